Source: an optimization exercise on an open RTL-to-GDS flow (aim: small area and a short achievable clock period). Production flows keep margins and buffers that such runs may drop.
Function was checked by simulation only, so behaviour that the tests miss may differ from the original.
Order is by start time. A run may have started before the one above it ended, and the first run may already hold edits.
Not every run is shown, and edits may drop behaviour that the tests do not exercise.
The flow treats the clock pin as an ideal source, which a real chip does not have.
Power is estimated from default activity; no workload was simulated.

==> flow/design.v <==
module int16to8 #(
    parameter pTYPE_OF_TRANSFORM = "lin"              
)(
    input                   iclk ,
    input        [15:0]     idata,
    output logic [7:0]      odata
);
    generate 
        if ( pTYPE_OF_TRANSFORM == "lin" ) begin : g_lin
            always_ff @( posedge iclk ) begin 
                odata <= idata / 8'd255;
            end    
        end
        else if ( pTYPE_OF_TRANSFORM == "log" ) begin : g_log  
            always_ff @( posedge iclk ) begin 
                if ( idata < 16'd255 ) begin         
                    odata <= {1'b0, idata[6:0]};
                end
                else if ( idata < 16'd511 ) begin    
                    odata <= idata[8:1] + 8'd128;
                end
                else if ( idata < 16'd1023 ) begin   
                    odata <= idata[9:2] + 8'd192;
                end
                else if ( idata < 16'd2043 ) begin   
                    odata <= idata[10:3] + 8'd224;
                end
                else if ( idata < 16'd4047 ) begin   
                    odata <= idata[11:4] + 8'd240;
                end 
                else if ( idata < 16'd8191 ) begin   
                    odata <= idata[12:5] + 8'd248;
                end
                else if ( idata < 16'd16383 ) begin   
                    odata <= idata[13:6] + 8'd248;
                end
                else if ( idata < 16'd32767  ) begin   
                    odata <= idata[14:7] + 8'd248;
                end
                else  begin   
                    odata <= idata[15:8] + 8'd254;
                end 
            end
        end
    endgenerate 
endmodule
module add3_3#(
    parameter pDATA_W = 8
)(
    input                               iclk ,
    input                               ien  ,
    input        [8:0][pDATA_W-1:0]     idata,
    output logic [(pDATA_W*2)-1:0]      odata
);
    localparam          lpNUM = 8;
    localparam          lpINT_W = pDATA_W + 4;
    logic [lpNUM-1:0][lpINT_W-1:0]      pre_adders;
    logic [2:0][lpINT_W-1:0]             data_9;
    always_ff @( posedge iclk ) begin : blockName
        if ( ien ) begin 
            pre_adders[0] <= idata[0] + idata[1];                
            pre_adders[1] <= idata[2] + idata[3];
            pre_adders[2] <= idata[4] + idata[5];
            pre_adders[3] <= idata[6] + idata[7];
            data_9[0]     <= idata[8];
            pre_adders[4] <= pre_adders[0] + pre_adders[1];      
            pre_adders[5] <= pre_adders[2] + pre_adders[3];
            data_9[1]     <= data_9[0];  
            pre_adders[6] <= pre_adders[4] + pre_adders[5];      
            data_9[2]     <= data_9[1];
            pre_adders[7] <= pre_adders[6] + data_9[2];          
            odata <= pre_adders[7] / 16;
        end
    end
endmodule
module mult_core_fast#(
    parameter pDATA_W   = 8,
    parameter pKERNEL_X = 3,
    parameter pKERNEL_Y = 3,
    parameter pTYPE_OF_TRANSFORM = "lin"
)(
    input                                           iclk        , 
    input                                           irst        ,
    input [pKERNEL_Y*pKERNEL_X*pDATA_W-1:0]         idata       ,
    input [pKERNEL_Y*pKERNEL_X*pDATA_W-1:0]         idata_kernel,
    input                                           icalc_en    ,
    output logic [pDATA_W-1:0]                      odata       ,
    output logic                                    odata_valid 
);
    localparam lpMULT_RES_W = pKERNEL_Y*pKERNEL_X;
    localparam lpLATENCY    = 7;
    logic [lpMULT_RES_W-1:0][pDATA_W-1:0]           mult_results;
    logic [lpMULT_RES_W-1:0][pDATA_W*2-1:0]         post_mult_results;    
    logic [pDATA_W*2-1:0]                           sum_result;
    logic [lpLATENCY-1:0]                           valid_pipe;
    generate
        if ( (pKERNEL_X == 3) && (pKERNEL_Y == 3) ) begin : g_add3_3
            add3_3 #(
                .pDATA_W (pDATA_W )
                ) u_add3_3(
            	    .iclk  ( iclk         ),
                    .ien   ( 1'b1         ),
                    .idata ( mult_results ),
                    .odata ( sum_result   )
            );
        end
        if ( pDATA_W == 8 ) begin : g_conv
            for ( genvar i = 0; i < lpMULT_RES_W; i++ ) begin : g_int16to8
                int16to8 #(
                    .pTYPE_OF_TRANSFORM (pTYPE_OF_TRANSFORM )
                )
                u_int16to8(
                    .iclk  ( iclk                 ),
                    .idata ( post_mult_results[i] ),
                    .odata ( mult_results[i]      )
                );
            end 
        end
    endgenerate
    assign odata       = sum_result[pDATA_W-1:0];
    assign odata_valid = valid_pipe[lpLATENCY-1];
    always_ff @( posedge iclk ) begin : MainBlock
        if ( irst ) begin 
            valid_pipe <= '0;
        end
        else begin 
            valid_pipe <= {valid_pipe[lpLATENCY-2:0], icalc_en};
            if ( icalc_en ) begin 
                for( int i=0; i<pKERNEL_Y; i++ ) begin
                    for( int j=0; j<pKERNEL_X; j++ ) begin 
                        post_mult_results[j+pKERNEL_X*i] <=
                            idata_kernel[(j+pKERNEL_X*i)*pDATA_W +: pDATA_W] *
                            idata       [(j+pKERNEL_X*i)*pDATA_W +: pDATA_W];
                    end
                end
            end
        end
    end
endmodule 
==> flow/run.sh <==
#!/bin/bash
# synth_recipe.tcl (not shown) runs the flow's synth.tcl, then flattens the netlist and writes it again
# the make line also repeats each setting of config.mk as NAME=value (left out here)
make -C /OpenROAD-flow-scripts/flow DESIGN_CONFIG=/design/flow/config.mk WORK_HOME=/design/flow/orfs CLKGATE_MAP_FILE= SYNTH_SCRIPT=/design/flow/synth_recipe.tcl finish
==> flow/config.mk <==
export PLATFORM = sky130hd
export DESIGN_NAME = mult_core_fast
export DESIGN_NICKNAME = mult_core_fast
export VERILOG_FILES = /design/flow/design.v
export SDC_FILE = /design/flow/constraint.sdc
export NUM_CORES = 4
export LEC_CHECK = 0
export CAP_MARGIN = 20
export CORE_MARGIN = 2
export CORE_UTILIZATION = 40
export SLEW_MARGIN = 20
==> flow/constraint.sdc <==
create_clock -name core_clock -period 8.5 [get_ports {iclk}]
set_input_delay 1.7000 -clock core_clock [delete_from_list [all_inputs] [get_ports {iclk}]]
set_output_delay 1.7000 -clock core_clock [all_outputs]
set_load 0.01 [all_outputs]
==> impl_metrics.py, run 1 <==
metrics = {
    "sta": {
        "finalCriticalPeriod_ns": 6.92,
        "final_hold_viol_count": 0,
        "fin_ws_ns": 1.58,
        "setup_tns_ns": 0,
        "worst_pin_slew_ns": 0.917,
        "period_share": 0.815,
        "grt_setup_unrepaired": "false",
        "relSlewSlack": 0.383,
        "max_freq_mhz": 144,
        "skew_ns": 0.0289,
        "setup_viol": 0,
        "slew_viol_final": 0,
    },
    "global_routing": {
        "antenna_found_initial": 2,
        "overflow": 0,
        "grt_first_pass_wirelength_mm": 174,
        "grt_usage": 0.182,
        "grt_max_degree": 145,
        "grt_pass1_vias": 35700,
    },
    "outcome": {
        "status": "no timing/DRC/antenna violations",
    },
    "synth": {
        "ys_seq_elements": 330,
        "postSynthAreaPerCell_um2": 8.46,
        "synth_warnings": 3,
        "synth_area_leaders": "fa_1 15%, ha_1 11%, edfxtp_1 9.9%, dfxtp_1 8.6%, inv_1 5.3%",
        "synth_nets": 6023,
        "async_flop_share": 0,
        "syn_inst": 5145,
        "yosys.area.top_type_share": 0.152,
        "synth_top_area_cell": "fa_1",
        "synth_edf_count": 144,
        "synth_cell_type_count": 128,
        "synth-main-ff-cell": "dfxtp_1",
        "synth_area_um2": 43500,
        "ys_seq_area_frac": 0.185,
    },
    "detailed_routing": {
        "wl_per_cell_um": 15.3,
        "wl_mm": 102,
        "drc": 0,
        "drtIter0Drc": 2415,
        "via_per_inst": 5.51,
        "final_antenna_net_count": 0,
        "vias": 36700,
        "drtPass1Iterations": 6,
    },
    "power": {
        "p_switching_mw": 7.96,
        "p_int_mw": 8.22,
        "comb_power_share": 0.678,
        "power_mw": 16.2,
        "ir_drop_uv": 144,
        "p_leak_nw": 21.1,
        "clkPwrFrac": 0.123,
        "swShare": 0.492,
        "seq_power_share": 0.199,
        "p_per_area_nw_per_um2": 338,
    },
    "clock_tree": {
        "post_cts_resized": 0,
        "cts_tree": "yes",
        "clock_path_buffers": 3,
        "insertion_delay_ns": 0.58,
        "path_clk_slew_ns": 0.06,
        "postCtsHoldBufs": 0,
        "cts_buffers": 42,
        "root_buffer": "clkbuf_16",
        "htreeDepth": 2,
        "clock-sinks": 330,
        "post_cts_buffers": 0,
    },
    "worst_setup_path": {
        "cp.arrival_ns": 7.44,
        "path_buf_inv": 0,
        "reg2reg_from": "post_mult_results[78]$_DFFE_PP_",
        "crit_type": "register to register",
        "critPathRequiredTime_ns": 9.02,
        "r2r-end": "g_conv.g_int16to8[4].u_int16to8.odata[0]$_DFF_P_",
        "worstPathMaxFanout": 9,
        "path_cells": "and4_1 -> o21ai_0 -> a211oi_2 -> nor3_1 -> or4b_1 -> nor2_1 -> a21boi_1 -> and3_1 -> a221oi_2 -> and3_1 -> a41oi_1 -> nand3_1 -> o21ai_1 -> mux2i_1 -> ha_1 -> o21ai_0 -> nor3b_1 -> and3_1 -> o211ai_1 -> o41a_1 -> a2111o_1 -> o21ai_1",
        "crit_family": "compound AO/OA/AOI/OAI gates",
        "r2r_slack_ns": 1.58,
        "cp_common_cell": "and3_1",
        "r2r_cells": 22,
        "cp-start-kind": "register",
        "cp_slowest_cell": "or4b_1",
        "slowest_delay_ns": 0.58,
        "endpoint_kind": "register",
    },
    "layout": {
        "syn_to_final_growth_pct": 9.80,
        "finalNetCount": 6084,
        "drive_above_1_share": 0.0410,
        "post-route-util": 0.441,
        "mostFrequentLayoutCell": "inv_1",
        "final_cell_mix": "619 x inv_1, 540 x nand2_1, 400 x ha_1, 366 x and2_1, 331 x fa_1",
    },
    "placed_design": {
        "portBuffers": 155,
        "gp_congestion": 0.888,
        "dp_worst_setup_slack_ns": 1.57,
        "dp.final_hpwl_mm": 81.5,
    },
    "die": {
        "die_area_um2": 112000,
        "die_h_um": 334,
        "start_util": 0.402,
        "die_x_um": 334,
        "core_um2": 108000,
        "ios": 156,
        "placementRows": 121,
    },
    "min_path": {
        "hold_depth": 0,
        "hp-class": "register to register",
        "min_from": "g_add3_3.u_add3_3.data_9[0]$_DFF_P_",
        "hold_end": "g_add3_3.u_add3_3.data_9[12]$_DFF_P_",
    },
    "flow_run": {
        "maxCapViolCount": 0,
    },
}
[cell usage after synthesis (33+ instances only)]
| cell | number |
|---|---|
| inv_1 | 619 |
| nand2_1 | 540 |
| ha_1 | 400 |
| and2_1 | 366 |
| fa_1 | 331 |
| a21oi_1 | 292 |
| nor2_1 | 223 |
| o21ai_0 | 206 |
| dfxtp_1 | 186 |
| xnor2_1 | 172 |
| edfxtp_1 | 144 |
| nand3_1 | 126 |
| xor2_1 | 92 |
| clkbuf_1 | 89 |
| a21o_1 | 75 |
| nor3_1 | 75 |
| nand4_1 | 70 |
| and3_1 | 66 |
| a31oi_1 | 65 |
| o21bai_1 | 50 |
| o211ai_1 | 44 |
| or3_1 | 40 |
| o31ai_1 | 35 |
| or2_2 | 34 |
| and4_1 | 33 |
[cell type report]
cell class                      instances  area, um2
Fill cell                           10600      60600
Multi-Input combinational cell       4056      32600
Sequential cell                       330       8050
Inverter                              619       2320
Tap cell                             1414       1770
Timing Repair Buffer                  157       1580
Clock buffer                           54       1210
Clock inverter                         23        329
Antenna cell                            1       2.50
[flip-flops by register name (all words and copies together) (netlist names)]
signal	flops
g_add3_3.u_add3_3.odata	8
g_conv.g_int16to8.u_int16to8.odata	72
g_add3_3.u_add3_3.data_9	24
g_add3_3.u_add3_3.pre_adders	75
post_mult_results	144
valid_pipe	7
[how the worst max path moves through the flow]
| stage | startpoint | end | slack (ns) | cells after the start |
|---|---|---|---|---|
| global route | post_mult_results[24]$_DFFE_PP_ | g_conv.g_int16to8[1].u_int16to8.odata[0]$_DFF_P_ | 0.85 | 21 |
| global placement | idata[44] | post_mult_results[95]$_DFFE_PP_ | 1.66 | 20 |
| CTS | post_mult_results[79]$_DFFE_PP_ | g_conv.g_int16to8[4].u_int16to8.odata[0]$_DFF_P_ | 1.71 | 22 |
| floorplan | idata[4] | post_mult_results[15]$_DFFE_PP_ | 2.53 | 19 |
| detailed placement | idata[52] | post_mult_results[111]$_DFFE_PP_ | 1.57 | 20 |
| finish | post_mult_results[78]$_DFFE_PP_ | g_conv.g_int16to8[4].u_int16to8.odata[0]$_DFF_P_ | 1.58 | 22 |
[worst reg2reg max path, stage by stage, from the launching register on]
cell and delay (ns):
edfxtp_1 0.52, and4_1 0.39, o21ai_0 0.14, a211oi_2 0.55, nor3_1 0.22, or4b_1 0.58
nor2_1 0.43, a21boi_1 0.23, and3_1 0.25, a221oi_2 0.55, and3_1 0.33, a41oi_1 0.15
nand3_1 0.29, o21ai_1 0.20, mux2i_1 0.24, ha_1 0.21, o21ai_0 0.11, nor3b_1 0.21
and3_1 0.18, o211ai_1 0.09, o41a_1 0.48, a2111o_1 0.39, o21ai_1 0.13
[power groups by stage]
| stage | clock network, mW | registers [mW] | logic (mW) |
|---|---|---|---|
| final | 1.99 | 3.23 | 11.0 |
| after global routing | 2.11 | 3.32 | 12.4 |
| after global placement | 0 | 3.25 | 10.8 |
| after floorplan | 0 | 2.77 | 8.96 |
| after detailed placement | 0 | 3.25 | 10.9 |
| after CTS | 2.06 | 3.22 | 11.0 |
[cell families after synthesis]
logic type               count (synthesis)  share of synthesized area
AO/OA/AOI/OAI                         1222                      0.197
XOR/XNOR                               266                     0.0540
adder cells (fa/ha/maj)                745                      0.270
buffers and inverters                  759                     0.0678
flip-flops                             330                      0.185
multiplexers                            49                     0.0127
AND/OR/NAND/NOR                       1774                      0.214
[layer usage]
| layer | vias up | wire length (um) | share of wire | GRT usage |
|---|---|---|---|---|
| met5 | - | 0 | 0 | 0 |
| met4 | 0 | 1870 | 0.018 | 0.0411 |
| met3 | 106 | 3720 | 0.037 | 0.0173 |
| met2 | 714 | 47700 | 0.47 | 0.306 |
| met1 | 17600 | 48500 | 0.48 | 0.251 |
| li1 | 18300 | - | - | - |
[through the flow]
stage               cell area, um2  hold slack, ns  std cells
finish                       47800           0.324       6654
floorplan                    43500           0.310       5145
global route                 47800           0.329       6653
detailed placement           46300           0.312       6576
global placement             46300           0.310       6576
CTS                          47800           0.325       6653
==> run 2: changes to the inputs <==
==> flow/design.v (replaced) <==
module int16to8 (
    input        [15:0]     idata,
    output logic [7:0]      oh   ,
    output logic            oc
);
    logic [8:0] t;
    assign t  = {1'b0, idata[15:8]} + {1'b0, idata[7:0]} + 9'd1;
    assign oh = idata[15:8];
    assign oc = t[8];
endmodule
module add3_3 (
    input        [8:0][7:0]     ih,
    input        [8:0]          ic,
    output logic [11:0]         osum
);
    always_comb begin
        osum = 12'd0;
        for (int e = 0; e < 9; e++)
            osum = osum + {4'd0, ih[e]} + {11'd0, ic[e]};
    end
endmodule
module mult_core_fast #(
    parameter CUT_IN = 1,
    parameter CUT_P  = 1,
    parameter CUT_HC = 0,
    parameter CUT_OUT = 1
)(
    input                iclk        ,
    input                irst        ,
    input        [71:0]  idata       ,
    input        [71:0]  idata_kernel,
    input                icalc_en    ,
    output logic [7:0]   odata       ,
    output logic         odata_valid
);
    localparam LAT = CUT_IN + CUT_P + CUT_HC + CUT_OUT;
    logic [71:0]          d_a, d_b;
    logic [8:0][15:0]     p, p_q;
    logic [8:0][7:0]      h, h_q;
    logic [8:0]           c, c_q;
    logic [11:0]          s;
    logic [7:0]           o;
    generate
        if (CUT_IN) begin : g_in
            always_ff @(posedge iclk) begin d_a <= idata; d_b <= idata_kernel; end
        end else begin : g_nin
            assign d_a = idata; assign d_b = idata_kernel;
        end
        for (genvar e = 0; e < 9; e++) begin : g_mul
            assign p[e] = d_a[8*e +: 8] * d_b[8*e +: 8];
        end
        if (CUT_P) begin : g_p
            always_ff @(posedge iclk) p_q <= p;
        end else begin : g_np
            assign p_q = p;
        end
        for (genvar e = 0; e < 9; e++) begin : g_rs
            int16to8 u_rs (.idata(p_q[e]), .oh(h[e]), .oc(c[e]));
        end
        if (CUT_HC) begin : g_hc
            always_ff @(posedge iclk) begin h_q <= h; c_q <= c; end
        end else begin : g_nhc
            assign h_q = h; assign c_q = c;
        end
    endgenerate
    add3_3 u_sum (.ih(h_q), .ic(c_q), .osum(s));
    generate
        if (CUT_OUT) begin : g_out
            always_ff @(posedge iclk) o <= s[11:4];
        end else begin : g_nout
            assign o = s[11:4];
        end
        if (LAT == 0) begin : g_v0
            assign odata_valid = icalc_en & ~irst;
        end else begin : g_v
            logic [LAT-1:0] valid_pipe;
            always_ff @(posedge iclk) begin
                if (irst) valid_pipe <= '0;
                else      valid_pipe <= LAT == 1 ? icalc_en : {valid_pipe, icalc_en};
            end
            assign odata_valid = valid_pipe[LAT-1];
        end
    endgenerate
    assign odata = o;
endmodule
==> impl_metrics.py, run 2 <==
metrics = {
    "outcome": {
        "status": "no timing/DRC/antenna violations",
    },
    "synth": {
        "synth-main-ff-cell": "dfxtp_1",
        "ys_seq_elements": 299,
        "synth_area_leaders": "fa_1 27%, dfxtp_1 21%, ha_1 18%, and2_1 7.3%, inv_1 6.7%",
        "synth_warnings": 2,
        "ys_seq_area_frac": 0.214,
        "synthMostInstantiatedCell": "inv_1",
        "synth_area_um2": 27900,
        "async_flop_share": 0,
        "synth_top_area_cell": "fa_1",
        "syn_inst": 2857,
        "synth_cell_type_count": 63,
        "yosys-top-cells-count": "498 x inv_1, 401 x ha_1, 383 x fa_1",
        "synth_nets": 3788,
        "synth_edf_count": 0,
        "yosys.area.top_type_share": 0.274,
        "postSynthAreaPerCell_um2": 9.78,
    },
    "die": {
        "die_area_um2": 72000,
        "die_x_um": 268,
        "die_h_um": 268,
        "ios": 156,
        "start_util": 0.406,
        "core_um2": 68800,
        "placementRows": 96,
    },
    "global_routing": {
        "grt_pass1_vias": 21500,
        "overflow": 0,
        "grt_first_pass_wirelength_mm": 105,
        "antenna_found_initial": 0,
        "grt_usage": 0.179,
        "grt_max_degree": 15,
    },
    "clock_tree": {
        "cts_tree": "yes",
        "post_cts_resized": 0,
        "htreeDepth": 2,
        "cts_buffers": 38,
        "path_clk_slew_ns": 0.06,
        "postCtsHoldBufs": 0,
        "post_cts_buffers": 0,
        "clock-sinks": 299,
        "insertion_delay_ns": 0.57,
        "clock_path_buffers": 3,
        "root_buffer": "clkbuf_16",
    },
    "detailed_routing": {
        "drc": 0,
        "final_antenna_net_count": 0,
        "vias": 19700,
        "wl_per_cell_um": 15.3,
        "drtIter0Drc": 847,
        "wl_mm": 61.3,
        "drtPass1Iterations": 5,
        "via_per_inst": 4.92,
    },
    "layout": {
        "drive_above_1_share": 0.0319,
        "postLayoutCellArea_um2": 31900,
        "mostFrequentLayoutCell": "inv_1",
        "largestRegisters": "p_q: 144 flops, d_a: 72 flops, d_b: 72 flops",
        "n_fill_cell": 6399,
        "regArea_um2": 5990,
        "n_antenna_cell": 0,
        "post-route-util": 0.464,
        "final_cell_mix": "498 x inv_1, 401 x ha_1, 383 x fa_1, 325 x and2_1, 308 x nand2_1",
        "multiInputGateArea_um2": 20100,
        "syn_to_final_growth_pct": 14.2,
        "largest_reg_flops": 144,
        "top_register": "p_q",
        "finalNetCount": 3977,
    },
    "worst_setup_path": {
        "cp-start-kind": "register",
        "slowest_delay_ns": 0.51,
        "cp_slowest_cell": "fa_1",
        "path_cells": "ha_1 -> o21a_1 -> o21a_1 -> o21a_1 -> o211ai_1 -> a21oi_1 -> ha_1 -> xor2_1 -> fa_1 -> inv_1 -> fa_1 -> fa_1 -> fa_1 -> inv_1 -> ha_1 -> o21ai_0 -> o21ai_1 -> a31oi_2 -> nor4b_1 -> or3_1",
        "critPathRequiredTime_ns": 8.96,
        "crit_type": "register to register",
        "startpoint": "p_q[9]$_DFF_P_",
        "reg2reg_from": "p_q[9]$_DFF_P_",
        "endpoint_kind": "register",
        "worstPathMaxFanout": 6,
        "cp.arrival_ns": 5.88,
        "cp_common_cell": "fa_1",
    },
    "sta": {
        "grt_setup_unrepaired": "false",
        "setup_tns_ns": 0,
        "relSlewSlack": 0.421,
        "worst_pin_slew_ns": 0.857,
        "skew_ns": 0.0166,
        "max_freq_mhz": 184,
        "setup_viol": 0,
        "slew_viol_final": 0,
        "period_share": 0.638,
        "finalCriticalPeriod_ns": 5.42,
        "final_hold_viol_count": 0,
    },
    "min_path": {
        "hp-class": "register to register",
        "min_from": "g_v.valid_pipe[0]$_SDFF_PP0_",
    },
    "placed_design": {
        "gp_congestion": 0.841,
        "place_area_um2": 30600,
        "portBuffers": 155,
        "dp.final_hpwl_mm": 50.5,
    },
    "flow_run": {
        "maxCapViolCount": 0,
    },
}
run 2: cell count changes after synthesis, sizes merged, moves of 52 or more:
cell,change
clkbuf,-84
dfxtp,+113
nand4,-63
a31oi,-58
o21ai,-160
xor2,-62
nand2,-235
a21oi,-214
nand3,-96
nor2,-165
xnor2,-102
edfxtp,-144
inv,-121
fa,+52
run 2: cell families after synthesis:
group,Yosys count,share of synthesized area
and+or+nand+nor,861,0.158
adders and majority gates,784,0.454
buffers and inverters,504,0.0677
AOI/OAI and AO/OA,303,0.0725
DFF,299,0.214
xor gates and xnor gates,101,0.0317
muxes,5,0.00184
run 2: cell type report:
cell class	instances	area share
well taps	931	0.0365
flip-flops and latches	299	0.187
repair buffers	155	0.0486
multi-input cells	2054	0.629
inverters	498	0.0586
clock buffers	40	0.0303
clock inverters	29	0.00984
run 2: worst paths after layout:
path / end / slack, ns / cells after the start
worst min register to register: g_v.valid_pipe[1]$_SDFF_PP0_ / 0.44 / 1
worst max register to register: o[4]$_DFF_P_ / 3.08 / 20
worst min-delay path: g_v.valid_pipe[1]$_SDFF_PP0_ / 0.44 / 1
worst max-delay path: o[4]$_DFF_P_ / 3.08 / 20
run 2: through the flow:
stage / std cells / setup WS, ns / hold slack [ns]
2_1_floorplan: 2857 / 3.50 / 0.414
3_3_place_gp: 3937 / 3.26 / 0.430
3_5_place_dp: 3937 / 3.13 / 0.424
4_1_cts: 4006 / 3.08 / 0.447
5_1_grt: 4006 / 2.85 / 0.472
6_report: 4006 / 3.08 / 0.444
run 2: metal layers:
layer | global-route usage | up-vias | share of wire
li1 | - | 9516 | -
met1 | 0.222 | 9748 | 0.43
met2 | 0.318 | 332 | 0.50
met3 | 0.0300 | 97 | 0.040
met4 | 0.0517 | 0 | 0.027
met5 | 0 | - | 0
run 2: critical path: cells and delay by family, from the launching register on:
kind            cells  cell delay, ns
fa+ha+maj           7            2.62
compound gates      8            1.43
simple gates        2            0.47
flops               1            0.43
xor+xnor            1            0.22
buf+inv             2            0.13
Power of run 2 is not shown: the default activity estimate is doubtful for this run.
## Run 3: large edit since run 2, in outline
flow/design.v: 85 -> 3275 lines; modules unchanged: 0
  add_fa: new, 6 lines
  add_ha: new, 6 lines
  add_han: new, 7 lines
  mult_core_fast: edited, 64 -> 3256 lines, shown in part
  removed: int16to8, add3_3
==> module add_fa as of run 3 <==
module add_fa (
    input  a, b, c,
    output s, co
);
    assign {co, s} = a + b + c;
endmodule
==> module add_ha as of run 3 <==
module add_ha (
    input  a, b,
    output s, co
);
    assign {co, s} = a + b;
endmodule
==> module add_han as of run 3 <==
module add_han (
    input  a, b,
    output s, co
);
    assign s  = ~(a ^ b);
    assign co = a | b;
endmodule
==> module mult_core_fast as of run 3, first 92 of 3256 lines <==
module mult_core_fast (
    input                iclk        ,
    input                irst        ,
    input        [71:0]  idata       ,
    input        [71:0]  idata_kernel,
    input                icalc_en    ,
    output logic [7:0]   odata       ,
    output logic         odata_valid
);
    logic rin_1;
    logic rin_2;
    logic rin_3;
    logic rin_4;
    logic rin_5;
    logic rin_6;
    logic rin_7;
    logic rin_8;
    logic rin_9;
    logic rin_10;
    logic rin_11;
    logic rin_12;
    logic rin_13;
    logic rin_14;
    logic rin_15;
    logic rin_16;
    logic rin_17;
    logic rin_18;
    logic rin_19;
    logic rin_20;
    logic rin_21;
    logic rin_22;
    logic rin_23;
    logic rin_24;
    logic rin_25;
    logic rin_26;
    logic rin_27;
    logic rin_28;
    logic rin_29;
    logic rin_30;
    logic rin_31;
    logic rin_32;
    logic rin_33;
    logic rin_34;
    logic rin_35;
    logic rin_36;
    logic rin_37;
    logic rin_38;
    logic rin_39;
    logic rin_40;
    logic rin_41;
    logic rin_42;
    logic rin_43;
    logic rin_44;
    logic rin_45;
    logic rin_46;
    logic rin_47;
    logic rin_48;
    logic rin_49;
    logic rin_50;
    logic rin_51;
    logic rin_52;
    logic rin_53;
    logic rin_54;
    logic rin_55;
    logic rin_56;
    logic rin_57;
    logic rin_58;
    logic rin_59;
    logic rin_60;
    logic rin_61;
    logic rin_62;
    logic rin_63;
    logic rin_64;
    logic rin_65;
    logic rin_66;
    logic rin_67;
    logic rin_68;
    logic rin_69;
    logic rin_70;
    logic rin_71;
    logic rin_72;
    logic rin_73;
    logic rin_74;
    logic rin_75;
    logic rin_76;
    logic rin_77;
    logic rin_78;
    logic rin_79;
    logic rin_80;
    logic rin_81;
    logic rin_82;
    logic rin_83;
--- a/flow/config.mk
+++ b/flow/config.mk
@@ -9,3 +9,4 @@
 export CORE_MARGIN = 2
 export CORE_UTILIZATION = 40
 export SLEW_MARGIN = 20
+export SYNTH_HIERARCHICAL = 1
==> impl_metrics.py, run 3 <==
metrics = {
    "global_routing": {
        "grt_first_pass_wirelength_mm": 96.2,
        "overflow": 0,
        "grt_pass1_vias": 19000,
        "grt_usage": 0.180,
        "antenna_found_initial": 0,
        "grt_max_degree": 14,
    },
    "synth": {
        "ys_seq_elements": 312,
        "synthMostInstantiatedCell": "and2_1",
        "async_flop_share": 0,
        "synth_area_um2": 25300,
        "yosys.area.top_type_share": 0.304,
        "synth_cell_type_count": 53,
        "synth_top_area_cell": "fa_1",
        "synth_edf_count": 0,
        "synth_nets": 3060,
        "postSynthAreaPerCell_um2": 11.2,
        "syn_inst": 2255,
        "synth_area_leaders": "fa_1 30%, dfxtp_1 25%, and2_1 14%, ha_1 14%, xnor2_1 2.6%",
        "yosys-top-cells-count": "572 x and2_1, 384 x fa_1, 312 x dfxtp_1",
        "synth-main-ff-cell": "dfxtp_1",
        "synth_warnings": 7,
        "ys_seq_area_frac": 0.247,
    },
    "min_path": {
        "hold_depth": 1,
        "hold_end": "valid_pipe[2]$_SDFF_PP0_",
        "min_from": "valid_pipe[1]$_SDFF_PP0_",
        "hp-class": "register to register",
    },
    "worst_setup_path": {
        "r2r-end": "rp_1614$_DFF_P_",
        "path_cells": "ha_1 -> o21ai_0 -> a22oi_1 -> a31oi_2 -> nor2_1 -> a311oi_1 -> xnor2_1 -> clkdlybuf4s50_1",
        "endpoint_kind": "output pin",
        "worstPathMaxFanout": 4,
        "cp_slowest_cell": "a311oi_1",
        "critPathRequiredTime_ns": 6.80,
        "slowest_delay_ns": 0.69,
        "r2r_cells": 10,
        "reg2reg_from": "rin_99$_DFF_P_",
        "crit_type": "register to output pin",
        "r2r_slack_ns": 4.41,
        "cp.arrival_ns": 3.34,
        "cp-start-kind": "register",
    },
    "layout": {
        "final_cell_mix": "572 x and2_1, 384 x fa_1, 312 x dfxtp_1, 274 x ha_1, 155 x clkdlybuf4s50_1",
        "n_antenna_cell": 0,
        "mostFrequentLayoutCell": "and2_1",
        "postLayoutCellArea_um2": 29300,
        "drive_above_1_share": 0.0315,
        "syn_to_final_growth_pct": 15.8,
        "top_register": "valid_pipe",
        "finalNetCount": 3251,
        "largest_reg_flops": 3,
    },
    "detailed_routing": {
        "wl_mm": 55.7,
        "drtIter0Drc": 621,
        "drtPass1Iterations": 5,
        "wl_per_cell_um": 16.8,
        "via_per_inst": 5.00,
        "final_antenna_net_count": 0,
        "drc": 0,
        "vias": 16600,
    },
    "placed_design": {
        "place_area_um2": 27900,
        "gp_congestion": 0.842,
        "dp.final_hpwl_mm": 45.2,
        "portBuffers": 155,
    },
    "die": {
        "die_area_um2": 65300,
        "die_h_um": 255,
        "ios": 156,
        "core_um2": 62900,
        "placementRows": 92,
        "start_util": 0.402,
        "die_x_um": 255,
    },
    "clock_tree": {
        "path_clk_slew_ns": 0.06,
        "clock-sinks": 312,
        "postCtsHoldBufs": 0,
        "htreeDepth": 2,
        "root_buffer": "clkbuf_16",
        "post_cts_buffers": 0,
        "insertion_delay_ns": 0.56,
        "cts_tree": "yes",
        "post_cts_resized": 0,
        "clock_path_buffers": 3,
        "cts_buffers": 39,
    },
    "sta": {
        "grt_setup_unrepaired": "false",
        "finalCriticalPeriod_ns": 5.04,
        "setup_viol": 0,
        "worst_pin_slew_ns": 0.786,
        "skew_ns": 0.00898,
        "slew_viol_final": 0,
        "relSlewSlack": 0.472,
        "max_freq_mhz": 198,
        "hold_ws_ns": 0.435,
        "period_share": 0.593,
        "final_hold_viol_count": 0,
        "setup_tns_ns": 0,
    },
    "power": {
        "p_per_area_nw_per_um2": 331,
        "ir_drop_uv": 342,
        "p_leak_nw": 13.1,
        "power_mw": 9.70,
        "swShare": 0.405,
        "comb_power_share": 0.579,
        "p_int_mw": 5.77,
        "p_switching_mw": 3.93,
        "seq_power_share": 0.236,
        "clkPwrFrac": 0.185,
    },
    "outcome": {
        "status": "no timing/DRC/antenna violations",
    },
    "flow_run": {
        "maxCapViolCount": 0,
    },
}
## run 3: changes by cell type in the layout (fill, tap and decap cells not counted), moves of 13 or more
cell,change
nand2_1,-270
nor3_1,-24
dfxtp_1,+13
ha_1,-127
a21oi_1,+25
nand3_1,-20
and2_1,+247
a21o_1,+30
inv_1,-458
## run 3: how the worst max path moves through the flow
stage / end / start / cells past startpoint
after floorplan: rp_1551$_DFF_P_ / rin_48$_DFF_P_ / 13
after global placement: odata[6] / rs_1825$_DFF_P_ / 8
after detailed placement: odata[6] / rs_1825$_DFF_P_ / 8
after CTS: odata[6] / rs_1825$_DFF_P_ / 8
after global routing: odata[6] / rs_1825$_DFF_P_ / 8
final: odata[6] / rs_1825$_DFF_P_ / 8
## run 3: area by class of cell
class / instances / area, um2
multi-input cells: 1898 / 18900
well taps: 846 / 1060
fillers: 5822 / 33600
flip-flops and latches: 312 / 6250
inverters: 40 / 150
repair buffers: 155 / 1550
clock buffers: 47 / 1090
clock inverters: 22 / 309
## run 3: per-layer routing
metal | track usage | vias to the layer above | wire [um]
met5 | 0 | - | 0
met4 | 0.0507 | 0 | 1230
met3 | 0.0249 | 75 | 1690
met2 | 0.320 | 207 | 28100
met1 | 0.227 | 8318 | 24600
li1 | - | 7987 | -
## run 3: cells by family (layout without fill, tap and decap cells)
kind of cell               count (synthesis)  after routing  synth area share
AOI/OAI and AO/OA                        348            348            0.0878
DFF                                      312            312             0.247
and+or+nand+nor                          793            793             0.185
xor gates and xnor gates                  98             98            0.0339
buffers and inverters                     45            264           0.00668
adders and majority gates                658            658             0.439
muxes                                      1              1          0.000396
## run 3: stage by stage
step / setup slack, ns / std cells / utilization
after floorplan: 4.79 / 2255 / -
after global placement: 4.03 / 3251 / 0.444
after detailed placement: 4.04 / 3251 / 0.444
after CTS: 3.39 / 3320 / 0.466
after global routing: 3.25 / 3320 / 0.466
final: 3.46 / 3320 / 0.466
## run 3: power groups by stage
stage	Sequential [mW]	Clock [mW]	Combinational [mW]
floorplan	2.16	0	4.05
global placement	2.32	0	5.56
detailed placement	2.33	0	5.66
CTS	2.30	1.86	5.73
global route	2.34	1.91	6.50
finish	2.29	1.79	5.62
## run 3: critical path: cells and delay by family (launching register included)
family	cells	cell delay, ns
flops	1	0.30
xor+xnor	1	0.19
buf+inv	1	0.56
simple gates	1	0.09
compound gates	4	1.36
fa+ha+maj	1	0.28
## run 3: modules after synthesis (local to each module, per instance)
module / copies in the design / flip-flops and latches / area [um2] / cells inside
mult_core_fast: 1 / 312 / 16800 / 1804
add_fa: 375 / 0 / 20.0 / 1
add_ha: 76 / 0 / 12.5 / 1
==> run 4: changes to the inputs <==
--- a/flow/config.mk
+++ b/flow/config.mk
@@ -7,6 +7,6 @@
 export LEC_CHECK = 0
 export CAP_MARGIN = 20
 export CORE_MARGIN = 2
-export CORE_UTILIZATION = 40
+export CORE_UTILIZATION = 65
 export SLEW_MARGIN = 20
 export SYNTH_HIERARCHICAL = 1
==> impl_metrics.py, run 4 <==
metrics = {
    "placed_design": {
        "dp_worst_setup_slack_ns": 4.27,
        "gp_congestion": 0.886,
        "dp.final_hpwl_mm": 42.4,
        "portBuffers": 155,
        "place_inst": 2923,
    },
    "power": {
        "seq_power_share": 0.244,
        "swShare": 0.409,
        "p_leak_nw": 13.1,
        "clkPwrFrac": 0.170,
        "comb_power_share": 0.587,
        "p_per_area_nw_per_um2": 329,
        "p_int_mw": 5.58,
        "p_switching_mw": 3.86,
        "ir_drop_uv": 358,
    },
    "clock_tree": {
        "post_cts_buffers": 0,
        "path_clk_slew_ns": 0.06,
        "postCtsHoldBufs": 0,
        "root_buffer": "clkbuf_16",
        "cts_buffers": 38,
        "htreeDepth": 2,
        "clock_path_buffers": 3,
        "post_cts_resized": 0,
        "insertion_delay_ns": 0.56,
        "cts_tree": "yes",
        "clock-sinks": 312,
    },
    "layout": {
        "mostFrequentLayoutCell": "and2_1",
        "syn_to_final_growth_pct": 13.6,
        "n_antenna_cell": 0,
        "post-route-util": 0.745,
        "top_register": "valid_pipe",
        "drive_above_1_share": 0.0303,
        "finalNetCount": 3250,
        "largest_reg_flops": 3,
        "final_cell_mix": "572 x and2_1, 384 x fa_1, 312 x dfxtp_1, 274 x ha_1, 155 x clkdlybuf4s50_1",
        "layout.cells.non_filler": 2992,
    },
    "worst_setup_path": {
        "crit_type": "register to output pin",
        "r2r_cells": 10,
        "worstPathMaxFanout": 4,
        "cp.arrival_ns": 3.13,
        "path_cells": "ha_1 -> o21ai_0 -> a22oi_1 -> a31oi_2 -> nor2_1 -> a311oi_1 -> xnor2_1 -> clkdlybuf4s50_1",
        "cp-start-kind": "register",
        "critPathRequiredTime_ns": 6.80,
        "endpoint_kind": "output pin",
        "cp_slowest_cell": "clkdlybuf4s50_1",
        "path_buf_inv": 1,
        "crit_cells": 8,
        "slowest_delay_ns": 0.56,
        "crit_family": "compound AO/OA/AOI/OAI gates",
    },
    "die": {
        "die_h_um": 201,
        "ios": 156,
        "core_um2": 38600,
        "start_util": 0.656,
        "placementRows": 72,
        "die_x_um": 201,
        "die_area_um2": 40500,
    },
    "sta": {
        "setup_tns_ns": 0,
        "hold_ws_ns": 0.440,
        "period_share": 0.568,
        "relSlewSlack": 0.548,
        "finalCriticalPeriod_ns": 4.83,
        "skew_ns": 0.0171,
        "worst_pin_slew_ns": 0.669,
        "slew_viol_final": 0,
        "final_hold_viol_count": 0,
        "max_freq_mhz": 207,
        "grt_setup_unrepaired": "false",
        "setup_viol": 0,
        "fin_ws_ns": 3.67,
    },
    "synth": {
        "synth-main-ff-cell": "dfxtp_1",
        "postSynthAreaPerCell_um2": 11.2,
        "async_flop_share": 0,
        "yosys.area.top_type_share": 0.304,
        "synth_warnings": 7,
        "synth_area_um2": 25300,
        "synth_top_area_cell": "fa_1",
        "synth_area_leaders": "fa_1 30%, dfxtp_1 25%, and2_1 14%, ha_1 14%, xnor2_1 2.6%",
        "ys_seq_area_frac": 0.247,
        "synthMostInstantiatedCell": "and2_1",
        "synth_edf_count": 0,
        "synth_cell_type_count": 53,
        "synth_nets": 3060,
        "yosys-top-cells-count": "572 x and2_1, 384 x fa_1, 312 x dfxtp_1",
        "syn_inst": 2255,
        "ys_seq_elements": 312,
    },
    "min_path": {
        "hp-class": "register to register",
        "hold_depth": 1,
    },
    "global_routing": {
        "grt_first_pass_wirelength_mm": 89.8,
        "antenna_found_initial": 0,
        "grt_usage": 0.273,
        "grt_pass1_vias": 18700,
        "overflow": 0,
        "grt_max_degree": 14,
    },
    "detailed_routing": {
        "drc": 0,
        "highest_layer": "met4",
        "via_per_inst": 5.59,
        "vias": 16700,
        "wl_per_cell_um": 17.3,
        "final_antenna_net_count": 0,
        "drtIter0Drc": 704,
        "drtPass1Iterations": 5,
        "wl_met1_mm": 22.6,
        "dr_wl_met2_mm": 26.0,
        "wl_met3_mm": 1.73,
        "wl_mm": 51.8,
    },
    "flow_run": {
        "maxCapViolCount": 0,
    },
    "outcome": {
        "status": "no timing/DRC/antenna violations",
    },
}
==> run 4: cell counts after synthesis <==
Identical to the previous run, type by type.
==> run 4: Yosys stat by module (local to each module, per instance) <==
| module | flops+latches | cells |
|---|---|---|
| mult_core_fast | 312 | 1804 |
| add_fa | 0 | 1 |
| add_ha | 0 | 1 |
==> run 4: path summary, 6_finish.rpt <==
kind	startpoint	slack, ns	endpoint
max reg2reg	rin_111$_DFF_P_	4.45	rp_1614$_DFF_P_
min	valid_pipe[1]$_SDFF_PP0_	0.44	valid_pipe[2]$_SDFF_PP0_
min reg2reg	valid_pipe[1]$_SDFF_PP0_	0.44	valid_pipe[2]$_SDFF_PP0_
max	rs_1825$_DFF_P_	3.67	odata[6]
==> run 4: routing by layer <==
layer / vias up / global-route usage
met4: 0 / 0.0922
met5: - / 0
met2: 282 / 0.475
li1: 7998 / -
met1: 8356 / 0.355
met3: 81 / 0.0347
==> run 4: cell families (layout without fill, tap and decap cells) <==
family	after synthesis	count (layout)	share of synthesized area
xor gates and xnor gates	98	98	0.0339
muxes	1	1	0.000396
adders and majority gates	658	658	0.439
buffers and inverters	45	264	0.00668
AOI/OAI and AO/OA	348	348	0.0878
DFF	312	312	0.247
and+or+nand+nor	793	793	0.185
==> run 4: power groups by stage <==
stage	sequential, mW	combinational (mW)	clock, mW
after floorplan	2.16	4.05	0
final	2.30	5.54	1.60
after global placement	2.33	5.36	0
after global routing	2.34	6.30	1.70
after CTS	2.31	5.58	1.64
after detailed placement	2.34	5.53	0
==> run 4: layout make-up <==
type | instances | area, um2
multi-input cells | 1898 | 18900
flip-flops and latches | 312 | 6250
repair buffers | 155 | 1550
well taps | 518 | 648
inverters | 40 | 150
fillers | 2805 | 9830
clock buffers | 50 | 1100
clock inverters | 19 | 153
==> run 4: worst register-to-register path, cell delays in order, from the launching register on <==
cell      delay [ns]
dfxtp_1         0.45
and2_1          0.21
fa_1            0.46
fa_1            0.42
fa_1            0.52
fa_1            0.42
ha_1            0.34
nor2b_1         0.15
o41ai_1         0.56
o311ai_0        0.23
xor2_1          0.18
==> run 4: stage by stage <==
step | cell area [um2] | total power, mW
4_1_cts | 28700 | 9.54
6_report | 28700 | 9.44
5_1_grt | 28700 | 10.3
3_5_place_dp | 27500 | 7.86
2_1_floorplan | 25300 | 6.21
3_3_place_gp | 27500 | 7.69
## Run 5: large edit since run 4, in outline
flow/design.v: 3275 -> 4871 lines; modules unchanged: 3
  mult_core_fast: edited, 3256 -> 4852 lines, shown in part
==> module mult_core_fast, changes in run 5, first 81 of 2883 lines <==
@@ -1483,204 +1483,204 @@
     logic c1474;
     logic s1475;
     logic c1476;
-    logic [15:0] ca1477;
-    logic [15:0] cb1478;
-    logic [15:0] cy1479;
-    logic [15:0] ca1480;
-    logic [15:0] cb1481;
-    logic [15:0] cy1482;
-    logic [15:0] ca1483;
-    logic [15:0] cb1484;
-    logic [15:0] cy1485;
-    logic [15:0] ca1486;
-    logic [15:0] cb1487;
-    logic [15:0] cy1488;
-    logic [15:0] ca1489;
-    logic [15:0] cb1490;
-    logic [15:0] cy1491;
-    logic [15:0] ca1492;
-    logic [15:0] cb1493;
-    logic [15:0] cy1494;
-    logic [15:0] ca1495;
-    logic [15:0] cb1496;
-    logic [15:0] cy1497;
-    logic [15:0] ca1498;
-    logic [15:0] cb1499;
-    logic [15:0] cy1500;
-    logic [15:0] ca1501;
-    logic [15:0] cb1502;
-    logic [15:0] cy1503;
-    logic rp_1504;
-    logic rp_1505;
-    logic rp_1506;
-    logic rp_1507;
-    logic rp_1508;
-    logic rp_1509;
-    logic rp_1510;
-    logic rp_1511;
-    logic rp_1512;
-    logic rp_1513;
-    logic rp_1514;
-    logic rp_1515;
-    logic rp_1516;
-    logic rp_1517;
-    logic rp_1518;
-    logic rp_1519;
-    logic rp_1520;
-    logic rp_1521;
-    logic rp_1522;
-    logic rp_1523;
-    logic rp_1524;
-    logic rp_1525;
-    logic rp_1526;
-    logic rp_1527;
-    logic rp_1528;
-    logic rp_1529;
-    logic rp_1530;
-    logic rp_1531;
-    logic rp_1532;
-    logic rp_1533;
-    logic rp_1534;
-    logic rp_1535;
-    logic rp_1536;
-    logic rp_1537;
-    logic rp_1538;
-    logic rp_1539;
-    logic rp_1540;
-    logic rp_1541;
-    logic rp_1542;
-    logic rp_1543;
-    logic rp_1544;
-    logic rp_1545;
-    logic rp_1546;
-    logic rp_1547;
-    logic rp_1548;
-    logic rp_1549;
-    logic rp_1550;
-    logic rp_1551;
-    logic rp_1552;
-    logic rp_1553;
==> impl_metrics.py, run 5 <==
metrics = {
    "sta": {
        "fin_ws_ns": 4.51,
        "period_share": 0.470,
        "hold_ws_ns": 0.431,
        "skew_ns": 0.0160,
        "relSlewSlack": 0.702,
        "grt_setup_unrepaired": "false",
        "worst_pin_slew_ns": 0.442,
        "final_hold_viol_count": 0,
        "finalCriticalPeriod_ns": 3.99,
        "max_freq_mhz": 250,
        "slew_viol_final": 0,
        "setup_viol": 0,
        "setup_tns_ns": 0,
    },
    "placed_design": {
        "portBuffers": 155,
        "place_area_um2": 27000,
        "dp_worst_setup_slack_ns": 4.53,
        "dp.final_hpwl_mm": 41.6,
        "gp_congestion": 0.871,
        "place_inst": 2772,
    },
    "global_routing": {
        "grt_max_degree": 13,
        "grt_pass1_vias": 17500,
        "grt_first_pass_wirelength_mm": 85.6,
        "overflow": 0,
        "grt_usage": 0.276,
        "antenna_found_initial": 0,
    },
    "detailed_routing": {
        "vias": 15700,
        "dr_wl_met2_mm": 25.5,
        "drc": 0,
        "wl_met1_mm": 21.4,
        "final_antenna_net_count": 0,
        "wl_per_cell_um": 17.9,
        "wl_met3_mm": 2.07,
        "drtPass1Iterations": 5,
        "highest_layer": "met4",
        "wl_mm": 50.8,
        "via_per_inst": 5.54,
        "drtIter0Drc": 533,
    },
    "clock_tree": {
        "root_buffer": "clkbuf_16",
        "clock_path_buffers": 3,
        "clock-sinks": 321,
        "postCtsHoldBufs": 0,
        "insertion_delay_ns": 0.55,
        "cts_tree": "yes",
        "htreeDepth": 2,
        "cts_buffers": 38,
        "path_clk_slew_ns": 0.05,
        "post_cts_resized": 0,
        "post_cts_buffers": 0,
    },
    "layout": {
        "largest_reg_flops": 4,
        "post-route-util": 0.749,
        "mostFrequentLayoutCell": "and2_1",
        "drive_above_1_share": 0.0353,
        "n_antenna_cell": 0,
        "postLayoutCellArea_um2": 28200,
        "n_fill_cell": 2706,
        "final_cell_mix": "577 x and2_1, 375 x fa_1, 321 x dfxtp_1, 304 x ha_1, 155 x clkdlybuf4s50_1",
        "layout.cells.non_filler": 2833,
        "finalNetCount": 3127,
        "syn_to_final_growth_pct": 13.4,
        "top_register": "valid_pipe",
        "multiInputGateArea_um2": 18400,
        "regArea_um2": 6430,
    },
    "worst_setup_path": {
        "crit_type": "register to register",
        "cp.arrival_ns": 4.43,
        "startpoint": "rin_48$_DFF_P_",
        "r2r_slack_ns": 4.51,
        "cp-start-kind": "register",
        "endpoint_kind": "register",
        "reg2reg_from": "rin_48$_DFF_P_",
        "critPathRequiredTime_ns": 8.94,
        "worstPathMaxFanout": 8,
        "r2r_cells": 12,
        "r2r-end": "rp_2352$_DFF_P_",
    },
    "die": {
        "die_x_um": 200,
        "start_util": 0.661,
        "ios": 156,
        "core_um2": 37700,
        "die_area_um2": 39900,
        "placementRows": 71,
        "die_h_um": 200,
    },
    "synth": {
        "synth_area_leaders": "fa_1 30%, dfxtp_1 26%, ha_1 15%, and2_1 15%, a21o_1 2.1%",
        "synth_top_area_cell": "fa_1",
        "ys_seq_area_frac": 0.258,
        "synthMostInstantiatedCell": "and2_1",
        "synth_warnings": 7,
        "synth_nets": 2940,
        "syn_inst": 2114,
        "synth_area_um2": 24900,
        "ys_seq_elements": 321,
        "yosys-top-cells-count": "577 x and2_1, 375 x fa_1, 321 x dfxtp_1",
        "synth_cell_type_count": 38,
        "postSynthAreaPerCell_um2": 11.8,
        "async_flop_share": 0,
        "synth-main-ff-cell": "dfxtp_1",
        "yosys.area.top_type_share": 0.302,
        "synth_edf_count": 0,
    },
    "min_path": {
        "min_from": "valid_pipe[1]$_SDFF_PP0_",
        "hold_end": "valid_pipe[2]$_SDFF_PP0_",
        "hp-class": "register to register",
        "hold_depth": 1,
    },
    "flow_run": {
        "maxCapViolCount": 0,
    },
    "power": {
        "ir_drop_uv": 329,
        "p_per_area_nw_per_um2": 315,
        "power_mw": 8.90,
        "p_leak_nw": 13.2,
    },
    "outcome": {
        "status": "no timing/DRC/antenna violations",
    },
}
## run 5: changes by cell type after synthesis, sizes merged, moves of 9 or more
cell   before  now
dfxtp     312  321
nor2b      23    9
a21o       57   68
xnor2      76   58
fa        384  375
ha        274  304
inv        40   10
o21a       31   15
o21ai      72   47
a21oi     105   44
## run 5: critical path: stages (launching register included)
cell and delay (ns):
dfxtp_1 0.36, and2_1 0.20, fa_1 0.50, fa_1 0.43, fa_1 0.52, fa_1 0.41
ha_1 0.33, and3_1 0.19, a22oi_2 0.25, a211oi_2 0.13, o31ai_2 0.26, nand2b_1 0.13
a21o_1 0.19
## run 5: worst max-delay path by stage
stage	endpoint	slack, ns
after floorplan	rp_2320$_DFF_P_	4.80
after global placement	rp_2448$_DFF_P_	4.61
after detailed placement	rp_2352$_DFF_P_	4.53
after CTS	rp_2352$_DFF_P_	4.49
after global routing	rp_2352$_DFF_P_	4.24
final	rp_2352$_DFF_P_	4.51
## run 5: kinds of logic (layout without fill, tap and decap cells)
group / count (synthesis) / in the layout / share of synthesized area
buffers and inverters: 18 / 226 / 0.00392
DFF: 321 / 321 / 0.258
adders and majority gates: 679 / 679 / 0.454
and+or+nand+nor: 773 / 773 / 0.185
xor gates and xnor gates: 83 / 83 / 0.0292
AOI/OAI and AO/OA: 240 / 240 / 0.0690
## run 5: power breakdown
part           internal (mW)  leakage [nW]  switching, mW
Combinational           2.40          9.95           2.52
Sequential              2.02          2.70          0.356
Clock                  0.971         0.586          0.630
## run 5: per-module statistics from Yosys, one instance, submodules excluded
module	flops+latches	cells inside	copies in the design
mult_core_fast	321	1527	1
add_ha	0	1	212
add_fa	0	1	375
## run 5: cell type report
type | count | share of cell area
clock buffer | 51 | 0.0380
clock inverter | 10 | 0.00474
inverter | 10 | 0.00133
multi-input combinational | 1775 | 0.651
sequential | 321 | 0.228
tap | 511 | 0.0227
timing repair buffer | 155 | 0.0550
## run 5: metal layers
| metal | up-vias | GRT usage |
|---|---|---|
| met2 | 278 | 0.481 |
| met3 | 123 | 0.0496 |
| met5 | - | 0 |
| met4 | 0 | 0.102 |
| li1 | 7456 | - |
| met1 | 7836 | 0.344 |
==> run 6: changes to the inputs <==
--- a/flow/config.mk
+++ b/flow/config.mk
@@ -8,5 +8,6 @@
 export CAP_MARGIN = 20
 export CORE_MARGIN = 2
 export CORE_UTILIZATION = 65
+export SETUP_SLACK_MARGIN = 4.7
 export SLEW_MARGIN = 20
 export SYNTH_HIERARCHICAL = 1
==> impl_metrics.py, run 6 <==
metrics = {
    "clock_tree": {
        "htreeDepth": 2,
        "insertion_delay_ns": 0.55,
        "clock-sinks": 321,
        "clock_path_buffers": 3,
        "path_clk_slew_ns": 0.05,
        "root_buffer": "clkbuf_16",
        "cts_tree": "yes",
        "cts_buffers": 38,
    },
    "worst_setup_path": {
        "cp.arrival_ns": 4.29,
        "cp-start-kind": "register",
        "worstPathMaxFanout": 8,
        "critPathRequiredTime_ns": 8.94,
        "endpoint_kind": "register",
        "crit_type": "register to register",
    },
    "synth": {
        "yosys-top-cells-count": "577 x and2_1, 375 x fa_1, 321 x dfxtp_1",
        "synth_area_leaders": "fa_1 30%, dfxtp_1 26%, ha_1 15%, and2_1 15%, a21o_1 2.1%",
        "synth_warnings": 7,
        "postSynthAreaPerCell_um2": 11.8,
        "async_flop_share": 0,
        "ys_seq_area_frac": 0.258,
        "synth_cell_type_count": 38,
        "synth_area_um2": 24900,
        "syn_inst": 2114,
        "synth_top_area_cell": "fa_1",
        "synthMostInstantiatedCell": "and2_1",
        "synth_nets": 2940,
        "synth-main-ff-cell": "dfxtp_1",
        "synth_edf_count": 0,
        "yosys.area.top_type_share": 0.302,
        "ys_seq_elements": 321,
    },
    "outcome": {
        "status": "no timing/DRC/antenna violations",
    },
    "layout": {
        "finalNetCount": 3147,
        "syn_to_final_growth_pct": 16.4,
        "top_register": "valid_pipe",
        "final_cell_mix": "567 x and2_1, 358 x fa_1, 280 x ha_1, 254 x dfxtp_1, 155 x clkdlybuf4s50_1",
        "mostFrequentLayoutCell": "and2_1",
        "largest_reg_flops": 4,
        "n_antenna_cell": 0,
        "drive_above_1_share": 0.108,
    },
    "sta": {
        "period_share": 0.452,
        "setup_tns_ns": 0,
        "slew_viol_final": 0,
        "relSlewSlack": 0.694,
        "worst_pin_slew_ns": 0.454,
        "fin_ws_ns": 4.66,
        "grt_setup_unrepaired": "true",
        "finalCriticalPeriod_ns": 3.84,
        "final_hold_viol_count": 0,
        "skew_ns": 0.0193,
        "max_freq_mhz": 260,
        "setup_viol": 0,
    },
    "die": {
        "die_h_um": 200,
        "placementRows": 71,
        "core_um2": 37700,
        "die_area_um2": 39900,
        "die_x_um": 200,
        "ios": 156,
        "start_util": 0.661,
    },
    "flow_run": {
        "maxCapViolCount": 0,
    },
    "min_path": {
        "hp-class": "register to register",
    },
    "global_routing": {
        "grt_pass1_vias": 17600,
        "grt_usage": 0.279,
        "antenna_found_initial": 0,
        "grt_max_degree": 13,
        "grt_first_pass_wirelength_mm": 86.4,
        "overflow": 0,
    },
    "power": {
        "ir_drop_uv": 329,
        "p_per_area_nw_per_um2": 321,
        "p_leak_nw": 13.3,
    },
    "placed_design": {
        "portBuffers": 155,
        "dp.final_hpwl_mm": 41.6,
        "dp_worst_setup_slack_ns": 4.53,
        "gp_congestion": 0.871,
    },
    "detailed_routing": {
        "via_per_inst": 5.57,
        "drc": 0,
        "wl_mm": 52.3,
        "drtPass1Iterations": 4,
        "drtIter0Drc": 513,
        "wl_per_cell_um": 18.3,
        "vias": 15900,
        "final_antenna_net_count": 0,
    },
}
-- run 6: cell counts after synthesis --
No cell type changed its count.
-- run 6: path summary, 6_finish.rpt --
kind                            start                       end  slack, ns  cells after the start
max                   rin_128$_DFF_P_           rp_2432$_DFF_P_       4.66                     12
min          valid_pipe[1]$_SDFF_PP0_  valid_pipe[2]$_SDFF_PP0_       0.43                      1
max reg2reg           rin_128$_DFF_P_           rp_2432$_DFF_P_       4.66                     12
min reg2reg  valid_pipe[1]$_SDFF_PP0_  valid_pipe[2]$_SDFF_PP0_       0.43                      1
-- run 6: cell type report --
class,instances,area (um2)
multi-input cells,1775,18800
fillers,2558,8690
flip-flops and latches,321,6560
repair buffers,175,1700
clock buffers,51,1070
well taps,511,639
clock inverters,10,134
inverters,10,37.5
-- run 6: layer usage --
metal	wire length (um)	vias up	global-route usage
li1	-	7489	-
met1	21800	7965	0.347
met2	26300	304	0.486
met3	2210	139	0.0500
met4	2020	0	0.104
met5	0	-	0
-- run 6: modules after synthesis, one instance, submodules excluded --
module / cells inside / copies in the design
mult_core_fast: 1527 / 1
add_fa: 1 / 375
add_ha: 1 / 212
-- run 6: where the power goes --
part | leakage (nW) | internal, mW | switching (mW)
Clock | 0.586 | 0.971 | 0.634
Combinational | 10.0 | 2.64 | 2.67
Sequential | 2.71 | 2.02 | 0.355
-- run 6: worst max-delay path: stages (launching register included) --
cell and delay, ns:
dfxtp_4 0.37, and2_4 0.16, fa_1 0.49, fa_2 0.37, fa_1 0.46, fa_1 0.53
ha_4 0.22, and3_4 0.15, a22oi_2 0.29, a211oi_4 0.12, o31ai_2 0.27, nand2b_1 0.12
a21o_1 0.19
-- run 6: stage by stage --
stage | util | power (mW) | area [um2] | hold slack [ns] | instances
after floorplan | - | 5.96 | 24900 | 0.414 | 2114
after global placement | 0.717 | 7.09 | 27000 | 0.421 | 2772
after detailed placement | 0.717 | 7.32 | 27000 | 0.422 | 2772
after CTS | 0.757 | 9.16 | 28500 | 0.436 | 2837
after global routing | 0.769 | 10.2 | 29000 | 0.455 | 2853
final | 0.769 | 9.29 | 29000 | 0.430 | 2853
-- run 6: what timing repair did --
| action | CTS | global route |
|---|---|---|
| setup buffers | 4 | 16 |
| gates cloned | 0 | 0 |
| pin swaps | 19 | 44 |
| hold buffers | 0 | 0 |
| setup endpoints to repair | 34 | 40 |
| resized for setup | 84 | 111 |
-- run 6: cell families (layout without fill, tap and decap cells) --
family,count (synthesis),in the layout,share of synthesized area
compound gates,240,240,0.0690
xor+xnor,83,83,0.0292
fa+ha+maj,679,679,0.454
buf+inv,18,246,0.00392
flops,321,321,0.258
simple gates,773,773,0.185
==> run 7: changes to the inputs <==
==> flow/flow/run.sh (new file) <==
#!/bin/bash
# Standard layout, except that the port buffers are plain buf_1 cells instead of
# the default delay buffers. Each tool's output goes to its own log in this folder.
set -euo pipefail
export BUFFER_PORTS_ARGS="-buffer_cell sky130_fd_sc_hd__buf_1"
bash standard.sh > orfs_make.log 2>&1
==> flow/standard.sh (new file) <==
#!/bin/bash
# synth_recipe.tcl (not shown) runs the flow's synth.tcl, then flattens the netlist and writes it again
# the make line also repeats each setting of config.mk as NAME=value (left out here)
make -C /OpenROAD-flow-scripts/flow DESIGN_CONFIG=/design/flow/config.mk WORK_HOME=/design/flow/orfs CLKGATE_MAP_FILE= SYNTH_SCRIPT=/design/flow/synth_recipe.tcl "${@:-finish}"
--- a/flow/config.mk
+++ b/flow/config.mk
@@ -8,6 +8,5 @@
 export CAP_MARGIN = 20
 export CORE_MARGIN = 2
 export CORE_UTILIZATION = 65
-export SETUP_SLACK_MARGIN = 4.7
 export SLEW_MARGIN = 20
 export SYNTH_HIERARCHICAL = 1
removed: flow/run.sh
==> impl_metrics.py, run 7 <==
metrics = {
    "worst_setup_path": {
        "r2r_cells": 12,
        "endpoint_kind": "register",
        "r2r-end": "rp_2400$_DFF_P_",
        "reg2reg_from": "rin_95$_DFF_P_",
        "worstPathMaxFanout": 8,
        "crit_type": "register to register",
        "cp.arrival_ns": 4.44,
        "cp-start-kind": "register",
        "r2r_slack_ns": 4.51,
        "critPathRequiredTime_ns": 8.95,
    },
    "clock_tree": {
        "post_cts_resized": 0,
        "htreeDepth": 2,
        "cts_buffers": 37,
        "insertion_delay_ns": 0.55,
        "clock-sinks": 321,
        "postCtsHoldBufs": 0,
        "post_cts_buffers": 0,
        "cts_tree": "yes",
        "clock_path_buffers": 3,
        "root_buffer": "clkbuf_16",
        "path_clk_slew_ns": 0.06,
    },
    "min_path": {
        "min_from": "rs_2642$_DFF_P_",
        "hp-class": "register to register",
        "hold_end": "ro_2709$_DFF_P_",
        "hold_depth": 1,
    },
    "placed_design": {
        "portBuffers": 155,
        "dp.final_hpwl_mm": 40.8,
        "gp_congestion": 0.872,
        "dp_worst_setup_slack_ns": 4.54,
    },
    "power": {
        "comb_power_share": 0.547,
        "p_switching_mw": 3.56,
        "swShare": 0.397,
        "clkPwrFrac": 0.188,
        "seq_power_share": 0.265,
        "p_int_mw": 5.40,
        "p_leak_nw": 12.9,
        "ir_drop_uv": 323,
        "p_per_area_nw_per_um2": 327,
        "power_mw": 8.96,
    },
    "layout": {
        "syn_to_final_growth_pct": 9.92,
        "largest_reg_flops": 4,
        "mostFrequentLayoutCell": "and2_1",
        "regArea_um2": 6430,
        "multiInputGateArea_um2": 18400,
        "top_register": "valid_pipe",
        "n_fill_cell": 2782,
        "drive_above_1_share": 0.0399,
        "finalNetCount": 3126,
        "final_cell_mix": "577 x and2_1, 375 x fa_1, 321 x dfxtp_1, 304 x ha_1, 155 x buf_1",
        "post-route-util": 0.726,
        "n_antenna_cell": 0,
    },
    "detailed_routing": {
        "final_antenna_net_count": 0,
        "wl_per_cell_um": 17.6,
        "wl_mm": 49.8,
        "vias": 15400,
        "drtIter0Drc": 520,
        "via_per_inst": 5.44,
        "drtPass1Iterations": 5,
        "drc": 0,
    },
    "synth": {
        "synth_area_leaders": "fa_1 30%, dfxtp_1 26%, ha_1 15%, and2_1 15%, a21o_1 2.1%",
        "synth-main-ff-cell": "dfxtp_1",
        "synth_warnings": 7,
        "ys_seq_elements": 321,
        "synth_top_area_cell": "fa_1",
        "synth_nets": 2940,
        "synthMostInstantiatedCell": "and2_1",
        "synth_area_um2": 24900,
        "async_flop_share": 0,
        "syn_inst": 2114,
        "ys_seq_area_frac": 0.258,
        "postSynthAreaPerCell_um2": 11.8,
        "synth_cell_type_count": 38,
        "yosys-top-cells-count": "577 x and2_1, 375 x fa_1, 321 x dfxtp_1",
        "yosys.area.top_type_share": 0.302,
        "synth_edf_count": 0,
    },
    "global_routing": {
        "grt_first_pass_wirelength_mm": 83.5,
        "grt_usage": 0.269,
        "antenna_found_initial": 0,
        "overflow": 0,
        "grt_max_degree": 15,
        "grt_pass1_vias": 16800,
    },
    "die": {
        "ios": 156,
        "die_area_um2": 39900,
        "die_x_um": 200,
        "start_util": 0.661,
        "core_um2": 37700,
        "placementRows": 71,
        "die_h_um": 200,
    },
    "sta": {
        "slew_viol_final": 0,
        "hold_ws_ns": 0.441,
        "fin_ws_ns": 4.51,
        "setup_tns_ns": 0,
        "skew_ns": 0.0120,
        "setup_viol": 0,
        "worst_pin_slew_ns": 0.424,
        "grt_setup_unrepaired": "false",
        "final_hold_viol_count": 0,
        "finalCriticalPeriod_ns": 3.99,
        "max_freq_mhz": 250,
        "period_share": 0.470,
        "relSlewSlack": 0.715,
    },
    "outcome": {
        "status": "no timing/DRC/antenna violations",
    },
    "flow_run": {
        "maxCapViolCount": 0,
    },
}
[run 7: cell counts after synthesis]
No cell type changed its count.
[run 7: worst max-delay path by stage]
stage	from	to	slack, ns	depth (start not counted)
after global routing	rin_79$_DFF_P_	rp_2384$_DFF_P_	4.29	12
after CTS	rin_95$_DFF_P_	rp_2400$_DFF_P_	4.50	12
after global placement	rin_129$_DFF_P_	rp_2448$_DFF_P_	4.63	12
after detailed placement	rin_95$_DFF_P_	rp_2400$_DFF_P_	4.54	12
after floorplan	rin_16$_DFF_P_	rp_2320$_DFF_P_	4.80	12
final	rin_95$_DFF_P_	rp_2400$_DFF_P_	4.51	12
[run 7: cells by family after synthesis]
kind of cell / count (synthesis) / synth area share
adder cells (fa/ha/maj): 679 / 0.454
flip-flops: 321 / 0.258
AND/OR/NAND/NOR: 773 / 0.185
XOR/XNOR: 83 / 0.0292
buffers and inverters: 18 / 0.00392
AO/OA/AOI/OAI: 240 / 0.0690
[run 7: metrics by stage]
stage          instance area (um2)  std cells
2_1_floorplan                24900       2114
3_3_place_gp                 26000       2772
3_5_place_dp                 26000       2772
4_1_cts                      27400       2839
5_1_grt                      27400       2839
6_report                     27400       2839
[run 7: cell type report]
type / instances / area share
flip-flops and latches: 321 / 0.235
multi-input cells: 1775 / 0.671
inverters: 10 / 0.00137
well taps: 511 / 0.0234
repair buffers: 155 / 0.0213
clock buffers: 50 / 0.0397
clock inverters: 17 / 0.00810
[run 7: power groups by stage]
| stage | clock network (mW) | registers (mW) | logic [mW] |
|---|---|---|---|
| floorplan | 0 | 2.23 | 3.73 |
| global placement | 0 | 2.41 | 4.65 |
| detailed placement | 0 | 2.41 | 4.90 |
| CTS | 1.72 | 2.38 | 4.97 |
| global route | 1.78 | 2.42 | 5.67 |
| finish | 1.68 | 2.37 | 4.90 |
[run 7: metal layers]
layer  vias to the layer above  track usage  wire length, um
met2                       223        0.473            25500
met4                         0       0.0680             1010
met5                         -            0                0
met3                        71       0.0456             1850
li1                       7463            -                -
met1                      7692        0.345            21400
[run 7: Yosys stat by module (local to each module, per instance)]
module | cells | copies in the design | cell area [um2] | flops+latches
add_fa | 1 | 375 | 20.0 | 0
mult_core_fast | 1527 | 1 | 14700 | 321
add_ha | 1 | 212 | 12.5 | 0
[run 7: critical path: stages, from the launching register on]
cell,delay (ns)
dfxtp_1,0.43
and2_1,0.20
fa_1,0.44
fa_1,0.41
fa_1,0.51
fa_1,0.42
ha_1,0.33
and3_1,0.18
a22oi_2,0.26
a211oi_2,0.13
o31ai_2,0.27
nand2b_1,0.12
a21o_1,0.19
==> run 8: changes to the inputs <==
==> flow/run.sh (new file) <==
#!/bin/bash
# synth_recipe.tcl (not shown) runs the flow's synth.tcl, then flattens the netlist and writes it again
# the make line also repeats each setting of config.mk as NAME=value (left out here)
make -C /OpenROAD-flow-scripts/flow DESIGN_CONFIG=/design/flow/config.mk WORK_HOME=/design/flow/orfs CLKGATE_MAP_FILE= SYNTH_SCRIPT=/design/flow/synth_recipe.tcl finish
--- a/flow/config.mk
+++ b/flow/config.mk
@@ -7,6 +7,8 @@
 export LEC_CHECK = 0
 export CAP_MARGIN = 20
 export CORE_MARGIN = 2
-export CORE_UTILIZATION = 65
+export CORE_UTILIZATION = 75
+export CTS_BUF_LIST = sky130_fd_sc_hd__clkbuf_8
+export CTS_CLUSTER_SIZE = 20
 export SLEW_MARGIN = 20
 export SYNTH_HIERARCHICAL = 1
removed: flow/flow/run.sh
removed: flow/standard.sh
==> impl_metrics.py, run 8 <==
metrics = {
    "worst_setup_path": {
        "cp.arrival_ns": 4.62,
        "crit_family": "adder cells",
        "r2r_slack_ns": 4.41,
        "endpoint_kind": "register",
        "cp_slowest_cell": "fa_1",
        "cp-start-kind": "register",
        "crit_type": "register to register",
        "crit_end": "rp_2432$_DFF_P_",
        "startpoint": "rin_114$_DFF_P_",
        "crit_cells": 12,
        "path_buf_inv": 0,
        "worstPathMaxFanout": 8,
        "critPathRequiredTime_ns": 9.02,
        "r2r_cells": 12,
        "slowest_delay_ns": 0.53,
        "cp_common_cell": "fa_1",
        "path_cells": "and2_1 -> fa_1 -> fa_1 -> fa_1 -> fa_1 -> ha_1 -> and3_1 -> a22oi_2 -> a211oi_2 -> o31ai_2 -> nand2b_1 -> a21o_1",
        "reg2reg_from": "rin_114$_DFF_P_",
        "r2r-end": "rp_2432$_DFF_P_",
    },
    "layout": {
        "n_antenna_cell": 0,
        "final_cell_mix": "577 x and2_1, 375 x fa_1, 321 x dfxtp_1, 304 x ha_1, 155 x clkdlybuf4s50_1",
        "mostFrequentLayoutCell": "and2_1",
        "n_fill_cell": 1650,
        "finalNetCount": 3142,
        "largest_reg_flops": 4,
        "drive_above_1_share": 0.0488,
        "syn_to_final_growth_pct": 12.7,
        "top_register": "valid_pipe",
    },
    "power": {
        "ir_drop_uv": 345,
        "p_int_mw": 5.23,
        "power_mw": 8.91,
        "seq_power_share": 0.267,
        "swShare": 0.413,
        "clkPwrFrac": 0.158,
        "comb_power_share": 0.575,
        "p_switching_mw": 3.68,
        "p_leak_nw": 13.3,
        "p_per_area_nw_per_um2": 318,
    },
    "sta": {
        "final_hold_viol_count": 0,
        "period_share": 0.481,
        "setup_viol": 0,
        "grt_setup_unrepaired": "false",
        "setup_tns_ns": 0,
        "finalCriticalPeriod_ns": 4.09,
        "skew_ns": 0.0177,
        "fin_ws_ns": 4.41,
        "worst_pin_slew_ns": 0.487,
        "slew_viol_final": 0,
        "hold_ws_ns": 0.441,
        "max_freq_mhz": 244,
        "relSlewSlack": 0.672,
    },
    "detailed_routing": {
        "wl_per_cell_um": 19.1,
        "drtIter0Drc": 720,
        "via_per_inst": 5.87,
        "final_antenna_net_count": 0,
        "drtPass1Iterations": 7,
        "vias": 16400,
        "wl_mm": 53.3,
        "drc": 0,
    },
    "die": {
        "core_um2": 32600,
        "placementRows": 66,
        "die_area_um2": 34700,
        "start_util": 0.763,
        "die_x_um": 186,
        "die_h_um": 186,
        "ios": 156,
    },
    "synth": {
        "ys_seq_elements": 321,
        "synth-main-ff-cell": "dfxtp_1",
        "syn_inst": 2114,
        "synth_area_leaders": "fa_1 30%, dfxtp_1 26%, ha_1 15%, and2_1 15%, a21o_1 2.1%",
        "async_flop_share": 0,
        "synth_nets": 2940,
        "yosys.area.top_type_share": 0.302,
        "synth_top_area_cell": "fa_1",
        "synth_edf_count": 0,
        "synth_cell_type_count": 38,
        "postSynthAreaPerCell_um2": 11.8,
        "synthMostInstantiatedCell": "and2_1",
        "synth_warnings": 7,
        "ys_seq_area_frac": 0.258,
        "yosys-top-cells-count": "577 x and2_1, 375 x fa_1, 321 x dfxtp_1",
        "synth_area_um2": 24900,
    },
    "global_routing": {
        "antenna_found_initial": 0,
        "grtUsageMet2": 0.589,
        "grt_max_degree": 14,
        "grt_usage": 0.328,
        "grt_first_pass_wirelength_mm": 88.6,
        "grt-busiest-layer": "met2",
        "overflow": 0,
        "met3_usage": 0.0535,
        "grt_pass1_vias": 18400,
        "met1_usage": 0.393,
    },
    "clock_tree": {
        "htreeDepth": 2,
        "postCtsHoldBufs": 0,
        "post_cts_buffers": 0,
        "root_buffer": "clkbuf_8",
        "insertion_delay_ns": 0.63,
        "clock_path_buffers": 3,
        "post_cts_resized": 0,
        "cts_buffers": 53,
        "cts_tree": "yes",
        "path_clk_slew_ns": 0.07,
        "clock-sinks": 321,
    },
    "placed_design": {
        "gp_congestion": 0.865,
        "dp_worst_setup_slack_ns": 4.46,
        "dp.final_hpwl_mm": 42.0,
        "portBuffers": 155,
    },
    "outcome": {
        "status": "no timing/DRC/antenna violations",
    },
    "flow_run": {
        "maxCapViolCount": 0,
    },
    "min_path": {
        "hp-class": "register to register",
    },
}
## run 8: cell type report
| type | count | area, um2 | share of cell area |
|---|---|---|---|
| sequential | 321 | 6430 | 0.229 |
| timing repair buffer | 155 | 1550 | 0.0553 |
| clock buffer | 67 | 922 | 0.0329 |
| inverter | 10 | 37.5 | 0.00134 |
| multi-input combinational | 1775 | 18400 | 0.655 |
| clock inverter | 28 | 194 | 0.00691 |
| tap | 442 | 553 | 0.0197 |
## run 8: Yosys stat by module (local to each module, per instance)
module	cell area [um2]	times used	cells
mult_core_fast	14700	1	1527
add_fa	20.0	375	1
add_ha	12.5	212	1
## run 8: cells by family after synthesis
| group | count (synthesis) | synth area share |
|---|---|---|
| adders and majority gates | 679 | 0.454 |
| DFF | 321 | 0.258 |
| xor gates and xnor gates | 83 | 0.0292 |
| and+or+nand+nor | 773 | 0.185 |
| buffers and inverters | 18 | 0.00392 |
| AOI/OAI and AO/OA | 240 | 0.0690 |
## run 8: per-stage QoR
| stage | instance area (um2) | std cells | utilization |
|---|---|---|---|
| floorplan | 24900 | 2114 | - |
| global placement | 26900 | 2703 | 0.826 |
| detailed placement | 26900 | 2703 | 0.826 |
| CTS | 28000 | 2798 | 0.860 |
| global route | 28000 | 2798 | 0.860 |
| finish | 28000 | 2798 | 0.860 |
## run 8: power by group through the flow
stage / combinational (mW) / sequential [mW] / clock (mW)
final: 5.12 / 2.37 / 1.41
after global placement: 4.64 / 2.39 / 0
after global routing: 5.80 / 2.41 / 1.51
after detailed placement: 4.96 / 2.40 / 0
after CTS: 5.08 / 2.37 / 1.44
after floorplan: 3.73 / 2.23 / 0
## run 8: worst min path at each step
stage / start / end / slack, ns / cells after the start
2_1_floorplan: valid_pipe[0]$_SDFF_PP0_ / valid_pipe[1]$_SDFF_PP0_ / 0.41 / 1
3_3_place_gp: valid_pipe[1]$_SDFF_PP0_ / valid_pipe[2]$_SDFF_PP0_ / 0.42 / 1
3_5_place_dp: valid_pipe[2]$_SDFF_PP0_ / valid_pipe[3]$_SDFF_PP0_ / 0.43 / 1
4_1_cts: valid_pipe[2]$_SDFF_PP0_ / valid_pipe[3]$_SDFF_PP0_ / 0.44 / 1
5_1_grt: valid_pipe[2]$_SDFF_PP0_ / valid_pipe[3]$_SDFF_PP0_ / 0.46 / 1
6_report: valid_pipe[2]$_SDFF_PP0_ / valid_pipe[3]$_SDFF_PP0_ / 0.44 / 1
## run 8: per-layer routing
| metal | vias up | wire (um) |
|---|---|---|
| li1 | 7516 | - |
| met1 | 8240 | 20700 |
| met2 | 489 | 27900 |
| met3 | 181 | 2430 |
| met4 | 0 | 2240 |
| met5 | - | 0 |
--- run 9: outline of the changes from run 8 ---
flow/design.v: 4871 -> 5281 lines; modules unchanged: 2
  add_xnor: new, 6 lines
  add_or: new, 6 lines
  mult_core_fast: edited, 4852 -> 5257 lines, shown in part
  removed: add_han
==> module add_xnor as of run 9 <==
module add_xnor (
    input  a, b,
    output y
);
    assign y = ~(a ^ b);
endmodule
==> module add_or as of run 9 <==
module add_or (
    input  a, b,
    output y
);
    assign y = a | b;
endmodule
==> module mult_core_fast, changes in run 9, first 97 of 6199 lines <==
@@ -1483,159 +1483,159 @@
     logic c1474;
     logic s1475;
     logic c1476;
-    logic s1477;
-    logic c1478;
-    logic s1479;
-    logic c1480;
+    logic p1477;
+    logic s1478;
+    logic c1479;
+    logic g1480;
     logic s1481;
     logic c1482;
-    logic s1483;
-    logic c1484;
-    logic s1485;
-    logic c1486;
+    logic g1483;
+    logic s1484;
+    logic c1485;
+    logic g1486;
     logic s1487;
     logic c1488;
-    logic s1489;
-    logic c1490;
-    logic s1491;
-    logic c1492;
+    logic g1489;
+    logic s1490;
+    logic c1491;
+    logic g1492;
     logic s1493;
     logic c1494;
-    logic s1495;
-    logic c1496;
-    logic s1497;
-    logic c1498;
+    logic g1495;
+    logic s1496;
+    logic c1497;
+    logic g1498;
     logic s1499;
     logic c1500;
-    logic s1501;
-    logic c1502;
-    logic s1503;
-    logic c1504;
-    logic gg1505;
-    logic gg1506;
-    logic pq1507;
-    logic gg1508;
-    logic pq1509;
-    logic gg1510;
-    logic pq1511;
-    logic gg1512;
-    logic pq1513;
-    logic gg1514;
-    logic pq1515;
-    logic gg1516;
-    logic pq1517;
-    logic gg1518;
-    logic pq1519;
+    logic g1501;
+    logic s1502;
+    logic c1503;
+    logic g1504;
+    logic s1505;
+    logic c1506;
+    logic g1507;
+    logic s1508;
+    logic c1509;
+    logic g1510;
+    logic s1511;
+    logic c1512;
+    logic g1513;
+    logic s1514;
+    logic c1515;
+    logic g1516;
+    logic s1517;
+    logic c1518;
+    logic g1519;
     logic gg1520;
     logic gg1521;
-    logic gg1522;
-    logic pq1523;
-    logic gg1524;
-    logic pq1525;
-    logic gg1526;
-    logic pq1527;
-    logic gg1528;
-    logic pq1529;
-    logic gg1530;
-    logic pq1531;
-    logic gg1532;
-    logic pq1533;
-    logic gg1534;
removed: flow/run.sh
==> flow/flow/run.sh (new file) <==
#!/bin/bash
# Standard layout, except that the port buffers are plain buf_1 cells instead of
# the default delay buffers. Each tool's output goes to its own log in this folder.
set -euo pipefail
export BUFFER_PORTS_ARGS="-buffer_cell sky130_fd_sc_hd__buf_1"
bash standard.sh > orfs_make.log 2>&1
==> flow/standard.sh (new file) <==
#!/bin/bash
# synth_recipe.tcl (not shown) runs the flow's synth.tcl, then flattens the netlist and writes it again
# the make line also repeats each setting of config.mk as NAME=value (left out here)
make -C /OpenROAD-flow-scripts/flow DESIGN_CONFIG=/design/flow/config.mk WORK_HOME=/design/flow/orfs CLKGATE_MAP_FILE= SYNTH_SCRIPT=/design/flow/synth_recipe.tcl "${@:-finish}"
--- a/flow/config.mk
+++ b/flow/config.mk
@@ -7,8 +7,8 @@
 export LEC_CHECK = 0
 export CAP_MARGIN = 20
 export CORE_MARGIN = 2
-export CORE_UTILIZATION = 75
-export CTS_BUF_LIST = sky130_fd_sc_hd__clkbuf_8
-export CTS_CLUSTER_SIZE = 20
+export CORE_UTILIZATION = 65
+export CTS_CLUSTER_DIAMETER = 100
+export CTS_CLUSTER_SIZE = 40
 export SLEW_MARGIN = 20
 export SYNTH_HIERARCHICAL = 1
==> impl_metrics.py, run 9 <==
metrics = {
    "clock_tree": {
        "htreeDepth": 1,
        "clock-sinks": 321,
        "cts_buffers": 15,
        "clock_path_buffers": 3,
        "path_clk_slew_ns": 0.12,
        "cts_tree": "yes",
        "post_cts_buffers": 0,
        "insertion_delay_ns": 0.52,
        "root_buffer": "clkbuf_16",
        "post_cts_resized": 0,
        "postCtsHoldBufs": 0,
    },
    "layout": {
        "post-route-util": 0.692,
        "n_antenna_cell": 0,
        "syn_to_final_growth_pct": 4.76,
        "final_cell_mix": "629 x nand2_1, 375 x fa_1, 321 x dfxtp_1, 155 x buf_1, 151 x ha_1",
        "regArea_um2": 6430,
        "mostFrequentLayoutCell": "nand2_1",
        "layout.cells.non_filler": 2802,
        "finalNetCount": 3006,
        "top_register": "valid_pipe",
        "drive_above_1_share": 0.0367,
        "multiInputGateArea_um2": 16500,
        "largest_reg_flops": 4,
        "n_fill_cell": 2819,
        "postLayoutCellArea_um2": 24700,
    },
    "global_routing": {
        "grt_pass1_vias": 16200,
        "grt_usage": 0.257,
        "grt_first_pass_wirelength_mm": 78.9,
        "antenna_found_initial": 0,
        "overflow": 0,
        "grt_max_degree": 35,
    },
    "worst_setup_path": {
        "cp_common_cell": "fa_1",
        "r2r_cells": 12,
        "path_buf_inv": 0,
        "path_cells": "nand2_1 -> fa_1 -> fa_1 -> fa_1 -> fa_1 -> ha_1 -> nand4_1 -> or3b_1 -> a31oi_1 -> o31a_2 -> a21oi_1 -> xnor2_1",
        "cp.arrival_ns": 4.53,
        "critPathRequiredTime_ns": 8.90,
        "cp_slowest_cell": "dfxtp_1",
        "endpoint_kind": "register",
        "crit_type": "register to register",
        "worstPathMaxFanout": 8,
        "slowest_delay_ns": 0.52,
        "crit_cells": 12,
        "crit_family": "adder cells",
        "cp-start-kind": "register",
    },
    "placed_design": {
        "dp_worst_setup_slack_ns": 4.42,
        "place_inst": 2777,
        "gp_congestion": 0.900,
        "place_area_um2": 24200,
        "portBuffers": 155,
        "dp.final_hpwl_mm": 38.3,
    },
    "die": {
        "ios": 156,
        "die_area_um2": 37800,
        "start_util": 0.660,
        "core_um2": 35700,
        "die_h_um": 194,
        "die_x_um": 194,
        "placementRows": 69,
    },
    "sta": {
        "fin_ws_ns": 4.37,
        "skew_ns": 0.0177,
        "setup_tns_ns": 0,
        "hold_ws_ns": 0.452,
        "setup_viol": 0,
        "slew_viol_final": 0,
        "period_share": 0.486,
        "max_freq_mhz": 242,
        "grt_setup_unrepaired": "false",
        "finalCriticalPeriod_ns": 4.13,
        "final_hold_viol_count": 0,
        "worst_pin_slew_ns": 0.403,
        "relSlewSlack": 0.729,
    },
    "synth": {
        "ys_seq_area_frac": 0.273,
        "synth_area_um2": 23500,
        "synth_cell_type_count": 48,
        "syn_inst": 2295,
        "synth_nets": 2968,
        "synthMostInstantiatedCell": "nand2_1",
        "async_flop_share": 0,
        "synth_top_area_cell": "fa_1",
        "yosys.area.top_type_share": 0.319,
        "synth_area_leaders": "fa_1 32%, dfxtp_1 27%, nand2_1 10%, ha_1 8.0%, xnor2_1 5.2%",
        "synth-main-ff-cell": "dfxtp_1",
        "postSynthAreaPerCell_um2": 10.3,
        "synth_edf_count": 0,
        "yosys-top-cells-count": "629 x nand2_1, 375 x fa_1, 321 x dfxtp_1",
        "synth_warnings": 7,
        "ys_seq_elements": 321,
    },
    "detailed_routing": {
        "drtIter0Drc": 774,
        "via_per_inst": 5.55,
        "drtPass1Iterations": 21,
        "vias": 15600,
        "final_antenna_net_count": 0,
        "drc": 0,
        "wl_mm": 46.3,
        "wl_per_cell_um": 16.5,
    },
    "min_path": {
        "hp-class": "register to register",
        "hold_depth": 1,
    },
    "power": {
        "p_leak_nw": 9.33,
        "power_mw": 9.02,
        "ir_drop_uv": 330,
        "p_per_area_nw_per_um2": 366,
    },
    "outcome": {
        "status": "no timing/DRC/antenna violations",
    },
    "flow_run": {
        "maxCapViolCount": 0,
    },
}
run 9: kinds of logic after synthesis:
logic type	Yosys count	synth area share
fa+ha+maj	553	0.412
simple gates	854	0.153
mux	19	0.00850
xor+xnor	184	0.0684
flops	321	0.273
compound gates	203	0.0584
buf+inv	161	0.0269
run 9: layout make-up:
class / count / area share
Timing Repair Buffer: 155 / 0.0236
Multi-Input combinational cell: 1813 / 0.668
Clock buffer: 16 / 0.0158
Sequential cell: 321 / 0.261
Clock inverter: 9 / 0.00431
Tap cell: 461 / 0.0234
Inverter: 27 / 0.00411
run 9: path summary, 6_finish.rpt:
check	from	to	slack, ns
setup / recovery	rin_2$_DFF_P_	rp_2454$_DFF_P_	4.37
hold reg to reg	rs_2777$_DFF_P_	ro_2844$_DFF_P_	0.45
setup reg to reg	rin_2$_DFF_P_	rp_2454$_DFF_P_	4.37
hold / removal	rs_2777$_DFF_P_	ro_2844$_DFF_P_	0.45
run 9: per-layer routing:
layer / GRT usage / share of wire
met5: 0 / 0
met4: 0.0405 / 0.014
met3: 0.0298 / 0.044
met1: 0.355 / 0.44
met2: 0.450 / 0.50
run 9: where the power goes:
group          switching (mW)  internal (mW)  total [mW]  leakage, nW
Sequential              0.451           2.09        2.54         2.71
Clock                   0.519          0.361       0.880        0.243
Combinational            2.88           2.73        5.61         6.38
run 9: Yosys stat by module, one instance, submodules excluded:
module | flip-flops and latches | cells inside | area (um2) | times used
add_fa | 0 | 1 | 20.0 | 375
add_ha | 0 | 1 | 12.5 | 149
add_or | 0 | 1 | 6.26 | 63
add_xnor | 0 | 1 | 8.76 | 63
mult_core_fast | 321 | 1645 | 13200 | 1
==> run 10: changes to the inputs <==
--- a/flow/config.mk
+++ b/flow/config.mk
@@ -8,7 +8,5 @@
 export CAP_MARGIN = 20
 export CORE_MARGIN = 2
 export CORE_UTILIZATION = 65
-export CTS_CLUSTER_DIAMETER = 100
-export CTS_CLUSTER_SIZE = 40
 export SLEW_MARGIN = 20
 export SYNTH_HIERARCHICAL = 1
==> impl_metrics.py, run 10 <==
metrics = {
    "sta": {
        "grt_setup_unrepaired": "false",
        "relSlewSlack": 0.730,
        "finalCriticalPeriod_ns": 4.11,
        "setup_viol": 0,
        "fin_ws_ns": 4.39,
        "setup_tns_ns": 0,
        "period_share": 0.483,
        "max_freq_mhz": 243,
        "hold_ws_ns": 0.441,
        "worst_pin_slew_ns": 0.402,
        "skew_ns": 0.0167,
        "slew_viol_final": 0,
        "final_hold_viol_count": 0,
    },
    "global_routing": {
        "antenna_found_initial": 0,
        "grt_usage": 0.265,
        "grt_max_degree": 15,
        "grt_pass1_vias": 16500,
        "overflow": 0,
        "grt_first_pass_wirelength_mm": 80.5,
    },
    "worst_setup_path": {
        "crit_cells": 12,
        "critPathRequiredTime_ns": 8.91,
        "cp.arrival_ns": 4.52,
        "path_buf_inv": 0,
        "path_cells": "nand2_1 -> fa_1 -> fa_1 -> fa_1 -> fa_1 -> ha_1 -> nand4_1 -> or3b_1 -> a31oi_1 -> o31a_2 -> a21oi_1 -> xnor2_1",
        "r2r_slack_ns": 4.39,
        "r2r-end": "rp_2454$_DFF_P_",
        "cp_common_cell": "fa_1",
        "endpoint_kind": "register",
        "worstPathMaxFanout": 8,
        "crit_type": "register to register",
        "crit_family": "adder cells",
        "r2r_cells": 12,
        "startpoint": "rin_2$_DFF_P_",
        "crit_end": "rp_2454$_DFF_P_",
        "cp-start-kind": "register",
        "reg2reg_from": "rin_2$_DFF_P_",
        "cp_slowest_cell": "fa_1",
        "slowest_delay_ns": 0.52,
    },
    "layout": {
        "finalNetCount": 3027,
        "final_cell_mix": "629 x nand2_1, 375 x fa_1, 321 x dfxtp_1, 155 x buf_1, 151 x ha_1",
        "drive_above_1_share": 0.0504,
        "syn_to_final_growth_pct": 8.03,
        "n_fill_cell": 2738,
        "n_antenna_cell": 0,
        "mostFrequentLayoutCell": "nand2_1",
        "largest_reg_flops": 4,
        "top_register": "valid_pipe",
    },
    "synth": {
        "yosys.area.top_type_share": 0.319,
        "ys_seq_area_frac": 0.273,
        "synth_area_leaders": "fa_1 32%, dfxtp_1 27%, nand2_1 10%, ha_1 8.0%, xnor2_1 5.2%",
        "synth-main-ff-cell": "dfxtp_1",
        "postSynthAreaPerCell_um2": 10.3,
        "ys_seq_elements": 321,
        "async_flop_share": 0,
        "yosys-top-cells-count": "629 x nand2_1, 375 x fa_1, 321 x dfxtp_1",
        "synth_top_area_cell": "fa_1",
        "syn_inst": 2295,
        "synth_cell_type_count": 48,
        "synth_edf_count": 0,
        "synthMostInstantiatedCell": "nand2_1",
        "synth_nets": 2968,
        "synth_area_um2": 23500,
        "synth_warnings": 7,
    },
    "die": {
        "ios": 156,
        "die_area_um2": 37800,
        "die_x_um": 194,
        "die_h_um": 194,
        "core_um2": 35700,
        "start_util": 0.660,
        "placementRows": 69,
    },
    "clock_tree": {
        "postCtsHoldBufs": 0,
        "path_clk_slew_ns": 0.06,
        "clock_path_buffers": 3,
        "post_cts_buffers": 0,
        "root_buffer": "clkbuf_16",
        "post_cts_resized": 0,
        "insertion_delay_ns": 0.54,
        "htreeDepth": 2,
        "clock-sinks": 321,
        "cts_tree": "yes",
        "cts_buffers": 36,
    },
    "detailed_routing": {
        "via_per_inst": 5.54,
        "wl_mm": 47.5,
        "drtPass1Iterations": 22,
        "wl_per_cell_um": 16.7,
        "vias": 15800,
        "final_antenna_net_count": 0,
        "drtIter0Drc": 674,
        "drc": 0,
    },
    "placed_design": {
        "dp.final_hpwl_mm": 38.3,
        "portBuffers": 155,
        "dp_worst_setup_slack_ns": 4.42,
        "gp_congestion": 0.900,
    },
    "min_path": {
        "hp-class": "register to register",
        "hold_depth": 1,
    },
    "flow_run": {
        "maxCapViolCount": 0,
    },
    "power": {
        "p_leak_nw": 9.70,
        "p_per_area_nw_per_um2": 386,
        "ir_drop_uv": 335,
    },
    "outcome": {
        "status": "no timing/DRC/antenna violations",
    },
}
-- run 10: logic make-up (layout without fill, tap and decap cells) --
group                      Yosys count  in the layout  share of synthesized area
AOI/OAI and AO/OA                  203            203                     0.0584
xor gates and xnor gates           184            184                     0.0684
adders and majority gates          553            553                      0.412
buffers and inverters              161            246                     0.0269
DFF                                321            321                      0.273
muxes                               19             19                    0.00850
and+or+nand+nor                    854            854                      0.153
-- run 10: layout make-up --
class | instances | area [um2] | area share
multi-input cells | 1813 | 16500 | 0.648
flip-flops and latches | 321 | 6430 | 0.253
clock buffers | 50 | 1050 | 0.0415
repair buffers | 155 | 582 | 0.0229
well taps | 461 | 577 | 0.0227
clock inverters | 14 | 211 | 0.00831
inverters | 27 | 101 | 0.00398
-- run 10: how the worst min path moves through the flow --
stage | startpoint | end | slack (ns)
finish | valid_pipe[2]$_SDFF_PP0_ | valid_pipe[3]$_SDFF_PP0_ | 0.44
global route | valid_pipe[1]$_SDFF_PP0_ | valid_pipe[2]$_SDFF_PP0_ | 0.47
CTS | rs_2777$_DFF_P_ | ro_2844$_DFF_P_ | 0.45
detailed placement | valid_pipe[2]$_SDFF_PP0_ | valid_pipe[3]$_SDFF_PP0_ | 0.43
global placement | valid_pipe[0]$_SDFF_PP0_ | valid_pipe[1]$_SDFF_PP0_ | 0.42
floorplan | valid_pipe[0]$_SDFF_PP0_ | valid_pipe[1]$_SDFF_PP0_ | 0.41
-- run 10: power by group --
part / total [mW] / switching, mW / internal [mW]
Clock: 1.64 / 0.624 / 1.02
Sequential: 2.55 / 0.454 / 2.09
Combinational: 5.64 / 2.90 / 2.74
-- run 10: layer usage --
layer | track usage | part of all wire | up-vias
met4 | 0.0726 | 0.020 | 0
met5 | 0 | 0 | -
met2 | 0.457 | 0.50 | 378
met3 | 0.0375 | 0.048 | 65
li1 | - | - | 7484
met1 | 0.355 | 0.44 | 7826
-- run 10: per-module statistics from Yosys (local to each module, per instance) --
| module | cells inside | flops+latches | cell area [um2] | times used |
|---|---|---|---|---|
| add_or | 1 | 0 | 6.26 | 63 |
| add_xnor | 1 | 0 | 8.76 | 63 |
| mult_core_fast | 1645 | 321 | 13200 | 1 |
| add_ha | 1 | 0 | 12.5 | 149 |
| add_fa | 1 | 0 | 20.0 | 375 |
-- run 10: per-stage QoR --
stage          cells  power, mW   util  area (um2)
2_1_floorplan   2295       6.85      -       23500
3_3_place_gp    2777       8.08  0.678       24200
3_5_place_dp    2777       8.23  0.678       24200
4_1_cts         2841       9.94  0.713       25400
5_1_grt         2841       10.8  0.713       25400
6_report        2841       9.83  0.713       25400
-- run 10: worst register-to-register path, stage by stage, from the launching register on --
cell and delay, ns:
dfxtp_1 0.51, nand2_1 0.13, fa_1 0.49, fa_1 0.40, fa_1 0.52, fa_1 0.41, ha_1 0.37, nand4_1 0.11
or3b_1 0.38, a31oi_1 0.24, o31a_2 0.20, a21oi_1 0.08, xnor2_1 0.14
==> run 11: changes to the inputs <==
--- a/flow/config.mk
+++ b/flow/config.mk
@@ -8,5 +8,8 @@
 export CAP_MARGIN = 20
 export CORE_MARGIN = 2
 export CORE_UTILIZATION = 65
+export CTS_CLUSTER_DIAMETER = 100
+export CTS_CLUSTER_SIZE = 40
+export SETUP_SLACK_MARGIN = 4.6
 export SLEW_MARGIN = 20
 export SYNTH_HIERARCHICAL = 1
==> impl_metrics.py, run 11 <==
metrics = {
    "layout": {
        "syn_to_final_growth_pct": 8.87,
        "finalNetCount": 3041,
        "regArea_um2": 6730,
        "n_fill_cell": 2678,
        "largest_reg_flops": 4,
        "top_register": "valid_pipe",
        "final_cell_mix": "626 x nand2_1, 367 x fa_1, 190 x dfxtp_1, 155 x buf_1, 141 x xnor2_1",
        "multiInputGateArea_um2": 16900,
        "mostFrequentLayoutCell": "nand2_1",
        "drive_above_1_share": 0.132,
        "n_antenna_cell": 0,
    },
    "synth": {
        "synthMostInstantiatedCell": "nand2_1",
        "synth_cell_type_count": 48,
        "synth-main-ff-cell": "dfxtp_1",
        "synth_area_leaders": "fa_1 32%, dfxtp_1 27%, nand2_1 10%, ha_1 8.0%, xnor2_1 5.2%",
        "yosys.area.top_type_share": 0.319,
        "synth_nets": 2968,
        "ys_seq_area_frac": 0.273,
        "synth_top_area_cell": "fa_1",
        "ys_seq_elements": 321,
        "synth_edf_count": 0,
        "synth_area_um2": 23500,
        "postSynthAreaPerCell_um2": 10.3,
        "async_flop_share": 0,
        "yosys-top-cells-count": "629 x nand2_1, 375 x fa_1, 321 x dfxtp_1",
        "syn_inst": 2295,
        "synth_warnings": 7,
    },
    "sta": {
        "setup_tns_ns": 0,
        "grt_setup_unrepaired": "true",
        "relSlewSlack": 0.729,
        "finalCriticalPeriod_ns": 3.81,
        "slew_viol_final": 0,
        "max_freq_mhz": 262,
        "worst_pin_slew_ns": 0.402,
        "fin_ws_ns": 4.69,
        "period_share": 0.449,
        "skew_ns": 0.0177,
        "final_hold_viol_count": 0,
        "setup_viol": 0,
    },
    "worst_setup_path": {
        "endpoint_kind": "register",
        "cp-start-kind": "register",
        "r2r-end": "rp_2486$_DFF_P_",
        "reg2reg_from": "rin_33$_DFF_P_",
        "r2r_cells": 12,
        "slowest_delay_ns": 0.51,
        "path_cells": "nand2_1 -> fa_1 -> fa_1 -> fa_1 -> fa_1 -> ha_4 -> nand4_1 -> or3b_4 -> a31oi_2 -> o31a_2 -> a21oi_1 -> xnor2_1",
        "cp_slowest_cell": "fa_1",
        "critPathRequiredTime_ns": 8.92,
        "crit_type": "register to register",
        "r2r_slack_ns": 4.69,
        "cp_common_cell": "fa_1",
        "cp.arrival_ns": 4.24,
        "worstPathMaxFanout": 8,
    },
    "global_routing": {
        "grt_pass1_vias": 16300,
        "overflow": 0,
        "antenna_found_initial": 0,
        "grt_first_pass_wirelength_mm": 79.2,
        "grt_max_degree": 35,
        "grt_usage": 0.258,
    },
    "die": {
        "ios": 156,
        "core_um2": 35700,
        "start_util": 0.660,
        "die_h_um": 194,
        "die_x_um": 194,
        "placementRows": 69,
        "die_area_um2": 37800,
    },
    "power": {
        "clkPwrFrac": 0.094,
        "comb_power_share": 0.637,
        "p_leak_nw": 9.53,
        "seq_power_share": 0.269,
        "ir_drop_uv": 331,
        "power_mw": 9.42,
        "p_int_mw": 5.41,
        "swShare": 0.426,
        "p_per_area_nw_per_um2": 368,
        "p_switching_mw": 4.01,
    },
    "detailed_routing": {
        "drtPass1Iterations": 23,
        "via_per_inst": 5.58,
        "wl_mm": 47.7,
        "drc": 0,
        "wl_per_cell_um": 16.8,
        "vias": 15800,
        "final_antenna_net_count": 0,
        "drtIter0Drc": 803,
    },
    "clock_tree": {
        "cts_tree": "yes",
        "postCtsHoldBufs": 0,
        "clock_path_buffers": 3,
        "root_buffer": "clkbuf_16",
        "clock-sinks": 321,
        "path_clk_slew_ns": 0.12,
        "cts_buffers": 15,
        "htreeDepth": 1,
        "insertion_delay_ns": 0.52,
    },
    "placed_design": {
        "dp.final_hpwl_mm": 38.3,
        "gp_congestion": 0.900,
        "portBuffers": 155,
        "dp_worst_setup_slack_ns": 4.42,
    },
    "min_path": {
        "hold_end": "ro_2844$_DFF_P_",
        "hold_depth": 1,
        "hp-class": "register to register",
        "min_from": "rs_2777$_DFF_P_",
    },
    "outcome": {
        "status": "no timing/DRC/antenna violations",
    },
    "flow_run": {
        "maxCapViolCount": 0,
    },
}
[run 11: changes by cell type in the layout (fill, tap and decap cells not counted), sizes merged]
cell / delta
inv: +6
clkbuf: -34
bufinv: -5
clkinvlp: -5
buf: +35
clkinv: -1
[run 11: metal layers]
layer  global-route usage  wire length (um)  share of wire  vias to the layer above
li1                     -                 -              -                     7501
met1                0.357             20700           0.43                     7928
met2                0.452             24200           0.51                      365
met3               0.0298              2140          0.045                       38
met4               0.0405               672          0.014                        0
met5                    0                 0              0                        -
[run 11: power by group through the flow]
| stage | combinational (mW) | sequential, mW | clock (mW) |
|---|---|---|---|
| after floorplan | 4.51 | 2.33 | 0 |
| after global routing | 6.91 | 2.58 | 0.962 |
| final | 6.01 | 2.53 | 0.883 |
| after global placement | 5.51 | 2.57 | 0 |
| after CTS | 5.74 | 2.55 | 0.911 |
| after detailed placement | 5.66 | 2.58 | 0 |
[run 11: worst max path at each step]
stage                         start              end  slack [ns]  depth (start not counted)
detailed placement    rin_2$_DFF_P_  rp_2454$_DFF_P_        4.42                         12
CTS                   rin_4$_DFF_P_  rp_2454$_DFF_P_        4.57                         12
floorplan            rin_16$_DFF_P_  rp_2454$_DFF_P_        4.66                         13
global route        rin_129$_DFF_P_  rp_2582$_DFF_P_        4.57                         12
global placement     rin_98$_DFF_P_  rp_2549$_DFF_P_        4.56                         12
finish               rin_33$_DFF_P_  rp_2486$_DFF_P_        4.69                         12
[run 11: worst max-delay path: cells and delay by family, from the launching register on]
kind	cells	cell delay, ns
compound gates	3	0.46
xor+xnor	1	0.12
simple gates	3	0.54
flops	1	0.41
fa+ha+maj	5	2.19
[run 11: cell type report]
cell class,count,area share
Tap cell,461,0.0225
Multi-Input combinational cell,1813,0.659
Timing Repair Buffer,190,0.0329
Clock inverter,9,0.00415
Clock buffer,16,0.0152
Sequential cell,321,0.263
Inverter,27,0.00395
[run 11: cells by family (layout without fill, tap and decap cells)]
kind of cell,count (synthesis),count (layout),synth area share
buf+inv,161,242,0.0269
fa+ha+maj,553,553,0.412
xor+xnor,184,184,0.0684
flops,321,321,0.273
simple gates,854,854,0.153
compound gates,203,203,0.0584
mux,19,19,0.00850
[run 11: metrics by stage]
stage / instance area (um2) / instances / hold slack (ns) / utilization
finish: 25600 / 2837 / 0.452 / 0.719
global route: 25600 / 2837 / 0.476 / 0.719
CTS: 24800 / 2802 / 0.455 / 0.696
detailed placement: 24200 / 2777 / 0.429 / 0.678
global placement: 24200 / 2777 / 0.421 / 0.678
floorplan: 23500 / 2295 / 0.414 / -
[run 11: timing repair]
item,4_1_cts,5_1_grt
hold endpoints to repair,0,0
setup buffers,0,35
resized for setup,85,170
setup endpoints to repair,29,44
pin swaps,0,23
[run 11: Yosys stat by module, one instance, submodules excluded]
module / flops+latches / cell area (um2) / cells inside / copies in the design
add_ha: 0 / 12.5 / 1 / 149
mult_core_fast: 321 / 13200 / 1645 / 1
add_xnor: 0 / 8.76 / 1 / 63
add_fa: 0 / 20.0 / 1 / 375
add_or: 0 / 6.26 / 1 / 63
==> run 12: changes to the inputs <==
--- a/flow/config.mk
+++ b/flow/config.mk
@@ -9,7 +9,7 @@
 export CORE_MARGIN = 2
 export CORE_UTILIZATION = 65
 export CTS_CLUSTER_DIAMETER = 100
-export CTS_CLUSTER_SIZE = 40
+export CTS_CLUSTER_SIZE = 30
 export SETUP_SLACK_MARGIN = 4.6
 export SLEW_MARGIN = 20
 export SYNTH_HIERARCHICAL = 1
==> impl_metrics.py, run 12 <==
metrics = {
    "synth": {
        "synth_compound_area_frac": 0.0584,
        "synth-main-ff-cell": "dfxtp_1",
        "yosys.area_share.simple": 0.153,
        "ys_seq_area_frac": 0.273,
        "postSynthAreaPerCell_um2": 10.3,
        "synth.area.mux_share": 0.00850,
        "synth_nets": 2968,
        "yosys.area.top_type_share": 0.319,
        "synth_warnings": 7,
        "yosys-top-cells-count": "629 x nand2_1, 375 x fa_1, 321 x dfxtp_1",
        "synth_cell_type_count": 48,
        "ys_seq_elements": 321,
        "synth_area_um2": 23500,
        "synth_edf_count": 0,
        "synthMostInstantiatedCell": "nand2_1",
        "synth_area_leaders": "fa_1 32%, dfxtp_1 27%, nand2_1 10%, ha_1 8.0%, xnor2_1 5.2%",
        "synthXorXnorAreaFrac": 0.0684,
        "synthAdderAreaFrac": 0.412,
        "synth_top_area_cell": "fa_1",
        "syn_inst": 2295,
        "synth_top_family_by_area": "adder cells",
        "async_flop_share": 0,
    },
    "layout": {
        "largest_reg_flops": 4,
        "mostFrequentLayoutCell": "nand2_1",
        "regArea_um2": 6740,
        "finalNetCount": 3027,
        "postLayoutCellArea_um2": 25500,
        "top_register": "valid_pipe",
        "n_antenna_cell": 0,
        "drive_above_1_share": 0.123,
        "syn_to_final_growth_pct": 8.32,
        "layout.cells.non_filler": 2822,
        "multiInputGateArea_um2": 16900,
        "n_fill_cell": 2703,
        "final_cell_mix": "627 x nand2_1, 369 x fa_1, 189 x dfxtp_1, 155 x buf_1, 141 x xnor2_1",
        "post-route-util": 0.715,
    },
    "die": {
        "die_x_um": 194,
        "start_util": 0.660,
        "die_area_um2": 37800,
        "ios": 156,
        "placementRows": 69,
        "core_um2": 35700,
        "die_h_um": 194,
    },
    "clock_tree": {
        "clock-sinks": 321,
        "postCtsHoldBufs": 0,
        "htreeDepth": 1,
        "path_clk_slew_ns": 0.11,
        "clock_path_buffers": 3,
        "cts_buffers": 15,
        "cts_tree": "yes",
        "root_buffer": "clkbuf_16",
        "insertion_delay_ns": 0.52,
    },
    "detailed_routing": {
        "drtPass1Iterations": 22,
        "via_per_inst": 5.56,
        "final_antenna_net_count": 0,
        "drtIter0Drc": 774,
        "drc": 0,
        "wl_mm": 47.3,
        "wl_per_cell_um": 16.8,
        "vias": 15700,
    },
    "worst_setup_path": {
        "cp_slowest_cell": "fa_1",
        "critPathRequiredTime_ns": 8.92,
        "crit_cells": 12,
        "cp.arrival_ns": 4.22,
        "reg2reg_from": "rin_48$_DFF_P_",
        "path_cells": "nand2_1 -> fa_1 -> fa_1 -> fa_1 -> fa_1 -> ha_4 -> nand4_1 -> or3b_4 -> a31oi_2 -> o31a_2 -> a21oi_1 -> xnor2_1",
        "r2r_cells": 12,
        "worstPathMaxFanout": 8,
        "crit_end": "rp_2486$_DFF_P_",
        "crit_family": "adder cells",
        "path_buf_inv": 0,
        "cp_common_cell": "fa_1",
        "crit_type": "register to register",
        "r2r_slack_ns": 4.69,
        "startpoint": "rin_48$_DFF_P_",
        "r2r-end": "rp_2486$_DFF_P_",
        "endpoint_kind": "register",
        "slowest_delay_ns": 0.51,
        "cp-start-kind": "register",
    },
    "sta": {
        "grt_setup_unrepaired": "true",
        "finalCriticalPeriod_ns": 3.81,
        "period_share": 0.448,
        "setup_viol": 0,
        "hold_ws_ns": 0.451,
        "final_hold_viol_count": 0,
        "fin_ws_ns": 4.69,
        "worst_pin_slew_ns": 0.403,
        "setup_tns_ns": 0,
        "slew_viol_final": 0,
        "max_freq_mhz": 263,
        "skew_ns": 0.0158,
        "relSlewSlack": 0.729,
    },
    "power": {
        "p_leak_nw": 9.47,
        "p_per_area_nw_per_um2": 368,
        "clkPwrFrac": 0.095,
        "ir_drop_uv": 350,
        "p_switching_mw": 3.96,
        "p_int_mw": 5.42,
        "power_mw": 9.38,
        "comb_power_share": 0.634,
        "seq_power_share": 0.270,
        "swShare": 0.422,
    },
    "min_path": {
        "hp-class": "register to register",
    },
    "global_routing": {
        "grt_max_degree": 31,
        "grt_pass1_vias": 16200,
        "antenna_found_initial": 0,
        "grt_usage": 0.258,
        "overflow": 0,
        "grt_first_pass_wirelength_mm": 79.1,
    },
    "placed_design": {
        "dp_worst_setup_slack_ns": 4.42,
        "portBuffers": 155,
        "gp_congestion": 0.900,
        "place_area_um2": 24200,
        "dp.final_hpwl_mm": 38.3,
        "place_inst": 2777,
    },
    "flow_run": {
        "maxCapViolCount": 0,
    },
    "outcome": {
        "status": "no timing/DRC/antenna violations",
    },
}
run 12: layout make-up:
type,count,share of cell area
Clock buffer,18,0.0156
Inverter,27,0.00397
Clock inverter,6,0.00383
Sequential cell,321,0.264
Multi-Input combinational cell,1813,0.661
Timing Repair Buffer,176,0.0290
Tap cell,461,0.0226
run 12: cell families after synthesis:
kind of cell / count (synthesis)
AND/OR/NAND/NOR: 854
adder cells (fa/ha/maj): 553
flip-flops: 321
AO/OA/AOI/OAI: 203
XOR/XNOR: 184
buffers and inverters: 161
multiplexers: 19
run 12: power groups by stage:
stage	sequential, mW	combinational (mW)	clock [mW]
2_1_floorplan	2.33	4.51	0
3_3_place_gp	2.57	5.51	0
3_5_place_dp	2.58	5.66	0
4_1_cts	2.55	5.75	0.926
5_1_grt	2.58	6.84	0.973
6_report	2.53	5.95	0.895
run 12: repair_timing:
action	in CTS	in global routing
buffers inserted	0	21
resized for setup	89	159
pin swaps	0	11
setup endpoints to repair	28	41
run 12: metal layers:
metal / global-route usage / vias up / share of wire
met4: 0.0427 / 0 / 0.015
met3: 0.0311 / 38 / 0.044
met5: 0 / - / 0
met1: 0.355 / 7853 / 0.44
met2: 0.450 / 324 / 0.50
li1: - / 7477 / -
run 12: per-module statistics from Yosys (local to each module, per instance):
module | copies in the design | area, um2 | cells | flops+latches
add_fa | 375 | 20.0 | 1 | 0
add_ha | 149 | 12.5 | 1 | 0
add_or | 63 | 6.26 | 1 | 0
add_xnor | 63 | 8.76 | 1 | 0
mult_core_fast | 1 | 13200 | 1645 | 321
run 12: worst min path at each step:
stage | endpoint | cells past startpoint | startpoint
detailed placement | valid_pipe[3]$_SDFF_PP0_ | 1 | valid_pipe[2]$_SDFF_PP0_
global route | valid_pipe[2]$_SDFF_PP0_ | 1 | valid_pipe[1]$_SDFF_PP0_
floorplan | valid_pipe[1]$_SDFF_PP0_ | 1 | valid_pipe[0]$_SDFF_PP0_
finish | ro_2844$_DFF_P_ | 1 | rs_2777$_DFF_P_
CTS | ro_2844$_DFF_P_ | 1 | rs_2777$_DFF_P_
global placement | valid_pipe[1]$_SDFF_PP0_ | 1 | valid_pipe[0]$_SDFF_PP0_
==> run 13: changes to the inputs <==
==> flow/flow/run.sh (replaced) <==
#!/bin/bash
# Standard layout with two changes:
#  - the port buffers are plain buf_1 cells instead of the default delay buffers;
#  - after clock tree synthesis, flow/skew.tcl delays the clock of the two
#    internal register banks (rp_*: products, rs_*: adder-tree rows), whose
#    inputs and outputs are all other registers, to balance the three internal
#    register-to-register stages (useful skew). Registers next to ports
#    (rin_*, ro_*, valid_pipe) keep the tree's clock.
# Each tool's output goes to its own log in this folder.
set -euo pipefail
export BUFFER_PORTS_ARGS="-buffer_cell sky130_fd_sc_hd__buf_1"
bash standard.sh cts > orfs_to_cts.log 2>&1
R=orfs/results/sky130hd/mult_core_fast/base
export SKEW_IN=$R/4_1_cts.odb
export SKEW_OUT=$R/4_1_cts.odb
export SKEW_CLASSES="rp_* sky130_fd_sc_hd__clkdlybuf4s50_1 sky130_fd_sc_hd__clkbuf_1 ; rs_* sky130_fd_sc_hd__clkdlybuf4s50_1 sky130_fd_sc_hd__clkdlybuf4s50_1"
openroad -no_splash -exit flow/skew.tcl > skew.log 2>&1
cp $R/4_1_cts.odb $R/4_cts.odb
bash standard.sh > orfs_finish.log 2>&1
==> flow/flow/skew.tcl (new file) <==
# Useful skew for internal register-to-register paths.
# Delays the clock of the registers named in SKEW_CLASSES by putting a chain of
# clock buffers between their leaf clock net and their clock pins, one chain per
# leaf net and class. Only registers whose inputs and outputs are other
# registers (no port paths) are listed.
# env: SKEW_IN, SKEW_OUT (odb files), SKEW_CLASSES: "pattern cell cell ... ; pattern cell ..."
# (the listed cells make the delay; a clkbuf sized for the sink count is added last)
read_db $::env(SKEW_IN)
set db [ord::get_db]
set block [ord::get_db_block]
set classes {}
foreach spec [split $::env(SKEW_CLASSES) ";"] {
  set spec [string trim $spec]
  if {$spec eq ""} continue
  lappend classes $spec
}
set n 0
set nets {}
foreach net [$block getNets] {
  if {[$net getSigType] eq "CLOCK"} { lappend nets $net }
}
foreach net $nets {
  foreach spec $classes {
    set pat [lindex $spec 0]
    set cells [lrange $spec 1 end]
    set sinks {}
    foreach it [$net getITerms] {
      if {[[$it getMTerm] getName] ne "CLK"} continue
      if {[string match $pat [[$it getInst] getName]]} { lappend sinks $it }
    }
    if {[llength $sinks] == 0} continue
    # centroid of the sinks
    set sx 0; set sy 0
    foreach it $sinks {
      set b [[$it getInst] getBBox]
      set sx [expr {$sx + [$b xMin]}]; set sy [expr {$sy + [$b yMin]}]
    }
    set cx [expr {int($sx / [llength $sinks])}]; set cy [expr {int($sy / [llength $sinks])}]
    set drv $net
    # the last buffer drives the sinks: size it by their number
    set k [llength $sinks]
    if {$k <= 8} { set last sky130_fd_sc_hd__clkbuf_4 } elseif {$k <= 18} { set last sky130_fd_sc_hd__clkbuf_8 } else { set last sky130_fd_sc_hd__clkbuf_16 }
    foreach cell [concat $cells $last] {
      set m [$db findMaster $cell]
      incr n
      set inst [odb::dbInst_create $block $m "skewbuf_$n"]
      set onet [odb::dbNet_create $block "skewnet_$n"]
      $onet setSigType CLOCK
      [$inst findITerm A] connect $drv
      [$inst findITerm X] connect $onet
      $inst setLocation $cx $cy
      $inst setPlacementStatus PLACED
      set drv $onet
    }
    foreach it $sinks {
      $it disconnect
      $it connect $drv
    }
    puts "skew: net [$net getName] class $pat: [llength $sinks] sinks behind [llength $cells] buffers"
  }
}
detailed_placement
check_placement -verbose
write_db $::env(SKEW_OUT)
--- a/flow/config.mk
+++ b/flow/config.mk
@@ -9,7 +9,6 @@
 export CORE_MARGIN = 2
 export CORE_UTILIZATION = 65
 export CTS_CLUSTER_DIAMETER = 100
-export CTS_CLUSTER_SIZE = 30
-export SETUP_SLACK_MARGIN = 4.6
+export CTS_CLUSTER_SIZE = 40
 export SLEW_MARGIN = 20
 export SYNTH_HIERARCHICAL = 1
==> impl_metrics.py, run 13 <==
metrics = {
    "outcome": {
        "status": "complete, but fails checks",
        "violations": "hold timing",
    },
    "worst_setup_path": {
        "crit_type": "register to register",
        "critPathRequiredTime_ns": 9.60,
        "reg2reg_from": "rin_2$_DFF_P_",
        "r2r_slack_ns": 5.06,
        "cp-start-kind": "register",
        "worstPathMaxFanout": 8,
        "cp.arrival_ns": 4.53,
        "r2r_cells": 12,
        "endpoint_kind": "register",
        "r2r-end": "rp_2454$_DFF_P_",
    },
    "layout": {
        "final_cell_mix": "629 x nand2_1, 375 x fa_1, 321 x dfxtp_1, 155 x buf_1, 151 x ha_1",
        "top_register": "valid_pipe",
        "post-route-util": 0.716,
        "multiInputGateArea_um2": 16500,
        "regArea_um2": 6430,
        "n_fill_cell": 2713,
        "syn_to_final_growth_pct": 8.50,
        "n_antenna_cell": 0,
        "largest_reg_flops": 4,
        "mostFrequentLayoutCell": "nand2_1",
        "finalNetCount": 3098,
        "drive_above_1_share": 0.0423,
    },
    "synth": {
        "yosys.area_share.simple": 0.153,
        "synth_warnings": 7,
        "synth-main-ff-cell": "dfxtp_1",
        "synth_area_um2": 23500,
        "synth_top_family_by_area": "adder cells",
        "yosys.area.top_type_share": 0.319,
        "synthMostInstantiatedCell": "nand2_1",
        "synth_area_leaders": "fa_1 32%, dfxtp_1 27%, nand2_1 10%, ha_1 8.0%, xnor2_1 5.2%",
        "ys_seq_elements": 321,
        "synth_cell_type_count": 48,
        "synth_compound_area_frac": 0.0584,
        "async_flop_share": 0,
        "synth_edf_count": 0,
        "synthAdderAreaFrac": 0.412,
        "synth_nets": 2968,
        "yosys-top-cells-count": "629 x nand2_1, 375 x fa_1, 321 x dfxtp_1",
        "synth_top_area_cell": "fa_1",
        "ys_seq_area_frac": 0.273,
        "syn_inst": 2295,
        "synthXorXnorAreaFrac": 0.0684,
        "synth.area.mux_share": 0.00850,
        "postSynthAreaPerCell_um2": 10.3,
    },
    "clock_tree": {
        "cts_tree": "yes",
        "clock-sinks": 321,
        "cts_buffers": 15,
        "path_clk_slew_ns": 0.09,
        "htreeDepth": 1,
        "root_buffer": "clkbuf_16",
        "clock_path_buffers": 3,
        "post_cts_buffers": 0,
        "insertion_delay_ns": 1.63,
        "postCtsHoldBufs": 0,
        "post_cts_resized": 0,
    },
    "detailed_routing": {
        "via_per_inst": 5.52,
        "drtIter0Drc": 834,
        "wl_per_cell_um": 16.5,
        "wl_mm": 47.8,
        "drtPass1Iterations": 23,
        "final_antenna_net_count": 0,
        "drc": 0,
        "vias": 16000,
    },
    "placed_design": {
        "portBuffers": 155,
        "dp.final_hpwl_mm": 38.3,
        "dp_worst_setup_slack_ns": 4.42,
        "gp_congestion": 0.900,
    },
    "die": {
        "start_util": 0.660,
        "ios": 156,
        "die_area_um2": 37800,
        "core_um2": 35700,
        "placementRows": 69,
        "die_x_um": 194,
        "die_h_um": 194,
    },
    "sta": {
        "relSlewSlack": 0.729,
        "fin_ws_ns": 5.06,
        "skew_ns": 1.15,
        "hold_ws_ns": -0.0124,
        "period_share": 0.404,
        "worst_pin_slew_ns": 0.402,
        "finalCriticalPeriod_ns": 3.44,
        "setup_viol": 0,
        "final_hold_viol_count": 2,
        "slew_viol_final": 0,
        "setup_tns_ns": 0,
        "max_freq_mhz": 291,
        "grt_setup_unrepaired": "false",
    },
    "min_path": {
        "min_from": "rin_121$_DFF_P_",
        "hold_depth": 3,
        "hp-class": "register to register",
        "hold_end": "rp_2554$_DFF_P_",
    },
    "flow_run": {
        "maxCapViolCount": 0,
    },
    "power": {
        "p_per_area_nw_per_um2": 373,
        "p_leak_nw": 9.73,
        "ir_drop_uv": 332,
    },
    "global_routing": {
        "antenna_found_initial": 0,
        "grt_max_degree": 28,
        "grt_pass1_vias": 16700,
        "grt_usage": 0.263,
        "overflow": 0,
        "grt_first_pass_wirelength_mm": 80.3,
    },
}
run 13: worst max path at each step:
stage               slack (ns)            from         endpoint
floorplan                 4.66  rin_16$_DFF_P_  rp_2454$_DFF_P_
CTS                       4.39   rin_2$_DFF_P_  rp_2454$_DFF_P_
global placement          4.56  rin_98$_DFF_P_  rp_2549$_DFF_P_
finish                    5.06   rin_2$_DFF_P_  rp_2454$_DFF_P_
global route              4.85   rin_2$_DFF_P_  rp_2454$_DFF_P_
detailed placement        4.42   rin_2$_DFF_P_  rp_2454$_DFF_P_
run 13: power breakdown:
part / internal [mW] / switching [mW] / total, mW
clock: 0.709 / 0.626 / 1.34
combinational: 2.76 / 2.91 / 5.66
sequential: 2.09 / 0.451 / 2.54
run 13: cell type report:
class / count / area share
Buffer: 51 / 0.0184
Sequential cell: 321 / 0.252
Clock inverter: 9 / 0.00416
Inverter: 27 / 0.00397
Clock buffer: 16 / 0.0152
Tap cell: 461 / 0.0226
Multi-Input combinational cell: 1813 / 0.645
Timing Repair Buffer: 196 / 0.0388
run 13: worst max-delay path, cell delays in order, from the launching register on:
cell and delay [ns]:
dfxtp_1 0.52, nand2_1 0.13, fa_1 0.50, fa_1 0.41, fa_1 0.52, fa_1 0.42, ha_1 0.37, nand4_1 0.11
or3b_1 0.39, a31oi_1 0.24, o31a_2 0.20, a21oi_1 0.08, xnor2_1 0.14
run 13: cell families after synthesis:
family / Yosys count
xor gates and xnor gates: 184
buffers and inverters: 161
AOI/OAI and AO/OA: 203
and+or+nand+nor: 854
adders and majority gates: 553
DFF: 321
muxes: 19
run 13: Yosys stat by module, one instance, submodules excluded:
module | cells inside | flops+latches | area, um2
add_ha | 1 | 0 | 12.5
add_xnor | 1 | 0 | 8.76
mult_core_fast | 1645 | 321 | 13200
add_or | 1 | 0 | 6.26
add_fa | 1 | 0 | 20.0
run 13: metal layers:
layer	vias to the layer above	track usage	part of all wire	wire length (um)
met1	7961	0.358	0.44	21000
met5	-	0	0	0
met4	0	0.0533	0.017	816
met3	59	0.0333	0.043	2080
li1	7618	-	-	-
met2	348	0.456	0.50	23900
run 13: stage by stage:
stage / power, mW / cell area [um2] / std cells / hold WS (ns)
floorplan: 6.85 / 23500 / 2295 / 0.414
global placement: 8.08 / 24200 / 2777 / 0.421
detailed placement: 8.23 / 24200 / 2777 / 0.429
CTS: 9.15 / 24700 / 2802 / 0.455
global route: 10.6 / 25500 / 2894 / 0.00132
finish: 9.54 / 25500 / 2894 / -0.0124
==> run 14: changes to the inputs <==
--- a/flow/flow/run.sh
+++ b/flow/flow/run.sh
@@ -6,6 +6,8 @@
 #    inputs and outputs are all other registers, to balance the three internal
 #    register-to-register stages (useful skew). Registers next to ports
 #    (rin_*, ro_*, valid_pipe) keep the tree's clock.
+# From global routing on, timing repair keeps a hold margin (and, where set
+# here, a setup margin) over the skewed clocks.
 # Each tool's output goes to its own log in this folder.
 set -euo pipefail
 export BUFFER_PORTS_ARGS="-buffer_cell sky130_fd_sc_hd__buf_1"
@@ -16,4 +18,4 @@
 export SKEW_CLASSES="rp_* sky130_fd_sc_hd__clkdlybuf4s50_1 sky130_fd_sc_hd__clkbuf_1 ; rs_* sky130_fd_sc_hd__clkdlybuf4s50_1 sky130_fd_sc_hd__clkdlybuf4s50_1"
 openroad -no_splash -exit flow/skew.tcl > skew.log 2>&1
 cp $R/4_1_cts.odb $R/4_cts.odb
-bash standard.sh > orfs_finish.log 2>&1
+HOLD_SLACK_MARGIN=0.1 bash standard.sh > orfs_finish.log 2>&1
--- a/flow/config.mk
+++ b/flow/config.mk
@@ -9,6 +9,6 @@
 export CORE_MARGIN = 2
 export CORE_UTILIZATION = 65
 export CTS_CLUSTER_DIAMETER = 100
-export CTS_CLUSTER_SIZE = 40
+export CTS_CLUSTER_SIZE = 30
 export SLEW_MARGIN = 20
 export SYNTH_HIERARCHICAL = 1
==> impl_metrics.py, run 14 <==
metrics = {
    "worst_setup_path": {
        "path_cells": "nand2_1 -> fa_1 -> fa_1 -> fa_1 -> fa_1 -> ha_1 -> nand4_1 -> or3b_1 -> a31oi_1 -> o31a_2 -> a21oi_1 -> xnor2_1",
        "worstPathMaxFanout": 8,
        "endpoint_kind": "register",
        "cp_slowest_cell": "dfxtp_1",
        "critPathRequiredTime_ns": 9.59,
        "cp-start-kind": "register",
        "crit_type": "register to register",
        "cp.arrival_ns": 4.53,
        "cp_common_cell": "fa_1",
        "slowest_delay_ns": 0.52,
    },
    "die": {
        "core_um2": 35700,
        "die_area_um2": 37800,
        "die_x_um": 194,
        "placementRows": 69,
        "start_util": 0.660,
        "die_h_um": 194,
        "ios": 156,
    },
    "layout": {
        "drive_above_1_share": 0.0408,
        "postLayoutCellArea_um2": 25700,
        "largest_reg_flops": 4,
        "mostFrequentLayoutCell": "nand2_1",
        "final_cell_mix": "629 x nand2_1, 375 x fa_1, 321 x dfxtp_1, 155 x buf_1, 151 x ha_1",
        "syn_to_final_growth_pct": 9.24,
        "layout.cells.non_filler": 2911,
        "n_antenna_cell": 0,
        "finalNetCount": 3116,
        "top_register": "valid_pipe",
    },
    "placed_design": {
        "gp_congestion": 0.900,
        "place_inst": 2777,
        "portBuffers": 155,
        "dp.final_hpwl_mm": 38.3,
        "place_area_um2": 24200,
    },
    "global_routing": {
        "overflow": 0,
        "grt_first_pass_wirelength_mm": 80.1,
        "antenna_found_initial": 0,
        "grt_pass1_vias": 16600,
        "grt_max_degree": 27,
        "grt_usage": 0.262,
    },
    "clock_tree": {
        "cts_tree": "yes",
        "root_buffer": "clkbuf_16",
        "insertion_delay_ns": 1.62,
        "post_cts_buffers": 0,
        "clock-sinks": 321,
        "post_cts_resized": 0,
        "path_clk_slew_ns": 0.10,
        "clock_path_buffers": 3,
        "cts_buffers": 15,
        "htreeDepth": 1,
    },
    "synth": {
        "postSynthAreaPerCell_um2": 10.3,
        "synth_area_um2": 23500,
        "synth_warnings": 7,
        "synthMostInstantiatedCell": "nand2_1",
        "synth_area_leaders": "fa_1 32%, dfxtp_1 27%, nand2_1 10%, ha_1 8.0%, xnor2_1 5.2%",
        "yosys-top-cells-count": "629 x nand2_1, 375 x fa_1, 321 x dfxtp_1",
        "ys_seq_elements": 321,
        "synth_nets": 2968,
        "syn_inst": 2295,
        "async_flop_share": 0,
        "synth_cell_type_count": 48,
        "yosys.area.top_type_share": 0.319,
        "synth_top_area_cell": "fa_1",
        "synth-main-ff-cell": "dfxtp_1",
        "ys_seq_area_frac": 0.273,
        "synth_edf_count": 0,
    },
    "sta": {
        "finalCriticalPeriod_ns": 3.44,
        "worst_pin_slew_ns": 0.401,
        "grt_setup_unrepaired": "false",
        "slew_viol_final": 0,
        "relSlewSlack": 0.730,
        "hold_ws_ns": 0.0768,
        "period_share": 0.405,
        "setup_tns_ns": 0,
        "setup_viol": 0,
        "max_freq_mhz": 290,
        "final_hold_viol_count": 0,
        "skew_ns": 1.15,
    },
    "detailed_routing": {
        "final_antenna_net_count": 0,
        "wl_mm": 47.9,
        "vias": 16100,
        "drc": 0,
        "drtIter0Drc": 723,
        "drtPass1Iterations": 22,
        "wl_per_cell_um": 16.4,
        "via_per_inst": 5.52,
    },
    "power": {
        "ir_drop_uv": 342,
        "p_per_area_nw_per_um2": 372,
        "p_leak_nw": 9.79,
        "power_mw": 9.56,
    },
    "outcome": {
        "status": "no timing/DRC/antenna violations",
    },
    "min_path": {
        "hp-class": "register to register",
    },
    "flow_run": {
        "maxCapViolCount": 0,
    },
}
run 14: cell counts after synthesis:
No cell type changed its count.
run 14: report_power, final:
group	internal [mW]	switching, mW
clock network	0.749	0.590
logic	2.76	2.92
registers	2.09	0.451
total	5.60	3.96
run 14: worst paths after layout:
path,slack [ns],to,startpoint,cells past startpoint
worst min-delay path,0.08,rp_2567$_DFF_P_,rin_120$_DFF_P_,3
worst max-delay path,5.06,rp_2454$_DFF_P_,rin_2$_DFF_P_,12
worst max register to register,5.06,rp_2454$_DFF_P_,rin_2$_DFF_P_,12
worst min register to register,0.08,rp_2567$_DFF_P_,rin_120$_DFF_P_,3
run 14: critical path, delay by kind of cell (launching register included):
| family | cells | cell delay, ns |
|---|---|---|
| adders and majority gates | 5 | 2.23 |
| and+or+nand+nor | 3 | 0.63 |
| DFF | 1 | 0.52 |
| AOI/OAI and AO/OA | 3 | 0.52 |
| xor gates and xnor gates | 1 | 0.14 |
run 14: modules after synthesis (local to each module, per instance):
module          copies in the design  cell area [um2]  flops+latches  cells inside
add_or                            63             6.26              0             1
add_xnor                          63             8.76              0             1
add_ha                           149             12.5              0             1
mult_core_fast                     1            13200            321          1645
add_fa                           375             20.0              0             1
run 14: cell type report:
cell class                      instances  area [um2]
Timing Repair Buffer                  214        1170
Fill cell                            2723        9930
Tap cell                              461         577
Sequential cell                       321        6430
Buffer                                 51         465
Clock buffer                           18         397
Clock inverter                          6        97.6
Multi-Input combinational cell       1813       16500
Inverter                               27         101
run 14: logic make-up after synthesis:
group	Yosys count	synth area share
adder cells (fa/ha/maj)	553	0.412
multiplexers	19	0.00850
AO/OA/AOI/OAI	203	0.0584
flip-flops	321	0.273
XOR/XNOR	184	0.0684
buffers and inverters	161	0.0269
AND/OR/NAND/NOR	854	0.153
run 14: stage by stage:
step | setup WS, ns | utilization
after detailed placement | 4.42 | 0.678
after CTS | 4.39 | 0.692
after global placement | 4.56 | 0.678
after global routing | 4.85 | 0.721
final | 5.06 | 0.721
after floorplan | 4.66 | -
run 14: repair_timing:
action                                  in CTS  in global routing
endpoints found under the setup margin       0                  0
hold buffers                                 0                 59
endpoints found under the hold margin        0                 31
run 14: routing by layer:
layer  track usage  vias up  wire (um)
met5             0        -          0
met4        0.0533        0        814
met3        0.0345       51       2240
met2         0.454      371      23800
met1         0.356     7992      21000
li1              -     7652          -
==> run 15: changes to the inputs <==
--- a/flow/flow/run.sh
+++ b/flow/flow/run.sh
@@ -18,4 +18,4 @@
 export SKEW_CLASSES="rp_* sky130_fd_sc_hd__clkdlybuf4s50_1 sky130_fd_sc_hd__clkbuf_1 ; rs_* sky130_fd_sc_hd__clkdlybuf4s50_1 sky130_fd_sc_hd__clkdlybuf4s50_1"
 openroad -no_splash -exit flow/skew.tcl > skew.log 2>&1
 cp $R/4_1_cts.odb $R/4_cts.odb
-HOLD_SLACK_MARGIN=0.1 bash standard.sh > orfs_finish.log 2>&1
+HOLD_SLACK_MARGIN=0.1 SETUP_SLACK_MARGIN=5.2 bash standard.sh > orfs_finish.log 2>&1
==> impl_metrics.py, run 15 <==
metrics = {
    "power": {
        "p_leak_nw": 9.86,
        "p_per_area_nw_per_um2": 371,
        "ir_drop_uv": 339,
    },
    "detailed_routing": {
        "wl_mm": 48.3,
        "drtPass1Iterations": 22,
        "final_antenna_net_count": 0,
        "vias": 16100,
        "drtIter0Drc": 736,
        "wl_per_cell_um": 16.5,
        "via_per_inst": 5.51,
        "drc": 0,
    },
    "layout": {
        "top_register": "valid_pipe",
        "mostFrequentLayoutCell": "nand2_1",
        "final_cell_mix": "629 x nand2_1, 373 x fa_1, 239 x dfxtp_1, 155 x buf_1, 147 x ha_1",
        "finalNetCount": 3131,
        "syn_to_final_growth_pct": 10.9,
        "n_antenna_cell": 0,
        "post-route-util": 0.733,
        "drive_above_1_share": 0.0815,
        "largest_reg_flops": 4,
    },
    "sta": {
        "setup_viol": 0,
        "relSlewSlack": 0.730,
        "max_freq_mhz": 311,
        "setup_tns_ns": 0,
        "skew_ns": 1.14,
        "slew_viol_final": 0,
        "finalCriticalPeriod_ns": 3.21,
        "period_share": 0.378,
        "grt_setup_unrepaired": "true",
        "final_hold_viol_count": 0,
        "fin_ws_ns": 5.29,
        "worst_pin_slew_ns": 0.401,
    },
    "synth": {
        "synth_warnings": 7,
        "synth_top_area_cell": "fa_1",
        "synthMostInstantiatedCell": "nand2_1",
        "yosys.area.top_type_share": 0.319,
        "synth_edf_count": 0,
        "postSynthAreaPerCell_um2": 10.3,
        "ys_seq_area_frac": 0.273,
        "synth_nets": 2968,
        "synth_area_leaders": "fa_1 32%, dfxtp_1 27%, nand2_1 10%, ha_1 8.0%, xnor2_1 5.2%",
        "async_flop_share": 0,
        "synth-main-ff-cell": "dfxtp_1",
        "synth_area_um2": 23500,
        "yosys-top-cells-count": "629 x nand2_1, 375 x fa_1, 321 x dfxtp_1",
        "syn_inst": 2295,
        "ys_seq_elements": 321,
        "synth_cell_type_count": 48,
    },
    "worst_setup_path": {
        "worstPathMaxFanout": 3,
        "crit_type": "register to register",
        "cp.arrival_ns": 4.71,
        "critPathRequiredTime_ns": 10.00,
        "endpoint_kind": "register",
        "cp-start-kind": "register",
    },
    "die": {
        "core_um2": 35700,
        "die_x_um": 194,
        "die_area_um2": 37800,
        "start_util": 0.660,
        "ios": 156,
        "placementRows": 69,
        "die_h_um": 194,
    },
    "global_routing": {
        "overflow": 0,
        "grt_usage": 0.262,
        "antenna_found_initial": 0,
        "grt_max_degree": 27,
        "grt_pass1_vias": 16600,
        "grt_first_pass_wirelength_mm": 80.1,
    },
    "clock_tree": {
        "cts_buffers": 15,
        "root_buffer": "clkbuf_16",
        "clock-sinks": 321,
        "path_clk_slew_ns": 0.09,
        "htreeDepth": 1,
        "insertion_delay_ns": 1.61,
        "cts_tree": "yes",
        "clock_path_buffers": 3,
    },
    "flow_run": {
        "maxCapViolCount": 0,
    },
    "placed_design": {
        "dp_worst_setup_slack_ns": 4.42,
        "dp.final_hpwl_mm": 38.3,
        "portBuffers": 155,
        "gp_congestion": 0.900,
    },
    "min_path": {
        "hp-class": "register to register",
    },
    "outcome": {
        "status": "no timing/DRC/antenna violations",
    },
}
[run 15: what timing repair did]
action,in CTS,in global routing
gates resized for setup,0,113
endpoints found under the hold margin,0,39
hold buffers,0,73
setup buffers,0,1
endpoints found under the setup margin,0,35
[run 15: metal layers]
| metal | global-route usage | vias up | wire length, um |
|---|---|---|---|
| met5 | 0 | - | 0 |
| li1 | - | 7680 | - |
| met4 | 0.0533 | 0 | 787 |
| met2 | 0.454 | 363 | 24200 |
| met1 | 0.356 | 8032 | 21200 |
| met3 | 0.0345 | 52 | 2140 |
[run 15: metrics by stage]
stage	instances	power (mW)	hold WS (ns)	area (um2)
5_1_grt	2926	10.7	0.119	26100
3_5_place_dp	2777	8.23	0.429	24200
2_1_floorplan	2295	6.85	0.414	23500
3_3_place_gp	2777	8.08	0.421	24200
4_1_cts	2801	9.16	0.444	24700
6_report	2926	9.70	0.110	26100
[run 15: cell families after synthesis]
group / Yosys count / share of synthesized area
XOR/XNOR: 184 / 0.0684
AND/OR/NAND/NOR: 854 / 0.153
buffers and inverters: 161 / 0.0269
AO/OA/AOI/OAI: 203 / 0.0584
flip-flops: 321 / 0.273
adder cells (fa/ha/maj): 553 / 0.412
multiplexers: 19 / 0.00850
[run 15: area by class of cell]
class                   instances  area (um2)
fillers                      2666        9540
multi-input cells            1813       16600
plain buffers                  51         465
well taps                     461         577
repair buffers                229        1320
flip-flops and latches        321        6560
inverters                      27         101
clock inverters                 6        97.6
clock buffers                  18         397
[run 15: critical path, cell delays in order (launching register included)]
cell,delay [ns]
dfxtp_1,0.36
a22oi_1,0.22
a21oi_1,0.11
maj3_2,0.31
maj3_2,0.31
maj3_2,0.31
a221oi_2,0.21
a21oi_2,0.08
fa_2,0.40
ha_4,0.29
fa_1,0.42
fa_1,0.43
[run 15: worst paths after layout]
check                       start  slack [ns]               to  cells after the start
setup / recovery  rp_2514$_DFF_P_        5.29  rs_2760$_DFF_P_                     11
hold / removal     rin_42$_DFF_P_        0.11  rp_2474$_DFF_P_                      4
setup reg to reg  rp_2514$_DFF_P_        5.29  rs_2760$_DFF_P_                     11
hold reg to reg    rin_42$_DFF_P_        0.11  rp_2474$_DFF_P_                      4
[run 15: modules after synthesis, one instance, submodules excluded]
module | cell area, um2 | cells
add_fa | 20.0 | 1
add_ha | 12.5 | 1
add_or | 6.26 | 1
add_xnor | 8.76 | 1
mult_core_fast | 13200 | 1645
[run 15: power breakdown]
part / switching (mW) / internal (mW) / leakage (nW)
combinational: 2.97 / 2.84 / 6.69
sequential: 0.451 / 2.10 / 2.71
clock: 0.590 / 0.749 / 0.453
==> run 16: changes to the inputs <==
--- a/flow/design.v
+++ b/flow/design.v
@@ -1,3 +1,22 @@
+module int16to8 (
+    input  [7:0] ih,
+    input  [7:0] il,
+    output       oc
+);
+    wire [7:0] g = ih & il;
+    wire [7:0] p = ih | il;
+    wire g10 = g[1] | (p[1] & (g[0] | p[0]));
+    wire g32 = g[3] | (p[3] & g[2]);
+    wire p32 = p[3] & p[2];
+    wire g54 = g[5] | (p[5] & g[4]);
+    wire p54 = p[5] & p[4];
+    wire g76 = g[7] | (p[7] & g[6]);
+    wire p76 = p[7] & p[6];
+    wire g30 = g32 | (p32 & g10);
+    wire g74 = g76 | (p76 & g54);
+    wire p74 = p76 & p54;
+    assign oc = g74 | (p74 & g30);
+endmodule
 module add_fa (
     input  a, b, c,
     output s, co
@@ -4732,103 +4751,40 @@
     assign sum2439 = 1'b0 ^ gg2423;
     assign hv2584 = {rp_2455, rp_2454, rp_2453, rp_2452, rp_2451, rp_2450, rp_2449, rp_2448};
     assign lv2585 = {rp_2447, rp_2446, rp_2445, rp_2444, rp_2443, rp_2442, rp_2441, rp_2440};
-    assign t2586[0] = 1'b1;
-    assign t2586[1] = (hv2584[0] & lv2585[0]) | (t2586[0] & (hv2584[0] | lv2585[0]));
-    assign t2586[2] = (hv2584[1] & lv2585[1]) | (t2586[1] & (hv2584[1] | lv2585[1]));
-    assign t2586[3] = (hv2584[2] & lv2585[2]) | (t2586[2] & (hv2584[2] | lv2585[2]));
-    assign t2586[4] = (hv2584[3] & lv2585[3]) | (t2586[3] & (hv2584[3] | lv2585[3]));
-    assign t2586[5] = (hv2584[4] & lv2585[4]) | (t2586[4] & (hv2584[4] | lv2585[4]));
-    assign t2586[6] = (hv2584[5] & lv2585[5]) | (t2586[5] & (hv2584[5] | lv2585[5]));
-    assign t2586[7] = (hv2584[6] & lv2585[6]) | (t2586[6] & (hv2584[6] | lv2585[6]));
-    assign t2586[8] = (hv2584[7] & lv2585[7]) | (t2586[7] & (hv2584[7] | lv2585[7]));
+    int16to8 u_cmp0 (.ih(hv2584), .il(lv2585), .oc(t2586[8]));
+    assign t2586[7:0] = 8'd0;
     assign hv2587 = {rp_2471, rp_2470, rp_2469, rp_2468, rp_2467, rp_2466, rp_2465, rp_2464};
     assign lv2588 = {rp_2463, rp_2462, rp_2461, rp_2460, rp_2459, rp_2458, rp_2457, rp_2456};
-    assign t2589[0] = 1'b1;
-    assign t2589[1] = (hv2587[0] & lv2588[0]) | (t2589[0] & (hv2587[0] | lv2588[0]));
-    assign t2589[2] = (hv2587[1] & lv2588[1]) | (t2589[1] & (hv2587[1] | lv2588[1]));
-    assign t2589[3] = (hv2587[2] & lv2588[2]) | (t2589[2] & (hv2587[2] | lv2588[2]));
-    assign t2589[4] = (hv2587[3] & lv2588[3]) | (t2589[3] & (hv2587[3] | lv2588[3]));
-    assign t2589[5] = (hv2587[4] & lv2588[4]) | (t2589[4] & (hv2587[4] | lv2588[4]));
-    assign t2589[6] = (hv2587[5] & lv2588[5]) | (t2589[5] & (hv2587[5] | lv2588[5]));
-    assign t2589[7] = (hv2587[6] & lv2588[6]) | (t2589[6] & (hv2587[6] | lv2588[6]));
-    assign t2589[8] = (hv2587[7] & lv2588[7]) | (t2589[7] & (hv2587[7] | lv2588[7]));
+    int16to8 u_cmp1 (.ih(hv2587), .il(lv2588), .oc(t2589[8]));
+    assign t2589[7:0] = 8'd0;
     assign hv2590 = {rp_2487, rp_2486, rp_2485, rp_2484, rp_2483, rp_2482, rp_2481, rp_2480};
     assign lv2591 = {rp_2479, rp_2478, rp_2477, rp_2476, rp_2475, rp_2474, rp_2473, rp_2472};
-    assign t2592[0] = 1'b1;
-    assign t2592[1] = (hv2590[0] & lv2591[0]) | (t2592[0] & (hv2590[0] | lv2591[0]));
-    assign t2592[2] = (hv2590[1] & lv2591[1]) | (t2592[1] & (hv2590[1] | lv2591[1]));
-    assign t2592[3] = (hv2590[2] & lv2591[2]) | (t2592[2] & (hv2590[2] | lv2591[2]));
-    assign t2592[4] = (hv2590[3] & lv2591[3]) | (t2592[3] & (hv2590[3] | lv2591[3]));
-    assign t2592[5] = (hv2590[4] & lv2591[4]) | (t2592[4] & (hv2590[4] | lv2591[4]));
-    assign t2592[6] = (hv2590[5] & lv2591[5]) | (t2592[5] & (hv2590[5] | lv2591[5]));
-    assign t2592[7] = (hv2590[6] & lv2591[6]) | (t2592[6] & (hv2590[6] | lv2591[6]));
-    assign t2592[8] = (hv2590[7] & lv2591[7]) | (t2592[7] & (hv2590[7] | lv2591[7]));
+    int16to8 u_cmp2 (.ih(hv2590), .il(lv2591), .oc(t2592[8]));
+    assign t2592[7:0] = 8'd0;
     assign hv2593 = {rp_2503, rp_2502, rp_2501, rp_2500, rp_2499, rp_2498, rp_2497, rp_2496};
     assign lv2594 = {rp_2495, rp_2494, rp_2493, rp_2492, rp_2491, rp_2490, rp_2489, rp_2488};
-    assign t2595[0] = 1'b1;
-    assign t2595[1] = (hv2593[0] & lv2594[0]) | (t2595[0] & (hv2593[0] | lv2594[0]));
-    assign t2595[2] = (hv2593[1] & lv2594[1]) | (t2595[1] & (hv2593[1] | lv2594[1]));
-    assign t2595[3] = (hv2593[2] & lv2594[2]) | (t2595[2] & (hv2593[2] | lv2594[2]));
-    assign t2595[4] = (hv2593[3] & lv2594[3]) | (t2595[3] & (hv2593[3] | lv2594[3]));
-    assign t2595[5] = (hv2593[4] & lv2594[4]) | (t2595[4] & (hv2593[4] | lv2594[4]));
-    assign t2595[6] = (hv2593[5] & lv2594[5]) | (t2595[5] & (hv2593[5] | lv2594[5]));
-    assign t2595[7] = (hv2593[6] & lv2594[6]) | (t2595[6] & (hv2593[6] | lv2594[6]));
-    assign t2595[8] = (hv2593[7] & lv2594[7]) | (t2595[7] & (hv2593[7] | lv2594[7]));
+    int16to8 u_cmp3 (.ih(hv2593), .il(lv2594), .oc(t2595[8]));
+    assign t2595[7:0] = 8'd0;
     assign hv2596 = {rp_2519, rp_2518, rp_2517, rp_2516, rp_2515, rp_2514, rp_2513, rp_2512};
     assign lv2597 = {rp_2511, rp_2510, rp_2509, rp_2508, rp_2507, rp_2506, rp_2505, rp_2504};
-    assign t2598[0] = 1'b1;
-    assign t2598[1] = (hv2596[0] & lv2597[0]) | (t2598[0] & (hv2596[0] | lv2597[0]));
-    assign t2598[2] = (hv2596[1] & lv2597[1]) | (t2598[1] & (hv2596[1] | lv2597[1]));
-    assign t2598[3] = (hv2596[2] & lv2597[2]) | (t2598[2] & (hv2596[2] | lv2597[2]));
-    assign t2598[4] = (hv2596[3] & lv2597[3]) | (t2598[3] & (hv2596[3] | lv2597[3]));
-    assign t2598[5] = (hv2596[4] & lv2597[4]) | (t2598[4] & (hv2596[4] | lv2597[4]));
-    assign t2598[6] = (hv2596[5] & lv2597[5]) | (t2598[5] & (hv2596[5] | lv2597[5]));
-    assign t2598[7] = (hv2596[6] & lv2597[6]) | (t2598[6] & (hv2596[6] | lv2597[6]));
-    assign t2598[8] = (hv2596[7] & lv2597[7]) | (t2598[7] & (hv2596[7] | lv2597[7]));
+    int16to8 u_cmp4 (.ih(hv2596), .il(lv2597), .oc(t2598[8]));
+    assign t2598[7:0] = 8'd0;
     assign hv2599 = {rp_2535, rp_2534, rp_2533, rp_2532, rp_2531, rp_2530, rp_2529, rp_2528};
     assign lv2600 = {rp_2527, rp_2526, rp_2525, rp_2524, rp_2523, rp_2522, rp_2521, rp_2520};
-    assign t2601[0] = 1'b1;
-    assign t2601[1] = (hv2599[0] & lv2600[0]) | (t2601[0] & (hv2599[0] | lv2600[0]));
-    assign t2601[2] = (hv2599[1] & lv2600[1]) | (t2601[1] & (hv2599[1] | lv2600[1]));
-    assign t2601[3] = (hv2599[2] & lv2600[2]) | (t2601[2] & (hv2599[2] | lv2600[2]));
-    assign t2601[4] = (hv2599[3] & lv2600[3]) | (t2601[3] & (hv2599[3] | lv2600[3]));
-    assign t2601[5] = (hv2599[4] & lv2600[4]) | (t2601[4] & (hv2599[4] | lv2600[4]));
-    assign t2601[6] = (hv2599[5] & lv2600[5]) | (t2601[5] & (hv2599[5] | lv2600[5]));
-    assign t2601[7] = (hv2599[6] & lv2600[6]) | (t2601[6] & (hv2599[6] | lv2600[6]));
-    assign t2601[8] = (hv2599[7] & lv2600[7]) | (t2601[7] & (hv2599[7] | lv2600[7]));
+    int16to8 u_cmp5 (.ih(hv2599), .il(lv2600), .oc(t2601[8]));
+    assign t2601[7:0] = 8'd0;
     assign hv2602 = {rp_2551, rp_2550, rp_2549, rp_2548, rp_2547, rp_2546, rp_2545, rp_2544};
     assign lv2603 = {rp_2543, rp_2542, rp_2541, rp_2540, rp_2539, rp_2538, rp_2537, rp_2536};
-    assign t2604[0] = 1'b1;
-    assign t2604[1] = (hv2602[0] & lv2603[0]) | (t2604[0] & (hv2602[0] | lv2603[0]));
-    assign t2604[2] = (hv2602[1] & lv2603[1]) | (t2604[1] & (hv2602[1] | lv2603[1]));
-    assign t2604[3] = (hv2602[2] & lv2603[2]) | (t2604[2] & (hv2602[2] | lv2603[2]));
-    assign t2604[4] = (hv2602[3] & lv2603[3]) | (t2604[3] & (hv2602[3] | lv2603[3]));
-    assign t2604[5] = (hv2602[4] & lv2603[4]) | (t2604[4] & (hv2602[4] | lv2603[4]));
-    assign t2604[6] = (hv2602[5] & lv2603[5]) | (t2604[5] & (hv2602[5] | lv2603[5]));
-    assign t2604[7] = (hv2602[6] & lv2603[6]) | (t2604[6] & (hv2602[6] | lv2603[6]));
-    assign t2604[8] = (hv2602[7] & lv2603[7]) | (t2604[7] & (hv2602[7] | lv2603[7]));
+    int16to8 u_cmp6 (.ih(hv2602), .il(lv2603), .oc(t2604[8]));
+    assign t2604[7:0] = 8'd0;
     assign hv2605 = {rp_2567, rp_2566, rp_2565, rp_2564, rp_2563, rp_2562, rp_2561, rp_2560};
     assign lv2606 = {rp_2559, rp_2558, rp_2557, rp_2556, rp_2555, rp_2554, rp_2553, rp_2552};
-    assign t2607[0] = 1'b1;
-    assign t2607[1] = (hv2605[0] & lv2606[0]) | (t2607[0] & (hv2605[0] | lv2606[0]));
-    assign t2607[2] = (hv2605[1] & lv2606[1]) | (t2607[1] & (hv2605[1] | lv2606[1]));
-    assign t2607[3] = (hv2605[2] & lv2606[2]) | (t2607[2] & (hv2605[2] | lv2606[2]));
-    assign t2607[4] = (hv2605[3] & lv2606[3]) | (t2607[3] & (hv2605[3] | lv2606[3]));
-    assign t2607[5] = (hv2605[4] & lv2606[4]) | (t2607[4] & (hv2605[4] | lv2606[4]));
-    assign t2607[6] = (hv2605[5] & lv2606[5]) | (t2607[5] & (hv2605[5] | lv2606[5]));
-    assign t2607[7] = (hv2605[6] & lv2606[6]) | (t2607[6] & (hv2605[6] | lv2606[6]));
-    assign t2607[8] = (hv2605[7] & lv2606[7]) | (t2607[7] & (hv2605[7] | lv2606[7]));
+    int16to8 u_cmp7 (.ih(hv2605), .il(lv2606), .oc(t2607[8]));
+    assign t2607[7:0] = 8'd0;
     assign hv2608 = {rp_2583, rp_2582, rp_2581, rp_2580, rp_2579, rp_2578, rp_2577, rp_2576};
     assign lv2609 = {rp_2575, rp_2574, rp_2573, rp_2572, rp_2571, rp_2570, rp_2569, rp_2568};
-    assign t2610[0] = 1'b1;
-    assign t2610[1] = (hv2608[0] & lv2609[0]) | (t2610[0] & (hv2608[0] | lv2609[0]));
-    assign t2610[2] = (hv2608[1] & lv2609[1]) | (t2610[1] & (hv2608[1] | lv2609[1]));
-    assign t2610[3] = (hv2608[2] & lv2609[2]) | (t2610[2] & (hv2608[2] | lv2609[2]));
-    assign t2610[4] = (hv2608[3] & lv2609[3]) | (t2610[3] & (hv2608[3] | lv2609[3]));
-    assign t2610[5] = (hv2608[4] & lv2609[4]) | (t2610[4] & (hv2608[4] | lv2609[4]));
-    assign t2610[6] = (hv2608[5] & lv2609[5]) | (t2610[5] & (hv2608[5] | lv2609[5]));
-    assign t2610[7] = (hv2608[6] & lv2609[6]) | (t2610[6] & (hv2608[6] | lv2609[6]));
-    assign t2610[8] = (hv2608[7] & lv2609[7]) | (t2610[7] & (hv2608[7] | lv2609[7]));
+    int16to8 u_cmp8 (.ih(hv2608), .il(lv2609), .oc(t2610[8]));
+    assign t2610[7:0] = 8'd0;
     add_fa u_s2611 (.a(rp_2448), .b(rp_2464), .c(rp_2480), .s(s2611), .co(c2612));
     add_fa u_s2613 (.a(rp_2496), .b(rp_2512), .c(rp_2528), .s(s2613), .co(c2614));
     add_ha u_s2615 (.a(rp_2544), .b(rp_2560), .s(s2615), .co(c2616));
--- a/flow/flow/run.sh
+++ b/flow/flow/run.sh
@@ -15,7 +15,7 @@
 R=orfs/results/sky130hd/mult_core_fast/base
 export SKEW_IN=$R/4_1_cts.odb
 export SKEW_OUT=$R/4_1_cts.odb
-export SKEW_CLASSES="rp_* sky130_fd_sc_hd__clkdlybuf4s50_1 sky130_fd_sc_hd__clkbuf_1 ; rs_* sky130_fd_sc_hd__clkdlybuf4s50_1 sky130_fd_sc_hd__clkdlybuf4s50_1"
+export SKEW_CLASSES="rp_* sky130_fd_sc_hd__clkdlybuf4s50_1 sky130_fd_sc_hd__clkbuf_1 sky130_fd_sc_hd__clkbuf_1 ; rs_* sky130_fd_sc_hd__clkdlybuf4s50_1 sky130_fd_sc_hd__clkdlybuf4s50_1"
 openroad -no_splash -exit flow/skew.tcl > skew.log 2>&1
 cp $R/4_1_cts.odb $R/4_cts.odb
 HOLD_SLACK_MARGIN=0.1 SETUP_SLACK_MARGIN=5.2 bash standard.sh > orfs_finish.log 2>&1
==> impl_metrics.py, run 16 <==
metrics = {
    "layout": {
        "mostFrequentLayoutCell": "nand2_1",
        "n_antenna_cell": 0,
        "syn_to_final_growth_pct": 10.2,
        "n_fill_cell": 2868,
        "final_cell_mix": "617 x nand2_1, 375 x fa_1, 280 x dfxtp_1, 155 x buf_1, 151 x ha_1",
        "drive_above_1_share": 0.0503,
        "postLayoutCellArea_um2": 27300,
        "top_register": "valid_pipe",
        "largest_reg_flops": 4,
        "finalNetCount": 3329,
        "post-route-util": 0.726,
    },
    "worst_setup_path": {
        "cp-start-kind": "register",
        "cp.arrival_ns": 3.56,
        "endpoint_kind": "register",
        "critPathRequiredTime_ns": 8.90,
        "crit_type": "register to register",
        "worstPathMaxFanout": 4,
    },
    "detailed_routing": {
        "final_antenna_net_count": 0,
        "wl_per_cell_um": 16.3,
        "wl_mm": 51.7,
        "drtIter0Drc": 905,
        "drtPass1Iterations": 6,
        "drc": 0,
        "vias": 18000,
        "via_per_inst": 5.68,
    },
    "sta": {
        "final_hold_viol_count": 0,
        "relSlewSlack": 0.666,
        "setup_viol": 0,
        "max_freq_mhz": 316,
        "period_share": 0.372,
        "worst_pin_slew_ns": 0.496,
        "grt_setup_unrepaired": "true",
        "setup_tns_ns": 0,
        "skew_ns": 1.14,
        "finalCriticalPeriod_ns": 3.17,
        "slew_viol_final": 0,
    },
    "clock_tree": {
        "insertion_delay_ns": 1.63,
        "post_cts_buffers": 0,
        "clock_path_buffers": 3,
        "root_buffer": "clkbuf_16",
        "cts_tree": "yes",
        "path_clk_slew_ns": 0.09,
        "clock-sinks": 321,
        "cts_buffers": 16,
        "htreeDepth": 1,
    },
    "placed_design": {
        "gp_congestion": 0.867,
        "dp.final_hpwl_mm": 40.8,
        "place_area_um2": 25400,
        "portBuffers": 155,
    },
    "synth": {
        "synth_cell_type_count": 52,
        "synth_area_um2": 24800,
        "synth_edf_count": 0,
        "async_flop_share": 0,
        "synthMostInstantiatedCell": "nand2_1",
        "yosys-top-cells-count": "617 x nand2_1, 375 x fa_1, 321 x dfxtp_1",
        "ys_seq_area_frac": 0.259,
        "synth_area_leaders": "fa_1 30%, dfxtp_1 26%, nand2_1 9.3%, ha_1 7.6%, xnor2_1 3.8%",
        "postSynthAreaPerCell_um2": 9.97,
        "synth_nets": 3161,
        "synth_warnings": 7,
        "synth_top_area_cell": "fa_1",
        "synth-main-ff-cell": "dfxtp_1",
        "syn_inst": 2488,
        "ys_seq_elements": 321,
        "yosys.area.top_type_share": 0.303,
    },
    "global_routing": {
        "grt_usage": 0.268,
        "grt_max_degree": 26,
        "grt_first_pass_wirelength_mm": 85.7,
        "grt_pass1_vias": 18300,
        "antenna_found_initial": 0,
        "overflow": 0,
    },
    "die": {
        "placementRows": 71,
        "start_util": 0.659,
        "die_area_um2": 39700,
        "die_x_um": 199,
        "core_um2": 37700,
        "ios": 156,
        "die_h_um": 199,
    },
    "power": {
        "ir_drop_uv": 332,
        "p_leak_nw": 10.2,
        "power_mw": 10.3,
        "p_per_area_nw_per_um2": 379,
    },
    "min_path": {
        "hp-class": "register to register",
    },
    "flow_run": {
        "maxCapViolCount": 0,
    },
    "outcome": {
        "status": "no timing/DRC/antenna violations",
    },
}
## run 16: changes by cell type in the layout (fill, tap and decap cells not counted), moves of 30 or more
cell | before | now
xnor2_1 | 141 | 108
nor2_1 | 76 | 109
dfxtp_1 | 239 | 280
nand2b_1 | 11 | 47
o21ai_0 | 33 | 63
## run 16: layout make-up
type / count / area (um2) / share of cell area
clock buffer: 17 / 425 / 0.0156
timing repair buffer: 235 / 1380 / 0.0506
buffer: 64 / 514 / 0.0188
tap: 511 / 639 / 0.0234
inverter: 3 / 11.3 / 0.000412
multi-input combinational: 2015 / 17800 / 0.651
clock inverter: 9 / 91.3 / 0.00334
sequential: 321 / 6480 / 0.237
## run 16: cell families after synthesis
family,after synthesis,share of synthesized area
buf+inv,152,0.0245
simple gates,1018,0.189
compound gates,269,0.0746
xor+xnor,163,0.0575
flops,321,0.259
mux,30,0.0126
fa+ha+maj,535,0.383
## run 16: timing repair
item / CTS / global route
hold buffers: 0 / 80
hold endpoints to repair: 0 / 45
setup endpoints to repair: 0 / 24
gates resized for setup: 0 / 45
## run 16: power by group
part           total [mW]  internal (mW)  switching (mW)
combinational        6.38           2.99            3.39
sequential           2.56           2.10           0.464
clock                1.40          0.753           0.650
## run 16: layer usage
layer | track usage | part of all wire | routed length [um] | up-vias
met2 | 0.466 | 0.50 | 25800 | 407
met4 | 0.0664 | 0.018 | 909 | 0
li1 | - | - | - | 8577
met1 | 0.361 | 0.44 | 22800 | 8977
met3 | 0.0307 | 0.043 | 2240 | 58
met5 | 0 | 0 | 0 | -
## run 16: worst max-delay path, cell delays in order, from the launching register on
cell	delay [ns]
dfxtp_1	0.30
ha_1	0.28
a21oi_1	0.20
o21ai_1	0.13
a31o_2	0.30
nor3_2	0.18
nor2_1	0.09
ha_1	0.18
nor2_1	0.11
xnor2_1	0.17
## run 16: path summary, 6_finish.rpt
| check | startpoint | endpoint | slack, ns | cells past startpoint |
|---|---|---|---|---|
| hold / removal | rin_10$_DFF_P_ | rp_2442$_DFF_P_ | 0.06 | 4 |
| hold reg to reg | rin_10$_DFF_P_ | rp_2442$_DFF_P_ | 0.06 | 4 |
| setup / recovery | rs_2759$_DFF_P_ | ro_2843$_DFF_P_ | 5.33 | 9 |
| setup reg to reg | rs_2759$_DFF_P_ | ro_2843$_DFF_P_ | 5.33 | 9 |
## run 16: per-module statistics from Yosys, one instance, submodules excluded
| module | flip-flops and latches | cell area, um2 | times used | cells |
|---|---|---|---|---|
| mult_core_fast | 321 | 13600 | 1 | 1685 |
| add_or | 0 | 6.26 | 63 | 1 |
| int16to8 | 0 | 96.3 | 9 | 17 |
| add_fa | 0 | 20.0 | 375 | 1 |
| add_xnor | 0 | 8.76 | 63 | 1 |
| add_ha | 0 | 12.5 | 149 | 1 |
## run 16: through the flow
stage	setup WS [ns]	hold WS (ns)	cells
2_1_floorplan	4.74	0.414	2488
3_3_place_gp	4.55	0.432	3005
3_5_place_dp	4.47	0.437	3005
4_1_cts	4.43	0.461	3031
5_1_grt	5.14	0.0996	3175
6_report	5.33	0.0620	3175
==> run 17: changes to the inputs <==
--- a/flow/flow/run.sh
+++ b/flow/flow/run.sh
@@ -18,4 +18,4 @@
 export SKEW_CLASSES="rp_* sky130_fd_sc_hd__clkdlybuf4s50_1 sky130_fd_sc_hd__clkbuf_1 sky130_fd_sc_hd__clkbuf_1 ; rs_* sky130_fd_sc_hd__clkdlybuf4s50_1 sky130_fd_sc_hd__clkdlybuf4s50_1"
 openroad -no_splash -exit flow/skew.tcl > skew.log 2>&1
 cp $R/4_1_cts.odb $R/4_cts.odb
-HOLD_SLACK_MARGIN=0.1 SETUP_SLACK_MARGIN=5.2 bash standard.sh > orfs_finish.log 2>&1
+HOLD_SLACK_MARGIN=0.1 SETUP_SLACK_MARGIN=5.45 bash standard.sh > orfs_finish.log 2>&1
==> impl_metrics.py, run 17 <==
metrics = {
    "clock_tree": {
        "root_buffer": "clkbuf_16",
        "cts_buffers": 16,
        "insertion_delay_ns": 1.61,
        "clock-sinks": 321,
        "path_clk_slew_ns": 0.09,
        "htreeDepth": 1,
        "clock_path_buffers": 3,
        "cts_tree": "yes",
    },
    "sta": {
        "setup_tns_ns": 0,
        "setup_viol": 0,
        "max_freq_mhz": 332,
        "skew_ns": 1.13,
        "period_share": 0.354,
        "worst_pin_slew_ns": 0.492,
        "slew_viol_final": 0,
        "grt_setup_unrepaired": "true",
        "finalCriticalPeriod_ns": 3.01,
        "final_hold_viol_count": 0,
        "relSlewSlack": 0.669,
    },
    "die": {
        "die_area_um2": 39700,
        "ios": 156,
        "die_x_um": 199,
        "start_util": 0.659,
        "die_h_um": 199,
        "placementRows": 71,
        "core_um2": 37700,
    },
    "worst_setup_path": {
        "cp.arrival_ns": 4.50,
        "r2r_cells": 8,
        "cp_common_cell": "fa_1",
        "endpoint_kind": "register",
        "worstPathMaxFanout": 3,
        "crit_family": "adder cells",
        "path_buf_inv": 0,
        "r2r_slack_ns": 5.49,
        "r2r-end": "rs_2760$_DFF_P_",
        "reg2reg_from": "rp_2481$_DFF_P_",
        "path_cells": "o31ai_2 -> a31oi_1 -> maj3_2 -> a211o_1 -> fa_1 -> ha_1 -> fa_1 -> fa_1",
        "slowest_delay_ns": 0.53,
        "cp-start-kind": "register",
        "cp_slowest_cell": "fa_1",
        "critPathRequiredTime_ns": 9.98,
        "crit_type": "register to register",
    },
    "power": {
        "clkPwrFrac": 0.131,
        "ir_drop_uv": 339,
        "seq_power_share": 0.239,
        "p_int_mw": 6.11,
        "p_per_area_nw_per_um2": 383,
        "comb_power_share": 0.631,
        "swShare": 0.432,
        "p_leak_nw": 10.3,
        "p_switching_mw": 4.65,
        "power_mw": 10.8,
    },
    "synth": {
        "syn_inst": 2488,
        "synth_top_area_cell": "fa_1",
        "synth_top_family_by_area": "adder cells",
        "synthAdderAreaFrac": 0.383,
        "synth_warnings": 7,
        "synth_cell_type_count": 52,
        "synth_nets": 3161,
        "synth.area.mux_share": 0.0126,
        "synth_edf_count": 0,
        "synth_area_leaders": "fa_1 30%, dfxtp_1 26%, nand2_1 9.3%, ha_1 7.6%, xnor2_1 3.8%",
        "async_flop_share": 0,
        "synth-main-ff-cell": "dfxtp_1",
        "synth_compound_area_frac": 0.0746,
        "yosys-top-cells-count": "617 x nand2_1, 375 x fa_1, 321 x dfxtp_1",
        "ys_seq_elements": 321,
        "synthMostInstantiatedCell": "nand2_1",
        "ys_seq_area_frac": 0.259,
        "yosys.area.top_type_share": 0.303,
        "yosys.area_share.simple": 0.189,
        "synth_area_um2": 24800,
        "postSynthAreaPerCell_um2": 9.97,
        "synthXorXnorAreaFrac": 0.0575,
    },
    "outcome": {
        "status": "no timing/DRC/antenna violations",
    },
    "global_routing": {
        "grt_first_pass_wirelength_mm": 85.7,
        "overflow": 0,
        "grt_max_degree": 26,
        "grt_pass1_vias": 18300,
        "antenna_found_initial": 0,
        "grt_usage": 0.268,
    },
    "placed_design": {
        "place_area_um2": 25400,
        "gp_congestion": 0.867,
        "portBuffers": 155,
        "dp.final_hpwl_mm": 40.8,
    },
    "layout": {
        "n_antenna_cell": 0,
        "finalNetCount": 3340,
        "drive_above_1_share": 0.0957,
        "mostFrequentLayoutCell": "nand2_1",
        "postLayoutCellArea_um2": 28100,
        "largest_reg_flops": 4,
        "top_register": "valid_pipe",
        "final_cell_mix": "617 x nand2_1, 374 x fa_1, 225 x dfxtp_1, 155 x buf_1, 117 x ha_1",
        "syn_to_final_growth_pct": 13.2,
    },
    "detailed_routing": {
        "drtPass1Iterations": 6,
        "wl_per_cell_um": 16.7,
        "final_antenna_net_count": 0,
        "via_per_inst": 5.69,
        "drtIter0Drc": 922,
        "vias": 18100,
        "drc": 0,
        "wl_mm": 53.1,
    },
    "min_path": {
        "hold_end": "rp_2442$_DFF_P_",
        "hold_depth": 4,
        "hp-class": "register to register",
        "min_from": "rin_10$_DFF_P_",
    },
    "flow_run": {
        "maxCapViolCount": 0,
    },
}
run 17: cell counts after synthesis:
No cell type changed its count.
run 17: Yosys stat by module, one instance, submodules excluded:
| module | cells inside | flip-flops and latches | area, um2 | times used |
|---|---|---|---|---|
| mult_core_fast | 1685 | 321 | 13600 | 1 |
| int16to8 | 17 | 0 | 96.3 | 9 |
| add_or | 1 | 0 | 6.26 | 63 |
| add_ha | 1 | 0 | 12.5 | 149 |
| add_fa | 1 | 0 | 20.0 | 375 |
| add_xnor | 1 | 0 | 8.76 | 63 |
run 17: tightest hold or removal path: cells and delay by family (launching register included):
family / cells / cell delay [ns]
XOR/XNOR: 1 / 0.12
flip-flops: 1 / 0.40
AND/OR/NAND/NOR: 2 / 0.17
adder cells (fa/ha/maj): 1 / 0.19
run 17: final cells by class:
cell class                      count  area, um2
Inverter                            3       11.3
Fill cell                        2770       9590
Clock buffer                       17        425
Multi-Input combinational cell   2015      18300
Tap cell                          511        639
Clock inverter                      9       91.3
Sequential cell                   321       6660
Buffer                             64        514
Timing Repair Buffer              246       1480
run 17: cell families (layout without fill, tap and decap cells):
group	count (synthesis)	count (layout)
adders and majority gates	535	535
xor gates and xnor gates	163	163
and+or+nand+nor	1018	1018
AOI/OAI and AO/OA	269	269
buffers and inverters	152	339
muxes	30	30
DFF	321	321
run 17: power groups by stage:
stage          Clock (mW)  Sequential [mW]  Combinational (mW)
2_1_floorplan           0             2.34                5.03
3_3_place_gp            0             2.58                6.09
3_5_place_dp            0             2.60                6.32
4_1_cts             0.950             2.56                6.36
5_1_grt              1.51             2.62                7.71
6_report             1.41             2.57                6.78
run 17: worst max path at each step:
stage                    start              end  slack [ns]  depth (start not counted)
6_report       rp_2481$_DFF_P_  rs_2760$_DFF_P_        5.49                          8
3_3_place_gp   rin_129$_DFF_P_  rp_2582$_DFF_P_        4.55                         11
5_1_grt        rs_2764$_DFF_P_  ro_2843$_DFF_P_        5.40                          9
4_1_cts         rin_34$_DFF_P_  rp_2485$_DFF_P_        4.43                         11
3_5_place_dp    rin_34$_DFF_P_  rp_2485$_DFF_P_        4.47                         11
2_1_floorplan   rin_34$_DFF_P_  rp_2486$_DFF_P_        4.74                         12
run 17: what timing repair did:
| item | 4_1_cts | 5_1_grt |
|---|---|---|
| endpoints found under the hold margin | 0 | 48 |
| hold buffers | 0 | 85 |
| gates resized for setup | 0 | 230 |
| setup endpoints to repair | 0 | 56 |
| setup buffers | 0 | 6 |
run 17: per-layer routing:
layer / routed length, um / vias to the layer above / track usage / share of wire
li1: - / 8603 / - / -
met1: 23300 / 9082 / 0.361 / 0.44
met2: 26700 / 379 / 0.466 / 0.50
met3: 2040 / 68 / 0.0307 / 0.038
met4: 1020 / 0 / 0.0664 / 0.019
met5: 0 / - / 0 / 0
run 17: through the flow:
stage | hold WS (ns) | utilization | setup WS [ns] | std cells
after CTS | 0.461 | 0.689 | 4.43 | 3031
after global placement | 0.432 | 0.675 | 4.55 | 3005
after global routing | 0.0861 | 0.746 | 5.40 | 3186
after floorplan | 0.414 | - | 4.74 | 2488
final | 0.0463 | 0.746 | 5.49 | 3186
after detailed placement | 0.437 | 0.675 | 4.47 | 3005
==> run 18: changes to the inputs <==
--- a/flow/design.v
+++ b/flow/design.v
@@ -1,22 +1,3 @@
-module int16to8 (
-    input  [7:0] ih,
-    input  [7:0] il,
-    output       oc
-);
-    wire [7:0] g = ih & il;
-    wire [7:0] p = ih | il;
-    wire g10 = g[1] | (p[1] & (g[0] | p[0]));
-    wire g32 = g[3] | (p[3] & g[2]);
-    wire p32 = p[3] & p[2];
-    wire g54 = g[5] | (p[5] & g[4]);
-    wire p54 = p[5] & p[4];
-    wire g76 = g[7] | (p[7] & g[6]);
-    wire p76 = p[7] & p[6];
-    wire g30 = g32 | (p32 & g10);
-    wire g74 = g76 | (p76 & g54);
-    wire p74 = p76 & p54;
-    assign oc = g74 | (p74 & g30);
-endmodule
 module add_fa (
     input  a, b, c,
     output s, co
@@ -2489,51 +2470,51 @@
     logic sum2437;
     logic sum2438;
     logic sum2439;
-    logic rp_2440;
-    logic rp_2441;
-    logic rp_2442;
-    logic rp_2443;
-    logic rp_2444;
-    logic rp_2445;
-    logic rp_2446;
-    logic rp_2447;
-    logic rp_2448;
-    logic rp_2449;
-    logic rp_2450;
-    logic rp_2451;
-    logic rp_2452;
-    logic rp_2453;
-    logic rp_2454;
-    logic rp_2455;
-    logic rp_2456;
-    logic rp_2457;
-    logic rp_2458;
-    logic rp_2459;
-    logic rp_2460;
-    logic rp_2461;
-    logic rp_2462;
-    logic rp_2463;
-    logic rp_2464;
-    logic rp_2465;
-    logic rp_2466;
-    logic rp_2467;
-    logic rp_2468;
-    logic rp_2469;
-    logic rp_2470;
-    logic rp_2471;
-    logic rp_2472;
-    logic rp_2473;
-    logic rp_2474;
-    logic rp_2475;
-    logic rp_2476;
-    logic rp_2477;
-    logic rp_2478;
-    logic rp_2479;
-    logic rp_2480;
-    logic rp_2481;
-    logic rp_2482;
-    logic rp_2483;
-    logic rp_2484;
+    logic rpl_2440;
+    logic rpl_2441;
+    logic rpl_2442;
+    logic rpl_2443;
+    logic rpl_2444;
+    logic rpl_2445;
+    logic rpl_2446;
+    logic rpl_2447;
+    logic rpl_2448;
+    logic rpl_2449;
+    logic rpl_2450;
+    logic rpl_2451;
+    logic rpl_2452;
+    logic rpl_2453;
+    logic rpl_2454;
+    logic rpl_2455;
+    logic rpl_2456;
+    logic rpl_2457;
+    logic rpl_2458;
+    logic rpl_2459;
+    logic rpl_2460;
+    logic rpl_2461;
+    logic rpl_2462;
+    logic rpl_2463;
+    logic rpl_2464;
+    logic rpl_2465;
+    logic rpl_2466;
+    logic rpl_2467;
+    logic rpl_2468;
+    logic rpl_2469;
+    logic rpl_2470;
+    logic rpl_2471;
+    logic rpl_2472;
+    logic rpl_2473;
+    logic rpl_2474;
+    logic rpl_2475;
+    logic rpl_2476;
+    logic rpl_2477;
+    logic rpl_2478;
+    logic rpl_2479;
+    logic rpl_2480;
+    logic rpl_2481;
+    logic rpl_2482;
+    logic rpl_2483;
+    logic rpl_2484;
     logic rp_2485;
     logic rp_2486;
     logic rp_2487;
@@ -4749,79 +4730,142 @@
     assign sum2437 = s2370 ^ gg2421;
     assign sum2438 = s2373 ^ gg2422;
     assign sum2439 = 1'b0 ^ gg2423;
-    assign hv2584 = {rp_2455, rp_2454, rp_2453, rp_2452, rp_2451, rp_2450, rp_2449, rp_2448};
-    assign lv2585 = {rp_2447, rp_2446, rp_2445, rp_2444, rp_2443, rp_2442, rp_2441, rp_2440};
-    int16to8 u_cmp0 (.ih(hv2584), .il(lv2585), .oc(t2586[8]));
-    assign t2586[7:0] = 8'd0;
-    assign hv2587 = {rp_2471, rp_2470, rp_2469, rp_2468, rp_2467, rp_2466, rp_2465, rp_2464};
-    assign lv2588 = {rp_2463, rp_2462, rp_2461, rp_2460, rp_2459, rp_2458, rp_2457, rp_2456};
-    int16to8 u_cmp1 (.ih(hv2587), .il(lv2588), .oc(t2589[8]));
-    assign t2589[7:0] = 8'd0;
-    assign hv2590 = {rp_2487, rp_2486, rp_2485, rp_2484, rp_2483, rp_2482, rp_2481, rp_2480};
-    assign lv2591 = {rp_2479, rp_2478, rp_2477, rp_2476, rp_2475, rp_2474, rp_2473, rp_2472};
-    int16to8 u_cmp2 (.ih(hv2590), .il(lv2591), .oc(t2592[8]));
-    assign t2592[7:0] = 8'd0;
-    assign hv2593 = {rp_2503, rp_2502, rp_2501, rp_2500, rp_2499, rp_2498, rp_2497, rp_2496};
-    assign lv2594 = {rp_2495, rp_2494, rp_2493, rp_2492, rp_2491, rp_2490, rp_2489, rp_2488};
-    int16to8 u_cmp3 (.ih(hv2593), .il(lv2594), .oc(t2595[8]));
-    assign t2595[7:0] = 8'd0;
-    assign hv2596 = {rp_2519, rp_2518, rp_2517, rp_2516, rp_2515, rp_2514, rp_2513, rp_2512};
-    assign lv2597 = {rp_2511, rp_2510, rp_2509, rp_2508, rp_2507, rp_2506, rp_2505, rp_2504};
-    int16to8 u_cmp4 (.ih(hv2596), .il(lv2597), .oc(t2598[8]));
-    assign t2598[7:0] = 8'd0;
-    assign hv2599 = {rp_2535, rp_2534, rp_2533, rp_2532, rp_2531, rp_2530, rp_2529, rp_2528};
-    assign lv2600 = {rp_2527, rp_2526, rp_2525, rp_2524, rp_2523, rp_2522, rp_2521, rp_2520};
-    int16to8 u_cmp5 (.ih(hv2599), .il(lv2600), .oc(t2601[8]));
-    assign t2601[7:0] = 8'd0;
-    assign hv2602 = {rp_2551, rp_2550, rp_2549, rp_2548, rp_2547, rp_2546, rp_2545, rp_2544};
-    assign lv2603 = {rp_2543, rp_2542, rp_2541, rp_2540, rp_2539, rp_2538, rp_2537, rp_2536};
-    int16to8 u_cmp6 (.ih(hv2602), .il(lv2603), .oc(t2604[8]));
-    assign t2604[7:0] = 8'd0;
-    assign hv2605 = {rp_2567, rp_2566, rp_2565, rp_2564, rp_2563, rp_2562, rp_2561, rp_2560};
-    assign lv2606 = {rp_2559, rp_2558, rp_2557, rp_2556, rp_2555, rp_2554, rp_2553, rp_2552};
-    int16to8 u_cmp7 (.ih(hv2605), .il(lv2606), .oc(t2607[8]));
-    assign t2607[7:0] = 8'd0;
+    assign hv2584 = {rp_2495, rp_2494, rp_2493, rp_2492, rp_2491, rp_2490, rp_2489, rp_2488};
+    assign lv2585 = {rp_2487, rp_2486, rp_2485, rpl_2444, rpl_2443, rpl_2442, rpl_2441, rpl_2440};
+    assign t2586[0] = 1'b1;
+    assign t2586[1] = (hv2584[0] & lv2585[0]) | (t2586[0] & (hv2584[0] | lv2585[0]));
+    assign t2586[2] = (hv2584[1] & lv2585[1]) | (t2586[1] & (hv2584[1] | lv2585[1]));
+    assign t2586[3] = (hv2584[2] & lv2585[2]) | (t2586[2] & (hv2584[2] | lv2585[2]));
+    assign t2586[4] = (hv2584[3] & lv2585[3]) | (t2586[3] & (hv2584[3] | lv2585[3]));
+    assign t2586[5] = (hv2584[4] & lv2585[4]) | (t2586[4] & (hv2584[4] | lv2585[4]));
+    assign t2586[6] = (hv2584[5] & lv2585[5]) | (t2586[5] & (hv2584[5] | lv2585[5]));
+    assign t2586[7] = (hv2584[6] & lv2585[6]) | (t2586[6] & (hv2584[6] | lv2585[6]));
+    assign t2586[8] = (hv2584[7] & lv2585[7]) | (t2586[7] & (hv2584[7] | lv2585[7]));
+    assign hv2587 = {rp_2506, rp_2505, rp_2504, rp_2503, rp_2502, rp_2501, rp_2500, rp_2499};
+    assign lv2588 = {rp_2498, rp_2497, rp_2496, rpl_2449, rpl_2448, rpl_2447, rpl_2446, rpl_2445};
+    assign t2589[0] = 1'b1;
+    assign t2589[1] = (hv2587[0] & lv2588[0]) | (t2589[0] & (hv2587[0] | lv2588[0]));
+    assign t2589[2] = (hv2587[1] & lv2588[1]) | (t2589[1] & (hv2587[1] | lv2588[1]));
+    assign t2589[3] = (hv2587[2] & lv2588[2]) | (t2589[2] & (hv2587[2] | lv2588[2]));
+    assign t2589[4] = (hv2587[3] & lv2588[3]) | (t2589[3] & (hv2587[3] | lv2588[3]));
+    assign t2589[5] = (hv2587[4] & lv2588[4]) | (t2589[4] & (hv2587[4] | lv2588[4]));
+    assign t2589[6] = (hv2587[5] & lv2588[5]) | (t2589[5] & (hv2587[5] | lv2588[5]));
+    assign t2589[7] = (hv2587[6] & lv2588[6]) | (t2589[6] & (hv2587[6] | lv2588[6]));
+    assign t2589[8] = (hv2587[7] & lv2588[7]) | (t2589[7] & (hv2587[7] | lv2588[7]));
+    assign hv2590 = {rp_2517, rp_2516, rp_2515, rp_2514, rp_2513, rp_2512, rp_2511, rp_2510};
+    assign lv2591 = {rp_2509, rp_2508, rp_2507, rpl_2454, rpl_2453, rpl_2452, rpl_2451, rpl_2450};
+    assign t2592[0] = 1'b1;
+    assign t2592[1] = (hv2590[0] & lv2591[0]) | (t2592[0] & (hv2590[0] | lv2591[0]));
+    assign t2592[2] = (hv2590[1] & lv2591[1]) | (t2592[1] & (hv2590[1] | lv2591[1]));
+    assign t2592[3] = (hv2590[2] & lv2591[2]) | (t2592[2] & (hv2590[2] | lv2591[2]));
+    assign t2592[4] = (hv2590[3] & lv2591[3]) | (t2592[3] & (hv2590[3] | lv2591[3]));
+    assign t2592[5] = (hv2590[4] & lv2591[4]) | (t2592[4] & (hv2590[4] | lv2591[4]));
+    assign t2592[6] = (hv2590[5] & lv2591[5]) | (t2592[5] & (hv2590[5] | lv2591[5]));
+    assign t2592[7] = (hv2590[6] & lv2591[6]) | (t2592[6] & (hv2590[6] | lv2591[6]));
+    assign t2592[8] = (hv2590[7] & lv2591[7]) | (t2592[7] & (hv2590[7] | lv2591[7]));
+    assign hv2593 = {rp_2528, rp_2527, rp_2526, rp_2525, rp_2524, rp_2523, rp_2522, rp_2521};
+    assign lv2594 = {rp_2520, rp_2519, rp_2518, rpl_2459, rpl_2458, rpl_2457, rpl_2456, rpl_2455};
+    assign t2595[0] = 1'b1;
+    assign t2595[1] = (hv2593[0] & lv2594[0]) | (t2595[0] & (hv2593[0] | lv2594[0]));
+    assign t2595[2] = (hv2593[1] & lv2594[1]) | (t2595[1] & (hv2593[1] | lv2594[1]));
+    assign t2595[3] = (hv2593[2] & lv2594[2]) | (t2595[2] & (hv2593[2] | lv2594[2]));
+    assign t2595[4] = (hv2593[3] & lv2594[3]) | (t2595[3] & (hv2593[3] | lv2594[3]));
+    assign t2595[5] = (hv2593[4] & lv2594[4]) | (t2595[4] & (hv2593[4] | lv2594[4]));
+    assign t2595[6] = (hv2593[5] & lv2594[5]) | (t2595[5] & (hv2593[5] | lv2594[5]));
+    assign t2595[7] = (hv2593[6] & lv2594[6]) | (t2595[6] & (hv2593[6] | lv2594[6]));
+    assign t2595[8] = (hv2593[7] & lv2594[7]) | (t2595[7] & (hv2593[7] | lv2594[7]));
+    assign hv2596 = {rp_2539, rp_2538, rp_2537, rp_2536, rp_2535, rp_2534, rp_2533, rp_2532};
+    assign lv2597 = {rp_2531, rp_2530, rp_2529, rpl_2464, rpl_2463, rpl_2462, rpl_2461, rpl_2460};
+    assign t2598[0] = 1'b1;
+    assign t2598[1] = (hv2596[0] & lv2597[0]) | (t2598[0] & (hv2596[0] | lv2597[0]));
+    assign t2598[2] = (hv2596[1] & lv2597[1]) | (t2598[1] & (hv2596[1] | lv2597[1]));
+    assign t2598[3] = (hv2596[2] & lv2597[2]) | (t2598[2] & (hv2596[2] | lv2597[2]));
+    assign t2598[4] = (hv2596[3] & lv2597[3]) | (t2598[3] & (hv2596[3] | lv2597[3]));
+    assign t2598[5] = (hv2596[4] & lv2597[4]) | (t2598[4] & (hv2596[4] | lv2597[4]));
+    assign t2598[6] = (hv2596[5] & lv2597[5]) | (t2598[5] & (hv2596[5] | lv2597[5]));
+    assign t2598[7] = (hv2596[6] & lv2597[6]) | (t2598[6] & (hv2596[6] | lv2597[6]));
+    assign t2598[8] = (hv2596[7] & lv2597[7]) | (t2598[7] & (hv2596[7] | lv2597[7]));
+    assign hv2599 = {rp_2550, rp_2549, rp_2548, rp_2547, rp_2546, rp_2545, rp_2544, rp_2543};
+    assign lv2600 = {rp_2542, rp_2541, rp_2540, rpl_2469, rpl_2468, rpl_2467, rpl_2466, rpl_2465};
+    assign t2601[0] = 1'b1;
+    assign t2601[1] = (hv2599[0] & lv2600[0]) | (t2601[0] & (hv2599[0] | lv2600[0]));
+    assign t2601[2] = (hv2599[1] & lv2600[1]) | (t2601[1] & (hv2599[1] | lv2600[1]));
+    assign t2601[3] = (hv2599[2] & lv2600[2]) | (t2601[2] & (hv2599[2] | lv2600[2]));
+    assign t2601[4] = (hv2599[3] & lv2600[3]) | (t2601[3] & (hv2599[3] | lv2600[3]));
+    assign t2601[5] = (hv2599[4] & lv2600[4]) | (t2601[4] & (hv2599[4] | lv2600[4]));
+    assign t2601[6] = (hv2599[5] & lv2600[5]) | (t2601[5] & (hv2599[5] | lv2600[5]));
+    assign t2601[7] = (hv2599[6] & lv2600[6]) | (t2601[6] & (hv2599[6] | lv2600[6]));
+    assign t2601[8] = (hv2599[7] & lv2600[7]) | (t2601[7] & (hv2599[7] | lv2600[7]));
+    assign hv2602 = {rp_2561, rp_2560, rp_2559, rp_2558, rp_2557, rp_2556, rp_2555, rp_2554};
+    assign lv2603 = {rp_2553, rp_2552, rp_2551, rpl_2474, rpl_2473, rpl_2472, rpl_2471, rpl_2470};
+    assign t2604[0] = 1'b1;
+    assign t2604[1] = (hv2602[0] & lv2603[0]) | (t2604[0] & (hv2602[0] | lv2603[0]));
+    assign t2604[2] = (hv2602[1] & lv2603[1]) | (t2604[1] & (hv2602[1] | lv2603[1]));
+    assign t2604[3] = (hv2602[2] & lv2603[2]) | (t2604[2] & (hv2602[2] | lv2603[2]));
+    assign t2604[4] = (hv2602[3] & lv2603[3]) | (t2604[3] & (hv2602[3] | lv2603[3]));
+    assign t2604[5] = (hv2602[4] & lv2603[4]) | (t2604[4] & (hv2602[4] | lv2603[4]));
+    assign t2604[6] = (hv2602[5] & lv2603[5]) | (t2604[5] & (hv2602[5] | lv2603[5]));
+    assign t2604[7] = (hv2602[6] & lv2603[6]) | (t2604[6] & (hv2602[6] | lv2603[6]));
+    assign t2604[8] = (hv2602[7] & lv2603[7]) | (t2604[7] & (hv2602[7] | lv2603[7]));
+    assign hv2605 = {rp_2572, rp_2571, rp_2570, rp_2569, rp_2568, rp_2567, rp_2566, rp_2565};
+    assign lv2606 = {rp_2564, rp_2563, rp_2562, rpl_2479, rpl_2478, rpl_2477, rpl_2476, rpl_2475};
+    assign t2607[0] = 1'b1;
+    assign t2607[1] = (hv2605[0] & lv2606[0]) | (t2607[0] & (hv2605[0] | lv2606[0]));
+    assign t2607[2] = (hv2605[1] & lv2606[1]) | (t2607[1] & (hv2605[1] | lv2606[1]));
+    assign t2607[3] = (hv2605[2] & lv2606[2]) | (t2607[2] & (hv2605[2] | lv2606[2]));
+    assign t2607[4] = (hv2605[3] & lv2606[3]) | (t2607[3] & (hv2605[3] | lv2606[3]));
+    assign t2607[5] = (hv2605[4] & lv2606[4]) | (t2607[4] & (hv2605[4] | lv2606[4]));
+    assign t2607[6] = (hv2605[5] & lv2606[5]) | (t2607[5] & (hv2605[5] | lv2606[5]));
+    assign t2607[7] = (hv2605[6] & lv2606[6]) | (t2607[6] & (hv2605[6] | lv2606[6]));
+    assign t2607[8] = (hv2605[7] & lv2606[7]) | (t2607[7] & (hv2605[7] | lv2606[7]));
     assign hv2608 = {rp_2583, rp_2582, rp_2581, rp_2580, rp_2579, rp_2578, rp_2577, rp_2576};
-    assign lv2609 = {rp_2575, rp_2574, rp_2573, rp_2572, rp_2571, rp_2570, rp_2569, rp_2568};
-    int16to8 u_cmp8 (.ih(hv2608), .il(lv2609), .oc(t2610[8]));
-    assign t2610[7:0] = 8'd0;
-    add_fa u_s2611 (.a(rp_2448), .b(rp_2464), .c(rp_2480), .s(s2611), .co(c2612));
-    add_fa u_s2613 (.a(rp_2496), .b(rp_2512), .c(rp_2528), .s(s2613), .co(c2614));
-    add_ha u_s2615 (.a(rp_2544), .b(rp_2560), .s(s2615), .co(c2616));
+    assign lv2609 = {rp_2575, rp_2574, rp_2573, rpl_2484, rpl_2483, rpl_2482, rpl_2481, rpl_2480};
+    assign t2610[0] = 1'b1;
+    assign t2610[1] = (hv2608[0] & lv2609[0]) | (t2610[0] & (hv2608[0] | lv2609[0]));
+    assign t2610[2] = (hv2608[1] & lv2609[1]) | (t2610[1] & (hv2608[1] | lv2609[1]));
+    assign t2610[3] = (hv2608[2] & lv2609[2]) | (t2610[2] & (hv2608[2] | lv2609[2]));
+    assign t2610[4] = (hv2608[3] & lv2609[3]) | (t2610[3] & (hv2608[3] | lv2609[3]));
+    assign t2610[5] = (hv2608[4] & lv2609[4]) | (t2610[4] & (hv2608[4] | lv2609[4]));
+    assign t2610[6] = (hv2608[5] & lv2609[5]) | (t2610[5] & (hv2608[5] | lv2609[5]));
+    assign t2610[7] = (hv2608[6] & lv2609[6]) | (t2610[6] & (hv2608[6] | lv2609[6]));
+    assign t2610[8] = (hv2608[7] & lv2609[7]) | (t2610[7] & (hv2608[7] | lv2609[7]));
+    add_fa u_s2611 (.a(rp_2488), .b(rp_2499), .c(rp_2510), .s(s2611), .co(c2612));
+    add_fa u_s2613 (.a(rp_2521), .b(rp_2532), .c(rp_2543), .s(s2613), .co(c2614));
+    add_ha u_s2615 (.a(rp_2554), .b(rp_2565), .s(s2615), .co(c2616));
     add_fa u_s2617 (.a(rp_2576), .b(s2615), .c(s2611), .s(s2617), .co(c2618));
     add_fa u_s2619 (.a(s2613), .b(t2586[8]), .c(t2589[8]), .s(s2619), .co(c2620));
-    add_fa u_s2621 (.a(rp_2449), .b(rp_2465), .c(rp_2481), .s(s2621), .co(c2622));
-    add_fa u_s2623 (.a(rp_2497), .b(rp_2513), .c(rp_2529), .s(s2623), .co(c2624));
-    add_ha u_s2625 (.a(rp_2545), .b(rp_2561), .s(s2625), .co(c2626));
-    add_fa u_s2627 (.a(rp_2450), .b(rp_2466), .c(rp_2482), .s(s2627), .co(c2628));
-    add_ha u_s2629 (.a(rp_2498), .b(rp_2514), .s(s2629), .co(c2630));
-    add_fa u_s2631 (.a(rp_2451), .b(rp_2467), .c(rp_2483), .s(s2631), .co(c2632));
-    add_ha u_s2633 (.a(rp_2452), .b(rp_2468), .s(s2633), .co(c2634));
-    add_ha u_s2635 (.a(rp_2453), .b(rp_2469), .s(s2635), .co(c2636));
-    add_ha u_s2637 (.a(rp_2454), .b(rp_2470), .s(s2637), .co(c2638));
-    add_ha u_s2639 (.a(rp_2455), .b(rp_2471), .s(s2639), .co(c2640));
+    add_fa u_s2621 (.a(rp_2489), .b(rp_2500), .c(rp_2511), .s(s2621), .co(c2622));
+    add_fa u_s2623 (.a(rp_2522), .b(rp_2533), .c(rp_2544), .s(s2623), .co(c2624));
+    add_ha u_s2625 (.a(rp_2555), .b(rp_2566), .s(s2625), .co(c2626));
+    add_fa u_s2627 (.a(rp_2490), .b(rp_2501), .c(rp_2512), .s(s2627), .co(c2628));
+    add_ha u_s2629 (.a(rp_2523), .b(rp_2534), .s(s2629), .co(c2630));
+    add_fa u_s2631 (.a(rp_2491), .b(rp_2502), .c(rp_2513), .s(s2631), .co(c2632));
+    add_ha u_s2633 (.a(rp_2492), .b(rp_2503), .s(s2633), .co(c2634));
+    add_ha u_s2635 (.a(rp_2493), .b(rp_2504), .s(s2635), .co(c2636));
+    add_ha u_s2637 (.a(rp_2494), .b(rp_2505), .s(s2637), .co(c2638));
+    add_ha u_s2639 (.a(rp_2495), .b(rp_2506), .s(s2639), .co(c2640));
     add_fa u_s2641 (.a(t2592[8]), .b(t2595[8]), .c(t2598[8]), .s(s2641), .co(c2642));
     add_ha u_s2643 (.a(t2601[8]), .b(t2604[8]), .s(s2643), .co(c2644));
     add_fa u_s2645 (.a(rp_2577), .b(s2625), .c(c2616), .s(s2645), .co(c2646));
     add_fa u_s2647 (.a(c2612), .b(c2614), .c(s2621), .s(s2647), .co(c2648));
     add_ha u_s2649 (.a(s2623), .b(c2618), .s(s2649), .co(c2650));
-    add_fa u_s2651 (.a(rp_2530), .b(rp_2546), .c(rp_2562), .s(s2651), .co(c2652));
+    add_fa u_s2651 (.a(rp_2545), .b(rp_2556), .c(rp_2567), .s(s2651), .co(c2652));
     add_fa u_s2653 (.a(rp_2578), .b(c2626), .c(s2629), .s(s2653), .co(c2654));
     add_fa u_s2655 (.a(c2622), .b(c2624), .c(s2627), .s(s2655), .co(c2656));
-    add_fa u_s2657 (.a(rp_2499), .b(rp_2515), .c(rp_2531), .s(s2657), .co(c2658));
-    add_fa u_s2659 (.a(rp_2547), .b(rp_2563), .c(rp_2579), .s(s2659), .co(c2660));
+    add_fa u_s2657 (.a(rp_2524), .b(rp_2535), .c(rp_2546), .s(s2657), .co(c2658));
+    add_fa u_s2659 (.a(rp_2557), .b(rp_2568), .c(rp_2579), .s(s2659), .co(c2660));
     add_fa u_s2661 (.a(c2630), .b(c2628), .c(s2631), .s(s2661), .co(c2662));
-    add_fa u_s2663 (.a(rp_2484), .b(rp_2500), .c(rp_2516), .s(s2663), .co(c2664));
-    add_fa u_s2665 (.a(rp_2532), .b(rp_2548), .c(rp_2564), .s(s2665), .co(c2666));
+    add_fa u_s2663 (.a(rp_2514), .b(rp_2525), .c(rp_2536), .s(s2663), .co(c2664));
+    add_fa u_s2665 (.a(rp_2547), .b(rp_2558), .c(rp_2569), .s(s2665), .co(c2666));
     add_fa u_s2667 (.a(rp_2580), .b(s2633), .c(c2632), .s(s2667), .co(c2668));
-    add_fa u_s2669 (.a(rp_2485), .b(rp_2501), .c(rp_2517), .s(s2669), .co(c2670));
-    add_fa u_s2671 (.a(rp_2533), .b(rp_2549), .c(rp_2565), .s(s2671), .co(c2672));
+    add_fa u_s2669 (.a(rp_2515), .b(rp_2526), .c(rp_2537), .s(s2669), .co(c2670));
+    add_fa u_s2671 (.a(rp_2548), .b(rp_2559), .c(rp_2570), .s(s2671), .co(c2672));
     add_fa u_s2673 (.a(rp_2581), .b(c2634), .c(s2635), .s(s2673), .co(c2674));
-    add_fa u_s2675 (.a(rp_2486), .b(rp_2502), .c(rp_2518), .s(s2675), .co(c2676));
-    add_fa u_s2677 (.a(rp_2534), .b(rp_2550), .c(rp_2566), .s(s2677), .co(c2678));
+    add_fa u_s2675 (.a(rp_2516), .b(rp_2527), .c(rp_2538), .s(s2675), .co(c2676));
+    add_fa u_s2677 (.a(rp_2549), .b(rp_2560), .c(rp_2571), .s(s2677), .co(c2678));
     add_fa u_s2679 (.a(rp_2582), .b(c2636), .c(s2637), .s(s2679), .co(c2680));
-    add_fa u_s2681 (.a(rp_2487), .b(rp_2503), .c(rp_2519), .s(s2681), .co(c2682));
-    add_fa u_s2683 (.a(rp_2535), .b(rp_2551), .c(rp_2567), .s(s2683), .co(c2684));
+    add_fa u_s2681 (.a(rp_2517), .b(rp_2528), .c(rp_2539), .s(s2681), .co(c2682));
+    add_fa u_s2683 (.a(rp_2550), .b(rp_2561), .c(rp_2572), .s(s2683), .co(c2684));
     add_fa u_s2685 (.a(rp_2583), .b(c2638), .c(s2639), .s(s2685), .co(c2686));
     add_fa u_s2687 (.a(t2607[8]), .b(t2610[8]), .c(s2617), .s(s2687), .co(c2688));
     add_fa u_s2689 (.a(s2645), .b(s2647), .c(c2644), .s(s2689), .co(c2690));
@@ -5053,139 +5097,139 @@
         rin_142 <= idata_kernel[69];
         rin_143 <= idata_kernel[70];
         rin_144 <= idata_kernel[71];
-        rp_2440 <= p1477;
-        rp_2441 <= sum1569;
-        rp_2442 <= sum1570;
-        rp_2443 <= sum1571;
-        rp_2444 <= sum1572;
-        rp_2445 <= sum1573;
-        rp_2446 <= sum1574;
-        rp_2447 <= sum1575;
-        rp_2448 <= sum1576;
-        rp_2449 <= sum1577;
-        rp_2450 <= sum1578;
-        rp_2451 <= sum1579;
-        rp_2452 <= sum1580;
-        rp_2453 <= sum1581;
-        rp_2454 <= sum1582;
-        rp_2455 <= sum1583;
-        rp_2456 <= p1584;
-        rp_2457 <= sum1676;
-        rp_2458 <= sum1677;
-        rp_2459 <= sum1678;
-        rp_2460 <= sum1679;
-        rp_2461 <= sum1680;
-        rp_2462 <= sum1681;
-        rp_2463 <= sum1682;
-        rp_2464 <= sum1683;
-        rp_2465 <= sum1684;
-        rp_2466 <= sum1685;
-        rp_2467 <= sum1686;
-        rp_2468 <= sum1687;
-        rp_2469 <= sum1688;
-        rp_2470 <= sum1689;
-        rp_2471 <= sum1690;
-        rp_2472 <= p1691;
-        rp_2473 <= sum1783;
-        rp_2474 <= sum1784;
-        rp_2475 <= sum1785;
-        rp_2476 <= sum1786;
-        rp_2477 <= sum1787;
-        rp_2478 <= sum1788;
-        rp_2479 <= sum1789;
-        rp_2480 <= sum1790;
-        rp_2481 <= sum1791;
-        rp_2482 <= sum1792;
-        rp_2483 <= sum1793;
-        rp_2484 <= sum1794;
-        rp_2485 <= sum1795;
-        rp_2486 <= sum1796;
-        rp_2487 <= sum1797;
-        rp_2488 <= p1798;
-        rp_2489 <= sum1890;
-        rp_2490 <= sum1891;
-        rp_2491 <= sum1892;
-        rp_2492 <= sum1893;
-        rp_2493 <= sum1894;
-        rp_2494 <= sum1895;
-        rp_2495 <= sum1896;
-        rp_2496 <= sum1897;
-        rp_2497 <= sum1898;
-        rp_2498 <= sum1899;
-        rp_2499 <= sum1900;
-        rp_2500 <= sum1901;
-        rp_2501 <= sum1902;
-        rp_2502 <= sum1903;
-        rp_2503 <= sum1904;
-        rp_2504 <= p1905;
-        rp_2505 <= sum1997;
-        rp_2506 <= sum1998;
-        rp_2507 <= sum1999;
-        rp_2508 <= sum2000;
-        rp_2509 <= sum2001;
-        rp_2510 <= sum2002;
-        rp_2511 <= sum2003;
-        rp_2512 <= sum2004;
-        rp_2513 <= sum2005;
-        rp_2514 <= sum2006;
-        rp_2515 <= sum2007;
-        rp_2516 <= sum2008;
-        rp_2517 <= sum2009;
-        rp_2518 <= sum2010;
-        rp_2519 <= sum2011;
-        rp_2520 <= p2012;
-        rp_2521 <= sum2104;
-        rp_2522 <= sum2105;
-        rp_2523 <= sum2106;
-        rp_2524 <= sum2107;
-        rp_2525 <= sum2108;
-        rp_2526 <= sum2109;
-        rp_2527 <= sum2110;
-        rp_2528 <= sum2111;
-        rp_2529 <= sum2112;
-        rp_2530 <= sum2113;
-        rp_2531 <= sum2114;
-        rp_2532 <= sum2115;
-        rp_2533 <= sum2116;
-        rp_2534 <= sum2117;
-        rp_2535 <= sum2118;
-        rp_2536 <= p2119;
-        rp_2537 <= sum2211;
-        rp_2538 <= sum2212;
-        rp_2539 <= sum2213;
-        rp_2540 <= sum2214;
-        rp_2541 <= sum2215;
-        rp_2542 <= sum2216;
-        rp_2543 <= sum2217;
-        rp_2544 <= sum2218;
-        rp_2545 <= sum2219;
-        rp_2546 <= sum2220;
-        rp_2547 <= sum2221;
-        rp_2548 <= sum2222;
-        rp_2549 <= sum2223;
-        rp_2550 <= sum2224;
-        rp_2551 <= sum2225;
-        rp_2552 <= p2226;
-        rp_2553 <= sum2318;
-        rp_2554 <= sum2319;
-        rp_2555 <= sum2320;
-        rp_2556 <= sum2321;
-        rp_2557 <= sum2322;
-        rp_2558 <= sum2323;
-        rp_2559 <= sum2324;
-        rp_2560 <= sum2325;
-        rp_2561 <= sum2326;
-        rp_2562 <= sum2327;
-        rp_2563 <= sum2328;
-        rp_2564 <= sum2329;
-        rp_2565 <= sum2330;
-        rp_2566 <= sum2331;
-        rp_2567 <= sum2332;
-        rp_2568 <= p2333;
-        rp_2569 <= sum2425;
-        rp_2570 <= sum2426;
-        rp_2571 <= sum2427;
-        rp_2572 <= sum2428;
+        rpl_2440 <= p1477;
+        rpl_2441 <= sum1569;
+        rpl_2442 <= sum1570;
+        rpl_2443 <= sum1571;
+        rpl_2444 <= sum1572;
+        rpl_2445 <= p1584;
+        rpl_2446 <= sum1676;
+        rpl_2447 <= sum1677;
+        rpl_2448 <= sum1678;
+        rpl_2449 <= sum1679;
+        rpl_2450 <= p1691;
+        rpl_2451 <= sum1783;
+        rpl_2452 <= sum1784;
+        rpl_2453 <= sum1785;
+        rpl_2454 <= sum1786;
+        rpl_2455 <= p1798;
+        rpl_2456 <= sum1890;
+        rpl_2457 <= sum1891;
+        rpl_2458 <= sum1892;
+        rpl_2459 <= sum1893;
+        rpl_2460 <= p1905;
+        rpl_2461 <= sum1997;
+        rpl_2462 <= sum1998;
+        rpl_2463 <= sum1999;
+        rpl_2464 <= sum2000;
+        rpl_2465 <= p2012;
+        rpl_2466 <= sum2104;
+        rpl_2467 <= sum2105;
+        rpl_2468 <= sum2106;
+        rpl_2469 <= sum2107;
+        rpl_2470 <= p2119;
+        rpl_2471 <= sum2211;
+        rpl_2472 <= sum2212;
+        rpl_2473 <= sum2213;
+        rpl_2474 <= sum2214;
+        rpl_2475 <= p2226;
+        rpl_2476 <= sum2318;
+        rpl_2477 <= sum2319;
+        rpl_2478 <= sum2320;
+        rpl_2479 <= sum2321;
+        rpl_2480 <= p2333;
+        rpl_2481 <= sum2425;
+        rpl_2482 <= sum2426;
+        rpl_2483 <= sum2427;
+        rpl_2484 <= sum2428;
+        rp_2485 <= sum1573;
+        rp_2486 <= sum1574;
+        rp_2487 <= sum1575;
+        rp_2488 <= sum1576;
+        rp_2489 <= sum1577;
+        rp_2490 <= sum1578;
+        rp_2491 <= sum1579;
+        rp_2492 <= sum1580;
+        rp_2493 <= sum1581;
+        rp_2494 <= sum1582;
+        rp_2495 <= sum1583;
+        rp_2496 <= sum1680;
+        rp_2497 <= sum1681;
+        rp_2498 <= sum1682;
+        rp_2499 <= sum1683;
+        rp_2500 <= sum1684;
+        rp_2501 <= sum1685;
+        rp_2502 <= sum1686;
+        rp_2503 <= sum1687;
+        rp_2504 <= sum1688;
+        rp_2505 <= sum1689;
+        rp_2506 <= sum1690;
+        rp_2507 <= sum1787;
+        rp_2508 <= sum1788;
+        rp_2509 <= sum1789;
+        rp_2510 <= sum1790;
+        rp_2511 <= sum1791;
+        rp_2512 <= sum1792;
+        rp_2513 <= sum1793;
+        rp_2514 <= sum1794;
+        rp_2515 <= sum1795;
+        rp_2516 <= sum1796;
+        rp_2517 <= sum1797;
+        rp_2518 <= sum1894;
+        rp_2519 <= sum1895;
+        rp_2520 <= sum1896;
+        rp_2521 <= sum1897;
+        rp_2522 <= sum1898;
+        rp_2523 <= sum1899;
+        rp_2524 <= sum1900;
+        rp_2525 <= sum1901;
+        rp_2526 <= sum1902;
+        rp_2527 <= sum1903;
+        rp_2528 <= sum1904;
+        rp_2529 <= sum2001;
+        rp_2530 <= sum2002;
+        rp_2531 <= sum2003;
+        rp_2532 <= sum2004;
+        rp_2533 <= sum2005;
+        rp_2534 <= sum2006;
+        rp_2535 <= sum2007;
+        rp_2536 <= sum2008;
+        rp_2537 <= sum2009;
+        rp_2538 <= sum2010;
+        rp_2539 <= sum2011;
+        rp_2540 <= sum2108;
+        rp_2541 <= sum2109;
+        rp_2542 <= sum2110;
+        rp_2543 <= sum2111;
+        rp_2544 <= sum2112;
+        rp_2545 <= sum2113;
+        rp_2546 <= sum2114;
+        rp_2547 <= sum2115;
+        rp_2548 <= sum2116;
+        rp_2549 <= sum2117;
+        rp_2550 <= sum2118;
+        rp_2551 <= sum2215;
+        rp_2552 <= sum2216;
+        rp_2553 <= sum2217;
+        rp_2554 <= sum2218;
+        rp_2555 <= sum2219;
+        rp_2556 <= sum2220;
+        rp_2557 <= sum2221;
+        rp_2558 <= sum2222;
+        rp_2559 <= sum2223;
+        rp_2560 <= sum2224;
+        rp_2561 <= sum2225;
+        rp_2562 <= sum2322;
+        rp_2563 <= sum2323;
+        rp_2564 <= sum2324;
+        rp_2565 <= sum2325;
+        rp_2566 <= sum2326;
+        rp_2567 <= sum2327;
+        rp_2568 <= sum2328;
+        rp_2569 <= sum2329;
+        rp_2570 <= sum2330;
+        rp_2571 <= sum2331;
+        rp_2572 <= sum2332;
         rp_2573 <= sum2429;
         rp_2574 <= sum2430;
         rp_2575 <= sum2431;
==> flow/flow/run.sh (replaced) <==
#!/bin/bash
set -euo pipefail
export BUFFER_PORTS_ARGS="-buffer_cell sky130_fd_sc_hd__buf_1"
bash standard.sh cts > orfs_to_cts.log 2>&1
R=orfs/results/sky130hd/mult_core_fast/base
export SKEW_IN=$R/4_1_cts.odb
export SKEW_OUT=$R/4_1_cts.odb
export SKEW_CLASSES="rp_* sky130_fd_sc_hd__clkdlybuf4s50_1 sky130_fd_sc_hd__clkbuf_1 ; rs_* sky130_fd_sc_hd__clkdlybuf4s50_1 sky130_fd_sc_hd__clkdlybuf4s50_1"
openroad -no_splash -exit flow/skew.tcl > skew.log 2>&1
cp $R/4_1_cts.odb $R/4_cts.odb
HOLD_SLACK_MARGIN=0.1 SETUP_SLACK_MARGIN=5.3 bash standard.sh > orfs_finish.log 2>&1
==> impl_metrics.py, run 18 <==
metrics = {
    "outcome": {
        "status": "no timing/DRC/antenna violations",
    },
    "layout": {
        "finalNetCount": 3067,
        "mostFrequentLayoutCell": "nand2_1",
        "largest_reg_flops": 4,
        "post-route-util": 0.720,
        "syn_to_final_growth_pct": 9.04,
        "drive_above_1_share": 0.113,
        "top_register": "valid_pipe",
        "final_cell_mix": "629 x nand2_1, 371 x fa_1, 195 x dfxtp_1, 155 x buf_1, 141 x xnor2_1",
        "n_antenna_cell": 0,
    },
    "die": {
        "die_x_um": 194,
        "core_um2": 35700,
        "placementRows": 69,
        "die_h_um": 194,
        "start_util": 0.660,
        "die_area_um2": 37800,
        "ios": 156,
    },
    "worst_setup_path": {
        "r2r_slack_ns": 5.33,
        "crit_cells": 11,
        "crit_type": "register to register",
        "path_cells": "a22oi_2 -> a21oi_2 -> maj3_2 -> maj3_2 -> maj3_2 -> a221oi_2 -> a21oi_2 -> fa_2 -> ha_4 -> fa_1 -> fa_1",
        "path_buf_inv": 0,
        "crit_family": "adder cells",
        "cp_common_cell": "maj3_2",
        "slowest_delay_ns": 0.44,
        "cp.arrival_ns": 4.65,
        "r2r-end": "rs_2760$_DFF_P_",
        "crit_end": "rs_2760$_DFF_P_",
        "cp-start-kind": "register",
        "critPathRequiredTime_ns": 9.98,
        "worstPathMaxFanout": 3,
        "cp_slowest_cell": "fa_2",
        "reg2reg_from": "rp_2522$_DFF_P_",
        "r2r_cells": 11,
        "startpoint": "rp_2522$_DFF_P_",
        "endpoint_kind": "register",
    },
    "synth": {
        "synth-main-ff-cell": "dfxtp_1",
        "synth_cell_type_count": 48,
        "async_flop_share": 0,
        "synth_area_leaders": "fa_1 32%, dfxtp_1 27%, nand2_1 10%, ha_1 8.0%, xnor2_1 5.2%",
        "synth_top_area_cell": "fa_1",
        "synth_area_um2": 23500,
        "synth_nets": 2968,
        "ys_seq_area_frac": 0.273,
        "synthMostInstantiatedCell": "nand2_1",
        "syn_inst": 2295,
        "ys_seq_elements": 321,
        "synth_warnings": 7,
        "postSynthAreaPerCell_um2": 10.3,
        "yosys.area.top_type_share": 0.319,
        "synth_edf_count": 0,
        "yosys-top-cells-count": "629 x nand2_1, 375 x fa_1, 321 x dfxtp_1",
    },
    "sta": {
        "grt_setup_unrepaired": "true",
        "final_hold_viol_count": 0,
        "period_share": 0.373,
        "relSlewSlack": 0.710,
        "setup_tns_ns": 0,
        "setup_viol": 0,
        "max_freq_mhz": 315,
        "hold_ws_ns": 0.0688,
        "skew_ns": 1.16,
        "slew_viol_final": 0,
        "finalCriticalPeriod_ns": 3.17,
        "worst_pin_slew_ns": 0.431,
    },
    "power": {
        "power_mw": 9.70,
        "seq_power_share": 0.263,
        "p_switching_mw": 4.06,
        "clkPwrFrac": 0.122,
        "p_per_area_nw_per_um2": 378,
        "swShare": 0.419,
        "comb_power_share": 0.615,
        "p_leak_nw": 9.58,
        "ir_drop_uv": 336,
        "p_int_mw": 5.64,
    },
    "detailed_routing": {
        "final_antenna_net_count": 0,
        "wl_per_cell_um": 16.6,
        "vias": 15700,
        "drtPass1Iterations": 18,
        "drtIter0Drc": 739,
        "via_per_inst": 5.50,
        "wl_mm": 47.6,
        "drc": 0,
    },
    "clock_tree": {
        "insertion_delay_ns": 1.64,
        "root_buffer": "clkbuf_16",
        "cts_tree": "yes",
        "path_clk_slew_ns": 0.10,
        "clock_path_buffers": 3,
        "htreeDepth": 1,
        "cts_buffers": 15,
        "clock-sinks": 321,
    },
    "global_routing": {
        "grt_first_pass_wirelength_mm": 80.2,
        "grt_max_degree": 29,
        "antenna_found_initial": 0,
        "grt_pass1_vias": 16700,
        "overflow": 0,
        "grt_usage": 0.263,
    },
    "flow_run": {
        "maxCapViolCount": 0,
    },
    "min_path": {
        "hp-class": "register to register",
    },
    "placed_design": {
        "gp_congestion": 0.890,
        "portBuffers": 155,
        "dp.final_hpwl_mm": 38.2,
    },
}
==> run 18: changes by cell type after synthesis, sizes merged, moves of 24 or more <==
cell / delta
xnor2: +33
nand2b: -36
nor4: -27
nor2: -33
inv: +24
o21ai: -27
o211ai: -27
nor3b: -29
==> run 18: kinds of logic (layout without fill, tap and decap cells) <==
group	count (synthesis)	in the layout	synth area share
AND/OR/NAND/NOR	854	854	0.153
XOR/XNOR	184	184	0.0684
adder cells (fa/ha/maj)	553	553	0.412
buffers and inverters	161	265	0.0269
AO/OA/AOI/OAI	203	203	0.0584
flip-flops	321	321	0.273
multiplexers	19	19	0.00850
==> run 18: worst register-to-register path, cell delays in order, from the launching register on <==
cell      delay, ns
dfxtp_4        0.36
a22oi_2        0.16
a21oi_2        0.08
maj3_2         0.31
maj3_2         0.31
maj3_2         0.31
a221oi_2       0.21
a21oi_2        0.08
fa_2           0.44
ha_4           0.29
fa_1           0.41
fa_1           0.43
==> run 18: modules after synthesis (local to each module, per instance) <==
| module | area, um2 | copies in the design | flops+latches | cells |
|---|---|---|---|---|
| add_xnor | 8.76 | 63 | 0 | 1 |
| mult_core_fast | 13200 | 1 | 321 | 1645 |
| add_ha | 12.5 | 149 | 0 | 1 |
| add_fa | 20.0 | 375 | 0 | 1 |
| add_or | 6.26 | 63 | 0 | 1 |
==> run 18: stage by stage <==
stage          worst slack (ns)  std cells  instance area [um2]
2_1_floorplan              4.66       2295                23500
3_3_place_gp               4.56       2777                24200
3_5_place_dp               4.48       2777                24200
4_1_cts                    4.45       2799                24600
5_1_grt                    5.23       2860                25700
6_report                   5.33       2860                25700
==> run 18: area by class of cell <==
cell class	count	area, um2
well taps	461	577
fillers	2723	9980
repair buffers	174	752
clock buffers	15	375
flip-flops and latches	321	6670
multi-input cells	1813	16800
clock inverters	7	56.3
inverters	27	101
plain buffers	42	383
==> run 18: worst min path at each step <==
stage                                    end  slack (ns)                     start  depth (start not counted)
finish                       rp_2582$_DFF_P_        0.07           rin_144$_DFF_P_                          3
global route                 rp_2527$_DFF_P_        0.11            rin_56$_DFF_P_                          3
CTS                          ro_2844$_DFF_P_        0.45           rs_2777$_DFF_P_                          1
detailed placement  valid_pipe[2]$_SDFF_PP0_        0.43  valid_pipe[1]$_SDFF_PP0_                          1
global placement    valid_pipe[2]$_SDFF_PP0_        0.42  valid_pipe[1]$_SDFF_PP0_                          1
floorplan           valid_pipe[1]$_SDFF_PP0_        0.41  valid_pipe[0]$_SDFF_PP0_                          1
==> run 18: power groups by stage <==
stage	clock network [mW]	logic [mW]	registers (mW)
4_1_cts	0.844	5.75	2.54
3_5_place_dp	0	5.72	2.58
3_3_place_gp	0	5.52	2.57
6_report	1.18	5.96	2.55
5_1_grt	1.28	6.88	2.60
2_1_floorplan	0	4.51	2.33
==> run 18: metal layers <==
layer  GRT usage  wire (um)  up-vias
li1            -          -     7542
met1       0.361      20900     7751
met2       0.445      23500      368
met3      0.0337       2070       65
met4      0.0675       1130        0
met5     0.00639          0        -
==> run 18: what timing repair did <==
action,CTS,global route
resized for setup,0,204
endpoints found under the setup margin,0,57
buffers inserted,0,8
hold buffers,0,11
endpoints found under the hold margin,0,11
==> run 19: changes to the inputs <==
--- a/flow/design.v
+++ b/flow/design.v
@@ -1,3 +1,22 @@
+module int16to8 (
+    input  [7:0] ih,
+    input  [7:0] il,
+    output       oc
+);
+    wire [7:0] g = ih & il;
+    wire [7:0] p = ih | il;
+    wire g10 = g[1] | (p[1] & (g[0] | p[0]));
+    wire g32 = g[3] | (p[3] & g[2]);
+    wire p32 = p[3] & p[2];
+    wire g54 = g[5] | (p[5] & g[4]);
+    wire p54 = p[5] & p[4];
+    wire g76 = g[7] | (p[7] & g[6]);
+    wire p76 = p[7] & p[6];
+    wire g30 = g32 | (p32 & g10);
+    wire g74 = g76 | (p76 & g54);
+    wire p74 = p76 & p54;
+    assign oc = g74 | (p74 & g30);
+endmodule
 module add_fa (
     input  a, b, c,
     output s, co
@@ -2515,15 +2534,15 @@
     logic rpl_2482;
     logic rpl_2483;
     logic rpl_2484;
-    logic rp_2485;
-    logic rp_2486;
-    logic rp_2487;
-    logic rp_2488;
-    logic rp_2489;
-    logic rp_2490;
-    logic rp_2491;
-    logic rp_2492;
-    logic rp_2493;
+    logic rpl_2485;
+    logic rpl_2486;
+    logic rpl_2487;
+    logic rpl_2488;
+    logic rpl_2489;
+    logic rpl_2490;
+    logic rpl_2491;
+    logic rpl_2492;
+    logic rpl_2493;
     logic rp_2494;
     logic rp_2495;
     logic rp_2496;
@@ -2717,58 +2736,58 @@
     logic c2684;
     logic s2685;
     logic c2686;
-    logic s2687;
-    logic c2688;
-    logic s2689;
-    logic c2690;
-    logic s2691;
-    logic c2692;
-    logic s2693;
-    logic c2694;
-    logic s2695;
-    logic c2696;
-    logic s2697;
-    logic c2698;
-    logic s2699;
-    logic c2700;
-    logic s2701;
-    logic c2702;
-    logic s2703;
-    logic c2704;
-    logic s2705;
-    logic c2706;
-    logic s2707;
-    logic c2708;
-    logic s2709;
-    logic c2710;
-    logic s2711;
-    logic c2712;
-    logic s2713;
-    logic c2714;
-    logic s2715;
-    logic c2716;
-    logic s2717;
-    logic c2718;
-    logic s2719;
-    logic c2720;
-    logic s2721;
-    logic c2722;
-    logic s2723;
-    logic c2724;
-    logic s2725;
-    logic c2726;
-    logic s2727;
-    logic c2728;
-    logic s2729;
-    logic c2730;
-    logic s2731;
-    logic c2732;
-    logic s2733;
-    logic c2734;
-    logic s2735;
-    logic c2736;
-    logic s2737;
-    logic c2738;
+    logic rt3_2687;
+    logic rt3_2688;
+    logic rt3_2689;
+    logic rt3_2690;
+    logic rt3_2691;
+    logic rt3_2692;
+    logic rt3_2693;
+    logic rt3_2694;
+    logic rt3_2695;
+    logic rt3_2696;
+    logic rt3_2697;
+    logic rt3_2698;
+    logic rt3_2699;
+    logic rt3_2700;
+    logic rt3_2701;
+    logic rt3_2702;
+    logic rt3_2703;
+    logic rt3_2704;
+    logic rt3_2705;
+    logic rt3_2706;
+    logic rt3_2707;
+    logic rt3_2708;
+    logic rt3_2709;
+    logic rt3_2710;
+    logic rt3_2711;
+    logic rt3_2712;
+    logic rt3_2713;
+    logic rt3_2714;
+    logic rt3_2715;
+    logic rt3_2716;
+    logic rt3_2717;
+    logic rt3_2718;
+    logic rt3_2719;
+    logic rt3_2720;
+    logic rt3_2721;
+    logic rt3_2722;
+    logic rt3_2723;
+    logic rt3_2724;
+    logic rt3_2725;
+    logic rt3_2726;
+    logic rt3_2727;
+    logic rt3_2728;
+    logic rt3_2729;
+    logic rt3_2730;
+    logic rt3_2731;
+    logic rt3_2732;
+    logic rt3_2733;
+    logic rt3_2734;
+    logic rt3_2735;
+    logic rt3_2736;
+    logic rt3_2737;
+    logic rt3_2738;
     logic s2739;
     logic c2740;
     logic s2741;
@@ -2787,95 +2806,147 @@
     logic c2754;
     logic s2755;
     logic c2756;
-    logic rs_2757;
-    logic rs_2758;
-    logic rs_2759;
-    logic rs_2760;
-    logic rs_2761;
-    logic rs_2762;
-    logic rs_2763;
-    logic rs_2764;
-    logic rs_2765;
-    logic rs_2766;
-    logic rs_2767;
-    logic rs_2768;
-    logic rs_2769;
-    logic rs_2770;
-    logic rs_2771;
-    logic rs_2772;
-    logic rs_2773;
-    logic rs_2774;
-    logic rs_2775;
-    logic rs_2776;
-    logic rs_2777;
-    logic s2778;
-    logic c2779;
-    logic s2780;
-    logic c2781;
-    logic s2782;
-    logic c2783;
-    logic s2784;
-    logic c2785;
-    logic s2786;
-    logic c2787;
-    logic s2788;
-    logic c2789;
-    logic s2790;
-    logic c2791;
-    logic s2792;
-    logic c2793;
-    logic s2794;
-    logic c2795;
-    logic s2796;
-    logic c2797;
-    logic gg2798;
-    logic gg2799;
-    logic pq2800;
-    logic gg2801;
-    logic pq2802;
-    logic gg2803;
-    logic pq2804;
-    logic gg2805;
-    logic pq2806;
-    logic gg2807;
-    logic pq2808;
-    logic gg2809;
-    logic gg2810;
-    logic gg2811;
-    logic pq2812;
-    logic gg2813;
-    logic pq2814;
-    logic gg2815;
-    logic pq2816;
-    logic gg2817;
-    logic pq2818;
-    logic gg2819;
-    logic gg2820;
-    logic gg2821;
-    logic gg2822;
-    logic gg2823;
-    logic gg2824;
-    logic gg2825;
-    logic gg2826;
-    logic sum2827;
-    logic sum2828;
-    logic sum2829;
-    logic sum2830;
-    logic sum2831;
-    logic sum2832;
-    logic sum2833;
-    logic sum2834;
-    logic sum2835;
-    logic sum2836;
-    logic sum2837;
-    logic ro_2838;
-    logic ro_2839;
-    logic ro_2840;
-    logic ro_2841;
-    logic ro_2842;
-    logic ro_2843;
-    logic ro_2844;
-    logic ro_2845;
+    logic s2757;
+    logic c2758;
+    logic s2759;
+    logic c2760;
+    logic s2761;
+    logic c2762;
+    logic s2763;
+    logic c2764;
+    logic s2765;
+    logic c2766;
+    logic s2767;
+    logic c2768;
+    logic s2769;
+    logic c2770;
+    logic s2771;
+    logic c2772;
+    logic s2773;
+    logic c2774;
+    logic s2775;
+    logic c2776;
+    logic s2777;
+    logic c2778;
+    logic s2779;
+    logic c2780;
+    logic s2781;
+    logic c2782;
+    logic s2783;
+    logic c2784;
+    logic s2785;
+    logic c2786;
+    logic s2787;
+    logic c2788;
+    logic s2789;
+    logic c2790;
+    logic s2791;
+    logic c2792;
+    logic s2793;
+    logic c2794;
+    logic s2795;
+    logic c2796;
+    logic s2797;
+    logic c2798;
+    logic s2799;
+    logic c2800;
+    logic s2801;
+    logic c2802;
+    logic s2803;
+    logic c2804;
+    logic s2805;
+    logic c2806;
+    logic s2807;
+    logic c2808;
+    logic rs_2809;
+    logic rs_2810;
+    logic rs_2811;
+    logic rs_2812;
+    logic rs_2813;
+    logic rs_2814;
+    logic rs_2815;
+    logic rs_2816;
+    logic rs_2817;
+    logic rs_2818;
+    logic rs_2819;
+    logic rs_2820;
+    logic rs_2821;
+    logic rs_2822;
+    logic rs_2823;
+    logic rs_2824;
+    logic rs_2825;
+    logic rs_2826;
+    logic rs_2827;
+    logic rs_2828;
+    logic rs_2829;
+    logic s2830;
+    logic c2831;
+    logic s2832;
+    logic c2833;
+    logic s2834;
+    logic c2835;
+    logic s2836;
+    logic c2837;
+    logic s2838;
+    logic c2839;
+    logic s2840;
+    logic c2841;
+    logic s2842;
+    logic c2843;
+    logic s2844;
+    logic c2845;
+    logic s2846;
+    logic c2847;
+    logic s2848;
+    logic c2849;
+    logic gg2850;
+    logic gg2851;
+    logic pq2852;
+    logic gg2853;
+    logic pq2854;
+    logic gg2855;
+    logic pq2856;
+    logic gg2857;
+    logic pq2858;
+    logic gg2859;
+    logic pq2860;
+    logic gg2861;
+    logic gg2862;
+    logic gg2863;
+    logic pq2864;
+    logic gg2865;
+    logic pq2866;
+    logic gg2867;
+    logic pq2868;
+    logic gg2869;
+    logic pq2870;
+    logic gg2871;
+    logic gg2872;
+    logic gg2873;
+    logic gg2874;
+    logic gg2875;
+    logic gg2876;
+    logic gg2877;
+    logic gg2878;
+    logic sum2879;
+    logic sum2880;
+    logic sum2881;
+    logic sum2882;
+    logic sum2883;
+    logic sum2884;
+    logic sum2885;
+    logic sum2886;
+    logic sum2887;
+    logic sum2888;
+    logic sum2889;
+    logic ro_2890;
+    logic ro_2891;
+    logic ro_2892;
+    logic ro_2893;
+    logic ro_2894;
+    logic ro_2895;
+    logic ro_2896;
+    logic ro_2897;
     assign pp145 = ~(rin_1 & rin_9);
     assign pp146 = ~(rin_1 & rin_10);
     assign pp147 = ~(rin_1 & rin_11);
@@ -4730,228 +4801,165 @@
     assign sum2437 = s2370 ^ gg2421;
     assign sum2438 = s2373 ^ gg2422;
     assign sum2439 = 1'b0 ^ gg2423;
-    assign hv2584 = {rp_2495, rp_2494, rp_2493, rp_2492, rp_2491, rp_2490, rp_2489, rp_2488};
-    assign lv2585 = {rp_2487, rp_2486, rp_2485, rpl_2444, rpl_2443, rpl_2442, rpl_2441, rpl_2440};
-    assign t2586[0] = 1'b1;
-    assign t2586[1] = (hv2584[0] & lv2585[0]) | (t2586[0] & (hv2584[0] | lv2585[0]));
-    assign t2586[2] = (hv2584[1] & lv2585[1]) | (t2586[1] & (hv2584[1] | lv2585[1]));
-    assign t2586[3] = (hv2584[2] & lv2585[2]) | (t2586[2] & (hv2584[2] | lv2585[2]));
-    assign t2586[4] = (hv2584[3] & lv2585[3]) | (t2586[3] & (hv2584[3] | lv2585[3]));
-    assign t2586[5] = (hv2584[4] & lv2585[4]) | (t2586[4] & (hv2584[4] | lv2585[4]));
-    assign t2586[6] = (hv2584[5] & lv2585[5]) | (t2586[5] & (hv2584[5] | lv2585[5]));
-    assign t2586[7] = (hv2584[6] & lv2585[6]) | (t2586[6] & (hv2584[6] | lv2585[6]));
-    assign t2586[8] = (hv2584[7] & lv2585[7]) | (t2586[7] & (hv2584[7] | lv2585[7]));
-    assign hv2587 = {rp_2506, rp_2505, rp_2504, rp_2503, rp_2502, rp_2501, rp_2500, rp_2499};
-    assign lv2588 = {rp_2498, rp_2497, rp_2496, rpl_2449, rpl_2448, rpl_2447, rpl_2446, rpl_2445};
-    assign t2589[0] = 1'b1;
-    assign t2589[1] = (hv2587[0] & lv2588[0]) | (t2589[0] & (hv2587[0] | lv2588[0]));
-    assign t2589[2] = (hv2587[1] & lv2588[1]) | (t2589[1] & (hv2587[1] | lv2588[1]));
-    assign t2589[3] = (hv2587[2] & lv2588[2]) | (t2589[2] & (hv2587[2] | lv2588[2]));
-    assign t2589[4] = (hv2587[3] & lv2588[3]) | (t2589[3] & (hv2587[3] | lv2588[3]));
-    assign t2589[5] = (hv2587[4] & lv2588[4]) | (t2589[4] & (hv2587[4] | lv2588[4]));
-    assign t2589[6] = (hv2587[5] & lv2588[5]) | (t2589[5] & (hv2587[5] | lv2588[5]));
-    assign t2589[7] = (hv2587[6] & lv2588[6]) | (t2589[6] & (hv2587[6] | lv2588[6]));
-    assign t2589[8] = (hv2587[7] & lv2588[7]) | (t2589[7] & (hv2587[7] | lv2588[7]));
-    assign hv2590 = {rp_2517, rp_2516, rp_2515, rp_2514, rp_2513, rp_2512, rp_2511, rp_2510};
-    assign lv2591 = {rp_2509, rp_2508, rp_2507, rpl_2454, rpl_2453, rpl_2452, rpl_2451, rpl_2450};
-    assign t2592[0] = 1'b1;
-    assign t2592[1] = (hv2590[0] & lv2591[0]) | (t2592[0] & (hv2590[0] | lv2591[0]));
-    assign t2592[2] = (hv2590[1] & lv2591[1]) | (t2592[1] & (hv2590[1] | lv2591[1]));
-    assign t2592[3] = (hv2590[2] & lv2591[2]) | (t2592[2] & (hv2590[2] | lv2591[2]));
-    assign t2592[4] = (hv2590[3] & lv2591[3]) | (t2592[3] & (hv2590[3] | lv2591[3]));
-    assign t2592[5] = (hv2590[4] & lv2591[4]) | (t2592[4] & (hv2590[4] | lv2591[4]));
-    assign t2592[6] = (hv2590[5] & lv2591[5]) | (t2592[5] & (hv2590[5] | lv2591[5]));
-    assign t2592[7] = (hv2590[6] & lv2591[6]) | (t2592[6] & (hv2590[6] | lv2591[6]));
-    assign t2592[8] = (hv2590[7] & lv2591[7]) | (t2592[7] & (hv2590[7] | lv2591[7]));
-    assign hv2593 = {rp_2528, rp_2527, rp_2526, rp_2525, rp_2524, rp_2523, rp_2522, rp_2521};
-    assign lv2594 = {rp_2520, rp_2519, rp_2518, rpl_2459, rpl_2458, rpl_2457, rpl_2456, rpl_2455};
-    assign t2595[0] = 1'b1;
-    assign t2595[1] = (hv2593[0] & lv2594[0]) | (t2595[0] & (hv2593[0] | lv2594[0]));
-    assign t2595[2] = (hv2593[1] & lv2594[1]) | (t2595[1] & (hv2593[1] | lv2594[1]));
-    assign t2595[3] = (hv2593[2] & lv2594[2]) | (t2595[2] & (hv2593[2] | lv2594[2]));
-    assign t2595[4] = (hv2593[3] & lv2594[3]) | (t2595[3] & (hv2593[3] | lv2594[3]));
-    assign t2595[5] = (hv2593[4] & lv2594[4]) | (t2595[4] & (hv2593[4] | lv2594[4]));
-    assign t2595[6] = (hv2593[5] & lv2594[5]) | (t2595[5] & (hv2593[5] | lv2594[5]));
-    assign t2595[7] = (hv2593[6] & lv2594[6]) | (t2595[6] & (hv2593[6] | lv2594[6]));
-    assign t2595[8] = (hv2593[7] & lv2594[7]) | (t2595[7] & (hv2593[7] | lv2594[7]));
-    assign hv2596 = {rp_2539, rp_2538, rp_2537, rp_2536, rp_2535, rp_2534, rp_2533, rp_2532};
-    assign lv2597 = {rp_2531, rp_2530, rp_2529, rpl_2464, rpl_2463, rpl_2462, rpl_2461, rpl_2460};
-    assign t2598[0] = 1'b1;
-    assign t2598[1] = (hv2596[0] & lv2597[0]) | (t2598[0] & (hv2596[0] | lv2597[0]));
-    assign t2598[2] = (hv2596[1] & lv2597[1]) | (t2598[1] & (hv2596[1] | lv2597[1]));
-    assign t2598[3] = (hv2596[2] & lv2597[2]) | (t2598[2] & (hv2596[2] | lv2597[2]));
-    assign t2598[4] = (hv2596[3] & lv2597[3]) | (t2598[3] & (hv2596[3] | lv2597[3]));
-    assign t2598[5] = (hv2596[4] & lv2597[4]) | (t2598[4] & (hv2596[4] | lv2597[4]));
-    assign t2598[6] = (hv2596[5] & lv2597[5]) | (t2598[5] & (hv2596[5] | lv2597[5]));
-    assign t2598[7] = (hv2596[6] & lv2597[6]) | (t2598[6] & (hv2596[6] | lv2597[6]));
-    assign t2598[8] = (hv2596[7] & lv2597[7]) | (t2598[7] & (hv2596[7] | lv2597[7]));
-    assign hv2599 = {rp_2550, rp_2549, rp_2548, rp_2547, rp_2546, rp_2545, rp_2544, rp_2543};
-    assign lv2600 = {rp_2542, rp_2541, rp_2540, rpl_2469, rpl_2468, rpl_2467, rpl_2466, rpl_2465};
-    assign t2601[0] = 1'b1;
-    assign t2601[1] = (hv2599[0] & lv2600[0]) | (t2601[0] & (hv2599[0] | lv2600[0]));
-    assign t2601[2] = (hv2599[1] & lv2600[1]) | (t2601[1] & (hv2599[1] | lv2600[1]));
-    assign t2601[3] = (hv2599[2] & lv2600[2]) | (t2601[2] & (hv2599[2] | lv2600[2]));
-    assign t2601[4] = (hv2599[3] & lv2600[3]) | (t2601[3] & (hv2599[3] | lv2600[3]));
-    assign t2601[5] = (hv2599[4] & lv2600[4]) | (t2601[4] & (hv2599[4] | lv2600[4]));
-    assign t2601[6] = (hv2599[5] & lv2600[5]) | (t2601[5] & (hv2599[5] | lv2600[5]));
-    assign t2601[7] = (hv2599[6] & lv2600[6]) | (t2601[6] & (hv2599[6] | lv2600[6]));
-    assign t2601[8] = (hv2599[7] & lv2600[7]) | (t2601[7] & (hv2599[7] | lv2600[7]));
-    assign hv2602 = {rp_2561, rp_2560, rp_2559, rp_2558, rp_2557, rp_2556, rp_2555, rp_2554};
-    assign lv2603 = {rp_2553, rp_2552, rp_2551, rpl_2474, rpl_2473, rpl_2472, rpl_2471, rpl_2470};
-    assign t2604[0] = 1'b1;
-    assign t2604[1] = (hv2602[0] & lv2603[0]) | (t2604[0] & (hv2602[0] | lv2603[0]));
-    assign t2604[2] = (hv2602[1] & lv2603[1]) | (t2604[1] & (hv2602[1] | lv2603[1]));
-    assign t2604[3] = (hv2602[2] & lv2603[2]) | (t2604[2] & (hv2602[2] | lv2603[2]));
-    assign t2604[4] = (hv2602[3] & lv2603[3]) | (t2604[3] & (hv2602[3] | lv2603[3]));
-    assign t2604[5] = (hv2602[4] & lv2603[4]) | (t2604[4] & (hv2602[4] | lv2603[4]));
-    assign t2604[6] = (hv2602[5] & lv2603[5]) | (t2604[5] & (hv2602[5] | lv2603[5]));
-    assign t2604[7] = (hv2602[6] & lv2603[6]) | (t2604[6] & (hv2602[6] | lv2603[6]));
-    assign t2604[8] = (hv2602[7] & lv2603[7]) | (t2604[7] & (hv2602[7] | lv2603[7]));
-    assign hv2605 = {rp_2572, rp_2571, rp_2570, rp_2569, rp_2568, rp_2567, rp_2566, rp_2565};
-    assign lv2606 = {rp_2564, rp_2563, rp_2562, rpl_2479, rpl_2478, rpl_2477, rpl_2476, rpl_2475};
-    assign t2607[0] = 1'b1;
-    assign t2607[1] = (hv2605[0] & lv2606[0]) | (t2607[0] & (hv2605[0] | lv2606[0]));
-    assign t2607[2] = (hv2605[1] & lv2606[1]) | (t2607[1] & (hv2605[1] | lv2606[1]));
-    assign t2607[3] = (hv2605[2] & lv2606[2]) | (t2607[2] & (hv2605[2] | lv2606[2]));
-    assign t2607[4] = (hv2605[3] & lv2606[3]) | (t2607[3] & (hv2605[3] | lv2606[3]));
-    assign t2607[5] = (hv2605[4] & lv2606[4]) | (t2607[4] & (hv2605[4] | lv2606[4]));
-    assign t2607[6] = (hv2605[5] & lv2606[5]) | (t2607[5] & (hv2605[5] | lv2606[5]));
-    assign t2607[7] = (hv2605[6] & lv2606[6]) | (t2607[6] & (hv2605[6] | lv2606[6]));
-    assign t2607[8] = (hv2605[7] & lv2606[7]) | (t2607[7] & (hv2605[7] | lv2606[7]));
+    assign hv2584 = {rp_2503, rp_2502, rp_2501, rp_2500, rp_2499, rp_2498, rp_2497, rp_2496};
+    assign lv2585 = {rp_2495, rp_2494, rpl_2445, rpl_2444, rpl_2443, rpl_2442, rpl_2441, rpl_2440};
+    int16to8 u_cmp0 (.ih(hv2584), .il(lv2585), .oc(t2586[8]));
+    assign t2586[7:0] = 8'd0;
+    assign hv2587 = {rp_2513, rp_2512, rp_2511, rp_2510, rp_2509, rp_2508, rp_2507, rp_2506};
+    assign lv2588 = {rp_2505, rp_2504, rpl_2451, rpl_2450, rpl_2449, rpl_2448, rpl_2447, rpl_2446};
+    int16to8 u_cmp1 (.ih(hv2587), .il(lv2588), .oc(t2589[8]));
+    assign t2589[7:0] = 8'd0;
+    assign hv2590 = {rp_2523, rp_2522, rp_2521, rp_2520, rp_2519, rp_2518, rp_2517, rp_2516};
+    assign lv2591 = {rp_2515, rp_2514, rpl_2457, rpl_2456, rpl_2455, rpl_2454, rpl_2453, rpl_2452};
+    int16to8 u_cmp2 (.ih(hv2590), .il(lv2591), .oc(t2592[8]));
+    assign t2592[7:0] = 8'd0;
+    assign hv2593 = {rp_2533, rp_2532, rp_2531, rp_2530, rp_2529, rp_2528, rp_2527, rp_2526};
+    assign lv2594 = {rp_2525, rp_2524, rpl_2463, rpl_2462, rpl_2461, rpl_2460, rpl_2459, rpl_2458};
+    int16to8 u_cmp3 (.ih(hv2593), .il(lv2594), .oc(t2595[8]));
+    assign t2595[7:0] = 8'd0;
+    assign hv2596 = {rp_2543, rp_2542, rp_2541, rp_2540, rp_2539, rp_2538, rp_2537, rp_2536};
+    assign lv2597 = {rp_2535, rp_2534, rpl_2469, rpl_2468, rpl_2467, rpl_2466, rpl_2465, rpl_2464};
+    int16to8 u_cmp4 (.ih(hv2596), .il(lv2597), .oc(t2598[8]));
+    assign t2598[7:0] = 8'd0;
+    assign hv2599 = {rp_2553, rp_2552, rp_2551, rp_2550, rp_2549, rp_2548, rp_2547, rp_2546};
+    assign lv2600 = {rp_2545, rp_2544, rpl_2475, rpl_2474, rpl_2473, rpl_2472, rpl_2471, rpl_2470};
+    int16to8 u_cmp5 (.ih(hv2599), .il(lv2600), .oc(t2601[8]));
+    assign t2601[7:0] = 8'd0;
+    assign hv2602 = {rp_2563, rp_2562, rp_2561, rp_2560, rp_2559, rp_2558, rp_2557, rp_2556};
+    assign lv2603 = {rp_2555, rp_2554, rpl_2481, rpl_2480, rpl_2479, rpl_2478, rpl_2477, rpl_2476};
+    int16to8 u_cmp6 (.ih(hv2602), .il(lv2603), .oc(t2604[8]));
+    assign t2604[7:0] = 8'd0;
+    assign hv2605 = {rp_2573, rp_2572, rp_2571, rp_2570, rp_2569, rp_2568, rp_2567, rp_2566};
+    assign lv2606 = {rp_2565, rp_2564, rpl_2487, rpl_2486, rpl_2485, rpl_2484, rpl_2483, rpl_2482};
+    int16to8 u_cmp7 (.ih(hv2605), .il(lv2606), .oc(t2607[8]));
+    assign t2607[7:0] = 8'd0;
     assign hv2608 = {rp_2583, rp_2582, rp_2581, rp_2580, rp_2579, rp_2578, rp_2577, rp_2576};
-    assign lv2609 = {rp_2575, rp_2574, rp_2573, rpl_2484, rpl_2483, rpl_2482, rpl_2481, rpl_2480};
-    assign t2610[0] = 1'b1;
-    assign t2610[1] = (hv2608[0] & lv2609[0]) | (t2610[0] & (hv2608[0] | lv2609[0]));
-    assign t2610[2] = (hv2608[1] & lv2609[1]) | (t2610[1] & (hv2608[1] | lv2609[1]));
-    assign t2610[3] = (hv2608[2] & lv2609[2]) | (t2610[2] & (hv2608[2] | lv2609[2]));
-    assign t2610[4] = (hv2608[3] & lv2609[3]) | (t2610[3] & (hv2608[3] | lv2609[3]));
-    assign t2610[5] = (hv2608[4] & lv2609[4]) | (t2610[4] & (hv2608[4] | lv2609[4]));
-    assign t2610[6] = (hv2608[5] & lv2609[5]) | (t2610[5] & (hv2608[5] | lv2609[5]));
-    assign t2610[7] = (hv2608[6] & lv2609[6]) | (t2610[6] & (hv2608[6] | lv2609[6]));
-    assign t2610[8] = (hv2608[7] & lv2609[7]) | (t2610[7] & (hv2608[7] | lv2609[7]));
-    add_fa u_s2611 (.a(rp_2488), .b(rp_2499), .c(rp_2510), .s(s2611), .co(c2612));
-    add_fa u_s2613 (.a(rp_2521), .b(rp_2532), .c(rp_2543), .s(s2613), .co(c2614));
-    add_ha u_s2615 (.a(rp_2554), .b(rp_2565), .s(s2615), .co(c2616));
+    assign lv2609 = {rp_2575, rp_2574, rpl_2493, rpl_2492, rpl_2491, rpl_2490, rpl_2489, rpl_2488};
+    int16to8 u_cmp8 (.ih(hv2608), .il(lv2609), .oc(t2610[8]));
+    assign t2610[7:0] = 8'd0;
+    add_fa u_s2611 (.a(rp_2496), .b(rp_2506), .c(rp_2516), .s(s2611), .co(c2612));
+    add_fa u_s2613 (.a(rp_2526), .b(rp_2536), .c(rp_2546), .s(s2613), .co(c2614));
+    add_ha u_s2615 (.a(rp_2556), .b(rp_2566), .s(s2615), .co(c2616));
     add_fa u_s2617 (.a(rp_2576), .b(s2615), .c(s2611), .s(s2617), .co(c2618));
     add_fa u_s2619 (.a(s2613), .b(t2586[8]), .c(t2589[8]), .s(s2619), .co(c2620));
-    add_fa u_s2621 (.a(rp_2489), .b(rp_2500), .c(rp_2511), .s(s2621), .co(c2622));
-    add_fa u_s2623 (.a(rp_2522), .b(rp_2533), .c(rp_2544), .s(s2623), .co(c2624));
-    add_ha u_s2625 (.a(rp_2555), .b(rp_2566), .s(s2625), .co(c2626));
-    add_fa u_s2627 (.a(rp_2490), .b(rp_2501), .c(rp_2512), .s(s2627), .co(c2628));
-    add_ha u_s2629 (.a(rp_2523), .b(rp_2534), .s(s2629), .co(c2630));
-    add_fa u_s2631 (.a(rp_2491), .b(rp_2502), .c(rp_2513), .s(s2631), .co(c2632));
-    add_ha u_s2633 (.a(rp_2492), .b(rp_2503), .s(s2633), .co(c2634));
-    add_ha u_s2635 (.a(rp_2493), .b(rp_2504), .s(s2635), .co(c2636));
-    add_ha u_s2637 (.a(rp_2494), .b(rp_2505), .s(s2637), .co(c2638));
-    add_ha u_s2639 (.a(rp_2495), .b(rp_2506), .s(s2639), .co(c2640));
+    add_fa u_s2621 (.a(rp_2497), .b(rp_2507), .c(rp_2517), .s(s2621), .co(c2622));
+    add_fa u_s2623 (.a(rp_2527), .b(rp_2537), .c(rp_2547), .s(s2623), .co(c2624));
+    add_ha u_s2625 (.a(rp_2557), .b(rp_2567), .s(s2625), .co(c2626));
+    add_fa u_s2627 (.a(rp_2498), .b(rp_2508), .c(rp_2518), .s(s2627), .co(c2628));
+    add_ha u_s2629 (.a(rp_2528), .b(rp_2538), .s(s2629), .co(c2630));
+    add_fa u_s2631 (.a(rp_2499), .b(rp_2509), .c(rp_2519), .s(s2631), .co(c2632));
+    add_ha u_s2633 (.a(rp_2500), .b(rp_2510), .s(s2633), .co(c2634));
+    add_ha u_s2635 (.a(rp_2501), .b(rp_2511), .s(s2635), .co(c2636));
+    add_ha u_s2637 (.a(rp_2502), .b(rp_2512), .s(s2637), .co(c2638));
+    add_ha u_s2639 (.a(rp_2503), .b(rp_2513), .s(s2639), .co(c2640));
     add_fa u_s2641 (.a(t2592[8]), .b(t2595[8]), .c(t2598[8]), .s(s2641), .co(c2642));
     add_ha u_s2643 (.a(t2601[8]), .b(t2604[8]), .s(s2643), .co(c2644));
     add_fa u_s2645 (.a(rp_2577), .b(s2625), .c(c2616), .s(s2645), .co(c2646));
     add_fa u_s2647 (.a(c2612), .b(c2614), .c(s2621), .s(s2647), .co(c2648));
     add_ha u_s2649 (.a(s2623), .b(c2618), .s(s2649), .co(c2650));
-    add_fa u_s2651 (.a(rp_2545), .b(rp_2556), .c(rp_2567), .s(s2651), .co(c2652));
+    add_fa u_s2651 (.a(rp_2548), .b(rp_2558), .c(rp_2568), .s(s2651), .co(c2652));
     add_fa u_s2653 (.a(rp_2578), .b(c2626), .c(s2629), .s(s2653), .co(c2654));
     add_fa u_s2655 (.a(c2622), .b(c2624), .c(s2627), .s(s2655), .co(c2656));
-    add_fa u_s2657 (.a(rp_2524), .b(rp_2535), .c(rp_2546), .s(s2657), .co(c2658));
-    add_fa u_s2659 (.a(rp_2557), .b(rp_2568), .c(rp_2579), .s(s2659), .co(c2660));
+    add_fa u_s2657 (.a(rp_2529), .b(rp_2539), .c(rp_2549), .s(s2657), .co(c2658));
+    add_fa u_s2659 (.a(rp_2559), .b(rp_2569), .c(rp_2579), .s(s2659), .co(c2660));
     add_fa u_s2661 (.a(c2630), .b(c2628), .c(s2631), .s(s2661), .co(c2662));
-    add_fa u_s2663 (.a(rp_2514), .b(rp_2525), .c(rp_2536), .s(s2663), .co(c2664));
-    add_fa u_s2665 (.a(rp_2547), .b(rp_2558), .c(rp_2569), .s(s2665), .co(c2666));
+    add_fa u_s2663 (.a(rp_2520), .b(rp_2530), .c(rp_2540), .s(s2663), .co(c2664));
+    add_fa u_s2665 (.a(rp_2550), .b(rp_2560), .c(rp_2570), .s(s2665), .co(c2666));
     add_fa u_s2667 (.a(rp_2580), .b(s2633), .c(c2632), .s(s2667), .co(c2668));
-    add_fa u_s2669 (.a(rp_2515), .b(rp_2526), .c(rp_2537), .s(s2669), .co(c2670));
-    add_fa u_s2671 (.a(rp_2548), .b(rp_2559), .c(rp_2570), .s(s2671), .co(c2672));
+    add_fa u_s2669 (.a(rp_2521), .b(rp_2531), .c(rp_2541), .s(s2669), .co(c2670));
+    add_fa u_s2671 (.a(rp_2551), .b(rp_2561), .c(rp_2571), .s(s2671), .co(c2672));
     add_fa u_s2673 (.a(rp_2581), .b(c2634), .c(s2635), .s(s2673), .co(c2674));
-    add_fa u_s2675 (.a(rp_2516), .b(rp_2527), .c(rp_2538), .s(s2675), .co(c2676));
-    add_fa u_s2677 (.a(rp_2549), .b(rp_2560), .c(rp_2571), .s(s2677), .co(c2678));
+    add_fa u_s2675 (.a(rp_2522), .b(rp_2532), .c(rp_2542), .s(s2675), .co(c2676));
+    add_fa u_s2677 (.a(rp_2552), .b(rp_2562), .c(rp_2572), .s(s2677), .co(c2678));
     add_fa u_s2679 (.a(rp_2582), .b(c2636), .c(s2637), .s(s2679), .co(c2680));
-    add_fa u_s2681 (.a(rp_2517), .b(rp_2528), .c(rp_2539), .s(s2681), .co(c2682));
-    add_fa u_s2683 (.a(rp_2550), .b(rp_2561), .c(rp_2572), .s(s2683), .co(c2684));
+    add_fa u_s2681 (.a(rp_2523), .b(rp_2533), .c(rp_2543), .s(s2681), .co(c2682));
+    add_fa u_s2683 (.a(rp_2553), .b(rp_2563), .c(rp_2573), .s(s2683), .co(c2684));
     add_fa u_s2685 (.a(rp_2583), .b(c2638), .c(s2639), .s(s2685), .co(c2686));
-    add_fa u_s2687 (.a(t2607[8]), .b(t2610[8]), .c(s2617), .s(s2687), .co(c2688));
-    add_fa u_s2689 (.a(s2645), .b(s2647), .c(c2644), .s(s2689), .co(c2690));
-    add_ha u_s2691 (.a(s2649), .b(c2642), .s(s2691), .co(c2692));
-    add_fa u_s2693 (.a(s2651), .b(c2646), .c(s2653), .s(s2693), .co(c2694));
-    add_fa u_s2695 (.a(c2648), .b(s2655), .c(c2650), .s(s2695), .co(c2696));
-    add_fa u_s2697 (.a(c2652), .b(s2657), .c(s2659), .s(s2697), .co(c2698));
-    add_fa u_s2699 (.a(c2654), .b(c2656), .c(s2661), .s(s2699), .co(c2700));
-    add_fa u_s2701 (.a(c2658), .b(c2660), .c(s2663), .s(s2701), .co(c2702));
-    add_fa u_s2703 (.a(s2665), .b(c2662), .c(s2667), .s(s2703), .co(c2704));
-    add_fa u_s2705 (.a(c2664), .b(c2666), .c(s2669), .s(s2705), .co(c2706));
-    add_fa u_s2707 (.a(s2671), .b(c2668), .c(s2673), .s(s2707), .co(c2708));
-    add_fa u_s2709 (.a(c2670), .b(c2672), .c(s2675), .s(s2709), .co(c2710));
-    add_fa u_s2711 (.a(s2677), .b(c2674), .c(s2679), .s(s2711), .co(c2712));
-    add_fa u_s2713 (.a(c2676), .b(c2678), .c(s2681), .s(s2713), .co(c2714));
-    add_fa u_s2715 (.a(s2683), .b(c2680), .c(s2685), .s(s2715), .co(c2716));
-    add_fa u_s2717 (.a(c2640), .b(c2682), .c(c2684), .s(s2717), .co(c2718));
-    add_ha u_s2719 (.a(s2643), .b(s2641), .s(s2719), .co(c2720));
-    add_fa u_s2721 (.a(c2620), .b(c2688), .c(s2691), .s(s2721), .co(c2722));
-    add_fa u_s2723 (.a(s2693), .b(c2690), .c(c2692), .s(s2723), .co(c2724));
-    add_fa u_s2725 (.a(s2697), .b(c2694), .c(s2699), .s(s2725), .co(c2726));
-    add_fa u_s2727 (.a(c2698), .b(s2701), .c(c2700), .s(s2727), .co(c2728));
-    add_fa u_s2729 (.a(c2702), .b(s2705), .c(c2704), .s(s2729), .co(c2730));
-    add_fa u_s2731 (.a(c2706), .b(s2709), .c(c2708), .s(s2731), .co(c2732));
-    add_fa u_s2733 (.a(c2710), .b(s2713), .c(c2712), .s(s2733), .co(c2734));
-    add_fa u_s2735 (.a(c2686), .b(c2714), .c(s2717), .s(s2735), .co(c2736));
-    add_ha u_s2737 (.a(s2619), .b(s2687), .s(s2737), .co(c2738));
-    add_fa u_s2739 (.a(c2720), .b(s2689), .c(s2721), .s(s2739), .co(c2740));
-    add_fa u_s2741 (.a(s2695), .b(c2722), .c(s2723), .s(s2741), .co(c2742));
-    add_fa u_s2743 (.a(c2696), .b(c2724), .c(s2725), .s(s2743), .co(c2744));
-    add_fa u_s2745 (.a(s2703), .b(c2726), .c(s2727), .s(s2745), .co(c2746));
-    add_fa u_s2747 (.a(s2707), .b(c2728), .c(s2729), .s(s2747), .co(c2748));
-    add_fa u_s2749 (.a(s2711), .b(c2730), .c(s2731), .s(s2749), .co(c2750));
-    add_fa u_s2751 (.a(s2715), .b(c2732), .c(s2733), .s(s2751), .co(c2752));
-    add_fa u_s2753 (.a(c2716), .b(s2735), .c(c2734), .s(s2753), .co(c2754));
-    add_ha u_s2755 (.a(c2718), .b(c2736), .s(s2755), .co(c2756));
-    add_ha u_s2778 (.a(rs_2757), .b(rs_2758), .s(s2778), .co(c2779));
-    add_ha u_s2780 (.a(rs_2759), .b(rs_2760), .s(s2780), .co(c2781));
-    add_ha u_s2782 (.a(rs_2761), .b(rs_2762), .s(s2782), .co(c2783));
-    add_ha u_s2784 (.a(rs_2763), .b(rs_2764), .s(s2784), .co(c2785));
-    add_ha u_s2786 (.a(rs_2765), .b(rs_2766), .s(s2786), .co(c2787));
-    add_ha u_s2788 (.a(rs_2767), .b(rs_2768), .s(s2788), .co(c2789));
-    add_ha u_s2790 (.a(rs_2769), .b(rs_2770), .s(s2790), .co(c2791));
-    add_ha u_s2792 (.a(rs_2771), .b(rs_2772), .s(s2792), .co(c2793));
-    add_ha u_s2794 (.a(rs_2773), .b(rs_2774), .s(s2794), .co(c2795));
-    add_ha u_s2796 (.a(rs_2775), .b(rs_2776), .s(s2796), .co(c2797));
-    assign gg2798 = c2781 | (s2780 & c2779);
-    assign gg2799 = c2785 | (s2784 & c2783);
-    assign pq2800 = s2784 & s2782;
-    assign gg2801 = c2789 | (s2788 & c2787);
-    assign pq2802 = s2788 & s2786;
-    assign gg2803 = c2793 | (s2792 & c2791);
-    assign pq2804 = s2792 & s2790;
-    assign gg2805 = c2797 | (s2796 & c2795);
-    assign pq2806 = s2796 & s2794;
-    assign gg2807 = 1'b0 | (1'b0 & 1'b0);
-    assign pq2808 = 1'b0 & rs_2777;
-    assign gg2809 = c2783 | (s2782 & gg2798);
-    assign gg2810 = gg2799 | (pq2800 & gg2798);
-    assign gg2811 = c2791 | (s2790 & gg2801);
-    assign pq2812 = s2790 & pq2802;
-    assign gg2813 = gg2803 | (pq2804 & gg2801);
-    assign pq2814 = pq2804 & pq2802;
-    assign gg2815 = 1'b0 | (rs_2777 & gg2805);
-    assign pq2816 = rs_2777 & pq2806;
-    assign gg2817 = gg2807 | (pq2808 & gg2805);
-    assign pq2818 = pq2808 & pq2806;
-    assign gg2819 = c2787 | (s2786 & gg2810);
-    assign gg2820 = gg2801 | (pq2802 & gg2810);
-    assign gg2821 = gg2811 | (pq2812 & gg2810);
-    assign gg2822 = gg2813 | (pq2814 & gg2810);
-    assign gg2823 = c2795 | (s2794 & gg2822);
-    assign gg2824 = gg2805 | (pq2806 & gg2822);
-    assign gg2825 = gg2815 | (pq2816 & gg2822);
-    assign gg2826 = gg2817 | (pq2818 & gg2822);
-    assign sum2827 = s2780 ^ c2779;
-    assign sum2828 = s2782 ^ gg2798;
-    assign sum2829 = s2784 ^ gg2809;
-    assign sum2830 = s2786 ^ gg2810;
-    assign sum2831 = s2788 ^ gg2819;
-    assign sum2832 = s2790 ^ gg2820;
-    assign sum2833 = s2792 ^ gg2821;
-    assign sum2834 = s2794 ^ gg2822;
-    assign sum2835 = s2796 ^ gg2823;
-    assign sum2836 = rs_2777 ^ gg2824;
-    assign sum2837 = 1'b0 ^ gg2825;
+    add_fa u_s2739 (.a(rt3_2687), .b(rt3_2688), .c(rt3_2689), .s(s2739), .co(c2740));
+    add_fa u_s2741 (.a(rt3_2693), .b(rt3_2694), .c(rt3_2695), .s(s2741), .co(c2742));
+    add_ha u_s2743 (.a(rt3_2696), .b(rt3_2697), .s(s2743), .co(c2744));
+    add_fa u_s2745 (.a(rt3_2699), .b(rt3_2700), .c(rt3_2701), .s(s2745), .co(c2746));
+    add_fa u_s2747 (.a(rt3_2702), .b(rt3_2703), .c(rt3_2704), .s(s2747), .co(c2748));
+    add_fa u_s2749 (.a(rt3_2705), .b(rt3_2706), .c(rt3_2707), .s(s2749), .co(c2750));
+    add_fa u_s2751 (.a(rt3_2708), .b(rt3_2709), .c(rt3_2710), .s(s2751), .co(c2752));
+    add_fa u_s2753 (.a(rt3_2711), .b(rt3_2712), .c(rt3_2713), .s(s2753), .co(c2754));
+    add_fa u_s2755 (.a(rt3_2714), .b(rt3_2715), .c(rt3_2716), .s(s2755), .co(c2756));
+    add_fa u_s2757 (.a(rt3_2717), .b(rt3_2718), .c(rt3_2719), .s(s2757), .co(c2758));
+    add_fa u_s2759 (.a(rt3_2720), .b(rt3_2721), .c(rt3_2722), .s(s2759), .co(c2760));
+    add_fa u_s2761 (.a(rt3_2723), .b(rt3_2724), .c(rt3_2725), .s(s2761), .co(c2762));
+    add_fa u_s2763 (.a(rt3_2726), .b(rt3_2727), .c(rt3_2728), .s(s2763), .co(c2764));
+    add_fa u_s2765 (.a(rt3_2729), .b(rt3_2730), .c(rt3_2731), .s(s2765), .co(c2766));
+    add_fa u_s2767 (.a(rt3_2732), .b(rt3_2733), .c(rt3_2734), .s(s2767), .co(c2768));
+    add_fa u_s2769 (.a(rt3_2735), .b(rt3_2736), .c(rt3_2737), .s(s2769), .co(c2770));
+    add_ha u_s2771 (.a(rt3_2690), .b(rt3_2691), .s(s2771), .co(c2772));
+    add_fa u_s2773 (.a(rt3_2698), .b(s2743), .c(c2740), .s(s2773), .co(c2774));
+    add_fa u_s2775 (.a(c2744), .b(c2742), .c(s2745), .s(s2775), .co(c2776));
+    add_fa u_s2777 (.a(c2746), .b(c2748), .c(s2749), .s(s2777), .co(c2778));
+    add_fa u_s2779 (.a(c2750), .b(c2752), .c(s2753), .s(s2779), .co(c2780));
+    add_fa u_s2781 (.a(c2754), .b(c2756), .c(s2757), .s(s2781), .co(c2782));
+    add_fa u_s2783 (.a(c2758), .b(c2760), .c(s2761), .s(s2783), .co(c2784));
+    add_fa u_s2785 (.a(c2762), .b(c2764), .c(s2765), .s(s2785), .co(c2786));
+    add_fa u_s2787 (.a(rt3_2738), .b(c2766), .c(c2768), .s(s2787), .co(c2788));
+    add_ha u_s2789 (.a(rt3_2692), .b(s2771), .s(s2789), .co(c2790));
+    add_fa u_s2791 (.a(c2772), .b(s2741), .c(s2773), .s(s2791), .co(c2792));
+    add_fa u_s2793 (.a(s2747), .b(c2774), .c(s2775), .s(s2793), .co(c2794));
+    add_fa u_s2795 (.a(s2751), .b(c2776), .c(s2777), .s(s2795), .co(c2796));
+    add_fa u_s2797 (.a(s2755), .b(c2778), .c(s2779), .s(s2797), .co(c2798));
+    add_fa u_s2799 (.a(s2759), .b(c2780), .c(s2781), .s(s2799), .co(c2800));
+    add_fa u_s2801 (.a(s2763), .b(c2782), .c(s2783), .s(s2801), .co(c2802));
+    add_fa u_s2803 (.a(s2767), .b(c2784), .c(s2785), .s(s2803), .co(c2804));
+    add_fa u_s2805 (.a(s2769), .b(c2786), .c(s2787), .s(s2805), .co(c2806));
+    add_ha u_s2807 (.a(c2770), .b(c2788), .s(s2807), .co(c2808));
+    add_ha u_s2830 (.a(rs_2809), .b(rs_2810), .s(s2830), .co(c2831));
+    add_ha u_s2832 (.a(rs_2811), .b(rs_2812), .s(s2832), .co(c2833));
+    add_ha u_s2834 (.a(rs_2813), .b(rs_2814), .s(s2834), .co(c2835));
+    add_ha u_s2836 (.a(rs_2815), .b(rs_2816), .s(s2836), .co(c2837));
+    add_ha u_s2838 (.a(rs_2817), .b(rs_2818), .s(s2838), .co(c2839));
+    add_ha u_s2840 (.a(rs_2819), .b(rs_2820), .s(s2840), .co(c2841));
+    add_ha u_s2842 (.a(rs_2821), .b(rs_2822), .s(s2842), .co(c2843));
+    add_ha u_s2844 (.a(rs_2823), .b(rs_2824), .s(s2844), .co(c2845));
+    add_ha u_s2846 (.a(rs_2825), .b(rs_2826), .s(s2846), .co(c2847));
+    add_ha u_s2848 (.a(rs_2827), .b(rs_2828), .s(s2848), .co(c2849));
+    assign gg2850 = c2833 | (s2832 & c2831);
+    assign gg2851 = c2837 | (s2836 & c2835);
+    assign pq2852 = s2836 & s2834;
+    assign gg2853 = c2841 | (s2840 & c2839);
+    assign pq2854 = s2840 & s2838;
+    assign gg2855 = c2845 | (s2844 & c2843);
+    assign pq2856 = s2844 & s2842;
+    assign gg2857 = c2849 | (s2848 & c2847);
+    assign pq2858 = s2848 & s2846;
+    assign gg2859 = 1'b0 | (1'b0 & 1'b0);
+    assign pq2860 = 1'b0 & rs_2829;
+    assign gg2861 = c2835 | (s2834 & gg2850);
+    assign gg2862 = gg2851 | (pq2852 & gg2850);
+    assign gg2863 = c2843 | (s2842 & gg2853);
+    assign pq2864 = s2842 & pq2854;
+    assign gg2865 = gg2855 | (pq2856 & gg2853);
+    assign pq2866 = pq2856 & pq2854;
+    assign gg2867 = 1'b0 | (rs_2829 & gg2857);
+    assign pq2868 = rs_2829 & pq2858;
+    assign gg2869 = gg2859 | (pq2860 & gg2857);
+    assign pq2870 = pq2860 & pq2858;
+    assign gg2871 = c2839 | (s2838 & gg2862);
+    assign gg2872 = gg2853 | (pq2854 & gg2862);
+    assign gg2873 = gg2863 | (pq2864 & gg2862);
+    assign gg2874 = gg2865 | (pq2866 & gg2862);
+    assign gg2875 = c2847 | (s2846 & gg2874);
+    assign gg2876 = gg2857 | (pq2858 & gg2874);
+    assign gg2877 = gg2867 | (pq2868 & gg2874);
+    assign gg2878 = gg2869 | (pq2870 & gg2874);
+    assign sum2879 = s2832 ^ c2831;
+    assign sum2880 = s2834 ^ gg2850;
+    assign sum2881 = s2836 ^ gg2861;
+    assign sum2882 = s2838 ^ gg2862;
+    assign sum2883 = s2840 ^ gg2871;
+    assign sum2884 = s2842 ^ gg2872;
+    assign sum2885 = s2844 ^ gg2873;
+    assign sum2886 = s2846 ^ gg2874;
+    assign sum2887 = s2848 ^ gg2875;
+    assign sum2888 = rs_2829 ^ gg2876;
+    assign sum2889 = 1'b0 ^ gg2877;
     always_ff @(posedge iclk) begin
         rin_1 <= idata[0];
         rin_2 <= idata[1];
@@ -5102,135 +5110,135 @@
         rpl_2442 <= sum1570;
         rpl_2443 <= sum1571;
         rpl_2444 <= sum1572;
-        rpl_2445 <= p1584;
-        rpl_2446 <= sum1676;
-        rpl_2447 <= sum1677;
-        rpl_2448 <= sum1678;
-        rpl_2449 <= sum1679;
-        rpl_2450 <= p1691;
-        rpl_2451 <= sum1783;
-        rpl_2452 <= sum1784;
-        rpl_2453 <= sum1785;
-        rpl_2454 <= sum1786;
-        rpl_2455 <= p1798;
-        rpl_2456 <= sum1890;
-        rpl_2457 <= sum1891;
-        rpl_2458 <= sum1892;
-        rpl_2459 <= sum1893;
-        rpl_2460 <= p1905;
-        rpl_2461 <= sum1997;
-        rpl_2462 <= sum1998;
-        rpl_2463 <= sum1999;
-        rpl_2464 <= sum2000;
-        rpl_2465 <= p2012;
-        rpl_2466 <= sum2104;
-        rpl_2467 <= sum2105;
-        rpl_2468 <= sum2106;
-        rpl_2469 <= sum2107;
-        rpl_2470 <= p2119;
-        rpl_2471 <= sum2211;
-        rpl_2472 <= sum2212;
-        rpl_2473 <= sum2213;
-        rpl_2474 <= sum2214;
-        rpl_2475 <= p2226;
-        rpl_2476 <= sum2318;
-        rpl_2477 <= sum2319;
-        rpl_2478 <= sum2320;
-        rpl_2479 <= sum2321;
-        rpl_2480 <= p2333;
-        rpl_2481 <= sum2425;
-        rpl_2482 <= sum2426;
-        rpl_2483 <= sum2427;
-        rpl_2484 <= sum2428;
-        rp_2485 <= sum1573;
-        rp_2486 <= sum1574;
-        rp_2487 <= sum1575;
-        rp_2488 <= sum1576;
-        rp_2489 <= sum1577;
-        rp_2490 <= sum1578;
-        rp_2491 <= sum1579;
-        rp_2492 <= sum1580;
-        rp_2493 <= sum1581;
-        rp_2494 <= sum1582;
-        rp_2495 <= sum1583;
-        rp_2496 <= sum1680;
-        rp_2497 <= sum1681;
-        rp_2498 <= sum1682;
-        rp_2499 <= sum1683;
-        rp_2500 <= sum1684;
-        rp_2501 <= sum1685;
-        rp_2502 <= sum1686;
-        rp_2503 <= sum1687;
-        rp_2504 <= sum1688;
-        rp_2505 <= sum1689;
-        rp_2506 <= sum1690;
-        rp_2507 <= sum1787;
-        rp_2508 <= sum1788;
-        rp_2509 <= sum1789;
-        rp_2510 <= sum1790;
-        rp_2511 <= sum1791;
-        rp_2512 <= sum1792;
-        rp_2513 <= sum1793;
-        rp_2514 <= sum1794;
-        rp_2515 <= sum1795;
-        rp_2516 <= sum1796;
-        rp_2517 <= sum1797;
-        rp_2518 <= sum1894;
-        rp_2519 <= sum1895;
-        rp_2520 <= sum1896;
-        rp_2521 <= sum1897;
-        rp_2522 <= sum1898;
-        rp_2523 <= sum1899;
-        rp_2524 <= sum1900;
-        rp_2525 <= sum1901;
-        rp_2526 <= sum1902;
-        rp_2527 <= sum1903;
-        rp_2528 <= sum1904;
-        rp_2529 <= sum2001;
-        rp_2530 <= sum2002;
-        rp_2531 <= sum2003;
-        rp_2532 <= sum2004;
-        rp_2533 <= sum2005;
-        rp_2534 <= sum2006;
-        rp_2535 <= sum2007;
-        rp_2536 <= sum2008;
-        rp_2537 <= sum2009;
-        rp_2538 <= sum2010;
-        rp_2539 <= sum2011;
-        rp_2540 <= sum2108;
-        rp_2541 <= sum2109;
-        rp_2542 <= sum2110;
-        rp_2543 <= sum2111;
-        rp_2544 <= sum2112;
-        rp_2545 <= sum2113;
-        rp_2546 <= sum2114;
-        rp_2547 <= sum2115;
-        rp_2548 <= sum2116;
-        rp_2549 <= sum2117;
-        rp_2550 <= sum2118;
-        rp_2551 <= sum2215;
-        rp_2552 <= sum2216;
-        rp_2553 <= sum2217;
-        rp_2554 <= sum2218;
-        rp_2555 <= sum2219;
-        rp_2556 <= sum2220;
-        rp_2557 <= sum2221;
-        rp_2558 <= sum2222;
-        rp_2559 <= sum2223;
-        rp_2560 <= sum2224;
-        rp_2561 <= sum2225;
-        rp_2562 <= sum2322;
-        rp_2563 <= sum2323;
-        rp_2564 <= sum2324;
-        rp_2565 <= sum2325;
-        rp_2566 <= sum2326;
-        rp_2567 <= sum2327;
-        rp_2568 <= sum2328;
-        rp_2569 <= sum2329;
-        rp_2570 <= sum2330;
-        rp_2571 <= sum2331;
-        rp_2572 <= sum2332;
-        rp_2573 <= sum2429;
+        rpl_2445 <= sum1573;
+        rpl_2446 <= p1584;
+        rpl_2447 <= sum1676;
+        rpl_2448 <= sum1677;
+        rpl_2449 <= sum1678;
+        rpl_2450 <= sum1679;
+        rpl_2451 <= sum1680;
+        rpl_2452 <= p1691;
+        rpl_2453 <= sum1783;
+        rpl_2454 <= sum1784;
+        rpl_2455 <= sum1785;
+        rpl_2456 <= sum1786;
+        rpl_2457 <= sum1787;
+        rpl_2458 <= p1798;
+        rpl_2459 <= sum1890;
+        rpl_2460 <= sum1891;
+        rpl_2461 <= sum1892;
+        rpl_2462 <= sum1893;
+        rpl_2463 <= sum1894;
+        rpl_2464 <= p1905;
+        rpl_2465 <= sum1997;
+        rpl_2466 <= sum1998;
+        rpl_2467 <= sum1999;
+        rpl_2468 <= sum2000;
+        rpl_2469 <= sum2001;
+        rpl_2470 <= p2012;
+        rpl_2471 <= sum2104;
+        rpl_2472 <= sum2105;
+        rpl_2473 <= sum2106;
+        rpl_2474 <= sum2107;
+        rpl_2475 <= sum2108;
+        rpl_2476 <= p2119;
+        rpl_2477 <= sum2211;
+        rpl_2478 <= sum2212;
+        rpl_2479 <= sum2213;
+        rpl_2480 <= sum2214;
+        rpl_2481 <= sum2215;
+        rpl_2482 <= p2226;
+        rpl_2483 <= sum2318;
+        rpl_2484 <= sum2319;
+        rpl_2485 <= sum2320;
+        rpl_2486 <= sum2321;
+        rpl_2487 <= sum2322;
+        rpl_2488 <= p2333;
+        rpl_2489 <= sum2425;
+        rpl_2490 <= sum2426;
+        rpl_2491 <= sum2427;
+        rpl_2492 <= sum2428;
+        rpl_2493 <= sum2429;
+        rp_2494 <= sum1574;
+        rp_2495 <= sum1575;
+        rp_2496 <= sum1576;
+        rp_2497 <= sum1577;
+        rp_2498 <= sum1578;
+        rp_2499 <= sum1579;
+        rp_2500 <= sum1580;
+        rp_2501 <= sum1581;
+        rp_2502 <= sum1582;
+        rp_2503 <= sum1583;
+        rp_2504 <= sum1681;
+        rp_2505 <= sum1682;
+        rp_2506 <= sum1683;
+        rp_2507 <= sum1684;
+        rp_2508 <= sum1685;
+        rp_2509 <= sum1686;
+        rp_2510 <= sum1687;
+        rp_2511 <= sum1688;
+        rp_2512 <= sum1689;
+        rp_2513 <= sum1690;
+        rp_2514 <= sum1788;
+        rp_2515 <= sum1789;
+        rp_2516 <= sum1790;
+        rp_2517 <= sum1791;
+        rp_2518 <= sum1792;
+        rp_2519 <= sum1793;
+        rp_2520 <= sum1794;
+        rp_2521 <= sum1795;
+        rp_2522 <= sum1796;
+        rp_2523 <= sum1797;
+        rp_2524 <= sum1895;
+        rp_2525 <= sum1896;
+        rp_2526 <= sum1897;
+        rp_2527 <= sum1898;
+        rp_2528 <= sum1899;
+        rp_2529 <= sum1900;
+        rp_2530 <= sum1901;
+        rp_2531 <= sum1902;
+        rp_2532 <= sum1903;
+        rp_2533 <= sum1904;
+        rp_2534 <= sum2002;
+        rp_2535 <= sum2003;
+        rp_2536 <= sum2004;
+        rp_2537 <= sum2005;
+        rp_2538 <= sum2006;
+        rp_2539 <= sum2007;
+        rp_2540 <= sum2008;
+        rp_2541 <= sum2009;
+        rp_2542 <= sum2010;
+        rp_2543 <= sum2011;
+        rp_2544 <= sum2109;
+        rp_2545 <= sum2110;
+        rp_2546 <= sum2111;
+        rp_2547 <= sum2112;
+        rp_2548 <= sum2113;
+        rp_2549 <= sum2114;
+        rp_2550 <= sum2115;
+        rp_2551 <= sum2116;
+        rp_2552 <= sum2117;
+        rp_2553 <= sum2118;
+        rp_2554 <= sum2216;
+        rp_2555 <= sum2217;
+        rp_2556 <= sum2218;
+        rp_2557 <= sum2219;
+        rp_2558 <= sum2220;
+        rp_2559 <= sum2221;
+        rp_2560 <= sum2222;
+        rp_2561 <= sum2223;
+        rp_2562 <= sum2224;
+        rp_2563 <= sum2225;
+        rp_2564 <= sum2323;
+        rp_2565 <= sum2324;
+        rp_2566 <= sum2325;
+        rp_2567 <= sum2326;
+        rp_2568 <= sum2327;
+        rp_2569 <= sum2328;
+        rp_2570 <= sum2329;
+        rp_2571 <= sum2330;
+        rp_2572 <= sum2331;
+        rp_2573 <= sum2332;
         rp_2574 <= sum2430;
         rp_2575 <= sum2431;
         rp_2576 <= sum2432;
@@ -5241,41 +5249,93 @@
         rp_2581 <= sum2437;
         rp_2582 <= sum2438;
         rp_2583 <= sum2439;
-        rs_2757 <= s2737;
-        rs_2758 <= s2719;
-        rs_2759 <= c2738;
-        rs_2760 <= s2739;
-        rs_2761 <= c2740;
-        rs_2762 <= s2741;
-        rs_2763 <= c2742;
-        rs_2764 <= s2743;
-        rs_2765 <= c2744;
-        rs_2766 <= s2745;
-        rs_2767 <= c2746;
-        rs_2768 <= s2747;
-        rs_2769 <= c2748;
-        rs_2770 <= s2749;
-        rs_2771 <= c2750;
-        rs_2772 <= s2751;
-        rs_2773 <= c2752;
-        rs_2774 <= s2753;
-        rs_2775 <= c2754;
-        rs_2776 <= s2755;
-        rs_2777 <= c2756;
-        ro_2838 <= sum2830;
-        ro_2839 <= sum2831;
-        ro_2840 <= sum2832;
-        ro_2841 <= sum2833;
-        ro_2842 <= sum2834;
-        ro_2843 <= sum2835;
-        ro_2844 <= sum2836;
-        ro_2845 <= sum2837;
+        rt3_2687 <= s2641;
+        rt3_2688 <= s2643;
+        rt3_2689 <= t2607[8];
+        rt3_2690 <= t2610[8];
+        rt3_2691 <= s2617;
+        rt3_2692 <= s2619;
+        rt3_2693 <= c2642;
+        rt3_2694 <= c2644;
+        rt3_2695 <= s2645;
+        rt3_2696 <= s2647;
+        rt3_2697 <= s2649;
+        rt3_2698 <= c2620;
+        rt3_2699 <= c2646;
+        rt3_2700 <= c2648;
+        rt3_2701 <= c2650;
+        rt3_2702 <= s2651;
+        rt3_2703 <= s2653;
+        rt3_2704 <= s2655;
+        rt3_2705 <= c2652;
+        rt3_2706 <= c2654;
+        rt3_2707 <= c2656;
+        rt3_2708 <= s2657;
+        rt3_2709 <= s2659;
+        rt3_2710 <= s2661;
+        rt3_2711 <= c2658;
+        rt3_2712 <= c2660;
+        rt3_2713 <= c2662;
+        rt3_2714 <= s2663;
+        rt3_2715 <= s2665;
+        rt3_2716 <= s2667;
+        rt3_2717 <= c2664;
+        rt3_2718 <= c2666;
+        rt3_2719 <= c2668;
+        rt3_2720 <= s2669;
+        rt3_2721 <= s2671;
+        rt3_2722 <= s2673;
+        rt3_2723 <= c2670;
+        rt3_2724 <= c2672;
+        rt3_2725 <= c2674;
+        rt3_2726 <= s2675;
+        rt3_2727 <= s2677;
+        rt3_2728 <= s2679;
+        rt3_2729 <= c2676;
+        rt3_2730 <= c2678;
+        rt3_2731 <= c2680;
+        rt3_2732 <= s2681;
+        rt3_2733 <= s2683;
+        rt3_2734 <= s2685;
+        rt3_2735 <= c2682;
+        rt3_2736 <= c2684;
+        rt3_2737 <= c2686;
+        rt3_2738 <= c2640;
+        rs_2809 <= s2789;
+        rs_2810 <= s2739;
+        rs_2811 <= c2790;
+        rs_2812 <= s2791;
+        rs_2813 <= c2792;
+        rs_2814 <= s2793;
+        rs_2815 <= c2794;
+        rs_2816 <= s2795;
+        rs_2817 <= c2796;
+        rs_2818 <= s2797;
+        rs_2819 <= c2798;
+        rs_2820 <= s2799;
+        rs_2821 <= c2800;
+        rs_2822 <= s2801;
+        rs_2823 <= c2802;
+        rs_2824 <= s2803;
+        rs_2825 <= c2804;
+        rs_2826 <= s2805;
+        rs_2827 <= c2806;
+        rs_2828 <= s2807;
+        rs_2829 <= c2808;
+        ro_2890 <= sum2882;
+        ro_2891 <= sum2883;
+        ro_2892 <= sum2884;
+        ro_2893 <= sum2885;
+        ro_2894 <= sum2886;
+        ro_2895 <= sum2887;
+        ro_2896 <= sum2888;
+        ro_2897 <= sum2889;
     end
-    assign odata = {ro_2845, ro_2844, ro_2843, ro_2842, ro_2841, ro_2840, ro_2839, ro_2838};
-    logic [3:0] valid_pipe;
+    assign odata = {ro_2897, ro_2896, ro_2895, ro_2894, ro_2893, ro_2892, ro_2891, ro_2890};
+    logic [4:0] valid_pipe;
     always_ff @(posedge iclk) begin
         if (irst) valid_pipe <= '0;
-        else      valid_pipe <= {valid_pipe[2:0], icalc_en};
+        else      valid_pipe <= {valid_pipe[3:0], icalc_en};
     end
-    assign odata_valid = valid_pipe[3];
+    assign odata_valid = valid_pipe[4];
 endmodule
==> flow/flow/run.sh (replaced) <==
#!/bin/bash
set -euo pipefail
export BUFFER_PORTS_ARGS="-buffer_cell sky130_fd_sc_hd__buf_1"
bash standard.sh cts > orfs_to_cts.log 2>&1
R=orfs/results/sky130hd/mult_core_fast/base
export SKEW_IN=$R/4_1_cts.odb
export SKEW_OUT=$R/4_1_cts.odb
export SKEW_CLASSES="rp_* sky130_fd_sc_hd__clkdlybuf4s50_1 sky130_fd_sc_hd__clkdlybuf4s50_1 sky130_fd_sc_hd__clkbuf_1 ; rt3_* sky130_fd_sc_hd__clkdlybuf4s50_1 ; rs_* sky130_fd_sc_hd__clkbuf_1"
openroad -no_splash -exit flow/skew.tcl > skew.log 2>&1
cp $R/4_1_cts.odb $R/4_cts.odb
HOLD_SLACK_MARGIN=0.1 SETUP_SLACK_MARGIN=5.65 bash standard.sh > orfs_finish.log 2>&1
==> impl_metrics.py, run 19 <==
metrics = {
    "placed_design": {
        "place_inst": 3073,
        "place_area_um2": 26500,
        "gp_congestion": 0.898,
        "dp_worst_setup_slack_ns": 4.41,
        "portBuffers": 155,
        "dp.final_hpwl_mm": 42.0,
    },
    "sta": {
        "relSlewSlack": 0.725,
        "period_share": 0.328,
        "finalCriticalPeriod_ns": 2.79,
        "slew_viol_final": 0,
        "skew_ns": 1.26,
        "final_hold_viol_count": 0,
        "grt_setup_unrepaired": "true",
        "setup_tns_ns": 0,
        "max_freq_mhz": 358,
        "setup_viol": 0,
        "worst_pin_slew_ns": 0.413,
        "fin_ws_ns": 5.71,
        "hold_ws_ns": 0.0360,
    },
    "die": {
        "die_area_um2": 41400,
        "die_x_um": 204,
        "core_um2": 39500,
        "start_util": 0.654,
        "ios": 156,
        "placementRows": 73,
        "die_h_um": 204,
    },
    "clock_tree": {
        "path_clk_slew_ns": 0.10,
        "clock_path_buffers": 3,
        "clock-sinks": 374,
        "cts_tree": "yes",
        "insertion_delay_ns": 1.77,
        "root_buffer": "clkbuf_16",
        "htreeDepth": 1,
        "post_cts_buffers": 0,
        "cts_buffers": 17,
    },
    "layout": {
        "mostFrequentLayoutCell": "nand2_1",
        "layout.cells.non_filler": 3273,
        "final_cell_mix": "617 x nand2_1, 375 x fa_1, 303 x dfxtp_1, 155 x buf_1, 148 x ha_1",
        "n_antenna_cell": 0,
        "largest_reg_flops": 5,
        "post-route-util": 0.728,
        "syn_to_final_growth_pct": 11.2,
        "n_fill_cell": 2901,
        "postLayoutCellArea_um2": 28800,
        "top_register": "valid_pipe",
        "finalNetCount": 3417,
        "drive_above_1_share": 0.0608,
    },
    "synth": {
        "synth_nets": 3215,
        "synth-main-ff-cell": "dfxtp_1",
        "synth_edf_count": 0,
        "async_flop_share": 0,
        "ys_seq_area_frac": 0.289,
        "postSynthAreaPerCell_um2": 10.2,
        "synth_area_leaders": "fa_1 29%, dfxtp_1 29%, nand2_1 9.0%, ha_1 7.3%, xnor2_1 3.7%",
        "synth_warnings": 7,
        "ys_seq_elements": 374,
        "synth_area_um2": 25900,
        "synth_cell_type_count": 50,
        "yosys.area.top_type_share": 0.290,
        "syn_inst": 2542,
        "synthMostInstantiatedCell": "nand2_1",
        "synth_top_area_cell": "fa_1",
        "yosys-top-cells-count": "617 x nand2_1, 375 x fa_1, 374 x dfxtp_1",
    },
    "detailed_routing": {
        "drc": 0,
        "wl_mm": 54.5,
        "final_antenna_net_count": 0,
        "drtIter0Drc": 1107,
        "vias": 18500,
        "wl_per_cell_um": 16.6,
        "via_per_inst": 5.65,
        "drtPass1Iterations": 5,
    },
    "global_routing": {
        "overflow": 0,
        "grt_max_degree": 31,
        "antenna_found_initial": 0,
        "grt_first_pass_wirelength_mm": 88.9,
        "grt_pass1_vias": 18800,
        "grt_usage": 0.265,
    },
    "worst_setup_path": {
        "r2r-end": "rp_2552$_DFF_P_",
        "path_cells": "buf_1",
        "r2r_slack_ns": 5.71,
        "crit_type": "register to output pin",
        "r2r_cells": 11,
        "slowest_delay_ns": 0.39,
        "critPathRequiredTime_ns": 6.80,
        "path_buf_inv": 1,
        "cp.arrival_ns": 1.09,
        "cp-start-kind": "register",
        "worstPathMaxFanout": 1,
        "reg2reg_from": "rin_82$_DFF_P_",
        "crit_cells": 1,
        "crit_family": "flip-flops",
        "endpoint_kind": "output pin",
        "cp_slowest_cell": "dfxtp_1",
    },
    "outcome": {
        "status": "no timing/DRC/antenna violations",
    },
    "min_path": {
        "hold_depth": 7,
        "hp-class": "register to register",
        "hold_end": "rp_2513$_DFF_P_",
        "min_from": "rin_32$_DFF_P_",
    },
    "power": {
        "p_per_area_nw_per_um2": 341,
        "p_leak_nw": 10.7,
        "power_mw": 9.83,
        "ir_drop_uv": 196,
    },
    "flow_run": {
        "maxCapViolCount": 0,
    },
}
[run 19: changes by cell type after synthesis, moves of 13 or more]
| cell | before | now |
|---|---|---|
| o21ai_0 | 33 | 64 |
| nand2b_1 | 11 | 48 |
| a31oi_1 | 26 | 39 |
| xnor2_1 | 141 | 108 |
| maj3_2 | 26 | 9 |
| nor3b_1 | 0 | 30 |
| nand3b_1 | 8 | 27 |
| nor2_1 | 76 | 109 |
| a21oi_1 | 55 | 39 |
| o211ai_1 | 0 | 27 |
| inv_1 | 27 | 3 |
| nor4_1 | 0 | 27 |
| dfxtp_1 | 321 | 374 |
| nor3_1 | 1 | 16 |
[run 19: modules after synthesis (local to each module, per instance)]
module | copies in the design | area (um2) | cells inside | flops+latches
add_fa | 375 | 20.0 | 1 | 0
add_ha | 149 | 12.5 | 1 | 0
add_or | 63 | 6.26 | 1 | 0
add_xnor | 63 | 8.76 | 1 | 0
int16to8 | 9 | 96.3 | 17 | 0
mult_core_fast | 1 | 14700 | 1739 | 374
[run 19: layout make-up]
class / instances / area [um2] / area share
flip-flops and latches: 374 / 7590 / 0.264
well taps: 525 / 657 / 0.0228
clock buffers: 18 / 429 / 0.0149
clock inverters: 5 / 60.1 / 0.00209
inverters: 3 / 11.3 / 0.000391
plain buffers: 70 / 581 / 0.0202
multi-input cells: 2016 / 17800 / 0.619
repair buffers: 262 / 1650 / 0.0574
[run 19: how the worst max path moves through the flow]
stage                         start  slack [ns]         endpoint
detailed placement   rin_34$_DFF_P_        4.41  rp_2523$_DFF_P_
CTS                  rin_34$_DFF_P_        4.37  rp_2523$_DFF_P_
floorplan            rin_34$_DFF_P_        4.74  rp_2522$_DFF_P_
global placement     rin_48$_DFF_P_        4.52  rp_2523$_DFF_P_
finish              ro_2893$_DFF_P_        5.71         odata[3]
global route         rin_34$_DFF_P_        5.60  rp_2523$_DFF_P_
[run 19: worst min-delay path: cells and delay by family (launching register included)]
family / cells / cell delay [ns]
fa+ha+maj: 3 / 0.50
simple gates: 2 / 0.14
compound gates: 2 / 0.19
flops: 1 / 0.38
[run 19: cell families after synthesis]
logic type               Yosys count  synth area share
AO/OA/AOI/OAI                    269            0.0715
XOR/XNOR                         163            0.0552
adder cells (fa/ha/maj)          535             0.367
buffers and inverters            152            0.0235
flip-flops                       374             0.289
multiplexers                      30            0.0120
AND/OR/NAND/NOR                 1019             0.181
[run 19: timing repair]
item,in CTS,in global routing
endpoints found under the setup margin,0,28
hold buffers,0,107
gates resized for setup,0,82
endpoints found under the hold margin,0,49
[run 19: where the power goes]
part           internal [mW]  switching (mW)  total [mW]
sequential              2.43           0.541        2.97
clock                  0.804           0.705        1.51
combinational           2.54            2.81        5.35
total                   5.78            4.05        9.83
[run 19: routing by layer]
metal  up-vias  routed length, um  global-route usage
met4         0               1200              0.0756
met3        88               2220              0.0268
met1      9127              23600               0.356
met2       488              27500               0.458
met5         -                  0                   0
li1       8797                  -                   -
==> run 20: changes to the inputs <==
--- a/flow/design.v
+++ b/flow/design.v
@@ -2534,42 +2534,42 @@
     logic rpl_2482;
     logic rpl_2483;
     logic rpl_2484;
-    logic rpl_2485;
-    logic rpl_2486;
-    logic rpl_2487;
-    logic rpl_2488;
-    logic rpl_2489;
-    logic rpl_2490;
-    logic rpl_2491;
-    logic rpl_2492;
-    logic rpl_2493;
-    logic rp_2494;
-    logic rp_2495;
-    logic rp_2496;
-    logic rp_2497;
-    logic rp_2498;
-    logic rp_2499;
-    logic rp_2500;
-    logic rp_2501;
-    logic rp_2502;
-    logic rp_2503;
-    logic rp_2504;
-    logic rp_2505;
-    logic rp_2506;
-    logic rp_2507;
-    logic rp_2508;
-    logic rp_2509;
-    logic rp_2510;
-    logic rp_2511;
-    logic rp_2512;
-    logic rp_2513;
-    logic rp_2514;
-    logic rp_2515;
-    logic rp_2516;
-    logic rp_2517;
-    logic rp_2518;
-    logic rp_2519;
-    logic rp_2520;
+    logic rpm_2485;
+    logic rpm_2486;
+    logic rpm_2487;
+    logic rpm_2488;
+    logic rpm_2489;
+    logic rpm_2490;
+    logic rpm_2491;
+    logic rpm_2492;
+    logic rpm_2493;
+    logic rpm_2494;
+    logic rpm_2495;
+    logic rpm_2496;
+    logic rpm_2497;
+    logic rpm_2498;
+    logic rpm_2499;
+    logic rpm_2500;
+    logic rpm_2501;
+    logic rpm_2502;
+    logic rpm_2503;
+    logic rpm_2504;
+    logic rpm_2505;
+    logic rpm_2506;
+    logic rpm_2507;
+    logic rpm_2508;
+    logic rpm_2509;
+    logic rpm_2510;
+    logic rpm_2511;
+    logic rpm_2512;
+    logic rpm_2513;
+    logic rpm_2514;
+    logic rpm_2515;
+    logic rpm_2516;
+    logic rpm_2517;
+    logic rpm_2518;
+    logic rpm_2519;
+    logic rpm_2520;
     logic rp_2521;
     logic rp_2522;
     logic rp_2523;
@@ -4801,79 +4801,79 @@
     assign sum2437 = s2370 ^ gg2421;
     assign sum2438 = s2373 ^ gg2422;
     assign sum2439 = 1'b0 ^ gg2423;
-    assign hv2584 = {rp_2503, rp_2502, rp_2501, rp_2500, rp_2499, rp_2498, rp_2497, rp_2496};
-    assign lv2585 = {rp_2495, rp_2494, rpl_2445, rpl_2444, rpl_2443, rpl_2442, rpl_2441, rpl_2440};
+    assign hv2584 = {rp_2527, rp_2526, rp_2525, rp_2524, rp_2523, rp_2522, rp_2521, rpm_2488};
+    assign lv2585 = {rpm_2487, rpm_2486, rpm_2485, rpl_2444, rpl_2443, rpl_2442, rpl_2441, rpl_2440};
     int16to8 u_cmp0 (.ih(hv2584), .il(lv2585), .oc(t2586[8]));
     assign t2586[7:0] = 8'd0;
-    assign hv2587 = {rp_2513, rp_2512, rp_2511, rp_2510, rp_2509, rp_2508, rp_2507, rp_2506};
-    assign lv2588 = {rp_2505, rp_2504, rpl_2451, rpl_2450, rpl_2449, rpl_2448, rpl_2447, rpl_2446};
+    assign hv2587 = {rp_2534, rp_2533, rp_2532, rp_2531, rp_2530, rp_2529, rp_2528, rpm_2492};
+    assign lv2588 = {rpm_2491, rpm_2490, rpm_2489, rpl_2449, rpl_2448, rpl_2447, rpl_2446, rpl_2445};
     int16to8 u_cmp1 (.ih(hv2587), .il(lv2588), .oc(t2589[8]));
     assign t2589[7:0] = 8'd0;
-    assign hv2590 = {rp_2523, rp_2522, rp_2521, rp_2520, rp_2519, rp_2518, rp_2517, rp_2516};
-    assign lv2591 = {rp_2515, rp_2514, rpl_2457, rpl_2456, rpl_2455, rpl_2454, rpl_2453, rpl_2452};
+    assign hv2590 = {rp_2541, rp_2540, rp_2539, rp_2538, rp_2537, rp_2536, rp_2535, rpm_2496};
+    assign lv2591 = {rpm_2495, rpm_2494, rpm_2493, rpl_2454, rpl_2453, rpl_2452, rpl_2451, rpl_2450};
     int16to8 u_cmp2 (.ih(hv2590), .il(lv2591), .oc(t2592[8]));
     assign t2592[7:0] = 8'd0;
-    assign hv2593 = {rp_2533, rp_2532, rp_2531, rp_2530, rp_2529, rp_2528, rp_2527, rp_2526};
-    assign lv2594 = {rp_2525, rp_2524, rpl_2463, rpl_2462, rpl_2461, rpl_2460, rpl_2459, rpl_2458};
+    assign hv2593 = {rp_2548, rp_2547, rp_2546, rp_2545, rp_2544, rp_2543, rp_2542, rpm_2500};
+    assign lv2594 = {rpm_2499, rpm_2498, rpm_2497, rpl_2459, rpl_2458, rpl_2457, rpl_2456, rpl_2455};
     int16to8 u_cmp3 (.ih(hv2593), .il(lv2594), .oc(t2595[8]));
     assign t2595[7:0] = 8'd0;
-    assign hv2596 = {rp_2543, rp_2542, rp_2541, rp_2540, rp_2539, rp_2538, rp_2537, rp_2536};
-    assign lv2597 = {rp_2535, rp_2534, rpl_2469, rpl_2468, rpl_2467, rpl_2466, rpl_2465, rpl_2464};
+    assign hv2596 = {rp_2555, rp_2554, rp_2553, rp_2552, rp_2551, rp_2550, rp_2549, rpm_2504};
+    assign lv2597 = {rpm_2503, rpm_2502, rpm_2501, rpl_2464, rpl_2463, rpl_2462, rpl_2461, rpl_2460};
     int16to8 u_cmp4 (.ih(hv2596), .il(lv2597), .oc(t2598[8]));
     assign t2598[7:0] = 8'd0;
-    assign hv2599 = {rp_2553, rp_2552, rp_2551, rp_2550, rp_2549, rp_2548, rp_2547, rp_2546};
-    assign lv2600 = {rp_2545, rp_2544, rpl_2475, rpl_2474, rpl_2473, rpl_2472, rpl_2471, rpl_2470};
+    assign hv2599 = {rp_2562, rp_2561, rp_2560, rp_2559, rp_2558, rp_2557, rp_2556, rpm_2508};
+    assign lv2600 = {rpm_2507, rpm_2506, rpm_2505, rpl_2469, rpl_2468, rpl_2467, rpl_2466, rpl_2465};
     int16to8 u_cmp5 (.ih(hv2599), .il(lv2600), .oc(t2601[8]));
     assign t2601[7:0] = 8'd0;
-    assign hv2602 = {rp_2563, rp_2562, rp_2561, rp_2560, rp_2559, rp_2558, rp_2557, rp_2556};
-    assign lv2603 = {rp_2555, rp_2554, rpl_2481, rpl_2480, rpl_2479, rpl_2478, rpl_2477, rpl_2476};
+    assign hv2602 = {rp_2569, rp_2568, rp_2567, rp_2566, rp_2565, rp_2564, rp_2563, rpm_2512};
+    assign lv2603 = {rpm_2511, rpm_2510, rpm_2509, rpl_2474, rpl_2473, rpl_2472, rpl_2471, rpl_2470};
     int16to8 u_cmp6 (.ih(hv2602), .il(lv2603), .oc(t2604[8]));
     assign t2604[7:0] = 8'd0;
-    assign hv2605 = {rp_2573, rp_2572, rp_2571, rp_2570, rp_2569, rp_2568, rp_2567, rp_2566};
-    assign lv2606 = {rp_2565, rp_2564, rpl_2487, rpl_2486, rpl_2485, rpl_2484, rpl_2483, rpl_2482};
+    assign hv2605 = {rp_2576, rp_2575, rp_2574, rp_2573, rp_2572, rp_2571, rp_2570, rpm_2516};
+    assign lv2606 = {rpm_2515, rpm_2514, rpm_2513, rpl_2479, rpl_2478, rpl_2477, rpl_2476, rpl_2475};
     int16to8 u_cmp7 (.ih(hv2605), .il(lv2606), .oc(t2607[8]));
     assign t2607[7:0] = 8'd0;
-    assign hv2608 = {rp_2583, rp_2582, rp_2581, rp_2580, rp_2579, rp_2578, rp_2577, rp_2576};
-    assign lv2609 = {rp_2575, rp_2574, rpl_2493, rpl_2492, rpl_2491, rpl_2490, rpl_2489, rpl_2488};
+    assign hv2608 = {rp_2583, rp_2582, rp_2581, rp_2580, rp_2579, rp_2578, rp_2577, rpm_2520};
+    assign lv2609 = {rpm_2519, rpm_2518, rpm_2517, rpl_2484, rpl_2483, rpl_2482, rpl_2481, rpl_2480};
     int16to8 u_cmp8 (.ih(hv2608), .il(lv2609), .oc(t2610[8]));
     assign t2610[7:0] = 8'd0;
-    add_fa u_s2611 (.a(rp_2496), .b(rp_2506), .c(rp_2516), .s(s2611), .co(c2612));
-    add_fa u_s2613 (.a(rp_2526), .b(rp_2536), .c(rp_2546), .s(s2613), .co(c2614));
-    add_ha u_s2615 (.a(rp_2556), .b(rp_2566), .s(s2615), .co(c2616));
-    add_fa u_s2617 (.a(rp_2576), .b(s2615), .c(s2611), .s(s2617), .co(c2618));
+    add_fa u_s2611 (.a(rpm_2488), .b(rpm_2492), .c(rpm_2496), .s(s2611), .co(c2612));
+    add_fa u_s2613 (.a(rpm_2500), .b(rpm_2504), .c(rpm_2508), .s(s2613), .co(c2614));
+    add_ha u_s2615 (.a(rpm_2512), .b(rpm_2516), .s(s2615), .co(c2616));
+    add_fa u_s2617 (.a(rpm_2520), .b(s2615), .c(s2611), .s(s2617), .co(c2618));
     add_fa u_s2619 (.a(s2613), .b(t2586[8]), .c(t2589[8]), .s(s2619), .co(c2620));
-    add_fa u_s2621 (.a(rp_2497), .b(rp_2507), .c(rp_2517), .s(s2621), .co(c2622));
-    add_fa u_s2623 (.a(rp_2527), .b(rp_2537), .c(rp_2547), .s(s2623), .co(c2624));
-    add_ha u_s2625 (.a(rp_2557), .b(rp_2567), .s(s2625), .co(c2626));
-    add_fa u_s2627 (.a(rp_2498), .b(rp_2508), .c(rp_2518), .s(s2627), .co(c2628));
-    add_ha u_s2629 (.a(rp_2528), .b(rp_2538), .s(s2629), .co(c2630));
-    add_fa u_s2631 (.a(rp_2499), .b(rp_2509), .c(rp_2519), .s(s2631), .co(c2632));
-    add_ha u_s2633 (.a(rp_2500), .b(rp_2510), .s(s2633), .co(c2634));
-    add_ha u_s2635 (.a(rp_2501), .b(rp_2511), .s(s2635), .co(c2636));
-    add_ha u_s2637 (.a(rp_2502), .b(rp_2512), .s(s2637), .co(c2638));
-    add_ha u_s2639 (.a(rp_2503), .b(rp_2513), .s(s2639), .co(c2640));
+    add_fa u_s2621 (.a(rp_2521), .b(rp_2528), .c(rp_2535), .s(s2621), .co(c2622));
+    add_fa u_s2623 (.a(rp_2542), .b(rp_2549), .c(rp_2556), .s(s2623), .co(c2624));
+    add_ha u_s2625 (.a(rp_2563), .b(rp_2570), .s(s2625), .co(c2626));
+    add_fa u_s2627 (.a(rp_2522), .b(rp_2529), .c(rp_2536), .s(s2627), .co(c2628));
+    add_ha u_s2629 (.a(rp_2543), .b(rp_2550), .s(s2629), .co(c2630));
+    add_fa u_s2631 (.a(rp_2523), .b(rp_2530), .c(rp_2537), .s(s2631), .co(c2632));
+    add_ha u_s2633 (.a(rp_2524), .b(rp_2531), .s(s2633), .co(c2634));
+    add_ha u_s2635 (.a(rp_2525), .b(rp_2532), .s(s2635), .co(c2636));
+    add_ha u_s2637 (.a(rp_2526), .b(rp_2533), .s(s2637), .co(c2638));
+    add_ha u_s2639 (.a(rp_2527), .b(rp_2534), .s(s2639), .co(c2640));
     add_fa u_s2641 (.a(t2592[8]), .b(t2595[8]), .c(t2598[8]), .s(s2641), .co(c2642));
     add_ha u_s2643 (.a(t2601[8]), .b(t2604[8]), .s(s2643), .co(c2644));
     add_fa u_s2645 (.a(rp_2577), .b(s2625), .c(c2616), .s(s2645), .co(c2646));
     add_fa u_s2647 (.a(c2612), .b(c2614), .c(s2621), .s(s2647), .co(c2648));
     add_ha u_s2649 (.a(s2623), .b(c2618), .s(s2649), .co(c2650));
-    add_fa u_s2651 (.a(rp_2548), .b(rp_2558), .c(rp_2568), .s(s2651), .co(c2652));
+    add_fa u_s2651 (.a(rp_2557), .b(rp_2564), .c(rp_2571), .s(s2651), .co(c2652));
     add_fa u_s2653 (.a(rp_2578), .b(c2626), .c(s2629), .s(s2653), .co(c2654));
     add_fa u_s2655 (.a(c2622), .b(c2624), .c(s2627), .s(s2655), .co(c2656));
-    add_fa u_s2657 (.a(rp_2529), .b(rp_2539), .c(rp_2549), .s(s2657), .co(c2658));
-    add_fa u_s2659 (.a(rp_2559), .b(rp_2569), .c(rp_2579), .s(s2659), .co(c2660));
+    add_fa u_s2657 (.a(rp_2544), .b(rp_2551), .c(rp_2558), .s(s2657), .co(c2658));
+    add_fa u_s2659 (.a(rp_2565), .b(rp_2572), .c(rp_2579), .s(s2659), .co(c2660));
     add_fa u_s2661 (.a(c2630), .b(c2628), .c(s2631), .s(s2661), .co(c2662));
-    add_fa u_s2663 (.a(rp_2520), .b(rp_2530), .c(rp_2540), .s(s2663), .co(c2664));
-    add_fa u_s2665 (.a(rp_2550), .b(rp_2560), .c(rp_2570), .s(s2665), .co(c2666));
+    add_fa u_s2663 (.a(rp_2538), .b(rp_2545), .c(rp_2552), .s(s2663), .co(c2664));
+    add_fa u_s2665 (.a(rp_2559), .b(rp_2566), .c(rp_2573), .s(s2665), .co(c2666));
     add_fa u_s2667 (.a(rp_2580), .b(s2633), .c(c2632), .s(s2667), .co(c2668));
-    add_fa u_s2669 (.a(rp_2521), .b(rp_2531), .c(rp_2541), .s(s2669), .co(c2670));
-    add_fa u_s2671 (.a(rp_2551), .b(rp_2561), .c(rp_2571), .s(s2671), .co(c2672));
+    add_fa u_s2669 (.a(rp_2539), .b(rp_2546), .c(rp_2553), .s(s2669), .co(c2670));
+    add_fa u_s2671 (.a(rp_2560), .b(rp_2567), .c(rp_2574), .s(s2671), .co(c2672));
     add_fa u_s2673 (.a(rp_2581), .b(c2634), .c(s2635), .s(s2673), .co(c2674));
-    add_fa u_s2675 (.a(rp_2522), .b(rp_2532), .c(rp_2542), .s(s2675), .co(c2676));
-    add_fa u_s2677 (.a(rp_2552), .b(rp_2562), .c(rp_2572), .s(s2677), .co(c2678));
+    add_fa u_s2675 (.a(rp_2540), .b(rp_2547), .c(rp_2554), .s(s2675), .co(c2676));
+    add_fa u_s2677 (.a(rp_2561), .b(rp_2568), .c(rp_2575), .s(s2677), .co(c2678));
     add_fa u_s2679 (.a(rp_2582), .b(c2636), .c(s2637), .s(s2679), .co(c2680));
-    add_fa u_s2681 (.a(rp_2523), .b(rp_2533), .c(rp_2543), .s(s2681), .co(c2682));
-    add_fa u_s2683 (.a(rp_2553), .b(rp_2563), .c(rp_2573), .s(s2683), .co(c2684));
+    add_fa u_s2681 (.a(rp_2541), .b(rp_2548), .c(rp_2555), .s(s2681), .co(c2682));
+    add_fa u_s2683 (.a(rp_2562), .b(rp_2569), .c(rp_2576), .s(s2683), .co(c2684));
     add_fa u_s2685 (.a(rp_2583), .b(c2638), .c(s2639), .s(s2685), .co(c2686));
     add_fa u_s2739 (.a(rt3_2687), .b(rt3_2688), .c(rt3_2689), .s(s2739), .co(c2740));
     add_fa u_s2741 (.a(rt3_2693), .b(rt3_2694), .c(rt3_2695), .s(s2741), .co(c2742));
@@ -5110,138 +5110,138 @@
         rpl_2442 <= sum1570;
         rpl_2443 <= sum1571;
         rpl_2444 <= sum1572;
-        rpl_2445 <= sum1573;
-        rpl_2446 <= p1584;
-        rpl_2447 <= sum1676;
-        rpl_2448 <= sum1677;
-        rpl_2449 <= sum1678;
-        rpl_2450 <= sum1679;
-        rpl_2451 <= sum1680;
-        rpl_2452 <= p1691;
-        rpl_2453 <= sum1783;
-        rpl_2454 <= sum1784;
-        rpl_2455 <= sum1785;
-        rpl_2456 <= sum1786;
-        rpl_2457 <= sum1787;
-        rpl_2458 <= p1798;
-        rpl_2459 <= sum1890;
-        rpl_2460 <= sum1891;
-        rpl_2461 <= sum1892;
-        rpl_2462 <= sum1893;
-        rpl_2463 <= sum1894;
-        rpl_2464 <= p1905;
-        rpl_2465 <= sum1997;
-        rpl_2466 <= sum1998;
-        rpl_2467 <= sum1999;
-        rpl_2468 <= sum2000;
-        rpl_2469 <= sum2001;
-        rpl_2470 <= p2012;
-        rpl_2471 <= sum2104;
-        rpl_2472 <= sum2105;
-        rpl_2473 <= sum2106;
-        rpl_2474 <= sum2107;
-        rpl_2475 <= sum2108;
-        rpl_2476 <= p2119;
-        rpl_2477 <= sum2211;
-        rpl_2478 <= sum2212;
-        rpl_2479 <= sum2213;
-        rpl_2480 <= sum2214;
-        rpl_2481 <= sum2215;
-        rpl_2482 <= p2226;
-        rpl_2483 <= sum2318;
-        rpl_2484 <= sum2319;
-        rpl_2485 <= sum2320;
-        rpl_2486 <= sum2321;
-        rpl_2487 <= sum2322;
-        rpl_2488 <= p2333;
-        rpl_2489 <= sum2425;
-        rpl_2490 <= sum2426;
-        rpl_2491 <= sum2427;
-        rpl_2492 <= sum2428;
-        rpl_2493 <= sum2429;
-        rp_2494 <= sum1574;
-        rp_2495 <= sum1575;
-        rp_2496 <= sum1576;
-        rp_2497 <= sum1577;
-        rp_2498 <= sum1578;
-        rp_2499 <= sum1579;
-        rp_2500 <= sum1580;
-        rp_2501 <= sum1581;
-        rp_2502 <= sum1582;
-        rp_2503 <= sum1583;
-        rp_2504 <= sum1681;
-        rp_2505 <= sum1682;
-        rp_2506 <= sum1683;
-        rp_2507 <= sum1684;
-        rp_2508 <= sum1685;
-        rp_2509 <= sum1686;
-        rp_2510 <= sum1687;
-        rp_2511 <= sum1688;
-        rp_2512 <= sum1689;
-        rp_2513 <= sum1690;
-        rp_2514 <= sum1788;
-        rp_2515 <= sum1789;
-        rp_2516 <= sum1790;
-        rp_2517 <= sum1791;
-        rp_2518 <= sum1792;
-        rp_2519 <= sum1793;
-        rp_2520 <= sum1794;
-        rp_2521 <= sum1795;
-        rp_2522 <= sum1796;
-        rp_2523 <= sum1797;
-        rp_2524 <= sum1895;
-        rp_2525 <= sum1896;
-        rp_2526 <= sum1897;
-        rp_2527 <= sum1898;
-        rp_2528 <= sum1899;
-        rp_2529 <= sum1900;
-        rp_2530 <= sum1901;
-        rp_2531 <= sum1902;
-        rp_2532 <= sum1903;
-        rp_2533 <= sum1904;
-        rp_2534 <= sum2002;
-        rp_2535 <= sum2003;
-        rp_2536 <= sum2004;
-        rp_2537 <= sum2005;
-        rp_2538 <= sum2006;
-        rp_2539 <= sum2007;
-        rp_2540 <= sum2008;
-        rp_2541 <= sum2009;
-        rp_2542 <= sum2010;
-        rp_2543 <= sum2011;
-        rp_2544 <= sum2109;
-        rp_2545 <= sum2110;
-        rp_2546 <= sum2111;
-        rp_2547 <= sum2112;
-        rp_2548 <= sum2113;
-        rp_2549 <= sum2114;
-        rp_2550 <= sum2115;
-        rp_2551 <= sum2116;
-        rp_2552 <= sum2117;
-        rp_2553 <= sum2118;
-        rp_2554 <= sum2216;
-        rp_2555 <= sum2217;
-        rp_2556 <= sum2218;
-        rp_2557 <= sum2219;
-        rp_2558 <= sum2220;
-        rp_2559 <= sum2221;
-        rp_2560 <= sum2222;
-        rp_2561 <= sum2223;
-        rp_2562 <= sum2224;
-        rp_2563 <= sum2225;
-        rp_2564 <= sum2323;
-        rp_2565 <= sum2324;
-        rp_2566 <= sum2325;
-        rp_2567 <= sum2326;
-        rp_2568 <= sum2327;
-        rp_2569 <= sum2328;
-        rp_2570 <= sum2329;
-        rp_2571 <= sum2330;
-        rp_2572 <= sum2331;
-        rp_2573 <= sum2332;
-        rp_2574 <= sum2430;
-        rp_2575 <= sum2431;
-        rp_2576 <= sum2432;
+        rpl_2445 <= p1584;
+        rpl_2446 <= sum1676;
+        rpl_2447 <= sum1677;
+        rpl_2448 <= sum1678;
+        rpl_2449 <= sum1679;
+        rpl_2450 <= p1691;
+        rpl_2451 <= sum1783;
+        rpl_2452 <= sum1784;
+        rpl_2453 <= sum1785;
+        rpl_2454 <= sum1786;
+        rpl_2455 <= p1798;
+        rpl_2456 <= sum1890;
+        rpl_2457 <= sum1891;
+        rpl_2458 <= sum1892;
+        rpl_2459 <= sum1893;
+        rpl_2460 <= p1905;
+        rpl_2461 <= sum1997;
+        rpl_2462 <= sum1998;
+        rpl_2463 <= sum1999;
+        rpl_2464 <= sum2000;
+        rpl_2465 <= p2012;
+        rpl_2466 <= sum2104;
+        rpl_2467 <= sum2105;
+        rpl_2468 <= sum2106;
+        rpl_2469 <= sum2107;
+        rpl_2470 <= p2119;
+        rpl_2471 <= sum2211;
+        rpl_2472 <= sum2212;
+        rpl_2473 <= sum2213;
+        rpl_2474 <= sum2214;
+        rpl_2475 <= p2226;
+        rpl_2476 <= sum2318;
+        rpl_2477 <= sum2319;
+        rpl_2478 <= sum2320;
+        rpl_2479 <= sum2321;
+        rpl_2480 <= p2333;
+        rpl_2481 <= sum2425;
+        rpl_2482 <= sum2426;
+        rpl_2483 <= sum2427;
+        rpl_2484 <= sum2428;
+        rpm_2485 <= sum1573;
+        rpm_2486 <= sum1574;
+        rpm_2487 <= sum1575;
+        rpm_2488 <= sum1576;
+        rpm_2489 <= sum1680;
+        rpm_2490 <= sum1681;
+        rpm_2491 <= sum1682;
+        rpm_2492 <= sum1683;
+        rpm_2493 <= sum1787;
+        rpm_2494 <= sum1788;
+        rpm_2495 <= sum1789;
+        rpm_2496 <= sum1790;
+        rpm_2497 <= sum1894;
+        rpm_2498 <= sum1895;
+        rpm_2499 <= sum1896;
+        rpm_2500 <= sum1897;
+        rpm_2501 <= sum2001;
+        rpm_2502 <= sum2002;
+        rpm_2503 <= sum2003;
+        rpm_2504 <= sum2004;
+        rpm_2505 <= sum2108;
+        rpm_2506 <= sum2109;
+        rpm_2507 <= sum2110;
+        rpm_2508 <= sum2111;
+        rpm_2509 <= sum2215;
+        rpm_2510 <= sum2216;
+        rpm_2511 <= sum2217;
+        rpm_2512 <= sum2218;
+        rpm_2513 <= sum2322;
+        rpm_2514 <= sum2323;
+        rpm_2515 <= sum2324;
+        rpm_2516 <= sum2325;
+        rpm_2517 <= sum2429;
+        rpm_2518 <= sum2430;
+        rpm_2519 <= sum2431;
+        rpm_2520 <= sum2432;
+        rp_2521 <= sum1577;
+        rp_2522 <= sum1578;
+        rp_2523 <= sum1579;
+        rp_2524 <= sum1580;
+        rp_2525 <= sum1581;
+        rp_2526 <= sum1582;
+        rp_2527 <= sum1583;
+        rp_2528 <= sum1684;
+        rp_2529 <= sum1685;
+        rp_2530 <= sum1686;
+        rp_2531 <= sum1687;
+        rp_2532 <= sum1688;
+        rp_2533 <= sum1689;
+        rp_2534 <= sum1690;
+        rp_2535 <= sum1791;
+        rp_2536 <= sum1792;
+        rp_2537 <= sum1793;
+        rp_2538 <= sum1794;
+        rp_2539 <= sum1795;
+        rp_2540 <= sum1796;
+        rp_2541 <= sum1797;
+        rp_2542 <= sum1898;
+        rp_2543 <= sum1899;
+        rp_2544 <= sum1900;
+        rp_2545 <= sum1901;
+        rp_2546 <= sum1902;
+        rp_2547 <= sum1903;
+        rp_2548 <= sum1904;
+        rp_2549 <= sum2005;
+        rp_2550 <= sum2006;
+        rp_2551 <= sum2007;
+        rp_2552 <= sum2008;
+        rp_2553 <= sum2009;
+        rp_2554 <= sum2010;
+        rp_2555 <= sum2011;
+        rp_2556 <= sum2112;
+        rp_2557 <= sum2113;
+        rp_2558 <= sum2114;
+        rp_2559 <= sum2115;
+        rp_2560 <= sum2116;
+        rp_2561 <= sum2117;
+        rp_2562 <= sum2118;
+        rp_2563 <= sum2219;
+        rp_2564 <= sum2220;
+        rp_2565 <= sum2221;
+        rp_2566 <= sum2222;
+        rp_2567 <= sum2223;
+        rp_2568 <= sum2224;
+        rp_2569 <= sum2225;
+        rp_2570 <= sum2326;
+        rp_2571 <= sum2327;
+        rp_2572 <= sum2328;
+        rp_2573 <= sum2329;
+        rp_2574 <= sum2330;
+        rp_2575 <= sum2331;
+        rp_2576 <= sum2332;
         rp_2577 <= sum2433;
         rp_2578 <= sum2434;
         rp_2579 <= sum2435;
==> flow/flow/run.sh (replaced) <==
#!/bin/bash
set -euo pipefail
export BUFFER_PORTS_ARGS="-buffer_cell sky130_fd_sc_hd__buf_1"
bash standard.sh cts > orfs_to_cts.log 2>&1
R=orfs/results/sky130hd/mult_core_fast/base
export SKEW_IN=$R/4_1_cts.odb
export SKEW_OUT=$R/4_1_cts.odb
export SKEW_CLASSES="rpm_* sky130_fd_sc_hd__clkdlybuf4s50_1 ; rp_* sky130_fd_sc_hd__clkdlybuf4s50_1 sky130_fd_sc_hd__clkdlybuf4s50_1 sky130_fd_sc_hd__clkbuf_1 ; rt3_* sky130_fd_sc_hd__clkdlybuf4s50_1 ; rs_* sky130_fd_sc_hd__clkbuf_1"
openroad -no_splash -exit flow/skew.tcl > skew.log 2>&1
cp $R/4_1_cts.odb $R/4_cts.odb
HOLD_SLACK_MARGIN=0.1 SETUP_SLACK_MARGIN=5.65 bash standard.sh > orfs_finish.log 2>&1
==> impl_metrics.py, run 20 <==
metrics = {
    "outcome": {
        "status": "no timing/DRC/antenna violations",
    },
    "min_path": {
        "min_from": "rin_46$_DFF_P_",
        "hold_end": "rp_2541$_DFF_P_",
        "hold_depth": 7,
        "hp-class": "register to register",
    },
    "global_routing": {
        "grt_usage": 0.269,
        "overflow": 0,
        "grt_max_degree": 24,
        "grt_first_pass_wirelength_mm": 90.7,
        "antenna_found_initial": 0,
        "grt_pass1_vias": 19300,
    },
    "synth": {
        "synthAdderAreaFrac": 0.367,
        "synth_area_um2": 25900,
        "synth_nets": 3215,
        "postSynthAreaPerCell_um2": 10.2,
        "syn_inst": 2542,
        "synth-main-ff-cell": "dfxtp_1",
        "yosys.area_share.simple": 0.181,
        "async_flop_share": 0,
        "synth_compound_area_frac": 0.0715,
        "synth.area.mux_share": 0.0120,
        "synth_top_area_cell": "fa_1",
        "synthXorXnorAreaFrac": 0.0552,
        "ys_seq_elements": 374,
        "synth_area_leaders": "fa_1 29%, dfxtp_1 29%, nand2_1 9.0%, ha_1 7.3%, xnor2_1 3.7%",
        "yosys-top-cells-count": "617 x nand2_1, 375 x fa_1, 374 x dfxtp_1",
        "synthMostInstantiatedCell": "nand2_1",
        "synth_warnings": 7,
        "synth_edf_count": 0,
        "yosys.area.top_type_share": 0.290,
        "ys_seq_area_frac": 0.289,
        "synth_cell_type_count": 50,
        "synth_top_family_by_area": "adder cells",
    },
    "sta": {
        "max_freq_mhz": 358,
        "grt_setup_unrepaired": "true",
        "final_hold_viol_count": 0,
        "fin_ws_ns": 5.71,
        "worst_pin_slew_ns": 0.418,
        "period_share": 0.329,
        "finalCriticalPeriod_ns": 2.79,
        "slew_viol_final": 0,
        "setup_tns_ns": 0,
        "relSlewSlack": 0.722,
        "setup_viol": 0,
        "skew_ns": 1.24,
    },
    "layout": {
        "largest_reg_flops": 5,
        "top_register": "valid_pipe",
        "post-route-util": 0.731,
        "finalNetCount": 3416,
        "n_antenna_cell": 0,
        "mostFrequentLayoutCell": "nand2_1",
        "regArea_um2": 7640,
        "syn_to_final_growth_pct": 11.8,
        "n_fill_cell": 2920,
        "drive_above_1_share": 0.0789,
        "multiInputGateArea_um2": 17800,
        "final_cell_mix": "617 x nand2_1, 375 x fa_1, 273 x dfxtp_1, 155 x buf_1, 143 x ha_1",
    },
    "detailed_routing": {
        "drtPass1Iterations": 5,
        "wl_per_cell_um": 16.7,
        "drc": 0,
        "wl_mm": 54.9,
        "drtIter0Drc": 970,
        "vias": 18600,
        "final_antenna_net_count": 0,
        "via_per_inst": 5.67,
    },
    "worst_setup_path": {
        "cp_slowest_cell": "fa_1",
        "r2r-end": "rpm_2492$_DFF_P_",
        "r2r_cells": 9,
        "cp.arrival_ns": 3.85,
        "worstPathMaxFanout": 8,
        "reg2reg_from": "rin_29$_DFF_P_",
        "r2r_slack_ns": 5.71,
        "path_cells": "nand2_1 -> fa_1 -> fa_1 -> fa_1 -> ha_1 -> and2b_1 -> mux2_2 -> o22a_4 -> xnor2_1",
        "cp_common_cell": "fa_1",
        "critPathRequiredTime_ns": 9.55,
        "endpoint_kind": "register",
        "cp-start-kind": "register",
        "slowest_delay_ns": 0.56,
        "crit_type": "register to register",
    },
    "power": {
        "p_per_area_nw_per_um2": 345,
        "p_leak_nw": 10.8,
        "ir_drop_uv": 190,
        "power_mw": 9.97,
    },
    "clock_tree": {
        "root_buffer": "clkbuf_16",
        "path_clk_slew_ns": 0.10,
        "clock_path_buffers": 3,
        "cts_buffers": 18,
        "post_cts_buffers": 0,
        "htreeDepth": 1,
        "clock-sinks": 374,
        "cts_tree": "yes",
        "insertion_delay_ns": 1.76,
    },
    "die": {
        "die_h_um": 204,
        "die_area_um2": 41400,
        "die_x_um": 204,
        "core_um2": 39500,
        "placementRows": 73,
        "start_util": 0.654,
        "ios": 156,
    },
    "placed_design": {
        "gp_congestion": 0.903,
        "dp_worst_setup_slack_ns": 4.49,
        "portBuffers": 155,
        "dp.final_hpwl_mm": 41.8,
    },
    "flow_run": {
        "maxCapViolCount": 0,
    },
}
-- run 20: repair_timing --
item	CTS	global route
resized for setup	0	124
setup endpoints to repair	0	43
endpoints found under the hold margin	0	38
hold buffers	0	91
-- run 20: cell type report --
class	instances	share of cell area
sequential	374	0.264
clock inverter	8	0.00420
buffer	84	0.0242
multi-input combinational	2016	0.616
inverter	3	0.000389
clock buffer	19	0.0164
tap	525	0.0227
timing repair buffer	246	0.0516
-- run 20: logic make-up after synthesis --
| family | Yosys count |
|---|---|
| xor gates and xnor gates | 163 |
| buffers and inverters | 152 |
| adders and majority gates | 535 |
| and+or+nand+nor | 1019 |
| muxes | 30 |
| DFF | 374 |
| AOI/OAI and AO/OA | 269 |
-- run 20: routing by layer --
| layer | wire length (um) | GRT usage | vias to the layer above |
|---|---|---|---|
| li1 | - | - | 8821 |
| met5 | 0 | 0 | - |
| met4 | 1050 | 0.0832 | 0 |
| met2 | 28000 | 0.465 | 397 |
| met3 | 1970 | 0.0289 | 85 |
| met1 | 23900 | 0.359 | 9250 |
-- run 20: Yosys stat by module (local to each module, per instance) --
module          flops+latches  copies in the design
add_fa                      0                   375
add_ha                      0                   149
add_or                      0                    63
add_xnor                    0                    63
int16to8                    0                     9
mult_core_fast            374                     1
-- run 20: report_power, final --
part,internal (mW),switching (mW)
sequential,2.43,0.544
clock,0.973,0.763
combinational,2.46,2.79
total,5.87,4.10
-- run 20: worst max path at each step --
stage	from	end	slack [ns]	cells after the start
2_1_floorplan	rin_34$_DFF_P_	rp_2540$_DFF_P_	4.74	12
3_3_place_gp	rin_20$_DFF_P_	rp_2533$_DFF_P_	4.58	11
3_5_place_dp	rin_34$_DFF_P_	rp_2540$_DFF_P_	4.49	11
4_1_cts	rin_48$_DFF_P_	rp_2540$_DFF_P_	4.40	11
5_1_grt	rin_66$_DFF_P_	rp_2555$_DFF_P_	5.61	11
6_report	rin_29$_DFF_P_	rpm_2492$_DFF_P_	5.71	9
-- run 20: critical path, delay by kind of cell (launching register included) --
family                     cells  cell delay, ns
xor gates and xnor gates       1            0.12
AOI/OAI and AO/OA              1            0.24
DFF                            1            0.50
and+or+nand+nor                2            0.35
muxes                          1            0.29
adders and majority gates      4            1.81
-- run 20: metrics by stage --
step	cells	hold slack [ns]	area, um2
6_report	3275	0.00988	28900
5_1_grt	3275	0.0999	28900
4_1_cts	3100	0.460	27100
3_5_place_dp	3073	0.425	26500
3_3_place_gp	3073	0.431	26500
2_1_floorplan	2542	0.414	25900
==> run 21: changes to the inputs <==
==> flow/design.v: back to that of run 18 <==
==> flow/flow/run.sh (replaced) <==
#!/bin/bash
set -euo pipefail
export BUFFER_PORTS_ARGS="-buffer_cell sky130_fd_sc_hd__buf_1"
bash standard.sh cts > orfs_to_cts.log 2>&1
R=orfs/results/sky130hd/mult_core_fast/base
export SKEW_IN=$R/4_1_cts.odb
export SKEW_OUT=$R/4_1_cts.odb
export SKEW_CLASSES="rp_* sky130_fd_sc_hd__clkdlybuf4s50_1 sky130_fd_sc_hd__clkbuf_1 ; rs_* sky130_fd_sc_hd__clkdlybuf4s50_1 sky130_fd_sc_hd__clkdlybuf4s50_1"
openroad -no_splash -exit flow/skew.tcl > skew.log 2>&1
cp $R/4_1_cts.odb $R/4_cts.odb
HOLD_SLACK_MARGIN=0.1 SETUP_SLACK_MARGIN=5.5 bash standard.sh > orfs_finish.log 2>&1
==> impl_metrics.py, run 21 <==
metrics = {
    "power": {
        "p_int_mw": 6.12,
        "p_leak_nw": 10.1,
        "ir_drop_uv": 353,
        "seq_power_share": 0.241,
        "comb_power_share": 0.646,
        "p_switching_mw": 4.42,
        "p_per_area_nw_per_um2": 389,
        "clkPwrFrac": 0.113,
        "swShare": 0.419,
    },
    "die": {
        "die_h_um": 194,
        "die_area_um2": 37800,
        "start_util": 0.660,
        "die_x_um": 194,
        "ios": 156,
        "core_um2": 35700,
        "placementRows": 69,
    },
    "sta": {
        "fin_ws_ns": 5.33,
        "skew_ns": 1.15,
        "max_freq_mhz": 315,
        "period_share": 0.373,
        "relSlewSlack": 0.745,
        "setup_tns_ns": 0,
        "slew_viol_final": 0,
        "final_hold_viol_count": 0,
        "setup_viol": 0,
        "finalCriticalPeriod_ns": 3.17,
        "worst_pin_slew_ns": 0.376,
        "grt_setup_unrepaired": "true",
    },
    "detailed_routing": {
        "dr_wl_met2_mm": 25.3,
        "wl_mm": 50.0,
        "drtIter0Drc": 777,
        "wl_per_cell_um": 17.1,
        "wl_met3_mm": 2.40,
        "wl_met1_mm": 21.1,
        "final_antenna_net_count": 0,
        "drtPass1Iterations": 17,
        "highest_layer": "met4",
        "drc": 0,
        "vias": 16300,
        "via_per_inst": 5.56,
    },
    "worst_setup_path": {
        "endpoint_kind": "register",
        "path_cells": "a22oi_2 -> a21oi_2 -> maj3_2 -> maj3_2 -> maj3_2 -> a221oi_2 -> a21oi_2 -> fa_2 -> ha_4 -> fa_1 -> fa_1",
        "slowest_delay_ns": 0.44,
        "cp.arrival_ns": 4.65,
        "critPathRequiredTime_ns": 9.98,
        "cp-start-kind": "register",
        "worstPathMaxFanout": 3,
        "r2r_cells": 11,
        "cp_common_cell": "maj3_2",
        "crit_type": "register to register",
        "cp_slowest_cell": "fa_2",
    },
    "synth": {
        "ys_seq_area_frac": 0.273,
        "ys_seq_elements": 321,
        "synth_cell_type_count": 48,
        "synth_nets": 2968,
        "async_flop_share": 0,
        "synth_area_leaders": "fa_1 32%, dfxtp_1 27%, nand2_1 10%, ha_1 8.0%, xnor2_1 5.2%",
        "postSynthAreaPerCell_um2": 10.3,
        "synth-main-ff-cell": "dfxtp_1",
        "yosys-top-cells-count": "629 x nand2_1, 375 x fa_1, 321 x dfxtp_1",
        "synth_warnings": 7,
        "synthMostInstantiatedCell": "nand2_1",
        "synth_top_area_cell": "fa_1",
        "yosys.area.top_type_share": 0.319,
        "synth_edf_count": 0,
        "synth_area_um2": 23500,
        "syn_inst": 2295,
    },
    "layout": {
        "top_register": "valid_pipe",
        "mostFrequentLayoutCell": "nand2_1",
        "drive_above_1_share": 0.189,
        "n_antenna_cell": 0,
        "n_fill_cell": 2489,
        "final_cell_mix": "608 x nand2_1, 353 x fa_1, 171 x dfxtp_1, 155 x buf_1, 137 x xnor2_1",
        "syn_to_final_growth_pct": 15.0,
        "postLayoutCellArea_um2": 27100,
        "post-route-util": 0.760,
        "finalNetCount": 3130,
        "largest_reg_flops": 4,
    },
    "clock_tree": {
        "path_clk_slew_ns": 0.10,
        "insertion_delay_ns": 1.63,
        "cts_tree": "yes",
        "cts_buffers": 15,
        "htreeDepth": 1,
        "clock-sinks": 321,
        "root_buffer": "clkbuf_16",
        "clock_path_buffers": 3,
    },
    "placed_design": {
        "dp_worst_setup_slack_ns": 4.48,
        "place_area_um2": 24200,
        "dp.final_hpwl_mm": 38.2,
        "gp_congestion": 0.890,
        "portBuffers": 155,
    },
    "flow_run": {
        "maxCapViolCount": 0,
    },
    "global_routing": {
        "grt_max_degree": 29,
        "grt_usage": 0.263,
        "grt_first_pass_wirelength_mm": 80.2,
        "antenna_found_initial": 0,
        "overflow": 0,
        "grt_pass1_vias": 16700,
    },
    "min_path": {
        "hp-class": "register to register",
        "hold_depth": 3,
    },
    "outcome": {
        "status": "no timing/DRC/antenna violations",
    },
}
## run 21: changes by cell type after synthesis, sizes merged, moves of 16 or more
cell / previous run / this run
nor3b: 30 / 1
a21oi: 39 / 55
nor4: 27 / 0
nor2: 109 / 76
inv: 3 / 27
xnor2: 108 / 141
nand3b: 27 / 8
o21ai: 64 / 37
maj3: 9 / 27
nand2b: 48 / 11
dfxtp: 374 / 321
o211ai: 27 / 0
## run 21: stage by stage
| stage | cells | power [mW] | hold WS (ns) |
|---|---|---|---|
| 3_3_place_gp | 2777 | 8.09 | 0.420 |
| 4_1_cts | 2799 | 9.14 | 0.455 |
| 2_1_floorplan | 2295 | 6.85 | 0.414 |
| 3_5_place_dp | 2777 | 8.30 | 0.429 |
| 6_report | 2923 | 10.5 | 0.0848 |
| 5_1_grt | 2923 | 11.6 | 0.130 |
## run 21: power by group through the flow
stage                     logic, mW  registers, mW  clock network [mW]
final                          6.81           2.55                1.19
after global routing           7.73           2.59                1.28
after CTS                      5.75           2.54               0.844
after detailed placement       5.72           2.58                   0
after global placement         5.52           2.57                   0
after floorplan                4.51           2.33                   0
## run 21: worst max-delay path: cells and delay by family (launching register included)
family,cells,cell delay [ns]
compound gates,4,0.52
fa+ha+maj,7,2.49
flops,1,0.36
## run 21: timing repair
action | 4_1_cts | 5_1_grt
gates resized for setup | 0 | 428
hold buffers | 0 | 10
endpoints found under the hold margin | 0 | 10
setup endpoints to repair | 0 | 70
setup buffers | 0 | 72
## run 21: cell type report
cell class / instances / area (um2) / share of cell area
tap: 461 / 577 / 0.0213
sequential: 321 / 6860 / 0.253
clock inverter: 7 / 56.3 / 0.00208
timing repair buffer: 237 / 1230 / 0.0456
multi-input combinational: 1813 / 17500 / 0.646
buffer: 42 / 383 / 0.0141
inverter: 27 / 101 / 0.00374
clock buffer: 15 / 375 / 0.0139
## run 21: logic make-up after synthesis
logic type,count (synthesis),synth area share
AO/OA/AOI/OAI,203,0.0584
XOR/XNOR,184,0.0684
adder cells (fa/ha/maj),553,0.412
buffers and inverters,161,0.0269
flip-flops,321,0.273
multiplexers,19,0.00850
AND/OR/NAND/NOR,854,0.153
## run 21: final timing paths
kind,end,startpoint,slack (ns)
worst min-delay path,rp_2582$_DFF_P_,rin_136$_DFF_P_,0.08
worst max register to register,rs_2760$_DFF_P_,rp_2522$_DFF_P_,5.33
worst max-delay path,rs_2760$_DFF_P_,rp_2522$_DFF_P_,5.33
worst min register to register,rp_2582$_DFF_P_,rin_136$_DFF_P_,0.08
## run 21: modules after synthesis (local to each module, per instance)
module | cells inside | copies in the design | cell area (um2)
add_or | 1 | 63 | 6.26
add_ha | 1 | 149 | 12.5
mult_core_fast | 1645 | 1 | 13200
add_fa | 1 | 375 | 20.0
add_xnor | 1 | 63 | 8.76
## run 21: per-layer routing
layer  GRT usage  vias to the layer above
met5     0.00639                        -
met4      0.0675                        0
met3      0.0337                       81
met2       0.445                      423
li1            -                     7683
met1       0.361                     8068
==> run 22: changes to the inputs <==
--- a/flow/design.v
+++ b/flow/design.v
@@ -2717,58 +2717,58 @@
     logic c2684;
     logic s2685;
     logic c2686;
-    logic s2687;
-    logic c2688;
-    logic s2689;
-    logic c2690;
-    logic s2691;
-    logic c2692;
-    logic s2693;
-    logic c2694;
-    logic s2695;
-    logic c2696;
-    logic s2697;
-    logic c2698;
-    logic s2699;
-    logic c2700;
-    logic s2701;
-    logic c2702;
-    logic s2703;
-    logic c2704;
-    logic s2705;
-    logic c2706;
-    logic s2707;
-    logic c2708;
-    logic s2709;
-    logic c2710;
-    logic s2711;
-    logic c2712;
-    logic s2713;
-    logic c2714;
-    logic s2715;
-    logic c2716;
-    logic s2717;
-    logic c2718;
-    logic s2719;
-    logic c2720;
-    logic s2721;
-    logic c2722;
-    logic s2723;
-    logic c2724;
-    logic s2725;
-    logic c2726;
-    logic s2727;
-    logic c2728;
-    logic s2729;
-    logic c2730;
-    logic s2731;
-    logic c2732;
-    logic s2733;
-    logic c2734;
-    logic s2735;
-    logic c2736;
-    logic s2737;
-    logic c2738;
+    logic rt3_2687;
+    logic rt3_2688;
+    logic rt3_2689;
+    logic rt3_2690;
+    logic rt3_2691;
+    logic rt3_2692;
+    logic rt3_2693;
+    logic rt3_2694;
+    logic rt3_2695;
+    logic rt3_2696;
+    logic rt3_2697;
+    logic rt3_2698;
+    logic rt3_2699;
+    logic rt3_2700;
+    logic rt3_2701;
+    logic rt3_2702;
+    logic rt3_2703;
+    logic rt3_2704;
+    logic rt3_2705;
+    logic rt3_2706;
+    logic rt3_2707;
+    logic rt3_2708;
+    logic rt3_2709;
+    logic rt3_2710;
+    logic rt3_2711;
+    logic rt3_2712;
+    logic rt3_2713;
+    logic rt3_2714;
+    logic rt3_2715;
+    logic rt3_2716;
+    logic rt3_2717;
+    logic rt3_2718;
+    logic rt3_2719;
+    logic rt3_2720;
+    logic rt3_2721;
+    logic rt3_2722;
+    logic rt3_2723;
+    logic rt3_2724;
+    logic rt3_2725;
+    logic rt3_2726;
+    logic rt3_2727;
+    logic rt3_2728;
+    logic rt3_2729;
+    logic rt3_2730;
+    logic rt3_2731;
+    logic rt3_2732;
+    logic rt3_2733;
+    logic rt3_2734;
+    logic rt3_2735;
+    logic rt3_2736;
+    logic rt3_2737;
+    logic rt3_2738;
     logic s2739;
     logic c2740;
     logic s2741;
@@ -2787,95 +2787,147 @@
     logic c2754;
     logic s2755;
     logic c2756;
-    logic rs_2757;
-    logic rs_2758;
-    logic rs_2759;
-    logic rs_2760;
-    logic rs_2761;
-    logic rs_2762;
-    logic rs_2763;
-    logic rs_2764;
-    logic rs_2765;
-    logic rs_2766;
-    logic rs_2767;
-    logic rs_2768;
-    logic rs_2769;
-    logic rs_2770;
-    logic rs_2771;
-    logic rs_2772;
-    logic rs_2773;
-    logic rs_2774;
-    logic rs_2775;
-    logic rs_2776;
-    logic rs_2777;
-    logic s2778;
-    logic c2779;
-    logic s2780;
-    logic c2781;
-    logic s2782;
-    logic c2783;
-    logic s2784;
-    logic c2785;
-    logic s2786;
-    logic c2787;
-    logic s2788;
-    logic c2789;
-    logic s2790;
-    logic c2791;
-    logic s2792;
-    logic c2793;
-    logic s2794;
-    logic c2795;
-    logic s2796;
-    logic c2797;
-    logic gg2798;
-    logic gg2799;
-    logic pq2800;
-    logic gg2801;
-    logic pq2802;
-    logic gg2803;
-    logic pq2804;
-    logic gg2805;
-    logic pq2806;
-    logic gg2807;
-    logic pq2808;
-    logic gg2809;
-    logic gg2810;
-    logic gg2811;
-    logic pq2812;
-    logic gg2813;
-    logic pq2814;
-    logic gg2815;
-    logic pq2816;
-    logic gg2817;
-    logic pq2818;
-    logic gg2819;
-    logic gg2820;
-    logic gg2821;
-    logic gg2822;
-    logic gg2823;
-    logic gg2824;
-    logic gg2825;
-    logic gg2826;
-    logic sum2827;
-    logic sum2828;
-    logic sum2829;
-    logic sum2830;
-    logic sum2831;
-    logic sum2832;
-    logic sum2833;
-    logic sum2834;
-    logic sum2835;
-    logic sum2836;
-    logic sum2837;
-    logic ro_2838;
-    logic ro_2839;
-    logic ro_2840;
-    logic ro_2841;
-    logic ro_2842;
-    logic ro_2843;
-    logic ro_2844;
-    logic ro_2845;
+    logic s2757;
+    logic c2758;
+    logic s2759;
+    logic c2760;
+    logic s2761;
+    logic c2762;
+    logic s2763;
+    logic c2764;
+    logic s2765;
+    logic c2766;
+    logic s2767;
+    logic c2768;
+    logic s2769;
+    logic c2770;
+    logic s2771;
+    logic c2772;
+    logic s2773;
+    logic c2774;
+    logic s2775;
+    logic c2776;
+    logic s2777;
+    logic c2778;
+    logic s2779;
+    logic c2780;
+    logic s2781;
+    logic c2782;
+    logic s2783;
+    logic c2784;
+    logic s2785;
+    logic c2786;
+    logic s2787;
+    logic c2788;
+    logic s2789;
+    logic c2790;
+    logic s2791;
+    logic c2792;
+    logic s2793;
+    logic c2794;
+    logic s2795;
+    logic c2796;
+    logic s2797;
+    logic c2798;
+    logic s2799;
+    logic c2800;
+    logic s2801;
+    logic c2802;
+    logic s2803;
+    logic c2804;
+    logic s2805;
+    logic c2806;
+    logic s2807;
+    logic c2808;
+    logic rs_2809;
+    logic rs_2810;
+    logic rs_2811;
+    logic rs_2812;
+    logic rs_2813;
+    logic rs_2814;
+    logic rs_2815;
+    logic rs_2816;
+    logic rs_2817;
+    logic rs_2818;
+    logic rs_2819;
+    logic rs_2820;
+    logic rs_2821;
+    logic rs_2822;
+    logic rs_2823;
+    logic rs_2824;
+    logic rs_2825;
+    logic rs_2826;
+    logic rs_2827;
+    logic rs_2828;
+    logic rs_2829;
+    logic s2830;
+    logic c2831;
+    logic s2832;
+    logic c2833;
+    logic s2834;
+    logic c2835;
+    logic s2836;
+    logic c2837;
+    logic s2838;
+    logic c2839;
+    logic s2840;
+    logic c2841;
+    logic s2842;
+    logic c2843;
+    logic s2844;
+    logic c2845;
+    logic s2846;
+    logic c2847;
+    logic s2848;
+    logic c2849;
+    logic gg2850;
+    logic gg2851;
+    logic pq2852;
+    logic gg2853;
+    logic pq2854;
+    logic gg2855;
+    logic pq2856;
+    logic gg2857;
+    logic pq2858;
+    logic gg2859;
+    logic pq2860;
+    logic gg2861;
+    logic gg2862;
+    logic gg2863;
+    logic pq2864;
+    logic gg2865;
+    logic pq2866;
+    logic gg2867;
+    logic pq2868;
+    logic gg2869;
+    logic pq2870;
+    logic gg2871;
+    logic gg2872;
+    logic gg2873;
+    logic gg2874;
+    logic gg2875;
+    logic gg2876;
+    logic gg2877;
+    logic gg2878;
+    logic sum2879;
+    logic sum2880;
+    logic sum2881;
+    logic sum2882;
+    logic sum2883;
+    logic sum2884;
+    logic sum2885;
+    logic sum2886;
+    logic sum2887;
+    logic sum2888;
+    logic sum2889;
+    logic ro_2890;
+    logic ro_2891;
+    logic ro_2892;
+    logic ro_2893;
+    logic ro_2894;
+    logic ro_2895;
+    logic ro_2896;
+    logic ro_2897;
     assign pp145 = ~(rin_1 & rin_9);
     assign pp146 = ~(rin_1 & rin_10);
     assign pp147 = ~(rin_1 & rin_11);
@@ -4867,91 +4919,91 @@
     add_fa u_s2681 (.a(rp_2517), .b(rp_2528), .c(rp_2539), .s(s2681), .co(c2682));
     add_fa u_s2683 (.a(rp_2550), .b(rp_2561), .c(rp_2572), .s(s2683), .co(c2684));
     add_fa u_s2685 (.a(rp_2583), .b(c2638), .c(s2639), .s(s2685), .co(c2686));
-    add_fa u_s2687 (.a(t2607[8]), .b(t2610[8]), .c(s2617), .s(s2687), .co(c2688));
-    add_fa u_s2689 (.a(s2645), .b(s2647), .c(c2644), .s(s2689), .co(c2690));
-    add_ha u_s2691 (.a(s2649), .b(c2642), .s(s2691), .co(c2692));
-    add_fa u_s2693 (.a(s2651), .b(c2646), .c(s2653), .s(s2693), .co(c2694));
-    add_fa u_s2695 (.a(c2648), .b(s2655), .c(c2650), .s(s2695), .co(c2696));
-    add_fa u_s2697 (.a(c2652), .b(s2657), .c(s2659), .s(s2697), .co(c2698));
-    add_fa u_s2699 (.a(c2654), .b(c2656), .c(s2661), .s(s2699), .co(c2700));
-    add_fa u_s2701 (.a(c2658), .b(c2660), .c(s2663), .s(s2701), .co(c2702));
-    add_fa u_s2703 (.a(s2665), .b(c2662), .c(s2667), .s(s2703), .co(c2704));
-    add_fa u_s2705 (.a(c2664), .b(c2666), .c(s2669), .s(s2705), .co(c2706));
-    add_fa u_s2707 (.a(s2671), .b(c2668), .c(s2673), .s(s2707), .co(c2708));
-    add_fa u_s2709 (.a(c2670), .b(c2672), .c(s2675), .s(s2709), .co(c2710));
-    add_fa u_s2711 (.a(s2677), .b(c2674), .c(s2679), .s(s2711), .co(c2712));
-    add_fa u_s2713 (.a(c2676), .b(c2678), .c(s2681), .s(s2713), .co(c2714));
-    add_fa u_s2715 (.a(s2683), .b(c2680), .c(s2685), .s(s2715), .co(c2716));
-    add_fa u_s2717 (.a(c2640), .b(c2682), .c(c2684), .s(s2717), .co(c2718));
-    add_ha u_s2719 (.a(s2643), .b(s2641), .s(s2719), .co(c2720));
-    add_fa u_s2721 (.a(c2620), .b(c2688), .c(s2691), .s(s2721), .co(c2722));
-    add_fa u_s2723 (.a(s2693), .b(c2690), .c(c2692), .s(s2723), .co(c2724));
-    add_fa u_s2725 (.a(s2697), .b(c2694), .c(s2699), .s(s2725), .co(c2726));
-    add_fa u_s2727 (.a(c2698), .b(s2701), .c(c2700), .s(s2727), .co(c2728));
-    add_fa u_s2729 (.a(c2702), .b(s2705), .c(c2704), .s(s2729), .co(c2730));
-    add_fa u_s2731 (.a(c2706), .b(s2709), .c(c2708), .s(s2731), .co(c2732));
-    add_fa u_s2733 (.a(c2710), .b(s2713), .c(c2712), .s(s2733), .co(c2734));
-    add_fa u_s2735 (.a(c2686), .b(c2714), .c(s2717), .s(s2735), .co(c2736));
-    add_ha u_s2737 (.a(s2619), .b(s2687), .s(s2737), .co(c2738));
-    add_fa u_s2739 (.a(c2720), .b(s2689), .c(s2721), .s(s2739), .co(c2740));
-    add_fa u_s2741 (.a(s2695), .b(c2722), .c(s2723), .s(s2741), .co(c2742));
-    add_fa u_s2743 (.a(c2696), .b(c2724), .c(s2725), .s(s2743), .co(c2744));
-    add_fa u_s2745 (.a(s2703), .b(c2726), .c(s2727), .s(s2745), .co(c2746));
-    add_fa u_s2747 (.a(s2707), .b(c2728), .c(s2729), .s(s2747), .co(c2748));
-    add_fa u_s2749 (.a(s2711), .b(c2730), .c(s2731), .s(s2749), .co(c2750));
-    add_fa u_s2751 (.a(s2715), .b(c2732), .c(s2733), .s(s2751), .co(c2752));
-    add_fa u_s2753 (.a(c2716), .b(s2735), .c(c2734), .s(s2753), .co(c2754));
-    add_ha u_s2755 (.a(c2718), .b(c2736), .s(s2755), .co(c2756));
-    add_ha u_s2778 (.a(rs_2757), .b(rs_2758), .s(s2778), .co(c2779));
-    add_ha u_s2780 (.a(rs_2759), .b(rs_2760), .s(s2780), .co(c2781));
-    add_ha u_s2782 (.a(rs_2761), .b(rs_2762), .s(s2782), .co(c2783));
-    add_ha u_s2784 (.a(rs_2763), .b(rs_2764), .s(s2784), .co(c2785));
-    add_ha u_s2786 (.a(rs_2765), .b(rs_2766), .s(s2786), .co(c2787));
-    add_ha u_s2788 (.a(rs_2767), .b(rs_2768), .s(s2788), .co(c2789));
-    add_ha u_s2790 (.a(rs_2769), .b(rs_2770), .s(s2790), .co(c2791));
-    add_ha u_s2792 (.a(rs_2771), .b(rs_2772), .s(s2792), .co(c2793));
-    add_ha u_s2794 (.a(rs_2773), .b(rs_2774), .s(s2794), .co(c2795));
-    add_ha u_s2796 (.a(rs_2775), .b(rs_2776), .s(s2796), .co(c2797));
-    assign gg2798 = c2781 | (s2780 & c2779);
-    assign gg2799 = c2785 | (s2784 & c2783);
-    assign pq2800 = s2784 & s2782;
-    assign gg2801 = c2789 | (s2788 & c2787);
-    assign pq2802 = s2788 & s2786;
-    assign gg2803 = c2793 | (s2792 & c2791);
-    assign pq2804 = s2792 & s2790;
-    assign gg2805 = c2797 | (s2796 & c2795);
-    assign pq2806 = s2796 & s2794;
-    assign gg2807 = 1'b0 | (1'b0 & 1'b0);
-    assign pq2808 = 1'b0 & rs_2777;
-    assign gg2809 = c2783 | (s2782 & gg2798);
-    assign gg2810 = gg2799 | (pq2800 & gg2798);
-    assign gg2811 = c2791 | (s2790 & gg2801);
-    assign pq2812 = s2790 & pq2802;
-    assign gg2813 = gg2803 | (pq2804 & gg2801);
-    assign pq2814 = pq2804 & pq2802;
-    assign gg2815 = 1'b0 | (rs_2777 & gg2805);
-    assign pq2816 = rs_2777 & pq2806;
-    assign gg2817 = gg2807 | (pq2808 & gg2805);
-    assign pq2818 = pq2808 & pq2806;
-    assign gg2819 = c2787 | (s2786 & gg2810);
-    assign gg2820 = gg2801 | (pq2802 & gg2810);
-    assign gg2821 = gg2811 | (pq2812 & gg2810);
-    assign gg2822 = gg2813 | (pq2814 & gg2810);
-    assign gg2823 = c2795 | (s2794 & gg2822);
-    assign gg2824 = gg2805 | (pq2806 & gg2822);
-    assign gg2825 = gg2815 | (pq2816 & gg2822);
-    assign gg2826 = gg2817 | (pq2818 & gg2822);
-    assign sum2827 = s2780 ^ c2779;
-    assign sum2828 = s2782 ^ gg2798;
-    assign sum2829 = s2784 ^ gg2809;
-    assign sum2830 = s2786 ^ gg2810;
-    assign sum2831 = s2788 ^ gg2819;
-    assign sum2832 = s2790 ^ gg2820;
-    assign sum2833 = s2792 ^ gg2821;
-    assign sum2834 = s2794 ^ gg2822;
-    assign sum2835 = s2796 ^ gg2823;
-    assign sum2836 = rs_2777 ^ gg2824;
-    assign sum2837 = 1'b0 ^ gg2825;
+    add_fa u_s2739 (.a(rt3_2687), .b(rt3_2688), .c(rt3_2689), .s(s2739), .co(c2740));
+    add_fa u_s2741 (.a(rt3_2693), .b(rt3_2694), .c(rt3_2695), .s(s2741), .co(c2742));
+    add_ha u_s2743 (.a(rt3_2696), .b(rt3_2697), .s(s2743), .co(c2744));
+    add_fa u_s2745 (.a(rt3_2699), .b(rt3_2700), .c(rt3_2701), .s(s2745), .co(c2746));
+    add_fa u_s2747 (.a(rt3_2702), .b(rt3_2703), .c(rt3_2704), .s(s2747), .co(c2748));
+    add_fa u_s2749 (.a(rt3_2705), .b(rt3_2706), .c(rt3_2707), .s(s2749), .co(c2750));
+    add_fa u_s2751 (.a(rt3_2708), .b(rt3_2709), .c(rt3_2710), .s(s2751), .co(c2752));
+    add_fa u_s2753 (.a(rt3_2711), .b(rt3_2712), .c(rt3_2713), .s(s2753), .co(c2754));
+    add_fa u_s2755 (.a(rt3_2714), .b(rt3_2715), .c(rt3_2716), .s(s2755), .co(c2756));
+    add_fa u_s2757 (.a(rt3_2717), .b(rt3_2718), .c(rt3_2719), .s(s2757), .co(c2758));
+    add_fa u_s2759 (.a(rt3_2720), .b(rt3_2721), .c(rt3_2722), .s(s2759), .co(c2760));
+    add_fa u_s2761 (.a(rt3_2723), .b(rt3_2724), .c(rt3_2725), .s(s2761), .co(c2762));
+    add_fa u_s2763 (.a(rt3_2726), .b(rt3_2727), .c(rt3_2728), .s(s2763), .co(c2764));
+    add_fa u_s2765 (.a(rt3_2729), .b(rt3_2730), .c(rt3_2731), .s(s2765), .co(c2766));
+    add_fa u_s2767 (.a(rt3_2732), .b(rt3_2733), .c(rt3_2734), .s(s2767), .co(c2768));
+    add_fa u_s2769 (.a(rt3_2735), .b(rt3_2736), .c(rt3_2737), .s(s2769), .co(c2770));
+    add_ha u_s2771 (.a(rt3_2690), .b(rt3_2691), .s(s2771), .co(c2772));
+    add_fa u_s2773 (.a(rt3_2698), .b(s2743), .c(c2740), .s(s2773), .co(c2774));
+    add_fa u_s2775 (.a(c2744), .b(c2742), .c(s2745), .s(s2775), .co(c2776));
+    add_fa u_s2777 (.a(c2746), .b(c2748), .c(s2749), .s(s2777), .co(c2778));
+    add_fa u_s2779 (.a(c2750), .b(c2752), .c(s2753), .s(s2779), .co(c2780));
+    add_fa u_s2781 (.a(c2754), .b(c2756), .c(s2757), .s(s2781), .co(c2782));
+    add_fa u_s2783 (.a(c2758), .b(c2760), .c(s2761), .s(s2783), .co(c2784));
+    add_fa u_s2785 (.a(c2762), .b(c2764), .c(s2765), .s(s2785), .co(c2786));
+    add_fa u_s2787 (.a(rt3_2738), .b(c2766), .c(c2768), .s(s2787), .co(c2788));
+    add_ha u_s2789 (.a(rt3_2692), .b(s2771), .s(s2789), .co(c2790));
+    add_fa u_s2791 (.a(c2772), .b(s2741), .c(s2773), .s(s2791), .co(c2792));
+    add_fa u_s2793 (.a(s2747), .b(c2774), .c(s2775), .s(s2793), .co(c2794));
+    add_fa u_s2795 (.a(s2751), .b(c2776), .c(s2777), .s(s2795), .co(c2796));
+    add_fa u_s2797 (.a(s2755), .b(c2778), .c(s2779), .s(s2797), .co(c2798));
+    add_fa u_s2799 (.a(s2759), .b(c2780), .c(s2781), .s(s2799), .co(c2800));
+    add_fa u_s2801 (.a(s2763), .b(c2782), .c(s2783), .s(s2801), .co(c2802));
+    add_fa u_s2803 (.a(s2767), .b(c2784), .c(s2785), .s(s2803), .co(c2804));
+    add_fa u_s2805 (.a(s2769), .b(c2786), .c(s2787), .s(s2805), .co(c2806));
+    add_ha u_s2807 (.a(c2770), .b(c2788), .s(s2807), .co(c2808));
+    add_ha u_s2830 (.a(rs_2809), .b(rs_2810), .s(s2830), .co(c2831));
+    add_ha u_s2832 (.a(rs_2811), .b(rs_2812), .s(s2832), .co(c2833));
+    add_ha u_s2834 (.a(rs_2813), .b(rs_2814), .s(s2834), .co(c2835));
+    add_ha u_s2836 (.a(rs_2815), .b(rs_2816), .s(s2836), .co(c2837));
+    add_ha u_s2838 (.a(rs_2817), .b(rs_2818), .s(s2838), .co(c2839));
+    add_ha u_s2840 (.a(rs_2819), .b(rs_2820), .s(s2840), .co(c2841));
+    add_ha u_s2842 (.a(rs_2821), .b(rs_2822), .s(s2842), .co(c2843));
+    add_ha u_s2844 (.a(rs_2823), .b(rs_2824), .s(s2844), .co(c2845));
+    add_ha u_s2846 (.a(rs_2825), .b(rs_2826), .s(s2846), .co(c2847));
+    add_ha u_s2848 (.a(rs_2827), .b(rs_2828), .s(s2848), .co(c2849));
+    assign gg2850 = c2833 | (s2832 & c2831);
+    assign gg2851 = c2837 | (s2836 & c2835);
+    assign pq2852 = s2836 & s2834;
+    assign gg2853 = c2841 | (s2840 & c2839);
+    assign pq2854 = s2840 & s2838;
+    assign gg2855 = c2845 | (s2844 & c2843);
+    assign pq2856 = s2844 & s2842;
+    assign gg2857 = c2849 | (s2848 & c2847);
+    assign pq2858 = s2848 & s2846;
+    assign gg2859 = 1'b0 | (1'b0 & 1'b0);
+    assign pq2860 = 1'b0 & rs_2829;
+    assign gg2861 = c2835 | (s2834 & gg2850);
+    assign gg2862 = gg2851 | (pq2852 & gg2850);
+    assign gg2863 = c2843 | (s2842 & gg2853);
+    assign pq2864 = s2842 & pq2854;
+    assign gg2865 = gg2855 | (pq2856 & gg2853);
+    assign pq2866 = pq2856 & pq2854;
+    assign gg2867 = 1'b0 | (rs_2829 & gg2857);
+    assign pq2868 = rs_2829 & pq2858;
+    assign gg2869 = gg2859 | (pq2860 & gg2857);
+    assign pq2870 = pq2860 & pq2858;
+    assign gg2871 = c2839 | (s2838 & gg2862);
+    assign gg2872 = gg2853 | (pq2854 & gg2862);
+    assign gg2873 = gg2863 | (pq2864 & gg2862);
+    assign gg2874 = gg2865 | (pq2866 & gg2862);
+    assign gg2875 = c2847 | (s2846 & gg2874);
+    assign gg2876 = gg2857 | (pq2858 & gg2874);
+    assign gg2877 = gg2867 | (pq2868 & gg2874);
+    assign gg2878 = gg2869 | (pq2870 & gg2874);
+    assign sum2879 = s2832 ^ c2831;
+    assign sum2880 = s2834 ^ gg2850;
+    assign sum2881 = s2836 ^ gg2861;
+    assign sum2882 = s2838 ^ gg2862;
+    assign sum2883 = s2840 ^ gg2871;
+    assign sum2884 = s2842 ^ gg2872;
+    assign sum2885 = s2844 ^ gg2873;
+    assign sum2886 = s2846 ^ gg2874;
+    assign sum2887 = s2848 ^ gg2875;
+    assign sum2888 = rs_2829 ^ gg2876;
+    assign sum2889 = 1'b0 ^ gg2877;
     always_ff @(posedge iclk) begin
         rin_1 <= idata[0];
         rin_2 <= idata[1];
@@ -5241,41 +5293,93 @@
         rp_2581 <= sum2437;
         rp_2582 <= sum2438;
         rp_2583 <= sum2439;
-        rs_2757 <= s2737;
-        rs_2758 <= s2719;
-        rs_2759 <= c2738;
-        rs_2760 <= s2739;
-        rs_2761 <= c2740;
-        rs_2762 <= s2741;
-        rs_2763 <= c2742;
-        rs_2764 <= s2743;
-        rs_2765 <= c2744;
-        rs_2766 <= s2745;
-        rs_2767 <= c2746;
-        rs_2768 <= s2747;
-        rs_2769 <= c2748;
-        rs_2770 <= s2749;
-        rs_2771 <= c2750;
-        rs_2772 <= s2751;
-        rs_2773 <= c2752;
-        rs_2774 <= s2753;
-        rs_2775 <= c2754;
-        rs_2776 <= s2755;
-        rs_2777 <= c2756;
-        ro_2838 <= sum2830;
-        ro_2839 <= sum2831;
-        ro_2840 <= sum2832;
-        ro_2841 <= sum2833;
-        ro_2842 <= sum2834;
-        ro_2843 <= sum2835;
-        ro_2844 <= sum2836;
-        ro_2845 <= sum2837;
+        rt3_2687 <= s2641;
+        rt3_2688 <= s2643;
+        rt3_2689 <= t2607[8];
+        rt3_2690 <= t2610[8];
+        rt3_2691 <= s2617;
+        rt3_2692 <= s2619;
+        rt3_2693 <= c2642;
+        rt3_2694 <= c2644;
+        rt3_2695 <= s2645;
+        rt3_2696 <= s2647;
+        rt3_2697 <= s2649;
+        rt3_2698 <= c2620;
+        rt3_2699 <= c2646;
+        rt3_2700 <= c2648;
+        rt3_2701 <= c2650;
+        rt3_2702 <= s2651;
+        rt3_2703 <= s2653;
+        rt3_2704 <= s2655;
+        rt3_2705 <= c2652;
+        rt3_2706 <= c2654;
+        rt3_2707 <= c2656;
+        rt3_2708 <= s2657;
+        rt3_2709 <= s2659;
+        rt3_2710 <= s2661;
+        rt3_2711 <= c2658;
+        rt3_2712 <= c2660;
+        rt3_2713 <= c2662;
+        rt3_2714 <= s2663;
+        rt3_2715 <= s2665;
+        rt3_2716 <= s2667;
+        rt3_2717 <= c2664;
+        rt3_2718 <= c2666;
+        rt3_2719 <= c2668;
+        rt3_2720 <= s2669;
+        rt3_2721 <= s2671;
+        rt3_2722 <= s2673;
+        rt3_2723 <= c2670;
+        rt3_2724 <= c2672;
+        rt3_2725 <= c2674;
+        rt3_2726 <= s2675;
+        rt3_2727 <= s2677;
+        rt3_2728 <= s2679;
+        rt3_2729 <= c2676;
+        rt3_2730 <= c2678;
+        rt3_2731 <= c2680;
+        rt3_2732 <= s2681;
+        rt3_2733 <= s2683;
+        rt3_2734 <= s2685;
+        rt3_2735 <= c2682;
+        rt3_2736 <= c2684;
+        rt3_2737 <= c2686;
+        rt3_2738 <= c2640;
+        rs_2809 <= s2789;
+        rs_2810 <= s2739;
+        rs_2811 <= c2790;
+        rs_2812 <= s2791;
+        rs_2813 <= c2792;
+        rs_2814 <= s2793;
+        rs_2815 <= c2794;
+        rs_2816 <= s2795;
+        rs_2817 <= c2796;
+        rs_2818 <= s2797;
+        rs_2819 <= c2798;
+        rs_2820 <= s2799;
+        rs_2821 <= c2800;
+        rs_2822 <= s2801;
+        rs_2823 <= c2802;
+        rs_2824 <= s2803;
+        rs_2825 <= c2804;
+        rs_2826 <= s2805;
+        rs_2827 <= c2806;
+        rs_2828 <= s2807;
+        rs_2829 <= c2808;
+        ro_2890 <= sum2882;
+        ro_2891 <= sum2883;
+        ro_2892 <= sum2884;
+        ro_2893 <= sum2885;
+        ro_2894 <= sum2886;
+        ro_2895 <= sum2887;
+        ro_2896 <= sum2888;
+        ro_2897 <= sum2889;
     end
-    assign odata = {ro_2845, ro_2844, ro_2843, ro_2842, ro_2841, ro_2840, ro_2839, ro_2838};
-    logic [3:0] valid_pipe;
+    assign odata = {ro_2897, ro_2896, ro_2895, ro_2894, ro_2893, ro_2892, ro_2891, ro_2890};
+    logic [4:0] valid_pipe;
     always_ff @(posedge iclk) begin
         if (irst) valid_pipe <= '0;
-        else      valid_pipe <= {valid_pipe[2:0], icalc_en};
+        else      valid_pipe <= {valid_pipe[3:0], icalc_en};
     end
-    assign odata_valid = valid_pipe[3];
+    assign odata_valid = valid_pipe[4];
 endmodule
==> flow/flow/run.sh (replaced) <==
#!/bin/bash
set -euo pipefail
export BUFFER_PORTS_ARGS="-buffer_cell sky130_fd_sc_hd__buf_1"
bash standard.sh cts > orfs_to_cts.log 2>&1
R=orfs/results/sky130hd/mult_core_fast/base
export SKEW_IN=$R/4_1_cts.odb
export SKEW_OUT=$R/4_1_cts.odb
export SKEW_CLASSES="rp_* sky130_fd_sc_hd__clkdlybuf4s50_1 sky130_fd_sc_hd__clkdlybuf4s50_1 sky130_fd_sc_hd__clkbuf_1 ; rt3_* sky130_fd_sc_hd__clkdlybuf4s50_1 sky130_fd_sc_hd__clkdlybuf4s50_1 ; rs_* sky130_fd_sc_hd__clkdlybuf4s50_1"
openroad -no_splash -exit flow/skew.tcl > skew.log 2>&1
cp $R/4_1_cts.odb $R/4_cts.odb
HOLD_SLACK_MARGIN=0.1 SETUP_SLACK_MARGIN=5.65 bash standard.sh > orfs_finish.log 2>&1
==> impl_metrics.py, run 22 <==
metrics = {
    "synth": {
        "synth.area.mux_share": 0.0170,
        "yosys.area_share.simple": 0.144,
        "async_flop_share": 0,
        "synth_warnings": 7,
        "synth_area_leaders": "fa_1 30%, dfxtp_1 30%, nand2_1 9.2%, ha_1 7.7%, xnor2_1 4.6%",
        "synth_area_um2": 24700,
        "yosys-top-cells-count": "602 x nand2_1, 375 x fa_1, 374 x dfxtp_1",
        "synth_top_family_by_area": "adder cells",
        "synth_cell_type_count": 55,
        "ys_seq_area_frac": 0.303,
        "postSynthAreaPerCell_um2": 10.6,
        "synthXorXnorAreaFrac": 0.0649,
        "yosys.area.top_type_share": 0.304,
        "synth_edf_count": 0,
        "syn_inst": 2330,
        "synth_compound_area_frac": 0.0535,
        "synth_top_area_cell": "fa_1",
        "synthMostInstantiatedCell": "nand2_1",
        "ys_seq_elements": 374,
        "synth_nets": 3003,
        "synthAdderAreaFrac": 0.393,
        "synth-main-ff-cell": "dfxtp_1",
    },
    "min_path": {
        "hold_depth": 7,
        "hold_end": "rp_2517$_DFF_P_",
        "min_from": "rin_46$_DFF_P_",
        "hp-class": "register to register",
    },
    "power": {
        "seq_power_share": 0.292,
        "p_int_mw": 6.16,
        "p_per_area_nw_per_um2": 339,
        "ir_drop_uv": 249,
        "clkPwrFrac": 0.174,
        "swShare": 0.385,
        "p_leak_nw": 11.2,
        "comb_power_share": 0.534,
        "p_switching_mw": 3.85,
    },
    "layout": {
        "postLayoutCellArea_um2": 29600,
        "largest_reg_flops": 5,
        "finalNetCount": 3364,
        "final_cell_mix": "595 x nand2_1, 368 x fa_1, 298 x dfxtp_1, 180 x dlygate4sd3_1, 155 x buf_1",
        "syn_to_final_growth_pct": 19.8,
        "mostFrequentLayoutCell": "nand2_1",
        "drive_above_1_share": 0.107,
        "n_antenna_cell": 0,
        "layout.cells.non_filler": 3208,
        "top_register": "valid_pipe",
    },
    "global_routing": {
        "grt_first_pass_wirelength_mm": 81.4,
        "overflow": 0,
        "grt_pass1_vias": 17000,
        "grt_max_degree": 31,
        "antenna_found_initial": 0,
        "grt_usage": 0.260,
    },
    "detailed_routing": {
        "drtPass1Iterations": 7,
        "vias": 17300,
        "via_per_inst": 5.41,
        "wl_mm": 54.5,
        "drtIter0Drc": 764,
        "final_antenna_net_count": 0,
        "drc": 0,
        "wl_per_cell_um": 17.0,
    },
    "die": {
        "die_area_um2": 39500,
        "ios": 156,
        "start_util": 0.658,
        "die_x_um": 199,
        "core_um2": 37500,
        "die_h_um": 199,
        "placementRows": 71,
    },
    "sta": {
        "finalCriticalPeriod_ns": 2.98,
        "period_share": 0.350,
        "setup_viol": 0,
        "fin_ws_ns": 5.52,
        "worst_pin_slew_ns": 0.405,
        "setup_tns_ns": 0,
        "max_freq_mhz": 336,
        "slew_viol_final": 0,
        "relSlewSlack": 0.728,
        "grt_setup_unrepaired": "true",
        "skew_ns": 1.28,
        "final_hold_viol_count": 0,
    },
    "outcome": {
        "status": "no timing/DRC/antenna violations",
    },
    "worst_setup_path": {
        "cp.arrival_ns": 4.63,
        "endpoint_kind": "register",
        "r2r_cells": 13,
        "crit_type": "register to register",
        "r2r_slack_ns": 5.52,
        "cp-start-kind": "register",
        "critPathRequiredTime_ns": 10.15,
        "worstPathMaxFanout": 5,
        "r2r-end": "rp_2549$_DFF_P_",
        "reg2reg_from": "rin_82$_DFF_P_",
    },
    "placed_design": {
        "place_area_um2": 25400,
        "place_inst": 2862,
        "dp_worst_setup_slack_ns": 4.10,
        "dp.final_hpwl_mm": 39.1,
        "gp_congestion": 0.879,
        "portBuffers": 155,
    },
    "flow_run": {
        "maxCapViolCount": 0,
    },
    "clock_tree": {
        "insertion_delay_ns": 1.78,
        "htreeDepth": 1,
        "path_clk_slew_ns": 0.11,
        "clock-sinks": 374,
        "cts_tree": "yes",
        "root_buffer": "clkbuf_16",
        "clock_path_buffers": 3,
        "cts_buffers": 17,
    },
}
-- run 22: logic make-up (layout without fill, tap and decap cells) --
group / count (synthesis) / in the layout
and+or+nand+nor: 833 / 833
adders and majority gates: 555 / 555
DFF: 374 / 374
AOI/OAI and AO/OA: 195 / 195
xor gates and xnor gates: 183 / 183
buffers and inverters: 152 / 519
muxes: 38 / 38
-- run 22: metrics by stage --
stage	power, mW	hold WS, ns	util
after floorplan	6.32	0.414	-
after global placement	7.30	0.430	0.677
after detailed placement	7.47	0.438	0.677
after CTS	8.54	0.464	0.692
after global routing	10.8	0.0853	0.789
final	10.0	0.0226	0.789
-- run 22: cell type report --
type / instances / area, um2
multi-input cells: 1804 / 17000
fillers: 2447 / 7920
flip-flops and latches: 374 / 7680
repair buffers: 396 / 2850
plain buffers: 80 / 734
well taps: 511 / 639
clock buffers: 18 / 439
clock inverters: 7 / 133
inverters: 18 / 67.6
-- run 22: how the worst max path moves through the flow --
stage,slack (ns),cells after the start,end,from
2_1_floorplan,4.30,14,rp_2505$_DFF_P_,rin_18$_DFF_P_
3_3_place_gp,4.23,13,rp_2549$_DFF_P_,rin_96$_DFF_P_
3_5_place_dp,4.10,13,rp_2549$_DFF_P_,rin_82$_DFF_P_
4_1_cts,4.03,13,rp_2549$_DFF_P_,rin_82$_DFF_P_
5_1_grt,5.38,13,rp_2527$_DFF_P_,rin_63$_DFF_P_
6_report,5.52,13,rp_2549$_DFF_P_,rin_82$_DFF_P_
-- run 22: power by group through the flow --
stage / logic (mW) / clock network, mW / registers (mW)
floorplan: 3.62 / 0 / 2.71
global placement: 4.34 / 0 / 2.96
detailed placement: 4.50 / 0 / 2.97
CTS: 4.55 / 1.06 / 2.93
global route: 5.99 / 1.86 / 2.99
finish: 5.34 / 1.74 / 2.93
-- run 22: layer usage --
metal / global-route usage / share of wire / vias to the layer above
met5: 0 / 0 / -
met4: 0.0650 / 0.020 / 0
met3: 0.0288 / 0.038 / 73
met2: 0.445 / 0.51 / 414
met1: 0.356 / 0.43 / 8656
li1: - / - / 8198
-- run 22: what timing repair did --
item / CTS / global route
endpoints found under the setup margin: 0 / 43
buffers inserted: 0 / 61
gates resized for setup: 0 / 195
hold buffers: 0 / 180
endpoints found under the hold margin: 0 / 78
-- run 22: Yosys stat by module, one instance, submodules excluded --
module          times used  cells
mult_core_fast           1   1680
add_fa                 375      1
add_ha                 149      1
add_xnor                63      1
add_or                  63      1
-- run 22: critical path: stages (launching register included) --
cell and delay (ns):
dfxtp_4 0.38, nand2_1 0.08, fa_1 0.53, fa_2 0.38, fa_1 0.51, fa_1 0.53, ha_4 0.31, or3b_4 0.39
a31oi_4 0.18, a21o_1 0.13, a31oi_1 0.06, mux2_4 0.31, a21oi_2 0.16, xor2_1 0.16
==> run 23: changes to the inputs <==
--- a/flow/flow/run.sh
+++ b/flow/flow/run.sh
@@ -8,4 +8,4 @@
 export SKEW_CLASSES="rp_* sky130_fd_sc_hd__clkdlybuf4s50_1 sky130_fd_sc_hd__clkdlybuf4s50_1 sky130_fd_sc_hd__clkbuf_1 ; rt3_* sky130_fd_sc_hd__clkdlybuf4s50_1 sky130_fd_sc_hd__clkdlybuf4s50_1 ; rs_* sky130_fd_sc_hd__clkdlybuf4s50_1"
 openroad -no_splash -exit flow/skew.tcl > skew.log 2>&1
 cp $R/4_1_cts.odb $R/4_cts.odb
-HOLD_SLACK_MARGIN=0.1 SETUP_SLACK_MARGIN=5.65 bash standard.sh > orfs_finish.log 2>&1
+HOLD_SLACK_MARGIN=0.1 SETUP_SLACK_MARGIN=5.5 bash standard.sh > orfs_finish.log 2>&1
==> impl_metrics.py, run 23 <==
metrics = {
    "sta": {
        "setup_tns_ns": 0,
        "worst_pin_slew_ns": 0.483,
        "setup_viol": 0,
        "final_hold_viol_count": 0,
        "slew_viol_final": 0,
        "finalCriticalPeriod_ns": 3.04,
        "relSlewSlack": 0.675,
        "grt_setup_unrepaired": "true",
        "period_share": 0.357,
        "max_freq_mhz": 329,
        "skew_ns": 1.25,
    },
    "placed_design": {
        "place_area_um2": 25400,
        "dp.final_hpwl_mm": 39.1,
        "portBuffers": 155,
        "place_inst": 2862,
        "gp_congestion": 0.879,
    },
    "layout": {
        "mostFrequentLayoutCell": "nand2_1",
        "n_antenna_cell": 0,
        "syn_to_final_growth_pct": 18.1,
        "final_cell_mix": "599 x nand2_1, 371 x fa_1, 312 x dfxtp_1, 167 x dlygate4sd3_1, 155 x buf_1",
        "layout.cells.non_filler": 3181,
        "drive_above_1_share": 0.0895,
        "n_fill_cell": 2514,
        "top_register": "valid_pipe",
        "finalNetCount": 3337,
        "largest_reg_flops": 5,
        "postLayoutCellArea_um2": 29100,
    },
    "synth": {
        "synth_top_area_cell": "fa_1",
        "syn_inst": 2330,
        "async_flop_share": 0,
        "postSynthAreaPerCell_um2": 10.6,
        "yosys-top-cells-count": "602 x nand2_1, 375 x fa_1, 374 x dfxtp_1",
        "synth_area_um2": 24700,
        "yosys.area.top_type_share": 0.304,
        "synth_warnings": 7,
        "synthMostInstantiatedCell": "nand2_1",
        "synth_area_leaders": "fa_1 30%, dfxtp_1 30%, nand2_1 9.2%, ha_1 7.7%, xnor2_1 4.6%",
        "ys_seq_elements": 374,
        "synth_cell_type_count": 55,
        "synth_edf_count": 0,
        "synth-main-ff-cell": "dfxtp_1",
        "ys_seq_area_frac": 0.303,
        "synth_nets": 3003,
    },
    "global_routing": {
        "antenna_found_initial": 0,
        "grt_first_pass_wirelength_mm": 81.4,
        "grt_usage": 0.260,
        "grt_max_degree": 31,
        "grt_pass1_vias": 17000,
        "overflow": 0,
    },
    "power": {
        "comb_power_share": 0.526,
        "p_per_area_nw_per_um2": 338,
        "clkPwrFrac": 0.177,
        "swShare": 0.384,
        "seq_power_share": 0.297,
        "ir_drop_uv": 228,
        "p_int_mw": 6.06,
        "p_switching_mw": 3.78,
        "power_mw": 9.84,
        "p_leak_nw": 11.1,
    },
    "die": {
        "placementRows": 71,
        "die_x_um": 199,
        "ios": 156,
        "start_util": 0.658,
        "die_area_um2": 39500,
        "die_h_um": 199,
        "core_um2": 37500,
    },
    "worst_setup_path": {
        "reg2reg_from": "rin_66$_DFF_P_",
        "endpoint_kind": "register",
        "slowest_delay_ns": 0.52,
        "startpoint": "rin_66$_DFF_P_",
        "crit_type": "register to register",
        "cp-start-kind": "register",
        "path_cells": "nand2_1 -> fa_1 -> fa_1 -> fa_1 -> fa_1 -> ha_4 -> or3b_2 -> a31oi_2 -> a21o_1 -> a31oi_1 -> mux2_4 -> a21oi_2 -> xor2_1",
        "critPathRequiredTime_ns": 10.18,
        "cp.arrival_ns": 4.71,
        "worstPathMaxFanout": 8,
        "cp_slowest_cell": "fa_1",
        "cp_common_cell": "fa_1",
    },
    "clock_tree": {
        "cts_buffers": 17,
        "root_buffer": "clkbuf_16",
        "htreeDepth": 1,
        "path_clk_slew_ns": 0.11,
        "clock-sinks": 374,
        "clock_path_buffers": 3,
        "cts_tree": "yes",
        "insertion_delay_ns": 1.74,
    },
    "detailed_routing": {
        "final_antenna_net_count": 0,
        "drtIter0Drc": 776,
        "via_per_inst": 5.41,
        "wl_per_cell_um": 16.9,
        "wl_mm": 53.7,
        "drtPass1Iterations": 7,
        "vias": 17200,
        "drc": 0,
    },
    "flow_run": {
        "maxCapViolCount": 0,
    },
    "outcome": {
        "status": "no timing/DRC/antenna violations",
    },
    "min_path": {
        "hp-class": "register to register",
        "min_from": "rin_13$_DFF_P_",
    },
}
run 23: what timing repair did:
item | 4_1_cts | 5_1_grt
gates resized for setup | 0 | 139
setup endpoints to repair | 0 | 30
hold buffers | 0 | 167
buffers inserted | 0 | 47
hold endpoints to repair | 0 | 77
run 23: worst paths after layout:
path | to | slack [ns] | cells after the start
setup / recovery | rp_2538$_DFF_P_ | 5.46 | 13
hold / removal | rp_2491$_DFF_P_ | 0.02 | 5
setup reg to reg | rp_2538$_DFF_P_ | 5.46 | 13
hold reg to reg | rp_2491$_DFF_P_ | 0.02 | 5
run 23: power by group through the flow:
stage	Sequential [mW]	Clock (mW)	Combinational, mW
2_1_floorplan	2.71	0	3.62
3_3_place_gp	2.96	0	4.34
3_5_place_dp	2.97	0	4.50
4_1_cts	2.93	1.06	4.55
5_1_grt	2.99	1.86	5.83
6_report	2.92	1.74	5.18
run 23: through the flow:
step           worst slack [ns]  hold WS [ns]   util
3_3_place_gp               4.23         0.430  0.677
4_1_cts                    4.03         0.464  0.692
3_5_place_dp               4.10         0.438  0.677
2_1_floorplan              4.30         0.414      -
5_1_grt                    5.31         0.101  0.777
6_report                   5.46        0.0194  0.777
run 23: metal layers:
| layer | vias to the layer above | part of all wire | global-route usage |
|---|---|---|---|
| met5 | - | 0 | 0 |
| met4 | 0 | 0.019 | 0.0650 |
| met3 | 71 | 0.036 | 0.0288 |
| met2 | 397 | 0.51 | 0.445 |
| met1 | 8614 | 0.43 | 0.356 |
| li1 | 8129 | - | - |
run 23: worst max-delay path: cells and delay by family (launching register included):
kind / cells / cell delay, ns
AO/OA/AOI/OAI: 4 / 0.57
adder cells (fa/ha/maj): 5 / 2.18
XOR/XNOR: 1 / 0.15
flip-flops: 1 / 0.41
AND/OR/NAND/NOR: 2 / 0.54
multiplexers: 1 / 0.32
run 23: cell families after synthesis:
| family | share of synthesized area |
|---|---|
| muxes | 0.0170 |
| and+or+nand+nor | 0.144 |
| buffers and inverters | 0.0243 |
| adders and majority gates | 0.393 |
| xor gates and xnor gates | 0.0649 |
| DFF | 0.303 |
| AOI/OAI and AO/OA | 0.0535 |
run 23: layout make-up:
cell class,count,area [um2],share of cell area
Buffer,80,734,0.0252
Clock buffer,18,439,0.0151
Clock inverter,7,133,0.00455
Inverter,18,67.6,0.00232
Multi-Input combinational cell,1804,16900,0.579
Sequential cell,374,7640,0.262
Tap cell,511,639,0.0219
Timing Repair Buffer,369,2610,0.0896
run 23: Yosys stat by module, one instance, submodules excluded:
module          area, um2  times used  flops+latches  cells
mult_core_fast      14400           1            374   1680
add_fa               20.0         375              0      1
add_ha               12.5         149              0      1
add_xnor             8.76          63              0      1
add_or               6.26          63              0      1
==> run 24: changes to the inputs <==
==> flow/design.v: back to that of run 19 <==
==> flow/flow/run.sh (replaced) <==
#!/bin/bash
set -euo pipefail
export BUFFER_PORTS_ARGS="-buffer_cell sky130_fd_sc_hd__buf_1"
bash standard.sh cts > orfs_to_cts.log 2>&1
R=orfs/results/sky130hd/mult_core_fast/base
export SKEW_IN=$R/4_1_cts.odb
export SKEW_OUT=$R/4_1_cts.odb
export SKEW_CLASSES="rp_* sky130_fd_sc_hd__clkdlybuf4s50_1 sky130_fd_sc_hd__clkdlybuf4s50_1 sky130_fd_sc_hd__clkbuf_1 sky130_fd_sc_hd__clkbuf_1 ; rt3_* sky130_fd_sc_hd__clkdlybuf4s50_1 ; rs_* sky130_fd_sc_hd__clkbuf_1"
openroad -no_splash -exit flow/skew.tcl > skew.log 2>&1
cp $R/4_1_cts.odb $R/4_cts.odb
HOLD_SLACK_MARGIN=0.1 SETUP_SLACK_MARGIN=5.8 bash standard.sh > orfs_finish.log 2>&1
==> impl_metrics.py, run 24 <==
metrics = {
    "sta": {
        "worst_pin_slew_ns": 0.422,
        "slew_viol_final": 0,
        "relSlewSlack": 0.719,
        "skew_ns": 1.42,
        "setup_viol": 0,
        "finalCriticalPeriod_ns": 2.75,
        "hold_ws_ns": -0.0505,
        "period_share": 0.324,
        "final_hold_viol_count": 3,
        "grt_setup_unrepaired": "true",
        "max_freq_mhz": 363,
        "setup_tns_ns": 0,
    },
    "clock_tree": {
        "clock_path_buffers": 3,
        "clock-sinks": 374,
        "root_buffer": "clkbuf_16",
        "path_clk_slew_ns": 0.10,
        "cts_tree": "yes",
        "cts_buffers": 17,
        "insertion_delay_ns": 1.94,
        "htreeDepth": 1,
    },
    "synth": {
        "synth_area_um2": 25900,
        "postSynthAreaPerCell_um2": 10.2,
        "ys_seq_area_frac": 0.289,
        "yosys.area.top_type_share": 0.290,
        "yosys-top-cells-count": "617 x nand2_1, 375 x fa_1, 374 x dfxtp_1",
        "synth_area_leaders": "fa_1 29%, dfxtp_1 29%, nand2_1 9.0%, ha_1 7.3%, xnor2_1 3.7%",
        "synth_edf_count": 0,
        "async_flop_share": 0,
        "synth_top_area_cell": "fa_1",
        "synthMostInstantiatedCell": "nand2_1",
        "synth_nets": 3215,
        "synth-main-ff-cell": "dfxtp_1",
        "syn_inst": 2542,
        "synth_cell_type_count": 50,
        "synth_warnings": 7,
        "ys_seq_elements": 374,
    },
    "outcome": {
        "status": "complete, but fails checks",
        "violations": "hold timing",
    },
    "layout": {
        "top_register": "valid_pipe",
        "finalNetCount": 3511,
        "n_antenna_cell": 0,
        "n_fill_cell": 2726,
        "mostFrequentLayoutCell": "nand2_1",
        "syn_to_final_growth_pct": 15.4,
        "multiInputGateArea_um2": 17900,
        "drive_above_1_share": 0.0855,
        "largest_reg_flops": 5,
        "final_cell_mix": "617 x nand2_1, 375 x fa_1, 259 x dfxtp_1, 185 x dlygate4sd3_1, 146 x buf_1",
        "regArea_um2": 7670,
    },
    "die": {
        "placementRows": 73,
        "die_x_um": 204,
        "die_area_um2": 41400,
        "start_util": 0.654,
        "die_h_um": 204,
        "core_um2": 39500,
        "ios": 156,
    },
    "global_routing": {
        "overflow": 0,
        "grt_max_degree": 31,
        "antenna_found_initial": 0,
        "grt_first_pass_wirelength_mm": 89.0,
        "grt_pass1_vias": 18800,
        "grt_usage": 0.265,
    },
    "detailed_routing": {
        "via_per_inst": 5.62,
        "final_antenna_net_count": 0,
        "wl_mm": 56.0,
        "drtPass1Iterations": 5,
        "vias": 18900,
        "drtIter0Drc": 1154,
        "drc": 0,
        "wl_per_cell_um": 16.6,
    },
    "placed_design": {
        "gp_congestion": 0.898,
        "dp.final_hpwl_mm": 42.0,
        "portBuffers": 155,
    },
    "worst_setup_path": {
        "critPathRequiredTime_ns": 9.59,
        "cp.arrival_ns": 3.85,
        "worstPathMaxFanout": 3,
        "crit_type": "register to register",
        "endpoint_kind": "register",
        "cp-start-kind": "register",
    },
    "min_path": {
        "hp-class": "register to register",
    },
    "power": {
        "p_per_area_nw_per_um2": 345,
        "ir_drop_uv": 204,
        "p_leak_nw": 11.1,
    },
    "flow_run": {
        "maxCapViolCount": 0,
    },
}
run 24: cell count changes after synthesis, sizes merged, moves of 15 or more:
cell    delta
clkbuf    +15
inv       -15
maj3      -20
nand2     +15
nand2b    +38
nand3b    +24
nor2      +39
nor2b     -22
nor3b     +26
nor4      +27
o211ai    +26
o21ai     +34
xnor2     -22
run 24: modules after synthesis (local to each module, per instance):
module / copies in the design / area (um2) / flops+latches
add_fa: 375 / 20.0 / 0
add_ha: 149 / 12.5 / 0
mult_core_fast: 1 / 14700 / 374
add_or: 63 / 6.26 / 0
int16to8: 9 / 96.3 / 0
add_xnor: 63 / 8.76 / 0
run 24: worst paths after layout:
path              cells after the start  slack, ns       startpoint               end
setup / recovery                      5       5.75  rp_2517$_DFF_P_  rt3_2687$_DFF_P_
hold / removal                        8      -0.05   rin_39$_DFF_P_   rp_2520$_DFF_P_
setup reg to reg                      5       5.75  rp_2517$_DFF_P_  rt3_2687$_DFF_P_
hold reg to reg                       8      -0.05   rin_39$_DFF_P_   rp_2520$_DFF_P_
run 24: kinds of logic after synthesis:
group	share of synthesized area
simple gates	0.181
buf+inv	0.0235
xor+xnor	0.0552
compound gates	0.0715
mux	0.0120
flops	0.289
fa+ha+maj	0.367
run 24: timing repair:
item                                   CTS  global route
buffers inserted                         0             4
resized for setup                        0           181
hold buffers                             0           185
endpoints found under the hold margin    0            81
setup endpoints to repair                0            54
run 24: through the flow:
stage / area [um2] / setup slack (ns) / utilization / total power [mW] / std cells
finish: 29900 / 5.75 / 0.755 / 10.3 / 3367
CTS: 27000 / 4.37 / 0.683 / 9.09 / 3096
global placement: 26500 / 4.52 / 0.670 / 7.92 / 3073
detailed placement: 26500 / 4.41 / 0.670 / 8.10 / 3073
floorplan: 25900 / 4.74 / - / 6.82 / 2542
global route: 29900 / 5.69 / 0.755 / 11.3 / 3367
run 24: power by group:
part,internal (mW),switching (mW)
clock,0.827,0.726
sequential,2.44,0.544
combinational,2.86,2.92
run 24: cell type report:
type	instances	share of cell area
multi-input cells	2016	0.600
flip-flops and latches	374	0.257
repair buffers	344	0.0839
well taps	525	0.0220
plain buffers	82	0.0210
clock buffers	18	0.0144
clock inverters	5	0.00201
inverters	3	0.000377
run 24: metal layers:
metal	share of wire	global-route usage	vias up	wire, um
met1	0.43	0.356	9331	24000
li1	-	-	8988	-
met2	0.51	0.458	499	28500
met4	0.022	0.0756	0	1220
met5	0	0	-	0
met3	0.040	0.0276	95	2240
run 24: worst max-delay path, stage by stage (launching register included):
cell,delay (ns)
dfxtp_2,0.36
o31ai_2,0.23
a31oi_1,0.12
maj3_2,0.33
a211o_4,0.36
fa_1,0.50
==> run 25: changes to the inputs <==
==> flow/flow/run.sh (replaced) <==
#!/bin/bash
set -euo pipefail
export BUFFER_PORTS_ARGS="-buffer_cell sky130_fd_sc_hd__buf_1"
bash standard.sh cts > orfs_to_cts.log 2>&1
R=orfs/results/sky130hd/mult_core_fast/base
export SKEW_IN=$R/4_1_cts.odb
export SKEW_OUT=$R/4_1_cts.odb
export SKEW_CLASSES="rp_* sky130_fd_sc_hd__clkdlybuf4s50_1 sky130_fd_sc_hd__clkdlybuf4s50_1 sky130_fd_sc_hd__clkbuf_1 ; rt3_* sky130_fd_sc_hd__clkdlybuf4s50_1 ; rs_* sky130_fd_sc_hd__clkbuf_1"
openroad -no_splash -exit flow/skew.tcl > skew.log 2>&1
cp $R/4_1_cts.odb $R/4_cts.odb
HOLD_SLACK_MARGIN=0.05 SETUP_SLACK_MARGIN=5.65 bash standard.sh > orfs_finish.log 2>&1
==> impl_metrics.py, run 25 <==
metrics = {
    "synth": {
        "ys_seq_area_frac": 0.289,
        "synth_top_family_by_area": "adder cells",
        "yosys-top-cells-count": "617 x nand2_1, 375 x fa_1, 374 x dfxtp_1",
        "synth-main-ff-cell": "dfxtp_1",
        "postSynthAreaPerCell_um2": 10.2,
        "async_flop_share": 0,
        "synthMostInstantiatedCell": "nand2_1",
        "synth_nets": 3215,
        "synth_cell_type_count": 50,
        "yosys.area_share.simple": 0.181,
        "synth_warnings": 7,
        "synth_compound_area_frac": 0.0715,
        "synthAdderAreaFrac": 0.367,
        "synth_area_leaders": "fa_1 29%, dfxtp_1 29%, nand2_1 9.0%, ha_1 7.3%, xnor2_1 3.7%",
        "syn_inst": 2542,
        "synthXorXnorAreaFrac": 0.0552,
        "yosys.area.top_type_share": 0.290,
        "synth.area.mux_share": 0.0120,
        "synth_area_um2": 25900,
        "synth_top_area_cell": "fa_1",
        "synth_edf_count": 0,
        "ys_seq_elements": 374,
    },
    "outcome": {
        "status": "complete, but fails checks",
        "violations": "hold timing",
    },
    "power": {
        "swShare": 0.414,
        "ir_drop_uv": 197,
        "p_per_area_nw_per_um2": 341,
        "p_switching_mw": 4.02,
        "clkPwrFrac": 0.156,
        "comb_power_share": 0.539,
        "p_leak_nw": 10.6,
        "seq_power_share": 0.306,
        "p_int_mw": 5.68,
    },
    "detailed_routing": {
        "wl_mm": 53.7,
        "wl_met1_mm": 23.3,
        "drtIter0Drc": 1043,
        "via_per_inst": 5.65,
        "drtPass1Iterations": 5,
        "wl_met3_mm": 2.25,
        "wl_per_cell_um": 16.6,
        "highest_layer": "met4",
        "final_antenna_net_count": 0,
        "dr_wl_met2_mm": 26.9,
        "drc": 0,
        "vias": 18300,
    },
    "sta": {
        "setup_viol": 0,
        "setup_tns_ns": 0,
        "grt_setup_unrepaired": "true",
        "hold_ws_ns": -0.0132,
        "finalCriticalPeriod_ns": 2.78,
        "relSlewSlack": 0.725,
        "final_hold_viol_count": 4,
        "skew_ns": 1.26,
        "max_freq_mhz": 359,
        "slew_viol_final": 0,
        "worst_pin_slew_ns": 0.412,
        "period_share": 0.328,
    },
    "placed_design": {
        "gp_congestion": 0.898,
        "place_inst": 3073,
        "place_area_um2": 26500,
        "dp.final_hpwl_mm": 42.0,
        "portBuffers": 155,
    },
    "layout": {
        "top_register": "valid_pipe",
        "finalNetCount": 3387,
        "final_cell_mix": "617 x nand2_1, 375 x fa_1, 303 x dfxtp_1, 155 x buf_1, 148 x ha_1",
        "mostFrequentLayoutCell": "nand2_1",
        "largest_reg_flops": 5,
        "n_antenna_cell": 0,
        "layout.cells.non_filler": 3243,
        "post-route-util": 0.720,
        "n_fill_cell": 2927,
        "syn_to_final_growth_pct": 10.1,
        "postLayoutCellArea_um2": 28500,
        "drive_above_1_share": 0.0614,
    },
    "worst_setup_path": {
        "critPathRequiredTime_ns": 6.80,
        "cp_slowest_cell": "dfxtp_1",
        "worstPathMaxFanout": 1,
        "path_cells": "buf_1",
        "slowest_delay_ns": 0.39,
        "endpoint_kind": "output pin",
        "cp.arrival_ns": 1.08,
        "crit_family": "flip-flops",
        "cp-start-kind": "register",
        "crit_type": "register to output pin",
        "path_buf_inv": 1,
        "r2r_slack_ns": 5.72,
    },
    "global_routing": {
        "grt_pass1_vias": 18800,
        "grt_first_pass_wirelength_mm": 88.9,
        "overflow": 0,
        "grt_usage": 0.265,
        "antenna_found_initial": 0,
        "grt_max_degree": 31,
    },
    "min_path": {
        "hp-class": "register to register",
    },
    "clock_tree": {
        "cts_buffers": 17,
        "htreeDepth": 1,
        "root_buffer": "clkbuf_16",
        "insertion_delay_ns": 1.78,
        "clock-sinks": 374,
        "clock_path_buffers": 3,
        "path_clk_slew_ns": 0.10,
        "cts_tree": "yes",
    },
    "die": {
        "die_x_um": 204,
        "die_area_um2": 41400,
        "core_um2": 39500,
        "start_util": 0.654,
        "placementRows": 73,
        "ios": 156,
        "die_h_um": 204,
    },
    "flow_run": {
        "maxCapViolCount": 0,
    },
}
[run 25: cell counts after synthesis]
No cell type changed its count.
[run 25: power by group through the flow]
| stage | combinational, mW | sequential (mW) | clock, mW |
|---|---|---|---|
| final | 5.23 | 2.97 | 1.51 |
| after global routing | 6.00 | 3.03 | 1.62 |
| after CTS | 5.15 | 2.96 | 0.979 |
| after detailed placement | 5.10 | 3.00 | 0 |
| after global placement | 4.94 | 2.99 | 0 |
| after floorplan | 4.09 | 2.73 | 0 |
[run 25: repair_timing]
item                                    CTS  global route
hold buffers                              0            77
buffers inserted                          0             0
endpoints found under the setup margin    0            28
hold endpoints to repair                  0            34
gates resized for setup                   0            82
[run 25: worst register-to-register path: cells and delay by family, from the launching register on]
| family | cells | cell delay (ns) |
|---|---|---|
| adder cells (fa/ha/maj) | 5 | 2.22 |
| AND/OR/NAND/NOR | 3 | 0.44 |
| flip-flops | 1 | 0.43 |
| AO/OA/AOI/OAI | 2 | 0.66 |
| multiplexers | 1 | 0.15 |
[run 25: per-module statistics from Yosys (local to each module, per instance)]
module | copies in the design | cells
add_ha | 149 | 1
add_fa | 375 | 1
int16to8 | 9 | 17
add_xnor | 63 | 1
mult_core_fast | 1 | 1739
add_or | 63 | 1
[run 25: area by class of cell]
class,count,area [um2],share of cell area
Inverter,3,11.3,0.000395
Timing Repair Buffer,232,1350,0.0475
Multi-Input combinational cell,2016,17800,0.625
Sequential cell,374,7590,0.266
Tap cell,525,657,0.0231
Clock buffer,18,429,0.0151
Buffer,70,581,0.0204
Clock inverter,5,60.1,0.00211
[run 25: stage by stage]
stage | setup WS (ns) | power, mW
CTS | 4.37 | 9.09
floorplan | 4.74 | 6.82
finish | 5.72 | 9.70
detailed placement | 4.41 | 8.10
global placement | 4.52 | 7.92
global route | 5.60 | 10.7
[run 25: kinds of logic (layout without fill, tap and decap cells)]
logic type / after synthesis / after routing
XOR/XNOR: 163 / 163
adder cells (fa/ha/maj): 535 / 535
flip-flops: 374 / 374
AND/OR/NAND/NOR: 1019 / 1019
buffers and inverters: 152 / 328
multiplexers: 30 / 30
AO/OA/AOI/OAI: 269 / 269
[run 25: final timing paths]
path,endpoint,startpoint,cells past startpoint
hold reg to reg,rp_2570$_DFF_P_,rin_126$_DFF_P_,6
hold / removal,rp_2570$_DFF_P_,rin_126$_DFF_P_,6
setup / recovery,odata[3],ro_2893$_DFF_P_,1
setup reg to reg,rp_2552$_DFF_P_,rin_82$_DFF_P_,11
[run 25: metal layers]
metal  GRT usage  vias up
li1            -     8745
met5           0        -
met4      0.0756        0
met2       0.458      464
met1       0.356     9045
met3      0.0268       82
==> run 26: changes to the inputs <==
==> flow/flow/run.sh (replaced) <==
#!/bin/bash
set -euo pipefail
export BUFFER_PORTS_ARGS="-buffer_cell sky130_fd_sc_hd__buf_1"
bash standard.sh cts > orfs_to_cts.log 2>&1
R=orfs/results/sky130hd/mult_core_fast/base
export SKEW_IN=$R/4_1_cts.odb
export SKEW_OUT=$R/4_1_cts.odb
export SKEW_CLASSES="rp_* sky130_fd_sc_hd__clkdlybuf4s50_1 sky130_fd_sc_hd__clkdlybuf4s50_1 sky130_fd_sc_hd__clkbuf_1 sky130_fd_sc_hd__clkbuf_1 ; rt3_* sky130_fd_sc_hd__clkdlybuf4s50_1 ; rs_* sky130_fd_sc_hd__clkbuf_1"
openroad -no_splash -exit flow/skew.tcl > skew.log 2>&1
cp $R/4_1_cts.odb $R/4_cts.odb
HOLD_SLACK_MARGIN=0.2 SETUP_SLACK_MARGIN=5.8 bash standard.sh > orfs_finish.log 2>&1
==> impl_metrics.py, run 26 <==
metrics = {
    "outcome": {
        "status": "no timing/DRC/antenna violations",
    },
    "power": {
        "p_leak_nw": 11.3,
        "power_mw": 10.5,
        "p_per_area_nw_per_um2": 347,
        "ir_drop_uv": 204,
    },
    "synth": {
        "syn_inst": 2542,
        "synthAdderAreaFrac": 0.367,
        "synthMostInstantiatedCell": "nand2_1",
        "yosys-top-cells-count": "617 x nand2_1, 375 x fa_1, 374 x dfxtp_1",
        "postSynthAreaPerCell_um2": 10.2,
        "ys_seq_area_frac": 0.289,
        "synth_warnings": 7,
        "synth_cell_type_count": 50,
        "async_flop_share": 0,
        "synth_compound_area_frac": 0.0715,
        "synth-main-ff-cell": "dfxtp_1",
        "yosys.area.top_type_share": 0.290,
        "synth_area_um2": 25900,
        "yosys.area_share.simple": 0.181,
        "ys_seq_elements": 374,
        "synth_top_family_by_area": "adder cells",
        "synth_top_area_cell": "fa_1",
        "synth_area_leaders": "fa_1 29%, dfxtp_1 29%, nand2_1 9.0%, ha_1 7.3%, xnor2_1 3.7%",
        "synth_nets": 3215,
        "synthXorXnorAreaFrac": 0.0552,
        "synth.area.mux_share": 0.0120,
        "synth_edf_count": 0,
    },
    "die": {
        "core_um2": 39500,
        "die_area_um2": 41400,
        "die_x_um": 204,
        "start_util": 0.654,
        "die_h_um": 204,
        "placementRows": 73,
        "ios": 156,
    },
    "clock_tree": {
        "root_buffer": "clkbuf_16",
        "htreeDepth": 1,
        "clock-sinks": 374,
        "insertion_delay_ns": 1.91,
        "path_clk_slew_ns": 0.10,
        "clock_path_buffers": 3,
        "cts_buffers": 17,
        "cts_tree": "yes",
    },
    "sta": {
        "setup_tns_ns": 0,
        "relSlewSlack": 0.723,
        "worst_pin_slew_ns": 0.415,
        "grt_setup_unrepaired": "true",
        "finalCriticalPeriod_ns": 2.71,
        "max_freq_mhz": 369,
        "fin_ws_ns": 5.79,
        "skew_ns": 1.39,
        "slew_viol_final": 0,
        "hold_ws_ns": 0.0681,
        "setup_viol": 0,
        "period_share": 0.319,
        "final_hold_viol_count": 0,
    },
    "worst_setup_path": {
        "endpoint_kind": "output pin",
        "cp.arrival_ns": 1.01,
        "worstPathMaxFanout": 1,
        "crit_cells": 1,
        "path_cells": "buf_6",
        "cp_slowest_cell": "dfxtp_2",
        "slowest_delay_ns": 0.38,
        "critPathRequiredTime_ns": 6.80,
        "crit_type": "register to output pin",
        "cp-start-kind": "register",
        "crit_family": "flip-flops",
        "path_buf_inv": 1,
        "r2r_cells": 8,
    },
    "detailed_routing": {
        "drtIter0Drc": 1147,
        "drtPass1Iterations": 6,
        "via_per_inst": 5.61,
        "final_antenna_net_count": 0,
        "vias": 19200,
        "wl_per_cell_um": 16.7,
        "wl_mm": 57.1,
        "drc": 0,
    },
    "layout": {
        "final_cell_mix": "617 x nand2_1, 375 x fa_1, 259 x dfxtp_1, 241 x dlygate4sd3_1, 146 x buf_1",
        "top_register": "valid_pipe",
        "finalNetCount": 3567,
        "largest_reg_flops": 5,
        "drive_above_1_share": 0.0839,
        "mostFrequentLayoutCell": "nand2_1",
        "syn_to_final_growth_pct": 17.6,
        "n_antenna_cell": 0,
    },
    "flow_run": {
        "maxCapViolCount": 0,
    },
    "placed_design": {
        "gp_congestion": 0.898,
        "dp.final_hpwl_mm": 42.0,
        "portBuffers": 155,
        "dp_worst_setup_slack_ns": 4.41,
    },
    "global_routing": {
        "antenna_found_initial": 0,
        "grt_max_degree": 31,
        "grt_usage": 0.265,
        "grt_pass1_vias": 18800,
        "overflow": 0,
        "grt_first_pass_wirelength_mm": 89.0,
    },
    "min_path": {
        "hold_depth": 7,
        "hp-class": "register to register",
    },
}
-- run 26: cell counts after synthesis --
No cell type changed its count.
-- run 26: worst min-delay path: cells and delay by family, from the launching register on --
family	cells	cell delay, ns
compound gates	1	0.09
fa+ha+maj	4	0.78
simple gates	2	0.16
flops	1	0.36
-- run 26: report_power, final --
part | internal [mW] | leakage [nW] | switching [mW]
clock | 0.827 | 0.511 | 0.726
combinational | 3.03 | 7.65 | 2.99
sequential | 2.44 | 3.16 | 0.542
-- run 26: timing repair --
| action | 4_1_cts | 5_1_grt |
|---|---|---|
| gates resized for setup | 0 | 181 |
| hold buffers | 0 | 241 |
| endpoints found under the hold margin | 0 | 93 |
| setup endpoints to repair | 0 | 54 |
| setup buffers | 0 | 4 |
-- run 26: final cells by class --
class,count,area [um2]
plain buffers,82,626
flip-flops and latches,374,7670
fillers,2660,9130
repair buffers,400,3070
well taps,525,657
clock inverters,5,60.1
clock buffers,18,429
multi-input cells,2016,17900
inverters,3,11.3
-- run 26: metal layers --
metal / wire length [um] / track usage
met3: 2060 / 0.0276
met2: 29200 / 0.458
met4: 1200 / 0.0756
met5: 0 / 0
met1: 24600 / 0.356
-- run 26: logic make-up (layout without fill, tap and decap cells) --
| kind of cell | Yosys count | count (layout) |
|---|---|---|
| AO/OA/AOI/OAI | 269 | 269 |
| XOR/XNOR | 163 | 163 |
| adder cells (fa/ha/maj) | 535 | 535 |
| buffers and inverters | 152 | 508 |
| flip-flops | 374 | 374 |
| multiplexers | 30 | 30 |
| AND/OR/NAND/NOR | 1019 | 1019 |
-- run 26: worst paths after layout --
kind	start	endpoint	slack, ns
setup / recovery	ro_2893$_DFF_P_	odata[3]	5.79
hold / removal	rin_126$_DFF_P_	rp_2570$_DFF_P_	0.07
setup reg to reg	rin_77$_DFF_P_	rp_2534$_DFF_P_	5.82
hold reg to reg	rin_126$_DFF_P_	rp_2570$_DFF_P_	0.07
-- run 26: per-module statistics from Yosys, one instance, submodules excluded --
module / times used / cells inside / area (um2) / flops+latches
add_ha: 149 / 1 / 12.5 / 0
add_fa: 375 / 1 / 20.0 / 0
mult_core_fast: 1 / 1739 / 14700 / 374
add_or: 63 / 1 / 6.26 / 0
int16to8: 9 / 17 / 96.3 / 0
add_xnor: 63 / 1 / 8.76 / 0
-- run 26: metrics by stage --
stage          area, um2  utilization  cells
2_1_floorplan      25900            -   2542
3_3_place_gp       26500        0.670   3073
3_5_place_dp       26500        0.670   3073
4_1_cts            27000        0.683   3096
5_1_grt            30400        0.769   3423
6_report           30400        0.769   3423
==> run 27: changes to the inputs <==
--- a/flow/flow/run.sh
+++ b/flow/flow/run.sh
@@ -8,4 +8,4 @@
 export SKEW_CLASSES="rp_* sky130_fd_sc_hd__clkdlybuf4s50_1 sky130_fd_sc_hd__clkdlybuf4s50_1 sky130_fd_sc_hd__clkbuf_1 sky130_fd_sc_hd__clkbuf_1 ; rt3_* sky130_fd_sc_hd__clkdlybuf4s50_1 ; rs_* sky130_fd_sc_hd__clkbuf_1"
 openroad -no_splash -exit flow/skew.tcl > skew.log 2>&1
 cp $R/4_1_cts.odb $R/4_cts.odb
-HOLD_SLACK_MARGIN=0.2 SETUP_SLACK_MARGIN=5.8 bash standard.sh > orfs_finish.log 2>&1
+HOLD_SLACK_MARGIN=0.2 SETUP_SLACK_MARGIN=5.65 bash standard.sh > orfs_finish.log 2>&1
==> impl_metrics.py, run 27 <==
metrics = {
    "outcome": {
        "status": "no timing/DRC/antenna violations",
    },
    "synth": {
        "synthAdderAreaFrac": 0.367,
        "yosys-top-cells-count": "617 x nand2_1, 375 x fa_1, 374 x dfxtp_1",
        "synth_cell_type_count": 50,
        "synthXorXnorAreaFrac": 0.0552,
        "yosys.area_share.simple": 0.181,
        "synth-main-ff-cell": "dfxtp_1",
        "synthMostInstantiatedCell": "nand2_1",
        "postSynthAreaPerCell_um2": 10.2,
        "syn_inst": 2542,
        "async_flop_share": 0,
        "synth_top_family_by_area": "adder cells",
        "synth.area.mux_share": 0.0120,
        "ys_seq_elements": 374,
        "ys_seq_area_frac": 0.289,
        "synth_nets": 3215,
        "synth_edf_count": 0,
        "synth_top_area_cell": "fa_1",
        "synth_area_leaders": "fa_1 29%, dfxtp_1 29%, nand2_1 9.0%, ha_1 7.3%, xnor2_1 3.7%",
        "synth_warnings": 7,
        "synth_area_um2": 25900,
        "synth_compound_area_frac": 0.0715,
        "yosys.area.top_type_share": 0.290,
    },
    "placed_design": {
        "dp.final_hpwl_mm": 42.0,
        "place_inst": 3073,
        "gp_congestion": 0.898,
        "place_area_um2": 26500,
        "dp_worst_setup_slack_ns": 4.41,
        "portBuffers": 155,
    },
    "global_routing": {
        "antenna_found_initial": 0,
        "grt_pass1_vias": 18800,
        "grt_max_degree": 31,
        "overflow": 0,
        "grt_usage": 0.265,
        "grt_first_pass_wirelength_mm": 89.0,
    },
    "detailed_routing": {
        "vias": 19100,
        "via_per_inst": 5.61,
        "wl_mm": 56.6,
        "drc": 0,
        "wl_per_cell_um": 16.6,
        "drtIter0Drc": 1118,
        "drtPass1Iterations": 7,
        "final_antenna_net_count": 0,
    },
    "worst_setup_path": {
        "endpoint_kind": "output pin",
        "critPathRequiredTime_ns": 6.80,
        "worstPathMaxFanout": 1,
        "crit_cells": 1,
        "path_cells": "buf_1",
        "path_buf_inv": 1,
        "reg2reg_from": "rin_84$_DFF_P_",
        "cp_slowest_cell": "dfxtp_1",
        "crit_family": "flip-flops",
        "cp.arrival_ns": 1.09,
        "r2r_cells": 11,
        "r2r_slack_ns": 5.72,
        "crit_type": "register to output pin",
        "slowest_delay_ns": 0.39,
        "r2r-end": "rp_2552$_DFF_P_",
        "cp-start-kind": "register",
    },
    "clock_tree": {
        "clock_path_buffers": 3,
        "root_buffer": "clkbuf_16",
        "insertion_delay_ns": 1.90,
        "path_clk_slew_ns": 0.10,
        "htreeDepth": 1,
        "clock-sinks": 374,
        "cts_buffers": 17,
        "cts_tree": "yes",
    },
    "die": {
        "placementRows": 73,
        "die_x_um": 204,
        "ios": 156,
        "die_h_um": 204,
        "start_util": 0.654,
        "die_area_um2": 41400,
        "core_um2": 39500,
    },
    "sta": {
        "setup_viol": 0,
        "max_freq_mhz": 358,
        "setup_tns_ns": 0,
        "finalCriticalPeriod_ns": 2.79,
        "worst_pin_slew_ns": 0.415,
        "relSlewSlack": 0.724,
        "period_share": 0.328,
        "slew_viol_final": 0,
        "hold_ws_ns": 0.115,
        "skew_ns": 1.38,
        "fin_ws_ns": 5.71,
        "final_hold_viol_count": 0,
        "grt_setup_unrepaired": "true",
    },
    "layout": {
        "top_register": "valid_pipe",
        "n_antenna_cell": 0,
        "finalNetCount": 3549,
        "largest_reg_flops": 5,
        "mostFrequentLayoutCell": "nand2_1",
        "drive_above_1_share": 0.0420,
        "postLayoutCellArea_um2": 29900,
        "final_cell_mix": "617 x nand2_1, 375 x fa_1, 344 x dfxtp_1, 227 x dlygate4sd3_1, 155 x buf_1",
        "layout.cells.non_filler": 3405,
        "syn_to_final_growth_pct": 15.8,
    },
    "flow_run": {
        "maxCapViolCount": 0,
    },
    "power": {
        "ir_drop_uv": 202,
        "p_per_area_nw_per_um2": 347,
        "p_leak_nw": 11.2,
    },
    "min_path": {
        "hp-class": "register to register",
        "min_from": "rin_33$_DFF_P_",
        "hold_end": "rp_2519$_DFF_P_",
        "hold_depth": 8,
    },
}
## run 27: worst max-delay path by stage
stage | slack (ns) | to | startpoint
after global placement | 4.52 | rp_2523$_DFF_P_ | rin_48$_DFF_P_
after detailed placement | 4.41 | rp_2523$_DFF_P_ | rin_34$_DFF_P_
after global routing | 5.54 | rp_2519$_DFF_P_ | rin_37$_DFF_P_
after CTS | 4.37 | rp_2523$_DFF_P_ | rin_34$_DFF_P_
after floorplan | 4.74 | rp_2522$_DFF_P_ | rin_34$_DFF_P_
final | 5.71 | odata[2] | ro_2892$_DFF_P_
## run 27: cell type report
| class | count | area, um2 |
|---|---|---|
| Buffer | 82 | 626 |
| Clock buffer | 18 | 429 |
| Inverter | 3 | 11.3 |
| Multi-Input combinational cell | 2016 | 17800 |
| Fill cell | 2721 | 9600 |
| Timing Repair Buffer | 382 | 2850 |
| Tap cell | 525 | 657 |
| Clock inverter | 5 | 60.1 |
| Sequential cell | 374 | 7520 |
## run 27: worst register-to-register path: stages (launching register included)
cell,delay (ns)
dfxtp_1,0.54
nand2_1,0.12
fa_1,0.46
fa_1,0.42
fa_1,0.52
fa_1,0.41
ha_1,0.36
nor3b_1,0.18
o211ai_1,0.29
mux2i_2,0.15
a311o_1,0.37
nor3_1,0.16
## run 27: stage by stage
| step | utilization | total power [mW] |
|---|---|---|
| 5_1_grt | 0.757 | 11.3 |
| 6_report | 0.757 | 10.4 |
| 3_3_place_gp | 0.670 | 7.92 |
| 4_1_cts | 0.683 | 9.09 |
| 2_1_floorplan | - | 6.82 |
| 3_5_place_dp | 0.670 | 8.10 |
## run 27: power breakdown
| group | internal [mW] | leakage [nW] | total [mW] | switching [mW] |
|---|---|---|---|---|
| clock | 0.827 | 0.511 | 1.55 | 0.723 |
| sequential | 2.43 | 3.15 | 2.96 | 0.538 |
| combinational | 2.93 | 7.52 | 5.87 | 2.94 |
## run 27: per-module statistics from Yosys, one instance, submodules excluded
| module | area [um2] | flops+latches | copies in the design |
|---|---|---|---|
| add_fa | 20.0 | 0 | 375 |
| add_ha | 12.5 | 0 | 149 |
| add_or | 6.26 | 0 | 63 |
| add_xnor | 8.76 | 0 | 63 |
| int16to8 | 96.3 | 0 | 9 |
| mult_core_fast | 14700 | 374 | 1 |
## run 27: routing by layer
layer	part of all wire	GRT usage	up-vias	routed length, um
li1	-	-	9060	-
met2	0.51	0.458	484	28900
met3	0.041	0.0276	97	2310
met1	0.43	0.356	9450	24200
met4	0.022	0.0756	0	1230
met5	0	0	-	0
## run 27: cell families after synthesis
kind of cell,Yosys count
adder cells (fa/ha/maj),535
AND/OR/NAND/NOR,1019
AO/OA/AOI/OAI,269
XOR/XNOR,163
multiplexers,30
flip-flops,374
buffers and inverters,152
## run 27: repair_timing
action / in CTS / in global routing
buffers inserted: 0 / 0
setup endpoints to repair: 0 / 19
endpoints found under the hold margin: 0 / 92
hold buffers: 0 / 227
resized for setup: 0 / 32
==> run 28: changes to the inputs <==
==> flow/flow/run.sh (replaced) <==
#!/bin/bash
set -euo pipefail
export BUFFER_PORTS_ARGS="-buffer_cell sky130_fd_sc_hd__buf_1"
bash standard.sh cts > orfs_to_cts.log 2>&1
R=orfs/results/sky130hd/mult_core_fast/base
export SKEW_IN=$R/4_1_cts.odb
export SKEW_OUT=$R/4_1_cts.odb
export SKEW_CLASSES="rp_* sky130_fd_sc_hd__clkdlybuf4s50_1 sky130_fd_sc_hd__clkdlybuf4s50_1 sky130_fd_sc_hd__clkbuf_1 ; rt3_* sky130_fd_sc_hd__clkdlybuf4s50_1 ; rs_* sky130_fd_sc_hd__clkbuf_1"
openroad -no_splash -exit flow/skew.tcl > skew.log 2>&1
cp $R/4_1_cts.odb $R/4_cts.odb
HOLD_SLACK_MARGIN=0.1 SETUP_SLACK_MARGIN=5.65 bash standard.sh > orfs_finish.log 2>&1
--- a/flow/config.mk
+++ b/flow/config.mk
@@ -7,7 +7,7 @@
 export LEC_CHECK = 0
 export CAP_MARGIN = 20
 export CORE_MARGIN = 2
-export CORE_UTILIZATION = 65
+export CORE_UTILIZATION = 70
 export CTS_CLUSTER_DIAMETER = 100
 export CTS_CLUSTER_SIZE = 30
 export SLEW_MARGIN = 20
==> impl_metrics.py, run 28 <==
metrics = {
    "sta": {
        "max_freq_mhz": 363,
        "slew_viol_final": 0,
        "setup_tns_ns": 0,
        "grt_setup_unrepaired": "false",
        "skew_ns": 1.31,
        "setup_viol": 0,
        "period_share": 0.324,
        "worst_pin_slew_ns": 0.444,
        "final_hold_viol_count": 0,
        "fin_ws_ns": 5.74,
        "finalCriticalPeriod_ns": 2.76,
        "relSlewSlack": 0.704,
        "hold_ws_ns": 0.0360,
    },
    "synth": {
        "synth-main-ff-cell": "dfxtp_1",
        "synthMostInstantiatedCell": "nand2_1",
        "synth_nets": 3215,
        "synth_edf_count": 0,
        "synth_top_area_cell": "fa_1",
        "synth_cell_type_count": 50,
        "syn_inst": 2542,
        "yosys.area.top_type_share": 0.290,
        "ys_seq_area_frac": 0.289,
        "ys_seq_elements": 374,
        "yosys-top-cells-count": "617 x nand2_1, 375 x fa_1, 374 x dfxtp_1",
        "synth_area_leaders": "fa_1 29%, dfxtp_1 29%, nand2_1 9.0%, ha_1 7.3%, xnor2_1 3.7%",
        "postSynthAreaPerCell_um2": 10.2,
        "synth_warnings": 7,
        "synth_area_um2": 25900,
        "async_flop_share": 0,
    },
    "layout": {
        "layout.cells.non_filler": 3214,
        "largest_reg_flops": 5,
        "multiInputGateArea_um2": 17800,
        "top_register": "valid_pipe",
        "final_cell_mix": "617 x nand2_1, 375 x fa_1, 311 x dfxtp_1, 155 x buf_1, 147 x ha_1",
        "finalNetCount": 3412,
        "n_fill_cell": 2427,
        "syn_to_final_growth_pct": 11.1,
        "mostFrequentLayoutCell": "nand2_1",
        "n_antenna_cell": 0,
        "regArea_um2": 7570,
        "drive_above_1_share": 0.0608,
    },
    "placed_design": {
        "dp_worst_setup_slack_ns": 4.49,
        "gp_congestion": 0.917,
        "place_inst": 3016,
        "dp.final_hpwl_mm": 41.8,
        "portBuffers": 155,
    },
    "power": {
        "p_leak_nw": 10.8,
        "p_per_area_nw_per_um2": 350,
        "power_mw": 10.1,
        "ir_drop_uv": 218,
    },
    "worst_setup_path": {
        "cp.arrival_ns": 1.06,
        "crit_family": "flip-flops",
        "cp_slowest_cell": "dfxtp_1",
        "slowest_delay_ns": 0.38,
        "path_cells": "buf_1",
        "cp-start-kind": "register",
        "endpoint_kind": "output pin",
        "crit_type": "register to output pin",
        "critPathRequiredTime_ns": 6.80,
        "path_buf_inv": 1,
        "worstPathMaxFanout": 1,
    },
    "outcome": {
        "status": "no timing/DRC/antenna violations",
    },
    "global_routing": {
        "grt_usage": 0.286,
        "grt_first_pass_wirelength_mm": 89.3,
        "grt_max_degree": 31,
        "grt_pass1_vias": 19000,
        "overflow": 0,
        "antenna_found_initial": 0,
    },
    "detailed_routing": {
        "wl_mm": 55.6,
        "via_per_inst": 5.80,
        "final_antenna_net_count": 0,
        "wl_per_cell_um": 17.3,
        "drc": 0,
        "drtIter0Drc": 887,
        "drtPass1Iterations": 5,
        "vias": 18700,
    },
    "die": {
        "die_h_um": 196,
        "start_util": 0.708,
        "placementRows": 70,
        "die_area_um2": 38500,
        "ios": 156,
        "die_x_um": 196,
        "core_um2": 36500,
    },
    "clock_tree": {
        "post_cts_buffers": 0,
        "clock_path_buffers": 3,
        "cts_tree": "yes",
        "path_clk_slew_ns": 0.10,
        "clock-sinks": 374,
        "htreeDepth": 1,
        "root_buffer": "clkbuf_16",
        "cts_buffers": 17,
        "insertion_delay_ns": 1.82,
    },
    "flow_run": {
        "maxCapViolCount": 0,
    },
    "min_path": {
        "hp-class": "register to register",
    },
}
==> run 28: timing repair <==
item / 4_1_cts / 5_1_grt
endpoints found under the hold margin: 0 / 48
endpoints found under the setup margin: 0 / 32
gates resized for setup: 0 / 77
hold buffers: 0 / 104
==> run 28: path summary, 6_finish.rpt <==
kind / from / endpoint / slack, ns / cells past startpoint
setup / recovery: ro_2890$_DFF_P_ / odata[0] / 5.74 / 1
hold / removal: rin_95$_DFF_P_ / rp_2551$_DFF_P_ / 0.04 / 5
setup reg to reg: rin_123$_DFF_P_ / rpl_2487$_DFF_P_ / 5.77 / 7
hold reg to reg: rin_95$_DFF_P_ / rp_2551$_DFF_P_ / 0.04 / 5
==> run 28: kinds of logic after synthesis <==
family                     Yosys count  synth area share
xor gates and xnor gates           163            0.0552
muxes                               30            0.0120
adders and majority gates          535             0.367
DFF                                374             0.289
and+or+nand+nor                   1019             0.181
buffers and inverters              152            0.0235
AOI/OAI and AO/OA                  269            0.0715
==> run 28: report_power, final <==
part           internal (mW)  switching, mW
clock network          0.852          0.714
registers               2.43          0.553
logic                   2.59           2.91
total                   5.87           4.18
==> run 28: area by class of cell <==
| class | count | share of cell area |
|---|---|---|
| inverter | 3 | 0.000392 |
| multi-input combinational | 2016 | 0.620 |
| buffer | 68 | 0.0209 |
| sequential | 374 | 0.263 |
| clock buffer | 17 | 0.0148 |
| clock inverter | 9 | 0.00344 |
| timing repair buffer | 259 | 0.0565 |
| tap | 468 | 0.0204 |
==> run 28: worst reg2reg max path, cell delays in order, from the launching register on <==
cell      delay, ns
dfxtp_1        0.50
nand2_1        0.13
fa_1           0.56
fa_1           0.43
ha_1           0.36
o211ai_1       0.20
o21ai_0        0.20
xor2_1         0.19
==> run 28: layer usage <==
metal,share of wire,wire length [um],global-route usage
met5,0,0,0
met4,0.023,1280,0.0794
met3,0.048,2650,0.0303
met2,0.51,28600,0.509
met1,0.42,23100,0.372
==> run 28: modules after synthesis (local to each module, per instance) <==
module | cells inside | cell area, um2 | flops+latches
add_ha | 1 | 12.5 | 0
add_or | 1 | 6.26 | 0
add_fa | 1 | 20.0 | 0
add_xnor | 1 | 8.76 | 0
mult_core_fast | 1739 | 14700 | 374
int16to8 | 17 | 96.3 | 0
==> run 28: stage by stage <==
| stage | util | cell area, um2 |
|---|---|---|
| floorplan | - | 25900 |
| global placement | 0.724 | 26400 |
| detailed placement | 0.724 | 26400 |
| CTS | 0.738 | 27000 |
| global route | 0.787 | 28700 |
| finish | 0.787 | 28700 |
==> run 29: changes to the inputs <==
--- a/flow/config.mk
+++ b/flow/config.mk
@@ -7,8 +7,8 @@
 export LEC_CHECK = 0
 export CAP_MARGIN = 20
 export CORE_MARGIN = 2
-export CORE_UTILIZATION = 70
+export CORE_UTILIZATION = 72
 export CTS_CLUSTER_DIAMETER = 100
-export CTS_CLUSTER_SIZE = 30
+export CTS_CLUSTER_SIZE = 25
 export SLEW_MARGIN = 20
 export SYNTH_HIERARCHICAL = 1
==> impl_metrics.py, run 29 <==
metrics = {
    "outcome": {
        "status": "no timing/DRC/antenna violations",
    },
    "detailed_routing": {
        "vias": 19000,
        "drc": 0,
        "final_antenna_net_count": 0,
        "wl_mm": 56.2,
        "via_per_inst": 5.90,
        "drtPass1Iterations": 7,
        "wl_per_cell_um": 17.5,
        "drtIter0Drc": 937,
    },
    "placed_design": {
        "dp.final_hpwl_mm": 42.5,
        "portBuffers": 155,
        "place_area_um2": 26400,
        "dp_worst_setup_slack_ns": 4.40,
        "gp_congestion": 0.897,
    },
    "global_routing": {
        "grt_max_degree": 25,
        "grt_first_pass_wirelength_mm": 91.2,
        "grt_pass1_vias": 19500,
        "overflow": 0,
        "antenna_found_initial": 0,
        "grt_usage": 0.296,
    },
    "worst_setup_path": {
        "r2r_slack_ns": 5.71,
        "path_buf_inv": 0,
        "reg2reg_from": "rin_46$_DFF_P_",
        "critPathRequiredTime_ns": 10.16,
        "path_cells": "nand2_1 -> fa_1 -> fa_1 -> fa_1 -> fa_1 -> ha_1 -> nor3b_1 -> o211ai_1 -> mux2i_2 -> a21oi_1 -> a31oi_2",
        "endpoint_kind": "register",
        "crit_cells": 11,
        "crit_family": "adder cells",
        "r2r_cells": 11,
        "cp_common_cell": "fa_1",
        "r2r-end": "rp_2523$_DFF_P_",
        "cp.arrival_ns": 4.44,
        "cp-start-kind": "register",
        "worstPathMaxFanout": 8,
        "slowest_delay_ns": 0.51,
        "cp_slowest_cell": "fa_1",
        "crit_type": "register to register",
    },
    "power": {
        "p_leak_nw": 10.8,
        "swShare": 0.412,
        "p_int_mw": 5.96,
        "comb_power_share": 0.541,
        "power_mw": 10.1,
        "p_switching_mw": 4.18,
        "ir_drop_uv": 289,
        "seq_power_share": 0.294,
        "clkPwrFrac": 0.165,
        "p_per_area_nw_per_um2": 352,
    },
    "synth": {
        "async_flop_share": 0,
        "synth_area_leaders": "fa_1 29%, dfxtp_1 29%, nand2_1 9.0%, ha_1 7.3%, xnor2_1 3.7%",
        "yosys-top-cells-count": "617 x nand2_1, 375 x fa_1, 374 x dfxtp_1",
        "synth_warnings": 7,
        "synth-main-ff-cell": "dfxtp_1",
        "synth_area_um2": 25900,
        "synthMostInstantiatedCell": "nand2_1",
        "synth_cell_type_count": 50,
        "synth_edf_count": 0,
        "syn_inst": 2542,
        "yosys.area.top_type_share": 0.290,
        "synth_top_area_cell": "fa_1",
        "synth_nets": 3215,
        "ys_seq_area_frac": 0.289,
        "postSynthAreaPerCell_um2": 10.2,
        "ys_seq_elements": 374,
    },
    "sta": {
        "finalCriticalPeriod_ns": 2.79,
        "setup_tns_ns": 0,
        "fin_ws_ns": 5.71,
        "grt_setup_unrepaired": "true",
        "skew_ns": 1.28,
        "setup_viol": 0,
        "max_freq_mhz": 359,
        "final_hold_viol_count": 0,
        "worst_pin_slew_ns": 0.428,
        "relSlewSlack": 0.714,
        "slew_viol_final": 0,
        "period_share": 0.328,
    },
    "layout": {
        "syn_to_final_growth_pct": 11.5,
        "postLayoutCellArea_um2": 28800,
        "n_fill_cell": 2191,
        "largest_reg_flops": 5,
        "final_cell_mix": "617 x nand2_1, 375 x fa_1, 308 x dfxtp_1, 155 x buf_1, 145 x ha_1",
        "post-route-util": 0.813,
        "mostFrequentLayoutCell": "nand2_1",
        "drive_above_1_share": 0.0631,
        "finalNetCount": 3426,
        "top_register": "valid_pipe",
        "n_antenna_cell": 0,
    },
    "min_path": {
        "hp-class": "register to register",
        "min_from": "rin_87$_DFF_P_",
        "hold_depth": 4,
        "hold_end": "rp_2553$_DFF_P_",
    },
    "clock_tree": {
        "path_clk_slew_ns": 0.09,
        "htreeDepth": 1,
        "clock-sinks": 374,
        "insertion_delay_ns": 1.80,
        "cts_buffers": 19,
        "clock_path_buffers": 3,
        "cts_tree": "yes",
        "root_buffer": "clkbuf_16",
    },
    "die": {
        "start_util": 0.729,
        "die_x_um": 194,
        "ios": 156,
        "die_area_um2": 37500,
        "placementRows": 69,
        "die_h_um": 194,
        "core_um2": 35500,
    },
    "flow_run": {
        "maxCapViolCount": 0,
    },
}
[run 29: how the worst max path moves through the flow]
stage | from | endpoint | slack, ns
3_3_place_gp | rin_48$_DFF_P_ | rp_2523$_DFF_P_ | 4.54
4_1_cts | rin_34$_DFF_P_ | rp_2523$_DFF_P_ | 4.37
3_5_place_dp | rin_34$_DFF_P_ | rp_2523$_DFF_P_ | 4.40
5_1_grt | rin_46$_DFF_P_ | rp_2523$_DFF_P_ | 5.59
2_1_floorplan | rin_34$_DFF_P_ | rp_2522$_DFF_P_ | 4.74
6_report | rin_46$_DFF_P_ | rp_2523$_DFF_P_ | 5.71
[run 29: Yosys stat by module, one instance, submodules excluded]
module / cell area [um2] / cells / flip-flops and latches
add_fa: 20.0 / 1 / 0
add_ha: 12.5 / 1 / 0
add_or: 6.26 / 1 / 0
add_xnor: 8.76 / 1 / 0
int16to8: 96.3 / 17 / 0
mult_core_fast: 14700 / 1739 / 374
[run 29: cell families after synthesis]
family,Yosys count,share of synthesized area
adder cells (fa/ha/maj),535,0.367
multiplexers,30,0.0120
flip-flops,374,0.289
XOR/XNOR,163,0.0552
AND/OR/NAND/NOR,1019,0.181
buffers and inverters,152,0.0235
AO/OA/AOI/OAI,269,0.0715
[run 29: stage by stage]
step	hold slack (ns)	cells
after floorplan	0.414	2542
after global placement	0.428	3009
after detailed placement	0.441	3009
after CTS	0.452	3035
after global routing	0.0963	3219
final	0.0489	3219
[run 29: routing by layer]
metal,up-vias,track usage,part of all wire
li1,8847,-,-
met3,132,0.0370,0.046
met5,-,0,0
met1,9411,0.386,0.41
met4,0,0.0987,0.030
met2,587,0.516,0.52
[run 29: cell type report]
| class | count | area, um2 | share of cell area |
|---|---|---|---|
| Inverter | 3 | 11.3 | 0.000391 |
| Sequential cell | 374 | 7570 | 0.263 |
| Clock inverter | 4 | 51.3 | 0.00178 |
| Buffer | 80 | 663 | 0.0230 |
| Multi-Input combinational cell | 2016 | 17800 | 0.618 |
| Tap cell | 461 | 577 | 0.0200 |
| Timing Repair Buffer | 259 | 1620 | 0.0562 |
| Clock buffer | 22 | 517 | 0.0179 |
[run 29: timing repair]
| item | in CTS | in global routing |
|---|---|---|
| resized for setup | 0 | 80 |
| setup buffers | 0 | 1 |
| hold buffers | 0 | 103 |
| endpoints found under the setup margin | 0 | 31 |
| hold endpoints to repair | 0 | 49 |
[run 29: tightest hold or removal path: stages (launching register included)]
cell and delay (ns):
dfxtp_1 0.42, nand2_1 0.14, fa_1 0.20, ha_1 0.29, a31oi_1 0.13
[run 29: power by group through the flow]
| stage | Combinational (mW) | Clock, mW | Sequential [mW] |
|---|---|---|---|
| after floorplan | 4.09 | 0 | 2.73 |
| after global placement | 4.88 | 0 | 2.98 |
| after detailed placement | 5.13 | 0 | 3.00 |
| after CTS | 5.17 | 1.05 | 2.96 |
| after global routing | 6.18 | 1.78 | 3.04 |
| final | 5.49 | 1.68 | 2.98 |
==> run 30: changes to the inputs <==
--- a/flow/config.mk
+++ b/flow/config.mk
@@ -7,8 +7,8 @@
 export LEC_CHECK = 0
 export CAP_MARGIN = 20
 export CORE_MARGIN = 2
-export CORE_UTILIZATION = 72
+export CORE_UTILIZATION = 75
 export CTS_CLUSTER_DIAMETER = 100
-export CTS_CLUSTER_SIZE = 25
+export CTS_CLUSTER_SIZE = 30
 export SLEW_MARGIN = 20
 export SYNTH_HIERARCHICAL = 1
==> impl_metrics.py, run 30 <==
metrics = {
    "clock_tree": {
        "cts_buffers": 17,
        "insertion_delay_ns": 1.82,
        "clock_path_buffers": 3,
        "root_buffer": "clkbuf_16",
        "cts_tree": "yes",
        "clock-sinks": 374,
        "path_clk_slew_ns": 0.10,
        "htreeDepth": 1,
    },
    "synth": {
        "synth_compound_area_frac": 0.0715,
        "synth_top_family_by_area": "adder cells",
        "synth_area_um2": 25900,
        "synth_edf_count": 0,
        "synth-main-ff-cell": "dfxtp_1",
        "synth_top_area_cell": "fa_1",
        "synth_cell_type_count": 50,
        "yosys.area.top_type_share": 0.290,
        "postSynthAreaPerCell_um2": 10.2,
        "synth.area.mux_share": 0.0120,
        "synth_area_leaders": "fa_1 29%, dfxtp_1 29%, nand2_1 9.0%, ha_1 7.3%, xnor2_1 3.7%",
        "ys_seq_area_frac": 0.289,
        "synth_nets": 3215,
        "synthMostInstantiatedCell": "nand2_1",
        "yosys-top-cells-count": "617 x nand2_1, 375 x fa_1, 374 x dfxtp_1",
        "syn_inst": 2542,
        "synthAdderAreaFrac": 0.367,
        "synthXorXnorAreaFrac": 0.0552,
        "async_flop_share": 0,
        "synth_warnings": 7,
        "yosys.area_share.simple": 0.181,
        "ys_seq_elements": 374,
    },
    "worst_setup_path": {
        "worstPathMaxFanout": 8,
        "cp_slowest_cell": "fa_1",
        "path_buf_inv": 0,
        "crit_family": "adder cells",
        "crit_type": "register to register",
        "cp_common_cell": "fa_1",
        "critPathRequiredTime_ns": 10.21,
        "path_cells": "nand2_1 -> fa_1 -> fa_1 -> fa_1 -> fa_1 -> ha_1 -> nor3b_2 -> o211ai_1 -> mux2i_1 -> a311o_1 -> nor3_1",
        "r2r_cells": 11,
        "reg2reg_from": "rin_65$_DFF_P_",
        "slowest_delay_ns": 0.52,
        "r2r-end": "rp_2542$_DFF_P_",
        "cp-start-kind": "register",
        "cp.arrival_ns": 4.54,
        "r2r_slack_ns": 5.67,
        "endpoint_kind": "register",
    },
    "flow_run": {
        "maxCapViolCount": 0,
    },
    "global_routing": {
        "grt_max_degree": 30,
        "overflow": 0,
        "grt_pass1_vias": 19700,
        "grt_usage": 0.319,
        "grt_first_pass_wirelength_mm": 92.2,
        "antenna_found_initial": 1,
    },
    "min_path": {
        "hold_end": "rp_2524$_DFF_P_",
        "min_from": "rin_52$_DFF_P_",
        "hold_depth": 5,
        "hp-class": "register to register",
    },
    "detailed_routing": {
        "drtPass1Iterations": 5,
        "wl_per_cell_um": 18.3,
        "vias": 19200,
        "drc": 0,
        "wl_mm": 58.7,
        "via_per_inst": 5.99,
        "final_antenna_net_count": 0,
        "drtIter0Drc": 1246,
    },
    "sta": {
        "setup_tns_ns": 0,
        "period_share": 0.333,
        "final_hold_viol_count": 0,
        "relSlewSlack": 0.687,
        "grt_setup_unrepaired": "true",
        "max_freq_mhz": 353,
        "hold_ws_ns": 0.00478,
        "slew_viol_final": 0,
        "finalCriticalPeriod_ns": 2.83,
        "worst_pin_slew_ns": 0.470,
        "setup_viol": 0,
        "skew_ns": 1.29,
    },
    "layout": {
        "largest_reg_flops": 5,
        "drive_above_1_share": 0.0624,
        "final_cell_mix": "617 x nand2_1, 375 x fa_1, 313 x dfxtp_1, 155 x buf_1, 149 x ha_1",
        "syn_to_final_growth_pct": 11.4,
        "finalNetCount": 3420,
        "top_register": "valid_pipe",
        "postLayoutCellArea_um2": 28800,
        "layout.cells.non_filler": 3210,
        "mostFrequentLayoutCell": "nand2_1",
        "n_fill_cell": 1965,
        "n_antenna_cell": 0,
        "post-route-util": 0.840,
    },
    "die": {
        "start_util": 0.754,
        "die_h_um": 190,
        "die_x_um": 190,
        "placementRows": 68,
        "die_area_um2": 36000,
        "ios": 156,
        "core_um2": 34300,
    },
    "power": {
        "p_leak_nw": 10.8,
        "p_per_area_nw_per_um2": 354,
        "ir_drop_uv": 266,
    },
    "placed_design": {
        "place_inst": 3003,
        "portBuffers": 155,
        "dp.final_hpwl_mm": 42.1,
        "place_area_um2": 26400,
        "gp_congestion": 0.887,
    },
    "outcome": {
        "status": "no timing/DRC/antenna violations",
    },
}
-- run 30: cell counts after synthesis --
Identical to the previous run, type by type.
-- run 30: cell type report --
class                   instances  area (um2)  share of cell area
clock buffers                  17         425              0.0148
repair buffers                263        1660              0.0575
inverters                       3        11.3            0.000391
multi-input cells            2016       17800               0.619
well taps                     455         569              0.0198
plain buffers                  72         617              0.0214
clock inverters                10         120             0.00417
flip-flops and latches        374        7570               0.263
-- run 30: worst max path at each step --
| stage | from | end | cells after the start |
|---|---|---|---|
| floorplan | rin_34$_DFF_P_ | rp_2522$_DFF_P_ | 12 |
| global placement | rin_130$_DFF_P_ | rp_2582$_DFF_P_ | 11 |
| detailed placement | rin_34$_DFF_P_ | rp_2523$_DFF_P_ | 11 |
| CTS | rin_34$_DFF_P_ | rp_2523$_DFF_P_ | 11 |
| global route | rin_78$_DFF_P_ | rp_2542$_DFF_P_ | 11 |
| finish | rin_65$_DFF_P_ | rp_2542$_DFF_P_ | 11 |
-- run 30: per-layer routing --
metal	share of wire	GRT usage
met1	0.39	0.397
met2	0.52	0.568
met3	0.053	0.0456
met4	0.038	0.121
met5	0.00022	0
-- run 30: cells by family (layout without fill, tap and decap cells) --
group / after synthesis / in the layout
AND/OR/NAND/NOR: 1019 / 1019
multiplexers: 30 / 30
buffers and inverters: 152 / 365
AO/OA/AOI/OAI: 269 / 269
flip-flops: 374 / 374
adder cells (fa/ha/maj): 535 / 535
XOR/XNOR: 163 / 163
-- run 30: worst reg2reg max path, cell delays in order, from the launching register on --
cell,delay (ns)
dfxtp_1,0.48
nand2_1,0.14
fa_1,0.46
fa_1,0.42
fa_1,0.52
fa_1,0.42
ha_1,0.39
nor3b_2,0.21
o211ai_1,0.28
mux2i_1,0.18
a311o_1,0.38
nor3_1,0.13
-- run 30: repair_timing --
item / in CTS / in global routing
gates resized for setup: 0 / 77
setup endpoints to repair: 0 / 31
hold buffers: 0 / 106
endpoints found under the hold margin: 0 / 47
buffers inserted: 0 / 2
-- run 30: Yosys stat by module, one instance, submodules excluded --
| module | area [um2] | cells inside |
|---|---|---|
| int16to8 | 96.3 | 17 |
| add_or | 6.26 | 1 |
| add_ha | 12.5 | 1 |
| add_xnor | 8.76 | 1 |
| add_fa | 20.0 | 1 |
| mult_core_fast | 14700 | 1739 |
-- run 30: power breakdown --
group          internal, mW  leakage (nW)  switching (mW)  total [mW]
logic                  2.60          7.11            3.00        5.60
clock network         0.892         0.541           0.731        1.62
registers              2.43          3.15           0.556        2.98
-- run 30: stage by stage --
stage	power, mW	setup slack [ns]
2_1_floorplan	6.82	4.74
3_3_place_gp	7.84	4.55
3_5_place_dp	8.15	4.47
4_1_cts	9.24	4.43
5_1_grt	11.0	5.53
6_report	10.2	5.67
==> run 31: changes to the inputs <==
--- a/flow/config.mk
+++ b/flow/config.mk
@@ -7,7 +7,7 @@
 export LEC_CHECK = 0
 export CAP_MARGIN = 20
 export CORE_MARGIN = 2
-export CORE_UTILIZATION = 75
+export CORE_UTILIZATION = 80
 export CTS_CLUSTER_DIAMETER = 100
 export CTS_CLUSTER_SIZE = 30
 export SLEW_MARGIN = 20
==> impl_metrics.py, run 31 <==
metrics = {
    "power": {
        "swShare": 0.438,
        "p_leak_nw": 10.8,
        "clkPwrFrac": 0.148,
        "seq_power_share": 0.284,
        "ir_drop_uv": 307,
        "p_switching_mw": 4.67,
        "power_mw": 10.7,
        "p_per_area_nw_per_um2": 369,
        "p_int_mw": 5.99,
        "comb_power_share": 0.569,
    },
    "clock_tree": {
        "clock_path_buffers": 3,
        "cts_tree": "yes",
        "cts_buffers": 17,
        "insertion_delay_ns": 1.87,
        "htreeDepth": 1,
        "path_clk_slew_ns": 0.10,
        "root_buffer": "clkbuf_16",
        "clock-sinks": 374,
    },
    "die": {
        "die_h_um": 184,
        "placementRows": 65,
        "core_um2": 31700,
        "ios": 156,
        "start_util": 0.816,
        "die_x_um": 184,
        "die_area_um2": 33800,
    },
    "detailed_routing": {
        "final_antenna_net_count": 0,
        "drc": 0,
        "drtIter0Drc": 1913,
        "via_per_inst": 6.53,
        "drtPass1Iterations": 6,
        "vias": 20700,
        "wl_mm": 68.8,
        "wl_per_cell_um": 21.7,
    },
    "worst_setup_path": {
        "r2r_slack_ns": 5.03,
        "worstPathMaxFanout": 8,
        "cp-start-kind": "register",
        "crit_type": "register to register",
        "cp.arrival_ns": 3.86,
        "r2r_cells": 8,
        "critPathRequiredTime_ns": 8.89,
        "r2r-end": "rpl_2475$_DFF_P_",
        "reg2reg_from": "rin_91$_DFF_P_",
        "endpoint_kind": "register",
    },
    "placed_design": {
        "place_area_um2": 26400,
        "dp.final_hpwl_mm": 43.0,
        "dp_worst_setup_slack_ns": 4.49,
        "place_inst": 2950,
        "portBuffers": 155,
        "gp_congestion": 0.884,
    },
    "sta": {
        "skew_ns": 1.35,
        "max_freq_mhz": 288,
        "hold_ws_ns": -0.0629,
        "relSlewSlack": 0.605,
        "grt_setup_unrepaired": "true",
        "final_hold_viol_count": 2,
        "setup_viol": 0,
        "finalCriticalPeriod_ns": 3.47,
        "setup_tns_ns": 0,
        "slew_viol_final": 0,
        "worst_pin_slew_ns": 0.589,
        "fin_ws_ns": 5.03,
        "period_share": 0.408,
    },
    "global_routing": {
        "overflow": 0,
        "grt_usage": 0.353,
        "grt_pass1_vias": 20300,
        "antenna_found_initial": 0,
        "grtUsageMet2": 0.627,
        "grt-busiest-layer": "met2",
        "grt_first_pass_wirelength_mm": 95.4,
        "met3_usage": 0.0475,
        "grt_max_degree": 27,
        "met1_usage": 0.436,
    },
    "synth": {
        "synth_top_area_cell": "fa_1",
        "syn_inst": 2542,
        "synth_nets": 3215,
        "synthMostInstantiatedCell": "nand2_1",
        "async_flop_share": 0,
        "synth_area_leaders": "fa_1 29%, dfxtp_1 29%, nand2_1 9.0%, ha_1 7.3%, xnor2_1 3.7%",
        "synth_area_um2": 25900,
        "ys_seq_area_frac": 0.289,
        "synth-main-ff-cell": "dfxtp_1",
        "synth_cell_type_count": 50,
        "synth_edf_count": 0,
        "ys_seq_elements": 374,
        "yosys-top-cells-count": "617 x nand2_1, 375 x fa_1, 374 x dfxtp_1",
        "postSynthAreaPerCell_um2": 10.2,
        "yosys.area.top_type_share": 0.290,
        "synth_warnings": 7,
    },
    "min_path": {
        "min_from": "rin_52$_DFF_P_",
        "hold_depth": 5,
        "hp-class": "register to register",
        "hold_end": "rp_2524$_DFF_P_",
    },
    "layout": {
        "syn_to_final_growth_pct": 11.6,
        "mostFrequentLayoutCell": "nand2_1",
        "drive_above_1_share": 0.0608,
        "largest_reg_flops": 5,
        "postLayoutCellArea_um2": 28900,
        "n_antenna_cell": 0,
        "final_cell_mix": "617 x nand2_1, 375 x fa_1, 310 x dfxtp_1, 155 x buf_1, 149 x ha_1",
        "layout.cells.non_filler": 3166,
        "top_register": "valid_pipe",
        "finalNetCount": 3433,
    },
    "flow_run": {
        "maxCapViolCount": 0,
    },
    "outcome": {
        "status": "complete, but fails checks",
        "violations": "hold timing",
    },
}
==> run 31: repair_timing <==
action,4_1_cts,5_1_grt
setup endpoints to repair,0,38
endpoints found under the hold margin,0,55
resized for setup,0,79
setup buffers,0,1
hold buffers,0,124
==> run 31: per-stage QoR <==
step / hold WS (ns) / utilization
after floorplan: 0.414 / -
after CTS: 0.449 / 0.848
final: -0.0629 / 0.910
after detailed placement: 0.424 / 0.831
after global placement: 0.430 / 0.831
after global routing: 0.00266 / 0.910
==> run 31: power by group through the flow <==
| stage | registers (mW) | clock network, mW | logic, mW |
|---|---|---|---|
| 2_1_floorplan | 2.73 | 0 | 4.09 |
| 3_3_place_gp | 2.97 | 0 | 4.86 |
| 3_5_place_dp | 2.99 | 0 | 5.19 |
| 4_1_cts | 2.96 | 0.994 | 5.28 |
| 5_1_grt | 3.06 | 1.65 | 6.58 |
| 6_report | 3.02 | 1.58 | 6.06 |
==> run 31: Yosys stat by module, one instance, submodules excluded <==
module,copies in the design,flip-flops and latches,area (um2),cells inside
add_or,63,0,6.26,1
int16to8,9,0,96.3,17
mult_core_fast,1,374,14700,1739
add_fa,375,0,20.0,1
add_ha,149,0,12.5,1
add_xnor,63,0,8.76,1
==> run 31: cells by family after synthesis <==
kind of cell | share of synthesized area
adder cells (fa/ha/maj) | 0.367
AND/OR/NAND/NOR | 0.181
XOR/XNOR | 0.0552
AO/OA/AOI/OAI | 0.0715
buffers and inverters | 0.0235
flip-flops | 0.289
multiplexers | 0.0120
==> run 31: per-layer routing <==
metal / up-vias / routed length [um]
li1: 8843 / -
met1: 10100 / 24400
met2: 1354 / 34800
met3: 382 / 5390
met4: 0 / 4230
met5: - / 0
==> run 31: final cells by class <==
class,instances,area (um2)
Clock inverter,5,85.1
Timing Repair Buffer,280,1830
Multi-Input combinational cell,2016,17800
Tap cell,402,503
Buffer,68,588
Sequential cell,374,7570
Fill cell,1279,2850
Clock buffer,18,439
Inverter,3,11.3
==> run 31: worst max path at each step <==
stage               startpoint          endpoint  slack [ns]  cells past startpoint
5_1_grt         rin_91$_DFF_P_  rpl_2475$_DFF_P_        5.00                      8
4_1_cts         rin_96$_DFF_P_   rp_2553$_DFF_P_        4.35                     11
3_5_place_dp    rin_96$_DFF_P_   rp_2552$_DFF_P_        4.49                     11
2_1_floorplan   rin_34$_DFF_P_   rp_2522$_DFF_P_        4.74                     12
6_report        rin_91$_DFF_P_  rpl_2475$_DFF_P_        5.03                      8
3_3_place_gp   rin_130$_DFF_P_   rp_2582$_DFF_P_        4.61                     11
==> run 31: critical path, cell delays in order (launching register included) <==
cell,delay (ns)
dfxtp_1,0.54
nand2_1,0.18
xnor2_1,0.54
fa_1,0.55
ha_1,0.39
o21ai_0,0.16
o211ai_1,0.46
o21ai_0,0.30
xor2_1,0.21

==> static timing again, ports no longer ideal <==
In the flow no input, the clock included, has a driving cell. The finished layouts below were timed again as built, in two steps. Step 1 assumes that a clkbuf_16 drives the clock port and a buf_2 every other input. Step 2, shift: input delay + t, output delay - t, t = (earliest + latest rising clock arrival at the registers) / 2. This alone moves slack from input paths to output paths. a / b / c = no drivers / after step 1 / after step 2; a / b = the first two.
run | t (ns) | setup slack, ns | worst hold slack (ns) | worst setup path at the end | clock arrival spread, ns | worst slew at a driven data input, ns
run 1 | 0.633 | 1.576 / 1.576 / 1.553 | 0.324 / 0.324 / 0.324 | input to register | 0.032 / 0.031 | 0.08
run 2 | 0.629 | 3.080 / 3.080 / 3.080 | 0.444 / 0.444 / 0.444 | register to register | 0.021 / 0.021 | 0.07
run 3 | 0.620 | 3.460 / 3.397 / 4.017 | 0.435 / 0.435 / 0.435 | register to output | 0.012 / 0.012 | 0.08
run 4 | 0.611 | 3.675 / 3.617 / 4.228 | 0.440 / 0.440 / 0.440 | register to output | 0.022 / 0.022 | 0.05
run 5 | 0.599 | 4.507 / 4.507 / 4.507 | 0.431 / 0.431 / 0.431 | register to register | 0.018 / 0.017 | 0.06
run 6 | 0.601 | 4.660 / 4.660 / 4.660 | 0.430 / 0.430 / 0.430 | register to register | 0.020 / 0.020 | 0.06
run 7 | 0.601 | 4.506 / 4.506 / 4.506 | 0.441 / 0.441 / 0.441 | register to register | 0.017 / 0.017 | 0.05
run 8 | 0.678 | 4.408 / 4.408 / 4.408 | 0.441 / 0.441 / 0.441 | register to register | 0.022 / 0.022 | 0.04
run 9 | 0.570 | 4.372 / 4.372 / 4.372 | 0.452 / 0.452 / 0.452 | register to register | 0.020 / 0.020 | 0.04
run 10 | 0.591 | 4.392 / 4.392 / 4.392 | 0.441 / 0.441 / 0.441 | register to register | 0.020 / 0.020 | 0.04
run 11 | 0.572 | 4.685 / 4.685 / 4.685 | 0.452 / 0.452 / 0.452 | register to register | 0.021 / 0.020 | 0.04
run 12 | 0.570 | 4.693 / 4.693 / 4.693 | 0.451 / 0.451 / 0.451 | register to register | 0.019 / 0.019 | 0.04
run 13 | 1.112 | 5.063 / 5.063 / 5.063 | -0.012 / -0.012 / -0.012 | register to register | 1.167 / 1.168 | 0.04
run 14 | 1.098 | 5.056 / 5.056 / 5.056 | 0.077 / 0.077 / 0.077 | register to register | 1.151 / 1.151 | 0.04
run 15 | 1.095 | 5.287 / 5.287 / 5.287 | 0.110 / 0.110 / 0.110 | register to register | 1.151 / 1.151 | 0.04
run 16 | 1.115 | 5.334 / 5.334 / 5.334 | 0.062 / 0.062 / 0.062 | register to register | 1.142 / 1.142 | 0.06
run 17 | 1.114 | 5.489 / 5.489 / 5.489 | 0.046 / 0.046 / 0.046 | register to register | 1.138 / 1.138 | 0.06
run 18 | 1.111 | 5.330 / 5.330 / 5.330 | 0.069 / 0.069 / 0.069 | register to register | 1.161 / 1.161 | 0.04
run 19 | 1.188 | 5.710 / 5.651 / 5.710 | 0.036 / 0.036 / 0.036 | register to register | 1.285 / 1.285 | 0.04
run 20 | 1.196 | 5.705 / 5.668 / 5.705 | 0.010 / 0.010 / 0.010 | register to register | 1.278 / 1.277 | 0.04
run 21 | 1.107 | 5.327 / 5.327 / 5.327 | 0.085 / 0.085 / 0.085 | register to register | 1.153 / 1.154 | 0.04
run 22 | 1.187 | 5.523 / 5.523 / 5.523 | 0.023 / 0.023 / 0.023 | register to register | 1.299 / 1.299 | 0.04
run 23 | 1.168 | 5.462 / 5.462 / 5.462 | 0.019 / 0.019 / 0.019 | register to register | 1.266 / 1.266 | 0.04
run 24 | 1.276 | 5.748 / 5.731 / 5.727 | -0.051 / -0.051 / -0.051 | input to register | 1.457 / 1.457 | 0.04
run 25 | 1.192 | 5.715 / 5.656 / 5.723 | -0.013 / -0.013 / -0.013 | register to register | 1.294 / 1.294 | 0.04
run 26 | 1.259 | 5.787 / 5.728 / 5.742 | 0.068 / 0.068 / 0.068 | input to register | 1.422 / 1.421 | 0.04
run 27 | 1.255 | 5.710 / 5.651 / 5.720 | 0.115 / 0.115 / 0.115 | register to register | 1.414 / 1.414 | 0.04
run 28 | 1.210 | 5.743 / 5.687 / 5.774 | 0.036 / 0.036 / 0.036 | register to register | 1.341 / 1.341 | 0.04
run 29 | 1.197 | 5.713 / 5.692 / 5.713 | 0.049 / 0.049 / 0.049 | register to register | 1.313 / 1.312 | 0.04
run 30 | 1.215 | 5.669 / 5.669 / 5.669 | 0.005 / 0.005 / 0.005 | register to register | 1.321 / 1.320 | 0.04
run 31 | 1.232 | 5.033 / 5.033 / 5.033 | -0.063 / -0.063 / -0.063 | register to register | 1.385 / 1.385 | 0.06
Clock arrivals are far apart in 19 of these runs, so t is only a midpoint there and step 2 fits no single register. The setup slack of run 26, which loses most, moves by -0.059 ns with the drivers and by -0.045 ns with both steps.
